From an optimization exercise on the open Yosys and OpenROAD flow, aimed at small area, a short achievable clock period and few clock cycles per item; shortcuts taken in it are not production practice.
At most, simulation tests tie the RTL to the original design; equivalence was not proved.
The runs stand in the order in which they began. Some may have run side by side, so a run need not build on the results above it, and the first need not be the original design.
Not every run is shown, and edits may drop behaviour that the tests do not exercise.
For runs 2 to 8, 10, 12 to 15, 17, 23, 24 and 28 to 30, only the layout was checked, not whether the RTL still works.

<file path="constraint.sdc">
create_clock -name core_clock -period 8.0 [get_ports {clk}]
set_input_delay 1.6000 -clock core_clock [delete_from_list [all_inputs] [get_ports {clk}]]
set_output_delay 1.6000 -clock core_clock [all_outputs]
set_load 0.01 [all_outputs]
</file>
<file path="run.sh">
#!/bin/bash
# synth_recipe.tcl (not shown) runs the flow's synth.tcl, then flattens the netlist and writes it again
# the make line also repeats each setting of config.mk as NAME=value (left out here)
make -C /OpenROAD-flow-scripts/flow DESIGN_CONFIG=/design/flow/config.mk WORK_HOME=/design/flow/orfs CLKGATE_MAP_FILE= SYNTH_SCRIPT=/design/flow/synth_recipe.tcl finish
</file>
<file path="design.v">
`timescale 1ns/10ps
module SVD (
    clk,
    rst,
    we,
    oe,
    data_i,
    element_sel,
    ready,
    data_o_UV,
    data_o_S
);
input                clk;
input                rst;
input                we;
input                oe;
input         [1:0]  element_sel;
input         [4:0]  data_i;
output reg           ready;
output        [7:0]  data_o_UV;
output        [6:0]  data_o_S;
parameter STAND_BY   = 3'd0;
parameter DATA_IN    = 3'd1;
parameter CACULATION = 3'd2;
parameter READY      = 3'd3;
parameter DATA_OUT   = 3'd4;
parameter INPUT_0    = 2'd0;
parameter INPUT_1    = 2'd1;
parameter INPUT_2    = 2'd2;
parameter INPUT_3    = 2'd3;
parameter OUTPUT_0   = 2'd0;
parameter OUTPUT_1   = 2'd1;
parameter OUTPUT_2   = 2'd2;
parameter OUTPUT_3   = 2'd3;
wire                 next_start;
wire                 next_output_bit_sel;
wire                 finish;
wire                 ready_next;
reg           [2:0]  state;
reg           [2:0]  next_state;
reg                  start;
reg                  output_bit_sel;
reg           [2:0]  element_cnt;
reg           [2:0]  next_element_cnt;
reg    signed [9:0]  a0_i;
reg    signed [9:0]  a1_i;
reg    signed [9:0]  a2_i;
reg    signed [9:0]  a3_i;
reg    signed [9:0]  next_a0_i;
reg    signed [9:0]  next_a1_i;
reg    signed [9:0]  next_a2_i;
reg    signed [9:0]  next_a3_i;
reg           [7:0]  data_o_UV_r;
reg           [6:0]  data_o_S_r;
wire   signed [13:0] S0, S1, S2, S3;         
wire   signed [7:0]  U0, U1, U2, U3;
wire   signed [7:0]  V0, V1, V2, V3;
reg    signed [10:0] U[0:1][0:1],            
                     U_next[0:1][0:1],
                     V[0:1][0:1],
                     V_next[0:1][0:1];
reg    signed [17:0] S[0:1][0:1],            
                     S_next[0:1][0:1];
reg                  uv_count;
wire                 uv_count_next;
reg           [3:0]  i_count;
wire          [3:0]  i_count_next;
reg                  ref_count;
wire                 ref_count_next;
reg           [1:0]  state_c, 
                     state_c_next;
reg    signed [26:0] temp_S[0:1][0:1];
reg    signed [19:0] temp_U[0:1][0:1],
                     temp_V[0:1][0:1];
parameter UV_COUNT  = 1'd1;
parameter I_COUNT   = 4'd9;
parameter REF_COUNT = 1'd1;
parameter WAIT      = 2'd0;
parameter ROTATE    = 2'd1;
parameter MULTIPLY  = 2'd2;
parameter REFLECT   = 2'd3;
wire signed [17:0] KS  = 18'b0_0000_0000_010_111_100;
wire signed [10:0] KUV = 11'b0_0_100_110_101;
integer i, j;
assign next_start  = (element_cnt == 3'd3 && next_element_cnt == 3'd4)? 1'd1 : 1'd0;
assign next_output_bit_sel = (state == DATA_OUT || state == DATA_IN)? ~output_bit_sel : 1'd0; 
assign finish = (state == DATA_OUT && element_sel == OUTPUT_3 && output_bit_sel == 1'd1)? 1'd1 : 1'd0;
assign data_o_UV   = data_o_UV_r;
assign data_o_S   = data_o_S_r;
always@(*) begin
    case(state)
        STAND_BY:begin
            if(we == 1'd1) next_state = DATA_IN;
            else next_state = STAND_BY;
        end
        DATA_IN:begin
            if(start == 1'd1) next_state = CACULATION;
            else next_state = DATA_IN;
        end
        CACULATION:begin
            if(ready == 1'd1) next_state = READY;
            else next_state = CACULATION;
        end
        READY:begin
            if(oe == 1'd1) next_state = DATA_OUT;
            else next_state = READY;
        end
        DATA_OUT:begin
            if(finish == 1'd1) next_state = STAND_BY;
            else next_state = DATA_OUT;
        end
        default:next_state = state;
    endcase
end
always@(*) begin
    next_a0_i        = a0_i;
    next_a1_i        = a1_i;
    next_a2_i        = a2_i;
    next_a3_i        = a3_i;
    next_element_cnt = 3'd0;
    data_o_UV_r      = 8'd0;
    data_o_S_r       = 7'd0;
    case(state)
        DATA_IN:begin
            case(element_sel)
                INPUT_0: begin
                    if(output_bit_sel == 1'd0) begin
                        next_a0_i[4:0] = data_i;
                        next_element_cnt = element_cnt;
                    end
                    else begin
                        next_a0_i[9:5] = data_i;
                        next_element_cnt = element_cnt + 3'd1;
                    end
                end
                INPUT_1:begin
                    if(output_bit_sel == 1'd0) begin
                        next_a1_i[4:0] = data_i;
                        next_element_cnt = element_cnt;
                    end
                    else begin
                        next_a1_i[9:5] = data_i;
                        next_element_cnt = element_cnt + 3'd1;
                    end
                end
                INPUT_2:begin
                    if(output_bit_sel == 1'd0) begin
                        next_a2_i[4:0] = data_i;
                        next_element_cnt = element_cnt;
                    end
                    else begin
                        next_a2_i[9:5] = data_i;
                        next_element_cnt = element_cnt + 3'd1;
                    end
                end
                INPUT_3:begin 
                    if(output_bit_sel == 1'd0) begin
                        next_a3_i[4:0] = data_i;
                        next_element_cnt = element_cnt;
                    end
                    else begin
                        next_a3_i[9:5] = data_i;
                        next_element_cnt = element_cnt + 3'd1;
                    end
                end
            endcase
        end
        DATA_OUT:begin
            case(element_sel)
                OUTPUT_0: begin
                    if(output_bit_sel == 1'd0) begin
                        data_o_UV_r = U0[7:0];
                        data_o_S_r  = S0[6:0];
                    end
                    else begin
                        data_o_UV_r = V0[7:0];
                        data_o_S_r  = S0[13:7];
                    end
                end
                OUTPUT_1: begin
                    if(output_bit_sel == 1'd0) begin
                        data_o_UV_r = U1[7:0];
                        data_o_S_r  = S1[6:0];
                    end
                    else begin
                        data_o_UV_r = V1[7:0];
                        data_o_S_r  = S1[13:7];
                    end
                end
                OUTPUT_2: begin
                    if(output_bit_sel == 1'd0) begin
                        data_o_UV_r = U2[7:0];
                        data_o_S_r  = S2[6:0];
                    end
                    else begin
                        data_o_UV_r = V2[7:0];
                        data_o_S_r  = S2[13:7];
                    end
                end
                OUTPUT_3: begin
                    if(output_bit_sel == 1'd0) begin
                        data_o_UV_r = U3[7:0];
                        data_o_S_r  = S3[6:0];
                    end
                    else begin
                        data_o_UV_r = V3[7:0];
                        data_o_S_r  = S3[13:7];
                    end
                end
            endcase
        end
        default:begin
            next_a0_i        = a0_i;
            next_a1_i        = a1_i;
            next_a2_i        = a2_i;
            next_a3_i        = a3_i;
            next_element_cnt = 3'd0;
            data_o_UV_r      = 8'd0;
            data_o_S_r       = 7'd0;
        end
    endcase
end
assign uv_count_next  = (state_c == WAIT)? 1'd0: uv_count + 1'b1;
assign i_count_next   = (start == 1'd1 || (uv_count == UV_COUNT && i_count == I_COUNT))? 
                            4'd0: (uv_count == UV_COUNT)? i_count + 4'd1: i_count;
assign ref_count_next = (state_c == MULTIPLY && state_c_next == REFLECT)? 1'd0: ~ref_count;
assign ready_next = (start == 1'd1)? 1'd0: (state_c == REFLECT && ref_count == REF_COUNT)? 1'd1: ready;
assign S0 = S[0][0] >>> 4;
assign S1 = S[0][1] >>> 4;
assign S2 = S[1][0] >>> 4;
assign S3 = S[1][1] >>> 4;
assign U0 = U[0][0] >>> 3;
assign U1 = U[0][1] >>> 3;
assign U2 = U[1][0] >>> 3;
assign U3 = U[1][1] >>> 3;
assign V0 = V[0][0] >>> 3;
assign V1 = V[0][1] >>> 3;
assign V2 = V[1][0] >>> 3;
assign V3 = V[1][1] >>> 3;
always@(*) begin
    state_c_next = state_c;
    case(state_c)
        WAIT:     if(start == 1'd1) state_c_next = ROTATE;
        ROTATE:   if(uv_count == UV_COUNT && i_count == I_COUNT) state_c_next = MULTIPLY;
        MULTIPLY: state_c_next = REFLECT;
        REFLECT:  if(ref_count == REF_COUNT) state_c_next = WAIT;
    endcase
end
always@(*) begin
    temp_S[0][0] = 27'd0;
    temp_S[0][1] = 27'd0;
    temp_S[1][0] = 27'd0;
    temp_S[1][1] = 27'd0;
    temp_U[0][0] = 20'd0;
    temp_U[0][1] = 20'd0;
    temp_U[1][0] = 20'd0;
    temp_U[1][1] = 20'd0;
    temp_V[0][0] = 20'd0;
    temp_V[0][1] = 20'd0;
    temp_V[1][0] = 20'd0;
    temp_V[1][1] = 20'd0;
    S_next[0][0] = S[0][0];
    S_next[0][1] = S[0][1];
    S_next[1][0] = S[1][0];
    S_next[1][1] = S[1][1];
    U_next[0][0] = U[0][0];
    U_next[0][1] = U[0][1];
    U_next[1][0] = U[1][0];
    U_next[1][1] = U[1][1];
    V_next[0][0] = V[0][0];
    V_next[0][1] = V[0][1];
    V_next[1][0] = V[1][0];
    V_next[1][1] = V[1][1];
    case(state_c)
        WAIT: begin
            if(start == 1'd1) begin
                S_next[0][0] = $signed({ {2{a0_i[9]}}, a0_i[8:0], 7'b0 });
                S_next[0][1] = $signed({ {2{a1_i[9]}}, a1_i[8:0], 7'b0 });
                S_next[1][0] = $signed({ {2{a2_i[9]}}, a2_i[8:0], 7'b0 });
                S_next[1][1] = $signed({ {2{a3_i[9]}}, a3_i[8:0], 7'b0 });
                U_next[0][0] = 11'd512;
                U_next[0][1] = 11'd0;
                U_next[1][0] = 11'd0;
                U_next[1][1] = 11'd512;
                V_next[0][0] = 11'd512;
                V_next[0][1] = 11'd0;
                V_next[1][0] = 11'd0;
                V_next[1][1] = 11'd512;
            end
        end
        ROTATE: begin
            if(uv_count == 1'd0 && S[1][0] != $signed(18'd0)) begin  
                if(S[0][0][17] ^ S[1][0][17]) begin
                    S_next[0][0] = S[0][0] - (S[1][0] >>> i_count);
                    S_next[1][0] = S[1][0] + (S[0][0] >>> i_count);
                    S_next[0][1] = S[0][1] - (S[1][1] >>> i_count);
                    S_next[1][1] = S[1][1] + (S[0][1] >>> i_count);
                    U_next[0][0] = U[0][0] - (U[0][1] >>> i_count);
                    U_next[0][1] = U[0][1] + (U[0][0] >>> i_count);
                    U_next[1][0] = U[1][0] - (U[1][1] >>> i_count);
                    U_next[1][1] = U[1][1] + (U[1][0] >>> i_count);
                end
                else begin
                    S_next[0][0] = S[0][0] + (S[1][0] >>> i_count);
                    S_next[1][0] = S[1][0] - (S[0][0] >>> i_count);
                    S_next[0][1] = S[0][1] + (S[1][1] >>> i_count);
                    S_next[1][1] = S[1][1] - (S[0][1] >>> i_count);
                    U_next[0][0] = U[0][0] + (U[0][1] >>> i_count);
                    U_next[0][1] = U[0][1] - (U[0][0] >>> i_count);
                    U_next[1][0] = U[1][0] + (U[1][1] >>> i_count);
                    U_next[1][1] = U[1][1] - (U[1][0] >>> i_count);
                end
            end
            else if(uv_count == 1'd1 && S[0][1] != $signed(18'd0))begin
                if(S[0][0][17] ^ S[0][1][17]) begin  
                    S_next[0][0] = S[0][0] - (S[0][1] >>> i_count);
                    S_next[0][1] = S[0][1] + (S[0][0] >>> i_count);
                    S_next[1][0] = S[1][0] - (S[1][1] >>> i_count);
                    S_next[1][1] = S[1][1] + (S[1][0] >>> i_count);
                    V_next[0][0] = V[0][0] - (V[0][1] >>> i_count);
                    V_next[0][1] = V[0][1] + (V[0][0] >>> i_count);
                    V_next[1][0] = V[1][0] - (V[1][1] >>> i_count);
                    V_next[1][1] = V[1][1] + (V[1][0] >>> i_count);
                end
                else begin
                    S_next[0][0] = S[0][0] + (S[0][1] >>> i_count);
                    S_next[0][1] = S[0][1] - (S[0][0] >>> i_count);
                    S_next[1][0] = S[1][0] + (S[1][1] >>> i_count);
                    S_next[1][1] = S[1][1] - (S[1][0] >>> i_count);
                    V_next[0][0] = V[0][0] + (V[0][1] >>> i_count);
                    V_next[0][1] = V[0][1] - (V[0][0] >>> i_count);
                    V_next[1][0] = V[1][0] + (V[1][1] >>> i_count);
                    V_next[1][1] = V[1][1] - (V[1][0] >>> i_count);
                end
            end
        end
        MULTIPLY: begin
            temp_S[0][0] = KS * S[0][0];
            temp_S[0][1] = KS * S[0][1];
            temp_S[1][0] = KS * S[1][0];
            temp_S[1][1] = KS * S[1][1];
            temp_U[0][0] = KUV * U[0][0];
            temp_U[0][1] = KUV * U[0][1];
            temp_U[1][0] = KUV * U[1][0];
            temp_U[1][1] = KUV * U[1][1];
            temp_V[0][0] = KUV * V[0][0];
            temp_V[0][1] = KUV * V[0][1];
            temp_V[1][0] = KUV * V[1][0];
            temp_V[1][1] = KUV * V[1][1];
            S_next[0][0] = temp_S[0][0] >>> 9; 
            S_next[0][1] = temp_S[0][1] >>> 9; 
            S_next[1][0] = temp_S[1][0] >>> 9; 
            S_next[1][1] = temp_S[1][1] >>> 9; 
            U_next[0][0] = temp_U[0][0] >>> 9; 
            U_next[0][1] = temp_U[0][1] >>> 9; 
            U_next[1][0] = temp_U[1][0] >>> 9; 
            U_next[1][1] = temp_U[1][1] >>> 9; 
            V_next[0][0] = temp_V[0][0] >>> 9; 
            V_next[0][1] = temp_V[0][1] >>> 9; 
            V_next[1][0] = temp_V[1][0] >>> 9; 
            V_next[1][1] = temp_V[1][1] >>> 9; 
        end
        REFLECT: begin
            if(S[ref_count][ref_count][17] == 1'd1) begin
                S_next[0][ref_count] = $signed(~S[0][ref_count] + 18'd1);
                S_next[1][ref_count] = $signed(~S[1][ref_count] + 18'd1);
                V_next[0][ref_count] = $signed(~V[0][ref_count] + 11'd1);
                V_next[1][ref_count] = $signed(~V[1][ref_count] + 11'd1);
            end
        end
    endcase
end
always@(posedge clk or negedge rst) begin
	if(!rst) begin
        state           <= STAND_BY;
        start           <= 1'd0;
        element_cnt     <= 3'd0;
        output_bit_sel  <= 1'd0;
        a0_i            <= 10'd0;
        a1_i            <= 10'd0;
        a2_i            <= 10'd0;
        a3_i            <= 10'd0;
        for(i = 0; i != 2; i = i + 1) begin
            for(j = 0; j != 2; j = j + 1) begin
                S[i][j] <= 18'd0;
                U[i][j] <= 11'd0;
                V[i][j] <= 11'd0;
            end
        end
        ready           <= 1'd1;
        uv_count        <= 1'd0;
        i_count         <= 4'd0;
        ref_count       <= 1'd0;
        state_c         <= WAIT;
	end
	else begin
        state           <= next_state;
        start           <= next_start;
        element_cnt     <= next_element_cnt;
        output_bit_sel  <= next_output_bit_sel;
        a0_i            <= next_a0_i;
        a1_i            <= next_a1_i;
        a2_i            <= next_a2_i;
        a3_i            <= next_a3_i;
        for(i = 0; i != 2; i = i + 1) begin
            for(j = 0; j != 2; j = j + 1) begin
                S[i][j] <= S_next[i][j];
                U[i][j] <= U_next[i][j];
                V[i][j] <= V_next[i][j];
            end
        end
        ready           <= ready_next;
        uv_count        <= uv_count_next;
        i_count         <= i_count_next;
        ref_count       <= ref_count_next;
        state_c         <= state_c_next;
	end
end
endmodule
</file>
<file path="config.mk">
export PLATFORM = sky130hd
export DESIGN_NAME = SVD
export DESIGN_NICKNAME = SVD
export VERILOG_FILES = /design/flow/design.v
export SDC_FILE = /design/flow/constraint.sdc
export NUM_CORES = 4
export LEC_CHECK = 0
export CAP_MARGIN = 20
export CORE_MARGIN = 2
export CORE_UTILIZATION = 40
export SLEW_MARGIN = 20
</file>
==> results of run 1 <==
## per-layer routing
| layer | up-vias | wire, um | track usage |
|---|---|---|---|
| met5 | - | 47 | 0 |
| met1 | 23099 | 77900 | 0.366 |
| met2 | 2197 | 83300 | 0.430 |
| met4 | 6 | 9320 | 0.120 |
| met3 | 434 | 16000 | 0.0424 |
| li1 | 21514 | - | - |
## cell usage after synthesis, types with 19 or more instances
| cell | n | area, um^2 |
|---|---|---|
| sky130_fd_sc_hd__o31ai_1 | 46 | 345 |
| sky130_fd_sc_hd__nand2b_1 | 42 | 263 |
| sky130_fd_sc_hd__fa_1 | 428 | 8570 |
| sky130_fd_sc_hd__ha_1 | 784 | 9810 |
| sky130_fd_sc_hd__o22ai_1 | 81 | 507 |
| sky130_fd_sc_hd__and3_1 | 35 | 219 |
| sky130_fd_sc_hd__nor2_1 | 403 | 1510 |
| sky130_fd_sc_hd__mux2_2 | 103 | 1160 |
| sky130_fd_sc_hd__xor2_1 | 183 | 1600 |
| sky130_fd_sc_hd__a21boi_0 | 45 | 338 |
| sky130_fd_sc_hd__nor3_1 | 90 | 450 |
| sky130_fd_sc_hd__o21bai_1 | 22 | 165 |
| sky130_fd_sc_hd__nor2b_1 | 55 | 344 |
| sky130_fd_sc_hd__or3_1 | 43 | 269 |
| sky130_fd_sc_hd__o21a_1 | 39 | 293 |
| sky130_fd_sc_hd__and2_1 | 59 | 369 |
| sky130_fd_sc_hd__a21oi_1 | 391 | 1960 |
| sky130_fd_sc_hd__a221oi_1 | 65 | 569 |
| sky130_fd_sc_hd__nand2_1 | 482 | 1810 |
| sky130_fd_sc_hd__a31oi_1 | 55 | 344 |
| sky130_fd_sc_hd__buf_1 | 47 | 176 |
| sky130_fd_sc_hd__dfrtp_1 | 216 | 5410 |
| sky130_fd_sc_hd__a31o_2 | 19 | 166 |
| sky130_fd_sc_hd__or2_2 | 23 | 144 |
| sky130_fd_sc_hd__mux4_2 | 125 | 2820 |
| sky130_fd_sc_hd__xnor2_1 | 361 | 3160 |
| sky130_fd_sc_hd__o21ai_0 | 408 | 2040 |
| sky130_fd_sc_hd__inv_1 | 676 | 2540 |
| sky130_fd_sc_hd__nand3_1 | 84 | 420 |
| sky130_fd_sc_hd__a21o_1 | 83 | 623 |
| sky130_fd_sc_hd__a211oi_1 | 35 | 263 |
| sky130_fd_sc_hd__mux2i_1 | 143 | 1430 |
| sky130_fd_sc_hd__buf_2 | 30 | 150 |
| sky130_fd_sc_hd__clkbuf_1 | 197 | 739 |
| sky130_fd_sc_hd__a22oi_1 | 29 | 218 |
## layout make-up
type,count,share of cell area
multi-input cells,5007,0.780
flip-flops and latches,217,0.0956
inverters,684,0.0450
well taps,1768,0.0387
repair buffers,161,0.0231
clock buffers,44,0.0155
clock inverters,10,0.00243
diodes,1,0.0000438
## kinds of logic after synthesis
family                   count (synthesis)
flip-flops                             217
XOR/XNOR                               547
AND/OR/NAND/NOR                       1397
multiplexers                           373
AO/OA/AOI/OAI                         1478
adder cells (fa/ha/maj)               1212
buffers and inverters                  969
## metrics by stage
stage | util | hold WS [ns]
final | 0.429 | 0.503
after global routing | 0.429 | 0.511
after CTS | 0.429 | 0.502
after detailed placement | 0.421 | 0.489
after global placement | 0.421 | 0.483
after floorplan | - | 0.439
## worst reg2reg max path, stage by stage (launching register included)
cell and delay (ns):
sky130_fd_sc_hd__dfrtp_4 0.79, sky130_fd_sc_hd__mux2_2 0.33, sky130_fd_sc_hd__a2bb2o_1 0.34, sky130_fd_sc_hd__o21ai_0 0.23
sky130_fd_sc_hd__o21ai_0 0.17, sky130_fd_sc_hd__ha_1 0.25, sky130_fd_sc_hd__inv_1 0.15, sky130_fd_sc_hd__or3_1 0.16
sky130_fd_sc_hd__o311a_1 0.34, sky130_fd_sc_hd__nand2_1 0.11, sky130_fd_sc_hd__mux2_2 0.29, sky130_fd_sc_hd__o2bb2ai_1 0.26
sky130_fd_sc_hd__nand3_1 0.17, sky130_fd_sc_hd__or4_1 0.62, sky130_fd_sc_hd__nor2_1 0.13, sky130_fd_sc_hd__o32ai_1 0.09
sky130_fd_sc_hd__xnor2_1 0.18, sky130_fd_sc_hd__o21ai_0 0.15, sky130_fd_sc_hd__ha_1 0.27, sky130_fd_sc_hd__or3_1 0.39
sky130_fd_sc_hd__a211o_1 0.25, sky130_fd_sc_hd__a31o_2 0.25, sky130_fd_sc_hd__a21o_1 0.20, sky130_fd_sc_hd__a31o_2 0.28
sky130_fd_sc_hd__and3_1 0.18, sky130_fd_sc_hd__mux2_2 0.26, sky130_fd_sc_hd__o31ai_1 0.30, sky130_fd_sc_hd__a31oi_1 0.13
## flip-flops by register name (all words and copies together), names as in the netlist
name	cells
element_cnt	3
ready	1
ref_count	1
uv_count	1
output_bit_sel	1
a1_i	10
state_c	2
U	44
state	3
a0_i	10
i_count	4
a2_i	10
start	1
V	44
S	72
a3_i	10
## worst paths after layout
kind,startpoint,endpoint,slack [ns],depth (start not counted)
setup / recovery,i_count[0],S[2][17],0.62,27
hold / removal,a0_i[3],a0_i[3],0.50,1
setup reg to reg,i_count[0],S[2][17],0.62,27
hold reg to reg,a0_i[3],a0_i[3],0.50,1
max in group asynchronous,rst,S[0][17],5.67,2
min in group asynchronous,rst,U[1][3],0.86,1
==> results_dict.tcl, run 1 <==
set metrics [dict create \
    pin_count 27 \
    synth_xor_xnor_area_share 0.0902 \
    path_max_fanout 35 \
    route.antenna.remaining_nets 0 \
    flip_flop_and_latch_count_after_synthesis 217 \
    drt_drc_violations_left 0 \
    final_common_cell "sky130_fd_sc_hd__ha_1" \
    top_library_cells_by_usage_in_the_layout_fill_and_taps_aside "sky130_fd_sc_hd__ha_1, sky130_fd_sc_hd__inv_1, sky130_fd_sc_hd__nand2_1, sky130_fd_sc_hd__fa_1, sky130_fd_sc_hd__o21ai_0" \
    routedWlPerCell_um 23.6 \
    synth_seq_area_share 0.101 \
    clk-insertion-delay-late_ns 0.67 \
    postSynth.topFlopCell "sky130_fd_sc_hd__dfrtp_1" \
    grt_pass1_wl_um 288000 \
    ff_latch_area_um2 5460 \
    yosysWarningCount 10 \
    synth-simple-area-share 0.120 \
    fp.dieArea_um2 137000 \
    initial_core_util 0.402 \
    timing.slew.headroom 0.229 \
    post-route-cell-area_um2 57100 \
    setup.worst_path.start_class "flip-flop" \
    ctsHtreeMaxLevel 1 \
    synth_cells 6193 \
    timing.critical_path.arrival_ns 7.90 \
    synth_nets 7416 \
    fillerInstances 13201 \
    synth_top_family_by_area "adder cells" \
    postSynth.asyncResetShare 1.00 \
    dpl_cell_area_um2 56100 \
    grt_pass1_vias 46903 \
    status "complete, no violations" \
    antenna_found_initial 5 \
    worst_clock_skew_ns 0.0291 \
    multi_input_comb_area_um2 44500 \
    final_net_count 7324 \
    fmaxAchievable_mhz 136 \
    globalRouteTotalUtil 0.272 \
    cts_tree "built" \
    timing.critical_path.buf_inv 1 \
    maxSlewViolCount 0 \
    min_tclk_post_route_ns 7.38 \
    cts_sink_cnt 217 \
    maxCapViolations 0 \
    detailedPlace.worstSlack_ns 0.790 \
    synth_edf_count 0 \
    tns_ns 0 \
    placementRows 134 \
    timing_worst_slew_pin_value_ns 1.15 \
    synth.lib_cells_used.distinct 98 \
    critical_path_class "reg -> reg" \
    dieWidth_um 370 \
    fraction_of_final_layout_cells_with_drive_strength_greater_than_1 0.0838 \
    place_inst 7837 \
    areaGrowthSynthToFinish_pct 6.57 \
    place.port_buffers 26 \
    avgSynthCellArea_um2 8.65 \
    timing.critical_path.max_delay_family "compound AO/OA/AOI/OAI gates" \
    hold_viol 0 \
    netlist_area_um2 53600 \
    cp-end-kind "flip-flop" \
    setup_repair_after_global_routing_missed_its_margin "false" \
    detailed_place_hpwl_um 142000 \
    cts_resized 0 \
    drt_first_iter_violations 4393 \
    die_y_um 370 \
    tritoncts.num_buffers 30 \
    synth-compound-area-share 0.173 \
    hp-class "reg -> reg" \
    vias 47250 \
    crit_path_top_delay_cell "sky130_fd_sc_hd__dfrtp_4" \
    synth_mux_area_frac 0.102 \
    routed_via_density 5.99 \
    drt-total-wl_um 187000 \
    grt_overflow 0 \
    finalWorstSetupSlack_ns 0.620 \
    design.core.area_um2 133000 \
    synth_adder_area_share 0.343 \
    fin_cells 7892 \
    period_share 0.922 \
    path_clk_slew_ns 0.06 \
    first_pass_iters 6 \
    critical_path.max_stage_delay_ns 0.79 \
    setup_viol 0 \
    cts-root-to-sink-buffers 3 \
    gpl.final_weighted_congestion 1.00 \
    cts_setup_buffers 0 \
    worstPathRequired_ns 8.52 \
    grt_start_max_net_pins 103 \
    cts.hold.buffers_added 0 \
    cts.root.buffer_cell "sky130_fd_sc_hd__clkbuf_16" \
]
Testbench counts, summed over its fixed seeds: cycles 8,256, items 192.
Power of run 1 is left out: the tool's default activity adds up to more than one toggle a clock period on the data nets, which glitch-free logic cannot reach.
==> run 2: changes to the inputs <==
==> design.v (replaced) <==
`timescale 1ns/10ps
module SVD (
    clk,
    rst,
    we,
    oe,
    data_i,
    element_sel,
    ready,
    data_o_UV,
    data_o_S
);
input                clk;
input                rst;
input                we;
input                oe;
input         [1:0]  element_sel;
input         [4:0]  data_i;
output reg           ready;
output        [7:0]  data_o_UV;
output        [6:0]  data_o_S;
localparam IDLE = 3'd0;
localparam LOAD = 3'd1;
localparam ROT  = 3'd2;
localparam GAIN = 3'd3;
localparam WAIT = 3'd4;
localparam OUT  = 3'd5;
reg  [2:0] st;
reg  [4:0] cnt;
reg        f;         
reg        kodd;      
reg  [4:0] lo;        
reg  signed [17:0] R0, R1, R2, R3;
reg  signed [10:0] A0, A1, A2, A3;
reg  signed [10:0] B0, B1, B2, B3;
wire rot  = (st == ROT);
wire gain = (st == GAIN);
wire [3:0] sh = cnt[4:1];
wire d  = R0[17] ^ R2[17];
wire en = rot & (|R2);
function [17:0] addsub18;
    input [17:0] x;
    input [17:0] y;
    input        sub;
    reg   [18:0] t;
    begin
        t = {x, 1'b1} + {y ^ {18{sub}}, sub};
        addsub18 = t[18:1];
    end
endfunction
function [10:0] addsub11;
    input [10:0] x;
    input [10:0] y;
    input        sub;
    reg   [11:0] t;
    begin
        t = {x, 1'b1} + {y ^ {11{sub}}, sub};
        addsub11 = t[11:1];
    end
endfunction
wire signed [17:0] y0_s = R2 >>> sh;
wire [17:0] y0 = y0_s & {18{en}};
wire signed [17:0] y2_s = R0 >>> sh;
wire [17:0] y2 = y2_s & {18{en}};
wire signed [17:0] y1_s = R3 >>> sh;
wire [17:0] y1 = y1_s & {18{en}};
wire signed [17:0] y3_s = R1 >>> sh;
wire [17:0] y3 = y3_s & {18{en}};
wire [17:0] s0 = addsub18(R0, y0, d);
wire [17:0] s2 = addsub18(R2, y2, ~d);
wire [17:0] s1 = addsub18(R1, y1, d);
wire [17:0] s3 = addsub18(R3, y3, ~d);
wire signed [10:0] z0_s = A1 >>> sh;
wire [10:0] z0 = z0_s & {11{en}};
wire signed [10:0] z1_s = A0 >>> sh;
wire [10:0] z1 = z1_s & {11{en}};
wire signed [10:0] z2_s = A3 >>> sh;
wire [10:0] z2 = z2_s & {11{en}};
wire signed [10:0] z3_s = A2 >>> sh;
wire [10:0] z3 = z3_s & {11{en}};
wire [10:0] u0 = addsub11(A0, z0, d);
wire [10:0] u1 = addsub11(A1, z1, ~d);
wire [10:0] u2 = addsub11(A2, z2, d);
wire [10:0] u3 = addsub11(A3, z3, ~d);
function [17:0] gainS;
    input [17:0] x;
    input        neg;
    reg   [26:0] xs;
    reg   [26:0] t;
    begin
        xs = {{9{x[17]}}, x};
        t = (xs << 8) - (xs << 6) - (xs << 2) - {17'd0, neg, 9'd0};
        gainS = t[26:9] ^ {18{neg}};
    end
endfunction
function [10:0] gainUV;
    input [10:0] x;
    input        neg;
    reg   [19:0] xs;
    reg   [19:0] t;
    begin
        xs = {{9{x[10]}}, x};
        t = (xs << 8) + (xs << 6) - (xs << 4) + (xs << 2) + xs - {10'd0, neg, 9'd0};
        gainUV = t[19:9] ^ {11{neg}};
    end
endfunction
wire neg0 = gain & R0[17];
wire neg1 = gain & R3[17];
wire uvgain = gain | (rot & (cnt == 5'd19));
always @(posedge clk or negedge rst) begin
    if (!rst) begin
        st    <= IDLE;
        cnt   <= 5'd0;
        ready <= 1'b1;
        f     <= 1'b0;
        kodd  <= 1'b0;
    end else begin
        f <= gain ? 1'b0 : ~f;
        case (st)
            IDLE: begin
                cnt <= 5'd0;
                if (we) st <= LOAD;
            end
            LOAD: begin
                ready <= 1'b0;
                cnt <= (cnt == 5'd7) ? 5'd0 : cnt + 5'd1;
                if (cnt == 5'd7) st <= ROT;
            end
            ROT: begin
                cnt <= cnt + 5'd1;
                if (cnt == 5'd18) ready <= 1'b1;
                if (cnt == 5'd19) st <= GAIN;
            end
            GAIN: begin
                kodd <= 1'b1;
                if (oe) st <= OUT;
                else    st <= WAIT;
            end
            WAIT: begin
                kodd <= 1'b1;
                if (oe) st <= OUT;
            end
            OUT: begin
                kodd <= ~kodd;
                if (!kodd && element_sel == 2'd3) st <= IDLE;
            end
            default: st <= IDLE;
        endcase
    end
end
wire load     = (st == LOAD);
wire ld_hi    = load & cnt[0];
wire [17:0] ldv = {{2{data_i[4]}}, data_i[3:0], lo, 7'd0};
always @(posedge clk) begin
    if (load & ~cnt[0]) lo <= data_i;
    if (gain) begin
        R0 <= gainS(R0, neg0);
        R1 <= gainS(R1, neg1);
        R2 <= gainS(R2, neg0);
        R3 <= gainS(R3, neg1);
    end else begin
        R0 <= (ld_hi && cnt[2:1] == 2'd0) ? ldv : s0;
        R1 <= (ld_hi && cnt[2:1] == 2'd1) ? ldv : s2;
        R2 <= (ld_hi && cnt[2:1] == 2'd2) ? ldv : s1;
        R3 <= (ld_hi && cnt[2:1] == 2'd3) ? ldv : s3;
    end
    if (load) begin
        A0 <= 11'd512; A1 <= 11'd0; A2 <= 11'd0; A3 <= 11'd512;
        B0 <= 11'd512; B1 <= 11'd0; B2 <= 11'd0; B3 <= 11'd512;
    end else begin
        if (uvgain) begin
            A0 <= gainUV(B0, neg0);
            A1 <= gainUV(B1, neg1);
            A2 <= gainUV(B2, neg0);
            A3 <= gainUV(B3, neg1);
        end else begin
            A0 <= B0; A1 <= B1; A2 <= B2; A3 <= B3;
        end
        B0 <= u0; B1 <= u1; B2 <= u2; B3 <= u3;
    end
end
wire [17:0] Q1 = f ? R2 : R1;
wire [17:0] Q2 = f ? R1 : R2;
reg  [17:0] se;
reg  [10:0] ua, ub;
always @(*) begin
    case (element_sel)
        2'd0: begin se = R0; ua = A0; ub = B0; end
        2'd1: begin se = Q1; ua = A1; ub = B1; end
        2'd2: begin se = Q2; ua = A2; ub = B2; end
        default: begin se = R3; ua = A3; ub = B3; end
    endcase
end
wire outen = (st == OUT);
wire [10:0] uvsel = (kodd ^ f) ? ub : ua;
assign data_o_UV = outen ? uvsel[10:3] : 8'd0;
assign data_o_S  = outen ? (kodd ? se[10:4] : se[17:11]) : 7'd0;
endmodule
==> results_dict.tcl, run 2 <==
set metrics [dict create \
    cp_common_cell "sky130_fd_sc_hd__clkdlybuf4s50_1" \
    globalRouteTotalUtil 0.242 \
    place.port_buffers 26 \
    yosysWarningCount 1 \
    cts_resized 0 \
    period_share 0.867 \
    use_met2 0.395 \
    design.core.area_um2 79000 \
    dieWidth_um 287 \
    routed_via_density 5.73 \
    routedWlPerCell_um 20.2 \
    maxCapViolations 0 \
    most_numerous_cell_types_in_the_synthesized_netlist "sky130_fd_sc_hd__inv_1, sky130_fd_sc_hd__ha_1, sky130_fd_sc_hd__xnor2_1" \
    cp-end-kind "output port" \
    timing.critical_path.arrival_ns 5.34 \
    crit_path_top_delay_cell "sky130_fd_sc_hd__nor4_1" \
    groute.layer.met3.usage 0.0512 \
    drt-total-wl_um 99000 \
    setup.worst_path.start_class "primary input" \
    cts-root-to-sink-buffers 2 \
    synth_edf_count 5 \
    grt_pass1_wl_um 156000 \
    final_common_cell "sky130_fd_sc_hd__inv_1" \
    route.antenna.remaining_nets 0 \
    cts.root.buffer_cell "sky130_fd_sc_hd__clkbuf_16" \
    drt_first_iter_violations 2627 \
    timing.slew.headroom 0.207 \
    pin_count 27 \
    global_route.usage.met1 0.314 \
    setup_viol 0 \
    timing.critical_path.max_delay_family "simple AND/OR/NAND/NOR gates" \
    cts_sink_cnt 176 \
    synth.lib_cells_used.distinct 84 \
    synth_seq_area_share 0.114 \
    vias 28073 \
    cts_tree "built" \
    synth_area_leaders "sky130_fd_sc_hd__ha_1, sky130_fd_sc_hd__xnor2_1, sky130_fd_sc_hd__fa_1, sky130_fd_sc_hd__dfxtp_1, sky130_fd_sc_hd__inv_1" \
    maxSlewViolCount 0 \
    netlist.top_cell.by_area "sky130_fd_sc_hd__ha_1" \
    drt_drc_violations_left 0 \
    synth_top_area_frac 0.181 \
    first_pass_iters 8 \
    grt-busiest-layer "met2" \
    critical_path_class "in -> out" \
    setup_repair_after_global_routing_missed_its_margin "false" \
    grt_start_max_net_pins 78 \
    final_net_count 4469 \
    cts_setup_buffers 0 \
    path_clk_slew_ns 0.07 \
    clk-insertion-delay-late_ns 0.52 \
    die_y_um 287 \
    timing.critical_path.buf_inv 2 \
    initial_core_util 0.404 \
    netlist_area_um2 31900 \
    fmaxAchievable_mhz 144 \
    grt_pass1_vias 27075 \
    worst_clock_skew_ns 0.0247 \
    grt_overflow 0 \
    timing_worst_slew_pin_value_ns 1.18 \
    gpl.final_weighted_congestion 0.953 \
    tritoncts.num_buffers 17 \
    postSynth.asyncResetShare 0.0625 \
    min_tclk_post_route_ns 6.94 \
    antenna_found_initial 1 \
    synth_nets 4559 \
    fraction_of_final_layout_cells_with_drive_strength_greater_than_1 0.0559 \
    cts.hold.buffers_added 0 \
    path_cells "clkdlybuf4s50_1 -> nand2_1 -> nand2b_1 -> a221o_1 -> a21oi_1 -> nor4_1 -> clkdlybuf4s50_1" \
    yosys.cell_count.top_type "sky130_fd_sc_hd__inv_1" \
    status "complete, no violations" \
    placementRows 103 \
    ctsHtreeMaxLevel 4 \
    synth_cells 3922 \
    hold_viol 0 \
    areaGrowthSynthToFinish_pct 5.84 \
    tns_ns 0 \
    worstPathRequired_ns 6.40 \
    postSynth.topFlopCell "sky130_fd_sc_hd__dfxtp_1" \
    flip_flop_and_latch_count_after_synthesis 176 \
    critical_path.max_stage_delay_ns 1.00 \
    fp.dieArea_um2 82100 \
    detailed_place_hpwl_um 75800 \
    top_library_cells_by_usage_in_the_layout_fill_and_taps_aside "sky130_fd_sc_hd__inv_1, sky130_fd_sc_hd__ha_1, sky130_fd_sc_hd__xnor2_1, sky130_fd_sc_hd__a21oi_1, sky130_fd_sc_hd__nor2_1" \
    hp-class "reg -> reg" \
    avgSynthCellArea_um2 8.14 \
    path_max_fanout 11 \
]
==> run 2: layer usage <==
metal / part of all wire / wire [um]
met5: 0 / 0
met4: 0.035 / 3490
met3: 0.078 / 7760
met2: 0.46 / 45100
met1: 0.43 / 42600
==> run 2: worst min-delay path, cell delays in order (launching register included) <==
cell and delay, ns:
sky130_fd_sc_hd__dfxtp_1 0.34, sky130_fd_sc_hd__nor2_1 0.11, sky130_fd_sc_hd__a211oi_1 0.05
==> run 2: cell families after synthesis <==
group,Yosys count,share of synthesized area
compound gates,1009,0.199
xor+xnor,448,0.123
fa+ha+maj,626,0.284
buf+inv,653,0.0782
flops,176,0.114
mux,176,0.0869
simple gates,834,0.116
==> run 2: metrics by stage <==
stage	std cells	setup slack [ns]	area [um^2]	util	hold WS [ns]
2_1_floorplan	3922	2.81	31900	-	0.493
3_5_place_dp	4863	1.29	33200	0.420	0.537
5_1_grt	4895	1.09	33800	0.428	0.568
3_3_place_gp	4863	1.32	33200	0.420	0.536
6_report	4896	1.06	33800	0.428	0.542
4_1_cts	4895	1.27	33800	0.428	0.548
==> run 2: path summary, 6_finish.rpt <==
path                                start     endpoint  slack, ns  depth (start not counted)
min reg2reg                         B2[1]        A2[1]       0.54                          2
max in group asynchronous             rst       cnt[1]       6.13                          1
min in group asynchronous             rst        st[2]       1.44                          1
max                        element_sel[1]  data_o_S[0]       1.06                          7
max reg2reg                        R2[16]       R3[16]       2.40                         20
min                                 B2[1]        A2[1]       0.54                          2
==> run 2: final cells by class <==
cell class              instances  area, um^2
multi-input cells            3093       25900
inverters                     477        1790
clock buffers                  19         443
clock inverters                13         154
fillers                      8024       45200
diodes                          1        2.50
flip-flops and latches        176        3650
repair buffers                 67         581
well taps                    1050        1310
Power of run 2 is left out for the same reason.
==> run 3: changes to the inputs <==
==> design.v (replaced) <==
`timescale 1ns/10ps
module SVD (
    clk,
    rst,
    we,
    oe,
    data_i,
    element_sel,
    ready,
    data_o_UV,
    data_o_S
);
input                clk;
input                rst;
input                we;
input                oe;
input         [1:0]  element_sel;
input         [4:0]  data_i;
output reg           ready;
output        [7:0]  data_o_UV;
output        [6:0]  data_o_S;
localparam IDLE = 2'd0;
localparam BUSY = 2'd1;
localparam OUT  = 2'd2;
reg  [1:0] st;
reg  [4:0] cnt;       
reg  [1:0] q;         
reg        kodd;      
reg        nf0, nf1;  
reg  [4:0] lo;        
reg  signed [17:0] R0, R1, R2, R3;
reg  signed [10:0] A0, A1, A2, A3;
reg  signed [10:0] B0, B1, B2, B3;
wire rot = (cnt >= 5'd8) & (cnt <= 5'd27);
wire [4:0] j = cnt - 5'd8;
wire [3:0] sh = j[4:1];
wire dsel = q[0] ^ q[1];
wire d    = dsel ? (R1[17] ^ R3[17]) : (R0[17] ^ R2[17]);
reg  nz;
always @(*) begin
    case (q)
        2'd0: nz = |R2;
        2'd1: nz = |R3;
        2'd2: nz = |R1;
        default: nz = |R0;
    endcase
end
wire en   = rot & nz;
wire sa   = d ^ q[1];         
function [17:0] addsub18;
    input [17:0] x;
    input [17:0] y;
    input        sub;
    reg   [18:0] t;
    begin
        t = {x, 1'b1} + {y ^ {18{sub}}, sub};
        addsub18 = t[18:1];
    end
endfunction
function [10:0] addsub11;
    input [10:0] x;
    input [10:0] y;
    input        sub;
    reg   [11:0] t;
    begin
        t = {x, 1'b1} + {y ^ {11{sub}}, sub};
        addsub11 = t[11:1];
    end
endfunction
wire signed [17:0] y0_s = R2 >>> sh;
wire signed [17:0] y2_s = R0 >>> sh;
wire signed [17:0] y1_s = R3 >>> sh;
wire signed [17:0] y3_s = R1 >>> sh;
wire [17:0] y0 = y0_s & {18{en}};
wire [17:0] y2 = y2_s & {18{en}};
wire [17:0] y1 = y1_s & {18{en}};
wire [17:0] y3 = y3_s & {18{en}};
wire [17:0] s0 = addsub18(R0, y0, sa);
wire [17:0] s2 = addsub18(R2, y2, ~sa);
wire [17:0] s1 = addsub18(R1, y1, sa);
wire [17:0] s3 = addsub18(R3, y3, ~sa);
wire signed [10:0] z0_s = A1 >>> sh;
wire signed [10:0] z1_s = A0 >>> sh;
wire signed [10:0] z2_s = A3 >>> sh;
wire signed [10:0] z3_s = A2 >>> sh;
wire [10:0] z0 = z0_s & {11{en}};
wire [10:0] z1 = z1_s & {11{en}};
wire [10:0] z2 = z2_s & {11{en}};
wire [10:0] z3 = z3_s & {11{en}};
wire [10:0] u0 = addsub11(A0, z0, sa);
wire [10:0] u1 = addsub11(A1, z1, ~sa);
wire [10:0] u2 = addsub11(A2, z2, sa);
wire [10:0] u3 = addsub11(A3, z3, ~sa);
function [17:0] gainS;
    input [17:0] x;
    input        neg;
    reg   [26:0] xs;
    reg   [26:0] t;
    begin
        xs = {{9{x[17]}}, x};
        t = (xs << 8) - (xs << 6) - (xs << 2) - {17'd0, neg, 9'd0};
        gainS = t[26:9] ^ {18{neg}};
    end
endfunction
function [10:0] gainUV;
    input [10:0] x;
    input        neg;
    reg   [19:0] xs;
    reg   [19:0] t;
    begin
        xs = {{9{x[10]}}, x};
        t = (xs << 8) + (xs << 6) - (xs << 4) + (xs << 2) + xs - {10'd0, neg, 9'd0};
        gainUV = t[19:9] ^ {11{neg}};
    end
endfunction
wire c27 = (cnt == 5'd27);
wire c28 = (cnt == 5'd28);
wire c29 = (cnt == 5'd29);
wire c30 = (cnt == 5'd30);
wire sgain  = c28 | c29;
wire uvgain = c27 | c28 | c29 | c30;
wire uvneg  = c28 | c30;
wire uvn0   = uvneg & (c28 ? nf0 : nf1);
always @(posedge clk or negedge rst) begin
    if (!rst) begin
        st    <= IDLE;
        cnt   <= 5'd0;
        q     <= 2'd0;
        ready <= 1'b1;
        kodd  <= 1'b0;
    end else begin
        q <= (st == IDLE) ? 2'd0 : q + 2'd1;
        case (st)
            IDLE: begin
                cnt <= 5'd0;
                if (we) st <= BUSY;
            end
            BUSY: begin
                if (cnt != 5'd31) cnt <= cnt + 5'd1;
                if (cnt == 5'd0) ready <= 1'b0;
                if (cnt == 5'd27) ready <= 1'b1;
                kodd <= 1'b1;
                if (oe && (cnt[4:2] == 3'b111 && cnt[1:0] != 2'b00)) st <= OUT;
            end
            OUT: begin
                if (cnt != 5'd31) cnt <= cnt + 5'd1;
                kodd <= ~kodd;
                if (!kodd && element_sel == 2'd3) st <= IDLE;
            end
            default: st <= IDLE;
        endcase
    end
end
wire load = (st == BUSY) & ~cnt[4] & ~cnt[3];
wire [17:0] ldv = {{2{data_i[4]}}, data_i[3:0], lo, 7'd0};
wire ld1 = load & cnt[0] & ~cnt[1];    
wire ld3 = load & cnt[0] & cnt[1];     
wire ldR1 = (ld1 & cnt[2]) | (ld3 & ~cnt[2]);
wire ldR3 = (ld1 & ~cnt[2]) | (ld3 & cnt[2]);
wire ldI  = load & (cnt[2:0] == 3'd7);
always @(posedge clk) begin
    if (load & ~cnt[0]) lo <= data_i;
    if (c27) begin
        nf0 <= s2[17];
        nf1 <= s1[17];
    end
    R0 <= s2;
    R1 <= sgain ? gainS(R0, nf0) : (ldR1 ? ldv : s0);
    R2 <= sgain ? gainS(R3, nf1) : s3;
    R3 <= ldR3 ? ldv : s1;
    if (ldI) begin
        A0 <= 11'd512; A1 <= 11'd0; A2 <= 11'd0; A3 <= 11'd512;
        B0 <= 11'd512; B1 <= 11'd0; B2 <= 11'd0; B3 <= 11'd512;
    end else begin
        A0 <= uvgain ? gainUV(B0, uvn0) : B0;
        A1 <= B1;
        A2 <= uvgain ? gainUV(B2, uvn0) : B2;
        A3 <= B3;
        B0 <= u1; B1 <= u0; B2 <= u3; B3 <= u2;
    end
end
reg [1:0] sp;
always @(*) begin
    case ({q, element_sel})
        4'h0: sp = 2'd0; 4'h1: sp = 2'd1; 4'h2: sp = 2'd2; 4'h3: sp = 2'd3;
        4'h4: sp = 2'd1; 4'h5: sp = 2'd3; 4'h6: sp = 2'd0; 4'h7: sp = 2'd2;
        4'h8: sp = 2'd3; 4'h9: sp = 2'd2; 4'ha: sp = 2'd1; 4'hb: sp = 2'd0;
        4'hc: sp = 2'd2; 4'hd: sp = 2'd0; 4'he: sp = 2'd3; default: sp = 2'd1;
    endcase
end
reg [17:0] se;
always @(*) begin
    case (sp)
        2'd0: se = R0;
        2'd1: se = R1;
        2'd2: se = R2;
        default: se = R3;
    endcase
end
wire bankB = kodd ? q[0] : ~q[0];
wire swp   = kodd ? (q[0] ^ q[1]) : q[1];
wire [1:0] ue = {element_sel[1], element_sel[0] ^ swp};
reg  [10:0] uvsel;
always @(*) begin
    case ({bankB, ue})
        3'd0: uvsel = A0; 3'd1: uvsel = A1; 3'd2: uvsel = A2; 3'd3: uvsel = A3;
        3'd4: uvsel = B0; 3'd5: uvsel = B1; 3'd6: uvsel = B2; default: uvsel = B3;
    endcase
end
wire outen = (st == OUT);
assign data_o_UV = outen ? uvsel[10:3] : 8'd0;
assign data_o_S  = outen ? (kodd ? se[10:4] : se[17:11]) : 7'd0;
endmodule
--- a/config.mk
+++ b/config.mk
@@ -7,5 +7,6 @@
 export LEC_CHECK = 0
 export CAP_MARGIN = 20
 export CORE_MARGIN = 2
-export CORE_UTILIZATION = 40
+export CORE_UTILIZATION = 55
+export SETUP_SLACK_MARGIN = 2.0
 export SLEW_MARGIN = 20
==> results_dict.tcl, run 3 <==
set metrics [dict create \
    status "complete, no violations" \
    detailed_place_hpwl_um 57200 \
    synth_cells 2971 \
    synth_top_area_frac 0.154 \
    tritoncts.num_buffers 17 \
    path_cells "clkdlybuf4s50_1 -> buf_4 -> nand2_1 -> o21ai_4 -> buf_12 -> xnor2_4 -> buf_4 -> mux4_2 -> mux2i_1 -> nor2b_1 -> clkdlybuf4s50_1" \
    routed_via_density 6.20 \
    path_max_fanout 24 \
    first_pass_iters 5 \
    die_y_um 216 \
    route.antenna.remaining_nets 0 \
    setup.worst_path.start_class "primary input" \
    fillerInstances 4125 \
    hp-class "reg -> reg" \
    postSynth.asyncResetShare 0.0618 \
    worst_hold_slack_ns 0.426 \
    timing.critical_path.max_delay_family "buffers and inverters" \
    cts.hold.buffers_added 0 \
    gpl.final_weighted_congestion 0.924 \
    synth.lib_cells_used.distinct 86 \
    ctsHtreeMaxLevel 4 \
    dieWidth_um 216 \
    routedWlPerCell_um 21.9 \
    timing.critical_path.arrival_ns 4.38 \
    synth_edf_count 7 \
    maxCapViolations 0 \
    fmaxAchievable_mhz 167 \
    design.core.area_um2 44300 \
    hold_viol 0 \
    setup_repair_after_global_routing_missed_its_margin "false" \
    netlist_area_um2 24800 \
    start_point_of_the_critical_path "element_sel[1]" \
    netlist.top_cell.by_area "sky130_fd_sc_hd__ha_1" \
    antenna_found_initial 0 \
    pin_count 27 \
    timing.critical_path.buf_inv 5 \
    postSynth.topFlopCell "sky130_fd_sc_hd__dfxtp_1" \
    flip_flop_and_latch_count_after_synthesis 178 \
    period_share 0.748 \
    most_numerous_cell_types_in_the_synthesized_netlist "sky130_fd_sc_hd__ha_1, sky130_fd_sc_hd__xnor2_1, sky130_fd_sc_hd__nand2_1" \
    place.port_buffers 26 \
    final_common_cell "sky130_fd_sc_hd__ha_1" \
    grt_overflow 0 \
    grt_pass1_wl_um 121000 \
    place_inst 3481 \
    final_net_count 3321 \
    drt-total-wl_um 77200 \
    areaGrowthSynthToFinish_pct 6.47 \
    globalRouteTotalUtil 0.329 \
    fraction_of_final_layout_cells_with_drive_strength_greater_than_1 0.0797 \
    hold_path.startpoint "B1[1]" \
    maxSlewViolCount 0 \
    fin_cells 3528 \
    drt_drc_violations_left 0 \
    clk-insertion-delay-late_ns 0.48 \
    avgSynthCellArea_um2 8.35 \
    crit-reg2reg-launch "cnt[1]" \
    synth_seq_area_share 0.149 \
    crit_path_top_delay_cell "sky130_fd_sc_hd__clkdlybuf4s50_1" \
    placementRows 77 \
    drt_first_iter_violations 1983 \
    path_clk_slew_ns 0.07 \
    yosys.cell_count.top_type "sky130_fd_sc_hd__ha_1" \
    cts_tree "built" \
    tns_ns 0 \
    worst_clock_skew_ns 0.0109 \
    min_tclk_post_route_ns 5.98 \
    yosysWarningCount 1 \
    worstPathRequired_ns 6.40 \
    top_library_cells_by_usage_in_the_layout_fill_and_taps_aside "sky130_fd_sc_hd__ha_1, sky130_fd_sc_hd__xnor2_1, sky130_fd_sc_hd__nand2_1, sky130_fd_sc_hd__inv_1, sky130_fd_sc_hd__a21oi_1" \
    critical_path.max_stage_delay_ns 0.62 \
    timing_worst_slew_pin_value_ns 1.10 \
    setup_viol 0 \
    cts_sink_cnt 178 \
    cts.root.buffer_cell "sky130_fd_sc_hd__clkbuf_16" \
    cts-root-to-sink-buffers 2 \
    vias 21868 \
    synth_area_leaders "sky130_fd_sc_hd__ha_1, sky130_fd_sc_hd__dfxtp_1, sky130_fd_sc_hd__xnor2_1, sky130_fd_sc_hd__mux4_2, sky130_fd_sc_hd__fa_1" \
    cp-end-kind "output port" \
    initial_core_util 0.559 \
    fp.dieArea_um2 46800 \
    grt_start_max_net_pins 57 \
    end_of_flow_core_utilization 0.596 \
    timing.slew.headroom 0.248 \
    grt_pass1_vias 21088 \
    critical_path_class "in -> out" \
    synth_nets 3370 \
]
[run 3: cell types whose count changed after synthesis, moves of 31 or more]
cell / delta
sky130_fd_sc_hd__a21oi_1: -78
sky130_fd_sc_hd__clkbuf_1: -37
sky130_fd_sc_hd__o21ai_0: -97
sky130_fd_sc_hd__fa_1: -82
sky130_fd_sc_hd__xnor2_1: -97
sky130_fd_sc_hd__mux2i_1: +31
sky130_fd_sc_hd__inv_1: -222
sky130_fd_sc_hd__a211oi_1: -57
sky130_fd_sc_hd__ha_1: -156
sky130_fd_sc_hd__nor2_1: -80
[run 3: cell families (layout without fill, tap and decap cells)]
group / count (synthesis) / count (layout) / share of synthesized area
and+or+nand+nor: 748 / 749 / 0.139
AOI/OAI and AO/OA: 714 / 714 / 0.186
buffers and inverters: 396 / 357 / 0.0620
adders and majority gates: 388 / 388 / 0.221
xor gates and xnor gates: 342 / 344 / 0.121
muxes: 205 / 205 / 0.122
DFF: 178 / 178 / 0.149
other: 0 / 1 / 0
[run 3: worst paths after layout]
check	slack, ns	endpoint	depth (start not counted)
setup / recovery	2.02	data_o_S[2]	11
hold / removal	0.43	A1[1]	1
setup reg to reg	2.39	A2[10]	19
hold reg to reg	0.43	A1[1]	1
max in group asynchronous	5.97	cnt[1]	1
min in group asynchronous	1.53	cnt[3]	1
[run 3: repair_timing]
item                                    CTS  global route
buffers inserted                          0            10
cloned                                    3             1
pin swaps                                 3             3
endpoints found under the setup margin   18            34
resized for setup                         5             7
[run 3: cell type report]
class / instances / area (um^2) / area share
multi-input cells: 2400 / 19700 / 0.748
inverters: 253 / 953 / 0.0361
flip-flops and latches: 178 / 3700 / 0.140
well taps: 592 / 741 / 0.0281
clock inverters: 14 / 168 / 0.00635
repair buffers: 71 / 643 / 0.0244
diodes: 1 / 2.50 / 0.0000948
repair inverters: 1 / 5.00 / 0.000190
clock buffers: 18 / 439 / 0.0166
[run 3: metrics by stage]
stage                     instance area, um^2  worst slack [ns]
after CTS                               26200              1.92
after floorplan                         24800              2.04
after global routing                    26400              1.98
after global placement                  25600              1.59
after detailed placement                25600              1.57
final                                   26400              2.02
[run 3: routing by layer]
layer,GRT usage,up-vias,part of all wire
met5,0,-,0
met4,0.120,0,0.035
met3,0.0546,151,0.068
met2,0.543,834,0.46
met1,0.434,10524,0.43
li1,-,10359,-
Power of run 3 is left out for the same reason.
==> run 4: changes to the inputs <==
--- a/config.mk
+++ b/config.mk
@@ -7,6 +7,6 @@
 export LEC_CHECK = 0
 export CAP_MARGIN = 20
 export CORE_MARGIN = 2
-export CORE_UTILIZATION = 55
-export SETUP_SLACK_MARGIN = 2.0
+export CORE_UTILIZATION = 40
+export SETUP_SLACK_MARGIN = 3.0
 export SLEW_MARGIN = 20
==> results_dict.tcl, run 4 <==
set metrics [dict create \
    cp-end-kind "output port" \
    finalWorstSetupSlack_ns 2.93 \
    vias 22279 \
    top_library_cells_by_usage_in_the_layout_fill_and_taps_aside "sky130_fd_sc_hd__ha_1, sky130_fd_sc_hd__xnor2_1, sky130_fd_sc_hd__nand2_1, sky130_fd_sc_hd__inv_1, sky130_fd_sc_hd__nor2_1" \
    globalRouteTotalUtil 0.248 \
    crit_path_top_delay_cell "sky130_fd_sc_hd__mux4_2" \
    cts_tree "built" \
    drt_first_iter_violations 2166 \
    synth_nets 3370 \
    status "complete, no violations" \
    cts-root-to-sink-buffers 2 \
    path_clk_slew_ns 0.07 \
    drt-total-wl_um 79600 \
    most_numerous_cell_types_in_the_synthesized_netlist "sky130_fd_sc_hd__ha_1, sky130_fd_sc_hd__xnor2_1, sky130_fd_sc_hd__nand2_1" \
    synth_area_leaders "sky130_fd_sc_hd__ha_1, sky130_fd_sc_hd__dfxtp_1, sky130_fd_sc_hd__xnor2_1, sky130_fd_sc_hd__mux4_2, sky130_fd_sc_hd__fa_1" \
    maxSlewViolCount 0 \
    netlist.top_cell.by_area "sky130_fd_sc_hd__ha_1" \
    path_max_fanout 4 \
    yosysWarningCount 1 \
    clk-insertion-delay-late_ns 0.49 \
    antenna_found_initial 1 \
    cts_sink_cnt 178 \
    initial_core_util 0.403 \
    die_y_um 253 \
    avgSynthCellArea_um2 8.35 \
    fin_cells 3771 \
    flip_flop_and_latch_count_after_synthesis 178 \
    synth_seq_area_share 0.149 \
    tritoncts.num_buffers 17 \
    setup_viol 0 \
    maxCapViolations 0 \
    final_common_cell "sky130_fd_sc_hd__ha_1" \
    setup_repair_after_global_routing_missed_its_margin "true" \
    critical_path_class "in -> out" \
    detailedPlace.worstSlack_ns 1.53 \
    cts.hold.buffers_added 0 \
    pin_count 27 \
    fmaxAchievable_mhz 197 \
    first_pass_iters 6 \
    areaGrowthSynthToFinish_pct 11.0 \
    timing_worst_slew_pin_value_ns 1.04 \
    fp.dieArea_um2 64000 \
    postSynth.asyncResetShare 0.0618 \
    detailed_place_hpwl_um 57700 \
    worst_clock_skew_ns 0.0154 \
    grt_pass1_vias 21583 \
    period_share 0.634 \
    hold_viol 0 \
    synth_edf_count 7 \
    grt_pass1_wl_um 124000 \
    synth.lib_cells_used.distinct 86 \
    netlist_area_um2 24800 \
    postSynth.topFlopCell "sky130_fd_sc_hd__dfxtp_1" \
    synth_cells 2971 \
    yosys.cell_count.top_type "sky130_fd_sc_hd__ha_1" \
    routedWlPerCell_um 21.1 \
    timing.critical_path.arrival_ns 3.47 \
    place_inst 3681 \
    place.port_buffers 26 \
    routed_via_density 5.91 \
    placementRows 91 \
    min_tclk_post_route_ns 5.07 \
    ctsHtreeMaxLevel 4 \
    cp_common_cell "sky130_fd_sc_hd__buf_6" \
    worstPathRequired_ns 6.40 \
    hp-class "reg -> reg" \
    grt_overflow 0 \
    final_net_count 3367 \
    tns_ns 0 \
    setup.worst_path.start_class "primary input" \
    design.core.area_um2 61500 \
    route.antenna.remaining_nets 0 \
    synth_top_area_frac 0.154 \
    critical_path.max_stage_delay_ns 0.45 \
    fraction_of_final_layout_cells_with_drive_strength_greater_than_1 0.116 \
    worst_hold_slack_ns 0.429 \
    dieWidth_um 253 \
    drt_drc_violations_left 0 \
    grt_start_max_net_pins 64 \
    gpl.final_weighted_congestion 0.941 \
    timing.slew.headroom 0.306 \
    path_cells "buf_8 -> buf_12 -> nand2_4 -> o21ai_4 -> buf_12 -> xnor2_4 -> buf_6 -> buf_6 -> nand2_2 -> o21ai_2 -> mux4_2 -> o211a_1 -> buf_6" \
    cts.root.buffer_cell "sky130_fd_sc_hd__clkbuf_16" \
]
## run 4: cell counts after synthesis
Identical to the previous run, type by type.
## run 4: kinds of logic (layout without fill, tap and decap cells)
group / count (synthesis) / after routing / share of synthesized area
other: 0 / 1 / 0
buffers and inverters: 396 / 401 / 0.0620
XOR/XNOR: 342 / 344 / 0.121
flip-flops: 178 / 178 / 0.149
AND/OR/NAND/NOR: 748 / 749 / 0.139
multiplexers: 205 / 205 / 0.122
adder cells (fa/ha/maj): 388 / 388 / 0.221
AO/OA/AOI/OAI: 714 / 715 / 0.186
## run 4: final cells by class
type / count / area (um^2)
Antenna cell: 1 / 2.50
Clock buffer: 21 / 462
Clock inverter: 10 / 148
Fill cell: 5990 / 34000
Inverter: 253 / 971
Multi-Input combinational cell: 2401 / 20000
Sequential cell: 178 / 3720
Tap cell: 790 / 988
Timing Repair Buffer: 117 / 1190
## run 4: worst max-delay path: cells and delay by family
| kind | cells | cell delay (ns) |
|---|---|---|
| AO/OA/AOI/OAI | 3 | 0.36 |
| multiplexers | 1 | 0.45 |
| XOR/XNOR | 1 | 0.16 |
| AND/OR/NAND/NOR | 2 | 0.12 |
| buffers and inverters | 6 | 0.76 |
## run 4: repair_timing
action / in CTS / in global routing
setup buffers: 30 / 22
cloned: 6 / 0
endpoints found under the setup margin: 80 / 42
resized for setup: 106 / 58
pin swaps: 10 / 10
## run 4: metrics by stage
step	area, um^2	util
2_1_floorplan	25000	-
3_3_place_gp	25900	0.421
3_5_place_dp	25900	0.421
4_1_cts	27200	0.442
5_1_grt	27500	0.447
6_report	27500	0.448
## run 4: worst paths after layout
| check | start | end | slack, ns | cells past startpoint |
|---|---|---|---|---|
| worst min-delay path | B3[2] | A3[2] | 0.43 | 1 |
| max in group asynchronous | rst | q[1] | 6.12 | 1 |
| min in group asynchronous | rst | cnt[3] | 1.47 | 1 |
| worst max-delay path | element_sel[1] | data_o_S[6] | 2.93 | 13 |
| worst min register to register | B3[2] | A3[2] | 0.43 | 1 |
| worst max register to register | nf1 | R2[16] | 3.14 | 15 |
## run 4: metal layers
| layer | share of wire | GRT usage | up-vias |
|---|---|---|---|
| met4 | 0.040 | 0.104 | 2 |
| met5 | 0.00016 | 0 | - |
| met1 | 0.44 | 0.332 | 10724 |
| li1 | - | - | 10454 |
| met3 | 0.074 | 0.0392 | 195 |
| met2 | 0.45 | 0.397 | 904 |
Power of run 4 is left out for the same reason.
==> run 5: changes to the inputs <==
--- a/design.v
+++ b/design.v
@@ -31,11 +31,24 @@
 reg  signed [17:0] R0, R1, R2, R3;
 reg  signed [10:0] A0, A1, A2, A3;
 reg  signed [10:0] B0, B1, B2, B3;
-wire rot = (cnt >= 5'd8) & (cnt <= 5'd27);
-wire [4:0] j = cnt - 5'd8;
-wire [3:0] sh = j[4:1];
-wire dsel = q[0] ^ q[1];
-wire d    = dsel ? (R1[17] ^ R3[17]) : (R0[17] ^ R2[17]);
+wire [4:0] cn = (st == IDLE) ? 5'd0 : (cnt == 5'd31) ? 5'd31 : cnt + 5'd1;
+wire [4:0] jn = cn - 5'd7;
+reg        rot, c7, sg, uvg, u27, u29;
+reg  [3:0] sh;
+always @(posedge clk or negedge rst) begin
+    if (!rst) begin
+        rot <= 1'b0; c7 <= 1'b0; sg <= 1'b0; uvg <= 1'b0; u27 <= 1'b0; u29 <= 1'b0;
+        sh <= 4'd0;
+    end else begin
+        rot <= (cn >= 5'd7) & (cn <= 5'd26);
+        c7  <= (st != OUT) & (cn == 5'd7);
+        sh  <= jn[4:1];
+        sg  <= (cn == 5'd27) | (cn == 5'd28);
+        uvg <= (cn >= 5'd26) & (cn <= 5'd29);
+        u27 <= (cn == 5'd27);
+        u29 <= (cn == 5'd29);
+    end
+end
 reg  nz;
 always @(*) begin
     case (q)
@@ -46,7 +59,7 @@
     endcase
 end
 wire en   = rot & nz;
-wire sa   = d ^ q[1];         
+reg  sa;
 function [17:0] addsub18;
     input [17:0] x;
     input [17:0] y;
@@ -73,12 +86,14 @@
 wire signed [17:0] y3_s = R1 >>> sh;
 wire [17:0] y0 = y0_s & {18{en}};
 wire [17:0] y2 = y2_s & {18{en}};
-wire [17:0] y1 = y1_s & {18{en}};
+wire [17:0] a3v = {{2{data_i[4]}}, data_i[3:0], lo, 7'd0};
+wire [17:0] y1 = (c7 ? a3v : y1_s) & {18{en}};
+wire [17:0] x3 = c7 ? a3v : R3;
 wire [17:0] y3 = y3_s & {18{en}};
 wire [17:0] s0 = addsub18(R0, y0, sa);
 wire [17:0] s2 = addsub18(R2, y2, ~sa);
 wire [17:0] s1 = addsub18(R1, y1, sa);
-wire [17:0] s3 = addsub18(R3, y3, ~sa);
+wire [17:0] s3 = addsub18(x3, y3, ~sa);
 wire signed [10:0] z0_s = A1 >>> sh;
 wire signed [10:0] z1_s = A0 >>> sh;
 wire signed [10:0] z2_s = A3 >>> sh;
@@ -87,6 +102,9 @@
 wire [10:0] z1 = z1_s & {11{en}};
 wire [10:0] z2 = z2_s & {11{en}};
 wire [10:0] z3 = z3_s & {11{en}};
+wire [1:0] qn = q + 2'd1;
+wire dn = (qn[0] ^ qn[1]) ? (s0[17] ^ s1[17]) : (s2[17] ^ s3[17]);
+always @(posedge clk) sa <= dn ^ qn[1];
 wire [10:0] u0 = addsub11(A0, z0, sa);
 wire [10:0] u1 = addsub11(A1, z1, ~sa);
 wire [10:0] u2 = addsub11(A2, z2, sa);
@@ -113,14 +131,9 @@
         gainUV = t[19:9] ^ {11{neg}};
     end
 endfunction
-wire c27 = (cnt == 5'd27);
-wire c28 = (cnt == 5'd28);
-wire c29 = (cnt == 5'd29);
-wire c30 = (cnt == 5'd30);
-wire sgain  = c28 | c29;
-wire uvgain = c27 | c28 | c29 | c30;
-wire uvneg  = c28 | c30;
-wire uvn0   = uvneg & (c28 ? nf0 : nf1);
+wire sgain  = sg;
+wire uvgain = uvg;
+wire uvn0   = (u27 & nf0) | (u29 & nf1);
 always @(posedge clk or negedge rst) begin
     if (!rst) begin
         st    <= IDLE;
@@ -129,7 +142,7 @@
         ready <= 1'b1;
         kodd  <= 1'b0;
     end else begin
-        q <= (st == IDLE) ? 2'd0 : q + 2'd1;
+        q <= (st == IDLE) ? 2'd1 : q + 2'd1;
         case (st)
             IDLE: begin
                 cnt <= 5'd0;
@@ -138,9 +151,9 @@
             BUSY: begin
                 if (cnt != 5'd31) cnt <= cnt + 5'd1;
                 if (cnt == 5'd0) ready <= 1'b0;
-                if (cnt == 5'd27) ready <= 1'b1;
+                if (cnt == 5'd26) ready <= 1'b1;
                 kodd <= 1'b1;
-                if (oe && (cnt[4:2] == 3'b111 && cnt[1:0] != 2'b00)) st <= OUT;
+                if (oe && cnt >= 5'd28) st <= OUT;
             end
             OUT: begin
                 if (cnt != 5'd31) cnt <= cnt + 5'd1;
@@ -153,20 +166,18 @@
 end
 wire load = (st == BUSY) & ~cnt[4] & ~cnt[3];
 wire [17:0] ldv = {{2{data_i[4]}}, data_i[3:0], lo, 7'd0};
-wire ld1 = load & cnt[0] & ~cnt[1];    
-wire ld3 = load & cnt[0] & cnt[1];     
-wire ldR1 = (ld1 & cnt[2]) | (ld3 & ~cnt[2]);
-wire ldR3 = (ld1 & ~cnt[2]) | (ld3 & cnt[2]);
-wire ldI  = load & (cnt[2:0] == 3'd7);
+wire ldR2 = load & (cnt[2:0] == 3'd1);
+wire ldR3 = load & cnt[0] & (cnt[2] ^ cnt[1]);
+wire ldI  = load & (cnt[2:0] == 3'd6);
 always @(posedge clk) begin
     if (load & ~cnt[0]) lo <= data_i;
-    if (c27) begin
+    if (uvg & ~u27 & ~u29 & ~sg) begin
         nf0 <= s2[17];
         nf1 <= s1[17];
     end
     R0 <= s2;
-    R1 <= sgain ? gainS(R0, nf0) : (ldR1 ? ldv : s0);
-    R2 <= sgain ? gainS(R3, nf1) : s3;
+    R1 <= sgain ? gainS(R0, nf0) : s0;
+    R2 <= sgain ? gainS(R3, nf1) : (ldR2 ? ldv : s3);
     R3 <= ldR3 ? ldv : s1;
     if (ldI) begin
         A0 <= 11'd512; A1 <= 11'd0; A2 <= 11'd0; A3 <= 11'd512;
--- a/config.mk
+++ b/config.mk
@@ -8,5 +8,5 @@
 export CAP_MARGIN = 20
 export CORE_MARGIN = 2
 export CORE_UTILIZATION = 40
-export SETUP_SLACK_MARGIN = 3.0
+export SETUP_SLACK_MARGIN = 3.5
 export SLEW_MARGIN = 20
==> results_dict.tcl, run 5 <==
set metrics [dict create \
    fmaxAchievable_mhz 197 \
    r2r_slack_ns 3.14 \
    yosys.cell_count.top_type "sky130_fd_sc_hd__ha_1" \
    timing.critical_path.max_delay_family "buffers and inverters" \
    timing.critical_path.buf_inv 5 \
    netlist.top_cell.by_area "sky130_fd_sc_hd__ha_1" \
    synth.lib_cells_used.distinct 88 \
    timing_worst_slew_pin_value_ns 1.05 \
    postSynth.asyncResetShare 0.111 \
    synth_top_area_frac 0.152 \
    start_point_of_the_critical_path "element_sel[1]" \
    cp-end-kind "output port" \
    postSynth.topFlopCell "sky130_fd_sc_hd__dfxtp_1" \
    status "complete, no violations" \
    cts_sink_cnt 189 \
    period_share 0.636 \
    setup_repair_after_global_routing_missed_its_margin "true" \
    maxSlewViolCount 0 \
    hold_path.startpoint "B3[2]" \
    cts.hold.buffers_added 0 \
    detailed_place_hpwl_um 56000 \
    top_library_cells_by_usage_in_the_layout_fill_and_taps_aside "sky130_fd_sc_hd__ha_1, sky130_fd_sc_hd__inv_1, sky130_fd_sc_hd__nor2_1, sky130_fd_sc_hd__xnor2_1, sky130_fd_sc_hd__nand2_1" \
    grt_overflow 0 \
    setup.worst_path.start_class "primary input" \
    grt_start_max_net_pins 83 \
    areaGrowthSynthToFinish_pct 19.9 \
    first_pass_iters 6 \
    path_clk_slew_ns 0.08 \
    fraction_of_final_layout_cells_with_drive_strength_greater_than_1 0.204 \
    fp.dieArea_um2 65200 \
    routedWlPerCell_um 20.8 \
    synth_seq_area_share 0.157 \
    crit-reg2reg-launch "R2[12]" \
    capture_point_of_the_worst_reg_to_reg_path "R1[16]" \
    cp_common_cell "sky130_fd_sc_hd__buf_12" \
    grt_pass1_wl_um 131000 \
    flip_flop_and_latch_count_after_synthesis 189 \
    count_of_cells_along_the_worst_register_to_register_path 22 \
    synth_nets 3475 \
    drt-total-wl_um 84900 \
    drt_drc_violations_left 0 \
    synth_cells 3074 \
    vias 23409 \
    drt_first_iter_violations 2200 \
    globalRouteTotalUtil 0.255 \
    final_net_count 3622 \
    grt_pass1_vias 22392 \
    setup_viol 0 \
    path_max_fanout 6 \
    tritoncts.num_buffers 17 \
    pin_count 27 \
    cts_tree "built" \
    yosysWarningCount 1 \
    tns_ns 0 \
    place.port_buffers 26 \
    path_cells "buf_8 -> buf_12 -> nand2_4 -> o21ai_4 -> buf_12 -> xnor2_4 -> clkbuf_16 -> o21ai_1 -> mux4_2 -> o211a_1 -> buf_2" \
    cts.root.buffer_cell "sky130_fd_sc_hd__clkbuf_16" \
    worstPathRequired_ns 6.40 \
    crit_path_top_delay_cell "sky130_fd_sc_hd__mux4_2" \
    timing.slew.headroom 0.301 \
    min_path_cells 1 \
    hold_viol 0 \
    synth_area_leaders "sky130_fd_sc_hd__ha_1, sky130_fd_sc_hd__dfxtp_1, sky130_fd_sc_hd__xnor2_1, sky130_fd_sc_hd__mux4_2, sky130_fd_sc_hd__fa_1" \
    most_numerous_cell_types_in_the_synthesized_netlist "sky130_fd_sc_hd__ha_1, sky130_fd_sc_hd__inv_1, sky130_fd_sc_hd__nor2_1" \
    ctsHtreeMaxLevel 4 \
    hold_path_end "A3[2]" \
    clk-insertion-delay-late_ns 0.52 \
    critical_path_class "in -> out" \
    fillerInstances 6004 \
    critical_path.max_stage_delay_ns 0.47 \
    antenna_found_initial 1 \
    synth_edf_count 7 \
    route.antenna.remaining_nets 0 \
    end_of_flow_core_utilization 0.483 \
    avgSynthCellArea_um2 8.23 \
    gpl.final_weighted_congestion 0.957 \
    netlist_area_um2 25300 \
    die_y_um 255 \
    placementRows 92 \
    cts-root-to-sink-buffers 2 \
    timing.critical_path.arrival_ns 3.49 \
    min_tclk_post_route_ns 5.09 \
    n_antenna_cell 0 \
    initial_core_util 0.403 \
    final_common_cell "sky130_fd_sc_hd__ha_1" \
    maxCapViolations 0 \
    routed_via_density 5.74 \
    worst_clock_skew_ns 0.0178 \
    dieWidth_um 255 \
    design.core.area_um2 62700 \
    hp-class "reg -> reg" \
]
==> run 5: cell types whose count changed in the layout (fill, tap and decap cells not counted), sizes merged, moves of 15 or more <==
cell and change:
nor2 +67, nand2 -15, a211oi +19, a21oi -18
buf +163, o21ai +49, inv +42, mux2i -35
==> run 5: logic make-up after synthesis <==
kind of cell	after synthesis	synth area share
compound gates	739	0.187
xor+xnor	333	0.115
simple gates	790	0.142
buf+inv	451	0.0684
flops	189	0.157
mux	182	0.114
fa+ha+maj	390	0.217
==> run 5: worst register-to-register path, stage by stage, from the launching register on <==
cell and delay [ns]:
sky130_fd_sc_hd__dfxtp_2 0.41, sky130_fd_sc_hd__nor4_1 0.35, sky130_fd_sc_hd__nand3_1 0.17, sky130_fd_sc_hd__o41ai_4 0.44
sky130_fd_sc_hd__a31o_4 0.31, sky130_fd_sc_hd__buf_4 0.15, sky130_fd_sc_hd__nor2_2 0.04, sky130_fd_sc_hd__xnor2_1 0.12
sky130_fd_sc_hd__ha_1 0.33, sky130_fd_sc_hd__a21o_1 0.19, sky130_fd_sc_hd__a21oi_2 0.13, sky130_fd_sc_hd__o21bai_1 0.11
sky130_fd_sc_hd__a21oi_2 0.16, sky130_fd_sc_hd__o21bai_1 0.11, sky130_fd_sc_hd__a21oi_2 0.16, sky130_fd_sc_hd__o21bai_1 0.08
sky130_fd_sc_hd__a21oi_1 0.18, sky130_fd_sc_hd__nand2b_4 0.17, sky130_fd_sc_hd__a211oi_2 0.08, sky130_fd_sc_hd__a41o_1 0.25
sky130_fd_sc_hd__o41ai_2 0.35, sky130_fd_sc_hd__xnor2_1 0.14, sky130_fd_sc_hd__a221o_1 0.32
==> run 5: layout make-up <==
cell class                 instances  area [um^2]  area share
multi-input combinational       2440        20600       0.680
sequential                       189         4050       0.134
timing repair buffer             278         2880      0.0949
inverter                         295         1140      0.0375
tap                              846         1060      0.0349
clock buffer                      19          443      0.0146
clock inverter                    13          124     0.00409
==> run 5: how the worst max path moves through the flow <==
stage,endpoint,slack (ns),depth (start not counted)
after global placement,data_o_S[1],1.76,8
after global routing,data_o_S[0],2.87,11
after CTS,data_o_S[4],2.96,11
final,data_o_S[0],2.91,11
after floorplan,sa,3.36,24
after detailed placement,data_o_S[1],1.76,8
==> run 5: routing by layer <==
metal | wire, um | global-route usage | vias to the layer above
met2 | 37500 | 0.400 | 1044
met3 | 7240 | 0.0535 | 216
met4 | 3780 | 0.108 | 0
met1 | 36400 | 0.340 | 11125
li1 | - | - | 11024
met5 | 0 | 0 | -
==> run 5: metrics by stage <==
step / setup WS (ns) / instance area (um^2) / cells / hold slack, ns
4_1_cts: 2.96 / 29700 / 4047 / 0.434
5_1_grt: 2.87 / 30300 / 4080 / 0.462
3_3_place_gp: 1.76 / 26400 / 3823 / 0.409
6_report: 2.91 / 30300 / 4080 / 0.432
2_1_floorplan: 3.36 / 25600 / 3074 / 0.405
3_5_place_dp: 1.76 / 26400 / 3823 / 0.414
==> run 5: what timing repair did <==
| item | CTS | global route |
|---|---|---|
| setup buffers | 178 | 28 |
| setup endpoints to repair | 96 | 66 |
| gates resized for setup | 328 | 106 |
| pin swaps | 126 | 66 |
| cloned | 14 | 5 |
Power of run 5 is left out for the same reason.
==> run 6: changes to the inputs <==
--- a/design.v
+++ b/design.v
@@ -33,17 +33,18 @@
 reg  signed [10:0] B0, B1, B2, B3;
 wire [4:0] cn = (st == IDLE) ? 5'd0 : (cnt == 5'd31) ? 5'd31 : cnt + 5'd1;
 wire [4:0] jn = cn - 5'd7;
-reg        rot, c7, sg, uvg, u27, u29;
+reg        rot, c7, sg, sn1, uvg, u27, u29;
 reg  [3:0] sh;
 always @(posedge clk or negedge rst) begin
     if (!rst) begin
-        rot <= 1'b0; c7 <= 1'b0; sg <= 1'b0; uvg <= 1'b0; u27 <= 1'b0; u29 <= 1'b0;
+        rot <= 1'b0; c7 <= 1'b0; sg <= 1'b0; sn1 <= 1'b0; uvg <= 1'b0; u27 <= 1'b0; u29 <= 1'b0;
         sh <= 4'd0;
     end else begin
         rot <= (cn >= 5'd7) & (cn <= 5'd26);
         c7  <= (st != OUT) & (cn == 5'd7);
         sh  <= jn[4:1];
-        sg  <= (cn == 5'd27) | (cn == 5'd28);
+        sg  <= (cn >= 5'd27) & (cn <= 5'd30);
+        sn1 <= (cn == 5'd29) | (cn == 5'd30);
         uvg <= (cn >= 5'd26) & (cn <= 5'd29);
         u27 <= (cn == 5'd27);
         u29 <= (cn == 5'd29);
@@ -151,9 +152,9 @@
             BUSY: begin
                 if (cnt != 5'd31) cnt <= cnt + 5'd1;
                 if (cnt == 5'd0) ready <= 1'b0;
-                if (cnt == 5'd26) ready <= 1'b1;
+                if (cnt == 5'd28) ready <= 1'b1;
                 kodd <= 1'b1;
-                if (oe && cnt >= 5'd28) st <= OUT;
+                if (oe && cnt >= 5'd30) st <= OUT;
             end
             OUT: begin
                 if (cnt != 5'd31) cnt <= cnt + 5'd1;
@@ -176,8 +177,8 @@
         nf1 <= s1[17];
     end
     R0 <= s2;
-    R1 <= sgain ? gainS(R0, nf0) : s0;
-    R2 <= sgain ? gainS(R3, nf1) : (ldR2 ? ldv : s3);
+    R1 <= sgain ? gainS(R0, sn1 ? nf1 : nf0) : s0;
+    R2 <= ldR2 ? ldv : s3;
     R3 <= ldR3 ? ldv : s1;
     if (ldI) begin
         A0 <= 11'd512; A1 <= 11'd0; A2 <= 11'd0; A3 <= 11'd512;
==> results_dict.tcl, run 6 <==
set metrics [dict create \
    areaGrowthSynthToFinish_pct 21.8 \
    met3_wirelength_um 5230 \
    antenna_found_initial 0 \
    ctsHtreeMaxLevel 4 \
    timing_worst_slew_pin_value_ns 1.11 \
    cts-root-to-sink-buffers 2 \
    r2r_slack_ns 2.68 \
    maxSlewViolCount 0 \
    postSynth.topFlopCell "sky130_fd_sc_hd__dfxtp_1" \
    min_tclk_post_route_ns 5.32 \
    netlist.top_cell.by_area "sky130_fd_sc_hd__ha_1" \
    synth_area_leaders "sky130_fd_sc_hd__ha_1, sky130_fd_sc_hd__dfxtp_1, sky130_fd_sc_hd__xnor2_1, sky130_fd_sc_hd__mux4_2, sky130_fd_sc_hd__fa_1" \
    finalWorstSetupSlack_ns 2.68 \
    hp-class "reg -> reg" \
    worst_clock_skew_ns 0.0135 \
    setup.worst_path.start_class "flip-flop" \
    cts.hold.buffers_added 0 \
    start_point_of_the_critical_path "R3[5]" \
    synth.lib_cells_used.distinct 81 \
    yosys.cell_count.top_type "sky130_fd_sc_hd__nor2_1" \
    timing.critical_path.arrival_ns 5.69 \
    setup_viol 0 \
    synth_cells 2802 \
    worstPathRequired_ns 8.38 \
    cts_sink_cnt 190 \
    fmaxAchievable_mhz 188 \
    maxCapViolations 0 \
    synth_edf_count 7 \
    setup.worst_path.end "sa" \
    grt_start_max_net_pins 98 \
    detailed_place_hpwl_um 52500 \
    cts.root.buffer_cell "sky130_fd_sc_hd__clkbuf_16" \
    count_of_cells_along_the_worst_register_to_register_path 21 \
    first_pass_iters 6 \
    postSynth.asyncResetShare 0.116 \
    dieWidth_um 244 \
    fillerInstances 5288 \
    avgSynthCellArea_um2 8.23 \
    period_share 0.664 \
    setup_repair_after_global_routing_missed_its_margin "true" \
    design.core.area_um2 57400 \
    top_library_cells_by_usage_in_the_layout_fill_and_taps_aside "sky130_fd_sc_hd__nor2_1, sky130_fd_sc_hd__ha_1, sky130_fd_sc_hd__nand2_1, sky130_fd_sc_hd__inv_1, sky130_fd_sc_hd__buf_4" \
    dpl_cell_area_um2 24100 \
    netlist_area_um2 23100 \
    path_clk_slew_ns 0.08 \
    route.antenna.remaining_nets 0 \
    flip_flop_and_latch_count_after_synthesis 190 \
    cp-end-kind "flip-flop" \
    post-route-cell-area_um2 28100 \
    fp.dieArea_um2 59600 \
    critical_path_class "reg -> reg" \
    clk-insertion-delay-late_ns 0.49 \
    drt_first_iter_violations 1764 \
    most_numerous_cell_types_in_the_synthesized_netlist "sky130_fd_sc_hd__nor2_1, sky130_fd_sc_hd__ha_1, sky130_fd_sc_hd__nand2_1" \
    timing.slew.headroom 0.260 \
    fraction_of_final_layout_cells_with_drive_strength_greater_than_1 0.228 \
    grt_pass1_wl_um 120000 \
    placementRows 88 \
    synth_top_area_frac 0.141 \
    highest_layer "met4" \
    detailedPlace.worstSlack_ns 1.84 \
    path_max_fanout 7 \
    place.port_buffers 26 \
    grt_pass1_vias 21069 \
    crit-reg2reg-launch "R3[5]" \
    met2_length_um 36800 \
    final_net_count 3296 \
    capture_point_of_the_worst_reg_to_reg_path "sa" \
    synth_seq_area_share 0.173 \
    tns_ns 0 \
    tritoncts.num_buffers 17 \
    n_antenna_cell 0 \
    status "complete, no violations" \
    initial_core_util 0.402 \
    grt_overflow 0 \
    gpl.final_weighted_congestion 0.931 \
    wirelength_met1_um 32800 \
    yosysWarningCount 1 \
    vias 21854 \
    drt_drc_violations_left 0 \
    synth_nets 3138 \
    routed_via_density 5.85 \
    final_common_cell "sky130_fd_sc_hd__nor2_1" \
    end_of_flow_core_utilization 0.490 \
    routedWlPerCell_um 21.1 \
    hold_viol 0 \
    cts_tree "built" \
    pin_count 27 \
    die_y_um 244 \
    globalRouteTotalUtil 0.258 \
    drt-total-wl_um 78700 \
]
## run 6: per-layer routing
metal  vias up  global-route usage
met5         -            0.000817
met4         0               0.126
met3       232              0.0372
met2       860               0.426
met1     10658               0.331
li1      10104                   -
## run 6: how the worst min path moves through the flow
| stage | from | end | slack [ns] | cells after the start |
|---|---|---|---|---|
| after floorplan | B1[0] | A1[0] | 0.41 | 1 |
| after global placement | B1[0] | A1[0] | 0.41 | 1 |
| after detailed placement | B1[0] | A1[0] | 0.41 | 1 |
| after CTS | B1[0] | A1[0] | 0.43 | 1 |
| after global routing | B1[0] | A1[0] | 0.44 | 1 |
| final | B1[0] | A1[0] | 0.43 | 1 |
## run 6: area by class of cell
type,instances,area [um^2],share of cell area
flip-flops and latches,190,4100,0.146
inverters,214,838,0.0299
repair buffers,284,2790,0.0993
multi-input cells,2253,18800,0.670
clock buffers,20,478,0.0170
clock inverters,12,114,0.00405
well taps,765,957,0.0341
## run 6: what timing repair did
item,in CTS,in global routing
setup buffers,180,47
cloned,10,0
gates resized for setup,313,126
setup endpoints to repair,97,73
pin swaps,168,101
## run 6: cells by family (layout without fill, tap and decap cells)
kind of cell               Yosys count  after routing  share of synthesized area
adders and majority gates          325            325                      0.198
AOI/OAI and AO/OA                  673            673                      0.186
muxes                              179            179                      0.118
DFF                                190            190                      0.173
xor gates and xnor gates           299            301                      0.114
buffers and inverters              361            530                     0.0593
and+or+nand+nor                    775            775                      0.152
## run 6: critical path, stage by stage (launching register included)
cell and delay (ns):
sky130_fd_sc_hd__dfxtp_4 0.39, sky130_fd_sc_hd__nor4_4 0.32, sky130_fd_sc_hd__nand3_2 0.16, sky130_fd_sc_hd__o41a_1 0.44
sky130_fd_sc_hd__buf_6 0.14, sky130_fd_sc_hd__o41ai_4 0.32, sky130_fd_sc_hd__buf_6 0.20, sky130_fd_sc_hd__a211oi_4 0.04
sky130_fd_sc_hd__xor2_1 0.17, sky130_fd_sc_hd__ha_1 0.42, sky130_fd_sc_hd__buf_6 0.15, sky130_fd_sc_hd__buf_6 0.11
sky130_fd_sc_hd__nand4_1 0.08, sky130_fd_sc_hd__o211ai_1 0.16, sky130_fd_sc_hd__o311a_1 0.41, sky130_fd_sc_hd__a41oi_2 0.22
sky130_fd_sc_hd__o211ai_1 0.17, sky130_fd_sc_hd__a2111oi_2 0.45, sky130_fd_sc_hd__a211oi_2 0.11, sky130_fd_sc_hd__xor2_1 0.19
sky130_fd_sc_hd__or3_1 0.36, sky130_fd_sc_hd__and4b_1 0.17
## run 6: through the flow
stage | hold slack [ns] | cells
final | 0.429 | 3738
after global routing | 0.443 | 3738
after CTS | 0.431 | 3691
after detailed placement | 0.412 | 3469
after global placement | 0.412 | 3468
after floorplan | 0.406 | 2802
Power of run 6 is left out for the same reason.
==> run 7: changes to the inputs <==
--- a/design.v
+++ b/design.v
@@ -81,10 +81,28 @@
         addsub11 = t[11:1];
     end
 endfunction
-wire signed [17:0] y0_s = R2 >>> sh;
-wire signed [17:0] y2_s = R0 >>> sh;
-wire signed [17:0] y1_s = R3 >>> sh;
-wire signed [17:0] y3_s = R1 >>> sh;
+function [17:0] shr18;
+    input [17:0] x;
+    input [3:0]  n;
+    reg   [17:0] f;
+    begin
+        f = $signed(x) >>> n[1:0];
+        shr18 = n[3] ? {{8{f[17]}}, f[17:8]} : n[2] ? {{4{f[17]}}, f[17:4]} : f;
+    end
+endfunction
+function [10:0] shr11;
+    input [10:0] x;
+    input [3:0]  n;
+    reg   [10:0] f;
+    begin
+        f = $signed(x) >>> n[1:0];
+        shr11 = n[3] ? {{8{f[10]}}, f[10:8]} : n[2] ? {{4{f[10]}}, f[10:4]} : f;
+    end
+endfunction
+wire [17:0] y0_s = shr18(R2, sh);
+wire [17:0] y2_s = shr18(R0, sh);
+wire [17:0] y1_s = shr18(R3, sh);
+wire [17:0] y3_s = shr18(R1, sh);
 wire [17:0] y0 = y0_s & {18{en}};
 wire [17:0] y2 = y2_s & {18{en}};
 wire [17:0] a3v = {{2{data_i[4]}}, data_i[3:0], lo, 7'd0};
@@ -95,10 +113,10 @@
 wire [17:0] s2 = addsub18(R2, y2, ~sa);
 wire [17:0] s1 = addsub18(R1, y1, sa);
 wire [17:0] s3 = addsub18(x3, y3, ~sa);
-wire signed [10:0] z0_s = A1 >>> sh;
-wire signed [10:0] z1_s = A0 >>> sh;
-wire signed [10:0] z2_s = A3 >>> sh;
-wire signed [10:0] z3_s = A2 >>> sh;
+wire [10:0] z0_s = shr11(A1, sh);
+wire [10:0] z1_s = shr11(A0, sh);
+wire [10:0] z2_s = shr11(A3, sh);
+wire [10:0] z3_s = shr11(A2, sh);
 wire [10:0] z0 = z0_s & {11{en}};
 wire [10:0] z1 = z1_s & {11{en}};
 wire [10:0] z2 = z2_s & {11{en}};
@@ -191,35 +209,69 @@
         B0 <= u1; B1 <= u0; B2 <= u3; B3 <= u2;
     end
 end
-reg [1:0] sp;
+wire [1:0] qx = (st == IDLE) ? 2'd1 : q + 2'd1;
+wire       kn = (st == BUSY) ? 1'b1 : (st == OUT) ? ~kodd : kodd;
+wire bkn = kn ? qx[0] : ~qx[0];
+wire swn = kn ? (qx[0] ^ qx[1]) : qx[1];
+reg [1:0] qs0, qs1, qs2, qs3, us0, us1, us2, us3;
+always @(posedge clk) begin
+    qs0 <= qx;
+    qs1 <= qx + 2'd1;
+    qs2 <= qx + 2'd3;
+    qs3 <= qx + 2'd2;
+    us0 <= {bkn, swn};
+    us1 <= {bkn, ~swn};
+    us2 <= {~bkn, swn};
+    us3 <= {~bkn, ~swn};
+end
+wire outen = (st == OUT);
+wire [6:0] H0 = {7{outen}} & (kodd ? R0[10:4] : R0[17:11]);
+wire [6:0] H1 = {7{outen}} & (kodd ? R1[10:4] : R1[17:11]);
+wire [6:0] H2 = {7{outen}} & (kodd ? R2[10:4] : R2[17:11]);
+wire [6:0] H3 = {7{outen}} & (kodd ? R3[10:4] : R3[17:11]);
+function [6:0] hp;
+    input [1:0] p;
+    input [6:0] h0, h1, h2, h3;
+    case (p)
+        2'd0: hp = h0;
+        2'd1: hp = h1;
+        2'd2: hp = h3;
+        default: hp = h2;
+    endcase
+endfunction
+wire [6:0] BS0 = hp(qs0, H0, H1, H2, H3);
+wire [6:0] BS1 = hp(qs1, H0, H1, H2, H3);
+wire [6:0] BS2 = hp(qs2, H0, H1, H2, H3);
+wire [6:0] BS3 = hp(qs3, H0, H1, H2, H3);
+function [7:0] uvb;
+    input [1:0]  sel;
+    input        en;
+    input [10:0] v0, v1, v2, v3;
+    reg   [10:0] v;
+    begin
+        case (sel)
+            2'd0: v = v0;
+            2'd1: v = v1;
+            2'd2: v = v2;
+            default: v = v3;
+        endcase
+        uvb = {8{en}} & v[10:3];
+    end
+endfunction
+wire [7:0] BU0 = uvb(us0, outen, A0, A1, B0, B1);
+wire [7:0] BU1 = uvb(us1, outen, A0, A1, B0, B1);
+wire [7:0] BU2 = uvb(us2, outen, B2, B3, A2, A3);
+wire [7:0] BU3 = uvb(us3, outen, B2, B3, A2, A3);
+reg [6:0] os;
+reg [7:0] ou;
 always @(*) begin
-    case ({q, element_sel})
-        4'h0: sp = 2'd0; 4'h1: sp = 2'd1; 4'h2: sp = 2'd2; 4'h3: sp = 2'd3;
-        4'h4: sp = 2'd1; 4'h5: sp = 2'd3; 4'h6: sp = 2'd0; 4'h7: sp = 2'd2;
-        4'h8: sp = 2'd3; 4'h9: sp = 2'd2; 4'ha: sp = 2'd1; 4'hb: sp = 2'd0;
-        4'hc: sp = 2'd2; 4'hd: sp = 2'd0; 4'he: sp = 2'd3; default: sp = 2'd1;
+    case (element_sel)
+        2'd0: begin os = BS0; ou = BU0; end
+        2'd1: begin os = BS1; ou = BU1; end
+        2'd2: begin os = BS2; ou = BU2; end
+        default: begin os = BS3; ou = BU3; end
     endcase
 end
-reg [17:0] se;
-always @(*) begin
-    case (sp)
-        2'd0: se = R0;
-        2'd1: se = R1;
-        2'd2: se = R2;
-        default: se = R3;
-    endcase
-end
-wire bankB = kodd ? q[0] : ~q[0];
-wire swp   = kodd ? (q[0] ^ q[1]) : q[1];
-wire [1:0] ue = {element_sel[1], element_sel[0] ^ swp};
-reg  [10:0] uvsel;
-always @(*) begin
-    case ({bankB, ue})
-        3'd0: uvsel = A0; 3'd1: uvsel = A1; 3'd2: uvsel = A2; 3'd3: uvsel = A3;
-        3'd4: uvsel = B0; 3'd5: uvsel = B1; 3'd6: uvsel = B2; default: uvsel = B3;
-    endcase
-end
-wire outen = (st == OUT);
-assign data_o_UV = outen ? uvsel[10:3] : 8'd0;
-assign data_o_S  = outen ? (kodd ? se[10:4] : se[17:11]) : 7'd0;
+assign data_o_S  = os;
+assign data_o_UV = ou;
 endmodule
==> results_dict.tcl, run 7 <==
set metrics [dict create \
    final_net_count 3239 \
    cp-end-kind "flip-flop" \
    yosysWarningCount 1 \
    timing.critical_path.arrival_ns 5.42 \
    detailed_place_hpwl_um 51800 \
    fraction_of_final_layout_cells_with_drive_strength_greater_than_1 0.231 \
    globalRouteTotalUtil 0.243 \
    netlist_area_um2 23900 \
    timing_worst_slew_pin_value_ns 1.04 \
    cts_tree "built" \
    fp.dieArea_um2 61600 \
    dieWidth_um 248 \
    fmaxAchievable_mhz 198 \
    place.port_buffers 26 \
    design.core.area_um2 59000 \
    most_numerous_cell_types_in_the_synthesized_netlist "sky130_fd_sc_hd__ha_1, sky130_fd_sc_hd__nor2_1, sky130_fd_sc_hd__o21ai_0" \
    synth.lib_cells_used.distinct 78 \
    capture_point_of_the_worst_reg_to_reg_path "sa" \
    n_antenna_cell 0 \
    status "complete, no violations" \
    grt_pass1_vias 20867 \
    synth_area_leaders "sky130_fd_sc_hd__dfxtp_1, sky130_fd_sc_hd__ha_1, sky130_fd_sc_hd__mux4_2, sky130_fd_sc_hd__xnor2_1, sky130_fd_sc_hd__fa_1" \
    worst_clock_skew_ns 0.0165 \
    setup_viol 0 \
    fin_cells 3688 \
    tritoncts.num_buffers 17 \
    tns_ns 0 \
    critical_path_class "reg -> reg" \
    path_clk_slew_ns 0.09 \
    grt_overflow 0 \
    cts.root.buffer_cell "sky130_fd_sc_hd__clkbuf_16" \
    worstPathRequired_ns 8.38 \
    yosys.cell_count.top_type "sky130_fd_sc_hd__ha_1" \
    cts-root-to-sink-buffers 2 \
    synth_top_area_frac 0.144 \
    route.antenna.remaining_nets 0 \
    areaGrowthSynthToFinish_pct 19.9 \
    timing.slew.headroom 0.308 \
    crit-reg2reg-launch "R1[14]" \
    postSynth.topFlopCell "sky130_fd_sc_hd__dfxtp_1" \
    final_common_cell "sky130_fd_sc_hd__ha_1" \
    hp-class "reg -> reg" \
    top_library_cells_by_usage_in_the_layout_fill_and_taps_aside "sky130_fd_sc_hd__ha_1, sky130_fd_sc_hd__nor2_1, sky130_fd_sc_hd__nand2_1, sky130_fd_sc_hd__inv_1, sky130_fd_sc_hd__xnor2_1" \
    die_y_um 248 \
    synth_edf_count 7 \
    avgSynthCellArea_um2 8.57 \
    clk-insertion-delay-late_ns 0.49 \
    cts.hold.buffers_added 0 \
    drt_first_iter_violations 1598 \
    flip_flop_and_latch_count_after_synthesis 200 \
    synth_nets 3120 \
    first_pass_iters 5 \
    r2r_slack_ns 2.95 \
    period_share 0.631 \
    start_point_of_the_critical_path "R1[14]" \
    drt-total-wl_um 76600 \
    path_max_fanout 5 \
    min_tclk_post_route_ns 5.05 \
    pin_count 27 \
    ctsHtreeMaxLevel 4 \
    maxCapViolations 0 \
    placementRows 89 \
    netlist.top_cell.by_area "sky130_fd_sc_hd__dfxtp_1" \
    count_of_cells_along_the_worst_register_to_register_path 21 \
    antenna_found_initial 1 \
    setup.worst_path.start_class "flip-flop" \
    drt_drc_violations_left 0 \
    vias 21358 \
    cts_sink_cnt 200 \
    place_inst 3457 \
    routed_via_density 5.79 \
    maxSlewViolCount 0 \
    synth_cells 2783 \
    gpl.final_weighted_congestion 0.952 \
    grt_start_max_net_pins 80 \
    postSynth.asyncResetShare 0.110 \
    grt_pass1_wl_um 117000 \
    routedWlPerCell_um 20.8 \
    setup.worst_path.end "sa" \
    hold_viol 0 \
    initial_core_util 0.404 \
    synth_seq_area_share 0.175 \
    setup_repair_after_global_routing_missed_its_margin "true" \
]
==> run 7: changes by cell type after synthesis, sizes merged, moves of 9 or more <==
cell / change
a211oi: -9
a21oi: +17
and2: -12
clkbuf: +10
dfxtp: +10
mux2: +13
mux2i: +19
mux4: +40
nand2: -25
nor2: -26
nor3: -16
o21ai: +15
xnor2: -9
==> run 7: kinds of logic after synthesis <==
| family | after synthesis | synth area share |
|---|---|---|
| AOI/OAI and AO/OA | 655 | 0.169 |
| xor gates and xnor gates | 297 | 0.109 |
| and+or+nand+nor | 682 | 0.129 |
| buffers and inverters | 372 | 0.0590 |
| muxes | 251 | 0.166 |
| DFF | 200 | 0.175 |
| adders and majority gates | 326 | 0.192 |
==> run 7: what timing repair did <==
action                                  in CTS  in global routing
gates resized for setup                    272                171
pin swaps                                  152                153
endpoints found under the setup margin      87                 74
buffers inserted                           123                 68
cloned                                       7                  1
==> run 7: worst min-delay path by stage <==
stage	from	end	slack (ns)	depth (start not counted)
after floorplan	B1[0]	A1[0]	0.41	1
after global placement	B1[2]	A1[2]	0.41	1
after detailed placement	B1[0]	A1[0]	0.41	1
after CTS	B1[0]	A1[0]	0.43	1
after global routing	B3[0]	A3[0]	0.44	1
final	B3[0]	A3[0]	0.42	1
==> run 7: stage by stage <==
step                      setup WS, ns  cell area (um^2)  hold slack [ns]  utilization
after floorplan                   3.37             24000            0.406            -
after global placement            1.92             24800            0.411        0.420
after detailed placement          1.89             24800            0.411        0.420
final                             2.95             28600            0.425        0.484
after global routing              2.81             28600            0.442        0.484
after CTS                         3.11             27400            0.427        0.465
==> run 7: cell type report <==
type	count	area, um^2
clock inverters	15	199
flip-flops and latches	200	4270
repair buffers	251	2410
well taps	773	967
fillers	5517	30400
inverters	219	833
clock buffers	17	425
repair inverters	1	7.51
multi-input cells	2212	19500
==> run 7: critical path, stage by stage, from the launching register on <==
cell	delay, ns
sky130_fd_sc_hd__dfxtp_4	0.37
sky130_fd_sc_hd__or4_1	0.53
sky130_fd_sc_hd__o41a_1	0.48
sky130_fd_sc_hd__o41ai_4	0.38
sky130_fd_sc_hd__buf_4	0.20
sky130_fd_sc_hd__buf_12	0.11
sky130_fd_sc_hd__a211oi_1	0.05
sky130_fd_sc_hd__xor2_1	0.21
sky130_fd_sc_hd__ha_1	0.36
sky130_fd_sc_hd__buf_4	0.14
sky130_fd_sc_hd__buf_4	0.13
sky130_fd_sc_hd__nand3_4	0.08
sky130_fd_sc_hd__o21ai_1	0.07
sky130_fd_sc_hd__a21o_1	0.20
sky130_fd_sc_hd__o41a_1	0.41
sky130_fd_sc_hd__a41oi_2	0.24
sky130_fd_sc_hd__mux2i_2	0.34
sky130_fd_sc_hd__nor2_4	0.10
sky130_fd_sc_hd__xnor2_2	0.16
sky130_fd_sc_hd__buf_4	0.14
sky130_fd_sc_hd__mux2i_1	0.14
sky130_fd_sc_hd__mux2i_1	0.08
==> run 7: metal layers <==
metal,part of all wire,track usage
met5,0,0
met3,0.061,0.0289
met2,0.48,0.411
met1,0.42,0.318
met4,0.034,0.0933
Power of run 7 is left out for the same reason.
==> run 8: changes to the inputs <==
--- a/design.v
+++ b/design.v
@@ -209,69 +209,35 @@
         B0 <= u1; B1 <= u0; B2 <= u3; B3 <= u2;
     end
 end
-wire [1:0] qx = (st == IDLE) ? 2'd1 : q + 2'd1;
-wire       kn = (st == BUSY) ? 1'b1 : (st == OUT) ? ~kodd : kodd;
-wire bkn = kn ? qx[0] : ~qx[0];
-wire swn = kn ? (qx[0] ^ qx[1]) : qx[1];
-reg [1:0] qs0, qs1, qs2, qs3, us0, us1, us2, us3;
-always @(posedge clk) begin
-    qs0 <= qx;
-    qs1 <= qx + 2'd1;
-    qs2 <= qx + 2'd3;
-    qs3 <= qx + 2'd2;
-    us0 <= {bkn, swn};
-    us1 <= {bkn, ~swn};
-    us2 <= {~bkn, swn};
-    us3 <= {~bkn, ~swn};
+reg [1:0] sp;
+always @(*) begin
+    case ({q, element_sel})
+        4'h0: sp = 2'd0; 4'h1: sp = 2'd1; 4'h2: sp = 2'd2; 4'h3: sp = 2'd3;
+        4'h4: sp = 2'd1; 4'h5: sp = 2'd3; 4'h6: sp = 2'd0; 4'h7: sp = 2'd2;
+        4'h8: sp = 2'd3; 4'h9: sp = 2'd2; 4'ha: sp = 2'd1; 4'hb: sp = 2'd0;
+        4'hc: sp = 2'd2; 4'hd: sp = 2'd0; 4'he: sp = 2'd3; default: sp = 2'd1;
+    endcase
+end
+reg [17:0] se;
+always @(*) begin
+    case (sp)
+        2'd0: se = R0;
+        2'd1: se = R1;
+        2'd2: se = R2;
+        default: se = R3;
+    endcase
+end
+wire bankB = kodd ? q[0] : ~q[0];
+wire swp   = kodd ? (q[0] ^ q[1]) : q[1];
+wire [1:0] ue = {element_sel[1], element_sel[0] ^ swp};
+reg  [10:0] uvsel;
+always @(*) begin
+    case ({bankB, ue})
+        3'd0: uvsel = A0; 3'd1: uvsel = A1; 3'd2: uvsel = A2; 3'd3: uvsel = A3;
+        3'd4: uvsel = B0; 3'd5: uvsel = B1; 3'd6: uvsel = B2; default: uvsel = B3;
+    endcase
 end
 wire outen = (st == OUT);
-wire [6:0] H0 = {7{outen}} & (kodd ? R0[10:4] : R0[17:11]);
-wire [6:0] H1 = {7{outen}} & (kodd ? R1[10:4] : R1[17:11]);
-wire [6:0] H2 = {7{outen}} & (kodd ? R2[10:4] : R2[17:11]);
-wire [6:0] H3 = {7{outen}} & (kodd ? R3[10:4] : R3[17:11]);
-function [6:0] hp;
-    input [1:0] p;
-    input [6:0] h0, h1, h2, h3;
-    case (p)
-        2'd0: hp = h0;
-        2'd1: hp = h1;
-        2'd2: hp = h3;
-        default: hp = h2;
-    endcase
-endfunction
-wire [6:0] BS0 = hp(qs0, H0, H1, H2, H3);
-wire [6:0] BS1 = hp(qs1, H0, H1, H2, H3);
-wire [6:0] BS2 = hp(qs2, H0, H1, H2, H3);
-wire [6:0] BS3 = hp(qs3, H0, H1, H2, H3);
-function [7:0] uvb;
-    input [1:0]  sel;
-    input        en;
-    input [10:0] v0, v1, v2, v3;
-    reg   [10:0] v;
-    begin
-        case (sel)
-            2'd0: v = v0;
-            2'd1: v = v1;
-            2'd2: v = v2;
-            default: v = v3;
-        endcase
-        uvb = {8{en}} & v[10:3];
-    end
-endfunction
-wire [7:0] BU0 = uvb(us0, outen, A0, A1, B0, B1);
-wire [7:0] BU1 = uvb(us1, outen, A0, A1, B0, B1);
-wire [7:0] BU2 = uvb(us2, outen, B2, B3, A2, A3);
-wire [7:0] BU3 = uvb(us3, outen, B2, B3, A2, A3);
-reg [6:0] os;
-reg [7:0] ou;
-always @(*) begin
-    case (element_sel)
-        2'd0: begin os = BS0; ou = BU0; end
-        2'd1: begin os = BS1; ou = BU1; end
-        2'd2: begin os = BS2; ou = BU2; end
-        default: begin os = BS3; ou = BU3; end
-    endcase
-end
-assign data_o_S  = os;
-assign data_o_UV = ou;
+assign data_o_UV = outen ? uvsel[10:3] : 8'd0;
+assign data_o_S  = outen ? (kodd ? se[10:4] : se[17:11]) : 7'd0;
 endmodule
--- a/config.mk
+++ b/config.mk
@@ -8,5 +8,5 @@
 export CAP_MARGIN = 20
 export CORE_MARGIN = 2
 export CORE_UTILIZATION = 40
-export SETUP_SLACK_MARGIN = 3.5
+export SETUP_SLACK_MARGIN = 3.0
 export SLEW_MARGIN = 20
==> results_dict.tcl, run 8 <==
set metrics [dict create \
    tns_ns 0 \
    dieWidth_um 242 \
    clk-insertion-delay-late_ns 0.49 \
    crit-reg2reg-launch "R3[1]" \
    netlist.top_cell.by_area "sky130_fd_sc_hd__ha_1" \
    cts_sink_cnt 190 \
    synth-compound-area-share 0.190 \
    globalRouteTotalUtil 0.241 \
    die_y_um 242 \
    detailed_place_hpwl_um 50400 \
    synth_edf_count 7 \
    cts.root.buffer_cell "sky130_fd_sc_hd__clkbuf_16" \
    cts-root-to-sink-buffers 2 \
    synth_top_family_by_area "adder cells" \
    routedWlPerCell_um 20.4 \
    cp-end-kind "flip-flop" \
    worst_clock_skew_ns 0.0174 \
    yosysWarningCount 1 \
    worstPathRequired_ns 8.37 \
    initial_core_util 0.403 \
    finalWorstSetupSlack_ns 2.88 \
    grt_pass1_wl_um 112000 \
    tritoncts.num_buffers 17 \
    synth_top_area_frac 0.143 \
    hold_viol 0 \
    grt_pass1_vias 19864 \
    postSynth.asyncResetShare 0.116 \
    final_common_cell "sky130_fd_sc_hd__ha_1" \
    min_tclk_post_route_ns 5.12 \
    vias 20304 \
    drt_first_iter_violations 1753 \
    grt_overflow 0 \
    pin_count 27 \
    cts_tree "built" \
    detailedPlace.worstSlack_ns 1.58 \
    postSynth.topFlopCell "sky130_fd_sc_hd__dfxtp_1" \
    timing_worst_slew_pin_value_ns 1.05 \
    most_numerous_cell_types_in_the_synthesized_netlist "sky130_fd_sc_hd__ha_1, sky130_fd_sc_hd__xnor2_1, sky130_fd_sc_hd__nor2_1" \
    top_library_cells_by_usage_in_the_layout_fill_and_taps_aside "sky130_fd_sc_hd__ha_1, sky130_fd_sc_hd__xnor2_1, sky130_fd_sc_hd__nor2_1, sky130_fd_sc_hd__nand2_1, sky130_fd_sc_hd__inv_1" \
    fp.dieArea_um2 58500 \
    drt-total-wl_um 72100 \
    first_pass_iters 5 \
    path_cells "or4_4 -> o41a_1 -> buf_4 -> o41a_4 -> and2_4 -> xnor2_1 -> ha_1 -> nor2b_1 -> o21ai_1 -> a21boi_1 -> o21ai_1 -> a21boi_2 -> o21ai_2 -> a21boi_2 -> o21ai_2 -> a21boi_2 -> o211a_1 -> o21a_1 -> o21a_1 -> o41ai_2 -> xnor2_1" \
    areaGrowthSynthToFinish_pct 13.8 \
    status "complete, no violations" \
    worst_hold_slack_ns 0.424 \
    synth_area_leaders "sky130_fd_sc_hd__ha_1, sky130_fd_sc_hd__dfxtp_1, sky130_fd_sc_hd__xnor2_1, sky130_fd_sc_hd__mux4_2, sky130_fd_sc_hd__fa_1" \
    setup.worst_path.start_class "flip-flop" \
    fillerInstances 5403 \
    maxCapViolations 0 \
    path_clk_slew_ns 0.09 \
    flip_flop_and_latch_count_after_synthesis 190 \
    place.port_buffers 26 \
    synth_mux_area_frac 0.118 \
    place_inst 3386 \
    avgSynthCellArea_um2 8.32 \
    design.core.area_um2 56200 \
    gpl.final_weighted_congestion 0.952 \
    crit_path_top_delay_cell "sky130_fd_sc_hd__or4_4" \
    final_net_count 3091 \
    maxSlewViolCount 0 \
    hp-class "reg -> reg" \
    routed_via_density 5.76 \
    fmaxAchievable_mhz 195 \
    hold_path.startpoint "B1[2]" \
    fraction_of_final_layout_cells_with_drive_strength_greater_than_1 0.152 \
    synth-simple-area-share 0.135 \
    synth.lib_cells_used.distinct 82 \
    grt_start_max_net_pins 88 \
    placementRows 87 \
    synth_nets 3057 \
    setup_repair_after_global_routing_missed_its_margin "true" \
    synth_cells 2721 \
    timing.slew.headroom 0.300 \
    n_antenna_cell 0 \
    timing.critical_path.arrival_ns 5.49 \
    setup_viol 0 \
    drt_drc_violations_left 0 \
    netlist_area_um2 22600 \
    fin_cells 3524 \
    yosys.cell_count.top_type "sky130_fd_sc_hd__ha_1" \
    route.antenna.remaining_nets 0 \
    path_max_fanout 4 \
    synth_adder_area_share 0.202 \
    ctsHtreeMaxLevel 4 \
    synth_xor_xnor_area_share 0.120 \
    cp_common_cell "sky130_fd_sc_hd__a21boi_2" \
    period_share 0.640 \
    critical_path.max_stage_delay_ns 0.56 \
    start_point_of_the_critical_path "R3[1]" \
    synth_seq_area_share 0.176 \
    critical_path_class "reg -> reg" \
    antenna_found_initial 0 \
    cts.hold.buffers_added 0 \
]
==> run 8: changes by cell type after synthesis, moves of 11 or more <==
cell,before,now
sky130_fd_sc_hd__xor2_1,110,55
sky130_fd_sc_hd__nand2_1,216,227
sky130_fd_sc_hd__mux2i_1,102,73
sky130_fd_sc_hd__inv_1,217,206
sky130_fd_sc_hd__xnor2_1,186,250
sky130_fd_sc_hd__mux4_2,112,68
sky130_fd_sc_hd__a21o_1,40,60
==> run 8: per-stage QoR <==
step	cell area (um^2)	util
6_report	25800	0.459
3_5_place_dp	23600	0.420
5_1_grt	25800	0.459
3_3_place_gp	23500	0.419
4_1_cts	25000	0.445
2_1_floorplan	22700	-
==> run 8: cell type report <==
type	instances	area [um^2]	area share
clock buffer	18	429	0.0167
multi-input combinational	2184	17900	0.695
sequential	190	4040	0.157
tap	756	946	0.0367
inverter	208	786	0.0305
timing repair buffer	154	1520	0.0591
clock inverter	14	145	0.00563
==> run 8: kinds of logic (layout without fill, tap and decap cells) <==
group,Yosys count,after routing
flip-flops,190,190
XOR/XNOR,308,310
multiplexers,176,176
AND/OR/NAND/NOR,683,683
AO/OA/AOI/OAI,689,690
buffers and inverters,350,394
adder cells (fa/ha/maj),325,325
==> run 8: repair_timing <==
action / in CTS / in global routing
setup buffers: 49 / 51
endpoints found under the setup margin: 61 / 43
cloned: 6 / 0
resized for setup: 110 / 119
pin swaps: 23 / 79
==> run 8: final timing paths <==
kind	to	slack [ns]	cells after the start
max	R0[16]	2.88	21
min	A1[2]	0.42	1
max reg2reg	R0[16]	2.88	21
min reg2reg	A1[2]	0.42	1
max in group asynchronous	sh[3]	6.51	1
min in group asynchronous	kodd	1.08	1
==> run 8: layer usage <==
metal / wire length [um] / global-route usage / share of wire / up-vias
met5: 0 / 0 / 0 / -
met4: 2630 / 0.100 / 0.036 / 0
met3: 4400 / 0.0290 / 0.061 / 153
met2: 33900 / 0.399 / 0.47 / 723
met1: 31200 / 0.317 / 0.43 / 9877
li1: - / - / - / 9551
==> run 8: worst max-delay path, delay by kind of cell (launching register included) <==
kind,cells,cell delay [ns]
AOI/OAI and AO/OA,14,3.08
and+or+nand+nor,3,0.87
DFF,1,0.34
adders and majority gates,1,0.33
xor gates and xnor gates,2,0.23
buffers and inverters,1,0.15
Power of run 8 is left out for the same reason.
==> run 9: changes to the inputs <==
--- a/design.v
+++ b/design.v
@@ -34,15 +34,16 @@
 wire [4:0] cn = (st == IDLE) ? 5'd0 : (cnt == 5'd31) ? 5'd31 : cnt + 5'd1;
 wire [4:0] jn = cn - 5'd7;
 reg        rot, c7, sg, sn1, uvg, u27, u29;
-reg  [3:0] sh;
+reg  [3:0] sh, shn;    
 always @(posedge clk or negedge rst) begin
     if (!rst) begin
         rot <= 1'b0; c7 <= 1'b0; sg <= 1'b0; sn1 <= 1'b0; uvg <= 1'b0; u27 <= 1'b0; u29 <= 1'b0;
-        sh <= 4'd0;
+        sh <= 4'd0; shn <= 4'hf;
     end else begin
         rot <= (cn >= 5'd7) & (cn <= 5'd26);
         c7  <= (st != OUT) & (cn == 5'd7);
         sh  <= jn[4:1];
+        shn <= ~jn[4:1];
         sg  <= (cn >= 5'd27) & (cn <= 5'd30);
         sn1 <= (cn == 5'd29) | (cn == 5'd30);
         uvg <= (cn >= 5'd26) & (cn <= 5'd29);
@@ -103,31 +104,25 @@
 wire [17:0] y2_s = shr18(R0, sh);
 wire [17:0] y1_s = shr18(R3, sh);
 wire [17:0] y3_s = shr18(R1, sh);
-wire [17:0] y0 = y0_s & {18{en}};
-wire [17:0] y2 = y2_s & {18{en}};
 wire [17:0] a3v = {{2{data_i[4]}}, data_i[3:0], lo, 7'd0};
-wire [17:0] y1 = (c7 ? a3v : y1_s) & {18{en}};
+wire [17:0] y1 = c7 ? a3v : y1_s;
 wire [17:0] x3 = c7 ? a3v : R3;
-wire [17:0] y3 = y3_s & {18{en}};
-wire [17:0] s0 = addsub18(R0, y0, sa);
-wire [17:0] s2 = addsub18(R2, y2, ~sa);
-wire [17:0] s1 = addsub18(R1, y1, sa);
-wire [17:0] s3 = addsub18(x3, y3, ~sa);
-wire [10:0] z0_s = shr11(A1, sh);
-wire [10:0] z1_s = shr11(A0, sh);
-wire [10:0] z2_s = shr11(A3, sh);
-wire [10:0] z3_s = shr11(A2, sh);
-wire [10:0] z0 = z0_s & {11{en}};
-wire [10:0] z1 = z1_s & {11{en}};
-wire [10:0] z2 = z2_s & {11{en}};
-wire [10:0] z3 = z3_s & {11{en}};
+wire [17:0] s0 = en ? addsub18(R0, y0_s, sa) : R0;
+wire [17:0] s2 = en ? addsub18(R2, y2_s, ~sa) : R2;
+wire [17:0] s1 = en ? addsub18(R1, y1, sa) : R1;
+wire [17:0] s3 = en ? addsub18(x3, y3_s, ~sa) : x3;
+wire [3:0]  shu = ~shn;
+wire [10:0] z0 = shr11(A1, shu);
+wire [10:0] z1 = shr11(A0, shu);
+wire [10:0] z2 = shr11(A3, shu);
+wire [10:0] z3 = shr11(A2, shu);
 wire [1:0] qn = q + 2'd1;
 wire dn = (qn[0] ^ qn[1]) ? (s0[17] ^ s1[17]) : (s2[17] ^ s3[17]);
 always @(posedge clk) sa <= dn ^ qn[1];
-wire [10:0] u0 = addsub11(A0, z0, sa);
-wire [10:0] u1 = addsub11(A1, z1, ~sa);
-wire [10:0] u2 = addsub11(A2, z2, sa);
-wire [10:0] u3 = addsub11(A3, z3, ~sa);
+wire [10:0] u0 = en ? addsub11(A0, z0, sa) : A0;
+wire [10:0] u1 = en ? addsub11(A1, z1, ~sa) : A1;
+wire [10:0] u2 = en ? addsub11(A2, z2, sa) : A2;
+wire [10:0] u3 = en ? addsub11(A3, z3, ~sa) : A3;
 function [17:0] gainS;
     input [17:0] x;
     input        neg;
@@ -209,35 +204,69 @@
         B0 <= u1; B1 <= u0; B2 <= u3; B3 <= u2;
     end
 end
-reg [1:0] sp;
+wire [1:0] qx = (st == IDLE) ? 2'd1 : q + 2'd1;
+wire       kn = (st == BUSY) ? 1'b1 : (st == OUT) ? ~kodd : kodd;
+wire bkn = kn ? qx[0] : ~qx[0];
+wire swn = kn ? (qx[0] ^ qx[1]) : qx[1];
+reg [1:0] qs0, qs1, qs2, qs3, us0, us1, us2, us3;
+always @(posedge clk) begin
+    qs0 <= qx;
+    qs1 <= qx + 2'd1;
+    qs2 <= qx + 2'd3;
+    qs3 <= qx + 2'd2;
+    us0 <= {bkn, swn};
+    us1 <= {bkn, ~swn};
+    us2 <= {~bkn, swn};
+    us3 <= {~bkn, ~swn};
+end
+wire outen = (st == OUT);
+wire [6:0] H0 = {7{outen}} & (kodd ? R0[10:4] : R0[17:11]);
+wire [6:0] H1 = {7{outen}} & (kodd ? R1[10:4] : R1[17:11]);
+wire [6:0] H2 = {7{outen}} & (kodd ? R2[10:4] : R2[17:11]);
+wire [6:0] H3 = {7{outen}} & (kodd ? R3[10:4] : R3[17:11]);
+function [6:0] hp;
+    input [1:0] p;
+    input [6:0] h0, h1, h2, h3;
+    case (p)
+        2'd0: hp = h0;
+        2'd1: hp = h1;
+        2'd2: hp = h3;
+        default: hp = h2;
+    endcase
+endfunction
+wire [6:0] BS0 = hp(qs0, H0, H1, H2, H3);
+wire [6:0] BS1 = hp(qs1, H0, H1, H2, H3);
+wire [6:0] BS2 = hp(qs2, H0, H1, H2, H3);
+wire [6:0] BS3 = hp(qs3, H0, H1, H2, H3);
+function [7:0] uvb;
+    input [1:0]  sel;
+    input        en;
+    input [10:0] v0, v1, v2, v3;
+    reg   [10:0] v;
+    begin
+        case (sel)
+            2'd0: v = v0;
+            2'd1: v = v1;
+            2'd2: v = v2;
+            default: v = v3;
+        endcase
+        uvb = {8{en}} & v[10:3];
+    end
+endfunction
+wire [7:0] BU0 = uvb(us0, outen, A0, A1, B0, B1);
+wire [7:0] BU1 = uvb(us1, outen, A0, A1, B0, B1);
+wire [7:0] BU2 = uvb(us2, outen, B2, B3, A2, A3);
+wire [7:0] BU3 = uvb(us3, outen, B2, B3, A2, A3);
+reg [6:0] os;
+reg [7:0] ou;
 always @(*) begin
-    case ({q, element_sel})
-        4'h0: sp = 2'd0; 4'h1: sp = 2'd1; 4'h2: sp = 2'd2; 4'h3: sp = 2'd3;
-        4'h4: sp = 2'd1; 4'h5: sp = 2'd3; 4'h6: sp = 2'd0; 4'h7: sp = 2'd2;
-        4'h8: sp = 2'd3; 4'h9: sp = 2'd2; 4'ha: sp = 2'd1; 4'hb: sp = 2'd0;
-        4'hc: sp = 2'd2; 4'hd: sp = 2'd0; 4'he: sp = 2'd3; default: sp = 2'd1;
+    case (element_sel)
+        2'd0: begin os = BS0; ou = BU0; end
+        2'd1: begin os = BS1; ou = BU1; end
+        2'd2: begin os = BS2; ou = BU2; end
+        default: begin os = BS3; ou = BU3; end
     endcase
 end
-reg [17:0] se;
-always @(*) begin
-    case (sp)
-        2'd0: se = R0;
-        2'd1: se = R1;
-        2'd2: se = R2;
-        default: se = R3;
-    endcase
-end
-wire bankB = kodd ? q[0] : ~q[0];
-wire swp   = kodd ? (q[0] ^ q[1]) : q[1];
-wire [1:0] ue = {element_sel[1], element_sel[0] ^ swp};
-reg  [10:0] uvsel;
-always @(*) begin
-    case ({bankB, ue})
-        3'd0: uvsel = A0; 3'd1: uvsel = A1; 3'd2: uvsel = A2; 3'd3: uvsel = A3;
-        3'd4: uvsel = B0; 3'd5: uvsel = B1; 3'd6: uvsel = B2; default: uvsel = B3;
-    endcase
-end
-wire outen = (st == OUT);
-assign data_o_UV = outen ? uvsel[10:3] : 8'd0;
-assign data_o_S  = outen ? (kodd ? se[10:4] : se[17:11]) : 7'd0;
+assign data_o_S  = os;
+assign data_o_UV = ou;
 endmodule
--- a/config.mk
+++ b/config.mk
@@ -8,5 +8,5 @@
 export CAP_MARGIN = 20
 export CORE_MARGIN = 2
 export CORE_UTILIZATION = 40
-export SETUP_SLACK_MARGIN = 3.0
+export SETUP_SLACK_MARGIN = 3.6
 export SLEW_MARGIN = 20
==> results_dict.tcl, run 9 <==
set metrics [dict create \
    min_tclk_post_route_ns 4.57 \
    netlist_area_um2 25300 \
    setup_viol 0 \
    maxCapViolations 0 \
    synth_seq_area_share 0.169 \
    met2_length_um 36000 \
    avgSynthCellArea_um2 8.24 \
    ctsHtreeMaxLevel 1 \
    gpl.final_weighted_congestion 0.935 \
    areaGrowthSynthToFinish_pct 15.8 \
    hold_path.startpoint "B1[0]" \
    antenna_found_initial 0 \
    postSynth.topFlopCell "sky130_fd_sc_hd__dfxtp_1" \
    detailed_place_hpwl_um 55300 \
    critical_path.max_stage_delay_ns 0.51 \
    routed_via_density 5.74 \
    tritoncts.num_buffers 25 \
    yosysWarningCount 1 \
    maxSlewViolCount 0 \
    path_cells "buf_12 -> mux2i_4 -> buf_12 -> mux4_2 -> o211a_1 -> buf_2" \
    synth_top_area_frac 0.135 \
    dieWidth_um 256 \
    crit-reg2reg-launch "sh[1]" \
    placementRows 92 \
    wirelength_met1_um 35800 \
    cts-root-to-sink-buffers 3 \
    vias 22699 \
    grt_start_max_net_pins 78 \
    grt_pass1_wl_um 123000 \
    worst_clock_skew_ns 0.0157 \
    globalRouteTotalUtil 0.234 \
    cts.root.buffer_cell "sky130_fd_sc_hd__clkbuf_16" \
    setup.worst_path.start_class "primary input" \
    highest_layer "met4" \
    met3_wirelength_um 5070 \
    hold_viol 0 \
    cts_tree "built" \
    design.core.area_um2 62900 \
    grt_pass1_vias 21473 \
    die_y_um 256 \
    grt_overflow 0 \
    first_pass_iters 8 \
    tns_ns 0 \
    drt_drc_violations_left 0 \
    path_max_fanout 7 \
    final_common_cell "sky130_fd_sc_hd__nand2_1" \
    cts_sink_cnt 204 \
    hp-class "reg -> reg" \
    route.antenna.remaining_nets 0 \
    drt_first_iter_violations 2053 \
    path_clk_slew_ns 0.05 \
    start_point_of_the_critical_path "element_sel[0]" \
    postSynth.asyncResetShare 0.127 \
    cp_common_cell "sky130_fd_sc_hd__buf_12" \
    synth_area_leaders "sky130_fd_sc_hd__dfxtp_1, sky130_fd_sc_hd__ha_1, sky130_fd_sc_hd__xnor2_1, sky130_fd_sc_hd__mux4_2, sky130_fd_sc_hd__mux2i_1" \
    synth_nets 3412 \
    timing_worst_slew_pin_value_ns 1.01 \
    count_of_cells_along_the_worst_register_to_register_path 19 \
    status "complete, no violations" \
    fillerInstances 6166 \
    most_numerous_cell_types_in_the_synthesized_netlist "sky130_fd_sc_hd__nand2_1, sky130_fd_sc_hd__a21oi_1, sky130_fd_sc_hd__ha_1" \
    timing.critical_path.buf_inv 3 \
    top_library_cells_by_usage_in_the_layout_fill_and_taps_aside "sky130_fd_sc_hd__nand2_1, sky130_fd_sc_hd__ha_1, sky130_fd_sc_hd__xnor2_1, sky130_fd_sc_hd__a21oi_1, sky130_fd_sc_hd__nor2_1" \
    routedWlPerCell_um 20.2 \
    timing.slew.headroom 0.325 \
    fraction_of_final_layout_cells_with_drive_strength_greater_than_1 0.172 \
    clk-insertion-delay-late_ns 0.57 \
    fmaxAchievable_mhz 219 \
    synth.lib_cells_used.distinct 84 \
    timing.critical_path.arrival_ns 2.97 \
    timing.critical_path.max_delay_family "multiplexers" \
    initial_core_util 0.403 \
    synth_edf_count 7 \
    worstPathRequired_ns 6.40 \
    final_net_count 3427 \
    capture_point_of_the_worst_reg_to_reg_path "sa" \
    setup_repair_after_global_routing_missed_its_margin "true" \
    netlist.top_cell.by_area "sky130_fd_sc_hd__dfxtp_1" \
    flip_flop_and_latch_count_after_synthesis 204 \
    fp.dieArea_um2 65400 \
    cp-end-kind "output port" \
    crit_path_top_delay_cell "sky130_fd_sc_hd__mux4_2" \
    crit_path_cell_count 6 \
    drt-total-wl_um 79900 \
    yosys.cell_count.top_type "sky130_fd_sc_hd__nand2_1" \
    n_antenna_cell 0 \
    period_share 0.572 \
    place.port_buffers 26 \
    critical_path_class "in -> out" \
    pin_count 27 \
    synth_cells 3074 \
    r2r_slack_ns 3.45 \
    setup.worst_path.end "data_o_UV[0]" \
]
## run 9: cell count changes after synthesis, moves of 18 or more
cell	previous run	this run
sky130_fd_sc_hd__inv_1	206	231
sky130_fd_sc_hd__mux4_2	68	92
sky130_fd_sc_hd__nand2_1	227	287
sky130_fd_sc_hd__a21oi_1	199	278
sky130_fd_sc_hd__buf_1	23	41
sky130_fd_sc_hd__mux2i_1	73	141
## run 9: worst reg2reg max path, delay by kind of cell, from the launching register on
family                     cells  cell delay [ns]
AOI/OAI and AO/OA              6             1.39
muxes                          3             0.66
xor gates and xnor gates       3             0.63
DFF                            1             0.51
and+or+nand+nor                3             0.51
buffers and inverters          3             0.43
adders and majority gates      1             0.34
## run 9: worst min-delay path by stage
stage                        to  slack (ns)  depth (start not counted)
after detailed placement  A1[0]        0.41                          1
after CTS                 A1[1]        0.42                          1
after floorplan           A1[0]        0.41                          1
final                     A1[0]        0.42                          1
after global placement    A1[0]        0.41                          1
after global routing      A1[0]        0.44                          1
## run 9: cells by family after synthesis
kind of cell    after synthesis  share of synthesized area
simple gates                819                      0.150
compound gates              752                      0.179
buf+inv                     400                     0.0606
fa+ha+maj                   327                      0.180
xor+xnor                    297                      0.103
mux                         275                      0.158
flops                       204                      0.169
## run 9: routing by layer
metal	track usage	up-vias
met2	0.377	808
met1	0.327	10859
li1	-	10867
met4	0.0851	0
met5	0	-
met3	0.0228	165
## run 9: cell type report
class	instances	area (um^2)	share of cell area
well taps	846	1060	0.0361
clock buffers	32	672	0.0229
multi-input cells	2470	20400	0.696
flip-flops and latches	204	4350	0.148
inverters	231	876	0.0299
clock inverters	14	191	0.00653
repair buffers	157	1790	0.0609
## run 9: repair_timing
action                     4_1_cts  5_1_grt
gates resized for setup        221      176
buffers inserted                52       39
setup endpoints to repair       71       60
hold buffers                     0        0
cloned                          11        2
pin swaps                       45       92
## run 9: stage by stage
stage                util  area, um^2  hold slack (ns)  setup WS [ns]  std cells
finish              0.467       29300            0.422           3.43       3954
global route        0.467       29300            0.439           3.34       3954
CTS                 0.451       28400            0.424           3.43       3913
detailed placement  0.418       26300            0.411           2.35       3804
global placement    0.418       26300            0.407           2.36       3804
floorplan               -       25400            0.406           3.51       3074
Testbench counts for the RTL of run 9, summed over its fixed seeds: cycles 7,680, items 192.
Power of run 9 is left out for the same reason.
==> run 10: changes to the inputs <==
--- a/design.v
+++ b/design.v
@@ -257,16 +257,26 @@
 wire [7:0] BU1 = uvb(us1, outen, A0, A1, B0, B1);
 wire [7:0] BU2 = uvb(us2, outen, B2, B3, A2, A3);
 wire [7:0] BU3 = uvb(us3, outen, B2, B3, A2, A3);
-reg [6:0] os;
-reg [7:0] ou;
+SVD_omux omux (
+    .sel(element_sel),
+    .s0(BS0), .s1(BS1), .s2(BS2), .s3(BS3),
+    .u0(BU0), .u1(BU1), .u2(BU2), .u3(BU3),
+    .os(data_o_S), .ou(data_o_UV)
+);
+endmodule
+module SVD_omux (
+    input      [1:0] sel,
+    input      [6:0] s0, s1, s2, s3,
+    input      [7:0] u0, u1, u2, u3,
+    output reg [6:0] os,
+    output reg [7:0] ou
+);
 always @(*) begin
-    case (element_sel)
-        2'd0: begin os = BS0; ou = BU0; end
-        2'd1: begin os = BS1; ou = BU1; end
-        2'd2: begin os = BS2; ou = BU2; end
-        default: begin os = BS3; ou = BU3; end
+    case (sel)
+        2'd0: begin os = s0; ou = u0; end
+        2'd1: begin os = s1; ou = u1; end
+        2'd2: begin os = s2; ou = u2; end
+        default: begin os = s3; ou = u3; end
     endcase
 end
-assign data_o_S  = os;
-assign data_o_UV = ou;
 endmodule
--- a/config.mk
+++ b/config.mk
@@ -8,5 +8,6 @@
 export CAP_MARGIN = 20
 export CORE_MARGIN = 2
 export CORE_UTILIZATION = 40
-export SETUP_SLACK_MARGIN = 3.6
+export SETUP_SLACK_MARGIN = 3.4
 export SLEW_MARGIN = 20
+export SYNTH_HIERARCHICAL = 1
==> results_dict.tcl, run 10 <==
set metrics [dict create \
    postSynth.asyncResetShare 0.127 \
    place.port_buffers 26 \
    synth_top_area_frac 0.134 \
    final_common_cell "sky130_fd_sc_hd__nand2_1" \
    synth.lib_cells_used.distinct 76 \
    n_antenna_cell 0 \
    yosys.cell_count.top_type "sky130_fd_sc_hd__a21oi_1" \
    flip_flop_and_latch_count_after_synthesis 204 \
    yosysWarningCount 8 \
    cts_sink_cnt 204 \
    synth_edf_count 7 \
    setup.worst_path.start_class "flip-flop" \
    post-route-cell-area_um2 28700 \
    path_max_fanout 7 \
    placementRows 92 \
    fillerInstances 6261 \
    dieWidth_um 257 \
    netlist_area_um2 25500 \
    timing.critical_path.arrival_ns 3.01 \
    worst_hold_slack_ns 0.427 \
    path_clk_slew_ns 0.06 \
    timing.slew.headroom 0.386 \
    hold_path.startpoint "B3[1]" \
    route.antenna.remaining_nets 0 \
    critical_path_class "reg -> out" \
    wirelength_met1_um 34800 \
    tritoncts.num_buffers 24 \
    areaGrowthSynthToFinish_pct 12.5 \
    min_tclk_post_route_ns 4.61 \
    grt_pass1_vias 20972 \
    setup_viol 0 \
    fp.dieArea_um2 65800 \
    cts.hold.buffers_added 0 \
    die_y_um 257 \
    grt_overflow 0 \
    routed_via_density 5.72 \
    synth_cells 3052 \
    globalRouteTotalUtil 0.229 \
    hold_viol 0 \
    highest_layer "met4" \
    hold_path_end "A3[1]" \
    netlist.top_cell.by_area "sky130_fd_sc_hd__dfxtp_1" \
    postSynth.topFlopCell "sky130_fd_sc_hd__dfxtp_1" \
    cts.root.buffer_cell "sky130_fd_sc_hd__clkbuf_16" \
    most_numerous_cell_types_in_the_synthesized_netlist "sky130_fd_sc_hd__a21oi_1, sky130_fd_sc_hd__nand2_1, sky130_fd_sc_hd__ha_1" \
    period_share 0.576 \
    crit-reg2reg-launch "shn[0]" \
    r2r_slack_ns 3.49 \
    routedWlPerCell_um 20.1 \
    initial_core_util 0.404 \
    setup_repair_after_global_routing_missed_its_margin "true" \
    final_net_count 3362 \
    antenna_found_initial 0 \
    vias 22231 \
    gpl.final_weighted_congestion 0.885 \
    synth_seq_area_share 0.168 \
    fmaxAchievable_mhz 217 \
    min_path_cells 1 \
    maxCapViolations 0 \
    dpl_cell_area_um2 26400 \
    clk-insertion-delay-late_ns 0.57 \
    cts-root-to-sink-buffers 3 \
    fraction_of_final_layout_cells_with_drive_strength_greater_than_1 0.146 \
    hp-class "reg -> reg" \
    pin_count 27 \
    drt-total-wl_um 78000 \
    tns_ns 0 \
    maxSlewViolCount 0 \
    drt_drc_violations_left 0 \
    status "complete, no violations" \
    capture_point_of_the_worst_reg_to_reg_path "B3[10]" \
    synth_area_leaders "sky130_fd_sc_hd__dfxtp_1, sky130_fd_sc_hd__ha_1, sky130_fd_sc_hd__mux4_2, sky130_fd_sc_hd__xnor2_1, sky130_fd_sc_hd__mux2i_1" \
    cts_tree "built" \
    worstPathRequired_ns 6.40 \
    drt_first_iter_violations 1901 \
    ctsHtreeMaxLevel 1 \
    count_of_cells_along_the_worst_register_to_register_path 20 \
    grt_pass1_wl_um 121000 \
    timing_worst_slew_pin_value_ns 0.920 \
    ff_latch_area_um2 4340 \
    design.core.area_um2 63100 \
    multi_input_comb_area_um2 20300 \
    met3_wirelength_um 4980 \
    worst_clock_skew_ns 0.0159 \
    top_library_cells_by_usage_in_the_layout_fill_and_taps_aside "sky130_fd_sc_hd__nand2_1, sky130_fd_sc_hd__a21oi_1, sky130_fd_sc_hd__ha_1, sky130_fd_sc_hd__xnor2_1, sky130_fd_sc_hd__inv_1" \
    first_pass_iters 6 \
    synth_nets 3390 \
    met2_length_um 35400 \
    end_of_flow_core_utilization 0.455 \
    grt_start_max_net_pins 79 \
    cp-end-kind "output port" \
    detailed_place_hpwl_um 54600 \
    avgSynthCellArea_um2 8.36 \
]
## run 10: worst max-delay path: stages, from the launching register on
cell                            delay [ns]
sky130_fd_sc_hd__dfrtp_4              0.52
sky130_fd_sc_hd__buf_12               0.19
sky130_fd_sc_hd__mux2i_2              0.34
sky130_fd_sc_hd__nor2b_1              0.14
sky130_fd_sc_hd__mux4_2               0.48
sky130_fd_sc_hd__mux4_2               0.46
sky130_fd_sc_hd__dlygate4sd2_1        0.30
## run 10: layer usage
metal  up-vias  GRT usage
li1      10655          -
met1     10696      0.316
met2       750      0.371
met3       130     0.0276
met4         0     0.0738
met5         -          0
## run 10: cell type report
| class | count | share of cell area |
|---|---|---|
| sequential | 204 | 0.151 |
| tap | 846 | 0.0369 |
| clock buffer | 32 | 0.0231 |
| timing repair buffer | 118 | 0.0456 |
| multi-input combinational | 2437 | 0.707 |
| clock inverter | 11 | 0.00532 |
| timing repair inverter | 1 | 0.000262 |
| inverter | 238 | 0.0313 |
## run 10: cell families after synthesis
kind of cell	Yosys count	synth area share
flops	204	0.168
xor+xnor	291	0.0999
compound gates	726	0.173
mux	294	0.171
buf+inv	411	0.0631
fa+ha+maj	327	0.179
simple gates	799	0.145
## run 10: worst max-delay path by stage
stage,cells past startpoint,to,start,slack [ns]
final,6,data_o_S[4],kodd,3.39
after global routing,19,R0[14],sh[0],3.32
after CTS,6,data_o_S[6],kodd,3.29
after detailed placement,18,R1[16],sh[1],2.56
after global placement,19,B1[10],shn[0],2.66
after floorplan,19,sa,sh[0],3.43
## run 10: through the flow
step | cells | worst slack (ns)
4_1_cts | 3849 | 3.29
3_3_place_gp | 3777 | 2.66
2_1_floorplan | 3052 | 3.43
3_5_place_dp | 3777 | 2.56
6_report | 3887 | 3.39
5_1_grt | 3887 | 3.32
## run 10: repair_timing
action                                  in CTS  in global routing
pin swaps                                    6                 70
setup buffers                               26                 35
endpoints found under the setup margin      55                 38
gates resized for setup                    120                160
gates cloned                                 3                  3
## run 10: Yosys stat by module, one instance, submodules excluded
module	flops+latches	times used	cells
SVD	204	1	3034
SVD_omux	0	1	18
Power of run 10 is left out for the same reason.
==> run 11: changes to the inputs <==
--- a/design.v
+++ b/design.v
@@ -257,26 +257,16 @@
 wire [7:0] BU1 = uvb(us1, outen, A0, A1, B0, B1);
 wire [7:0] BU2 = uvb(us2, outen, B2, B3, A2, A3);
 wire [7:0] BU3 = uvb(us3, outen, B2, B3, A2, A3);
-SVD_omux omux (
-    .sel(element_sel),
-    .s0(BS0), .s1(BS1), .s2(BS2), .s3(BS3),
-    .u0(BU0), .u1(BU1), .u2(BU2), .u3(BU3),
-    .os(data_o_S), .ou(data_o_UV)
-);
+reg [6:0] os;
+reg [7:0] ou;
+always @(*) begin
+    case (element_sel)
+        2'd0: begin os = BS0; ou = BU0; end
+        2'd1: begin os = BS1; ou = BU1; end
+        2'd2: begin os = BS2; ou = BU2; end
+        default: begin os = BS3; ou = BU3; end
+    endcase
+end
+assign data_o_S  = os;
+assign data_o_UV = ou;
 endmodule
-module SVD_omux (
-    input      [1:0] sel,
-    input      [6:0] s0, s1, s2, s3,
-    input      [7:0] u0, u1, u2, u3,
-    output reg [6:0] os,
-    output reg [7:0] ou
-);
-always @(*) begin
-    case (sel)
-        2'd0: begin os = s0; ou = u0; end
-        2'd1: begin os = s1; ou = u1; end
-        2'd2: begin os = s2; ou = u2; end
-        default: begin os = s3; ou = u3; end
-    endcase
-end
-endmodule
--- a/config.mk
+++ b/config.mk
@@ -8,6 +8,5 @@
 export CAP_MARGIN = 20
 export CORE_MARGIN = 2
 export CORE_UTILIZATION = 40
-export SETUP_SLACK_MARGIN = 3.4
+export SETUP_SLACK_MARGIN = 3.2
 export SLEW_MARGIN = 20
-export SYNTH_HIERARCHICAL = 1
==> results_dict.tcl, run 11 <==
set metrics [dict create \
    critical_path_class "reg -> out" \
    most_numerous_cell_types_in_the_synthesized_netlist "sky130_fd_sc_hd__nand2_1, sky130_fd_sc_hd__a21oi_1, sky130_fd_sc_hd__ha_1" \
    hold_path.startpoint "B1[1]" \
    end_of_flow_core_utilization 0.442 \
    synth-simple-area-share 0.150 \
    top_library_cells_by_usage_in_the_layout_fill_and_taps_aside "sky130_fd_sc_hd__nand2_1, sky130_fd_sc_hd__a21oi_1, sky130_fd_sc_hd__ha_1, sky130_fd_sc_hd__xnor2_1, sky130_fd_sc_hd__nor2_1" \
    count_of_cells_along_the_worst_register_to_register_path 18 \
    synth-compound-area-share 0.179 \
    worst_hold_slack_ns 0.425 \
    status "complete, no violations" \
    die_y_um 256 \
    fraction_of_final_layout_cells_with_drive_strength_greater_than_1 0.105 \
    detailed_place_hpwl_um 55700 \
    route.antenna.remaining_nets 0 \
    dieWidth_um 256 \
    maxCapViolations 0 \
    r2r_slack_ns 3.36 \
    postSynth.topFlopCell "sky130_fd_sc_hd__dfxtp_1" \
    final_common_cell "sky130_fd_sc_hd__nand2_1" \
    critical_path.max_stage_delay_ns 0.49 \
    areaGrowthSynthToFinish_pct 9.55 \
    hp-class "reg -> reg" \
    globalRouteTotalUtil 0.231 \
    crit-reg2reg-launch "sh[1]" \
    maxSlewViolCount 0 \
    timing.slew.headroom 0.349 \
    synth_xor_xnor_area_share 0.103 \
    path_clk_slew_ns 0.06 \
    timing.critical_path.arrival_ns 3.16 \
    capture_point_of_the_worst_reg_to_reg_path "R3[16]" \
    setup_viol 0 \
    routedWlPerCell_um 20.0 \
    drt_first_iter_violations 1782 \
    design.core.area_um2 62900 \
    n_antenna_cell 0 \
    synth_nets 3412 \
    gpl.final_weighted_congestion 0.939 \
    initial_core_util 0.403 \
    netlist_area_um2 25300 \
    avgSynthCellArea_um2 8.24 \
    final_net_count 3352 \
    yosysWarningCount 1 \
    min_path_cells 1 \
    cts.root.buffer_cell "sky130_fd_sc_hd__clkbuf_16" \
    routed_via_density 5.69 \
    path_cells "buf_12 -> mux2i_2 -> nor2b_1 -> mux4_2 -> mux4_2 -> clkdlybuf4s50_1" \
    synth_mux_area_frac 0.158 \
    grt_start_max_net_pins 90 \
    place.port_buffers 26 \
    cts-root-to-sink-buffers 3 \
    synth_top_area_frac 0.135 \
    synth_seq_area_share 0.169 \
    cts_tree "built" \
    cp_common_cell "sky130_fd_sc_hd__mux4_2" \
    netlist.top_cell.by_area "sky130_fd_sc_hd__dfxtp_1" \
    cp-end-kind "output port" \
    fp.dieArea_um2 65400 \
    tns_ns 0 \
    postSynth.asyncResetShare 0.127 \
    pin_count 27 \
    tritoncts.num_buffers 25 \
    fmaxAchievable_mhz 210 \
    hold_viol 0 \
    crit_path_top_delay_cell "sky130_fd_sc_hd__clkdlybuf4s50_1" \
    synth_edf_count 7 \
    path_max_fanout 26 \
    first_pass_iters 6 \
    drt-total-wl_um 77500 \
    worstPathRequired_ns 6.40 \
    timing_worst_slew_pin_value_ns 0.977 \
    synth_cells 3074 \
    drt_drc_violations_left 0 \
    flip_flop_and_latch_count_after_synthesis 204 \
    synth_adder_area_share 0.180 \
    synth_area_leaders "sky130_fd_sc_hd__dfxtp_1, sky130_fd_sc_hd__ha_1, sky130_fd_sc_hd__xnor2_1, sky130_fd_sc_hd__mux4_2, sky130_fd_sc_hd__mux2i_1" \
    grt_overflow 0 \
    grt_pass1_wl_um 122000 \
    yosys.cell_count.top_type "sky130_fd_sc_hd__nand2_1" \
    ctsHtreeMaxLevel 1 \
    placementRows 92 \
    period_share 0.595 \
    min_tclk_post_route_ns 4.76 \
    vias 22075 \
    setup.worst_path.start_class "flip-flop" \
    hold_path_end "A1[1]" \
    clk-insertion-delay-late_ns 0.56 \
    cts_sink_cnt 204 \
    setup_repair_after_global_routing_missed_its_margin "true" \
    grt_pass1_vias 21294 \
    synth.lib_cells_used.distinct 84 \
    synth_top_family_by_area "adder cells" \
    antenna_found_initial 0 \
    worst_clock_skew_ns 0.0157 \
]
==> run 11: changes by cell type after synthesis, moves of 11 or more <==
cell and delta:
sky130_fd_sc_hd__a21o_1 +11, sky130_fd_sc_hd__and2_1 -14, sky130_fd_sc_hd__nand2_1 +11, sky130_fd_sc_hd__nor2_1 +15, sky130_fd_sc_hd__nor2b_1 -17, sky130_fd_sc_hd__o21ai_0 +11, sky130_fd_sc_hd__o21ai_1 +15
==> run 11: worst max-delay path by stage <==
stage / from / endpoint / slack [ns] / cells after the start
after CTS: sh[1] / R3[16] / 3.20 / 17
after global placement: element_sel[0] / data_o_UV[0] / 2.26 / 6
final: kodd / data_o_S[3] / 3.24 / 6
after floorplan: shn[1] / B3[10] / 3.22 / 21
after global routing: sh[1] / R0[14] / 3.18 / 18
after detailed placement: element_sel[0] / data_o_UV[3] / 2.25 / 6
==> run 11: kinds of logic after synthesis <==
kind of cell / Yosys count
AO/OA/AOI/OAI: 752
buffers and inverters: 400
AND/OR/NAND/NOR: 819
multiplexers: 275
flip-flops: 204
XOR/XNOR: 297
adder cells (fa/ha/maj): 327
==> run 11: area by class of cell <==
| class | count | area (um^2) |
|---|---|---|
| clock buffers | 34 | 689 |
| clock inverters | 11 | 144 |
| fillers | 6385 | 35100 |
| inverters | 231 | 876 |
| multi-input cells | 2470 | 19700 |
| flip-flops and latches | 204 | 4330 |
| well taps | 846 | 1060 |
| repair buffers | 82 | 920 |
==> run 11: critical path, delay by kind of cell, from the launching register on <==
kind / cells / cell delay, ns
buf+inv: 2 / 0.72
flops: 1 / 0.39
mux: 3 / 1.32
simple gates: 1 / 0.14
==> run 11: per-stage QoR <==
stage          setup WS, ns  instances  cell area [um^2]
3_3_place_gp           2.26       3803             26200
6_report               3.24       3878             27800
4_1_cts                3.20       3860             27400
2_1_floorplan          3.22       3074             25300
3_5_place_dp           2.25       3803             26200
5_1_grt                3.18       3878             27800
==> run 11: repair_timing <==
action | 4_1_cts | 5_1_grt
hold buffers | 0 | 0
cloned | 2 | 2
setup buffers | 10 | 16
endpoints found under the setup margin | 47 | 40
resized for setup | 64 | 75
pin swaps | 0 | 11
==> run 11: routing by layer <==
layer / routed length, um / part of all wire / GRT usage
met5: 0 / 0 / 0
met4: 2230 / 0.029 / 0.0622
met3: 4350 / 0.056 / 0.0283
met2: 35700 / 0.46 / 0.382
met1: 35200 / 0.45 / 0.317
Testbench counts for the RTL of run 11, summed over its fixed seeds: cycles 7,680, items 192.
Power of run 11 is left out for the same reason.
==> run 12: changes to the inputs <==
--- a/design.v
+++ b/design.v
@@ -51,16 +51,8 @@
         u29 <= (cn == 5'd29);
     end
 end
-reg  nz;
-always @(*) begin
-    case (q)
-        2'd0: nz = |R2;
-        2'd1: nz = |R3;
-        2'd2: nz = |R1;
-        default: nz = |R0;
-    endcase
-end
-wire en   = rot & nz;
+reg  zf;
+wire en   = rot & ~zf;
 reg  sa;
 function [17:0] addsub18;
     input [17:0] x;
@@ -105,24 +97,40 @@
 wire [17:0] y1_s = shr18(R3, sh);
 wire [17:0] y3_s = shr18(R1, sh);
 wire [17:0] a3v = {{2{data_i[4]}}, data_i[3:0], lo, 7'd0};
-wire [17:0] y1 = c7 ? a3v : y1_s;
+wire [17:0] y0 = y0_s & {18{en}};
+wire [17:0] y1 = (c7 ? a3v : y1_s) & {18{en}};
+wire [17:0] y2 = y2_s & {18{en}};
+wire [17:0] y3 = y3_s & {18{en}};
 wire [17:0] x3 = c7 ? a3v : R3;
-wire [17:0] s0 = en ? addsub18(R0, y0_s, sa) : R0;
-wire [17:0] s2 = en ? addsub18(R2, y2_s, ~sa) : R2;
-wire [17:0] s1 = en ? addsub18(R1, y1, sa) : R1;
-wire [17:0] s3 = en ? addsub18(x3, y3_s, ~sa) : x3;
+wire [17:0] s0 = addsub18(R0, y0, sa);
+wire [17:0] s2 = addsub18(R2, y2, ~sa);
+wire [17:0] s1 = addsub18(R1, y1, sa);
+wire [17:0] s3 = addsub18(x3, y3, ~sa);
 wire [3:0]  shu = ~shn;
-wire [10:0] z0 = shr11(A1, shu);
-wire [10:0] z1 = shr11(A0, shu);
-wire [10:0] z2 = shr11(A3, shu);
-wire [10:0] z3 = shr11(A2, shu);
+wire [10:0] z0 = shr11(A1, shu) & {11{en}};
+wire [10:0] z1 = shr11(A0, shu) & {11{en}};
+wire [10:0] z2 = shr11(A3, shu) & {11{en}};
+wire [10:0] z3 = shr11(A2, shu) & {11{en}};
 wire [1:0] qn = q + 2'd1;
 wire dn = (qn[0] ^ qn[1]) ? (s0[17] ^ s1[17]) : (s2[17] ^ s3[17]);
 always @(posedge clk) sa <= dn ^ qn[1];
-wire [10:0] u0 = en ? addsub11(A0, z0, sa) : A0;
-wire [10:0] u1 = en ? addsub11(A1, z1, ~sa) : A1;
-wire [10:0] u2 = en ? addsub11(A2, z2, sa) : A2;
-wire [10:0] u3 = en ? addsub11(A3, z3, ~sa) : A3;
+wire zs0, zs1, zs2, zs3;
+SVD_zero18 zd0 (.a(s0), .z(zs0));
+SVD_zero18 zd1 (.a(s1), .z(zs1));
+SVD_zero18 zd2 (.a(s2), .z(zs2));
+SVD_zero18 zd3 (.a(s3), .z(zs3));
+always @(posedge clk) begin
+    case (qn)
+        2'd0: zf <= zs3;
+        2'd1: zf <= zs1;
+        2'd2: zf <= zs0;
+        default: zf <= zs2;
+    endcase
+end
+wire [10:0] u0 = addsub11(A0, z0, sa);
+wire [10:0] u1 = addsub11(A1, z1, ~sa);
+wire [10:0] u2 = addsub11(A2, z2, sa);
+wire [10:0] u3 = addsub11(A3, z3, ~sa);
 function [17:0] gainS;
     input [17:0] x;
     input        neg;
@@ -204,21 +212,16 @@
         B0 <= u1; B1 <= u0; B2 <= u3; B3 <= u2;
     end
 end
-wire [1:0] qx = (st == IDLE) ? 2'd1 : q + 2'd1;
-wire       kn = (st == BUSY) ? 1'b1 : (st == OUT) ? ~kodd : kodd;
-wire bkn = kn ? qx[0] : ~qx[0];
-wire swn = kn ? (qx[0] ^ qx[1]) : qx[1];
-reg [1:0] qs0, qs1, qs2, qs3, us0, us1, us2, us3;
-always @(posedge clk) begin
-    qs0 <= qx;
-    qs1 <= qx + 2'd1;
-    qs2 <= qx + 2'd3;
-    qs3 <= qx + 2'd2;
-    us0 <= {bkn, swn};
-    us1 <= {bkn, ~swn};
-    us2 <= {~bkn, swn};
-    us3 <= {~bkn, ~swn};
-end
+wire bkB = kodd ? q[0] : ~q[0];
+wire swp = kodd ? (q[0] ^ q[1]) : q[1];
+wire [1:0] qs0 = q;
+wire [1:0] qs1 = q + 2'd1;
+wire [1:0] qs2 = q + 2'd3;
+wire [1:0] qs3 = q + 2'd2;
+wire [1:0] us0 = {bkB, swp};
+wire [1:0] us1 = {bkB, ~swp};
+wire [1:0] us2 = {~bkB, swp};
+wire [1:0] us3 = {~bkB, ~swp};
 wire outen = (st == OUT);
 wire [6:0] H0 = {7{outen}} & (kodd ? R0[10:4] : R0[17:11]);
 wire [6:0] H1 = {7{outen}} & (kodd ? R1[10:4] : R1[17:11]);
@@ -257,16 +260,32 @@
 wire [7:0] BU1 = uvb(us1, outen, A0, A1, B0, B1);
 wire [7:0] BU2 = uvb(us2, outen, B2, B3, A2, A3);
 wire [7:0] BU3 = uvb(us3, outen, B2, B3, A2, A3);
-reg [6:0] os;
-reg [7:0] ou;
+SVD_omux omux (
+    .sel(element_sel),
+    .s0(BS0), .s1(BS1), .s2(BS2), .s3(BS3),
+    .u0(BU0), .u1(BU1), .u2(BU2), .u3(BU3),
+    .os(data_o_S), .ou(data_o_UV)
+);
+endmodule
+module SVD_omux (
+    input      [1:0] sel,
+    input      [6:0] s0, s1, s2, s3,
+    input      [7:0] u0, u1, u2, u3,
+    output reg [6:0] os,
+    output reg [7:0] ou
+);
 always @(*) begin
-    case (element_sel)
-        2'd0: begin os = BS0; ou = BU0; end
-        2'd1: begin os = BS1; ou = BU1; end
-        2'd2: begin os = BS2; ou = BU2; end
-        default: begin os = BS3; ou = BU3; end
+    case (sel)
+        2'd0: begin os = s0; ou = u0; end
+        2'd1: begin os = s1; ou = u1; end
+        2'd2: begin os = s2; ou = u2; end
+        default: begin os = s3; ou = u3; end
     endcase
 end
-assign data_o_S  = os;
-assign data_o_UV = ou;
 endmodule
+module SVD_zero18 (
+    input  [17:0] a,
+    output        z
+);
+assign z = ~|a;
+endmodule
--- a/config.mk
+++ b/config.mk
@@ -8,5 +8,6 @@
 export CAP_MARGIN = 20
 export CORE_MARGIN = 2
 export CORE_UTILIZATION = 40
-export SETUP_SLACK_MARGIN = 3.2
+export SETUP_SLACK_MARGIN = 3.3
 export SLEW_MARGIN = 20
+export SYNTH_HIERARCHICAL = 1
==> results_dict.tcl, run 12 <==
set metrics [dict create \
    yosys.cell_count.top_type "sky130_fd_sc_hd__nand2_1" \
    place_inst 3612 \
    top_library_cells_by_usage_in_the_layout_fill_and_taps_aside "sky130_fd_sc_hd__nand2_1, sky130_fd_sc_hd__ha_1, sky130_fd_sc_hd__xnor2_1, sky130_fd_sc_hd__inv_1, sky130_fd_sc_hd__a21oi_1" \
    cts.root.buffer_cell "sky130_fd_sc_hd__clkbuf_16" \
    drt_first_iter_violations 2307 \
    netlist.top_cell.by_area "sky130_fd_sc_hd__dfxtp_1" \
    drt-total-wl_um 76400 \
    netlist_area_um2 24500 \
    flip_flop_and_latch_count_after_synthesis 195 \
    final_net_count 3248 \
    maxSlewViolCount 0 \
    tns_ns 0 \
    ctsHtreeMaxLevel 4 \
    detailed_place_hpwl_um 55000 \
    yosysWarningCount 8 \
    status "complete, no violations" \
    fmaxAchievable_mhz 193 \
    finalWorstSetupSlack_ns 2.83 \
    dieWidth_um 251 \
    most_numerous_cell_types_in_the_synthesized_netlist "sky130_fd_sc_hd__nand2_1, sky130_fd_sc_hd__ha_1, sky130_fd_sc_hd__xnor2_1" \
    end_of_flow_core_utilization 0.454 \
    path_clk_slew_ns 0.08 \
    areaGrowthSynthToFinish_pct 12.0 \
    multi_input_comb_area_um2 19500 \
    avgSynthCellArea_um2 8.31 \
    initial_core_util 0.405 \
    routed_via_density 5.86 \
    timing.critical_path.arrival_ns 5.58 \
    cp-end-kind "flip-flop" \
    tritoncts.num_buffers 17 \
    ff_latch_area_um2 4140 \
    postSynth.asyncResetShare 0.133 \
    timing.slew.headroom 0.401 \
    place.port_buffers 26 \
    synth_area_leaders "sky130_fd_sc_hd__dfxtp_1, sky130_fd_sc_hd__ha_1, sky130_fd_sc_hd__xnor2_1, sky130_fd_sc_hd__mux2i_1, sky130_fd_sc_hd__fa_1" \
    synth_seq_area_share 0.168 \
    fillerInstances 5751 \
    route.antenna.remaining_nets 0 \
    setup_repair_after_global_routing_missed_its_margin "true" \
    hold_viol 0 \
    postSynth.topFlopCell "sky130_fd_sc_hd__dfxtp_1" \
    grt_pass1_vias 20821 \
    synth_cells 2942 \
    clk-insertion-delay-late_ns 0.48 \
    first_pass_iters 9 \
    synth_edf_count 7 \
    hp-class "reg -> reg" \
    globalRouteTotalUtil 0.235 \
    grt_overflow 0 \
    cts_tree "built" \
    pin_count 27 \
    gpl.final_weighted_congestion 0.930 \
    synth.lib_cells_used.distinct 86 \
    placementRows 90 \
    design.core.area_um2 60400 \
    detailedPlace.worstSlack_ns 1.86 \
    worst_clock_skew_ns 0.0175 \
    critical_path_class "reg -> reg" \
    die_y_um 251 \
    setup_viol 0 \
    synth_top_area_frac 0.133 \
    period_share 0.646 \
    n_antenna_cell 0 \
    grt_pass1_wl_um 117000 \
    worstPathRequired_ns 8.41 \
    cts.hold.buffers_added 0 \
    maxCapViolations 0 \
    timing_worst_slew_pin_value_ns 0.896 \
    fp.dieArea_um2 63100 \
    synth_nets 3275 \
    cts_sink_cnt 195 \
    routedWlPerCell_um 20.6 \
    r2r_slack_ns 2.83 \
    cts-root-to-sink-buffers 2 \
    drt_drc_violations_left 0 \
    path_max_fanout 11 \
    grt_start_max_net_pins 71 \
    final_common_cell "sky130_fd_sc_hd__nand2_1" \
    setup.worst_path.start_class "flip-flop" \
    antenna_found_initial 2 \
    vias 21726 \
    fraction_of_final_layout_cells_with_drive_strength_greater_than_1 0.129 \
    min_tclk_post_route_ns 5.17 \
    fin_cells 3710 \
]
==> run 12: cell count changes in the layout (fill, tap and decap cells not counted), moves of 17 or more <==
cell,delta
sky130_fd_sc_hd__o21ai_1,-19
sky130_fd_sc_hd__mux4_2,-35
sky130_fd_sc_hd__buf_4,+21
sky130_fd_sc_hd__mux2_2,+30
sky130_fd_sc_hd__mux2i_2,+18
sky130_fd_sc_hd__o21ai_0,-17
sky130_fd_sc_hd__and3_1,+30
sky130_fd_sc_hd__a21oi_1,-73
sky130_fd_sc_hd__nor2_1,-60
sky130_fd_sc_hd__a222oi_1,+29
==> run 12: logic make-up (layout without fill, tap and decap cells) <==
logic type | Yosys count | in the layout | share of synthesized area
buffers and inverters | 392 | 373 | 0.0632
xor gates and xnor gates | 305 | 305 | 0.110
AOI/OAI and AO/OA | 649 | 654 | 0.167
DFF | 195 | 195 | 0.168
muxes | 298 | 298 | 0.157
adders and majority gates | 322 | 322 | 0.184
and+or+nand+nor | 781 | 781 | 0.150
==> run 12: layout make-up <==
cell class | count | share of cell area
Clock buffer | 18 | 0.0157
Clock inverter | 14 | 0.00699
Inverter | 231 | 0.0322
Multi-Input combinational cell | 2360 | 0.712
Sequential cell | 195 | 0.151
Tap cell | 782 | 0.0357
Timing Repair Buffer | 110 | 0.0464
==> run 12: routing by layer <==
| layer | wire length, um | vias to the layer above | track usage |
|---|---|---|---|
| li1 | - | 10298 | - |
| met5 | 13 | - | 0 |
| met4 | 2160 | 2 | 0.0825 |
| met3 | 5330 | 124 | 0.0343 |
| met2 | 34600 | 823 | 0.378 |
| met1 | 34300 | 10479 | 0.321 |
==> run 12: modules after synthesis (local to each module, per instance) <==
module | cell area, um^2 | cells | flip-flops and latches
SVD | 23900 | 2900 | 195
SVD_omux | 393 | 18 | 0
SVD_zero18 | 43.8 | 6 | 0
==> run 12: worst paths after layout <==
check,from,depth (start not counted),end
worst max-delay path,sh[1],22,zf
worst min-delay path,B1[0],1,A1[0]
worst max register to register,sh[1],22,zf
worst min register to register,B1[0],1,A1[0]
max in group asynchronous,rst,2,sh[0]
min in group asynchronous,rst,2,cnt[4]
==> run 12: metrics by stage <==
stage	instance area, um^2	hold WS, ns
2_1_floorplan	24500	0.406
3_3_place_gp	25200	0.408
3_5_place_dp	25200	0.413
4_1_cts	26800	0.432
5_1_grt	27400	0.451
6_report	27400	0.430
==> run 12: critical path: stages (launching register included) <==
cell                       delay [ns]
sky130_fd_sc_hd__dfrtp_4         0.57
sky130_fd_sc_hd__buf_12          0.19
sky130_fd_sc_hd__mux2_2          0.25
sky130_fd_sc_hd__mux2i_2         0.08
sky130_fd_sc_hd__a211oi_1        0.30
sky130_fd_sc_hd__o21ai_1         0.12
sky130_fd_sc_hd__xnor2_1         0.15
sky130_fd_sc_hd__ha_1            0.37
sky130_fd_sc_hd__a21o_1          0.17
sky130_fd_sc_hd__a21oi_1         0.15
sky130_fd_sc_hd__o21ai_0         0.14
sky130_fd_sc_hd__a31o_2          0.27
sky130_fd_sc_hd__a21o_1          0.17
sky130_fd_sc_hd__and2_4          0.16
sky130_fd_sc_hd__o31a_1          0.29
sky130_fd_sc_hd__o41ai_4         0.39
sky130_fd_sc_hd__o21ai_2         0.09
sky130_fd_sc_hd__xor2_1          0.16
sky130_fd_sc_hd__nor4_1          0.28
sky130_fd_sc_hd__nand3_1         0.21
sky130_fd_sc_hd__nor4_4          0.28
sky130_fd_sc_hd__a222oi_1        0.17
sky130_fd_sc_hd__mux2i_1         0.15
==> run 12: timing repair <==
action | in CTS | in global routing
gates resized for setup | 124 | 88
cloned | 9 | 3
buffers inserted | 31 | 23
pin swaps | 15 | 31
endpoints found under the setup margin | 49 | 28
Power of run 12 is left out for the same reason.
==> run 13: changes to the inputs <==
--- a/design.v
+++ b/design.v
@@ -51,8 +51,16 @@
         u29 <= (cn == 5'd29);
     end
 end
-reg  zf;
-wire en   = rot & ~zf;
+reg  nz;
+always @(*) begin
+    case (q)
+        2'd0: nz = |R2;
+        2'd1: nz = |R3;
+        2'd2: nz = |R1;
+        default: nz = |R0;
+    endcase
+end
+wire en   = rot & nz;
 reg  sa;
 function [17:0] addsub18;
     input [17:0] x;
@@ -97,49 +105,40 @@
 wire [17:0] y1_s = shr18(R3, sh);
 wire [17:0] y3_s = shr18(R1, sh);
 wire [17:0] a3v = {{2{data_i[4]}}, data_i[3:0], lo, 7'd0};
-wire [17:0] y0 = y0_s & {18{en}};
-wire [17:0] y1 = (c7 ? a3v : y1_s) & {18{en}};
-wire [17:0] y2 = y2_s & {18{en}};
-wire [17:0] y3 = y3_s & {18{en}};
+wire [17:0] y1 = c7 ? a3v : y1_s;
 wire [17:0] x3 = c7 ? a3v : R3;
-wire [17:0] s0 = addsub18(R0, y0, sa);
-wire [17:0] s2 = addsub18(R2, y2, ~sa);
-wire [17:0] s1 = addsub18(R1, y1, sa);
-wire [17:0] s3 = addsub18(x3, y3, ~sa);
+wire [17:0] s0 = en ? addsub18(R0, y0_s, sa) : R0;
+wire [17:0] s2 = en ? addsub18(R2, y2_s, ~sa) : R2;
+wire [17:0] s1 = en ? addsub18(R1, y1, sa) : R1;
+wire [17:0] s3 = en ? addsub18(x3, y3_s, ~sa) : x3;
 wire [3:0]  shu = ~shn;
-wire [10:0] z0 = shr11(A1, shu) & {11{en}};
-wire [10:0] z1 = shr11(A0, shu) & {11{en}};
-wire [10:0] z2 = shr11(A3, shu) & {11{en}};
-wire [10:0] z3 = shr11(A2, shu) & {11{en}};
+wire [10:0] z0 = shr11(A1, shu);
+wire [10:0] z1 = shr11(A0, shu);
+wire [10:0] z2 = shr11(A3, shu);
+wire [10:0] z3 = shr11(A2, shu);
 wire [1:0] qn = q + 2'd1;
 wire dn = (qn[0] ^ qn[1]) ? (s0[17] ^ s1[17]) : (s2[17] ^ s3[17]);
 always @(posedge clk) sa <= dn ^ qn[1];
-wire zs0, zs1, zs2, zs3;
-SVD_zero18 zd0 (.a(s0), .z(zs0));
-SVD_zero18 zd1 (.a(s1), .z(zs1));
-SVD_zero18 zd2 (.a(s2), .z(zs2));
-SVD_zero18 zd3 (.a(s3), .z(zs3));
-always @(posedge clk) begin
-    case (qn)
-        2'd0: zf <= zs3;
-        2'd1: zf <= zs1;
-        2'd2: zf <= zs0;
-        default: zf <= zs2;
-    endcase
-end
-wire [10:0] u0 = addsub11(A0, z0, sa);
-wire [10:0] u1 = addsub11(A1, z1, ~sa);
-wire [10:0] u2 = addsub11(A2, z2, sa);
-wire [10:0] u3 = addsub11(A3, z3, ~sa);
+wire [10:0] u0 = en ? addsub11(A0, z0, sa) : A0;
+wire [10:0] u1 = en ? addsub11(A1, z1, ~sa) : A1;
+wire [10:0] u2 = en ? addsub11(A2, z2, sa) : A2;
+wire [10:0] u3 = en ? addsub11(A3, z3, ~sa) : A3;
 function [17:0] gainS;
     input [17:0] x;
     input        neg;
-    reg   [26:0] xs;
-    reg   [26:0] t;
-    begin
-        xs = {{9{x[17]}}, x};
-        t = (xs << 8) - (xs << 6) - (xs << 2) - {17'd0, neg, 9'd0};
-        gainS = t[26:9] ^ {18{neg}};
+    reg   [24:0] xs, a, b, c, k, s1, c1, s2, c2, t;
+    begin
+        xs = {{7{x[17]}}, x};
+        a  = xs << 6;
+        b  = ~(xs << 4);
+        c  = ~xs;
+        k  = neg ? 25'h1ffff82 : 25'h0000002;
+        s1 = a ^ b ^ c;
+        c1 = {(a[23:0] & b[23:0]) | (a[23:0] & c[23:0]) | (b[23:0] & c[23:0]), 1'b0};
+        s2 = s1 ^ c1 ^ k;
+        c2 = {(s1[23:0] & c1[23:0]) | (s1[23:0] & k[23:0]) | (c1[23:0] & k[23:0]), 1'b0};
+        t  = s2 + c2;
+        gainS = t[24:7] ^ {18{neg}};
     end
 endfunction
 function [10:0] gainUV;
@@ -283,9 +282,3 @@
     endcase
 end
 endmodule
-module SVD_zero18 (
-    input  [17:0] a,
-    output        z
-);
-assign z = ~|a;
-endmodule
--- a/config.mk
+++ b/config.mk
@@ -8,6 +8,6 @@
 export CAP_MARGIN = 20
 export CORE_MARGIN = 2
 export CORE_UTILIZATION = 40
-export SETUP_SLACK_MARGIN = 3.3
+export SETUP_SLACK_MARGIN = 3.2
 export SLEW_MARGIN = 20
 export SYNTH_HIERARCHICAL = 1
==> results_dict.tcl, run 13 <==
set metrics [dict create \
    timing.critical_path.arrival_ns 3.24 \
    synth.lib_cells_used.distinct 77 \
    netlist.top_cell.by_area "sky130_fd_sc_hd__dfxtp_1" \
    setup.worst_path.end "data_o_UV[3]" \
    crit_path_top_delay_cell "sky130_fd_sc_hd__dfrtp_4" \
    synth_nets 3370 \
    dieWidth_um 253 \
    grt_pass1_wl_um 122000 \
    r2r_slack_ns 3.37 \
    most_numerous_cell_types_in_the_synthesized_netlist "sky130_fd_sc_hd__a21oi_1, sky130_fd_sc_hd__nand2_1, sky130_fd_sc_hd__nor2_1" \
    crit-reg2reg-launch "sh[1]" \
    maxSlewViolCount 0 \
    worst_hold_slack_ns 0.429 \
    period_share 0.605 \
    flip_flop_and_latch_count_after_synthesis 194 \
    globalRouteTotalUtil 0.241 \
    top_library_cells_by_usage_in_the_layout_fill_and_taps_aside "sky130_fd_sc_hd__nand2_1, sky130_fd_sc_hd__nor2_1, sky130_fd_sc_hd__a21oi_1, sky130_fd_sc_hd__xnor2_1, sky130_fd_sc_hd__ha_1" \
    groute.layer.met3.usage 0.0377 \
    final_net_count 3311 \
    avgSynthCellArea_um2 8.18 \
    drt_drc_violations_left 0 \
    routed_via_density 5.90 \
    global_route.usage.met1 0.333 \
    hold_viol 0 \
    design.core.area_um2 61500 \
    worst_clock_skew_ns 0.0134 \
    hp-class "reg -> reg" \
    vias 22280 \
    grt_overflow 0 \
    die_y_um 253 \
    areaGrowthSynthToFinish_pct 9.93 \
    pin_count 27 \
    fp.dieArea_um2 63900 \
    grt_start_max_net_pins 206 \
    tns_ns 0 \
    detailed_place_hpwl_um 54700 \
    setup_repair_after_global_routing_missed_its_margin "true" \
    path_clk_slew_ns 0.08 \
    capture_point_of_the_worst_reg_to_reg_path "R0[16]" \
    drt_first_iter_violations 2166 \
    status "complete, no violations" \
    cts.root.buffer_cell "sky130_fd_sc_hd__clkbuf_16" \
    use_met2 0.380 \
    critical_path.max_stage_delay_ns 0.50 \
    initial_core_util 0.403 \
    antenna_found_initial 4 \
    gpl.final_weighted_congestion 0.937 \
    path_max_fanout 16 \
    postSynth.asyncResetShare 0.134 \
    cp-end-kind "output port" \
    timing_worst_slew_pin_value_ns 0.913 \
    drt-total-wl_um 77700 \
    synth_cells 3030 \
    placementRows 91 \
    grt_pass1_vias 21702 \
    clk-insertion-delay-late_ns 0.51 \
    setup.worst_path.start_class "flip-flop" \
    routedWlPerCell_um 20.6 \
    yosysWarningCount 8 \
    first_pass_iters 7 \
    place.port_buffers 26 \
    count_of_cells_along_the_worst_register_to_register_path 19 \
    cts_sink_cnt 194 \
    min_tclk_post_route_ns 4.84 \
    ctsHtreeMaxLevel 4 \
    route.antenna.remaining_nets 0 \
    fraction_of_final_layout_cells_with_drive_strength_greater_than_1 0.105 \
    worstPathRequired_ns 6.40 \
    synth_seq_area_share 0.165 \
    critical_path_class "reg -> out" \
    synth_top_area_frac 0.130 \
    netlist_area_um2 24800 \
    path_cells "buf_6 -> xnor2_4 -> buf_12 -> buf_16 -> mux2i_1 -> nand2_1 -> and3_1 -> mux4_2 -> clkdlybuf4s50_1" \
    grt-busiest-layer "met2" \
    final_common_cell "sky130_fd_sc_hd__nand2_1" \
    cts_tree "built" \
    maxCapViolations 0 \
    tritoncts.num_buffers 17 \
    start_point_of_the_critical_path "kodd" \
    fmaxAchievable_mhz 207 \
    yosys.cell_count.top_type "sky130_fd_sc_hd__a21oi_1" \
    fillerInstances 6009 \
    synth_edf_count 7 \
    cts-root-to-sink-buffers 2 \
    setup_viol 0 \
    timing.slew.headroom 0.391 \
    synth_area_leaders "sky130_fd_sc_hd__dfxtp_1, sky130_fd_sc_hd__ha_1, sky130_fd_sc_hd__xnor2_1, sky130_fd_sc_hd__mux2i_1, sky130_fd_sc_hd__fa_1" \
    postSynth.topFlopCell "sky130_fd_sc_hd__dfxtp_1" \
]
run 13: cell count changes after synthesis, sizes merged, moves of 15 or more:
| cell | change |
|---|---|
| fa | +15 |
| mux2 | -27 |
| o211ai | -15 |
| nand2 | -30 |
| inv | -37 |
| mux2i | +30 |
| nor2 | +88 |
| a21oi | +77 |
| nor2b | -15 |
run 13: cell type report:
| class | instances | area (um^2) | share of cell area |
|---|---|---|---|
| clock inverter | 10 | 92.6 | 0.00340 |
| inverter | 193 | 753 | 0.0277 |
| antenna | 1 | 2.50 | 0.0000919 |
| clock buffer | 21 | 470 | 0.0173 |
| multi-input combinational | 2474 | 19700 | 0.724 |
| timing repair buffer | 91 | 1070 | 0.0394 |
| tap | 790 | 988 | 0.0363 |
| sequential | 194 | 4130 | 0.151 |
run 13: modules after synthesis (local to each module, per instance):
module | flip-flops and latches | cells inside
SVD | 194 | 3012
SVD_omux | 0 | 18
run 13: worst min-delay path by stage:
stage / from / endpoint / cells after the start
final: B3[0] / A3[0] / 1
after global routing: B3[0] / A3[0] / 1
after CTS: B3[0] / A3[0] / 1
after detailed placement: B3[0] / A3[0] / 1
after global placement: B1[2] / A1[2] / 1
after floorplan: B1[0] / A1[0] / 1
run 13: worst max-delay path, delay by kind of cell, from the launching register on:
family                 cells  cell delay (ns)
flip-flops                 1             0.50
AND/OR/NAND/NOR            2             0.29
multiplexers               2             0.72
XOR/XNOR                   1             0.22
buffers and inverters      4             1.00
run 13: logic make-up (layout without fill, tap and decap cells):
logic type,Yosys count,after routing,synth area share
xor gates and xnor gates,303,303,0.107
buffers and inverters,366,315,0.0575
adders and majority gates,329,329,0.190
muxes,294,294,0.149
DFF,194,194,0.165
other,0,1,0
and+or+nand+nor,831,831,0.153
AOI/OAI and AO/OA,713,717,0.178
run 13: what timing repair did:
action                                  CTS  global route
hold buffers                              0             0
gates resized for setup                  73           103
endpoints found under the setup margin   51            46
gates cloned                              6             2
setup buffers                            25            15
pin swaps                                 2             9
run 13: through the flow:
stage	util	setup WS [ns]	cells	area (um^2)
6_report	0.443	3.16	3774	27200
5_1_grt	0.443	3.08	3773	27200
3_3_place_gp	0.415	2.54	3694	25500
4_1_cts	0.435	3.17	3756	26800
3_5_place_dp	0.416	2.54	3694	25600
2_1_floorplan	-	3.17	3030	24800
run 13: layer usage:
metal  vias up  part of all wire
li1      10522                 -
met1     10727              0.45
met2       871              0.44
met3       158             0.072
met4         2             0.033
met5         -           0.00014
Power of run 13 is left out for the same reason.
==> run 14: changes to the inputs <==
--- a/design.v
+++ b/design.v
@@ -51,13 +51,18 @@
         u29 <= (cn == 5'd29);
     end
 end
+wire zr0, zr1, zr2, zr3;
+SVD_zero18 zd0 (.a(R0), .z(zr0));
+SVD_zero18 zd1 (.a(R1), .z(zr1));
+SVD_zero18 zd2 (.a(R2), .z(zr2));
+SVD_zero18 zd3 (.a(R3), .z(zr3));
 reg  nz;
 always @(*) begin
     case (q)
-        2'd0: nz = |R2;
-        2'd1: nz = |R3;
-        2'd2: nz = |R1;
-        default: nz = |R0;
+        2'd0: nz = ~zr2;
+        2'd1: nz = ~zr3;
+        2'd2: nz = ~zr1;
+        default: nz = ~zr0;
     endcase
 end
 wire en   = rot & nz;
@@ -107,10 +112,11 @@
 wire [17:0] a3v = {{2{data_i[4]}}, data_i[3:0], lo, 7'd0};
 wire [17:0] y1 = c7 ? a3v : y1_s;
 wire [17:0] x3 = c7 ? a3v : R3;
-wire [17:0] s0 = en ? addsub18(R0, y0_s, sa) : R0;
-wire [17:0] s2 = en ? addsub18(R2, y2_s, ~sa) : R2;
-wire [17:0] s1 = en ? addsub18(R1, y1, sa) : R1;
-wire [17:0] s3 = en ? addsub18(x3, y3_s, ~sa) : x3;
+wire [17:0] s0, s1, s2, s3;
+SVD_as18 as0 (.x(R0), .y(y0_s & {18{en}}), .sub(sa),  .s(s0));
+SVD_as18 as2 (.x(R2), .y(y2_s & {18{en}}), .sub(~sa), .s(s2));
+SVD_as18 as1 (.x(R1), .y(y1 & {18{en}}),   .sub(sa),  .s(s1));
+SVD_as18 as3 (.x(x3), .y(y3_s & {18{en}}), .sub(~sa), .s(s3));
 wire [3:0]  shu = ~shn;
 wire [10:0] z0 = shr11(A1, shu);
 wire [10:0] z1 = shr11(A0, shu);
@@ -119,10 +125,11 @@
 wire [1:0] qn = q + 2'd1;
 wire dn = (qn[0] ^ qn[1]) ? (s0[17] ^ s1[17]) : (s2[17] ^ s3[17]);
 always @(posedge clk) sa <= dn ^ qn[1];
-wire [10:0] u0 = en ? addsub11(A0, z0, sa) : A0;
-wire [10:0] u1 = en ? addsub11(A1, z1, ~sa) : A1;
-wire [10:0] u2 = en ? addsub11(A2, z2, sa) : A2;
-wire [10:0] u3 = en ? addsub11(A3, z3, ~sa) : A3;
+wire [10:0] u0, u1, u2, u3;
+SVD_as11 au0 (.x(A0), .y(z0 & {11{en}}), .sub(sa),  .s(u0));
+SVD_as11 au1 (.x(A1), .y(z1 & {11{en}}), .sub(~sa), .s(u1));
+SVD_as11 au2 (.x(A2), .y(z2 & {11{en}}), .sub(sa),  .s(u2));
+SVD_as11 au3 (.x(A3), .y(z3 & {11{en}}), .sub(~sa), .s(u3));
 function [17:0] gainS;
     input [17:0] x;
     input        neg;
@@ -282,3 +289,27 @@
     endcase
 end
 endmodule
+module SVD_zero18 (
+    input  [17:0] a,
+    output        z
+);
+assign z = ~|a;
+endmodule
+module SVD_as18 (
+    input  [17:0] x,
+    input  [17:0] y,
+    input         sub,
+    output [17:0] s
+);
+wire [18:0] t = {x, 1'b1} + {y ^ {18{sub}}, sub};
+assign s = t[18:1];
+endmodule
+module SVD_as11 (
+    input  [10:0] x,
+    input  [10:0] y,
+    input         sub,
+    output [10:0] s
+);
+wire [11:0] t = {x, 1'b1} + {y ^ {11{sub}}, sub};
+assign s = t[11:1];
+endmodule
--- a/config.mk
+++ b/config.mk
@@ -8,6 +8,6 @@
 export CAP_MARGIN = 20
 export CORE_MARGIN = 2
 export CORE_UTILIZATION = 40
-export SETUP_SLACK_MARGIN = 3.2
+export SETUP_SLACK_MARGIN = 3.5
 export SLEW_MARGIN = 20
 export SYNTH_HIERARCHICAL = 1
==> results_dict.tcl, run 14 <==
set metrics [dict create \
    avgSynthCellArea_um2 8.39 \
    yosys.cell_count.top_type "sky130_fd_sc_hd__a21oi_1" \
    timing.critical_path.arrival_ns 2.94 \
    postSynth.asyncResetShare 0.134 \
    placementRows 93 \
    place_inst 3801 \
    synth_seq_area_share 0.159 \
    timing.critical_path.buf_inv 6 \
    crit_path_cell_count 11 \
    maxSlewViolCount 0 \
    fmaxAchievable_mhz 220 \
    start_point_of_the_critical_path "kodd" \
    detailed_place_hpwl_um 56100 \
    first_pass_iters 10 \
    netlist.top_cell.by_area "sky130_fd_sc_hd__dfxtp_1" \
    n_antenna_cell 0 \
    crit_path_top_delay_cell "sky130_fd_sc_hd__mux4_2" \
    synth_area_leaders "sky130_fd_sc_hd__dfxtp_1, sky130_fd_sc_hd__ha_1, sky130_fd_sc_hd__fa_1, sky130_fd_sc_hd__xor2_1, sky130_fd_sc_hd__mux2i_1" \
    path_max_fanout 8 \
    route.antenna.remaining_nets 0 \
    fp.dieArea_um2 66500 \
    timing.slew.headroom 0.312 \
    place.port_buffers 26 \
    setup.worst_path.end "data_o_UV[0]" \
    synth_edf_count 7 \
    ctsHtreeMaxLevel 4 \
    setup_viol 0 \
    die_y_um 258 \
    antenna_found_initial 0 \
    tritoncts.num_buffers 17 \
    routedWlPerCell_um 19.9 \
    path_cells "buf_12 -> buf_12 -> buf_12 -> xnor2_4 -> buf_6 -> buf_6 -> mux2i_4 -> nand2_1 -> and3_1 -> mux4_2 -> buf_6" \
    yosysWarningCount 8 \
    hold_viol 0 \
    hp-class "reg -> reg" \
    cts_sink_cnt 194 \
    worst_clock_skew_ns 0.0163 \
    cp-end-kind "output port" \
    critical_path.max_stage_delay_ns 0.53 \
    period_share 0.568 \
    r2r_slack_ns 3.56 \
    setup_repair_after_global_routing_missed_its_margin "true" \
    timing.critical_path.max_delay_family "buffers and inverters" \
    design.core.area_um2 64100 \
    final_common_cell "sky130_fd_sc_hd__a21oi_1" \
    detailedPlace.worstSlack_ns 2.27 \
    setup.worst_path.start_class "flip-flop" \
    cts.hold.buffers_added 0 \
    tns_ns 0 \
    cts_tree "built" \
    synth_cells 3072 \
    fillerInstances 6236 \
    fin_cells 3909 \
    final_net_count 3377 \
    min_tclk_post_route_ns 4.54 \
    grt_pass1_wl_um 121000 \
    grt_overflow 0 \
    timing_worst_slew_pin_value_ns 1.03 \
    critical_path_class "reg -> out" \
    gpl.final_weighted_congestion 0.895 \
    most_numerous_cell_types_in_the_synthesized_netlist "sky130_fd_sc_hd__a21oi_1, sky130_fd_sc_hd__nand2_1, sky130_fd_sc_hd__ha_1" \
    globalRouteTotalUtil 0.229 \
    capture_point_of_the_worst_reg_to_reg_path "sa" \
    cts.root.buffer_cell "sky130_fd_sc_hd__clkbuf_16" \
    grt_pass1_vias 21284 \
    initial_core_util 0.402 \
    postSynth.topFlopCell "sky130_fd_sc_hd__dfxtp_1" \
    pin_count 27 \
    synth_top_area_frac 0.125 \
    count_of_cells_along_the_worst_register_to_register_path 17 \
    dieWidth_um 258 \
    worst_hold_slack_ns 0.429 \
    drt_first_iter_violations 2092 \
    maxCapViolations 0 \
    crit-reg2reg-launch "sh[0]" \
    fraction_of_final_layout_cells_with_drive_strength_greater_than_1 0.169 \
    grt_start_max_net_pins 86 \
    path_clk_slew_ns 0.07 \
    cts-root-to-sink-buffers 2 \
    flip_flop_and_latch_count_after_synthesis 194 \
    vias 22626 \
    clk-insertion-delay-late_ns 0.50 \
    synth_nets 3408 \
    synth.lib_cells_used.distinct 85 \
    drt_drc_violations_left 0 \
    routed_via_density 5.79 \
    netlist_area_um2 25800 \
    worstPathRequired_ns 6.40 \
    areaGrowthSynthToFinish_pct 12.9 \
    drt-total-wl_um 77900 \
    finalWorstSetupSlack_ns 3.46 \
    top_library_cells_by_usage_in_the_layout_fill_and_taps_aside "sky130_fd_sc_hd__a21oi_1, sky130_fd_sc_hd__nand2_1, sky130_fd_sc_hd__ha_1, sky130_fd_sc_hd__nor2_1, sky130_fd_sc_hd__inv_1" \
    status "complete, no violations" \
]
## run 14: cell types whose count changed in the layout (fill, tap and decap cells not counted), sizes merged, moves of 22 or more
cell    previous run  this run
xor2              51       180
xnor2            252       144
nor2             267       195
and2              34        77
buf               61       104
mux2i            199       156
o21ai            178       136
mux2              41        72
o21bai            29         7
## run 14: layout make-up
cell class / instances / area [um^2] / area share
inverter: 192 / 744 / 0.0256
clock buffer: 23 / 468 / 0.0161
clock inverter: 9 / 71.3 / 0.00245
multi-input combinational: 2510 / 21200 / 0.727
timing repair inverter: 1 / 5.00 / 0.000172
sequential: 194 / 4170 / 0.143
tap: 855 / 1070 / 0.0368
timing repair buffer: 125 / 1420 / 0.0486
## run 14: Yosys stat by module, one instance, submodules excluded
| module | copies in the design | cells inside | area, um^2 | flip-flops and latches |
|---|---|---|---|---|
| SVD_as18 | 4 | 146 | 1130 | 0 |
| SVD_as11 | 4 | 75 | 629 | 0 |
| SVD_omux | 1 | 18 | 393 | 0 |
| SVD_zero18 | 4 | 6 | 43.8 | 0 |
| SVD | 1 | 2146 | 18200 | 194 |
## run 14: logic make-up (layout without fill, tap and decap cells)
logic type      after synthesis  after routing  synth area share
compound gates              784            785             0.210
mux                         267            267             0.128
fa+ha+maj                   325            325             0.181
xor+xnor                    323            324             0.110
simple gates                809            809             0.154
flops                       194            194             0.159
buf+inv                     370            350            0.0595
## run 14: timing repair
action | 4_1_cts | 5_1_grt
setup buffers | 38 | 26
setup endpoints to repair | 120 | 72
gates resized for setup | 202 | 145
cloned | 8 | 4
pin swaps | 28 | 55
## run 14: per-stage QoR
stage,instance area [um^2],util
finish,29100,0.454
global route,29100,0.454
CTS,28300,0.442
detailed placement,26600,0.414
global placement,26500,0.414
floorplan,25800,-
## run 14: worst min-delay path by stage
stage               start    end  slack, ns  depth (start not counted)
CTS                 B3[0]  A3[0]       0.43                          1
finish              B3[0]  A3[0]       0.43                          1
global route        B1[1]  A1[1]       0.45                          1
floorplan           B1[0]  A1[0]       0.41                          1
global placement    B1[0]  A1[0]       0.41                          1
detailed placement  B3[0]  A3[0]       0.41                          1
## run 14: routing by layer
layer | track usage | vias up | part of all wire
met5 | 0 | - | 0
met4 | 0.0925 | 0 | 0.036
met3 | 0.0407 | 136 | 0.063
met2 | 0.347 | 724 | 0.43
met1 | 0.321 | 10883 | 0.47
li1 | - | 10883 | -
Power of run 14 is left out for the same reason.
==> run 15: changes to the inputs <==
--- a/design.v
+++ b/design.v
@@ -218,16 +218,21 @@
         B0 <= u1; B1 <= u0; B2 <= u3; B3 <= u2;
     end
 end
-wire bkB = kodd ? q[0] : ~q[0];
-wire swp = kodd ? (q[0] ^ q[1]) : q[1];
-wire [1:0] qs0 = q;
-wire [1:0] qs1 = q + 2'd1;
-wire [1:0] qs2 = q + 2'd3;
-wire [1:0] qs3 = q + 2'd2;
-wire [1:0] us0 = {bkB, swp};
-wire [1:0] us1 = {bkB, ~swp};
-wire [1:0] us2 = {~bkB, swp};
-wire [1:0] us3 = {~bkB, ~swp};
+wire [1:0] qx = (st == IDLE) ? 2'd1 : q + 2'd1;
+wire       kn = (st == BUSY) ? 1'b1 : (st == OUT) ? ~kodd : kodd;
+wire bkn = kn ? qx[0] : ~qx[0];
+wire swn = kn ? (qx[0] ^ qx[1]) : qx[1];
+reg [1:0] qs0, qs1, qs2, qs3, us0, us1, us2, us3;
+always @(posedge clk) begin
+    qs0 <= qx;
+    qs1 <= qx + 2'd1;
+    qs2 <= qx + 2'd3;
+    qs3 <= qx + 2'd2;
+    us0 <= {bkn, swn};
+    us1 <= {bkn, ~swn};
+    us2 <= {~bkn, swn};
+    us3 <= {~bkn, ~swn};
+end
 wire outen = (st == OUT);
 wire [6:0] H0 = {7{outen}} & (kodd ? R0[10:4] : R0[17:11]);
 wire [6:0] H1 = {7{outen}} & (kodd ? R1[10:4] : R1[17:11]);
--- a/config.mk
+++ b/config.mk
@@ -8,6 +8,6 @@
 export CAP_MARGIN = 20
 export CORE_MARGIN = 2
 export CORE_UTILIZATION = 40
-export SETUP_SLACK_MARGIN = 3.5
+export SETUP_SLACK_MARGIN = 3.3
 export SLEW_MARGIN = 20
 export SYNTH_HIERARCHICAL = 1
==> results_dict.tcl, run 15 <==
set metrics [dict create \
    setup.worst_path.start_class "flip-flop" \
    yosysWarningCount 8 \
    synth_area_leaders "sky130_fd_sc_hd__dfxtp_1, sky130_fd_sc_hd__ha_1, sky130_fd_sc_hd__mux4_2, sky130_fd_sc_hd__fa_1, sky130_fd_sc_hd__xor2_1" \
    place.port_buffers 26 \
    netlist.top_cell.by_area "sky130_fd_sc_hd__dfxtp_1" \
    initial_core_util 0.403 \
    route.antenna.remaining_nets 0 \
    drt-total-wl_um 79600 \
    capture_point_of_the_worst_reg_to_reg_path "sa" \
    dieWidth_um 261 \
    synth_seq_area_share 0.163 \
    setup_repair_after_global_routing_missed_its_margin "true" \
    period_share 0.580 \
    synth_nets 3347 \
    areaGrowthSynthToFinish_pct 9.21 \
    tns_ns 0 \
    fillerInstances 6405 \
    yosys.cell_count.top_type "sky130_fd_sc_hd__ha_1" \
    postSynth.asyncResetShare 0.127 \
    cts.hold.buffers_added 0 \
    synth.lib_cells_used.distinct 95 \
    start_point_of_the_critical_path "R1[5]" \
    antenna_found_initial 0 \
    synth_cells 3010 \
    gpl.final_weighted_congestion 0.942 \
    drt_drc_violations_left 0 \
    ctsHtreeMaxLevel 1 \
    design.core.area_um2 65500 \
    routed_via_density 5.78 \
    cts.root.buffer_cell "sky130_fd_sc_hd__clkbuf_16" \
    globalRouteTotalUtil 0.227 \
    maxSlewViolCount 0 \
    worstPathRequired_ns 8.42 \
    setup.worst_path.end "sa" \
    path_max_fanout 21 \
    crit-reg2reg-launch "R1[5]" \
    postSynth.topFlopCell "sky130_fd_sc_hd__dfxtp_1" \
    vias 22110 \
    timing.critical_path.arrival_ns 5.06 \
    first_pass_iters 6 \
    timing.slew.headroom 0.282 \
    min_tclk_post_route_ns 4.64 \
    maxCapViolations 0 \
    worst_hold_slack_ns 0.426 \
    grt_pass1_wl_um 122000 \
    synth_top_area_frac 0.130 \
    cp-end-kind "flip-flop" \
    hp-class "reg -> reg" \
    synth_edf_count 7 \
    detailed_place_hpwl_um 59000 \
    r2r_slack_ns 3.36 \
    drt_first_iter_violations 1949 \
    cts_sink_cnt 204 \
    hold_viol 0 \
    cts_tree "built" \
    netlist_area_um2 26400 \
    pin_count 27 \
    fraction_of_final_layout_cells_with_drive_strength_greater_than_1 0.130 \
    setup_viol 0 \
    path_clk_slew_ns 0.06 \
    routedWlPerCell_um 20.8 \
    timing_worst_slew_pin_value_ns 1.08 \
    final_common_cell "sky130_fd_sc_hd__ha_1" \
    most_numerous_cell_types_in_the_synthesized_netlist "sky130_fd_sc_hd__ha_1, sky130_fd_sc_hd__a21oi_1, sky130_fd_sc_hd__nand2_1" \
    clk-insertion-delay-late_ns 0.56 \
    final_net_count 3277 \
    critical_path_class "reg -> reg" \
    ff_latch_area_um2 4320 \
    grt_start_max_net_pins 87 \
    count_of_cells_along_the_worst_register_to_register_path 19 \
    multi_input_comb_area_um2 20900 \
    grt_pass1_vias 20848 \
    die_y_um 261 \
    status "complete, no violations" \
    top_library_cells_by_usage_in_the_layout_fill_and_taps_aside "sky130_fd_sc_hd__ha_1, sky130_fd_sc_hd__a21oi_1, sky130_fd_sc_hd__nand2_1, sky130_fd_sc_hd__inv_1, sky130_fd_sc_hd__nor2_1" \
    flip_flop_and_latch_count_after_synthesis 204 \
    placementRows 94 \
    grt_overflow 0 \
    avgSynthCellArea_um2 8.76 \
    tritoncts.num_buffers 24 \
    worst_clock_skew_ns 0.0311 \
    cts-root-to-sink-buffers 3 \
    fmaxAchievable_mhz 215 \
    fp.dieArea_um2 68000 \
]
run 15: changes by cell type in the layout (fill, tap and decap cells not counted), moves of 15 or more:
cell,delta
sky130_fd_sc_hd__ha_1,+16
sky130_fd_sc_hd__mux4_2,+45
sky130_fd_sc_hd__dfxtp_1,+37
sky130_fd_sc_hd__and3_1,-24
sky130_fd_sc_hd__buf_4,-39
sky130_fd_sc_hd__a222oi_1,-28
sky130_fd_sc_hd__a21oi_1,-34
sky130_fd_sc_hd__nand2_1,-43
sky130_fd_sc_hd__o211a_1,+15
sky130_fd_sc_hd__and2_1,+19
sky130_fd_sc_hd__dfxtp_2,-19
run 15: cell families (layout without fill, tap and decap cells):
kind of cell	after synthesis	in the layout	share of synthesized area
AND/OR/NAND/NOR	780	780	0.147
buffers and inverters	365	313	0.0569
multiplexers	289	289	0.156
XOR/XNOR	311	311	0.103
flip-flops	204	204	0.163
AO/OA/AOI/OAI	735	735	0.197
other	0	1	0
adder cells (fa/ha/maj)	326	326	0.177
run 15: final cells by class:
| cell class | instances | area share |
|---|---|---|
| well taps | 864 | 0.0375 |
| multi-input cells | 2441 | 0.727 |
| clock inverters | 9 | 0.00413 |
| inverters | 198 | 0.0261 |
| repair buffers | 71 | 0.0297 |
| diodes | 1 | 0.0000869 |
| flip-flops and latches | 204 | 0.150 |
| clock buffers | 35 | 0.0258 |
run 15: worst min path at each step:
stage | start | to | slack [ns] | cells after the start
2_1_floorplan | B1[0] | A1[0] | 0.41 | 1
3_3_place_gp | B3[1] | A3[1] | 0.41 | 1
3_5_place_dp | B3[1] | A3[1] | 0.41 | 1
4_1_cts | B3[1] | A3[1] | 0.43 | 1
5_1_grt | B1[2] | A1[2] | 0.43 | 1
6_report | B1[2] | A1[2] | 0.43 | 1
run 15: through the flow:
stage	worst slack, ns	cell area (um^2)	instances	util
floorplan	3.42	26400	3010	-
global placement	2.63	27100	3754	0.414
detailed placement	2.62	27100	3754	0.414
CTS	3.17	28400	3807	0.434
global route	3.21	28800	3822	0.440
finish	3.36	28800	3823	0.440
run 15: critical path, stage by stage, from the launching register on:
cell and delay [ns]:
sky130_fd_sc_hd__dfxtp_1 0.37, sky130_fd_sc_hd__or4_4 0.57, sky130_fd_sc_hd__nor4_4 0.24, sky130_fd_sc_hd__nand2b_1 0.14, sky130_fd_sc_hd__o221ai_1 0.15, sky130_fd_sc_hd__o211ai_1 0.24, sky130_fd_sc_hd__buf_4 0.18, sky130_fd_sc_hd__buf_6 0.24
sky130_fd_sc_hd__nor2_1 0.09, sky130_fd_sc_hd__xor2_1 0.15, sky130_fd_sc_hd__ha_1 0.41, sky130_fd_sc_hd__nand4_1 0.17, sky130_fd_sc_hd__o221ai_4 0.24, sky130_fd_sc_hd__a31oi_4 0.17, sky130_fd_sc_hd__o211a_1 0.27, sky130_fd_sc_hd__nor3_2 0.41
sky130_fd_sc_hd__xor2_2 0.20, sky130_fd_sc_hd__nand2_1 0.07, sky130_fd_sc_hd__a21oi_1 0.12, sky130_fd_sc_hd__a31oi_1 0.05
run 15: per-layer routing:
layer | track usage | vias up | part of all wire
li1 | - | 10643 | -
met3 | 0.0497 | 144 | 0.075
met4 | 0.0760 | 0 | 0.035
met5 | 0 | - | 0
met1 | 0.313 | 10570 | 0.45
met2 | 0.349 | 753 | 0.44
run 15: modules after synthesis (local to each module, per instance):
module      cells  cell area (um^2)  times used
SVD_as18      146              1130           4
SVD_omux       18               393           1
SVD_as11       75               629           4
SVD          2084             18800           1
SVD_zero18      6              43.8           4
run 15: repair_timing:
| item | in CTS | in global routing |
|---|---|---|
| pin swaps | 2 | 7 |
| resized for setup | 75 | 55 |
| cloned | 4 | 2 |
| setup endpoints to repair | 46 | 48 |
| setup buffers | 5 | 13 |
Power of run 15 is left out for the same reason.
==> run 16: changes to the inputs <==
==> design.v: back to that of run 9 <==
--- a/config.mk
+++ b/config.mk
@@ -7,7 +7,6 @@
 export LEC_CHECK = 0
 export CAP_MARGIN = 20
 export CORE_MARGIN = 2
-export CORE_UTILIZATION = 40
-export SETUP_SLACK_MARGIN = 3.3
+export CORE_UTILIZATION = 50
+export SETUP_SLACK_MARGIN = 3.2
 export SLEW_MARGIN = 20
-export SYNTH_HIERARCHICAL = 1
==> results_dict.tcl, run 16 <==
set metrics [dict create \
    status "complete, no violations" \
    synth_cells 3074 \
    fp.dieArea_um2 52500 \
    synth_top_area_frac 0.135 \
    grt_overflow 0 \
    cts_sink_cnt 204 \
    place_inst 3628 \
    n_antenna_cell 0 \
    ctsHtreeMaxLevel 1 \
    path_clk_slew_ns 0.06 \
    timing_worst_slew_pin_value_ns 0.862 \
    synth_nets 3412 \
    route.antenna.remaining_nets 0 \
    detailed_place_hpwl_um 59000 \
    most_numerous_cell_types_in_the_synthesized_netlist "sky130_fd_sc_hd__nand2_1, sky130_fd_sc_hd__a21oi_1, sky130_fd_sc_hd__ha_1" \
    critical_path_class "reg -> out" \
    yosys.cell_count.top_type "sky130_fd_sc_hd__nand2_1" \
    synth_area_leaders "sky130_fd_sc_hd__dfxtp_1, sky130_fd_sc_hd__ha_1, sky130_fd_sc_hd__xnor2_1, sky130_fd_sc_hd__mux4_2, sky130_fd_sc_hd__mux2i_1" \
    hold_viol 0 \
    routedWlPerCell_um 22.0 \
    cts_tree "built" \
    cts-root-to-sink-buffers 3 \
    design.core.area_um2 50100 \
    drt_first_iter_violations 1921 \
    netlist.top_cell.by_area "sky130_fd_sc_hd__dfxtp_1" \
    final_net_count 3366 \
    postSynth.topFlopCell "sky130_fd_sc_hd__dfxtp_1" \
    grt_pass1_wl_um 127000 \
    tns_ns 0 \
    fin_cells 3720 \
    grt_start_max_net_pins 88 \
    die_y_um 229 \
    path_max_fanout 8 \
    vias 22735 \
    routed_via_density 6.11 \
    drt_drc_violations_left 0 \
    flip_flop_and_latch_count_after_synthesis 204 \
    maxCapViolations 0 \
    clk-insertion-delay-late_ns 0.58 \
    cts.root.buffer_cell "sky130_fd_sc_hd__clkbuf_16" \
    cts.hold.buffers_added 0 \
    top_library_cells_by_usage_in_the_layout_fill_and_taps_aside "sky130_fd_sc_hd__nand2_1, sky130_fd_sc_hd__a21oi_1, sky130_fd_sc_hd__ha_1, sky130_fd_sc_hd__xnor2_1, sky130_fd_sc_hd__nor2_1" \
    period_share 0.596 \
    initial_core_util 0.506 \
    timing.slew.headroom 0.424 \
    netlist_area_um2 25300 \
    avgSynthCellArea_um2 8.24 \
    grt_pass1_vias 22142 \
    timing.critical_path.arrival_ns 3.17 \
    pin_count 27 \
    synth_seq_area_share 0.169 \
    dieWidth_um 229 \
    areaGrowthSynthToFinish_pct 9.92 \
    yosysWarningCount 1 \
    antenna_found_initial 1 \
    cp-end-kind "output port" \
    maxSlewViolCount 0 \
    fraction_of_final_layout_cells_with_drive_strength_greater_than_1 0.119 \
    hp-class "reg -> reg" \
    worst_clock_skew_ns 0.0411 \
    first_pass_iters 6 \
    setup.worst_path.start_class "flip-flop" \
    drt-total-wl_um 81700 \
    worst_hold_slack_ns 0.424 \
    fmaxAchievable_mhz 210 \
    synth_edf_count 7 \
    setup_repair_after_global_routing_missed_its_margin "true" \
    min_tclk_post_route_ns 4.77 \
    tritoncts.num_buffers 26 \
    place.port_buffers 26 \
    final_common_cell "sky130_fd_sc_hd__nand2_1" \
    synth.lib_cells_used.distinct 84 \
    globalRouteTotalUtil 0.305 \
    gpl.final_weighted_congestion 0.942 \
    postSynth.asyncResetShare 0.127 \
    setup_viol 0 \
    worstPathRequired_ns 6.40 \
    placementRows 82 \
]
==> run 16: repair_timing <==
item | CTS | global route
setup endpoints to repair | 60 | 41
resized for setup | 76 | 100
endpoints found under the hold margin | 0 | 0
pin swaps | 0 | 10
gates cloned | 2 | 4
setup buffers | 20 | 18
==> run 16: cell families (layout without fill, tap and decap cells) <==
family,count (synthesis),after routing,synth area share
compound gates,752,752,0.179
xor+xnor,297,297,0.103
fa+ha+maj,327,327,0.180
buf+inv,400,374,0.0606
flops,204,204,0.169
mux,275,275,0.158
simple gates,819,819,0.150
==> run 16: critical path: stages, from the launching register on <==
cell	delay, ns
sky130_fd_sc_hd__dfrtp_2	0.53
sky130_fd_sc_hd__buf_12	0.20
sky130_fd_sc_hd__mux2i_2	0.27
sky130_fd_sc_hd__nor2b_1	0.11
sky130_fd_sc_hd__mux4_2	0.48
sky130_fd_sc_hd__mux4_2	0.50
sky130_fd_sc_hd__clkdlybuf4s50_1	0.50
==> run 16: path summary, 6_finish.rpt <==
check	startpoint	depth (start not counted)	slack (ns)	to
setup / recovery	kodd	6	3.23	data_o_S[4]
hold / removal	B3[1]	1	0.42	A3[1]
setup reg to reg	sh[1]	19	3.35	R3[16]
hold reg to reg	B3[1]	1	0.42	A3[1]
max in group asynchronous	rst	2	6.23	shn[3]
min in group asynchronous	rst	2	1.42	st[1]
==> run 16: through the flow <==
step	util	cell area, um^2	worst slack, ns
5_1_grt	0.556	27800	3.15
2_1_floorplan	-	25300	3.22
3_5_place_dp	0.519	26000	2.16
4_1_cts	0.547	27400	3.19
6_report	0.556	27800	3.23
3_3_place_gp	0.520	26000	2.20
==> run 16: layer usage <==
layer  vias to the layer above  global-route usage  wire length [um]
met5                         -                   0                 0
met4                         0               0.130              3870
met3                       238              0.0436              4910
met2                       813               0.508             37900
met1                     10942               0.394             35000
li1                      10742                   -                 -
==> run 16: layout make-up <==
class                           instances  area (um^2)
Clock buffer                           32          724
Inverter                              231          876
Clock inverter                         16          229
Timing Repair inverter                  1         7.51
Timing Repair Buffer                   94         1020
Tap cell                              672          841
Sequential cell                       204         4330
Fill cell                            4794        22200
Multi-Input combinational cell       2470        19800
Testbench counts for the RTL of run 16, summed over its fixed seeds: cycles 7,680, items 192.
Power of run 16 is left out for the same reason.
==> run 17: changes to the inputs <==
--- a/design.v
+++ b/design.v
@@ -51,13 +51,18 @@
         u29 <= (cn == 5'd29);
     end
 end
+wire zr0, zr1, zr2, zr3;
+SVD_zero18 zd0 (.a(R0), .z(zr0));
+SVD_zero18 zd1 (.a(R1), .z(zr1));
+SVD_zero18 zd2 (.a(R2), .z(zr2));
+SVD_zero18 zd3 (.a(R3), .z(zr3));
 reg  nz;
 always @(*) begin
     case (q)
-        2'd0: nz = |R2;
-        2'd1: nz = |R3;
-        2'd2: nz = |R1;
-        default: nz = |R0;
+        2'd0: nz = ~zr2;
+        2'd1: nz = ~zr3;
+        2'd2: nz = ~zr1;
+        default: nz = ~zr0;
     endcase
 end
 wire en   = rot & nz;
@@ -107,10 +112,10 @@
 wire [17:0] a3v = {{2{data_i[4]}}, data_i[3:0], lo, 7'd0};
 wire [17:0] y1 = c7 ? a3v : y1_s;
 wire [17:0] x3 = c7 ? a3v : R3;
-wire [17:0] s0 = en ? addsub18(R0, y0_s, sa) : R0;
-wire [17:0] s2 = en ? addsub18(R2, y2_s, ~sa) : R2;
-wire [17:0] s1 = en ? addsub18(R1, y1, sa) : R1;
-wire [17:0] s3 = en ? addsub18(x3, y3_s, ~sa) : x3;
+wire [17:0] s0 = addsub18(R0, y0_s & {18{en}}, sa);
+wire [17:0] s2 = addsub18(R2, y2_s & {18{en}}, ~sa);
+wire [17:0] s1 = addsub18(R1, y1 & {18{en}}, sa);
+wire [17:0] s3 = addsub18(x3, y3_s & {18{en}}, ~sa);
 wire [3:0]  shu = ~shn;
 wire [10:0] z0 = shr11(A1, shu);
 wire [10:0] z1 = shr11(A0, shu);
@@ -119,19 +124,26 @@
 wire [1:0] qn = q + 2'd1;
 wire dn = (qn[0] ^ qn[1]) ? (s0[17] ^ s1[17]) : (s2[17] ^ s3[17]);
 always @(posedge clk) sa <= dn ^ qn[1];
-wire [10:0] u0 = en ? addsub11(A0, z0, sa) : A0;
-wire [10:0] u1 = en ? addsub11(A1, z1, ~sa) : A1;
-wire [10:0] u2 = en ? addsub11(A2, z2, sa) : A2;
-wire [10:0] u3 = en ? addsub11(A3, z3, ~sa) : A3;
+wire [10:0] u0 = addsub11(A0, z0 & {11{en}}, sa);
+wire [10:0] u1 = addsub11(A1, z1 & {11{en}}, ~sa);
+wire [10:0] u2 = addsub11(A2, z2 & {11{en}}, sa);
+wire [10:0] u3 = addsub11(A3, z3 & {11{en}}, ~sa);
 function [17:0] gainS;
     input [17:0] x;
     input        neg;
-    reg   [26:0] xs;
-    reg   [26:0] t;
-    begin
-        xs = {{9{x[17]}}, x};
-        t = (xs << 8) - (xs << 6) - (xs << 2) - {17'd0, neg, 9'd0};
-        gainS = t[26:9] ^ {18{neg}};
+    reg   [24:0] xs, a, b, c, k, s1, c1, s2, c2, t;
+    begin
+        xs = {{7{x[17]}}, x};
+        a  = xs << 6;
+        b  = ~(xs << 4);
+        c  = ~xs;
+        k  = neg ? 25'h1ffff82 : 25'h0000002;
+        s1 = a ^ b ^ c;
+        c1 = {(a[23:0] & b[23:0]) | (a[23:0] & c[23:0]) | (b[23:0] & c[23:0]), 1'b0};
+        s2 = s1 ^ c1 ^ k;
+        c2 = {(s1[23:0] & c1[23:0]) | (s1[23:0] & k[23:0]) | (c1[23:0] & k[23:0]), 1'b0};
+        t  = s2 + c2;
+        gainS = t[24:7] ^ {18{neg}};
     end
 endfunction
 function [10:0] gainUV;
@@ -204,21 +216,16 @@
         B0 <= u1; B1 <= u0; B2 <= u3; B3 <= u2;
     end
 end
-wire [1:0] qx = (st == IDLE) ? 2'd1 : q + 2'd1;
-wire       kn = (st == BUSY) ? 1'b1 : (st == OUT) ? ~kodd : kodd;
-wire bkn = kn ? qx[0] : ~qx[0];
-wire swn = kn ? (qx[0] ^ qx[1]) : qx[1];
-reg [1:0] qs0, qs1, qs2, qs3, us0, us1, us2, us3;
-always @(posedge clk) begin
-    qs0 <= qx;
-    qs1 <= qx + 2'd1;
-    qs2 <= qx + 2'd3;
-    qs3 <= qx + 2'd2;
-    us0 <= {bkn, swn};
-    us1 <= {bkn, ~swn};
-    us2 <= {~bkn, swn};
-    us3 <= {~bkn, ~swn};
-end
+wire bkB = kodd ? q[0] : ~q[0];
+wire swp = kodd ? (q[0] ^ q[1]) : q[1];
+wire [1:0] qs0 = q;
+wire [1:0] qs1 = q + 2'd1;
+wire [1:0] qs2 = q + 2'd3;
+wire [1:0] qs3 = q + 2'd2;
+wire [1:0] us0 = {bkB, swp};
+wire [1:0] us1 = {bkB, ~swp};
+wire [1:0] us2 = {~bkB, swp};
+wire [1:0] us3 = {~bkB, ~swp};
 wire outen = (st == OUT);
 wire [6:0] H0 = {7{outen}} & (kodd ? R0[10:4] : R0[17:11]);
 wire [6:0] H1 = {7{outen}} & (kodd ? R1[10:4] : R1[17:11]);
@@ -257,16 +264,32 @@
 wire [7:0] BU1 = uvb(us1, outen, A0, A1, B0, B1);
 wire [7:0] BU2 = uvb(us2, outen, B2, B3, A2, A3);
 wire [7:0] BU3 = uvb(us3, outen, B2, B3, A2, A3);
-reg [6:0] os;
-reg [7:0] ou;
+SVD_omux omux (
+    .sel(element_sel),
+    .s0(BS0), .s1(BS1), .s2(BS2), .s3(BS3),
+    .u0(BU0), .u1(BU1), .u2(BU2), .u3(BU3),
+    .os(data_o_S), .ou(data_o_UV)
+);
+endmodule
+module SVD_omux (
+    input      [1:0] sel,
+    input      [6:0] s0, s1, s2, s3,
+    input      [7:0] u0, u1, u2, u3,
+    output reg [6:0] os,
+    output reg [7:0] ou
+);
 always @(*) begin
-    case (element_sel)
-        2'd0: begin os = BS0; ou = BU0; end
-        2'd1: begin os = BS1; ou = BU1; end
-        2'd2: begin os = BS2; ou = BU2; end
-        default: begin os = BS3; ou = BU3; end
+    case (sel)
+        2'd0: begin os = s0; ou = u0; end
+        2'd1: begin os = s1; ou = u1; end
+        2'd2: begin os = s2; ou = u2; end
+        default: begin os = s3; ou = u3; end
     endcase
 end
-assign data_o_S  = os;
-assign data_o_UV = ou;
 endmodule
+module SVD_zero18 (
+    input  [17:0] a,
+    output        z
+);
+assign z = ~|a;
+endmodule
--- a/config.mk
+++ b/config.mk
@@ -7,6 +7,7 @@
 export LEC_CHECK = 0
 export CAP_MARGIN = 20
 export CORE_MARGIN = 2
-export CORE_UTILIZATION = 50
+export CORE_UTILIZATION = 40
 export SETUP_SLACK_MARGIN = 3.2
 export SLEW_MARGIN = 20
+export SYNTH_HIERARCHICAL = 1
==> results_dict.tcl, run 17 <==
set metrics [dict create \
    synth_edf_count 7 \
    final_common_cell "sky130_fd_sc_hd__nand2_1" \
    die_y_um 249 \
    worst_clock_skew_ns 0.0148 \
    status "complete, no violations" \
    r2r_slack_ns 3.03 \
    cts.hold.buffers_added 0 \
    dieWidth_um 249 \
    fmaxAchievable_mhz 201 \
    first_pass_iters 8 \
    n_antenna_cell 0 \
    crit_path_top_delay_cell "sky130_fd_sc_hd__or4_4" \
    crit-reg2reg-launch "R3[4]" \
    globalRouteTotalUtil 0.234 \
    grt_start_max_net_pins 64 \
    drt_drc_violations_left 0 \
    areaGrowthSynthToFinish_pct 12.0 \
    fp.dieArea_um2 62000 \
    vias 21285 \
    synth_nets 3220 \
    yosys.cell_count.top_type "sky130_fd_sc_hd__nand2_1" \
    hold_path.startpoint "B1[0]" \
    tritoncts.num_buffers 17 \
    hp-class "reg -> reg" \
    grt_pass1_wl_um 115000 \
    maxSlewViolCount 0 \
    drt-total-wl_um 74400 \
    capture_point_of_the_worst_reg_to_reg_path "sa" \
    setup_repair_after_global_routing_missed_its_margin "true" \
    worst_hold_slack_ns 0.431 \
    timing.critical_path.max_delay_family "compound AO/OA/AOI/OAI gates" \
    most_numerous_cell_types_in_the_synthesized_netlist "sky130_fd_sc_hd__nand2_1, sky130_fd_sc_hd__ha_1, sky130_fd_sc_hd__nor2_1" \
    count_of_cells_along_the_worst_register_to_register_path 22 \
    cp-end-kind "flip-flop" \
    min_tclk_post_route_ns 4.97 \
    path_max_fanout 6 \
    detailed_place_hpwl_um 53900 \
    fraction_of_final_layout_cells_with_drive_strength_greater_than_1 0.147 \
    setup.worst_path.start_class "flip-flop" \
    path_cells "or4_4 -> nor4_4 -> nor2b_2 -> o41ai_4 -> buf_4 -> buf_12 -> buf_12 -> buf_12 -> nor2_1 -> xnor2_1 -> ha_1 -> a21o_1 -> a21oi_2 -> nor2_1 -> a21oi_2 -> a31oi_2 -> a221o_1 -> a21o_1 -> a311oi_4 -> xnor2_1 -> mux2i_1 -> xnor2_1" \
    antenna_found_initial 2 \
    ctsHtreeMaxLevel 4 \
    synth_top_area_frac 0.134 \
    yosysWarningCount 8 \
    cts-root-to-sink-buffers 2 \
    netlist_area_um2 24000 \
    min_path_cells 1 \
    placementRows 89 \
    timing_worst_slew_pin_value_ns 1.13 \
    timing.critical_path.buf_inv 4 \
    setup_viol 0 \
    avgSynthCellArea_um2 8.34 \
    place.port_buffers 26 \
    tns_ns 0 \
    design.core.area_um2 59200 \
    synth.lib_cells_used.distinct 82 \
    route.antenna.remaining_nets 0 \
    worstPathRequired_ns 8.40 \
    flip_flop_and_latch_count_after_synthesis 194 \
    maxCapViolations 0 \
    cts_tree "built" \
    grt_overflow 0 \
    critical_path_class "reg -> reg" \
    netlist.top_cell.by_area "sky130_fd_sc_hd__dfxtp_1" \
    grt_pass1_vias 20363 \
    postSynth.asyncResetShare 0.134 \
    timing.critical_path.arrival_ns 5.37 \
    routedWlPerCell_um 20.3 \
    routed_via_density 5.82 \
    clk-insertion-delay-late_ns 0.51 \
    hold_viol 0 \
    initial_core_util 0.406 \
    gpl.final_weighted_congestion 0.945 \
    cts.root.buffer_cell "sky130_fd_sc_hd__clkbuf_16" \
    critical_path.max_stage_delay_ns 0.54 \
    drt_first_iter_violations 1915 \
    final_net_count 3212 \
    pin_count 27 \
    cts_sink_cnt 194 \
    synth_cells 2880 \
    postSynth.topFlopCell "sky130_fd_sc_hd__dfxtp_1" \
    hold_path_end "A1[0]" \
    timing.slew.headroom 0.237 \
    synth_seq_area_share 0.170 \
    path_clk_slew_ns 0.08 \
    top_library_cells_by_usage_in_the_layout_fill_and_taps_aside "sky130_fd_sc_hd__nand2_1, sky130_fd_sc_hd__ha_1, sky130_fd_sc_hd__nor2_1, sky130_fd_sc_hd__xnor2_1, sky130_fd_sc_hd__inv_1" \
    period_share 0.621 \
    synth_area_leaders "sky130_fd_sc_hd__dfxtp_1, sky130_fd_sc_hd__ha_1, sky130_fd_sc_hd__xnor2_1, sky130_fd_sc_hd__mux2i_1, sky130_fd_sc_hd__fa_1" \
]
## run 17: how the worst max path moves through the flow
| stage | startpoint | endpoint | cells after the start |
|---|---|---|---|
| floorplan | R2[5] | R2[16] | 22 |
| global placement | q[1] | sa | 21 |
| detailed placement | R3[4] | R2[14] | 20 |
| CTS | R3[4] | sa | 21 |
| global route | R3[4] | sa | 22 |
| finish | R3[4] | sa | 22 |
## run 17: timing repair
action,in CTS,in global routing
gates resized for setup,121,133
cloned,4,1
setup endpoints to repair,65,46
pin swaps,21,79
buffers inserted,32,45
## run 17: logic make-up after synthesis
logic type	after synthesis	synth area share
compound gates	620	0.163
xor+xnor	307	0.112
fa+ha+maj	329	0.196
buf+inv	355	0.0577
flops	194	0.170
mux	268	0.144
simple gates	807	0.156
## run 17: layout make-up
cell class / count / area [um^2]
inverters: 196 / 743
clock inverters: 14 / 144
clock buffers: 18 / 429
flip-flops and latches: 194 / 4160
well taps: 773 / 967
repair buffers: 132 / 1310
fillers: 5813 / 32300
multi-input cells: 2331 / 19200
## run 17: routing by layer
layer  share of wire  vias up  routed length (um)  track usage
li1                -    10084                   -            -
met1            0.44    10328               33000        0.313
met2            0.45      732               33800        0.372
met3           0.062      141                4600       0.0352
met4           0.040        0                2960        0.106
met5               0        -                   0            0
## run 17: modules after synthesis (local to each module, per instance)
module / copies in the design / flops+latches / cells inside / area [um^2]
SVD_omux: 1 / 0 / 18 / 393
SVD: 1 / 194 / 2838 / 23500
SVD_zero18: 4 / 0 / 6 / 43.8
## run 17: worst register-to-register path: stages, from the launching register on
cell                       delay (ns)
sky130_fd_sc_hd__dfxtp_4         0.36
sky130_fd_sc_hd__or4_4           0.54
sky130_fd_sc_hd__nor4_4          0.32
sky130_fd_sc_hd__nor2b_2         0.11
sky130_fd_sc_hd__o41ai_4         0.38
sky130_fd_sc_hd__buf_4           0.20
sky130_fd_sc_hd__buf_12          0.12
sky130_fd_sc_hd__buf_12          0.11
sky130_fd_sc_hd__buf_12          0.13
sky130_fd_sc_hd__nor2_1          0.06
sky130_fd_sc_hd__xnor2_1         0.12
sky130_fd_sc_hd__ha_1            0.34
sky130_fd_sc_hd__a21o_1          0.19
sky130_fd_sc_hd__a21oi_2         0.15
sky130_fd_sc_hd__nor2_1          0.07
sky130_fd_sc_hd__a21oi_2         0.14
sky130_fd_sc_hd__a31oi_2         0.13
sky130_fd_sc_hd__a221o_1         0.40
sky130_fd_sc_hd__a21o_1          0.24
sky130_fd_sc_hd__a311oi_4        0.37
sky130_fd_sc_hd__xnor2_1         0.16
sky130_fd_sc_hd__mux2i_1         0.10
sky130_fd_sc_hd__xnor2_1         0.13
## run 17: metrics by stage
stage,area (um^2),util,std cells,worst slack [ns]
after floorplan,24000,-,2880,3.14
after global placement,24800,0.419,3544,2.20
after detailed placement,24800,0.419,3544,2.04
after CTS,26100,0.441,3612,3.11
after global routing,26900,0.454,3658,2.90
final,26900,0.454,3658,3.03
Power of run 17 is left out for the same reason.
==> run 18: changes to the inputs <==
==> design.v: back to that of run 9 <==
==> config.mk (replaced) <==
export PLATFORM = sky130hd
export DESIGN_NAME = SVD
export DESIGN_NICKNAME = SVD
export VERILOG_FILES = /design/flow/design.v
export SDC_FILE = /design/flow/constraint.sdc
export NUM_CORES = 4
export LEC_CHECK = 0
export CAP_MARGIN = 0
export CORE_MARGIN = 2
export CORE_UTILIZATION = 40
export SETUP_SLACK_MARGIN = 3.2
export SLEW_MARGIN = 0
==> results_dict.tcl, run 18 <==
set metrics [dict create \
    setup_viol 0 \
    timing.slew.headroom 0.349 \
    cts-root-to-sink-buffers 3 \
    worstPathRequired_ns 6.40 \
    post-route-cell-area_um2 27800 \
    ctsHtreeMaxLevel 1 \
    path_clk_slew_ns 0.06 \
    period_share 0.595 \
    setup.worst_path.end "data_o_S[3]" \
    maxCapViolations 0 \
    tns_ns 0 \
    hold_viol 0 \
    cts_tree "built" \
    dpl_cell_area_um2 26200 \
    final_net_count 3352 \
    grt_pass1_vias 21294 \
    grt_overflow 0 \
    cts.hold.buffers_added 0 \
    route.antenna.remaining_nets 0 \
    postSynth.asyncResetShare 0.127 \
    cp_common_cell "sky130_fd_sc_hd__mux4_2" \
    setup.worst_path.start_class "flip-flop" \
    fmaxAchievable_mhz 210 \
    postSynth.topFlopCell "sky130_fd_sc_hd__dfxtp_1" \
    grt_start_max_net_pins 90 \
    hp-class "reg -> reg" \
    grt_pass1_wl_um 122000 \
    netlist.top_cell.by_area "sky130_fd_sc_hd__dfxtp_1" \
    placementRows 92 \
    cts_sink_cnt 204 \
    crit-reg2reg-launch "sh[1]" \
    tritoncts.num_buffers 25 \
    gpl.final_weighted_congestion 0.939 \
    cp-end-kind "output port" \
    status "complete, no violations" \
    fp.dieArea_um2 65400 \
    timing.critical_path.buf_inv 2 \
    critical_path.max_stage_delay_ns 0.49 \
    min_tclk_post_route_ns 4.76 \
    n_antenna_cell 0 \
    synth_area_leaders "sky130_fd_sc_hd__dfxtp_1, sky130_fd_sc_hd__ha_1, sky130_fd_sc_hd__xnor2_1, sky130_fd_sc_hd__mux4_2, sky130_fd_sc_hd__mux2i_1" \
    routed_via_density 5.69 \
    path_cells "buf_12 -> mux2i_2 -> nor2b_1 -> mux4_2 -> mux4_2 -> clkdlybuf4s50_1" \
    worst_clock_skew_ns 0.0157 \
    timing.critical_path.arrival_ns 3.16 \
    synth_nets 3412 \
    clk-insertion-delay-late_ns 0.56 \
    globalRouteTotalUtil 0.231 \
    synth_top_area_frac 0.135 \
    synth_seq_area_share 0.169 \
    routedWlPerCell_um 20.0 \
    netlist_area_um2 25300 \
    critical_path_class "reg -> out" \
    worst_hold_slack_ns 0.425 \
    design.core.area_um2 62900 \
    final_common_cell "sky130_fd_sc_hd__nand2_1" \
    vias 22075 \
    r2r_slack_ns 3.36 \
    initial_core_util 0.403 \
    avgSynthCellArea_um2 8.24 \
    synth_cells 3074 \
    path_max_fanout 26 \
    fraction_of_final_layout_cells_with_drive_strength_greater_than_1 0.105 \
    capture_point_of_the_worst_reg_to_reg_path "R3[16]" \
    drt_first_iter_violations 1782 \
    dieWidth_um 256 \
    cts.root.buffer_cell "sky130_fd_sc_hd__clkbuf_16" \
    maxSlewViolCount 0 \
    setup_repair_after_global_routing_missed_its_margin "true" \
    antenna_found_initial 0 \
    yosys.cell_count.top_type "sky130_fd_sc_hd__nand2_1" \
    first_pass_iters 6 \
    synth.lib_cells_used.distinct 84 \
    crit_path_cell_count 6 \
    start_point_of_the_critical_path "kodd" \
    drt-total-wl_um 77500 \
    flip_flop_and_latch_count_after_synthesis 204 \
    most_numerous_cell_types_in_the_synthesized_netlist "sky130_fd_sc_hd__nand2_1, sky130_fd_sc_hd__a21oi_1, sky130_fd_sc_hd__ha_1" \
    pin_count 27 \
    count_of_cells_along_the_worst_register_to_register_path 18 \
    crit_path_top_delay_cell "sky130_fd_sc_hd__clkdlybuf4s50_1" \
    top_library_cells_by_usage_in_the_layout_fill_and_taps_aside "sky130_fd_sc_hd__nand2_1, sky130_fd_sc_hd__a21oi_1, sky130_fd_sc_hd__ha_1, sky130_fd_sc_hd__xnor2_1, sky130_fd_sc_hd__nor2_1" \
    die_y_um 256 \
    detailed_place_hpwl_um 55700 \
    areaGrowthSynthToFinish_pct 9.55 \
    drt_drc_violations_left 0 \
    place.port_buffers 26 \
    timing.critical_path.max_delay_family "multiplexers" \
    timing_worst_slew_pin_value_ns 0.977 \
    synth_edf_count 7 \
    yosysWarningCount 1 \
]
-- run 18: cell count changes in the layout (fill, tap and decap cells not counted), moves of 22 or more --
cell,change
sky130_fd_sc_hd__mux4_2,+38
sky130_fd_sc_hd__o21ai_0,+27
sky130_fd_sc_hd__and3_1,-22
sky130_fd_sc_hd__o21ai_1,+31
sky130_fd_sc_hd__a21oi_1,+112
sky130_fd_sc_hd__dfxtp_1,+22
sky130_fd_sc_hd__xor2_1,-55
sky130_fd_sc_hd__inv_1,+40
sky130_fd_sc_hd__xnor2_1,+47
sky130_fd_sc_hd__buf_4,-48
sky130_fd_sc_hd__a222oi_1,-28
-- run 18: repair_timing --
action,CTS,global route
endpoints found under the setup margin,47,40
setup buffers,10,16
pin swaps,0,11
gates resized for setup,64,75
gates cloned,2,2
-- run 18: final cells by class --
type	instances	area [um^2]
timing repair buffer	82	920
sequential	204	4330
clock inverter	11	144
inverter	231	876
fill	6385	35100
multi-input combinational	2470	19700
tap	846	1060
clock buffer	34	689
-- run 18: cell families (layout without fill, tap and decap cells) --
kind of cell	after synthesis	in the layout	synth area share
fa+ha+maj	327	327	0.180
flops	204	204	0.169
xor+xnor	297	297	0.103
compound gates	752	752	0.179
buf+inv	400	358	0.0606
mux	275	275	0.158
simple gates	819	819	0.150
-- run 18: worst min path at each step --
stage | startpoint | end | cells after the start
after global placement | B1[2] | A1[2] | 1
after CTS | B1[1] | A1[1] | 1
after global routing | B3[2] | A3[2] | 1
after floorplan | B1[0] | A1[0] | 1
final | B1[1] | A1[1] | 1
after detailed placement | B1[2] | A1[2] | 1
-- run 18: metal layers --
| metal | wire, um | vias up | track usage |
|---|---|---|---|
| met5 | 0 | - | 0 |
| met4 | 2230 | 0 | 0.0622 |
| met3 | 4350 | 124 | 0.0283 |
| met2 | 35700 | 677 | 0.382 |
| met1 | 35200 | 10575 | 0.317 |
| li1 | - | 10699 | - |
-- run 18: per-stage QoR --
stage	utilization	cells	setup WS [ns]
floorplan	-	3074	3.22
global placement	0.418	3803	2.26
detailed placement	0.418	3803	2.25
CTS	0.436	3860	3.20
global route	0.442	3878	3.18
finish	0.442	3878	3.24
Testbench counts for the RTL of run 18, summed over its fixed seeds: cycles 7,680, items 192.
Power of run 18 is left out for the same reason.
==> run 19: changes to the inputs <==
==> config.mk (replaced) <==
export PLATFORM = sky130hd
export DESIGN_NAME = SVD
export DESIGN_NICKNAME = SVD
export VERILOG_FILES = /design/flow/design.v
export SDC_FILE = /design/flow/constraint.sdc
export NUM_CORES = 4
export LEC_CHECK = 0
export CAP_MARGIN = 20
export CORE_MARGIN = 2
export CORE_UTILIZATION = 40
export SETUP_SLACK_MARGIN = 3.1
export SLEW_MARGIN = 20
==> results_dict.tcl, run 19 <==
set metrics [dict create \
    cts-root-to-sink-buffers 3 \
    final_net_count 3337 \
    grt_overflow 0 \
    setup_repair_after_global_routing_missed_its_margin "true" \
    synth.lib_cells_used.distinct 84 \
    worstPathRequired_ns 6.40 \
    routed_via_density 5.72 \
    path_cells "buf_12 -> mux2i_1 -> nor2b_1 -> mux4_2 -> mux4_2 -> clkdlybuf4s50_1" \
    areaGrowthSynthToFinish_pct 8.58 \
    min_tclk_post_route_ns 4.82 \
    yosys.cell_count.top_type "sky130_fd_sc_hd__nand2_1" \
    drt_drc_violations_left 0 \
    top_library_cells_by_usage_in_the_layout_fill_and_taps_aside "sky130_fd_sc_hd__nand2_1, sky130_fd_sc_hd__a21oi_1, sky130_fd_sc_hd__ha_1, sky130_fd_sc_hd__xnor2_1, sky130_fd_sc_hd__nor2_1" \
    capture_point_of_the_worst_reg_to_reg_path "sa" \
    min_path_cells 1 \
    path_max_fanout 37 \
    status "complete, no violations" \
    worst_clock_skew_ns 0.0206 \
    synth_nets 3412 \
    tns_ns 0 \
    post-route-cell-area_um2 27500 \
    dpl_cell_area_um2 26200 \
    avgSynthCellArea_um2 8.24 \
    timing.critical_path.buf_inv 2 \
    initial_core_util 0.403 \
    hp-class "reg -> reg" \
    cts.root.buffer_cell "sky130_fd_sc_hd__clkbuf_16" \
    crit_path_top_delay_cell "sky130_fd_sc_hd__mux4_2" \
    postSynth.topFlopCell "sky130_fd_sc_hd__dfxtp_1" \
    timing.critical_path.arrival_ns 3.22 \
    cts_sink_cnt 204 \
    crit-reg2reg-launch "sh[1]" \
    placementRows 92 \
    grt_pass1_vias 20927 \
    first_pass_iters 6 \
    dieWidth_um 256 \
    netlist_area_um2 25300 \
    place.port_buffers 26 \
    timing.critical_path.max_delay_family "multiplexers" \
    critical_path_class "reg -> out" \
    die_y_um 256 \
    synth_top_area_frac 0.135 \
    critical_path.max_stage_delay_ns 0.52 \
    routedWlPerCell_um 19.8 \
    end_of_flow_core_utilization 0.438 \
    drt_first_iter_violations 1885 \
    synth_seq_area_share 0.169 \
    final_common_cell "sky130_fd_sc_hd__nand2_1" \
    most_numerous_cell_types_in_the_synthesized_netlist "sky130_fd_sc_hd__nand2_1, sky130_fd_sc_hd__a21oi_1, sky130_fd_sc_hd__ha_1" \
    gpl.final_weighted_congestion 0.939 \
    antenna_found_initial 0 \
    yosysWarningCount 1 \
    hold_path_end "A1[0]" \
    clk-insertion-delay-late_ns 0.55 \
    timing.slew.headroom 0.290 \
    fp.dieArea_um2 65400 \
    global_route.usage.met1 0.307 \
    grt-busiest-layer "met2" \
    cp_common_cell "sky130_fd_sc_hd__mux4_2" \
    r2r_slack_ns 3.30 \
    fillerInstances 6344 \
    route.antenna.remaining_nets 0 \
    maxCapViolations 0 \
    n_antenna_cell 0 \
    netlist.top_cell.by_area "sky130_fd_sc_hd__dfxtp_1" \
    period_share 0.603 \
    synth_area_leaders "sky130_fd_sc_hd__dfxtp_1, sky130_fd_sc_hd__ha_1, sky130_fd_sc_hd__xnor2_1, sky130_fd_sc_hd__mux4_2, sky130_fd_sc_hd__mux2i_1" \
    fraction_of_final_layout_cells_with_drive_strength_greater_than_1 0.0961 \
    grt_start_max_net_pins 74 \
    grt_pass1_wl_um 119000 \
    globalRouteTotalUtil 0.226 \
    path_clk_slew_ns 0.06 \
    maxSlewViolCount 0 \
    use_met2 0.368 \
    cp-end-kind "output port" \
    ctsHtreeMaxLevel 1 \
    synth_edf_count 7 \
    setup_viol 0 \
    synth_cells 3074 \
    detailed_place_hpwl_um 55900 \
    hold_path.startpoint "B1[0]" \
    flip_flop_and_latch_count_after_synthesis 204 \
    tritoncts.num_buffers 24 \
    timing_worst_slew_pin_value_ns 1.07 \
    count_of_cells_along_the_worst_register_to_register_path 21 \
    cts_tree "built" \
    crit_path_cell_count 6 \
    pin_count 27 \
    postSynth.asyncResetShare 0.127 \
    design.core.area_um2 62900 \
    vias 22081 \
    hold_viol 0 \
    fmaxAchievable_mhz 207 \
    drt-total-wl_um 76600 \
    setup.worst_path.start_class "flip-flop" \
    groute.layer.met3.usage 0.0285 \
]
run 19: cell count changes in the layout (fill, tap and decap cells not counted), sizes merged, moves of 4 or more:
cell           previous run  this run
buf                      54        41
clkbuf                   38        32
clkdlybuf4s15             4         0
clkdlybuf4s50            14        18
clkinv                    5        10
run 19: cells by family (layout without fill, tap and decap cells):
| family | count (synthesis) | in the layout | synth area share |
|---|---|---|---|
| AND/OR/NAND/NOR | 819 | 819 | 0.150 |
| AO/OA/AOI/OAI | 752 | 752 | 0.179 |
| buffers and inverters | 400 | 343 | 0.0606 |
| adder cells (fa/ha/maj) | 327 | 327 | 0.180 |
| XOR/XNOR | 297 | 297 | 0.103 |
| multiplexers | 275 | 275 | 0.158 |
| flip-flops | 204 | 204 | 0.169 |
run 19: worst max path at each step:
stage / from / to
floorplan: sh[1] / sa
global placement: element_sel[0] / data_o_UV[2]
detailed placement: element_sel[0] / data_o_UV[2]
CTS: element_sel[0] / data_o_UV[2]
global route: shn[0] / B1[10]
finish: kodd / data_o_S[3]
run 19: final cells by class:
class                   count  area (um^2)  area share
repair buffers             68          752      0.0273
multi-input cells        2470        19700       0.715
flip-flops and latches    204         4320       0.157
inverters                 231          872      0.0317
well taps                 846         1060      0.0385
clock buffers              29          672      0.0244
clock inverters            15          165     0.00600
run 19: repair_timing:
action / 4_1_cts / 5_1_grt
setup buffers: 6 / 11
endpoints found under the setup margin: 42 / 32
hold buffers: 0 / 0
gates resized for setup: 33 / 69
gates cloned: 0 / 1
pin swaps: 0 / 4
run 19: per-layer routing:
metal,routed length [um],part of all wire,vias up
met5,0,0,-
met1,34200,0.45,10506
met2,34700,0.45,767
met3,4810,0.063,146
li1,-,-,10662
met4,2910,0.038,0
run 19: per-stage QoR:
stage / hold slack (ns) / instances / setup WS, ns
after floorplan: 0.406 / 3074 / 3.17
after global placement: 0.407 / 3801 / 2.21
after detailed placement: 0.417 / 3801 / 2.18
after CTS: 0.432 / 3851 / 3.02
after global routing: 0.431 / 3863 / 3.05
final: 0.426 / 3863 / 3.18
Power of run 19 is left out for the same reason.
==> run 20: changes to the inputs <==
--- a/config.mk
+++ b/config.mk
@@ -8,5 +8,5 @@
 export CAP_MARGIN = 20
 export CORE_MARGIN = 2
 export CORE_UTILIZATION = 40
-export SETUP_SLACK_MARGIN = 3.1
+export SETUP_SLACK_MARGIN = 3.3
 export SLEW_MARGIN = 20
==> results_dict.tcl, run 20 <==
set metrics [dict create \
    status "complete, no violations" \
    drt-total-wl_um 77200 \
    postSynth.topFlopCell "sky130_fd_sc_hd__dfxtp_1" \
    pin_count 27 \
    multi_input_comb_area_um2 19700 \
    timing.critical_path.max_delay_family "multiplexers" \
    synth_xor_xnor_area_share 0.103 \
    critical_path_class "in -> out" \
    maxSlewViolCount 0 \
    synth_area_leaders "sky130_fd_sc_hd__dfxtp_1, sky130_fd_sc_hd__ha_1, sky130_fd_sc_hd__xnor2_1, sky130_fd_sc_hd__mux4_2, sky130_fd_sc_hd__mux2i_1" \
    place.port_buffers 26 \
    grt_pass1_wl_um 122000 \
    fmaxAchievable_mhz 212 \
    avgSynthCellArea_um2 8.24 \
    setup_viol 0 \
    netlist_area_um2 25300 \
    n_antenna_cell 0 \
    synth_mux_area_frac 0.158 \
    timing.slew.headroom 0.307 \
    globalRouteTotalUtil 0.232 \
    grt_start_max_net_pins 89 \
    grt_pass1_vias 21079 \
    yosysWarningCount 1 \
    synth_adder_area_share 0.180 \
    path_max_fanout 4 \
    route.antenna.remaining_nets 0 \
    cts_sink_cnt 204 \
    place_inst 3802 \
    routed_via_density 5.66 \
    fp.dieArea_um2 65400 \
    routedWlPerCell_um 19.9 \
    tns_ns 0 \
    period_share 0.590 \
    worst_clock_skew_ns 0.0346 \
    first_pass_iters 6 \
    fillerInstances 6323 \
    gpl.final_weighted_congestion 0.906 \
    synth_edf_count 7 \
    synth_seq_area_share 0.169 \
    crit_path_top_delay_cell "sky130_fd_sc_hd__mux4_2" \
    drt_first_iter_violations 1811 \
    fraction_of_final_layout_cells_with_drive_strength_greater_than_1 0.110 \
    detailed_place_hpwl_um 55300 \
    critical_path.max_stage_delay_ns 0.47 \
    ctsHtreeMaxLevel 1 \
    final_net_count 3359 \
    maxCapViolations 0 \
    ff_latch_area_um2 4330 \
    cp-end-kind "output port" \
    synth-compound-area-share 0.179 \
    netlist.top_cell.by_area "sky130_fd_sc_hd__dfxtp_1" \
    cts_tree "built" \
    die_y_um 256 \
    clk-insertion-delay-late_ns 0.58 \
    flip_flop_and_latch_count_after_synthesis 204 \
    synth_cells 3074 \
    path_clk_slew_ns 0.06 \
    design.core.area_um2 62900 \
    min_tclk_post_route_ns 4.72 \
    hold_viol 0 \
    placementRows 92 \
    timing_worst_slew_pin_value_ns 1.04 \
    worstPathRequired_ns 6.40 \
    initial_core_util 0.403 \
    antenna_found_initial 0 \
    synth_top_family_by_area "adder cells" \
    grt_overflow 0 \
    top_library_cells_by_usage_in_the_layout_fill_and_taps_aside "sky130_fd_sc_hd__nand2_1, sky130_fd_sc_hd__a21oi_1, sky130_fd_sc_hd__ha_1, sky130_fd_sc_hd__xnor2_1, sky130_fd_sc_hd__nor2_1" \
    postSynth.asyncResetShare 0.127 \
    fin_cells 3887 \
    yosys.cell_count.top_type "sky130_fd_sc_hd__nand2_1" \
    vias 22018 \
    cts-root-to-sink-buffers 3 \
    synth_nets 3412 \
    final_common_cell "sky130_fd_sc_hd__nand2_1" \
    hp-class "reg -> reg" \
    areaGrowthSynthToFinish_pct 9.88 \
    synth-simple-area-share 0.150 \
    timing.critical_path.buf_inv 5 \
    path_cells "buf_8 -> buf_12 -> mux2i_4 -> buf_6 -> buf_4 -> mux4_2 -> o211a_1 -> buf_2" \
    setup_repair_after_global_routing_missed_its_margin "true" \
    dieWidth_um 256 \
    timing.critical_path.arrival_ns 3.12 \
    synth.lib_cells_used.distinct 84 \
    setup.worst_path.start_class "primary input" \
    cts.root.buffer_cell "sky130_fd_sc_hd__clkbuf_16" \
    drt_drc_violations_left 0 \
    cts.hold.buffers_added 0 \
    tritoncts.num_buffers 26 \
    most_numerous_cell_types_in_the_synthesized_netlist "sky130_fd_sc_hd__nand2_1, sky130_fd_sc_hd__a21oi_1, sky130_fd_sc_hd__ha_1" \
    synth_top_area_frac 0.135 \
]
run 20: cell counts after synthesis:
Identical to the previous run, type by type.
run 20: path summary, 6_finish.rpt:
| check | start | end | slack (ns) | cells after the start |
|---|---|---|---|---|
| worst max register to register | sh[0] | sa | 3.32 | 18 |
| worst min-delay path | B1[1] | A1[1] | 0.42 | 1 |
| worst max-delay path | element_sel[0] | data_o_UV[6] | 3.28 | 8 |
| worst min register to register | B1[1] | A1[1] | 0.42 | 1 |
| min in group asynchronous | rst | st[0] | 1.41 | 2 |
| max in group asynchronous | rst | shn[2] | 6.24 | 2 |
run 20: routing by layer:
layer	vias to the layer above	GRT usage	share of wire
li1	10690	-	-
met1	10428	0.321	0.45
met2	747	0.373	0.45
met3	153	0.0288	0.064
met4	0	0.0804	0.038
met5	-	0	0
run 20: cell families (layout without fill, tap and decap cells):
logic type      Yosys count  after routing
flops                   204            204
simple gates            819            819
fa+ha+maj               327            327
buf+inv                 400            367
compound gates          752            752
xor+xnor                297            297
mux                     275            275
run 20: through the flow:
| step | utilization | setup slack [ns] | cell area [um^2] | hold slack (ns) |
|---|---|---|---|---|
| CTS | 0.439 | 3.19 | 27600 | 0.428 |
| finish | 0.443 | 3.28 | 27800 | 0.424 |
| floorplan | - | 3.33 | 25400 | 0.406 |
| global route | 0.443 | 3.18 | 27800 | 0.450 |
| global placement | 0.417 | 2.21 | 26200 | 0.408 |
| detailed placement | 0.417 | 2.19 | 26200 | 0.414 |
run 20: layout make-up:
type / instances / share of cell area
clock buffer: 36 / 0.0273
clock inverter: 12 / 0.00526
inverter: 231 / 0.0314
multi-input combinational: 2470 / 0.709
sequential: 204 / 0.155
tap: 846 / 0.0380
timing repair buffer: 88 / 0.0336
run 20: timing repair:
action / in CTS / in global routing
pin swaps: 1 / 9
resized for setup: 82 / 74
gates cloned: 2 / 0
setup buffers: 29 / 6
endpoints found under the setup margin: 52 / 44
Power of run 20 is left out for the same reason.
==> run 21: changes to the inputs <==
--- a/config.mk
+++ b/config.mk
@@ -8,5 +8,6 @@
 export CAP_MARGIN = 20
 export CORE_MARGIN = 2
 export CORE_UTILIZATION = 40
-export SETUP_SLACK_MARGIN = 3.3
+export PLACE_DENSITY = 0.75
+export SETUP_SLACK_MARGIN = 3.2
 export SLEW_MARGIN = 20
==> results_dict.tcl, run 21 <==
set metrics [dict create \
    status "complete, no violations" \
    path_clk_slew_ns 0.06 \
    routedWlPerCell_um 19.2 \
    cts-root-to-sink-buffers 3 \
    maxCapViolations 0 \
    timing.critical_path.arrival_ns 5.29 \
    areaGrowthSynthToFinish_pct 8.78 \
    grt_start_max_net_pins 91 \
    place_inst 3801 \
    setup_repair_after_global_routing_missed_its_margin "true" \
    fp.dieArea_um2 65400 \
    min_tclk_post_route_ns 4.81 \
    timing_worst_slew_pin_value_ns 1.06 \
    flip_flop_and_latch_count_after_synthesis 204 \
    synth_seq_area_share 0.169 \
    pin_count 27 \
    synth_area_leaders "sky130_fd_sc_hd__dfxtp_1, sky130_fd_sc_hd__ha_1, sky130_fd_sc_hd__xnor2_1, sky130_fd_sc_hd__mux4_2, sky130_fd_sc_hd__mux2i_1" \
    end_of_flow_core_utilization 0.438 \
    avgSynthCellArea_um2 8.24 \
    path_max_fanout 30 \
    final_net_count 3342 \
    tritoncts.num_buffers 23 \
    synth_cells 3074 \
    place.port_buffers 26 \
    grt_overflow 0 \
    synth_mux_area_frac 0.158 \
    most_numerous_cell_types_in_the_synthesized_netlist "sky130_fd_sc_hd__nand2_1, sky130_fd_sc_hd__a21oi_1, sky130_fd_sc_hd__ha_1" \
    first_pass_iters 6 \
    clk-insertion-delay-late_ns 0.56 \
    fin_cells 3867 \
    critical_path_class "reg -> reg" \
    synth_top_area_frac 0.135 \
    setup_viol 0 \
    die_y_um 256 \
    final_common_cell "sky130_fd_sc_hd__nand2_1" \
    initial_core_util 0.403 \
    cts_sink_cnt 204 \
    synth_adder_area_share 0.180 \
    ctsHtreeMaxLevel 1 \
    route.antenna.remaining_nets 0 \
    synth_nets 3412 \
    drt-total-wl_um 74400 \
    netlist.top_cell.by_area "sky130_fd_sc_hd__dfxtp_1" \
    cts.hold.buffers_added 0 \
    synth_xor_xnor_area_share 0.103 \
    cts.root.buffer_cell "sky130_fd_sc_hd__clkbuf_16" \
    globalRouteTotalUtil 0.220 \
    n_antenna_cell 0 \
    setup.worst_path.start_class "flip-flop" \
    gpl.final_weighted_congestion 0.956 \
    netlist_area_um2 25300 \
    drt_drc_violations_left 0 \
    period_share 0.602 \
    synth_edf_count 7 \
    yosys.cell_count.top_type "sky130_fd_sc_hd__nand2_1" \
    detailed_place_hpwl_um 53400 \
    tns_ns 0 \
    vias 22448 \
    design.core.area_um2 62900 \
    cts_tree "built" \
    dpl_cell_area_um2 26200 \
    placementRows 92 \
    antenna_found_initial 1 \
    synth-simple-area-share 0.150 \
    cp-end-kind "flip-flop" \
    timing.slew.headroom 0.296 \
    synth.lib_cells_used.distinct 84 \
    postSynth.asyncResetShare 0.127 \
    grt_pass1_vias 21607 \
    postSynth.topFlopCell "sky130_fd_sc_hd__dfxtp_1" \
    worst_clock_skew_ns 0.0150 \
    hold_viol 0 \
    worstPathRequired_ns 8.48 \
    dieWidth_um 256 \
    yosysWarningCount 1 \
    fmaxAchievable_mhz 208 \
    routed_via_density 5.81 \
    hp-class "reg -> reg" \
    grt_pass1_wl_um 118000 \
    maxSlewViolCount 0 \
    post-route-cell-area_um2 27600 \
    drt_first_iter_violations 2413 \
    synth_top_family_by_area "adder cells" \
    fraction_of_final_layout_cells_with_drive_strength_greater_than_1 0.0976 \
    top_library_cells_by_usage_in_the_layout_fill_and_taps_aside "sky130_fd_sc_hd__nand2_1, sky130_fd_sc_hd__a21oi_1, sky130_fd_sc_hd__ha_1, sky130_fd_sc_hd__xnor2_1, sky130_fd_sc_hd__nor2_1" \
    synth-compound-area-share 0.179 \
]
==> run 21: kinds of logic (layout without fill, tap and decap cells) <==
kind of cell | Yosys count | after routing
AO/OA/AOI/OAI | 752 | 752
XOR/XNOR | 297 | 297
adder cells (fa/ha/maj) | 327 | 327
buffers and inverters | 400 | 347
flip-flops | 204 | 204
multiplexers | 275 | 275
AND/OR/NAND/NOR | 819 | 819
==> run 21: cell type report <==
| class | count | area (um^2) |
|---|---|---|
| fill | 6061 | 35300 |
| clock inverter | 9 | 103 |
| inverter | 231 | 883 |
| multi-input combinational | 2470 | 19700 |
| clock buffer | 33 | 684 |
| timing repair buffer | 74 | 845 |
| sequential | 204 | 4320 |
| tap | 846 | 1060 |
==> run 21: worst paths after layout <==
kind	start	to	cells past startpoint	slack (ns)
max	sh[1]	sa	21	3.19
min	B1[0]	A1[0]	1	0.43
max reg2reg	sh[1]	sa	21	3.19
min reg2reg	B1[0]	A1[0]	1	0.43
max in group asynchronous	rst	shn[2]	2	6.26
min in group asynchronous	rst	cnt[3]	2	1.43
==> run 21: metal layers <==
layer	share of wire	wire length, um	GRT usage
met5	0	0	0
met4	0.043	3180	0.0911
met3	0.081	6050	0.0363
met2	0.45	33500	0.353
met1	0.43	31600	0.292
==> run 21: worst max-delay path, stage by stage (launching register included) <==
cell	delay (ns)
sky130_fd_sc_hd__dfrtp_4	0.53
sky130_fd_sc_hd__buf_4	0.19
sky130_fd_sc_hd__bufbuf_16	0.32
sky130_fd_sc_hd__nand2_1	0.08
sky130_fd_sc_hd__o21ai_0	0.08
sky130_fd_sc_hd__o21ai_0	0.47
sky130_fd_sc_hd__o21ai_0	0.16
sky130_fd_sc_hd__o21ai_0	0.23
sky130_fd_sc_hd__xnor2_1	0.10
sky130_fd_sc_hd__ha_1	0.24
sky130_fd_sc_hd__a21o_1	0.17
sky130_fd_sc_hd__a21o_1	0.18
sky130_fd_sc_hd__a21o_1	0.19
sky130_fd_sc_hd__a21oi_1	0.15
sky130_fd_sc_hd__o21bai_1	0.08
sky130_fd_sc_hd__a21oi_1	0.13
sky130_fd_sc_hd__o21ai_0	0.11
sky130_fd_sc_hd__or3_1	0.41
sky130_fd_sc_hd__a21oi_2	0.22
sky130_fd_sc_hd__xnor3_1	0.38
sky130_fd_sc_hd__mux2i_1	0.15
sky130_fd_sc_hd__nor3b_2	0.16
==> run 21: repair_timing <==
action,CTS,global route
buffers inserted,10,11
pin swaps,3,4
resized for setup,53,54
endpoints found under the setup margin,62,39
cloned,2,1
==> run 21: per-stage QoR <==
stage                     worst slack (ns)  hold WS [ns]
after floorplan                       3.22         0.406
after global placement                2.05         0.408
after detailed placement              2.01         0.417
after CTS                             3.01         0.431
after global routing                  2.99         0.443
final                                 3.19         0.430
Power of run 21 is left out for the same reason.
==> run 22: changes to the inputs <==
--- a/config.mk
+++ b/config.mk
@@ -8,6 +8,6 @@
 export CAP_MARGIN = 20
 export CORE_MARGIN = 2
 export CORE_UTILIZATION = 40
-export PLACE_DENSITY = 0.75
+export GPL_TIMING_DRIVEN = 0
 export SETUP_SLACK_MARGIN = 3.2
 export SLEW_MARGIN = 20
==> results_dict.tcl, run 22 <==
set metrics [dict create \
    critical_path_class "reg -> reg" \
    fp.dieArea_um2 65400 \
    path_max_fanout 10 \
    synth_adder_area_share 0.180 \
    count_of_cells_along_the_worst_register_to_register_path 17 \
    routedWlPerCell_um 24.0 \
    synth.lib_cells_used.distinct 84 \
    top_library_cells_by_usage_in_the_layout_fill_and_taps_aside "sky130_fd_sc_hd__nand2_1, sky130_fd_sc_hd__a21oi_1, sky130_fd_sc_hd__ha_1, sky130_fd_sc_hd__xnor2_1, sky130_fd_sc_hd__nor2_1" \
    drt_drc_violations_left 0 \
    cp-end-kind "flip-flop" \
    synth_xor_xnor_area_share 0.103 \
    synth_seq_area_share 0.169 \
    routed_via_density 5.94 \
    tns_ns 0 \
    synth_mux_area_frac 0.158 \
    setup_viol 0 \
    grt_pass1_vias 22832 \
    clk-insertion-delay-late_ns 0.58 \
    drt-total-wl_um 96500 \
    crit_path_top_delay_cell "sky130_fd_sc_hd__clkdlybuf4s18_2" \
    synth_cells 3074 \
    cp_common_cell "sky130_fd_sc_hd__buf_4" \
    fmaxAchievable_mhz 206 \
    postSynth.topFlopCell "sky130_fd_sc_hd__dfxtp_1" \
    die_y_um 256 \
    min_tclk_post_route_ns 4.86 \
    timing_worst_slew_pin_value_ns 1.22 \
    capture_point_of_the_worst_reg_to_reg_path "sa" \
    period_share 0.608 \
    path_clk_slew_ns 0.07 \
    fraction_of_final_layout_cells_with_drive_strength_greater_than_1 0.128 \
    start_point_of_the_critical_path "sa" \
    flip_flop_and_latch_count_after_synthesis 204 \
    synth_top_family_by_area "adder cells" \
    yosys.cell_count.top_type "sky130_fd_sc_hd__nand2_1" \
    pin_count 27 \
    timing.critical_path.arrival_ns 5.32 \
    synth-compound-area-share 0.179 \
    maxSlewViolCount 0 \
    postSynth.asyncResetShare 0.127 \
    hp-class "reg -> reg" \
    route.antenna.remaining_nets 0 \
    maxCapViolations 0 \
    hold_viol 0 \
    cts_tree "built" \
    avgSynthCellArea_um2 8.24 \
    setup.worst_path.start_class "flip-flop" \
    final_common_cell "sky130_fd_sc_hd__nand2_1" \
    placementRows 92 \
    synth-simple-area-share 0.150 \
    areaGrowthSynthToFinish_pct 12.7 \
    final_net_count 3496 \
    cts_sink_cnt 204 \
    synth_area_leaders "sky130_fd_sc_hd__dfxtp_1, sky130_fd_sc_hd__ha_1, sky130_fd_sc_hd__xnor2_1, sky130_fd_sc_hd__mux4_2, sky130_fd_sc_hd__mux2i_1" \
    drt_first_iter_violations 2768 \
    cts.root.buffer_cell "sky130_fd_sc_hd__clkbuf_16" \
    setup_repair_after_global_routing_missed_its_margin "true" \
    initial_core_util 0.403 \
    netlist_area_um2 25300 \
    design.core.area_um2 62900 \
    r2r_slack_ns 3.14 \
    synth_top_area_frac 0.135 \
    n_antenna_cell 0 \
    path_cells "buf_4 -> buf_6 -> clkbuf_8 -> clkdlybuf4s18_2 -> xnor2_1 -> ha_1 -> o2111ai_2 -> a311oi_2 -> o21ai_2 -> a2111oi_4 -> buf_4 -> o21ai_1 -> nor3b_4 -> xnor2_2 -> xnor3_1 -> mux2i_1 -> nor3b_2" \
    timing.slew.headroom 0.186 \
    critical_path.max_stage_delay_ns 0.59 \
    place.port_buffers 25 \
    netlist.top_cell.by_area "sky130_fd_sc_hd__dfxtp_1" \
    tritoncts.num_buffers 24 \
    cts-root-to-sink-buffers 3 \
    most_numerous_cell_types_in_the_synthesized_netlist "sky130_fd_sc_hd__nand2_1, sky130_fd_sc_hd__a21oi_1, sky130_fd_sc_hd__ha_1" \
    synth_edf_count 7 \
    antenna_found_initial 0 \
    hold_path.startpoint "B3[1]" \
    ctsHtreeMaxLevel 1 \
    status "complete, no violations" \
    grt_pass1_wl_um 143000 \
    synth_nets 3412 \
    worst_clock_skew_ns 0.0148 \
    vias 23876 \
    crit-reg2reg-launch "sa" \
    first_pass_iters 6 \
    grt_start_max_net_pins 27 \
    yosysWarningCount 1 \
    setup.worst_path.end "sa" \
    worstPathRequired_ns 8.46 \
    gpl.final_weighted_congestion 1.06 \
    dieWidth_um 256 \
    globalRouteTotalUtil 0.286 \
    detailed_place_hpwl_um 74500 \
    grt_overflow 0 \
]
-- run 22: cell counts after synthesis --
Identical to the previous run, type by type.
-- run 22: area by class of cell --
| class | instances | area, um^2 |
|---|---|---|
| fillers | 6386 | 34300 |
| multi-input cells | 2470 | 19900 |
| flip-flops and latches | 204 | 4300 |
| plain buffers | 169 | 1110 |
| well taps | 846 | 1060 |
| inverters | 231 | 875 |
| clock buffers | 26 | 608 |
| repair buffers | 58 | 489 |
| clock inverters | 18 | 201 |
-- run 22: how the worst min path moves through the flow --
stage	to	depth (start not counted)
6_report	A3[1]	1
5_1_grt	A3[1]	1
4_1_cts	A3[1]	1
3_5_place_dp	A3[1]	1
3_3_place_gp	A1[0]	1
2_1_floorplan	A1[0]	1
-- run 22: per-stage QoR --
stage,hold WS [ns],cells,util,area [um^2],setup slack [ns]
finish,0.416,4022,0.454,28500,3.14
floorplan,0.406,3074,-,25300,3.22
CTS,0.417,3998,0.446,28000,3.11
detailed placement,0.411,3945,0.424,26700,0.977
global placement,0.407,3945,0.424,26700,0.924
global route,0.434,4022,0.454,28500,3.06
-- run 22: logic make-up (layout without fill, tap and decap cells) --
group | after synthesis | in the layout
AO/OA/AOI/OAI | 752 | 752
buffers and inverters | 400 | 502
multiplexers | 275 | 275
XOR/XNOR | 297 | 297
adder cells (fa/ha/maj) | 327 | 327
AND/OR/NAND/NOR | 819 | 819
flip-flops | 204 | 204
-- run 22: timing repair --
item	CTS	global route
hold buffers	0	0
setup endpoints to repair	127	44
setup buffers	9	24
resized for setup	209	152
cloned	0	0
pin swaps	9	32
-- run 22: critical path, delay by kind of cell, from the launching register on --
kind            cells  cell delay (ns)
fa+ha+maj           1             0.40
simple gates        2             0.23
compound gates      5             1.07
xor+xnor            3             0.73
mux                 1             0.20
buf+inv             5             1.63
flops               1             0.48
-- run 22: layer usage --
layer	GRT usage	vias to the layer above	wire length, um
met4	0.155	0	6180
met2	0.447	1202	41600
met3	0.0547	294	8840
met5	0	-	0
met1	0.372	11384	39900
li1	-	10996	-
Power of run 22 is left out for the same reason.
==> run 23: changes to the inputs <==
--- a/design.v
+++ b/design.v
@@ -220,10 +220,21 @@
     us3 <= {~bkn, ~swn};
 end
 wire outen = (st == OUT);
-wire [6:0] H0 = {7{outen}} & (kodd ? R0[10:4] : R0[17:11]);
-wire [6:0] H1 = {7{outen}} & (kodd ? R1[10:4] : R1[17:11]);
-wire [6:0] H2 = {7{outen}} & (kodd ? R2[10:4] : R2[17:11]);
-wire [6:0] H3 = {7{outen}} & (kodd ? R3[10:4] : R3[17:11]);
+wire stn_out = (st == BUSY) ? (oe && cnt >= 5'd30) :
+               (st == OUT)  ? ~(!kodd && element_sel == 2'd3) : 1'b0;
+reg  hl, hh;
+always @(posedge clk or negedge rst) begin
+    if (!rst) begin
+        hl <= 1'b0; hh <= 1'b0;
+    end else begin
+        hl <= stn_out & kn;
+        hh <= stn_out & ~kn;
+    end
+end
+wire [6:0] H0 = ({7{hl}} & R0[10:4]) | ({7{hh}} & R0[17:11]);
+wire [6:0] H1 = ({7{hl}} & R1[10:4]) | ({7{hh}} & R1[17:11]);
+wire [6:0] H2 = ({7{hl}} & R2[10:4]) | ({7{hh}} & R2[17:11]);
+wire [6:0] H3 = ({7{hl}} & R3[10:4]) | ({7{hh}} & R3[17:11]);
 function [6:0] hp;
     input [1:0] p;
     input [6:0] h0, h1, h2, h3;
--- a/config.mk
+++ b/config.mk
@@ -8,6 +8,5 @@
 export CAP_MARGIN = 20
 export CORE_MARGIN = 2
 export CORE_UTILIZATION = 40
-export GPL_TIMING_DRIVEN = 0
-export SETUP_SLACK_MARGIN = 3.2
+export SETUP_SLACK_MARGIN = 3.3
 export SLEW_MARGIN = 20
==> results_dict.tcl, run 23 <==
set metrics [dict create \
    drt-total-wl_um 76600 \
    path_clk_slew_ns 0.06 \
    n_antenna_cell 0 \
    ff_latch_area_um2 4380 \
    timing_worst_slew_pin_value_ns 0.854 \
    final_common_cell "sky130_fd_sc_hd__nand2_1" \
    worst_clock_skew_ns 0.0224 \
    yosys.cell_count.top_type "sky130_fd_sc_hd__nand2_1" \
    synth_nets 3392 \
    postSynth.topFlopCell "sky130_fd_sc_hd__dfxtp_1" \
    final_net_count 3364 \
    maxCapViolations 0 \
    capture_point_of_the_worst_reg_to_reg_path "R1[14]" \
    fp.dieArea_um2 64600 \
    path_cells "buf_12 -> buf_12 -> mux2i_4 -> buf_6 -> buf_6 -> mux4_2 -> o211a_1 -> buf_6" \
    synth_seq_area_share 0.173 \
    antenna_found_initial 0 \
    grt_overflow 0 \
    timing.critical_path.arrival_ns 3.14 \
    min_tclk_post_route_ns 4.74 \
    status "complete, no violations" \
    synth.lib_cells_used.distinct 80 \
    grt_start_max_net_pins 86 \
    most_numerous_cell_types_in_the_synthesized_netlist "sky130_fd_sc_hd__nand2_1, sky130_fd_sc_hd__a21oi_1, sky130_fd_sc_hd__ha_1" \
    route.antenna.remaining_nets 0 \
    synth_cells 3055 \
    worstPathRequired_ns 6.40 \
    ctsHtreeMaxLevel 1 \
    postSynth.asyncResetShare 0.136 \
    clk-insertion-delay-late_ns 0.57 \
    areaGrowthSynthToFinish_pct 11.8 \
    routed_via_density 5.68 \
    yosysWarningCount 1 \
    setup.worst_path.end "data_o_UV[0]" \
    tns_ns 0 \
    r2r_slack_ns 3.43 \
    grt_pass1_vias 20503 \
    cts.hold.buffers_added 0 \
    cts_sink_cnt 206 \
    grt_pass1_wl_um 117000 \
    fillerInstances 6134 \
    fmaxAchievable_mhz 211 \
    timing.critical_path.max_delay_family "multiplexers" \
    top_library_cells_by_usage_in_the_layout_fill_and_taps_aside "sky130_fd_sc_hd__nand2_1, sky130_fd_sc_hd__a21oi_1, sky130_fd_sc_hd__ha_1, sky130_fd_sc_hd__xnor2_1, sky130_fd_sc_hd__inv_1" \
    maxSlewViolCount 0 \
    netlist_area_um2 25000 \
    first_pass_iters 7 \
    synth_top_area_frac 0.137 \
    place.port_buffers 26 \
    gpl.final_weighted_congestion 0.911 \
    crit_path_top_delay_cell "sky130_fd_sc_hd__mux4_2" \
    setup.worst_path.start_class "primary input" \
    drt_drc_violations_left 0 \
    count_of_cells_along_the_worst_register_to_register_path 21 \
    cp-end-kind "output port" \
    flip_flop_and_latch_count_after_synthesis 206 \
    cp_common_cell "sky130_fd_sc_hd__buf_6" \
    cts.root.buffer_cell "sky130_fd_sc_hd__clkbuf_16" \
    timing.slew.headroom 0.429 \
    die_y_um 254 \
    period_share 0.593 \
    setup_viol 0 \
    vias 22051 \
    timing.critical_path.buf_inv 5 \
    routedWlPerCell_um 19.8 \
    avgSynthCellArea_um2 8.19 \
    critical_path.max_stage_delay_ns 0.48 \
    dieWidth_um 254 \
    hp-class "reg -> reg" \
    path_max_fanout 4 \
    pin_count 27 \
    detailed_place_hpwl_um 54400 \
    initial_core_util 0.405 \
    cts_tree "built" \
    critical_path_class "in -> out" \
    globalRouteTotalUtil 0.230 \
    placementRows 91 \
    synth_edf_count 7 \
    hold_viol 0 \
    netlist.top_cell.by_area "sky130_fd_sc_hd__dfxtp_1" \
    min_path_cells 1 \
    setup_repair_after_global_routing_missed_its_margin "true" \
    drt_first_iter_violations 2270 \
    synth_area_leaders "sky130_fd_sc_hd__dfxtp_1, sky130_fd_sc_hd__ha_1, sky130_fd_sc_hd__xnor2_1, sky130_fd_sc_hd__mux4_2, sky130_fd_sc_hd__a21oi_1" \
    cts-root-to-sink-buffers 3 \
    multi_input_comb_area_um2 19600 \
    crit-reg2reg-launch "sh[1]" \
    crit_path_cell_count 8 \
    start_point_of_the_critical_path "element_sel[0]" \
    fraction_of_final_layout_cells_with_drive_strength_greater_than_1 0.128 \
    design.core.area_um2 61800 \
    tritoncts.num_buffers 24 \
]
-- run 23: cell count changes in the layout (fill, tap and decap cells not counted), moves of 13 or more --
| cell | previous run | this run |
|---|---|---|
| sky130_fd_sc_hd__clkbuf_1 | 68 | 6 |
| sky130_fd_sc_hd__clkbuf_2 | 29 | 1 |
| sky130_fd_sc_hd__buf_4 | 36 | 61 |
| sky130_fd_sc_hd__nor2b_1 | 47 | 26 |
| sky130_fd_sc_hd__a22oi_1 | 0 | 20 |
| sky130_fd_sc_hd__o21ai_1 | 42 | 23 |
| sky130_fd_sc_hd__inv_1 | 229 | 245 |
| sky130_fd_sc_hd__buf_1 | 15 | 0 |
| sky130_fd_sc_hd__a21o_1 | 50 | 36 |
| sky130_fd_sc_hd__o21a_1 | 15 | 29 |
| sky130_fd_sc_hd__buf_2 | 18 | 5 |
-- run 23: cells by family after synthesis --
logic type      count (synthesis)  share of synthesized area
fa+ha+maj                     326                      0.182
buf+inv                       419                     0.0637
xor+xnor                      291                      0.102
mux                           241                      0.144
compound gates                778                      0.191
simple gates                  794                      0.144
flops                         206                      0.173
-- run 23: area by class of cell --
cell class | instances | area share
clock buffers | 31 | 0.0228
clock inverters | 10 | 0.00680
inverters | 249 | 0.0339
multi-input cells | 2430 | 0.700
flip-flops and latches | 206 | 0.157
well taps | 837 | 0.0374
repair buffers | 115 | 0.0424
repair inverters | 1 | 0.000179
-- run 23: how the worst min path moves through the flow --
stage,startpoint,end,slack [ns]
3_5_place_dp,B3[1],A3[1],0.41
2_1_floorplan,B1[0],A1[0],0.41
5_1_grt,B3[1],A3[1],0.44
3_3_place_gp,B1[2],A1[2],0.41
4_1_cts,B3[1],A3[1],0.42
6_report,B3[1],A3[1],0.42
-- run 23: layer usage --
| metal | global-route usage | wire (um) | share of wire |
|---|---|---|---|
| met1 | 0.322 | 34400 | 0.45 |
| met4 | 0.0578 | 2330 | 0.030 |
| met5 | 0 | 0 | 0 |
| met2 | 0.375 | 34600 | 0.45 |
| met3 | 0.0276 | 5310 | 0.069 |
-- run 23: timing repair --
| item | in CTS | in global routing |
|---|---|---|
| pin swaps | 5 | 58 |
| buffers inserted | 24 | 37 |
| resized for setup | 122 | 129 |
| cloned | 2 | 3 |
| hold endpoints to repair | 0 | 0 |
| setup endpoints to repair | 59 | 35 |
-- run 23: stage by stage --
stage                     hold slack (ns)  utilization  cell area [um^2]  setup slack (ns)  cells
after floorplan                     0.406            -             25100              3.33   3055
after global placement              0.409        0.419             25900              1.88   3772
after detailed placement            0.410        0.419             25900              1.88   3772
after CTS                           0.424        0.439             27200              3.24   3839
after global routing                0.435        0.452             28000              3.21   3879
final                               0.423        0.452             28000              3.26   3879
Power of run 23 is left out for the same reason.
==> run 24: changes to the inputs <==
--- a/config.mk
+++ b/config.mk
@@ -8,5 +8,5 @@
 export CAP_MARGIN = 20
 export CORE_MARGIN = 2
 export CORE_UTILIZATION = 40
-export SETUP_SLACK_MARGIN = 3.3
+export SETUP_SLACK_MARGIN = 3.2
 export SLEW_MARGIN = 20
==> results_dict.tcl, run 24 <==
set metrics [dict create \
    fp.dieArea_um2 64600 \
    globalRouteTotalUtil 0.231 \
    maxCapViolations 0 \
    synth_top_area_frac 0.137 \
    cts.hold.buffers_added 0 \
    wirelength_met1_um 34600 \
    route.antenna.remaining_nets 0 \
    capture_point_of_the_worst_reg_to_reg_path "R1[16]" \
    synth_seq_area_share 0.173 \
    routedWlPerCell_um 19.6 \
    place.port_buffers 26 \
    critical_path_class "in -> out" \
    timing.critical_path.arrival_ns 3.17 \
    end_of_flow_core_utilization 0.449 \
    tritoncts.num_buffers 23 \
    die_y_um 254 \
    crit-reg2reg-launch "sh[1]" \
    grt_start_max_net_pins 90 \
    min_tclk_post_route_ns 4.77 \
    design.core.area_um2 61800 \
    worstPathRequired_ns 6.40 \
    routed_via_density 5.68 \
    drt-total-wl_um 76100 \
    avgSynthCellArea_um2 8.19 \
    hold_viol 0 \
    detailed_place_hpwl_um 54700 \
    status "complete, no violations" \
    grt_pass1_vias 20787 \
    cts_tree "built" \
    initial_core_util 0.405 \
    synth_area_leaders "sky130_fd_sc_hd__dfxtp_1, sky130_fd_sc_hd__ha_1, sky130_fd_sc_hd__xnor2_1, sky130_fd_sc_hd__mux4_2, sky130_fd_sc_hd__a21oi_1" \
    count_of_cells_along_the_worst_register_to_register_path 21 \
    setup.worst_path.start_class "primary input" \
    worst_clock_skew_ns 0.0243 \
    drt_drc_violations_left 0 \
    r2r_slack_ns 3.36 \
    highest_layer "met5" \
    synth_nets 3392 \
    setup_viol 0 \
    met3_wirelength_um 4960 \
    antenna_found_initial 2 \
    ff_latch_area_um2 4370 \
    worst_hold_slack_ns 0.426 \
    fmaxAchievable_mhz 210 \
    grt_overflow 0 \
    cts-root-to-sink-buffers 3 \
    timing_worst_slew_pin_value_ns 0.943 \
    yosys.cell_count.top_type "sky130_fd_sc_hd__nand2_1" \
    clk-insertion-delay-late_ns 0.55 \
    vias 22038 \
    most_numerous_cell_types_in_the_synthesized_netlist "sky130_fd_sc_hd__nand2_1, sky130_fd_sc_hd__a21oi_1, sky130_fd_sc_hd__ha_1" \
    top_library_cells_by_usage_in_the_layout_fill_and_taps_aside "sky130_fd_sc_hd__nand2_1, sky130_fd_sc_hd__ha_1, sky130_fd_sc_hd__a21oi_1, sky130_fd_sc_hd__xnor2_1, sky130_fd_sc_hd__inv_1" \
    netlist.top_cell.by_area "sky130_fd_sc_hd__dfxtp_1" \
    cts_sink_cnt 206 \
    ctsHtreeMaxLevel 1 \
    multi_input_comb_area_um2 19500 \
    placementRows 91 \
    netlist_area_um2 25000 \
    pin_count 27 \
    gpl.final_weighted_congestion 0.915 \
    met2_length_um 34100 \
    drt_first_iter_violations 2026 \
    tns_ns 0 \
    postSynth.topFlopCell "sky130_fd_sc_hd__dfxtp_1" \
    setup_repair_after_global_routing_missed_its_margin "true" \
    timing.slew.headroom 0.371 \
    n_antenna_cell 0 \
    flip_flop_and_latch_count_after_synthesis 206 \
    fin_cells 3877 \
    yosysWarningCount 1 \
    postSynth.asyncResetShare 0.136 \
    grt_pass1_wl_um 118000 \
    first_pass_iters 5 \
    areaGrowthSynthToFinish_pct 11.0 \
    synth_cells 3055 \
    min_path_cells 1 \
    maxSlewViolCount 0 \
    hp-class "reg -> reg" \
    fraction_of_final_layout_cells_with_drive_strength_greater_than_1 0.119 \
    cts.root.buffer_cell "sky130_fd_sc_hd__clkbuf_16" \
    hold_path_end "A1[0]" \
    period_share 0.597 \
    place_inst 3773 \
    final_net_count 3360 \
    synth_edf_count 7 \
    hold_path.startpoint "B1[0]" \
    fillerInstances 6170 \
    dieWidth_um 254 \
    path_max_fanout 14 \
    final_common_cell "sky130_fd_sc_hd__nand2_1" \
    path_clk_slew_ns 0.06 \
    synth.lib_cells_used.distinct 80 \
    cp-end-kind "output port" \
]
-- run 24: critical path, cell delays in order --
cell and delay (ns):
sky130_fd_sc_hd__buf_16 0.13, sky130_fd_sc_hd__mux2i_4 0.25, sky130_fd_sc_hd__buf_12 0.13, sky130_fd_sc_hd__buf_4 0.10, sky130_fd_sc_hd__mux4_2 0.47, sky130_fd_sc_hd__o211a_1 0.21, sky130_fd_sc_hd__dlygate4sd2_1 0.28
-- run 24: stage by stage --
| stage | setup WS (ns) | cell area (um^2) |
|---|---|---|
| after floorplan | 3.24 | 25000 |
| after global placement | 1.78 | 25900 |
| after detailed placement | 1.75 | 25900 |
| after CTS | 3.13 | 27000 |
| after global routing | 3.08 | 27800 |
| final | 3.23 | 27800 |
-- run 24: metal layers --
layer,GRT usage,up-vias
met1,0.322,10396
met5,0,-
met2,0.368,791
met3,0.0356,142
li1,-,10705
met4,0.0642,4
-- run 24: worst max path at each step --
| stage | from | to | slack, ns | cells past startpoint |
|---|---|---|---|---|
| after floorplan | shn[0] | B0[10] | 3.24 | 21 |
| after global placement | element_sel[0] | data_o_UV[2] | 1.78 | 5 |
| after detailed placement | element_sel[0] | data_o_UV[4] | 1.75 | 5 |
| after CTS | shn[0] | B0[10] | 3.13 | 19 |
| after global routing | sh[1] | R3[16] | 3.08 | 19 |
| final | element_sel[0] | data_o_UV[5] | 3.23 | 7 |
-- run 24: area by class of cell --
cell class / instances / share of cell area
clock buffer: 37 / 0.0256
clock inverter: 5 / 0.00225
inverter: 249 / 0.0342
multi-input combinational: 2430 / 0.703
sequential: 206 / 0.158
tap: 837 / 0.0377
timing repair buffer: 112 / 0.0396
timing repair inverter: 1 / 0.000180
-- run 24: what timing repair did --
item,4_1_cts,5_1_grt
cloned,1,1
setup buffers,19,41
endpoints found under the setup margin,48,30
pin swaps,1,29
resized for setup,75,125
-- run 24: cell families (layout without fill, tap and decap cells) --
family	Yosys count	in the layout	share of synthesized area
compound gates	778	778	0.191
fa+ha+maj	326	326	0.182
buf+inv	419	404	0.0637
flops	206	206	0.173
mux	241	241	0.144
simple gates	794	794	0.144
xor+xnor	291	291	0.102
Power of run 24 is left out for the same reason.
==> run 25: changes to the inputs <==
--- a/design.v
+++ b/design.v
@@ -220,21 +220,10 @@
     us3 <= {~bkn, ~swn};
 end
 wire outen = (st == OUT);
-wire stn_out = (st == BUSY) ? (oe && cnt >= 5'd30) :
-               (st == OUT)  ? ~(!kodd && element_sel == 2'd3) : 1'b0;
-reg  hl, hh;
-always @(posedge clk or negedge rst) begin
-    if (!rst) begin
-        hl <= 1'b0; hh <= 1'b0;
-    end else begin
-        hl <= stn_out & kn;
-        hh <= stn_out & ~kn;
-    end
-end
-wire [6:0] H0 = ({7{hl}} & R0[10:4]) | ({7{hh}} & R0[17:11]);
-wire [6:0] H1 = ({7{hl}} & R1[10:4]) | ({7{hh}} & R1[17:11]);
-wire [6:0] H2 = ({7{hl}} & R2[10:4]) | ({7{hh}} & R2[17:11]);
-wire [6:0] H3 = ({7{hl}} & R3[10:4]) | ({7{hh}} & R3[17:11]);
+wire [6:0] H0 = {7{outen}} & (kodd ? R0[10:4] : R0[17:11]);
+wire [6:0] H1 = {7{outen}} & (kodd ? R1[10:4] : R1[17:11]);
+wire [6:0] H2 = {7{outen}} & (kodd ? R2[10:4] : R2[17:11]);
+wire [6:0] H3 = {7{outen}} & (kodd ? R3[10:4] : R3[17:11]);
 function [6:0] hp;
     input [1:0] p;
     input [6:0] h0, h1, h2, h3;
--- a/config.mk
+++ b/config.mk
@@ -10,3 +10,4 @@
 export CORE_UTILIZATION = 40
 export SETUP_SLACK_MARGIN = 3.2
 export SLEW_MARGIN = 20
+export TNS_END_PERCENT = 10
==> results_dict.tcl, run 25 <==
set metrics [dict create \
    gpl.final_weighted_congestion 0.924 \
    routedWlPerCell_um 19.7 \
    synth_nets 3412 \
    timing_worst_slew_pin_value_ns 0.917 \
    placementRows 92 \
    worst_clock_skew_ns 0.0176 \
    areaGrowthSynthToFinish_pct 8.73 \
    drt-total-wl_um 76200 \
    hold_viol 0 \
    timing.slew.headroom 0.387 \
    initial_core_util 0.403 \
    clk-insertion-delay-late_ns 0.57 \
    dieWidth_um 256 \
    end_of_flow_core_utilization 0.438 \
    tns_ns 0 \
    synth_edf_count 7 \
    final_common_cell "sky130_fd_sc_hd__nand2_1" \
    route.antenna.remaining_nets 0 \
    design.core.area_um2 62900 \
    globalRouteTotalUtil 0.227 \
    timing.critical_path.arrival_ns 3.34 \
    final_net_count 3343 \
    cts.hold.buffers_added 0 \
    postSynth.topFlopCell "sky130_fd_sc_hd__dfxtp_1" \
    cts.root.buffer_cell "sky130_fd_sc_hd__clkbuf_16" \
    vias 21904 \
    pin_count 27 \
    antenna_found_initial 0 \
    grt_pass1_wl_um 120000 \
    first_pass_iters 5 \
    cp-end-kind "output port" \
    tritoncts.num_buffers 26 \
    avgSynthCellArea_um2 8.24 \
    maxCapViolations 0 \
    top_library_cells_by_usage_in_the_layout_fill_and_taps_aside "sky130_fd_sc_hd__nand2_1, sky130_fd_sc_hd__a21oi_1, sky130_fd_sc_hd__ha_1, sky130_fd_sc_hd__xnor2_1, sky130_fd_sc_hd__nor2_1" \
    path_clk_slew_ns 0.06 \
    cts_tree "built" \
    synth_seq_area_share 0.169 \
    period_share 0.618 \
    place.port_buffers 26 \
    grt_overflow 0 \
    setup.worst_path.start_class "primary input" \
    fraction_of_final_layout_cells_with_drive_strength_greater_than_1 0.0939 \
    setup_viol 0 \
    critical_path_class "in -> out" \
    n_antenna_cell 0 \
    grt_start_max_net_pins 84 \
    min_tclk_post_route_ns 4.94 \
    hp-class "reg -> reg" \
    synth.lib_cells_used.distinct 84 \
    maxSlewViolCount 0 \
    worstPathRequired_ns 6.40 \
    fmaxAchievable_mhz 202 \
    cts-root-to-sink-buffers 3 \
    synth_top_area_frac 0.135 \
    most_numerous_cell_types_in_the_synthesized_netlist "sky130_fd_sc_hd__nand2_1, sky130_fd_sc_hd__a21oi_1, sky130_fd_sc_hd__ha_1" \
    synth_area_leaders "sky130_fd_sc_hd__dfxtp_1, sky130_fd_sc_hd__ha_1, sky130_fd_sc_hd__xnor2_1, sky130_fd_sc_hd__mux4_2, sky130_fd_sc_hd__mux2i_1" \
    drt_drc_violations_left 0 \
    yosys.cell_count.top_type "sky130_fd_sc_hd__nand2_1" \
    cts_sink_cnt 204 \
    grt_pass1_vias 21028 \
    path_max_fanout 7 \
    routed_via_density 5.66 \
    status "complete, no violations" \
    detailed_place_hpwl_um 55800 \
    postSynth.asyncResetShare 0.127 \
    netlist.top_cell.by_area "sky130_fd_sc_hd__dfxtp_1" \
    yosysWarningCount 1 \
    ctsHtreeMaxLevel 1 \
    drt_first_iter_violations 1723 \
    setup_repair_after_global_routing_missed_its_margin "true" \
    flip_flop_and_latch_count_after_synthesis 204 \
    die_y_um 256 \
    netlist_area_um2 25300 \
    fp.dieArea_um2 65400 \
    synth_cells 3074 \
]
run 25: changes by cell type in the layout (fill, tap and decap cells not counted), moves of 15 or more:
cell,change
sky130_fd_sc_hd__a22oi_1,-20
sky130_fd_sc_hd__buf_4,-35
sky130_fd_sc_hd__inv_1,-15
sky130_fd_sc_hd__mux2i_1,+27
sky130_fd_sc_hd__nor2b_1,+19
sky130_fd_sc_hd__o21ai_0,+30
sky130_fd_sc_hd__o21ai_2,-17
run 25: what timing repair did:
| action | 4_1_cts | 5_1_grt |
|---|---|---|
| gates resized for setup | 36 | 42 |
| pin swaps | 0 | 6 |
| endpoints found under the setup margin | 49 | 41 |
| setup buffers | 4 | 15 |
| hold endpoints to repair | 0 | 0 |
| cloned | 0 | 1 |
run 25: path summary, 6_finish.rpt:
| check | start | end | slack (ns) | cells past startpoint |
|---|---|---|---|---|
| min in group asynchronous | rst | st[1] | 1.42 | 2 |
| worst max register to register | R0[16] | sa | 3.22 | 18 |
| worst min register to register | B1[0] | A1[0] | 0.43 | 1 |
| worst max-delay path | element_sel[0] | data_o_UV[5] | 3.06 | 6 |
| worst min-delay path | B1[0] | A1[0] | 0.43 | 1 |
| max in group asynchronous | rst | shn[0] | 6.25 | 2 |
run 25: cell type report:
cell class | count | area [um^2]
clock inverter | 13 | 175
sequential | 204 | 4320
multi-input combinational | 2470 | 19600
tap | 846 | 1060
timing repair buffer | 72 | 759
fill | 6308 | 35300
inverter | 231 | 872
clock buffer | 35 | 716
run 25: critical path, stage by stage:
cell and delay, ns:
sky130_fd_sc_hd__buf_4 0.15, sky130_fd_sc_hd__mux2i_4 0.26, sky130_fd_sc_hd__buf_12 0.16, sky130_fd_sc_hd__mux4_2 0.48, sky130_fd_sc_hd__o211a_1 0.21, sky130_fd_sc_hd__clkdlybuf4s50_1 0.47
run 25: kinds of logic (layout without fill, tap and decap cells):
family / after synthesis / in the layout / synth area share
AND/OR/NAND/NOR: 819 / 819 / 0.150
AO/OA/AOI/OAI: 752 / 752 / 0.179
buffers and inverters: 400 / 351 / 0.0606
adder cells (fa/ha/maj): 327 / 327 / 0.180
XOR/XNOR: 297 / 297 / 0.103
multiplexers: 275 / 275 / 0.158
flip-flops: 204 / 204 / 0.169
run 25: through the flow:
stage | hold slack, ns | worst slack, ns | cell area (um^2) | cells
final | 0.427 | 3.06 | 27500 | 3871
after global routing | 0.442 | 2.99 | 27500 | 3871
after CTS | 0.427 | 3.05 | 27200 | 3855
after detailed placement | 0.412 | 2.21 | 26200 | 3803
after global placement | 0.408 | 2.22 | 26200 | 3803
after floorplan | 0.406 | 3.20 | 25300 | 3074
run 25: metal layers:
layer | vias up | track usage | wire length [um]
li1 | 10675 | - | -
met2 | 737 | 0.369 | 34500
met3 | 157 | 0.0277 | 4640
met1 | 10335 | 0.312 | 34200
met5 | - | 0 | 0
met4 | 0 | 0.0770 | 2870
Testbench counts for the RTL of run 25, summed over its fixed seeds: cycles 7,680, items 192.
Power of run 25 is left out for the same reason.
==> run 26: changes to the inputs <==
--- a/config.mk
+++ b/config.mk
@@ -8,6 +8,6 @@
 export CAP_MARGIN = 20
 export CORE_MARGIN = 2
 export CORE_UTILIZATION = 40
-export SETUP_SLACK_MARGIN = 3.2
+export SETUP_SLACK_MARGIN = 3.4
 export SLEW_MARGIN = 20
 export TNS_END_PERCENT = 10
==> results_dict.tcl, run 26 <==
set metrics [dict create \
    timing_worst_slew_pin_value_ns 0.924 \
    pin_count 27 \
    n_antenna_cell 0 \
    ctsHtreeMaxLevel 1 \
    synth_edf_count 7 \
    period_share 0.596 \
    setup_repair_after_global_routing_missed_its_margin "true" \
    final_net_count 3355 \
    timing.critical_path.arrival_ns 3.17 \
    detailedPlace.worstSlack_ns 2.37 \
    critical_path_class "reg -> out" \
    synth_top_area_frac 0.135 \
    min_tclk_post_route_ns 4.77 \
    fraction_of_final_layout_cells_with_drive_strength_greater_than_1 0.114 \
    maxSlewViolCount 0 \
    antenna_found_initial 1 \
    drt_first_iter_violations 1624 \
    worstPathRequired_ns 6.40 \
    areaGrowthSynthToFinish_pct 10.2 \
    routedWlPerCell_um 19.7 \
    fp.dieArea_um2 65400 \
    synth_cells 3074 \
    routed_via_density 5.67 \
    synth_nets 3412 \
    gpl.final_weighted_congestion 0.958 \
    fmaxAchievable_mhz 210 \
    setup.worst_path.start_class "flip-flop" \
    top_library_cells_by_usage_in_the_layout_fill_and_taps_aside "sky130_fd_sc_hd__nand2_1, sky130_fd_sc_hd__a21oi_1, sky130_fd_sc_hd__ha_1, sky130_fd_sc_hd__xnor2_1, sky130_fd_sc_hd__nor2_1" \
    final_common_cell "sky130_fd_sc_hd__nand2_1" \
    most_numerous_cell_types_in_the_synthesized_netlist "sky130_fd_sc_hd__nand2_1, sky130_fd_sc_hd__a21oi_1, sky130_fd_sc_hd__ha_1" \
    first_pass_iters 5 \
    tritoncts.num_buffers 26 \
    cp-end-kind "output port" \
    placementRows 92 \
    hold_viol 0 \
    r2r_slack_ns 3.35 \
    avgSynthCellArea_um2 8.24 \
    clk-insertion-delay-late_ns 0.59 \
    die_y_um 256 \
    drt_drc_violations_left 0 \
    end_of_flow_core_utilization 0.444 \
    worst_hold_slack_ns 0.427 \
    grt_pass1_wl_um 120000 \
    timing.slew.headroom 0.384 \
    netlist.top_cell.by_area "sky130_fd_sc_hd__dfxtp_1" \
    grt_pass1_vias 21227 \
    setup_viol 0 \
    finalWorstSetupSlack_ns 3.23 \
    synth_seq_area_share 0.169 \
    vias 22036 \
    design.core.area_um2 62900 \
    place.port_buffers 26 \
    tns_ns 0 \
    grt_overflow 0 \
    drt-total-wl_um 76600 \
    cts.hold.buffers_added 0 \
    worst_clock_skew_ns 0.0525 \
    maxCapViolations 0 \
    path_max_fanout 9 \
    yosysWarningCount 1 \
    cts-root-to-sink-buffers 3 \
    postSynth.asyncResetShare 0.127 \
    cts.root.buffer_cell "sky130_fd_sc_hd__clkbuf_16" \
    yosys.cell_count.top_type "sky130_fd_sc_hd__nand2_1" \
    hp-class "reg -> reg" \
    initial_core_util 0.403 \
    route.antenna.remaining_nets 0 \
    globalRouteTotalUtil 0.228 \
    path_clk_slew_ns 0.06 \
    synth_area_leaders "sky130_fd_sc_hd__dfxtp_1, sky130_fd_sc_hd__ha_1, sky130_fd_sc_hd__xnor2_1, sky130_fd_sc_hd__mux4_2, sky130_fd_sc_hd__mux2i_1" \
    cts_sink_cnt 204 \
    postSynth.topFlopCell "sky130_fd_sc_hd__dfxtp_1" \
    flip_flop_and_latch_count_after_synthesis 204 \
    detailed_place_hpwl_um 55600 \
    dieWidth_um 256 \
    status "complete, no violations" \
    grt_start_max_net_pins 83 \
    synth.lib_cells_used.distinct 84 \
    cts_tree "built" \
    netlist_area_um2 25300 \
]
-- run 26: cell count changes in the layout (fill, tap and decap cells not counted), moves of 5 or more --
cell                              previous run  this run
sky130_fd_sc_hd__mux2i_2                     0        11
sky130_fd_sc_hd__buf_2                       0         5
sky130_fd_sc_hd__clkbuf_1                    7         1
sky130_fd_sc_hd__a21oi_1                   272       264
sky130_fd_sc_hd__dfxtp_1                   166       161
sky130_fd_sc_hd__o21ai_0                   187       170
sky130_fd_sc_hd__o21ai_2                     2        11
sky130_fd_sc_hd__a21oi_2                     7        15
sky130_fd_sc_hd__clkdlybuf4s50_1            19        14
sky130_fd_sc_hd__dfxtp_2                     4         9
sky130_fd_sc_hd__mux2i_1                   139       127
sky130_fd_sc_hd__o21ai_1                    24        32
-- run 26: metrics by stage --
stage               area (um^2)  cells
global route              27900   3883
global placement          26200   3801
finish                    27900   3883
detailed placement        26200   3801
CTS                       27700   3874
floorplan                 25400   3074
-- run 26: logic make-up after synthesis --
kind of cell,share of synthesized area
xor+xnor,0.103
mux,0.158
fa+ha+maj,0.180
compound gates,0.179
flops,0.169
buf+inv,0.0606
simple gates,0.150
-- run 26: cell type report --
type | instances | area, um^2
Clock buffer | 31 | 721
Clock inverter | 17 | 234
Sequential cell | 204 | 4330
Multi-Input combinational cell | 2470 | 19800
Inverter | 231 | 870
Tap cell | 846 | 1060
Fill cell | 6307 | 34900
Timing Repair Buffer | 84 | 918
-- run 26: metal layers --
layer	global-route usage	wire length [um]	vias up
li1	-	-	10701
met1	0.314	34600	10467
met2	0.371	34700	729
met3	0.0303	4880	139
met4	0.0677	2370	0
met5	0	0	-
-- run 26: path summary, 6_finish.rpt --
path,from,to,cells after the start
max in group asynchronous,rst,shn[3],2
max reg2reg,sh[1],R3[16],20
min reg2reg,B3[1],A3[1],1
max,kodd,data_o_S[5],6
min in group asynchronous,rst,sh[1],2
min,B3[1],A3[1],1
-- run 26: worst max-delay path, stage by stage (launching register included) --
cell	delay, ns
sky130_fd_sc_hd__dfrtp_4	0.53
sky130_fd_sc_hd__buf_12	0.18
sky130_fd_sc_hd__mux2i_1	0.23
sky130_fd_sc_hd__mux4_2	0.53
sky130_fd_sc_hd__mux4_2	0.47
sky130_fd_sc_hd__nor2b_1	0.12
sky130_fd_sc_hd__clkdlybuf4s50_1	0.55
-- run 26: what timing repair did --
| action | CTS | global route |
|---|---|---|
| resized for setup | 90 | 69 |
| pin swaps | 1 | 11 |
| buffers inserted | 23 | 9 |
| setup endpoints to repair | 62 | 59 |
| cloned | 2 | 0 |
Power of run 26 is left out for the same reason.
==> run 27: changes to the inputs <==
--- a/design.v
+++ b/design.v
@@ -165,7 +165,7 @@
             BUSY: begin
                 if (cnt != 5'd31) cnt <= cnt + 5'd1;
                 if (cnt == 5'd0) ready <= 1'b0;
-                if (cnt == 5'd28) ready <= 1'b1;
+                if (cnt == 5'd28) ready <= 1'b1;    
                 kodd <= 1'b1;
                 if (oe && cnt >= 5'd30) st <= OUT;
             end
--- a/config.mk
+++ b/config.mk
@@ -8,6 +8,5 @@
 export CAP_MARGIN = 20
 export CORE_MARGIN = 2
 export CORE_UTILIZATION = 40
-export SETUP_SLACK_MARGIN = 3.4
+export SETUP_SLACK_MARGIN = 3.2
 export SLEW_MARGIN = 20
-export TNS_END_PERCENT = 10
==> results_dict.tcl, run 27 <==
set metrics [dict create \
    status "complete, no violations" \
    min_tclk_post_route_ns 4.76 \
    initial_core_util 0.403 \
    cts-root-to-sink-buffers 3 \
    timing.slew.headroom 0.349 \
    flip_flop_and_latch_count_after_synthesis 204 \
    cts.root.buffer_cell "sky130_fd_sc_hd__clkbuf_16" \
    netlist_area_um2 25300 \
    most_numerous_cell_types_in_the_synthesized_netlist "sky130_fd_sc_hd__nand2_1, sky130_fd_sc_hd__a21oi_1, sky130_fd_sc_hd__ha_1" \
    cp-end-kind "output port" \
    cts.hold.buffers_added 0 \
    tns_ns 0 \
    maxSlewViolCount 0 \
    placementRows 92 \
    critical_path.max_stage_delay_ns 0.49 \
    final_common_cell "sky130_fd_sc_hd__nand2_1" \
    vias 22075 \
    wirelength_met1_um 35200 \
    fillerInstances 6385 \
    dieWidth_um 256 \
    maxCapViolations 0 \
    antenna_found_initial 0 \
    timing.critical_path.max_delay_family "multiplexers" \
    timing.critical_path.arrival_ns 3.16 \
    period_share 0.595 \
    r2r_slack_ns 3.36 \
    die_y_um 256 \
    avgSynthCellArea_um2 8.24 \
    setup_repair_after_global_routing_missed_its_margin "true" \
    start_point_of_the_critical_path "kodd" \
    clk-insertion-delay-late_ns 0.56 \
    synth.lib_cells_used.distinct 84 \
    hold_viol 0 \
    netlist.top_cell.by_area "sky130_fd_sc_hd__dfxtp_1" \
    worst_clock_skew_ns 0.0157 \
    place.port_buffers 26 \
    count_of_cells_along_the_worst_register_to_register_path 18 \
    synth_seq_area_share 0.169 \
    met3_wirelength_um 4350 \
    met2_length_um 35700 \
    gpl.final_weighted_congestion 0.939 \
    path_clk_slew_ns 0.06 \
    n_antenna_cell 0 \
    yosys.cell_count.top_type "sky130_fd_sc_hd__nand2_1" \
    grt_overflow 0 \
    fin_cells 3878 \
    cts_sink_cnt 204 \
    final_net_count 3352 \
    cp_common_cell "sky130_fd_sc_hd__mux4_2" \
    drt_drc_violations_left 0 \
    highest_layer "met4" \
    drt_first_iter_violations 1782 \
    tritoncts.num_buffers 25 \
    top_library_cells_by_usage_in_the_layout_fill_and_taps_aside "sky130_fd_sc_hd__nand2_1, sky130_fd_sc_hd__a21oi_1, sky130_fd_sc_hd__ha_1, sky130_fd_sc_hd__xnor2_1, sky130_fd_sc_hd__nor2_1" \
    path_max_fanout 26 \
    setup_viol 0 \
    routedWlPerCell_um 20.0 \
    critical_path_class "reg -> out" \
    ctsHtreeMaxLevel 1 \
    setup.worst_path.end "data_o_S[3]" \
    route.antenna.remaining_nets 0 \
    fraction_of_final_layout_cells_with_drive_strength_greater_than_1 0.105 \
    crit-reg2reg-launch "sh[1]" \
    timing_worst_slew_pin_value_ns 0.977 \
    design.core.area_um2 62900 \
    detailed_place_hpwl_um 55700 \
    synth_cells 3074 \
    synth_edf_count 7 \
    pin_count 27 \
    fp.dieArea_um2 65400 \
    grt_pass1_wl_um 122000 \
    synth_top_area_frac 0.135 \
    synth_nets 3412 \
    routed_via_density 5.69 \
    capture_point_of_the_worst_reg_to_reg_path "R3[16]" \
    place_inst 3803 \
    synth_area_leaders "sky130_fd_sc_hd__dfxtp_1, sky130_fd_sc_hd__ha_1, sky130_fd_sc_hd__xnor2_1, sky130_fd_sc_hd__mux4_2, sky130_fd_sc_hd__mux2i_1" \
    cts_tree "built" \
    globalRouteTotalUtil 0.231 \
    areaGrowthSynthToFinish_pct 9.55 \
    worstPathRequired_ns 6.40 \
    crit_path_cell_count 6 \
    setup.worst_path.start_class "flip-flop" \
    path_cells "buf_12 -> mux2i_2 -> nor2b_1 -> mux4_2 -> mux4_2 -> clkdlybuf4s50_1" \
    postSynth.asyncResetShare 0.127 \
    grt_pass1_vias 21294 \
    crit_path_top_delay_cell "sky130_fd_sc_hd__clkdlybuf4s50_1" \
    fmaxAchievable_mhz 210 \
    grt_start_max_net_pins 90 \
    drt-total-wl_um 77500 \
    timing.critical_path.buf_inv 2 \
    hp-class "reg -> reg" \
    postSynth.topFlopCell "sky130_fd_sc_hd__dfxtp_1" \
    yosysWarningCount 1 \
    first_pass_iters 6 \
]
-- run 27: worst min path at each step --
stage / slack [ns] / endpoint / from / cells past startpoint
final: 0.42 / A1[1] / B1[1] / 1
after global routing: 0.44 / A3[2] / B3[2] / 1
after CTS: 0.42 / A1[1] / B1[1] / 1
after detailed placement: 0.41 / A1[2] / B1[2] / 1
after global placement: 0.41 / A1[2] / B1[2] / 1
after floorplan: 0.41 / A1[0] / B1[0] / 1
-- run 27: timing repair --
| item | 4_1_cts | 5_1_grt |
|---|---|---|
| pin swaps | 0 | 11 |
| cloned | 2 | 2 |
| endpoints found under the setup margin | 47 | 40 |
| resized for setup | 64 | 75 |
| setup buffers | 10 | 16 |
-- run 27: metrics by stage --
step | instance area (um^2) | util | hold WS [ns] | worst slack (ns)
after global routing | 27800 | 0.442 | 0.438 | 3.18
after global placement | 26200 | 0.418 | 0.410 | 2.26
after floorplan | 25300 | - | 0.406 | 3.22
after detailed placement | 26200 | 0.418 | 0.410 | 2.25
after CTS | 27400 | 0.436 | 0.424 | 3.20
final | 27800 | 0.442 | 0.425 | 3.24
-- run 27: metal layers --
| layer | GRT usage | up-vias |
|---|---|---|
| met5 | 0 | - |
| li1 | - | 10699 |
| met1 | 0.317 | 10575 |
| met3 | 0.0283 | 124 |
| met4 | 0.0622 | 0 |
| met2 | 0.382 | 677 |
-- run 27: cell type report --
class / instances / area [um^2] / share of cell area
Timing Repair Buffer: 82 / 920 / 0.0331
Tap cell: 846 / 1060 / 0.0381
Inverter: 231 / 876 / 0.0316
Multi-Input combinational cell: 2470 / 19700 / 0.711
Sequential cell: 204 / 4330 / 0.156
Clock buffer: 34 / 689 / 0.0248
Clock inverter: 11 / 144 / 0.00518
-- run 27: cell families (layout without fill, tap and decap cells) --
family | count (synthesis) | in the layout | share of synthesized area
muxes | 275 | 275 | 0.158
DFF | 204 | 204 | 0.169
AOI/OAI and AO/OA | 752 | 752 | 0.179
buffers and inverters | 400 | 358 | 0.0606
adders and majority gates | 327 | 327 | 0.180
and+or+nand+nor | 819 | 819 | 0.150
xor gates and xnor gates | 297 | 297 | 0.103
Testbench counts for the RTL of run 27, summed over its fixed seeds: cycles 7,680, items 192.
Power of run 27 is left out for the same reason.
==> run 28: changes to the inputs <==
--- a/design.v
+++ b/design.v
@@ -33,19 +33,18 @@
 reg  signed [10:0] B0, B1, B2, B3;
 wire [4:0] cn = (st == IDLE) ? 5'd0 : (cnt == 5'd31) ? 5'd31 : cnt + 5'd1;
 wire [4:0] jn = cn - 5'd7;
-reg        rot, c7, sg, sn1, uvg, u27, u29;
+reg        rot, c7, sg, uvg, u27, u29;
 reg  [3:0] sh, shn;    
 always @(posedge clk or negedge rst) begin
     if (!rst) begin
-        rot <= 1'b0; c7 <= 1'b0; sg <= 1'b0; sn1 <= 1'b0; uvg <= 1'b0; u27 <= 1'b0; u29 <= 1'b0;
+        rot <= 1'b0; c7 <= 1'b0; sg <= 1'b0; uvg <= 1'b0; u27 <= 1'b0; u29 <= 1'b0;
         sh <= 4'd0; shn <= 4'hf;
     end else begin
         rot <= (cn >= 5'd7) & (cn <= 5'd26);
         c7  <= (st != OUT) & (cn == 5'd7);
         sh  <= jn[4:1];
         shn <= ~jn[4:1];
-        sg  <= (cn >= 5'd27) & (cn <= 5'd30);
-        sn1 <= (cn == 5'd29) | (cn == 5'd30);
+        sg  <= (cn == 5'd27) | (cn == 5'd28);
         uvg <= (cn >= 5'd26) & (cn <= 5'd29);
         u27 <= (cn == 5'd27);
         u29 <= (cn == 5'd29);
@@ -165,9 +164,9 @@
             BUSY: begin
                 if (cnt != 5'd31) cnt <= cnt + 5'd1;
                 if (cnt == 5'd0) ready <= 1'b0;
-                if (cnt == 5'd28) ready <= 1'b1;    
+                if (cnt == 5'd26) ready <= 1'b1;    
                 kodd <= 1'b1;
-                if (oe && cnt >= 5'd30) st <= OUT;
+                if (oe && cnt >= 5'd28) st <= OUT;
             end
             OUT: begin
                 if (cnt != 5'd31) cnt <= cnt + 5'd1;
@@ -190,8 +189,8 @@
         nf1 <= s1[17];
     end
     R0 <= s2;
-    R1 <= sgain ? gainS(R0, sn1 ? nf1 : nf0) : s0;
-    R2 <= ldR2 ? ldv : s3;
+    R1 <= sgain ? gainS(R0, nf0) : s0;
+    R2 <= sgain ? gainS(R3, nf1) : (ldR2 ? ldv : s3);
     R3 <= ldR3 ? ldv : s1;
     if (ldI) begin
         A0 <= 11'd512; A1 <= 11'd0; A2 <= 11'd0; A3 <= 11'd512;
==> results_dict.tcl, run 28 <==
set metrics [dict create \
    timing.critical_path.max_delay_family "multiplexers" \
    crit_path_top_delay_cell "sky130_fd_sc_hd__mux4_2" \
    drt_first_iter_violations 2124 \
    synth_top_area_frac 0.142 \
    grt_pass1_wl_um 132000 \
    worst_clock_skew_ns 0.0246 \
    first_pass_iters 6 \
    fraction_of_final_layout_cells_with_drive_strength_greater_than_1 0.0896 \
    areaGrowthSynthToFinish_pct 9.24 \
    route.antenna.remaining_nets 0 \
    routed_via_density 5.75 \
    die_y_um 266 \
    top_library_cells_by_usage_in_the_layout_fill_and_taps_aside "sky130_fd_sc_hd__nand2_1, sky130_fd_sc_hd__a21oi_1, sky130_fd_sc_hd__ha_1, sky130_fd_sc_hd__inv_1, sky130_fd_sc_hd__xnor2_1" \
    hold_viol 0 \
    synth.lib_cells_used.distinct 83 \
    pin_count 27 \
    fp.dieArea_um2 70600 \
    grt_pass1_vias 22999 \
    path_max_fanout 14 \
    most_numerous_cell_types_in_the_synthesized_netlist "sky130_fd_sc_hd__nand2_1, sky130_fd_sc_hd__a21oi_1, sky130_fd_sc_hd__ha_1" \
    synth_cells 3421 \
    tns_ns 0 \
    globalRouteTotalUtil 0.233 \
    synth_nets 3824 \
    status "complete, no violations" \
    yosysWarningCount 1 \
    maxSlewViolCount 0 \
    cp-end-kind "output port" \
    clk-insertion-delay-late_ns 0.58 \
    netlist_area_um2 27400 \
    post-route-cell-area_um2 29900 \
    grt_overflow 0 \
    postSynth.asyncResetShare 0.123 \
    placementRows 95 \
    place_inst 4172 \
    n_antenna_cell 0 \
    netlist.top_cell.by_area "sky130_fd_sc_hd__ha_1" \
    setup_repair_after_global_routing_missed_its_margin "true" \
    cts.root.buffer_cell "sky130_fd_sc_hd__clkbuf_16" \
    drt-total-wl_um 84700 \
    path_cells "buf_16 -> mux2i_4 -> buf_12 -> mux4_2 -> o211a_1 -> dlygate4sd2_1" \
    yosys.cell_count.top_type "sky130_fd_sc_hd__nand2_1" \
    setup.worst_path.start_class "primary input" \
    critical_path.max_stage_delay_ns 0.49 \
    fmaxAchievable_mhz 210 \
    routedWlPerCell_um 20.0 \
    ctsHtreeMaxLevel 1 \
    critical_path_class "in -> out" \
    fin_cells 4245 \
    maxCapViolations 0 \
    place.port_buffers 26 \
    period_share 0.594 \
    avgSynthCellArea_um2 8.01 \
    timing.slew.headroom 0.374 \
    gpl.final_weighted_congestion 0.907 \
    min_tclk_post_route_ns 4.76 \
    cts_sink_cnt 203 \
    postSynth.topFlopCell "sky130_fd_sc_hd__dfxtp_1" \
    initial_core_util 0.406 \
    vias 24394 \
    worst_hold_slack_ns 0.426 \
    tritoncts.num_buffers 27 \
    final_net_count 3754 \
    dpl_cell_area_um2 28300 \
    detailed_place_hpwl_um 61800 \
    cts-root-to-sink-buffers 3 \
    synth_edf_count 7 \
    drt_drc_violations_left 0 \
    worstPathRequired_ns 6.40 \
    synth_area_leaders "sky130_fd_sc_hd__ha_1, sky130_fd_sc_hd__dfxtp_1, sky130_fd_sc_hd__xnor2_1, sky130_fd_sc_hd__mux4_2, sky130_fd_sc_hd__a21oi_1" \
    cts_tree "built" \
    timing.critical_path.buf_inv 3 \
    timing_worst_slew_pin_value_ns 0.940 \
    dieWidth_um 266 \
    final_common_cell "sky130_fd_sc_hd__nand2_1" \
    timing.critical_path.arrival_ns 3.16 \
    antenna_found_initial 1 \
    setup_viol 0 \
    flip_flop_and_latch_count_after_synthesis 203 \
    synth_seq_area_share 0.156 \
    path_clk_slew_ns 0.06 \
    grt_start_max_net_pins 73 \
    design.core.area_um2 67500 \
    hp-class "reg -> reg" \
]
-- run 28: changes by cell type after synthesis, moves of 17 or more --
cell,delta
sky130_fd_sc_hd__ha_1,+49
sky130_fd_sc_hd__a211oi_1,+17
sky130_fd_sc_hd__mux4_2,-19
sky130_fd_sc_hd__o21ai_0,+22
sky130_fd_sc_hd__xnor2_1,+17
sky130_fd_sc_hd__nand2_1,+50
sky130_fd_sc_hd__a21oi_1,+44
sky130_fd_sc_hd__inv_1,+59
-- run 28: worst paths after layout --
check                                from           end  slack, ns  cells past startpoint
setup / recovery           element_sel[0]  data_o_UV[2]       3.24                      6
hold / removal                      B3[2]         A3[2]       0.43                      1
setup reg to reg                   shn[0]        B3[10]       3.25                     18
hold reg to reg                     B3[2]         A3[2]       0.43                      1
max in group asynchronous             rst         ready       6.30                      2
min in group asynchronous             rst        cnt[4]       1.40                      2
-- run 28: layout make-up --
| cell class | count | area, um^2 |
|---|---|---|
| clock buffers | 36 | 759 |
| clock inverters | 14 | 163 |
| fillers | 6782 | 37600 |
| inverters | 291 | 1100 |
| multi-input cells | 2748 | 21600 |
| flip-flops and latches | 203 | 4300 |
| well taps | 873 | 1090 |
| repair buffers | 79 | 896 |
| repair inverters | 1 | 5.00 |
-- run 28: repair_timing --
item,4_1_cts,5_1_grt
pin swaps,1,8
endpoints found under the setup margin,57,44
buffers inserted,11,7
cloned,1,4
hold buffers,0,0
gates resized for setup,63,92
-- run 28: logic make-up after synthesis --
family                   count (synthesis)  share of synthesized area
AO/OA/AOI/OAI                          890                      0.198
AND/OR/NAND/NOR                        885                      0.147
buffers and inverters                  470                     0.0651
adder cells (fa/ha/maj)                392                      0.201
XOR/XNOR                               326                      0.105
multiplexers                           255                      0.128
flip-flops                             203                      0.156
-- run 28: layer usage --
| metal | track usage | up-vias | share of wire |
|---|---|---|---|
| met5 | 0 | - | 0 |
| met4 | 0.0812 | 0 | 0.036 |
| met3 | 0.0229 | 156 | 0.066 |
| met2 | 0.372 | 871 | 0.45 |
| met1 | 0.328 | 11470 | 0.45 |
| li1 | - | 11897 | - |
-- run 28: per-stage QoR --
stage / utilization / setup slack, ns
after global placement: 0.420 / 1.80
after detailed placement: 0.420 / 1.75
after CTS: 0.437 / 3.00
final: 0.444 / 3.24
after global routing: 0.444 / 2.99
after floorplan: - / 3.18
Power of run 28 is left out for the same reason.
==> run 29: changes to the inputs <==
--- a/design.v
+++ b/design.v
@@ -33,18 +33,19 @@
 reg  signed [10:0] B0, B1, B2, B3;
 wire [4:0] cn = (st == IDLE) ? 5'd0 : (cnt == 5'd31) ? 5'd31 : cnt + 5'd1;
 wire [4:0] jn = cn - 5'd7;
-reg        rot, c7, sg, uvg, u27, u29;
+reg        rot, c7, sg, sn1, uvg, u27, u29;
 reg  [3:0] sh, shn;    
 always @(posedge clk or negedge rst) begin
     if (!rst) begin
-        rot <= 1'b0; c7 <= 1'b0; sg <= 1'b0; uvg <= 1'b0; u27 <= 1'b0; u29 <= 1'b0;
+        rot <= 1'b0; c7 <= 1'b0; sg <= 1'b0; sn1 <= 1'b0; uvg <= 1'b0; u27 <= 1'b0; u29 <= 1'b0;
         sh <= 4'd0; shn <= 4'hf;
     end else begin
         rot <= (cn >= 5'd7) & (cn <= 5'd26);
         c7  <= (st != OUT) & (cn == 5'd7);
         sh  <= jn[4:1];
         shn <= ~jn[4:1];
-        sg  <= (cn == 5'd27) | (cn == 5'd28);
+        sg  <= (cn >= 5'd27) & (cn <= 5'd30);
+        sn1 <= (cn == 5'd29) | (cn == 5'd30);
         uvg <= (cn >= 5'd26) & (cn <= 5'd29);
         u27 <= (cn == 5'd27);
         u29 <= (cn == 5'd29);
@@ -118,10 +119,10 @@
 wire [1:0] qn = q + 2'd1;
 wire dn = (qn[0] ^ qn[1]) ? (s0[17] ^ s1[17]) : (s2[17] ^ s3[17]);
 always @(posedge clk) sa <= dn ^ qn[1];
-wire [10:0] u0 = en ? addsub11(A0, z0, sa) : A0;
-wire [10:0] u1 = en ? addsub11(A1, z1, ~sa) : A1;
-wire [10:0] u2 = en ? addsub11(A2, z2, sa) : A2;
-wire [10:0] u3 = en ? addsub11(A3, z3, ~sa) : A3;
+wire [10:0] u0 = addsub11(A0, z0 & {11{en}}, sa);
+wire [10:0] u1 = addsub11(A1, z1 & {11{en}}, ~sa);
+wire [10:0] u2 = addsub11(A2, z2 & {11{en}}, sa);
+wire [10:0] u3 = addsub11(A3, z3 & {11{en}}, ~sa);
 function [17:0] gainS;
     input [17:0] x;
     input        neg;
@@ -164,9 +165,9 @@
             BUSY: begin
                 if (cnt != 5'd31) cnt <= cnt + 5'd1;
                 if (cnt == 5'd0) ready <= 1'b0;
-                if (cnt == 5'd26) ready <= 1'b1;    
+                if (cnt == 5'd28) ready <= 1'b1;    
                 kodd <= 1'b1;
-                if (oe && cnt >= 5'd28) st <= OUT;
+                if (oe && cnt >= 5'd30) st <= OUT;
             end
             OUT: begin
                 if (cnt != 5'd31) cnt <= cnt + 5'd1;
@@ -189,8 +190,8 @@
         nf1 <= s1[17];
     end
     R0 <= s2;
-    R1 <= sgain ? gainS(R0, nf0) : s0;
-    R2 <= sgain ? gainS(R3, nf1) : (ldR2 ? ldv : s3);
+    R1 <= sgain ? gainS(R0, sn1 ? nf1 : nf0) : s0;
+    R2 <= ldR2 ? ldv : s3;
     R3 <= ldR3 ? ldv : s1;
     if (ldI) begin
         A0 <= 11'd512; A1 <= 11'd0; A2 <= 11'd0; A3 <= 11'd512;
@@ -219,10 +220,21 @@
     us3 <= {~bkn, ~swn};
 end
 wire outen = (st == OUT);
-wire [6:0] H0 = {7{outen}} & (kodd ? R0[10:4] : R0[17:11]);
-wire [6:0] H1 = {7{outen}} & (kodd ? R1[10:4] : R1[17:11]);
-wire [6:0] H2 = {7{outen}} & (kodd ? R2[10:4] : R2[17:11]);
-wire [6:0] H3 = {7{outen}} & (kodd ? R3[10:4] : R3[17:11]);
+wire stn_out = (st == BUSY) ? (oe && cnt >= 5'd30) :
+               (st == OUT)  ? ~(!kodd && element_sel == 2'd3) : 1'b0;
+reg  hl, hh;
+always @(posedge clk or negedge rst) begin
+    if (!rst) begin
+        hl <= 1'b0; hh <= 1'b0;
+    end else begin
+        hl <= stn_out & kn;
+        hh <= stn_out & ~kn;
+    end
+end
+wire [6:0] H0 = ({7{hl}} & R0[10:4]) | ({7{hh}} & R0[17:11]);
+wire [6:0] H1 = ({7{hl}} & R1[10:4]) | ({7{hh}} & R1[17:11]);
+wire [6:0] H2 = ({7{hl}} & R2[10:4]) | ({7{hh}} & R2[17:11]);
+wire [6:0] H3 = ({7{hl}} & R3[10:4]) | ({7{hh}} & R3[17:11]);
 function [6:0] hp;
     input [1:0] p;
     input [6:0] h0, h1, h2, h3;
==> results_dict.tcl, run 29 <==
set metrics [dict create \
    synth.lib_cells_used.distinct 81 \
    netlist_area_um2 24400 \
    timing_worst_slew_pin_value_ns 1.09 \
    most_numerous_cell_types_in_the_synthesized_netlist "sky130_fd_sc_hd__ha_1, sky130_fd_sc_hd__xnor2_1, sky130_fd_sc_hd__nor2_1" \
    worst_clock_skew_ns 0.0145 \
    grt_start_max_net_pins 66 \
    place_inst 3628 \
    place.port_buffers 26 \
    route.antenna.remaining_nets 0 \
    detailed_place_hpwl_um 55600 \
    setup_viol 0 \
    timing.critical_path.arrival_ns 5.17 \
    netlist.top_cell.by_area "sky130_fd_sc_hd__dfxtp_1" \
    cts.root.buffer_cell "sky130_fd_sc_hd__clkbuf_16" \
    top_library_cells_by_usage_in_the_layout_fill_and_taps_aside "sky130_fd_sc_hd__ha_1, sky130_fd_sc_hd__nor2_1, sky130_fd_sc_hd__xnor2_1, sky130_fd_sc_hd__nand2_1, sky130_fd_sc_hd__a21oi_1" \
    routedWlPerCell_um 21.0 \
    timing.slew.headroom 0.270 \
    fin_cells 3733 \
    first_pass_iters 8 \
    crit_path_top_delay_cell "sky130_fd_sc_hd__mux4_2" \
    worst_hold_slack_ns 0.425 \
    finalWorstSetupSlack_ns 3.23 \
    initial_core_util 0.404 \
    cts-root-to-sink-buffers 3 \
    yosys.cell_count.top_type "sky130_fd_sc_hd__ha_1" \
    setup_repair_after_global_routing_missed_its_margin "true" \
    areaGrowthSynthToFinish_pct 12.2 \
    maxCapViolations 0 \
    fraction_of_final_layout_cells_with_drive_strength_greater_than_1 0.119 \
    cts.hold.buffers_added 0 \
    gpl.final_weighted_congestion 0.938 \
    pin_count 27 \
    path_cells "buf_12 -> mux4_2 -> mux4_2 -> xnor2_1 -> ha_1 -> nor2b_1 -> o21ai_1 -> a21boi_2 -> o21bai_1 -> a21boi_2 -> o21a_1 -> o31a_1 -> o21ai_2 -> a21o_1 -> a21oi_1 -> or4_1 -> nand3_1 -> a31oi_1" \
    dieWidth_um 251 \
    hold_viol 0 \
    clk-insertion-delay-late_ns 0.57 \
    worstPathRequired_ns 8.40 \
    synth_cells 2961 \
    synth_area_leaders "sky130_fd_sc_hd__dfxtp_1, sky130_fd_sc_hd__ha_1, sky130_fd_sc_hd__xnor2_1, sky130_fd_sc_hd__mux4_2, sky130_fd_sc_hd__mux2i_1" \
    tritoncts.num_buffers 25 \
    cts_sink_cnt 206 \
    synth_top_area_frac 0.140 \
    setup.worst_path.start_class "flip-flop" \
    postSynth.asyncResetShare 0.136 \
    grt_pass1_vias 21467 \
    path_max_fanout 10 \
    status "complete, no violations" \
    avgSynthCellArea_um2 8.24 \
    period_share 0.596 \
    synth_edf_count 7 \
    fillerInstances 5882 \
    antenna_found_initial 0 \
    synth_seq_area_share 0.178 \
    routed_via_density 5.88 \
    drt_drc_violations_left 0 \
    tns_ns 0 \
    grt_pass1_wl_um 120000 \
    vias 21959 \
    globalRouteTotalUtil 0.240 \
    final_common_cell "sky130_fd_sc_hd__ha_1" \
    n_antenna_cell 0 \
    fp.dieArea_um2 63000 \
    design.core.area_um2 60400 \
    flip_flop_and_latch_count_after_synthesis 206 \
    ctsHtreeMaxLevel 1 \
    postSynth.topFlopCell "sky130_fd_sc_hd__dfxtp_1" \
    drt_first_iter_violations 1901 \
    grt_overflow 0 \
    yosysWarningCount 1 \
    maxSlewViolCount 0 \
    path_clk_slew_ns 0.06 \
    critical_path_class "reg -> reg" \
    placementRows 90 \
    min_tclk_post_route_ns 4.77 \
    drt-total-wl_um 78300 \
    critical_path.max_stage_delay_ns 0.51 \
    cp-end-kind "flip-flop" \
    die_y_um 251 \
    detailedPlace.worstSlack_ns 1.84 \
    synth_nets 3297 \
    cts_tree "built" \
    hp-class "reg -> reg" \
    final_net_count 3268 \
    fmaxAchievable_mhz 210 \
]
-- run 29: cell count changes in the layout (fill, tap and decap cells not counted), sizes merged, moves of 12 or more --
cell    previous run  this run
nand2            337       236
a21oi            323       253
inv              292       227
ha               312       261
o21ai            222       182
buf               51        79
a22oi              9        32
nand3             49        29
a211oi            56        40
fa                80        64
o211ai            24        10
xor2              59        45
nand2b            24        36
-- run 29: path summary, 6_finish.rpt --
path / from / to / slack (ns) / cells past startpoint
setup / recovery: sh[1] / R2[16] / 3.23 / 18
max in group asynchronous: rst / shn[2] / 6.22 / 2
hold / removal: B3[1] / A3[1] / 0.43 / 1
hold reg to reg: B3[1] / A3[1] / 0.43 / 1
setup reg to reg: sh[1] / R2[16] / 3.23 / 18
min in group asynchronous: rst / kodd / 1.44 / 2
-- run 29: layout make-up --
| class | count | area [um^2] | area share |
|---|---|---|---|
| Sequential cell | 206 | 4380 | 0.160 |
| Timing Repair Buffer | 107 | 1140 | 0.0417 |
| Clock inverter | 11 | 149 | 0.00544 |
| Clock buffer | 35 | 724 | 0.0265 |
| Multi-Input combinational cell | 2363 | 19100 | 0.699 |
| Tap cell | 782 | 978 | 0.0357 |
| Inverter | 229 | 868 | 0.0317 |
-- run 29: worst max-delay path: cells and delay by family, from the launching register on --
kind | cells | cell delay, ns
compound gates | 10 | 1.73
mux | 2 | 1.00
simple gates | 3 | 0.71
flops | 1 | 0.50
fa+ha+maj | 1 | 0.34
buf+inv | 1 | 0.16
xor+xnor | 1 | 0.15
-- run 29: metal layers --
metal,global-route usage,up-vias,wire (um)
met1,0.316,10507,33600
met2,0.391,869,35600
li1,-,10367,-
met5,0,-,0
met4,0.0940,0,3090
met3,0.0410,216,6040
-- run 29: timing repair --
item                                    CTS  global route
buffers inserted                         21            32
endpoints found under the setup margin   62            42
resized for setup                        88           123
pin swaps                                12            39
cloned                                    3             3
-- run 29: logic make-up (layout without fill, tap and decap cells) --
kind of cell / after synthesis / in the layout / share of synthesized area
AO/OA/AOI/OAI: 743 / 745 / 0.189
XOR/XNOR: 305 / 305 / 0.110
adder cells (fa/ha/maj): 325 / 325 / 0.186
buffers and inverters: 394 / 382 / 0.0618
flip-flops: 206 / 206 / 0.178
multiplexers: 236 / 236 / 0.134
AND/OR/NAND/NOR: 752 / 752 / 0.141
-- run 29: stage by stage --
| stage | instance area (um^2) | utilization |
|---|---|---|
| 5_1_grt | 27400 | 0.454 |
| 3_3_place_gp | 25300 | 0.418 |
| 6_report | 27400 | 0.454 |
| 3_5_place_dp | 25300 | 0.418 |
| 4_1_cts | 26700 | 0.442 |
| 2_1_floorplan | 24400 | - |
Power of run 29 is left out for the same reason.
==> run 30: changes to the inputs <==
--- a/config.mk
+++ b/config.mk
@@ -8,5 +8,5 @@
 export CAP_MARGIN = 20
 export CORE_MARGIN = 2
 export CORE_UTILIZATION = 40
-export SETUP_SLACK_MARGIN = 3.2
+export SETUP_SLACK_MARGIN = 3.3
 export SLEW_MARGIN = 20
==> results_dict.tcl, run 30 <==
set metrics [dict create \
    synth_seq_area_share 0.178 \
    crit_path_top_delay_cell "sky130_fd_sc_hd__dfrtp_4" \
    cts.root.buffer_cell "sky130_fd_sc_hd__clkbuf_16" \
    critical_path_class "reg -> reg" \
    hold_viol 0 \
    detailed_place_hpwl_um 56200 \
    fmaxAchievable_mhz 213 \
    drt-total-wl_um 80100 \
    flip_flop_and_latch_count_after_synthesis 206 \
    tritoncts.num_buffers 24 \
    period_share 0.588 \
    most_numerous_cell_types_in_the_synthesized_netlist "sky130_fd_sc_hd__ha_1, sky130_fd_sc_hd__xnor2_1, sky130_fd_sc_hd__nor2_1" \
    min_path_cells 1 \
    die_y_um 251 \
    areaGrowthSynthToFinish_pct 12.9 \
    place_inst 3627 \
    postSynth.asyncResetShare 0.136 \
    finalWorstSetupSlack_ns 3.30 \
    worst_clock_skew_ns 0.0278 \
    placementRows 90 \
    cts.hold.buffers_added 0 \
    status "complete, no violations" \
    initial_core_util 0.404 \
    cp-end-kind "flip-flop" \
    ctsHtreeMaxLevel 1 \
    place.port_buffers 26 \
    capture_point_of_the_worst_reg_to_reg_path "sa" \
    setup_viol 0 \
    pin_count 27 \
    path_clk_slew_ns 0.06 \
    clk-insertion-delay-late_ns 0.58 \
    routed_via_density 5.91 \
    setup_repair_after_global_routing_missed_its_margin "true" \
    gpl.final_weighted_congestion 0.952 \
    cts-root-to-sink-buffers 3 \
    netlist_area_um2 24400 \
    route.antenna.remaining_nets 0 \
    groute.layer.met3.usage 0.0342 \
    hp-class "reg -> reg" \
    synth_area_leaders "sky130_fd_sc_hd__dfxtp_1, sky130_fd_sc_hd__ha_1, sky130_fd_sc_hd__xnor2_1, sky130_fd_sc_hd__mux4_2, sky130_fd_sc_hd__mux2i_1" \
    timing.slew.headroom 0.301 \
    r2r_slack_ns 3.30 \
    globalRouteTotalUtil 0.243 \
    maxCapViolations 0 \
    fin_cells 3754 \
    design.core.area_um2 60400 \
    fp.dieArea_um2 63000 \
    synth_cells 2961 \
    grt_pass1_wl_um 122000 \
    routedWlPerCell_um 21.3 \
    vias 22176 \
    n_antenna_cell 0 \
    avgSynthCellArea_um2 8.24 \
    use_met2 0.399 \
    yosysWarningCount 1 \
    grt-busiest-layer "met2" \
    hold_path.startpoint "B3[1]" \
    count_of_cells_along_the_worst_register_to_register_path 19 \
    min_tclk_post_route_ns 4.70 \
    first_pass_iters 6 \
    synth_edf_count 7 \
    timing_worst_slew_pin_value_ns 1.04 \
    grt_overflow 0 \
    path_max_fanout 10 \
    synth.lib_cells_used.distinct 81 \
    drt_drc_violations_left 0 \
    synth_nets 3297 \
    postSynth.topFlopCell "sky130_fd_sc_hd__dfxtp_1" \
    cts_sink_cnt 206 \
    final_common_cell "sky130_fd_sc_hd__ha_1" \
    hold_path_end "A3[1]" \
    maxSlewViolCount 0 \
    fraction_of_final_layout_cells_with_drive_strength_greater_than_1 0.132 \
    antenna_found_initial 1 \
    tns_ns 0 \
    top_library_cells_by_usage_in_the_layout_fill_and_taps_aside "sky130_fd_sc_hd__ha_1, sky130_fd_sc_hd__xnor2_1, sky130_fd_sc_hd__nor2_1, sky130_fd_sc_hd__nand2_1, sky130_fd_sc_hd__a21oi_1" \
    detailedPlace.worstSlack_ns 1.92 \
    dieWidth_um 251 \
    synth_top_area_frac 0.140 \
    crit-reg2reg-launch "sh[1]" \
    drt_first_iter_violations 1787 \
    grt_pass1_vias 21514 \
    end_of_flow_core_utilization 0.457 \
    yosys.cell_count.top_type "sky130_fd_sc_hd__ha_1" \
    worstPathRequired_ns 8.47 \
    path_cells "buf_12 -> mux2_2 -> mux2i_1 -> nor2_1 -> a211oi_2 -> a211oi_1 -> xnor2_1 -> ha_1 -> a211o_1 -> o21ai_0 -> a21bo_2 -> a41o_1 -> a311o_1 -> a221oi_2 -> xor2_2 -> buf_6 -> xnor2_4 -> o211ai_2 -> a21boi_2" \
    cts_tree "built" \
    global_route.usage.met1 0.324 \
    final_net_count 3292 \
    grt_start_max_net_pins 86 \
    setup.worst_path.start_class "flip-flop" \
    netlist.top_cell.by_area "sky130_fd_sc_hd__dfxtp_1" \
    critical_path.max_stage_delay_ns 0.49 \
    timing.critical_path.arrival_ns 5.17 \
]
==> run 30: worst max-delay path, delay by kind of cell (launching register included) <==
family / cells / cell delay [ns]
compound gates: 10 / 2.30
mux: 2 / 0.56
xor+xnor: 3 / 0.50
flops: 1 / 0.49
fa+ha+maj: 1 / 0.34
buf+inv: 2 / 0.33
simple gates: 1 / 0.08
==> run 30: cell type report <==
type / instances / area, um^2
fill: 5854 / 32800
multi-input combinational: 2364 / 19100
sequential: 206 / 4400
timing repair buffer: 131 / 1330
tap: 782 / 978
inverter: 229 / 880
clock buffer: 31 / 688
clock inverter: 11 / 161
==> run 30: per-stage QoR <==
| stage | instance area [um^2] | hold WS [ns] |
|---|---|---|
| finish | 27600 | 0.428 |
| global route | 27600 | 0.433 |
| detailed placement | 25300 | 0.414 |
| global placement | 25200 | 0.408 |
| floorplan | 24400 | 0.406 |
| CTS | 26800 | 0.426 |
==> run 30: worst max-delay path by stage <==
stage / start / to / slack [ns] / depth (start not counted)
after global routing: sh[1] / R2[16] / 3.15 / 18
after floorplan: shn[0] / B2[10] / 3.32 / 21
final: sh[1] / sa / 3.30 / 19
after detailed placement: element_sel[0] / data_o_UV[3] / 1.92 / 5
after global placement: element_sel[0] / data_o_UV[6] / 2.01 / 5
after CTS: sh[0] / sa / 3.25 / 20
==> run 30: metal layers <==
| layer | up-vias | share of wire |
|---|---|---|
| met4 | 0 | 0.036 |
| li1 | 10403 | - |
| met5 | - | 0 |
| met1 | 10738 | 0.43 |
| met2 | 847 | 0.46 |
| met3 | 188 | 0.072 |
==> run 30: cell families (layout without fill, tap and decap cells) <==
group                    Yosys count  after routing  synth area share
AND/OR/NAND/NOR                  752            752             0.141
AO/OA/AOI/OAI                    743            746             0.189
buffers and inverters            394            402            0.0618
adder cells (fa/ha/maj)          325            325             0.186
XOR/XNOR                         305            305             0.110
multiplexers                     236            236             0.134
flip-flops                       206            206             0.178
==> run 30: what timing repair did <==
item,CTS,global route
setup buffers,26,52
setup endpoints to repair,69,42
pin swaps,12,31
gates cloned,4,3
resized for setup,126,121
Power of run 30 is left out for the same reason.

re-timing with driven ports:
How much do the figures lean on ideal ports? The routed layouts below were timed once more, with nothing changed but the port constraints.
Step 1: set_driving_cell puts a clkbuf_16 on clk and a buf_2 on each other input, an assumption about the parent block.
Step 2, shift: input delay + t, output delay - t, t = (earliest + latest rising clock arrival at the registers) / 2. This alone moves slack from input paths to output paths.
Three values: ideal ports, drivers, drivers and shift; two values: the first two.
run | t, ns | setup slack, ns | worst hold slack (ns)
run 1 | 0.732 | 0.620 / 0.620 / 0.620 | 0.503 / 0.503 / 0.503
run 2 | 0.566 | 1.062 / 1.037 / 1.037 | 0.542 / 0.542 / 0.542
run 3 | 0.532 | 2.017 / 1.994 / 1.994 | 0.426 / 0.426 / 0.426
run 4 | 0.540 | 2.931 / 2.882 / 2.882 | 0.429 / 0.429 / 0.429
run 5 | 0.575 | 2.914 / 2.876 / 2.876 | 0.432 / 0.432 / 0.432
run 6 | 0.543 | 2.685 / 2.685 / 2.685 | 0.429 / 0.429 / 0.429
run 7 | 0.548 | 2.955 / 2.955 / 2.955 | 0.425 / 0.425 / 0.425
run 8 | 0.530 | 2.879 / 2.879 / 2.879 | 0.424 / 0.424 / 0.424
run 9 | 0.625 | 3.427 / 3.366 / 3.123 | 0.422 / 0.422 / 0.422
run 10 | 0.623 | 3.392 / 3.333 / 3.014 | 0.427 / 0.427 / 0.427
run 11 | 0.620 | 3.244 / 3.180 / 2.884 | 0.425 / 0.425 / 0.425
run 12 | 0.528 | 2.829 / 2.829 / 2.829 | 0.430 / 0.430 / 0.430
run 13 | 0.566 | 3.158 / 3.100 / 3.262 | 0.429 / 0.429 / 0.429
run 14 | 0.548 | 3.456 / 3.398 / 3.359 | 0.429 / 0.429 / 0.429
run 15 | 0.601 | 3.359 / 3.308 / 3.322 | 0.426 / 0.426 / 0.426
run 16 | 0.621 | 3.233 / 3.171 / 2.962 | 0.424 / 0.424 / 0.424
run 17 | 0.560 | 3.029 / 3.029 / 3.029 | 0.431 / 0.431 / 0.431
run 18 | 0.620 | 3.244 / 3.180 / 2.884 | 0.425 / 0.425 / 0.425
run 19 | 0.603 | 3.176 / 3.118 / 2.895 | 0.426 / 0.426 / 0.426
run 20 | 0.625 | 3.280 / 3.225 / 3.050 | 0.424 / 0.424 / 0.424
run 21 | 0.611 | 3.187 / 3.187 / 2.732 | 0.430 / 0.430 / 0.430
run 22 | 0.631 | 3.139 / 3.117 / 2.813 | 0.416 / 0.416 / 0.416
run 23 | 0.619 | 3.259 / 3.159 / 3.159 | 0.423 / 0.423 / 0.423
run 24 | 0.600 | 3.228 / 3.138 / 3.138 | 0.426 / 0.426 / 0.426
run 25 | 0.620 | 3.056 / 3.011 / 2.746 | 0.427 / 0.427 / 0.427
run 26 | 0.628 | 3.231 / 3.168 / 3.100 | 0.427 / 0.427 / 0.427
run 27 | 0.620 | 3.244 / 3.180 / 2.884 | 0.425 / 0.425 / 0.425
run 28 | 0.621 | 3.244 / 3.119 / 2.953 | 0.426 / 0.426 / 0.426
run 29 | 0.629 | 3.233 / 3.173 / 3.034 | 0.425 / 0.425 / 0.425
run 30 | 0.630 | 3.297 / 3.295 / 2.923 | 0.428 / 0.428 / 0.428
After both steps setup and hold are still met in every run listed. The setup slack of run 21, which loses most, moves by 0.000 ns with the drivers and by -0.455 ns with both steps.
